This design comes from an exercise in tuning for small area and a short achievable clock period on the open sky130 flow, not from production work.
At most, simulation tests tie the RTL to the original design; equivalence was not proved.
Runs are listed by start time; runs that overlapped did not see each other's results, and the first one shown may already differ from the original design.
Some runs may be left out. An edit can pass the tests and still lose a function that they never use.
For runs 2 to 8, 11 and 13 to 15, only the layout was checked, not whether the RTL still works.
Power and IR drop assume default switching activity.

File: flow/config.mk
export PLATFORM = sky130hd
export DESIGN_NAME = nco_core
export DESIGN_NICKNAME = nco_core
export VERILOG_FILES = /design/flow/design.v
export SDC_FILE = /design/flow/constraint.sdc
export NUM_CORES = 4
export LEC_CHECK = 0
export CAP_MARGIN = 20
export CORE_MARGIN = 2
export CORE_UTILIZATION = 30
export SLEW_MARGIN = 20
export SYNTH_MEMORY_MAX_BITS = 65536
File: flow/constraint.sdc
create_clock -name core_clock -period 7.0 [get_ports {clk}]
set_input_delay 1.4000 -clock core_clock [delete_from_list [all_inputs] [get_ports {clk}]]
set_output_delay 1.4000 -clock core_clock [all_outputs]
set_load 0.01 [all_outputs]
File: flow/run.sh
#!/bin/bash
# synth_recipe.tcl (not shown) runs the flow's synth.tcl, then flattens the netlist and writes it again
# the make line also repeats each setting of config.mk as NAME=value (left out here)
make -C /OpenROAD-flow-scripts/flow DESIGN_CONFIG=/design/flow/config.mk WORK_HOME=/design/flow/orfs CLKGATE_MAP_FILE= SYNTH_SCRIPT=/design/flow/synth_recipe.tcl finish
File: flow/design.v
module pac(clk, eo, phase, amplitude);
parameter N = 14;
parameter P = 12;
input clk, eo;
input [N-1:0] phase;
output [P-1:0] amplitude;
reg eos;
reg [P-1:0] data;
reg [N-3:0] address;
reg [P-2:0] magnitude;
wire [1:0] quadrant;
assign amplitude = eos ? data : {P{1'b0}};
assign quadrant  = phase[N-1:N-2];
always @(*) begin
    address = quadrant[0] ? ~phase[N-3:0] : phase[N-3:0];
    case (address)
        0 : magnitude = 11'h000;
        1 : magnitude = 11'h000;
        2 : magnitude = 11'h001;
        3 : magnitude = 11'h002;
        4 : magnitude = 11'h003;
        5 : magnitude = 11'h003;
        6 : magnitude = 11'h004;
        7 : magnitude = 11'h005;
        8 : magnitude = 11'h006;
        9 : magnitude = 11'h007;
        10 : magnitude = 11'h007;
        11 : magnitude = 11'h008;
        12 : magnitude = 11'h009;
        13 : magnitude = 11'h00a;
        14 : magnitude = 11'h00a;
        15 : magnitude = 11'h00b;
        16 : magnitude = 11'h00c;
        17 : magnitude = 11'h00d;
        18 : magnitude = 11'h00e;
        19 : magnitude = 11'h00e;
        20 : magnitude = 11'h00f;
        21 : magnitude = 11'h010;
        22 : magnitude = 11'h011;
        23 : magnitude = 11'h012;
        24 : magnitude = 11'h012;
        25 : magnitude = 11'h013;
        26 : magnitude = 11'h014;
        27 : magnitude = 11'h015;
        28 : magnitude = 11'h015;
        29 : magnitude = 11'h016;
        30 : magnitude = 11'h017;
        31 : magnitude = 11'h018;
        32 : magnitude = 11'h019;
        33 : magnitude = 11'h019;
        34 : magnitude = 11'h01a;
        35 : magnitude = 11'h01b;
        36 : magnitude = 11'h01c;
        37 : magnitude = 11'h01d;
        38 : magnitude = 11'h01d;
        39 : magnitude = 11'h01e;
        40 : magnitude = 11'h01f;
        41 : magnitude = 11'h020;
        42 : magnitude = 11'h020;
        43 : magnitude = 11'h021;
        44 : magnitude = 11'h022;
        45 : magnitude = 11'h023;
        46 : magnitude = 11'h024;
        47 : magnitude = 11'h024;
        48 : magnitude = 11'h025;
        49 : magnitude = 11'h026;
        50 : magnitude = 11'h027;
        51 : magnitude = 11'h028;
        52 : magnitude = 11'h028;
        53 : magnitude = 11'h029;
        54 : magnitude = 11'h02a;
        55 : magnitude = 11'h02b;
        56 : magnitude = 11'h02b;
        57 : magnitude = 11'h02c;
        58 : magnitude = 11'h02d;
        59 : magnitude = 11'h02e;
        60 : magnitude = 11'h02f;
        61 : magnitude = 11'h02f;
        62 : magnitude = 11'h030;
        63 : magnitude = 11'h031;
        64 : magnitude = 11'h032;
        65 : magnitude = 11'h033;
        66 : magnitude = 11'h033;
        67 : magnitude = 11'h034;
        68 : magnitude = 11'h035;
        69 : magnitude = 11'h036;
        70 : magnitude = 11'h036;
        71 : magnitude = 11'h037;
        72 : magnitude = 11'h038;
        73 : magnitude = 11'h039;
        74 : magnitude = 11'h03a;
        75 : magnitude = 11'h03a;
        76 : magnitude = 11'h03b;
        77 : magnitude = 11'h03c;
        78 : magnitude = 11'h03d;
        79 : magnitude = 11'h03e;
        80 : magnitude = 11'h03e;
        81 : magnitude = 11'h03f;
        82 : magnitude = 11'h040;
        83 : magnitude = 11'h041;
        84 : magnitude = 11'h041;
        85 : magnitude = 11'h042;
        86 : magnitude = 11'h043;
        87 : magnitude = 11'h044;
        88 : magnitude = 11'h045;
        89 : magnitude = 11'h045;
        90 : magnitude = 11'h046;
        91 : magnitude = 11'h047;
        92 : magnitude = 11'h048;
        93 : magnitude = 11'h049;
        94 : magnitude = 11'h049;
        95 : magnitude = 11'h04a;
        96 : magnitude = 11'h04b;
        97 : magnitude = 11'h04c;
        98 : magnitude = 11'h04c;
        99 : magnitude = 11'h04d;
        100 : magnitude = 11'h04e;
        101 : magnitude = 11'h04f;
        102 : magnitude = 11'h050;
        103 : magnitude = 11'h050;
        104 : magnitude = 11'h051;
        105 : magnitude = 11'h052;
        106 : magnitude = 11'h053;
        107 : magnitude = 11'h053;
        108 : magnitude = 11'h054;
        109 : magnitude = 11'h055;
        110 : magnitude = 11'h056;
        111 : magnitude = 11'h057;
        112 : magnitude = 11'h057;
        113 : magnitude = 11'h058;
        114 : magnitude = 11'h059;
        115 : magnitude = 11'h05a;
        116 : magnitude = 11'h05b;
        117 : magnitude = 11'h05b;
        118 : magnitude = 11'h05c;
        119 : magnitude = 11'h05d;
        120 : magnitude = 11'h05e;
        121 : magnitude = 11'h05e;
        122 : magnitude = 11'h05f;
        123 : magnitude = 11'h060;
        124 : magnitude = 11'h061;
        125 : magnitude = 11'h062;
        126 : magnitude = 11'h062;
        127 : magnitude = 11'h063;
        128 : magnitude = 11'h064;
        129 : magnitude = 11'h065;
        130 : magnitude = 11'h066;
        131 : magnitude = 11'h066;
        132 : magnitude = 11'h067;
        133 : magnitude = 11'h068;
        134 : magnitude = 11'h069;
        135 : magnitude = 11'h069;
        136 : magnitude = 11'h06a;
        137 : magnitude = 11'h06b;
        138 : magnitude = 11'h06c;
        139 : magnitude = 11'h06d;
        140 : magnitude = 11'h06d;
        141 : magnitude = 11'h06e;
        142 : magnitude = 11'h06f;
        143 : magnitude = 11'h070;
        144 : magnitude = 11'h071;
        145 : magnitude = 11'h071;
        146 : magnitude = 11'h072;
        147 : magnitude = 11'h073;
        148 : magnitude = 11'h074;
        149 : magnitude = 11'h074;
        150 : magnitude = 11'h075;
        151 : magnitude = 11'h076;
        152 : magnitude = 11'h077;
        153 : magnitude = 11'h078;
        154 : magnitude = 11'h078;
        155 : magnitude = 11'h079;
        156 : magnitude = 11'h07a;
        157 : magnitude = 11'h07b;
        158 : magnitude = 11'h07b;
        159 : magnitude = 11'h07c;
        160 : magnitude = 11'h07d;
        161 : magnitude = 11'h07e;
        162 : magnitude = 11'h07f;
        163 : magnitude = 11'h07f;
        164 : magnitude = 11'h080;
        165 : magnitude = 11'h081;
        166 : magnitude = 11'h082;
        167 : magnitude = 11'h083;
        168 : magnitude = 11'h083;
        169 : magnitude = 11'h084;
        170 : magnitude = 11'h085;
        171 : magnitude = 11'h086;
        172 : magnitude = 11'h086;
        173 : magnitude = 11'h087;
        174 : magnitude = 11'h088;
        175 : magnitude = 11'h089;
        176 : magnitude = 11'h08a;
        177 : magnitude = 11'h08a;
        178 : magnitude = 11'h08b;
        179 : magnitude = 11'h08c;
        180 : magnitude = 11'h08d;
        181 : magnitude = 11'h08e;
        182 : magnitude = 11'h08e;
        183 : magnitude = 11'h08f;
        184 : magnitude = 11'h090;
        185 : magnitude = 11'h091;
        186 : magnitude = 11'h091;
        187 : magnitude = 11'h092;
        188 : magnitude = 11'h093;
        189 : magnitude = 11'h094;
        190 : magnitude = 11'h095;
        191 : magnitude = 11'h095;
        192 : magnitude = 11'h096;
        193 : magnitude = 11'h097;
        194 : magnitude = 11'h098;
        195 : magnitude = 11'h098;
        196 : magnitude = 11'h099;
        197 : magnitude = 11'h09a;
        198 : magnitude = 11'h09b;
        199 : magnitude = 11'h09c;
        200 : magnitude = 11'h09c;
        201 : magnitude = 11'h09d;
        202 : magnitude = 11'h09e;
        203 : magnitude = 11'h09f;
        204 : magnitude = 11'h0a0;
        205 : magnitude = 11'h0a0;
        206 : magnitude = 11'h0a1;
        207 : magnitude = 11'h0a2;
        208 : magnitude = 11'h0a3;
        209 : magnitude = 11'h0a3;
        210 : magnitude = 11'h0a4;
        211 : magnitude = 11'h0a5;
        212 : magnitude = 11'h0a6;
        213 : magnitude = 11'h0a7;
        214 : magnitude = 11'h0a7;
        215 : magnitude = 11'h0a8;
        216 : magnitude = 11'h0a9;
        217 : magnitude = 11'h0aa;
        218 : magnitude = 11'h0aa;
        219 : magnitude = 11'h0ab;
        220 : magnitude = 11'h0ac;
        221 : magnitude = 11'h0ad;
        222 : magnitude = 11'h0ae;
        223 : magnitude = 11'h0ae;
        224 : magnitude = 11'h0af;
        225 : magnitude = 11'h0b0;
        226 : magnitude = 11'h0b1;
        227 : magnitude = 11'h0b2;
        228 : magnitude = 11'h0b2;
        229 : magnitude = 11'h0b3;
        230 : magnitude = 11'h0b4;
        231 : magnitude = 11'h0b5;
        232 : magnitude = 11'h0b5;
        233 : magnitude = 11'h0b6;
        234 : magnitude = 11'h0b7;
        235 : magnitude = 11'h0b8;
        236 : magnitude = 11'h0b9;
        237 : magnitude = 11'h0b9;
        238 : magnitude = 11'h0ba;
        239 : magnitude = 11'h0bb;
        240 : magnitude = 11'h0bc;
        241 : magnitude = 11'h0bc;
        242 : magnitude = 11'h0bd;
        243 : magnitude = 11'h0be;
        244 : magnitude = 11'h0bf;
        245 : magnitude = 11'h0c0;
        246 : magnitude = 11'h0c0;
        247 : magnitude = 11'h0c1;
        248 : magnitude = 11'h0c2;
        249 : magnitude = 11'h0c3;
        250 : magnitude = 11'h0c4;
        251 : magnitude = 11'h0c4;
        252 : magnitude = 11'h0c5;
        253 : magnitude = 11'h0c6;
        254 : magnitude = 11'h0c7;
        255 : magnitude = 11'h0c7;
        256 : magnitude = 11'h0c8;
        257 : magnitude = 11'h0c9;
        258 : magnitude = 11'h0ca;
        259 : magnitude = 11'h0cb;
        260 : magnitude = 11'h0cb;
        261 : magnitude = 11'h0cc;
        262 : magnitude = 11'h0cd;
        263 : magnitude = 11'h0ce;
        264 : magnitude = 11'h0ce;
        265 : magnitude = 11'h0cf;
        266 : magnitude = 11'h0d0;
        267 : magnitude = 11'h0d1;
        268 : magnitude = 11'h0d2;
        269 : magnitude = 11'h0d2;
        270 : magnitude = 11'h0d3;
        271 : magnitude = 11'h0d4;
        272 : magnitude = 11'h0d5;
        273 : magnitude = 11'h0d5;
        274 : magnitude = 11'h0d6;
        275 : magnitude = 11'h0d7;
        276 : magnitude = 11'h0d8;
        277 : magnitude = 11'h0d9;
        278 : magnitude = 11'h0d9;
        279 : magnitude = 11'h0da;
        280 : magnitude = 11'h0db;
        281 : magnitude = 11'h0dc;
        282 : magnitude = 11'h0dc;
        283 : magnitude = 11'h0dd;
        284 : magnitude = 11'h0de;
        285 : magnitude = 11'h0df;
        286 : magnitude = 11'h0e0;
        287 : magnitude = 11'h0e0;
        288 : magnitude = 11'h0e1;
        289 : magnitude = 11'h0e2;
        290 : magnitude = 11'h0e3;
        291 : magnitude = 11'h0e4;
        292 : magnitude = 11'h0e4;
        293 : magnitude = 11'h0e5;
        294 : magnitude = 11'h0e6;
        295 : magnitude = 11'h0e7;
        296 : magnitude = 11'h0e7;
        297 : magnitude = 11'h0e8;
        298 : magnitude = 11'h0e9;
        299 : magnitude = 11'h0ea;
        300 : magnitude = 11'h0eb;
        301 : magnitude = 11'h0eb;
        302 : magnitude = 11'h0ec;
        303 : magnitude = 11'h0ed;
        304 : magnitude = 11'h0ee;
        305 : magnitude = 11'h0ee;
        306 : magnitude = 11'h0ef;
        307 : magnitude = 11'h0f0;
        308 : magnitude = 11'h0f1;
        309 : magnitude = 11'h0f2;
        310 : magnitude = 11'h0f2;
        311 : magnitude = 11'h0f3;
        312 : magnitude = 11'h0f4;
        313 : magnitude = 11'h0f5;
        314 : magnitude = 11'h0f5;
        315 : magnitude = 11'h0f6;
        316 : magnitude = 11'h0f7;
        317 : magnitude = 11'h0f8;
        318 : magnitude = 11'h0f9;
        319 : magnitude = 11'h0f9;
        320 : magnitude = 11'h0fa;
        321 : magnitude = 11'h0fb;
        322 : magnitude = 11'h0fc;
        323 : magnitude = 11'h0fc;
        324 : magnitude = 11'h0fd;
        325 : magnitude = 11'h0fe;
        326 : magnitude = 11'h0ff;
        327 : magnitude = 11'h100;
        328 : magnitude = 11'h100;
        329 : magnitude = 11'h101;
        330 : magnitude = 11'h102;
        331 : magnitude = 11'h103;
        332 : magnitude = 11'h103;
        333 : magnitude = 11'h104;
        334 : magnitude = 11'h105;
        335 : magnitude = 11'h106;
        336 : magnitude = 11'h107;
        337 : magnitude = 11'h107;
        338 : magnitude = 11'h108;
        339 : magnitude = 11'h109;
        340 : magnitude = 11'h10a;
        341 : magnitude = 11'h10a;
        342 : magnitude = 11'h10b;
        343 : magnitude = 11'h10c;
        344 : magnitude = 11'h10d;
        345 : magnitude = 11'h10e;
        346 : magnitude = 11'h10e;
        347 : magnitude = 11'h10f;
        348 : magnitude = 11'h110;
        349 : magnitude = 11'h111;
        350 : magnitude = 11'h111;
        351 : magnitude = 11'h112;
        352 : magnitude = 11'h113;
        353 : magnitude = 11'h114;
        354 : magnitude = 11'h115;
        355 : magnitude = 11'h115;
        356 : magnitude = 11'h116;
        357 : magnitude = 11'h117;
        358 : magnitude = 11'h118;
        359 : magnitude = 11'h118;
        360 : magnitude = 11'h119;
        361 : magnitude = 11'h11a;
        362 : magnitude = 11'h11b;
        363 : magnitude = 11'h11c;
        364 : magnitude = 11'h11c;
        365 : magnitude = 11'h11d;
        366 : magnitude = 11'h11e;
        367 : magnitude = 11'h11f;
        368 : magnitude = 11'h11f;
        369 : magnitude = 11'h120;
        370 : magnitude = 11'h121;
        371 : magnitude = 11'h122;
        372 : magnitude = 11'h123;
        373 : magnitude = 11'h123;
        374 : magnitude = 11'h124;
        375 : magnitude = 11'h125;
        376 : magnitude = 11'h126;
        377 : magnitude = 11'h126;
        378 : magnitude = 11'h127;
        379 : magnitude = 11'h128;
        380 : magnitude = 11'h129;
        381 : magnitude = 11'h12a;
        382 : magnitude = 11'h12a;
        383 : magnitude = 11'h12b;
        384 : magnitude = 11'h12c;
        385 : magnitude = 11'h12d;
        386 : magnitude = 11'h12d;
        387 : magnitude = 11'h12e;
        388 : magnitude = 11'h12f;
        389 : magnitude = 11'h130;
        390 : magnitude = 11'h131;
        391 : magnitude = 11'h131;
        392 : magnitude = 11'h132;
        393 : magnitude = 11'h133;
        394 : magnitude = 11'h134;
        395 : magnitude = 11'h134;
        396 : magnitude = 11'h135;
        397 : magnitude = 11'h136;
        398 : magnitude = 11'h137;
        399 : magnitude = 11'h138;
        400 : magnitude = 11'h138;
        401 : magnitude = 11'h139;
        402 : magnitude = 11'h13a;
        403 : magnitude = 11'h13b;
        404 : magnitude = 11'h13b;
        405 : magnitude = 11'h13c;
        406 : magnitude = 11'h13d;
        407 : magnitude = 11'h13e;
        408 : magnitude = 11'h13f;
        409 : magnitude = 11'h13f;
        410 : magnitude = 11'h140;
        411 : magnitude = 11'h141;
        412 : magnitude = 11'h142;
        413 : magnitude = 11'h142;
        414 : magnitude = 11'h143;
        415 : magnitude = 11'h144;
        416 : magnitude = 11'h145;
        417 : magnitude = 11'h146;
        418 : magnitude = 11'h146;
        419 : magnitude = 11'h147;
        420 : magnitude = 11'h148;
        421 : magnitude = 11'h149;
        422 : magnitude = 11'h149;
        423 : magnitude = 11'h14a;
        424 : magnitude = 11'h14b;
        425 : magnitude = 11'h14c;
        426 : magnitude = 11'h14d;
        427 : magnitude = 11'h14d;
        428 : magnitude = 11'h14e;
        429 : magnitude = 11'h14f;
        430 : magnitude = 11'h150;
        431 : magnitude = 11'h150;
        432 : magnitude = 11'h151;
        433 : magnitude = 11'h152;
        434 : magnitude = 11'h153;
        435 : magnitude = 11'h153;
        436 : magnitude = 11'h154;
        437 : magnitude = 11'h155;
        438 : magnitude = 11'h156;
        439 : magnitude = 11'h157;
        440 : magnitude = 11'h157;
        441 : magnitude = 11'h158;
        442 : magnitude = 11'h159;
        443 : magnitude = 11'h15a;
        444 : magnitude = 11'h15a;
        445 : magnitude = 11'h15b;
        446 : magnitude = 11'h15c;
        447 : magnitude = 11'h15d;
        448 : magnitude = 11'h15e;
        449 : magnitude = 11'h15e;
        450 : magnitude = 11'h15f;
        451 : magnitude = 11'h160;
        452 : magnitude = 11'h161;
        453 : magnitude = 11'h161;
        454 : magnitude = 11'h162;
        455 : magnitude = 11'h163;
        456 : magnitude = 11'h164;
        457 : magnitude = 11'h165;
        458 : magnitude = 11'h165;
        459 : magnitude = 11'h166;
        460 : magnitude = 11'h167;
        461 : magnitude = 11'h168;
        462 : magnitude = 11'h168;
        463 : magnitude = 11'h169;
        464 : magnitude = 11'h16a;
        465 : magnitude = 11'h16b;
        466 : magnitude = 11'h16b;
        467 : magnitude = 11'h16c;
        468 : magnitude = 11'h16d;
        469 : magnitude = 11'h16e;
        470 : magnitude = 11'h16f;
        471 : magnitude = 11'h16f;
        472 : magnitude = 11'h170;
        473 : magnitude = 11'h171;
        474 : magnitude = 11'h172;
        475 : magnitude = 11'h172;
        476 : magnitude = 11'h173;
        477 : magnitude = 11'h174;
        478 : magnitude = 11'h175;
        479 : magnitude = 11'h176;
        480 : magnitude = 11'h176;
        481 : magnitude = 11'h177;
        482 : magnitude = 11'h178;
        483 : magnitude = 11'h179;
        484 : magnitude = 11'h179;
        485 : magnitude = 11'h17a;
        486 : magnitude = 11'h17b;
        487 : magnitude = 11'h17c;
        488 : magnitude = 11'h17c;
        489 : magnitude = 11'h17d;
        490 : magnitude = 11'h17e;
        491 : magnitude = 11'h17f;
        492 : magnitude = 11'h180;
        493 : magnitude = 11'h180;
        494 : magnitude = 11'h181;
        495 : magnitude = 11'h182;
        496 : magnitude = 11'h183;
        497 : magnitude = 11'h183;
        498 : magnitude = 11'h184;
        499 : magnitude = 11'h185;
        500 : magnitude = 11'h186;
        501 : magnitude = 11'h186;
        502 : magnitude = 11'h187;
        503 : magnitude = 11'h188;
        504 : magnitude = 11'h189;
        505 : magnitude = 11'h18a;
        506 : magnitude = 11'h18a;
        507 : magnitude = 11'h18b;
        508 : magnitude = 11'h18c;
        509 : magnitude = 11'h18d;
        510 : magnitude = 11'h18d;
        511 : magnitude = 11'h18e;
        512 : magnitude = 11'h18f;
        513 : magnitude = 11'h190;
        514 : magnitude = 11'h190;
        515 : magnitude = 11'h191;
        516 : magnitude = 11'h192;
        517 : magnitude = 11'h193;
        518 : magnitude = 11'h194;
        519 : magnitude = 11'h194;
        520 : magnitude = 11'h195;
        521 : magnitude = 11'h196;
        522 : magnitude = 11'h197;
        523 : magnitude = 11'h197;
        524 : magnitude = 11'h198;
        525 : magnitude = 11'h199;
        526 : magnitude = 11'h19a;
        527 : magnitude = 11'h19a;
        528 : magnitude = 11'h19b;
        529 : magnitude = 11'h19c;
        530 : magnitude = 11'h19d;
        531 : magnitude = 11'h19e;
        532 : magnitude = 11'h19e;
        533 : magnitude = 11'h19f;
        534 : magnitude = 11'h1a0;
        535 : magnitude = 11'h1a1;
        536 : magnitude = 11'h1a1;
        537 : magnitude = 11'h1a2;
        538 : magnitude = 11'h1a3;
        539 : magnitude = 11'h1a4;
        540 : magnitude = 11'h1a4;
        541 : magnitude = 11'h1a5;
        542 : magnitude = 11'h1a6;
        543 : magnitude = 11'h1a7;
        544 : magnitude = 11'h1a8;
        545 : magnitude = 11'h1a8;
        546 : magnitude = 11'h1a9;
        547 : magnitude = 11'h1aa;
        548 : magnitude = 11'h1ab;
        549 : magnitude = 11'h1ab;
        550 : magnitude = 11'h1ac;
        551 : magnitude = 11'h1ad;
        552 : magnitude = 11'h1ae;
        553 : magnitude = 11'h1ae;
        554 : magnitude = 11'h1af;
        555 : magnitude = 11'h1b0;
        556 : magnitude = 11'h1b1;
        557 : magnitude = 11'h1b2;
        558 : magnitude = 11'h1b2;
        559 : magnitude = 11'h1b3;
        560 : magnitude = 11'h1b4;
        561 : magnitude = 11'h1b5;
        562 : magnitude = 11'h1b5;
        563 : magnitude = 11'h1b6;
        564 : magnitude = 11'h1b7;
        565 : magnitude = 11'h1b8;
        566 : magnitude = 11'h1b8;
        567 : magnitude = 11'h1b9;
        568 : magnitude = 11'h1ba;
        569 : magnitude = 11'h1bb;
        570 : magnitude = 11'h1bc;
        571 : magnitude = 11'h1bc;
        572 : magnitude = 11'h1bd;
        573 : magnitude = 11'h1be;
        574 : magnitude = 11'h1bf;
        575 : magnitude = 11'h1bf;
        576 : magnitude = 11'h1c0;
        577 : magnitude = 11'h1c1;
        578 : magnitude = 11'h1c2;
        579 : magnitude = 11'h1c2;
        580 : magnitude = 11'h1c3;
        581 : magnitude = 11'h1c4;
        582 : magnitude = 11'h1c5;
        583 : magnitude = 11'h1c5;
        584 : magnitude = 11'h1c6;
        585 : magnitude = 11'h1c7;
        586 : magnitude = 11'h1c8;
        587 : magnitude = 11'h1c9;
        588 : magnitude = 11'h1c9;
        589 : magnitude = 11'h1ca;
        590 : magnitude = 11'h1cb;
        591 : magnitude = 11'h1cc;
        592 : magnitude = 11'h1cc;
        593 : magnitude = 11'h1cd;
        594 : magnitude = 11'h1ce;
        595 : magnitude = 11'h1cf;
        596 : magnitude = 11'h1cf;
        597 : magnitude = 11'h1d0;
        598 : magnitude = 11'h1d1;
        599 : magnitude = 11'h1d2;
        600 : magnitude = 11'h1d2;
        601 : magnitude = 11'h1d3;
        602 : magnitude = 11'h1d4;
        603 : magnitude = 11'h1d5;
        604 : magnitude = 11'h1d6;
        605 : magnitude = 11'h1d6;
        606 : magnitude = 11'h1d7;
        607 : magnitude = 11'h1d8;
        608 : magnitude = 11'h1d9;
        609 : magnitude = 11'h1d9;
        610 : magnitude = 11'h1da;
        611 : magnitude = 11'h1db;
        612 : magnitude = 11'h1dc;
        613 : magnitude = 11'h1dc;
        614 : magnitude = 11'h1dd;
        615 : magnitude = 11'h1de;
        616 : magnitude = 11'h1df;
        617 : magnitude = 11'h1df;
        618 : magnitude = 11'h1e0;
        619 : magnitude = 11'h1e1;
        620 : magnitude = 11'h1e2;
        621 : magnitude = 11'h1e3;
        622 : magnitude = 11'h1e3;
        623 : magnitude = 11'h1e4;
        624 : magnitude = 11'h1e5;
        625 : magnitude = 11'h1e6;
        626 : magnitude = 11'h1e6;
        627 : magnitude = 11'h1e7;
        628 : magnitude = 11'h1e8;
        629 : magnitude = 11'h1e9;
        630 : magnitude = 11'h1e9;
        631 : magnitude = 11'h1ea;
        632 : magnitude = 11'h1eb;
        633 : magnitude = 11'h1ec;
        634 : magnitude = 11'h1ec;
        635 : magnitude = 11'h1ed;
        636 : magnitude = 11'h1ee;
        637 : magnitude = 11'h1ef;
        638 : magnitude = 11'h1ef;
        639 : magnitude = 11'h1f0;
        640 : magnitude = 11'h1f1;
        641 : magnitude = 11'h1f2;
        642 : magnitude = 11'h1f3;
        643 : magnitude = 11'h1f3;
        644 : magnitude = 11'h1f4;
        645 : magnitude = 11'h1f5;
        646 : magnitude = 11'h1f6;
        647 : magnitude = 11'h1f6;
        648 : magnitude = 11'h1f7;
        649 : magnitude = 11'h1f8;
        650 : magnitude = 11'h1f9;
        651 : magnitude = 11'h1f9;
        652 : magnitude = 11'h1fa;
        653 : magnitude = 11'h1fb;
        654 : magnitude = 11'h1fc;
        655 : magnitude = 11'h1fc;
        656 : magnitude = 11'h1fd;
        657 : magnitude = 11'h1fe;
        658 : magnitude = 11'h1ff;
        659 : magnitude = 11'h1ff;
        660 : magnitude = 11'h200;
        661 : magnitude = 11'h201;
        662 : magnitude = 11'h202;
        663 : magnitude = 11'h203;
        664 : magnitude = 11'h203;
        665 : magnitude = 11'h204;
        666 : magnitude = 11'h205;
        667 : magnitude = 11'h206;
        668 : magnitude = 11'h206;
        669 : magnitude = 11'h207;
        670 : magnitude = 11'h208;
        671 : magnitude = 11'h209;
        672 : magnitude = 11'h209;
        673 : magnitude = 11'h20a;
        674 : magnitude = 11'h20b;
        675 : magnitude = 11'h20c;
        676 : magnitude = 11'h20c;
        677 : magnitude = 11'h20d;
        678 : magnitude = 11'h20e;
        679 : magnitude = 11'h20f;
        680 : magnitude = 11'h20f;
        681 : magnitude = 11'h210;
        682 : magnitude = 11'h211;
        683 : magnitude = 11'h212;
        684 : magnitude = 11'h212;
        685 : magnitude = 11'h213;
        686 : magnitude = 11'h214;
        687 : magnitude = 11'h215;
        688 : magnitude = 11'h215;
        689 : magnitude = 11'h216;
        690 : magnitude = 11'h217;
        691 : magnitude = 11'h218;
        692 : magnitude = 11'h219;
        693 : magnitude = 11'h219;
        694 : magnitude = 11'h21a;
        695 : magnitude = 11'h21b;
        696 : magnitude = 11'h21c;
        697 : magnitude = 11'h21c;
        698 : magnitude = 11'h21d;
        699 : magnitude = 11'h21e;
        700 : magnitude = 11'h21f;
        701 : magnitude = 11'h21f;
        702 : magnitude = 11'h220;
        703 : magnitude = 11'h221;
        704 : magnitude = 11'h222;
        705 : magnitude = 11'h222;
        706 : magnitude = 11'h223;
        707 : magnitude = 11'h224;
        708 : magnitude = 11'h225;
        709 : magnitude = 11'h225;
        710 : magnitude = 11'h226;
        711 : magnitude = 11'h227;
        712 : magnitude = 11'h228;
        713 : magnitude = 11'h228;
        714 : magnitude = 11'h229;
        715 : magnitude = 11'h22a;
        716 : magnitude = 11'h22b;
        717 : magnitude = 11'h22b;
        718 : magnitude = 11'h22c;
        719 : magnitude = 11'h22d;
        720 : magnitude = 11'h22e;
        721 : magnitude = 11'h22e;
        722 : magnitude = 11'h22f;
        723 : magnitude = 11'h230;
        724 : magnitude = 11'h231;
        725 : magnitude = 11'h231;
        726 : magnitude = 11'h232;
        727 : magnitude = 11'h233;
        728 : magnitude = 11'h234;
        729 : magnitude = 11'h234;
        730 : magnitude = 11'h235;
        731 : magnitude = 11'h236;
        732 : magnitude = 11'h237;
        733 : magnitude = 11'h238;
        734 : magnitude = 11'h238;
        735 : magnitude = 11'h239;
        736 : magnitude = 11'h23a;
        737 : magnitude = 11'h23b;
        738 : magnitude = 11'h23b;
        739 : magnitude = 11'h23c;
        740 : magnitude = 11'h23d;
        741 : magnitude = 11'h23e;
        742 : magnitude = 11'h23e;
        743 : magnitude = 11'h23f;
        744 : magnitude = 11'h240;
        745 : magnitude = 11'h241;
        746 : magnitude = 11'h241;
        747 : magnitude = 11'h242;
        748 : magnitude = 11'h243;
        749 : magnitude = 11'h244;
        750 : magnitude = 11'h244;
        751 : magnitude = 11'h245;
        752 : magnitude = 11'h246;
        753 : magnitude = 11'h247;
        754 : magnitude = 11'h247;
        755 : magnitude = 11'h248;
        756 : magnitude = 11'h249;
        757 : magnitude = 11'h24a;
        758 : magnitude = 11'h24a;
        759 : magnitude = 11'h24b;
        760 : magnitude = 11'h24c;
        761 : magnitude = 11'h24d;
        762 : magnitude = 11'h24d;
        763 : magnitude = 11'h24e;
        764 : magnitude = 11'h24f;
        765 : magnitude = 11'h250;
        766 : magnitude = 11'h250;
        767 : magnitude = 11'h251;
        768 : magnitude = 11'h252;
        769 : magnitude = 11'h253;
        770 : magnitude = 11'h253;
        771 : magnitude = 11'h254;
        772 : magnitude = 11'h255;
        773 : magnitude = 11'h256;
        774 : magnitude = 11'h256;
        775 : magnitude = 11'h257;
        776 : magnitude = 11'h258;
        777 : magnitude = 11'h259;
        778 : magnitude = 11'h259;
        779 : magnitude = 11'h25a;
        780 : magnitude = 11'h25b;
        781 : magnitude = 11'h25c;
        782 : magnitude = 11'h25c;
        783 : magnitude = 11'h25d;
        784 : magnitude = 11'h25e;
        785 : magnitude = 11'h25f;
        786 : magnitude = 11'h25f;
        787 : magnitude = 11'h260;
        788 : magnitude = 11'h261;
        789 : magnitude = 11'h262;
        790 : magnitude = 11'h262;
        791 : magnitude = 11'h263;
        792 : magnitude = 11'h264;
        793 : magnitude = 11'h265;
        794 : magnitude = 11'h265;
        795 : magnitude = 11'h266;
        796 : magnitude = 11'h267;
        797 : magnitude = 11'h268;
        798 : magnitude = 11'h268;
        799 : magnitude = 11'h269;
        800 : magnitude = 11'h26a;
        801 : magnitude = 11'h26b;
        802 : magnitude = 11'h26b;
        803 : magnitude = 11'h26c;
        804 : magnitude = 11'h26d;
        805 : magnitude = 11'h26e;
        806 : magnitude = 11'h26e;
        807 : magnitude = 11'h26f;
        808 : magnitude = 11'h270;
        809 : magnitude = 11'h271;
        810 : magnitude = 11'h271;
        811 : magnitude = 11'h272;
        812 : magnitude = 11'h273;
        813 : magnitude = 11'h274;
        814 : magnitude = 11'h274;
        815 : magnitude = 11'h275;
        816 : magnitude = 11'h276;
        817 : magnitude = 11'h277;
        818 : magnitude = 11'h277;
        819 : magnitude = 11'h278;
        820 : magnitude = 11'h279;
        821 : magnitude = 11'h27a;
        822 : magnitude = 11'h27a;
        823 : magnitude = 11'h27b;
        824 : magnitude = 11'h27c;
        825 : magnitude = 11'h27d;
        826 : magnitude = 11'h27d;
        827 : magnitude = 11'h27e;
        828 : magnitude = 11'h27f;
        829 : magnitude = 11'h280;
        830 : magnitude = 11'h280;
        831 : magnitude = 11'h281;
        832 : magnitude = 11'h282;
        833 : magnitude = 11'h283;
        834 : magnitude = 11'h283;
        835 : magnitude = 11'h284;
        836 : magnitude = 11'h285;
        837 : magnitude = 11'h285;
        838 : magnitude = 11'h286;
        839 : magnitude = 11'h287;
        840 : magnitude = 11'h288;
        841 : magnitude = 11'h288;
        842 : magnitude = 11'h289;
        843 : magnitude = 11'h28a;
        844 : magnitude = 11'h28b;
        845 : magnitude = 11'h28b;
        846 : magnitude = 11'h28c;
        847 : magnitude = 11'h28d;
        848 : magnitude = 11'h28e;
        849 : magnitude = 11'h28e;
        850 : magnitude = 11'h28f;
        851 : magnitude = 11'h290;
        852 : magnitude = 11'h291;
        853 : magnitude = 11'h291;
        854 : magnitude = 11'h292;
        855 : magnitude = 11'h293;
        856 : magnitude = 11'h294;
        857 : magnitude = 11'h294;
        858 : magnitude = 11'h295;
        859 : magnitude = 11'h296;
        860 : magnitude = 11'h297;
        861 : magnitude = 11'h297;
        862 : magnitude = 11'h298;
        863 : magnitude = 11'h299;
        864 : magnitude = 11'h29a;
        865 : magnitude = 11'h29a;
        866 : magnitude = 11'h29b;
        867 : magnitude = 11'h29c;
        868 : magnitude = 11'h29d;
        869 : magnitude = 11'h29d;
        870 : magnitude = 11'h29e;
        871 : magnitude = 11'h29f;
        872 : magnitude = 11'h2a0;
        873 : magnitude = 11'h2a0;
        874 : magnitude = 11'h2a1;
        875 : magnitude = 11'h2a2;
        876 : magnitude = 11'h2a2;
        877 : magnitude = 11'h2a3;
        878 : magnitude = 11'h2a4;
        879 : magnitude = 11'h2a5;
        880 : magnitude = 11'h2a5;
        881 : magnitude = 11'h2a6;
        882 : magnitude = 11'h2a7;
        883 : magnitude = 11'h2a8;
        884 : magnitude = 11'h2a8;
        885 : magnitude = 11'h2a9;
        886 : magnitude = 11'h2aa;
        887 : magnitude = 11'h2ab;
        888 : magnitude = 11'h2ab;
        889 : magnitude = 11'h2ac;
        890 : magnitude = 11'h2ad;
        891 : magnitude = 11'h2ae;
        892 : magnitude = 11'h2ae;
        893 : magnitude = 11'h2af;
        894 : magnitude = 11'h2b0;
        895 : magnitude = 11'h2b1;
        896 : magnitude = 11'h2b1;
        897 : magnitude = 11'h2b2;
        898 : magnitude = 11'h2b3;
        899 : magnitude = 11'h2b3;
        900 : magnitude = 11'h2b4;
        901 : magnitude = 11'h2b5;
        902 : magnitude = 11'h2b6;
        903 : magnitude = 11'h2b6;
        904 : magnitude = 11'h2b7;
        905 : magnitude = 11'h2b8;
        906 : magnitude = 11'h2b9;
        907 : magnitude = 11'h2b9;
        908 : magnitude = 11'h2ba;
        909 : magnitude = 11'h2bb;
        910 : magnitude = 11'h2bc;
        911 : magnitude = 11'h2bc;
        912 : magnitude = 11'h2bd;
        913 : magnitude = 11'h2be;
        914 : magnitude = 11'h2bf;
        915 : magnitude = 11'h2bf;
        916 : magnitude = 11'h2c0;
        917 : magnitude = 11'h2c1;
        918 : magnitude = 11'h2c2;
        919 : magnitude = 11'h2c2;
        920 : magnitude = 11'h2c3;
        921 : magnitude = 11'h2c4;
        922 : magnitude = 11'h2c4;
        923 : magnitude = 11'h2c5;
        924 : magnitude = 11'h2c6;
        925 : magnitude = 11'h2c7;
        926 : magnitude = 11'h2c7;
        927 : magnitude = 11'h2c8;
        928 : magnitude = 11'h2c9;
        929 : magnitude = 11'h2ca;
        930 : magnitude = 11'h2ca;
        931 : magnitude = 11'h2cb;
        932 : magnitude = 11'h2cc;
        933 : magnitude = 11'h2cd;
        934 : magnitude = 11'h2cd;
        935 : magnitude = 11'h2ce;
        936 : magnitude = 11'h2cf;
        937 : magnitude = 11'h2d0;
        938 : magnitude = 11'h2d0;
        939 : magnitude = 11'h2d1;
        940 : magnitude = 11'h2d2;
        941 : magnitude = 11'h2d2;
        942 : magnitude = 11'h2d3;
        943 : magnitude = 11'h2d4;
        944 : magnitude = 11'h2d5;
        945 : magnitude = 11'h2d5;
        946 : magnitude = 11'h2d6;
        947 : magnitude = 11'h2d7;
        948 : magnitude = 11'h2d8;
        949 : magnitude = 11'h2d8;
        950 : magnitude = 11'h2d9;
        951 : magnitude = 11'h2da;
        952 : magnitude = 11'h2db;
        953 : magnitude = 11'h2db;
        954 : magnitude = 11'h2dc;
        955 : magnitude = 11'h2dd;
        956 : magnitude = 11'h2dd;
        957 : magnitude = 11'h2de;
        958 : magnitude = 11'h2df;
        959 : magnitude = 11'h2e0;
        960 : magnitude = 11'h2e0;
        961 : magnitude = 11'h2e1;
        962 : magnitude = 11'h2e2;
        963 : magnitude = 11'h2e3;
        964 : magnitude = 11'h2e3;
        965 : magnitude = 11'h2e4;
        966 : magnitude = 11'h2e5;
        967 : magnitude = 11'h2e6;
        968 : magnitude = 11'h2e6;
        969 : magnitude = 11'h2e7;
        970 : magnitude = 11'h2e8;
        971 : magnitude = 11'h2e8;
        972 : magnitude = 11'h2e9;
        973 : magnitude = 11'h2ea;
        974 : magnitude = 11'h2eb;
        975 : magnitude = 11'h2eb;
        976 : magnitude = 11'h2ec;
        977 : magnitude = 11'h2ed;
        978 : magnitude = 11'h2ee;
        979 : magnitude = 11'h2ee;
        980 : magnitude = 11'h2ef;
        981 : magnitude = 11'h2f0;
        982 : magnitude = 11'h2f0;
        983 : magnitude = 11'h2f1;
        984 : magnitude = 11'h2f2;
        985 : magnitude = 11'h2f3;
        986 : magnitude = 11'h2f3;
        987 : magnitude = 11'h2f4;
        988 : magnitude = 11'h2f5;
        989 : magnitude = 11'h2f6;
        990 : magnitude = 11'h2f6;
        991 : magnitude = 11'h2f7;
        992 : magnitude = 11'h2f8;
        993 : magnitude = 11'h2f9;
        994 : magnitude = 11'h2f9;
        995 : magnitude = 11'h2fa;
        996 : magnitude = 11'h2fb;
        997 : magnitude = 11'h2fb;
        998 : magnitude = 11'h2fc;
        999 : magnitude = 11'h2fd;
        1000 : magnitude = 11'h2fe;
        1001 : magnitude = 11'h2fe;
        1002 : magnitude = 11'h2ff;
        1003 : magnitude = 11'h300;
        1004 : magnitude = 11'h301;
        1005 : magnitude = 11'h301;
        1006 : magnitude = 11'h302;
        1007 : magnitude = 11'h303;
        1008 : magnitude = 11'h303;
        1009 : magnitude = 11'h304;
        1010 : magnitude = 11'h305;
        1011 : magnitude = 11'h306;
        1012 : magnitude = 11'h306;
        1013 : magnitude = 11'h307;
        1014 : magnitude = 11'h308;
        1015 : magnitude = 11'h309;
        1016 : magnitude = 11'h309;
        1017 : magnitude = 11'h30a;
        1018 : magnitude = 11'h30b;
        1019 : magnitude = 11'h30b;
        1020 : magnitude = 11'h30c;
        1021 : magnitude = 11'h30d;
        1022 : magnitude = 11'h30e;
        1023 : magnitude = 11'h30e;
        1024 : magnitude = 11'h30f;
        1025 : magnitude = 11'h310;
        1026 : magnitude = 11'h310;
        1027 : magnitude = 11'h311;
        1028 : magnitude = 11'h312;
        1029 : magnitude = 11'h313;
        1030 : magnitude = 11'h313;
        1031 : magnitude = 11'h314;
        1032 : magnitude = 11'h315;
        1033 : magnitude = 11'h316;
        1034 : magnitude = 11'h316;
        1035 : magnitude = 11'h317;
        1036 : magnitude = 11'h318;
        1037 : magnitude = 11'h318;
        1038 : magnitude = 11'h319;
        1039 : magnitude = 11'h31a;
        1040 : magnitude = 11'h31b;
        1041 : magnitude = 11'h31b;
        1042 : magnitude = 11'h31c;
        1043 : magnitude = 11'h31d;
        1044 : magnitude = 11'h31e;
        1045 : magnitude = 11'h31e;
        1046 : magnitude = 11'h31f;
        1047 : magnitude = 11'h320;
        1048 : magnitude = 11'h320;
        1049 : magnitude = 11'h321;
        1050 : magnitude = 11'h322;
        1051 : magnitude = 11'h323;
        1052 : magnitude = 11'h323;
        1053 : magnitude = 11'h324;
        1054 : magnitude = 11'h325;
        1055 : magnitude = 11'h325;
        1056 : magnitude = 11'h326;
        1057 : magnitude = 11'h327;
        1058 : magnitude = 11'h328;
        1059 : magnitude = 11'h328;
        1060 : magnitude = 11'h329;
        1061 : magnitude = 11'h32a;
        1062 : magnitude = 11'h32b;
        1063 : magnitude = 11'h32b;
        1064 : magnitude = 11'h32c;
        1065 : magnitude = 11'h32d;
        1066 : magnitude = 11'h32d;
        1067 : magnitude = 11'h32e;
        1068 : magnitude = 11'h32f;
        1069 : magnitude = 11'h330;
        1070 : magnitude = 11'h330;
        1071 : magnitude = 11'h331;
        1072 : magnitude = 11'h332;
        1073 : magnitude = 11'h332;
        1074 : magnitude = 11'h333;
        1075 : magnitude = 11'h334;
        1076 : magnitude = 11'h335;
        1077 : magnitude = 11'h335;
        1078 : magnitude = 11'h336;
        1079 : magnitude = 11'h337;
        1080 : magnitude = 11'h337;
        1081 : magnitude = 11'h338;
        1082 : magnitude = 11'h339;
        1083 : magnitude = 11'h33a;
        1084 : magnitude = 11'h33a;
        1085 : magnitude = 11'h33b;
        1086 : magnitude = 11'h33c;
        1087 : magnitude = 11'h33d;
        1088 : magnitude = 11'h33d;
        1089 : magnitude = 11'h33e;
        1090 : magnitude = 11'h33f;
        1091 : magnitude = 11'h33f;
        1092 : magnitude = 11'h340;
        1093 : magnitude = 11'h341;
        1094 : magnitude = 11'h342;
        1095 : magnitude = 11'h342;
        1096 : magnitude = 11'h343;
        1097 : magnitude = 11'h344;
        1098 : magnitude = 11'h344;
        1099 : magnitude = 11'h345;
        1100 : magnitude = 11'h346;
        1101 : magnitude = 11'h347;
        1102 : magnitude = 11'h347;
        1103 : magnitude = 11'h348;
        1104 : magnitude = 11'h349;
        1105 : magnitude = 11'h349;
        1106 : magnitude = 11'h34a;
        1107 : magnitude = 11'h34b;
        1108 : magnitude = 11'h34c;
        1109 : magnitude = 11'h34c;
        1110 : magnitude = 11'h34d;
        1111 : magnitude = 11'h34e;
        1112 : magnitude = 11'h34e;
        1113 : magnitude = 11'h34f;
        1114 : magnitude = 11'h350;
        1115 : magnitude = 11'h351;
        1116 : magnitude = 11'h351;
        1117 : magnitude = 11'h352;
        1118 : magnitude = 11'h353;
        1119 : magnitude = 11'h353;
        1120 : magnitude = 11'h354;
        1121 : magnitude = 11'h355;
        1122 : magnitude = 11'h356;
        1123 : magnitude = 11'h356;
        1124 : magnitude = 11'h357;
        1125 : magnitude = 11'h358;
        1126 : magnitude = 11'h358;
        1127 : magnitude = 11'h359;
        1128 : magnitude = 11'h35a;
        1129 : magnitude = 11'h35b;
        1130 : magnitude = 11'h35b;
        1131 : magnitude = 11'h35c;
        1132 : magnitude = 11'h35d;
        1133 : magnitude = 11'h35d;
        1134 : magnitude = 11'h35e;
        1135 : magnitude = 11'h35f;
        1136 : magnitude = 11'h360;
        1137 : magnitude = 11'h360;
        1138 : magnitude = 11'h361;
        1139 : magnitude = 11'h362;
        1140 : magnitude = 11'h362;
        1141 : magnitude = 11'h363;
        1142 : magnitude = 11'h364;
        1143 : magnitude = 11'h365;
        1144 : magnitude = 11'h365;
        1145 : magnitude = 11'h366;
        1146 : magnitude = 11'h367;
        1147 : magnitude = 11'h367;
        1148 : magnitude = 11'h368;
        1149 : magnitude = 11'h369;
        1150 : magnitude = 11'h369;
        1151 : magnitude = 11'h36a;
        1152 : magnitude = 11'h36b;
        1153 : magnitude = 11'h36c;
        1154 : magnitude = 11'h36c;
        1155 : magnitude = 11'h36d;
        1156 : magnitude = 11'h36e;
        1157 : magnitude = 11'h36e;
        1158 : magnitude = 11'h36f;
        1159 : magnitude = 11'h370;
        1160 : magnitude = 11'h371;
        1161 : magnitude = 11'h371;
        1162 : magnitude = 11'h372;
        1163 : magnitude = 11'h373;
        1164 : magnitude = 11'h373;
        1165 : magnitude = 11'h374;
        1166 : magnitude = 11'h375;
        1167 : magnitude = 11'h376;
        1168 : magnitude = 11'h376;
        1169 : magnitude = 11'h377;
        1170 : magnitude = 11'h378;
        1171 : magnitude = 11'h378;
        1172 : magnitude = 11'h379;
        1173 : magnitude = 11'h37a;
        1174 : magnitude = 11'h37b;
        1175 : magnitude = 11'h37b;
        1176 : magnitude = 11'h37c;
        1177 : magnitude = 11'h37d;
        1178 : magnitude = 11'h37d;
        1179 : magnitude = 11'h37e;
        1180 : magnitude = 11'h37f;
        1181 : magnitude = 11'h37f;
        1182 : magnitude = 11'h380;
        1183 : magnitude = 11'h381;
        1184 : magnitude = 11'h382;
        1185 : magnitude = 11'h382;
        1186 : magnitude = 11'h383;
        1187 : magnitude = 11'h384;
        1188 : magnitude = 11'h384;
        1189 : magnitude = 11'h385;
        1190 : magnitude = 11'h386;
        1191 : magnitude = 11'h387;
        1192 : magnitude = 11'h387;
        1193 : magnitude = 11'h388;
        1194 : magnitude = 11'h389;
        1195 : magnitude = 11'h389;
        1196 : magnitude = 11'h38a;
        1197 : magnitude = 11'h38b;
        1198 : magnitude = 11'h38b;
        1199 : magnitude = 11'h38c;
        1200 : magnitude = 11'h38d;
        1201 : magnitude = 11'h38e;
        1202 : magnitude = 11'h38e;
        1203 : magnitude = 11'h38f;
        1204 : magnitude = 11'h390;
        1205 : magnitude = 11'h390;
        1206 : magnitude = 11'h391;
        1207 : magnitude = 11'h392;
        1208 : magnitude = 11'h392;
        1209 : magnitude = 11'h393;
        1210 : magnitude = 11'h394;
        1211 : magnitude = 11'h395;
        1212 : magnitude = 11'h395;
        1213 : magnitude = 11'h396;
        1214 : magnitude = 11'h397;
        1215 : magnitude = 11'h397;
        1216 : magnitude = 11'h398;
        1217 : magnitude = 11'h399;
        1218 : magnitude = 11'h399;
        1219 : magnitude = 11'h39a;
        1220 : magnitude = 11'h39b;
        1221 : magnitude = 11'h39c;
        1222 : magnitude = 11'h39c;
        1223 : magnitude = 11'h39d;
        1224 : magnitude = 11'h39e;
        1225 : magnitude = 11'h39e;
        1226 : magnitude = 11'h39f;
        1227 : magnitude = 11'h3a0;
        1228 : magnitude = 11'h3a0;
        1229 : magnitude = 11'h3a1;
        1230 : magnitude = 11'h3a2;
        1231 : magnitude = 11'h3a3;
        1232 : magnitude = 11'h3a3;
        1233 : magnitude = 11'h3a4;
        1234 : magnitude = 11'h3a5;
        1235 : magnitude = 11'h3a5;
        1236 : magnitude = 11'h3a6;
        1237 : magnitude = 11'h3a7;
        1238 : magnitude = 11'h3a7;
        1239 : magnitude = 11'h3a8;
        1240 : magnitude = 11'h3a9;
        1241 : magnitude = 11'h3aa;
        1242 : magnitude = 11'h3aa;
        1243 : magnitude = 11'h3ab;
        1244 : magnitude = 11'h3ac;
        1245 : magnitude = 11'h3ac;
        1246 : magnitude = 11'h3ad;
        1247 : magnitude = 11'h3ae;
        1248 : magnitude = 11'h3ae;
        1249 : magnitude = 11'h3af;
        1250 : magnitude = 11'h3b0;
        1251 : magnitude = 11'h3b1;
        1252 : magnitude = 11'h3b1;
        1253 : magnitude = 11'h3b2;
        1254 : magnitude = 11'h3b3;
        1255 : magnitude = 11'h3b3;
        1256 : magnitude = 11'h3b4;
        1257 : magnitude = 11'h3b5;
        1258 : magnitude = 11'h3b5;
        1259 : magnitude = 11'h3b6;
        1260 : magnitude = 11'h3b7;
        1261 : magnitude = 11'h3b8;
        1262 : magnitude = 11'h3b8;
        1263 : magnitude = 11'h3b9;
        1264 : magnitude = 11'h3ba;
        1265 : magnitude = 11'h3ba;
        1266 : magnitude = 11'h3bb;
        1267 : magnitude = 11'h3bc;
        1268 : magnitude = 11'h3bc;
        1269 : magnitude = 11'h3bd;
        1270 : magnitude = 11'h3be;
        1271 : magnitude = 11'h3be;
        1272 : magnitude = 11'h3bf;
        1273 : magnitude = 11'h3c0;
        1274 : magnitude = 11'h3c1;
        1275 : magnitude = 11'h3c1;
        1276 : magnitude = 11'h3c2;
        1277 : magnitude = 11'h3c3;
        1278 : magnitude = 11'h3c3;
        1279 : magnitude = 11'h3c4;
        1280 : magnitude = 11'h3c5;
        1281 : magnitude = 11'h3c5;
        1282 : magnitude = 11'h3c6;
        1283 : magnitude = 11'h3c7;
        1284 : magnitude = 11'h3c7;
        1285 : magnitude = 11'h3c8;
        1286 : magnitude = 11'h3c9;
        1287 : magnitude = 11'h3ca;
        1288 : magnitude = 11'h3ca;
        1289 : magnitude = 11'h3cb;
        1290 : magnitude = 11'h3cc;
        1291 : magnitude = 11'h3cc;
        1292 : magnitude = 11'h3cd;
        1293 : magnitude = 11'h3ce;
        1294 : magnitude = 11'h3ce;
        1295 : magnitude = 11'h3cf;
        1296 : magnitude = 11'h3d0;
        1297 : magnitude = 11'h3d0;
        1298 : magnitude = 11'h3d1;
        1299 : magnitude = 11'h3d2;
        1300 : magnitude = 11'h3d3;
        1301 : magnitude = 11'h3d3;
        1302 : magnitude = 11'h3d4;
        1303 : magnitude = 11'h3d5;
        1304 : magnitude = 11'h3d5;
        1305 : magnitude = 11'h3d6;
        1306 : magnitude = 11'h3d7;
        1307 : magnitude = 11'h3d7;
        1308 : magnitude = 11'h3d8;
        1309 : magnitude = 11'h3d9;
        1310 : magnitude = 11'h3d9;
        1311 : magnitude = 11'h3da;
        1312 : magnitude = 11'h3db;
        1313 : magnitude = 11'h3db;
        1314 : magnitude = 11'h3dc;
        1315 : magnitude = 11'h3dd;
        1316 : magnitude = 11'h3de;
        1317 : magnitude = 11'h3de;
        1318 : magnitude = 11'h3df;
        1319 : magnitude = 11'h3e0;
        1320 : magnitude = 11'h3e0;
        1321 : magnitude = 11'h3e1;
        1322 : magnitude = 11'h3e2;
        1323 : magnitude = 11'h3e2;
        1324 : magnitude = 11'h3e3;
        1325 : magnitude = 11'h3e4;
        1326 : magnitude = 11'h3e4;
        1327 : magnitude = 11'h3e5;
        1328 : magnitude = 11'h3e6;
        1329 : magnitude = 11'h3e6;
        1330 : magnitude = 11'h3e7;
        1331 : magnitude = 11'h3e8;
        1332 : magnitude = 11'h3e9;
        1333 : magnitude = 11'h3e9;
        1334 : magnitude = 11'h3ea;
        1335 : magnitude = 11'h3eb;
        1336 : magnitude = 11'h3eb;
        1337 : magnitude = 11'h3ec;
        1338 : magnitude = 11'h3ed;
        1339 : magnitude = 11'h3ed;
        1340 : magnitude = 11'h3ee;
        1341 : magnitude = 11'h3ef;
        1342 : magnitude = 11'h3ef;
        1343 : magnitude = 11'h3f0;
        1344 : magnitude = 11'h3f1;
        1345 : magnitude = 11'h3f1;
        1346 : magnitude = 11'h3f2;
        1347 : magnitude = 11'h3f3;
        1348 : magnitude = 11'h3f3;
        1349 : magnitude = 11'h3f4;
        1350 : magnitude = 11'h3f5;
        1351 : magnitude = 11'h3f5;
        1352 : magnitude = 11'h3f6;
        1353 : magnitude = 11'h3f7;
        1354 : magnitude = 11'h3f8;
        1355 : magnitude = 11'h3f8;
        1356 : magnitude = 11'h3f9;
        1357 : magnitude = 11'h3fa;
        1358 : magnitude = 11'h3fa;
        1359 : magnitude = 11'h3fb;
        1360 : magnitude = 11'h3fc;
        1361 : magnitude = 11'h3fc;
        1362 : magnitude = 11'h3fd;
        1363 : magnitude = 11'h3fe;
        1364 : magnitude = 11'h3fe;
        1365 : magnitude = 11'h3ff;
        1366 : magnitude = 11'h400;
        1367 : magnitude = 11'h400;
        1368 : magnitude = 11'h401;
        1369 : magnitude = 11'h402;
        1370 : magnitude = 11'h402;
        1371 : magnitude = 11'h403;
        1372 : magnitude = 11'h404;
        1373 : magnitude = 11'h404;
        1374 : magnitude = 11'h405;
        1375 : magnitude = 11'h406;
        1376 : magnitude = 11'h406;
        1377 : magnitude = 11'h407;
        1378 : magnitude = 11'h408;
        1379 : magnitude = 11'h409;
        1380 : magnitude = 11'h409;
        1381 : magnitude = 11'h40a;
        1382 : magnitude = 11'h40b;
        1383 : magnitude = 11'h40b;
        1384 : magnitude = 11'h40c;
        1385 : magnitude = 11'h40d;
        1386 : magnitude = 11'h40d;
        1387 : magnitude = 11'h40e;
        1388 : magnitude = 11'h40f;
        1389 : magnitude = 11'h40f;
        1390 : magnitude = 11'h410;
        1391 : magnitude = 11'h411;
        1392 : magnitude = 11'h411;
        1393 : magnitude = 11'h412;
        1394 : magnitude = 11'h413;
        1395 : magnitude = 11'h413;
        1396 : magnitude = 11'h414;
        1397 : magnitude = 11'h415;
        1398 : magnitude = 11'h415;
        1399 : magnitude = 11'h416;
        1400 : magnitude = 11'h417;
        1401 : magnitude = 11'h417;
        1402 : magnitude = 11'h418;
        1403 : magnitude = 11'h419;
        1404 : magnitude = 11'h419;
        1405 : magnitude = 11'h41a;
        1406 : magnitude = 11'h41b;
        1407 : magnitude = 11'h41b;
        1408 : magnitude = 11'h41c;
        1409 : magnitude = 11'h41d;
        1410 : magnitude = 11'h41d;
        1411 : magnitude = 11'h41e;
        1412 : magnitude = 11'h41f;
        1413 : magnitude = 11'h41f;
        1414 : magnitude = 11'h420;
        1415 : magnitude = 11'h421;
        1416 : magnitude = 11'h422;
        1417 : magnitude = 11'h422;
        1418 : magnitude = 11'h423;
        1419 : magnitude = 11'h424;
        1420 : magnitude = 11'h424;
        1421 : magnitude = 11'h425;
        1422 : magnitude = 11'h426;
        1423 : magnitude = 11'h426;
        1424 : magnitude = 11'h427;
        1425 : magnitude = 11'h428;
        1426 : magnitude = 11'h428;
        1427 : magnitude = 11'h429;
        1428 : magnitude = 11'h42a;
        1429 : magnitude = 11'h42a;
        1430 : magnitude = 11'h42b;
        1431 : magnitude = 11'h42c;
        1432 : magnitude = 11'h42c;
        1433 : magnitude = 11'h42d;
        1434 : magnitude = 11'h42e;
        1435 : magnitude = 11'h42e;
        1436 : magnitude = 11'h42f;
        1437 : magnitude = 11'h430;
        1438 : magnitude = 11'h430;
        1439 : magnitude = 11'h431;
        1440 : magnitude = 11'h432;
        1441 : magnitude = 11'h432;
        1442 : magnitude = 11'h433;
        1443 : magnitude = 11'h434;
        1444 : magnitude = 11'h434;
        1445 : magnitude = 11'h435;
        1446 : magnitude = 11'h436;
        1447 : magnitude = 11'h436;
        1448 : magnitude = 11'h437;
        1449 : magnitude = 11'h438;
        1450 : magnitude = 11'h438;
        1451 : magnitude = 11'h439;
        1452 : magnitude = 11'h43a;
        1453 : magnitude = 11'h43a;
        1454 : magnitude = 11'h43b;
        1455 : magnitude = 11'h43c;
        1456 : magnitude = 11'h43c;
        1457 : magnitude = 11'h43d;
        1458 : magnitude = 11'h43e;
        1459 : magnitude = 11'h43e;
        1460 : magnitude = 11'h43f;
        1461 : magnitude = 11'h440;
        1462 : magnitude = 11'h440;
        1463 : magnitude = 11'h441;
        1464 : magnitude = 11'h442;
        1465 : magnitude = 11'h442;
        1466 : magnitude = 11'h443;
        1467 : magnitude = 11'h444;
        1468 : magnitude = 11'h444;
        1469 : magnitude = 11'h445;
        1470 : magnitude = 11'h446;
        1471 : magnitude = 11'h446;
        1472 : magnitude = 11'h447;
        1473 : magnitude = 11'h448;
        1474 : magnitude = 11'h448;
        1475 : magnitude = 11'h449;
        1476 : magnitude = 11'h44a;
        1477 : magnitude = 11'h44a;
        1478 : magnitude = 11'h44b;
        1479 : magnitude = 11'h44c;
        1480 : magnitude = 11'h44c;
        1481 : magnitude = 11'h44d;
        1482 : magnitude = 11'h44e;
        1483 : magnitude = 11'h44e;
        1484 : magnitude = 11'h44f;
        1485 : magnitude = 11'h450;
        1486 : magnitude = 11'h450;
        1487 : magnitude = 11'h451;
        1488 : magnitude = 11'h452;
        1489 : magnitude = 11'h452;
        1490 : magnitude = 11'h453;
        1491 : magnitude = 11'h453;
        1492 : magnitude = 11'h454;
        1493 : magnitude = 11'h455;
        1494 : magnitude = 11'h455;
        1495 : magnitude = 11'h456;
        1496 : magnitude = 11'h457;
        1497 : magnitude = 11'h457;
        1498 : magnitude = 11'h458;
        1499 : magnitude = 11'h459;
        1500 : magnitude = 11'h459;
        1501 : magnitude = 11'h45a;
        1502 : magnitude = 11'h45b;
        1503 : magnitude = 11'h45b;
        1504 : magnitude = 11'h45c;
        1505 : magnitude = 11'h45d;
        1506 : magnitude = 11'h45d;
        1507 : magnitude = 11'h45e;
        1508 : magnitude = 11'h45f;
        1509 : magnitude = 11'h45f;
        1510 : magnitude = 11'h460;
        1511 : magnitude = 11'h461;
        1512 : magnitude = 11'h461;
        1513 : magnitude = 11'h462;
        1514 : magnitude = 11'h463;
        1515 : magnitude = 11'h463;
        1516 : magnitude = 11'h464;
        1517 : magnitude = 11'h465;
        1518 : magnitude = 11'h465;
        1519 : magnitude = 11'h466;
        1520 : magnitude = 11'h467;
        1521 : magnitude = 11'h467;
        1522 : magnitude = 11'h468;
        1523 : magnitude = 11'h469;
        1524 : magnitude = 11'h469;
        1525 : magnitude = 11'h46a;
        1526 : magnitude = 11'h46a;
        1527 : magnitude = 11'h46b;
        1528 : magnitude = 11'h46c;
        1529 : magnitude = 11'h46c;
        1530 : magnitude = 11'h46d;
        1531 : magnitude = 11'h46e;
        1532 : magnitude = 11'h46e;
        1533 : magnitude = 11'h46f;
        1534 : magnitude = 11'h470;
        1535 : magnitude = 11'h470;
        1536 : magnitude = 11'h471;
        1537 : magnitude = 11'h472;
        1538 : magnitude = 11'h472;
        1539 : magnitude = 11'h473;
        1540 : magnitude = 11'h474;
        1541 : magnitude = 11'h474;
        1542 : magnitude = 11'h475;
        1543 : magnitude = 11'h476;
        1544 : magnitude = 11'h476;
        1545 : magnitude = 11'h477;
        1546 : magnitude = 11'h478;
        1547 : magnitude = 11'h478;
        1548 : magnitude = 11'h479;
        1549 : magnitude = 11'h47a;
        1550 : magnitude = 11'h47a;
        1551 : magnitude = 11'h47b;
        1552 : magnitude = 11'h47b;
        1553 : magnitude = 11'h47c;
        1554 : magnitude = 11'h47d;
        1555 : magnitude = 11'h47d;
        1556 : magnitude = 11'h47e;
        1557 : magnitude = 11'h47f;
        1558 : magnitude = 11'h47f;
        1559 : magnitude = 11'h480;
        1560 : magnitude = 11'h481;
        1561 : magnitude = 11'h481;
        1562 : magnitude = 11'h482;
        1563 : magnitude = 11'h483;
        1564 : magnitude = 11'h483;
        1565 : magnitude = 11'h484;
        1566 : magnitude = 11'h485;
        1567 : magnitude = 11'h485;
        1568 : magnitude = 11'h486;
        1569 : magnitude = 11'h486;
        1570 : magnitude = 11'h487;
        1571 : magnitude = 11'h488;
        1572 : magnitude = 11'h488;
        1573 : magnitude = 11'h489;
        1574 : magnitude = 11'h48a;
        1575 : magnitude = 11'h48a;
        1576 : magnitude = 11'h48b;
        1577 : magnitude = 11'h48c;
        1578 : magnitude = 11'h48c;
        1579 : magnitude = 11'h48d;
        1580 : magnitude = 11'h48e;
        1581 : magnitude = 11'h48e;
        1582 : magnitude = 11'h48f;
        1583 : magnitude = 11'h490;
        1584 : magnitude = 11'h490;
        1585 : magnitude = 11'h491;
        1586 : magnitude = 11'h491;
        1587 : magnitude = 11'h492;
        1588 : magnitude = 11'h493;
        1589 : magnitude = 11'h493;
        1590 : magnitude = 11'h494;
        1591 : magnitude = 11'h495;
        1592 : magnitude = 11'h495;
        1593 : magnitude = 11'h496;
        1594 : magnitude = 11'h497;
        1595 : magnitude = 11'h497;
        1596 : magnitude = 11'h498;
        1597 : magnitude = 11'h499;
        1598 : magnitude = 11'h499;
        1599 : magnitude = 11'h49a;
        1600 : magnitude = 11'h49a;
        1601 : magnitude = 11'h49b;
        1602 : magnitude = 11'h49c;
        1603 : magnitude = 11'h49c;
        1604 : magnitude = 11'h49d;
        1605 : magnitude = 11'h49e;
        1606 : magnitude = 11'h49e;
        1607 : magnitude = 11'h49f;
        1608 : magnitude = 11'h4a0;
        1609 : magnitude = 11'h4a0;
        1610 : magnitude = 11'h4a1;
        1611 : magnitude = 11'h4a2;
        1612 : magnitude = 11'h4a2;
        1613 : magnitude = 11'h4a3;
        1614 : magnitude = 11'h4a3;
        1615 : magnitude = 11'h4a4;
        1616 : magnitude = 11'h4a5;
        1617 : magnitude = 11'h4a5;
        1618 : magnitude = 11'h4a6;
        1619 : magnitude = 11'h4a7;
        1620 : magnitude = 11'h4a7;
        1621 : magnitude = 11'h4a8;
        1622 : magnitude = 11'h4a9;
        1623 : magnitude = 11'h4a9;
        1624 : magnitude = 11'h4aa;
        1625 : magnitude = 11'h4aa;
        1626 : magnitude = 11'h4ab;
        1627 : magnitude = 11'h4ac;
        1628 : magnitude = 11'h4ac;
        1629 : magnitude = 11'h4ad;
        1630 : magnitude = 11'h4ae;
        1631 : magnitude = 11'h4ae;
        1632 : magnitude = 11'h4af;
        1633 : magnitude = 11'h4b0;
        1634 : magnitude = 11'h4b0;
        1635 : magnitude = 11'h4b1;
        1636 : magnitude = 11'h4b1;
        1637 : magnitude = 11'h4b2;
        1638 : magnitude = 11'h4b3;
        1639 : magnitude = 11'h4b3;
        1640 : magnitude = 11'h4b4;
        1641 : magnitude = 11'h4b5;
        1642 : magnitude = 11'h4b5;
        1643 : magnitude = 11'h4b6;
        1644 : magnitude = 11'h4b7;
        1645 : magnitude = 11'h4b7;
        1646 : magnitude = 11'h4b8;
        1647 : magnitude = 11'h4b8;
        1648 : magnitude = 11'h4b9;
        1649 : magnitude = 11'h4ba;
        1650 : magnitude = 11'h4ba;
        1651 : magnitude = 11'h4bb;
        1652 : magnitude = 11'h4bc;
        1653 : magnitude = 11'h4bc;
        1654 : magnitude = 11'h4bd;
        1655 : magnitude = 11'h4be;
        1656 : magnitude = 11'h4be;
        1657 : magnitude = 11'h4bf;
        1658 : magnitude = 11'h4bf;
        1659 : magnitude = 11'h4c0;
        1660 : magnitude = 11'h4c1;
        1661 : magnitude = 11'h4c1;
        1662 : magnitude = 11'h4c2;
        1663 : magnitude = 11'h4c3;
        1664 : magnitude = 11'h4c3;
        1665 : magnitude = 11'h4c4;
        1666 : magnitude = 11'h4c4;
        1667 : magnitude = 11'h4c5;
        1668 : magnitude = 11'h4c6;
        1669 : magnitude = 11'h4c6;
        1670 : magnitude = 11'h4c7;
        1671 : magnitude = 11'h4c8;
        1672 : magnitude = 11'h4c8;
        1673 : magnitude = 11'h4c9;
        1674 : magnitude = 11'h4c9;
        1675 : magnitude = 11'h4ca;
        1676 : magnitude = 11'h4cb;
        1677 : magnitude = 11'h4cb;
        1678 : magnitude = 11'h4cc;
        1679 : magnitude = 11'h4cd;
        1680 : magnitude = 11'h4cd;
        1681 : magnitude = 11'h4ce;
        1682 : magnitude = 11'h4cf;
        1683 : magnitude = 11'h4cf;
        1684 : magnitude = 11'h4d0;
        1685 : magnitude = 11'h4d0;
        1686 : magnitude = 11'h4d1;
        1687 : magnitude = 11'h4d2;
        1688 : magnitude = 11'h4d2;
        1689 : magnitude = 11'h4d3;
        1690 : magnitude = 11'h4d4;
        1691 : magnitude = 11'h4d4;
        1692 : magnitude = 11'h4d5;
        1693 : magnitude = 11'h4d5;
        1694 : magnitude = 11'h4d6;
        1695 : magnitude = 11'h4d7;
        1696 : magnitude = 11'h4d7;
        1697 : magnitude = 11'h4d8;
        1698 : magnitude = 11'h4d9;
        1699 : magnitude = 11'h4d9;
        1700 : magnitude = 11'h4da;
        1701 : magnitude = 11'h4da;
        1702 : magnitude = 11'h4db;
        1703 : magnitude = 11'h4dc;
        1704 : magnitude = 11'h4dc;
        1705 : magnitude = 11'h4dd;
        1706 : magnitude = 11'h4de;
        1707 : magnitude = 11'h4de;
        1708 : magnitude = 11'h4df;
        1709 : magnitude = 11'h4df;
        1710 : magnitude = 11'h4e0;
        1711 : magnitude = 11'h4e1;
        1712 : magnitude = 11'h4e1;
        1713 : magnitude = 11'h4e2;
        1714 : magnitude = 11'h4e3;
        1715 : magnitude = 11'h4e3;
        1716 : magnitude = 11'h4e4;
        1717 : magnitude = 11'h4e4;
        1718 : magnitude = 11'h4e5;
        1719 : magnitude = 11'h4e6;
        1720 : magnitude = 11'h4e6;
        1721 : magnitude = 11'h4e7;
        1722 : magnitude = 11'h4e7;
        1723 : magnitude = 11'h4e8;
        1724 : magnitude = 11'h4e9;
        1725 : magnitude = 11'h4e9;
        1726 : magnitude = 11'h4ea;
        1727 : magnitude = 11'h4eb;
        1728 : magnitude = 11'h4eb;
        1729 : magnitude = 11'h4ec;
        1730 : magnitude = 11'h4ec;
        1731 : magnitude = 11'h4ed;
        1732 : magnitude = 11'h4ee;
        1733 : magnitude = 11'h4ee;
        1734 : magnitude = 11'h4ef;
        1735 : magnitude = 11'h4f0;
        1736 : magnitude = 11'h4f0;
        1737 : magnitude = 11'h4f1;
        1738 : magnitude = 11'h4f1;
        1739 : magnitude = 11'h4f2;
        1740 : magnitude = 11'h4f3;
        1741 : magnitude = 11'h4f3;
        1742 : magnitude = 11'h4f4;
        1743 : magnitude = 11'h4f4;
        1744 : magnitude = 11'h4f5;
        1745 : magnitude = 11'h4f6;
        1746 : magnitude = 11'h4f6;
        1747 : magnitude = 11'h4f7;
        1748 : magnitude = 11'h4f8;
        1749 : magnitude = 11'h4f8;
        1750 : magnitude = 11'h4f9;
        1751 : magnitude = 11'h4f9;
        1752 : magnitude = 11'h4fa;
        1753 : magnitude = 11'h4fb;
        1754 : magnitude = 11'h4fb;
        1755 : magnitude = 11'h4fc;
        1756 : magnitude = 11'h4fc;
        1757 : magnitude = 11'h4fd;
        1758 : magnitude = 11'h4fe;
        1759 : magnitude = 11'h4fe;
        1760 : magnitude = 11'h4ff;
        1761 : magnitude = 11'h500;
        1762 : magnitude = 11'h500;
        1763 : magnitude = 11'h501;
        1764 : magnitude = 11'h501;
        1765 : magnitude = 11'h502;
        1766 : magnitude = 11'h503;
        1767 : magnitude = 11'h503;
        1768 : magnitude = 11'h504;
        1769 : magnitude = 11'h504;
        1770 : magnitude = 11'h505;
        1771 : magnitude = 11'h506;
        1772 : magnitude = 11'h506;
        1773 : magnitude = 11'h507;
        1774 : magnitude = 11'h507;
        1775 : magnitude = 11'h508;
        1776 : magnitude = 11'h509;
        1777 : magnitude = 11'h509;
        1778 : magnitude = 11'h50a;
        1779 : magnitude = 11'h50b;
        1780 : magnitude = 11'h50b;
        1781 : magnitude = 11'h50c;
        1782 : magnitude = 11'h50c;
        1783 : magnitude = 11'h50d;
        1784 : magnitude = 11'h50e;
        1785 : magnitude = 11'h50e;
        1786 : magnitude = 11'h50f;
        1787 : magnitude = 11'h50f;
        1788 : magnitude = 11'h510;
        1789 : magnitude = 11'h511;
        1790 : magnitude = 11'h511;
        1791 : magnitude = 11'h512;
        1792 : magnitude = 11'h512;
        1793 : magnitude = 11'h513;
        1794 : magnitude = 11'h514;
        1795 : magnitude = 11'h514;
        1796 : magnitude = 11'h515;
        1797 : magnitude = 11'h515;
        1798 : magnitude = 11'h516;
        1799 : magnitude = 11'h517;
        1800 : magnitude = 11'h517;
        1801 : magnitude = 11'h518;
        1802 : magnitude = 11'h518;
        1803 : magnitude = 11'h519;
        1804 : magnitude = 11'h51a;
        1805 : magnitude = 11'h51a;
        1806 : magnitude = 11'h51b;
        1807 : magnitude = 11'h51c;
        1808 : magnitude = 11'h51c;
        1809 : magnitude = 11'h51d;
        1810 : magnitude = 11'h51d;
        1811 : magnitude = 11'h51e;
        1812 : magnitude = 11'h51f;
        1813 : magnitude = 11'h51f;
        1814 : magnitude = 11'h520;
        1815 : magnitude = 11'h520;
        1816 : magnitude = 11'h521;
        1817 : magnitude = 11'h522;
        1818 : magnitude = 11'h522;
        1819 : magnitude = 11'h523;
        1820 : magnitude = 11'h523;
        1821 : magnitude = 11'h524;
        1822 : magnitude = 11'h525;
        1823 : magnitude = 11'h525;
        1824 : magnitude = 11'h526;
        1825 : magnitude = 11'h526;
        1826 : magnitude = 11'h527;
        1827 : magnitude = 11'h528;
        1828 : magnitude = 11'h528;
        1829 : magnitude = 11'h529;
        1830 : magnitude = 11'h529;
        1831 : magnitude = 11'h52a;
        1832 : magnitude = 11'h52b;
        1833 : magnitude = 11'h52b;
        1834 : magnitude = 11'h52c;
        1835 : magnitude = 11'h52c;
        1836 : magnitude = 11'h52d;
        1837 : magnitude = 11'h52e;
        1838 : magnitude = 11'h52e;
        1839 : magnitude = 11'h52f;
        1840 : magnitude = 11'h52f;
        1841 : magnitude = 11'h530;
        1842 : magnitude = 11'h531;
        1843 : magnitude = 11'h531;
        1844 : magnitude = 11'h532;
        1845 : magnitude = 11'h532;
        1846 : magnitude = 11'h533;
        1847 : magnitude = 11'h534;
        1848 : magnitude = 11'h534;
        1849 : magnitude = 11'h535;
        1850 : magnitude = 11'h535;
        1851 : magnitude = 11'h536;
        1852 : magnitude = 11'h536;
        1853 : magnitude = 11'h537;
        1854 : magnitude = 11'h538;
        1855 : magnitude = 11'h538;
        1856 : magnitude = 11'h539;
        1857 : magnitude = 11'h539;
        1858 : magnitude = 11'h53a;
        1859 : magnitude = 11'h53b;
        1860 : magnitude = 11'h53b;
        1861 : magnitude = 11'h53c;
        1862 : magnitude = 11'h53c;
        1863 : magnitude = 11'h53d;
        1864 : magnitude = 11'h53e;
        1865 : magnitude = 11'h53e;
        1866 : magnitude = 11'h53f;
        1867 : magnitude = 11'h53f;
        1868 : magnitude = 11'h540;
        1869 : magnitude = 11'h541;
        1870 : magnitude = 11'h541;
        1871 : magnitude = 11'h542;
        1872 : magnitude = 11'h542;
        1873 : magnitude = 11'h543;
        1874 : magnitude = 11'h544;
        1875 : magnitude = 11'h544;
        1876 : magnitude = 11'h545;
        1877 : magnitude = 11'h545;
        1878 : magnitude = 11'h546;
        1879 : magnitude = 11'h546;
        1880 : magnitude = 11'h547;
        1881 : magnitude = 11'h548;
        1882 : magnitude = 11'h548;
        1883 : magnitude = 11'h549;
        1884 : magnitude = 11'h549;
        1885 : magnitude = 11'h54a;
        1886 : magnitude = 11'h54b;
        1887 : magnitude = 11'h54b;
        1888 : magnitude = 11'h54c;
        1889 : magnitude = 11'h54c;
        1890 : magnitude = 11'h54d;
        1891 : magnitude = 11'h54e;
        1892 : magnitude = 11'h54e;
        1893 : magnitude = 11'h54f;
        1894 : magnitude = 11'h54f;
        1895 : magnitude = 11'h550;
        1896 : magnitude = 11'h550;
        1897 : magnitude = 11'h551;
        1898 : magnitude = 11'h552;
        1899 : magnitude = 11'h552;
        1900 : magnitude = 11'h553;
        1901 : magnitude = 11'h553;
        1902 : magnitude = 11'h554;
        1903 : magnitude = 11'h555;
        1904 : magnitude = 11'h555;
        1905 : magnitude = 11'h556;
        1906 : magnitude = 11'h556;
        1907 : magnitude = 11'h557;
        1908 : magnitude = 11'h558;
        1909 : magnitude = 11'h558;
        1910 : magnitude = 11'h559;
        1911 : magnitude = 11'h559;
        1912 : magnitude = 11'h55a;
        1913 : magnitude = 11'h55a;
        1914 : magnitude = 11'h55b;
        1915 : magnitude = 11'h55c;
        1916 : magnitude = 11'h55c;
        1917 : magnitude = 11'h55d;
        1918 : magnitude = 11'h55d;
        1919 : magnitude = 11'h55e;
        1920 : magnitude = 11'h55f;
        1921 : magnitude = 11'h55f;
        1922 : magnitude = 11'h560;
        1923 : magnitude = 11'h560;
        1924 : magnitude = 11'h561;
        1925 : magnitude = 11'h561;
        1926 : magnitude = 11'h562;
        1927 : magnitude = 11'h563;
        1928 : magnitude = 11'h563;
        1929 : magnitude = 11'h564;
        1930 : magnitude = 11'h564;
        1931 : magnitude = 11'h565;
        1932 : magnitude = 11'h565;
        1933 : magnitude = 11'h566;
        1934 : magnitude = 11'h567;
        1935 : magnitude = 11'h567;
        1936 : magnitude = 11'h568;
        1937 : magnitude = 11'h568;
        1938 : magnitude = 11'h569;
        1939 : magnitude = 11'h56a;
        1940 : magnitude = 11'h56a;
        1941 : magnitude = 11'h56b;
        1942 : magnitude = 11'h56b;
        1943 : magnitude = 11'h56c;
        1944 : magnitude = 11'h56c;
        1945 : magnitude = 11'h56d;
        1946 : magnitude = 11'h56e;
        1947 : magnitude = 11'h56e;
        1948 : magnitude = 11'h56f;
        1949 : magnitude = 11'h56f;
        1950 : magnitude = 11'h570;
        1951 : magnitude = 11'h570;
        1952 : magnitude = 11'h571;
        1953 : magnitude = 11'h572;
        1954 : magnitude = 11'h572;
        1955 : magnitude = 11'h573;
        1956 : magnitude = 11'h573;
        1957 : magnitude = 11'h574;
        1958 : magnitude = 11'h574;
        1959 : magnitude = 11'h575;
        1960 : magnitude = 11'h576;
        1961 : magnitude = 11'h576;
        1962 : magnitude = 11'h577;
        1963 : magnitude = 11'h577;
        1964 : magnitude = 11'h578;
        1965 : magnitude = 11'h578;
        1966 : magnitude = 11'h579;
        1967 : magnitude = 11'h57a;
        1968 : magnitude = 11'h57a;
        1969 : magnitude = 11'h57b;
        1970 : magnitude = 11'h57b;
        1971 : magnitude = 11'h57c;
        1972 : magnitude = 11'h57c;
        1973 : magnitude = 11'h57d;
        1974 : magnitude = 11'h57e;
        1975 : magnitude = 11'h57e;
        1976 : magnitude = 11'h57f;
        1977 : magnitude = 11'h57f;
        1978 : magnitude = 11'h580;
        1979 : magnitude = 11'h580;
        1980 : magnitude = 11'h581;
        1981 : magnitude = 11'h582;
        1982 : magnitude = 11'h582;
        1983 : magnitude = 11'h583;
        1984 : magnitude = 11'h583;
        1985 : magnitude = 11'h584;
        1986 : magnitude = 11'h584;
        1987 : magnitude = 11'h585;
        1988 : magnitude = 11'h586;
        1989 : magnitude = 11'h586;
        1990 : magnitude = 11'h587;
        1991 : magnitude = 11'h587;
        1992 : magnitude = 11'h588;
        1993 : magnitude = 11'h588;
        1994 : magnitude = 11'h589;
        1995 : magnitude = 11'h58a;
        1996 : magnitude = 11'h58a;
        1997 : magnitude = 11'h58b;
        1998 : magnitude = 11'h58b;
        1999 : magnitude = 11'h58c;
        2000 : magnitude = 11'h58c;
        2001 : magnitude = 11'h58d;
        2002 : magnitude = 11'h58e;
        2003 : magnitude = 11'h58e;
        2004 : magnitude = 11'h58f;
        2005 : magnitude = 11'h58f;
        2006 : magnitude = 11'h590;
        2007 : magnitude = 11'h590;
        2008 : magnitude = 11'h591;
        2009 : magnitude = 11'h591;
        2010 : magnitude = 11'h592;
        2011 : magnitude = 11'h593;
        2012 : magnitude = 11'h593;
        2013 : magnitude = 11'h594;
        2014 : magnitude = 11'h594;
        2015 : magnitude = 11'h595;
        2016 : magnitude = 11'h595;
        2017 : magnitude = 11'h596;
        2018 : magnitude = 11'h597;
        2019 : magnitude = 11'h597;
        2020 : magnitude = 11'h598;
        2021 : magnitude = 11'h598;
        2022 : magnitude = 11'h599;
        2023 : magnitude = 11'h599;
        2024 : magnitude = 11'h59a;
        2025 : magnitude = 11'h59a;
        2026 : magnitude = 11'h59b;
        2027 : magnitude = 11'h59c;
        2028 : magnitude = 11'h59c;
        2029 : magnitude = 11'h59d;
        2030 : magnitude = 11'h59d;
        2031 : magnitude = 11'h59e;
        2032 : magnitude = 11'h59e;
        2033 : magnitude = 11'h59f;
        2034 : magnitude = 11'h5a0;
        2035 : magnitude = 11'h5a0;
        2036 : magnitude = 11'h5a1;
        2037 : magnitude = 11'h5a1;
        2038 : magnitude = 11'h5a2;
        2039 : magnitude = 11'h5a2;
        2040 : magnitude = 11'h5a3;
        2041 : magnitude = 11'h5a3;
        2042 : magnitude = 11'h5a4;
        2043 : magnitude = 11'h5a5;
        2044 : magnitude = 11'h5a5;
        2045 : magnitude = 11'h5a6;
        2046 : magnitude = 11'h5a6;
        2047 : magnitude = 11'h5a7;
        2048 : magnitude = 11'h5a7;
        2049 : magnitude = 11'h5a8;
        2050 : magnitude = 11'h5a8;
        2051 : magnitude = 11'h5a9;
        2052 : magnitude = 11'h5aa;
        2053 : magnitude = 11'h5aa;
        2054 : magnitude = 11'h5ab;
        2055 : magnitude = 11'h5ab;
        2056 : magnitude = 11'h5ac;
        2057 : magnitude = 11'h5ac;
        2058 : magnitude = 11'h5ad;
        2059 : magnitude = 11'h5ad;
        2060 : magnitude = 11'h5ae;
        2061 : magnitude = 11'h5af;
        2062 : magnitude = 11'h5af;
        2063 : magnitude = 11'h5b0;
        2064 : magnitude = 11'h5b0;
        2065 : magnitude = 11'h5b1;
        2066 : magnitude = 11'h5b1;
        2067 : magnitude = 11'h5b2;
        2068 : magnitude = 11'h5b2;
        2069 : magnitude = 11'h5b3;
        2070 : magnitude = 11'h5b3;
        2071 : magnitude = 11'h5b4;
        2072 : magnitude = 11'h5b5;
        2073 : magnitude = 11'h5b5;
        2074 : magnitude = 11'h5b6;
        2075 : magnitude = 11'h5b6;
        2076 : magnitude = 11'h5b7;
        2077 : magnitude = 11'h5b7;
        2078 : magnitude = 11'h5b8;
        2079 : magnitude = 11'h5b8;
        2080 : magnitude = 11'h5b9;
        2081 : magnitude = 11'h5ba;
        2082 : magnitude = 11'h5ba;
        2083 : magnitude = 11'h5bb;
        2084 : magnitude = 11'h5bb;
        2085 : magnitude = 11'h5bc;
        2086 : magnitude = 11'h5bc;
        2087 : magnitude = 11'h5bd;
        2088 : magnitude = 11'h5bd;
        2089 : magnitude = 11'h5be;
        2090 : magnitude = 11'h5be;
        2091 : magnitude = 11'h5bf;
        2092 : magnitude = 11'h5c0;
        2093 : magnitude = 11'h5c0;
        2094 : magnitude = 11'h5c1;
        2095 : magnitude = 11'h5c1;
        2096 : magnitude = 11'h5c2;
        2097 : magnitude = 11'h5c2;
        2098 : magnitude = 11'h5c3;
        2099 : magnitude = 11'h5c3;
        2100 : magnitude = 11'h5c4;
        2101 : magnitude = 11'h5c4;
        2102 : magnitude = 11'h5c5;
        2103 : magnitude = 11'h5c6;
        2104 : magnitude = 11'h5c6;
        2105 : magnitude = 11'h5c7;
        2106 : magnitude = 11'h5c7;
        2107 : magnitude = 11'h5c8;
        2108 : magnitude = 11'h5c8;
        2109 : magnitude = 11'h5c9;
        2110 : magnitude = 11'h5c9;
        2111 : magnitude = 11'h5ca;
        2112 : magnitude = 11'h5ca;
        2113 : magnitude = 11'h5cb;
        2114 : magnitude = 11'h5cb;
        2115 : magnitude = 11'h5cc;
        2116 : magnitude = 11'h5cd;
        2117 : magnitude = 11'h5cd;
        2118 : magnitude = 11'h5ce;
        2119 : magnitude = 11'h5ce;
        2120 : magnitude = 11'h5cf;
        2121 : magnitude = 11'h5cf;
        2122 : magnitude = 11'h5d0;
        2123 : magnitude = 11'h5d0;
        2124 : magnitude = 11'h5d1;
        2125 : magnitude = 11'h5d1;
        2126 : magnitude = 11'h5d2;
        2127 : magnitude = 11'h5d2;
        2128 : magnitude = 11'h5d3;
        2129 : magnitude = 11'h5d4;
        2130 : magnitude = 11'h5d4;
        2131 : magnitude = 11'h5d5;
        2132 : magnitude = 11'h5d5;
        2133 : magnitude = 11'h5d6;
        2134 : magnitude = 11'h5d6;
        2135 : magnitude = 11'h5d7;
        2136 : magnitude = 11'h5d7;
        2137 : magnitude = 11'h5d8;
        2138 : magnitude = 11'h5d8;
        2139 : magnitude = 11'h5d9;
        2140 : magnitude = 11'h5d9;
        2141 : magnitude = 11'h5da;
        2142 : magnitude = 11'h5db;
        2143 : magnitude = 11'h5db;
        2144 : magnitude = 11'h5dc;
        2145 : magnitude = 11'h5dc;
        2146 : magnitude = 11'h5dd;
        2147 : magnitude = 11'h5dd;
        2148 : magnitude = 11'h5de;
        2149 : magnitude = 11'h5de;
        2150 : magnitude = 11'h5df;
        2151 : magnitude = 11'h5df;
        2152 : magnitude = 11'h5e0;
        2153 : magnitude = 11'h5e0;
        2154 : magnitude = 11'h5e1;
        2155 : magnitude = 11'h5e1;
        2156 : magnitude = 11'h5e2;
        2157 : magnitude = 11'h5e3;
        2158 : magnitude = 11'h5e3;
        2159 : magnitude = 11'h5e4;
        2160 : magnitude = 11'h5e4;
        2161 : magnitude = 11'h5e5;
        2162 : magnitude = 11'h5e5;
        2163 : magnitude = 11'h5e6;
        2164 : magnitude = 11'h5e6;
        2165 : magnitude = 11'h5e7;
        2166 : magnitude = 11'h5e7;
        2167 : magnitude = 11'h5e8;
        2168 : magnitude = 11'h5e8;
        2169 : magnitude = 11'h5e9;
        2170 : magnitude = 11'h5e9;
        2171 : magnitude = 11'h5ea;
        2172 : magnitude = 11'h5ea;
        2173 : magnitude = 11'h5eb;
        2174 : magnitude = 11'h5ec;
        2175 : magnitude = 11'h5ec;
        2176 : magnitude = 11'h5ed;
        2177 : magnitude = 11'h5ed;
        2178 : magnitude = 11'h5ee;
        2179 : magnitude = 11'h5ee;
        2180 : magnitude = 11'h5ef;
        2181 : magnitude = 11'h5ef;
        2182 : magnitude = 11'h5f0;
        2183 : magnitude = 11'h5f0;
        2184 : magnitude = 11'h5f1;
        2185 : magnitude = 11'h5f1;
        2186 : magnitude = 11'h5f2;
        2187 : magnitude = 11'h5f2;
        2188 : magnitude = 11'h5f3;
        2189 : magnitude = 11'h5f3;
        2190 : magnitude = 11'h5f4;
        2191 : magnitude = 11'h5f4;
        2192 : magnitude = 11'h5f5;
        2193 : magnitude = 11'h5f6;
        2194 : magnitude = 11'h5f6;
        2195 : magnitude = 11'h5f7;
        2196 : magnitude = 11'h5f7;
        2197 : magnitude = 11'h5f8;
        2198 : magnitude = 11'h5f8;
        2199 : magnitude = 11'h5f9;
        2200 : magnitude = 11'h5f9;
        2201 : magnitude = 11'h5fa;
        2202 : magnitude = 11'h5fa;
        2203 : magnitude = 11'h5fb;
        2204 : magnitude = 11'h5fb;
        2205 : magnitude = 11'h5fc;
        2206 : magnitude = 11'h5fc;
        2207 : magnitude = 11'h5fd;
        2208 : magnitude = 11'h5fd;
        2209 : magnitude = 11'h5fe;
        2210 : magnitude = 11'h5fe;
        2211 : magnitude = 11'h5ff;
        2212 : magnitude = 11'h5ff;
        2213 : magnitude = 11'h600;
        2214 : magnitude = 11'h600;
        2215 : magnitude = 11'h601;
        2216 : magnitude = 11'h602;
        2217 : magnitude = 11'h602;
        2218 : magnitude = 11'h603;
        2219 : magnitude = 11'h603;
        2220 : magnitude = 11'h604;
        2221 : magnitude = 11'h604;
        2222 : magnitude = 11'h605;
        2223 : magnitude = 11'h605;
        2224 : magnitude = 11'h606;
        2225 : magnitude = 11'h606;
        2226 : magnitude = 11'h607;
        2227 : magnitude = 11'h607;
        2228 : magnitude = 11'h608;
        2229 : magnitude = 11'h608;
        2230 : magnitude = 11'h609;
        2231 : magnitude = 11'h609;
        2232 : magnitude = 11'h60a;
        2233 : magnitude = 11'h60a;
        2234 : magnitude = 11'h60b;
        2235 : magnitude = 11'h60b;
        2236 : magnitude = 11'h60c;
        2237 : magnitude = 11'h60c;
        2238 : magnitude = 11'h60d;
        2239 : magnitude = 11'h60d;
        2240 : magnitude = 11'h60e;
        2241 : magnitude = 11'h60e;
        2242 : magnitude = 11'h60f;
        2243 : magnitude = 11'h60f;
        2244 : magnitude = 11'h610;
        2245 : magnitude = 11'h610;
        2246 : magnitude = 11'h611;
        2247 : magnitude = 11'h611;
        2248 : magnitude = 11'h612;
        2249 : magnitude = 11'h612;
        2250 : magnitude = 11'h613;
        2251 : magnitude = 11'h614;
        2252 : magnitude = 11'h614;
        2253 : magnitude = 11'h615;
        2254 : magnitude = 11'h615;
        2255 : magnitude = 11'h616;
        2256 : magnitude = 11'h616;
        2257 : magnitude = 11'h617;
        2258 : magnitude = 11'h617;
        2259 : magnitude = 11'h618;
        2260 : magnitude = 11'h618;
        2261 : magnitude = 11'h619;
        2262 : magnitude = 11'h619;
        2263 : magnitude = 11'h61a;
        2264 : magnitude = 11'h61a;
        2265 : magnitude = 11'h61b;
        2266 : magnitude = 11'h61b;
        2267 : magnitude = 11'h61c;
        2268 : magnitude = 11'h61c;
        2269 : magnitude = 11'h61d;
        2270 : magnitude = 11'h61d;
        2271 : magnitude = 11'h61e;
        2272 : magnitude = 11'h61e;
        2273 : magnitude = 11'h61f;
        2274 : magnitude = 11'h61f;
        2275 : magnitude = 11'h620;
        2276 : magnitude = 11'h620;
        2277 : magnitude = 11'h621;
        2278 : magnitude = 11'h621;
        2279 : magnitude = 11'h622;
        2280 : magnitude = 11'h622;
        2281 : magnitude = 11'h623;
        2282 : magnitude = 11'h623;
        2283 : magnitude = 11'h624;
        2284 : magnitude = 11'h624;
        2285 : magnitude = 11'h625;
        2286 : magnitude = 11'h625;
        2287 : magnitude = 11'h626;
        2288 : magnitude = 11'h626;
        2289 : magnitude = 11'h627;
        2290 : magnitude = 11'h627;
        2291 : magnitude = 11'h628;
        2292 : magnitude = 11'h628;
        2293 : magnitude = 11'h629;
        2294 : magnitude = 11'h629;
        2295 : magnitude = 11'h62a;
        2296 : magnitude = 11'h62a;
        2297 : magnitude = 11'h62b;
        2298 : magnitude = 11'h62b;
        2299 : magnitude = 11'h62c;
        2300 : magnitude = 11'h62c;
        2301 : magnitude = 11'h62d;
        2302 : magnitude = 11'h62d;
        2303 : magnitude = 11'h62e;
        2304 : magnitude = 11'h62e;
        2305 : magnitude = 11'h62f;
        2306 : magnitude = 11'h62f;
        2307 : magnitude = 11'h630;
        2308 : magnitude = 11'h630;
        2309 : magnitude = 11'h631;
        2310 : magnitude = 11'h631;
        2311 : magnitude = 11'h632;
        2312 : magnitude = 11'h632;
        2313 : magnitude = 11'h633;
        2314 : magnitude = 11'h633;
        2315 : magnitude = 11'h634;
        2316 : magnitude = 11'h634;
        2317 : magnitude = 11'h635;
        2318 : magnitude = 11'h635;
        2319 : magnitude = 11'h636;
        2320 : magnitude = 11'h636;
        2321 : magnitude = 11'h637;
        2322 : magnitude = 11'h637;
        2323 : magnitude = 11'h638;
        2324 : magnitude = 11'h638;
        2325 : magnitude = 11'h639;
        2326 : magnitude = 11'h639;
        2327 : magnitude = 11'h63a;
        2328 : magnitude = 11'h63a;
        2329 : magnitude = 11'h63b;
        2330 : magnitude = 11'h63b;
        2331 : magnitude = 11'h63c;
        2332 : magnitude = 11'h63c;
        2333 : magnitude = 11'h63d;
        2334 : magnitude = 11'h63d;
        2335 : magnitude = 11'h63e;
        2336 : magnitude = 11'h63e;
        2337 : magnitude = 11'h63f;
        2338 : magnitude = 11'h63f;
        2339 : magnitude = 11'h640;
        2340 : magnitude = 11'h640;
        2341 : magnitude = 11'h641;
        2342 : magnitude = 11'h641;
        2343 : magnitude = 11'h641;
        2344 : magnitude = 11'h642;
        2345 : magnitude = 11'h642;
        2346 : magnitude = 11'h643;
        2347 : magnitude = 11'h643;
        2348 : magnitude = 11'h644;
        2349 : magnitude = 11'h644;
        2350 : magnitude = 11'h645;
        2351 : magnitude = 11'h645;
        2352 : magnitude = 11'h646;
        2353 : magnitude = 11'h646;
        2354 : magnitude = 11'h647;
        2355 : magnitude = 11'h647;
        2356 : magnitude = 11'h648;
        2357 : magnitude = 11'h648;
        2358 : magnitude = 11'h649;
        2359 : magnitude = 11'h649;
        2360 : magnitude = 11'h64a;
        2361 : magnitude = 11'h64a;
        2362 : magnitude = 11'h64b;
        2363 : magnitude = 11'h64b;
        2364 : magnitude = 11'h64c;
        2365 : magnitude = 11'h64c;
        2366 : magnitude = 11'h64d;
        2367 : magnitude = 11'h64d;
        2368 : magnitude = 11'h64e;
        2369 : magnitude = 11'h64e;
        2370 : magnitude = 11'h64f;
        2371 : magnitude = 11'h64f;
        2372 : magnitude = 11'h650;
        2373 : magnitude = 11'h650;
        2374 : magnitude = 11'h651;
        2375 : magnitude = 11'h651;
        2376 : magnitude = 11'h651;
        2377 : magnitude = 11'h652;
        2378 : magnitude = 11'h652;
        2379 : magnitude = 11'h653;
        2380 : magnitude = 11'h653;
        2381 : magnitude = 11'h654;
        2382 : magnitude = 11'h654;
        2383 : magnitude = 11'h655;
        2384 : magnitude = 11'h655;
        2385 : magnitude = 11'h656;
        2386 : magnitude = 11'h656;
        2387 : magnitude = 11'h657;
        2388 : magnitude = 11'h657;
        2389 : magnitude = 11'h658;
        2390 : magnitude = 11'h658;
        2391 : magnitude = 11'h659;
        2392 : magnitude = 11'h659;
        2393 : magnitude = 11'h65a;
        2394 : magnitude = 11'h65a;
        2395 : magnitude = 11'h65b;
        2396 : magnitude = 11'h65b;
        2397 : magnitude = 11'h65c;
        2398 : magnitude = 11'h65c;
        2399 : magnitude = 11'h65d;
        2400 : magnitude = 11'h65d;
        2401 : magnitude = 11'h65d;
        2402 : magnitude = 11'h65e;
        2403 : magnitude = 11'h65e;
        2404 : magnitude = 11'h65f;
        2405 : magnitude = 11'h65f;
        2406 : magnitude = 11'h660;
        2407 : magnitude = 11'h660;
        2408 : magnitude = 11'h661;
        2409 : magnitude = 11'h661;
        2410 : magnitude = 11'h662;
        2411 : magnitude = 11'h662;
        2412 : magnitude = 11'h663;
        2413 : magnitude = 11'h663;
        2414 : magnitude = 11'h664;
        2415 : magnitude = 11'h664;
        2416 : magnitude = 11'h665;
        2417 : magnitude = 11'h665;
        2418 : magnitude = 11'h665;
        2419 : magnitude = 11'h666;
        2420 : magnitude = 11'h666;
        2421 : magnitude = 11'h667;
        2422 : magnitude = 11'h667;
        2423 : magnitude = 11'h668;
        2424 : magnitude = 11'h668;
        2425 : magnitude = 11'h669;
        2426 : magnitude = 11'h669;
        2427 : magnitude = 11'h66a;
        2428 : magnitude = 11'h66a;
        2429 : magnitude = 11'h66b;
        2430 : magnitude = 11'h66b;
        2431 : magnitude = 11'h66c;
        2432 : magnitude = 11'h66c;
        2433 : magnitude = 11'h66d;
        2434 : magnitude = 11'h66d;
        2435 : magnitude = 11'h66d;
        2436 : magnitude = 11'h66e;
        2437 : magnitude = 11'h66e;
        2438 : magnitude = 11'h66f;
        2439 : magnitude = 11'h66f;
        2440 : magnitude = 11'h670;
        2441 : magnitude = 11'h670;
        2442 : magnitude = 11'h671;
        2443 : magnitude = 11'h671;
        2444 : magnitude = 11'h672;
        2445 : magnitude = 11'h672;
        2446 : magnitude = 11'h673;
        2447 : magnitude = 11'h673;
        2448 : magnitude = 11'h674;
        2449 : magnitude = 11'h674;
        2450 : magnitude = 11'h674;
        2451 : magnitude = 11'h675;
        2452 : magnitude = 11'h675;
        2453 : magnitude = 11'h676;
        2454 : magnitude = 11'h676;
        2455 : magnitude = 11'h677;
        2456 : magnitude = 11'h677;
        2457 : magnitude = 11'h678;
        2458 : magnitude = 11'h678;
        2459 : magnitude = 11'h679;
        2460 : magnitude = 11'h679;
        2461 : magnitude = 11'h67a;
        2462 : magnitude = 11'h67a;
        2463 : magnitude = 11'h67a;
        2464 : magnitude = 11'h67b;
        2465 : magnitude = 11'h67b;
        2466 : magnitude = 11'h67c;
        2467 : magnitude = 11'h67c;
        2468 : magnitude = 11'h67d;
        2469 : magnitude = 11'h67d;
        2470 : magnitude = 11'h67e;
        2471 : magnitude = 11'h67e;
        2472 : magnitude = 11'h67f;
        2473 : magnitude = 11'h67f;
        2474 : magnitude = 11'h67f;
        2475 : magnitude = 11'h680;
        2476 : magnitude = 11'h680;
        2477 : magnitude = 11'h681;
        2478 : magnitude = 11'h681;
        2479 : magnitude = 11'h682;
        2480 : magnitude = 11'h682;
        2481 : magnitude = 11'h683;
        2482 : magnitude = 11'h683;
        2483 : magnitude = 11'h684;
        2484 : magnitude = 11'h684;
        2485 : magnitude = 11'h685;
        2486 : magnitude = 11'h685;
        2487 : magnitude = 11'h685;
        2488 : magnitude = 11'h686;
        2489 : magnitude = 11'h686;
        2490 : magnitude = 11'h687;
        2491 : magnitude = 11'h687;
        2492 : magnitude = 11'h688;
        2493 : magnitude = 11'h688;
        2494 : magnitude = 11'h689;
        2495 : magnitude = 11'h689;
        2496 : magnitude = 11'h68a;
        2497 : magnitude = 11'h68a;
        2498 : magnitude = 11'h68a;
        2499 : magnitude = 11'h68b;
        2500 : magnitude = 11'h68b;
        2501 : magnitude = 11'h68c;
        2502 : magnitude = 11'h68c;
        2503 : magnitude = 11'h68d;
        2504 : magnitude = 11'h68d;
        2505 : magnitude = 11'h68e;
        2506 : magnitude = 11'h68e;
        2507 : magnitude = 11'h68e;
        2508 : magnitude = 11'h68f;
        2509 : magnitude = 11'h68f;
        2510 : magnitude = 11'h690;
        2511 : magnitude = 11'h690;
        2512 : magnitude = 11'h691;
        2513 : magnitude = 11'h691;
        2514 : magnitude = 11'h692;
        2515 : magnitude = 11'h692;
        2516 : magnitude = 11'h692;
        2517 : magnitude = 11'h693;
        2518 : magnitude = 11'h693;
        2519 : magnitude = 11'h694;
        2520 : magnitude = 11'h694;
        2521 : magnitude = 11'h695;
        2522 : magnitude = 11'h695;
        2523 : magnitude = 11'h696;
        2524 : magnitude = 11'h696;
        2525 : magnitude = 11'h697;
        2526 : magnitude = 11'h697;
        2527 : magnitude = 11'h697;
        2528 : magnitude = 11'h698;
        2529 : magnitude = 11'h698;
        2530 : magnitude = 11'h699;
        2531 : magnitude = 11'h699;
        2532 : magnitude = 11'h69a;
        2533 : magnitude = 11'h69a;
        2534 : magnitude = 11'h69b;
        2535 : magnitude = 11'h69b;
        2536 : magnitude = 11'h69b;
        2537 : magnitude = 11'h69c;
        2538 : magnitude = 11'h69c;
        2539 : magnitude = 11'h69d;
        2540 : magnitude = 11'h69d;
        2541 : magnitude = 11'h69e;
        2542 : magnitude = 11'h69e;
        2543 : magnitude = 11'h69e;
        2544 : magnitude = 11'h69f;
        2545 : magnitude = 11'h69f;
        2546 : magnitude = 11'h6a0;
        2547 : magnitude = 11'h6a0;
        2548 : magnitude = 11'h6a1;
        2549 : magnitude = 11'h6a1;
        2550 : magnitude = 11'h6a2;
        2551 : magnitude = 11'h6a2;
        2552 : magnitude = 11'h6a2;
        2553 : magnitude = 11'h6a3;
        2554 : magnitude = 11'h6a3;
        2555 : magnitude = 11'h6a4;
        2556 : magnitude = 11'h6a4;
        2557 : magnitude = 11'h6a5;
        2558 : magnitude = 11'h6a5;
        2559 : magnitude = 11'h6a5;
        2560 : magnitude = 11'h6a6;
        2561 : magnitude = 11'h6a6;
        2562 : magnitude = 11'h6a7;
        2563 : magnitude = 11'h6a7;
        2564 : magnitude = 11'h6a8;
        2565 : magnitude = 11'h6a8;
        2566 : magnitude = 11'h6a9;
        2567 : magnitude = 11'h6a9;
        2568 : magnitude = 11'h6a9;
        2569 : magnitude = 11'h6aa;
        2570 : magnitude = 11'h6aa;
        2571 : magnitude = 11'h6ab;
        2572 : magnitude = 11'h6ab;
        2573 : magnitude = 11'h6ac;
        2574 : magnitude = 11'h6ac;
        2575 : magnitude = 11'h6ac;
        2576 : magnitude = 11'h6ad;
        2577 : magnitude = 11'h6ad;
        2578 : magnitude = 11'h6ae;
        2579 : magnitude = 11'h6ae;
        2580 : magnitude = 11'h6af;
        2581 : magnitude = 11'h6af;
        2582 : magnitude = 11'h6af;
        2583 : magnitude = 11'h6b0;
        2584 : magnitude = 11'h6b0;
        2585 : magnitude = 11'h6b1;
        2586 : magnitude = 11'h6b1;
        2587 : magnitude = 11'h6b2;
        2588 : magnitude = 11'h6b2;
        2589 : magnitude = 11'h6b2;
        2590 : magnitude = 11'h6b3;
        2591 : magnitude = 11'h6b3;
        2592 : magnitude = 11'h6b4;
        2593 : magnitude = 11'h6b4;
        2594 : magnitude = 11'h6b5;
        2595 : magnitude = 11'h6b5;
        2596 : magnitude = 11'h6b5;
        2597 : magnitude = 11'h6b6;
        2598 : magnitude = 11'h6b6;
        2599 : magnitude = 11'h6b7;
        2600 : magnitude = 11'h6b7;
        2601 : magnitude = 11'h6b8;
        2602 : magnitude = 11'h6b8;
        2603 : magnitude = 11'h6b8;
        2604 : magnitude = 11'h6b9;
        2605 : magnitude = 11'h6b9;
        2606 : magnitude = 11'h6ba;
        2607 : magnitude = 11'h6ba;
        2608 : magnitude = 11'h6bb;
        2609 : magnitude = 11'h6bb;
        2610 : magnitude = 11'h6bb;
        2611 : magnitude = 11'h6bc;
        2612 : magnitude = 11'h6bc;
        2613 : magnitude = 11'h6bd;
        2614 : magnitude = 11'h6bd;
        2615 : magnitude = 11'h6be;
        2616 : magnitude = 11'h6be;
        2617 : magnitude = 11'h6be;
        2618 : magnitude = 11'h6bf;
        2619 : magnitude = 11'h6bf;
        2620 : magnitude = 11'h6c0;
        2621 : magnitude = 11'h6c0;
        2622 : magnitude = 11'h6c0;
        2623 : magnitude = 11'h6c1;
        2624 : magnitude = 11'h6c1;
        2625 : magnitude = 11'h6c2;
        2626 : magnitude = 11'h6c2;
        2627 : magnitude = 11'h6c3;
        2628 : magnitude = 11'h6c3;
        2629 : magnitude = 11'h6c3;
        2630 : magnitude = 11'h6c4;
        2631 : magnitude = 11'h6c4;
        2632 : magnitude = 11'h6c5;
        2633 : magnitude = 11'h6c5;
        2634 : magnitude = 11'h6c6;
        2635 : magnitude = 11'h6c6;
        2636 : magnitude = 11'h6c6;
        2637 : magnitude = 11'h6c7;
        2638 : magnitude = 11'h6c7;
        2639 : magnitude = 11'h6c8;
        2640 : magnitude = 11'h6c8;
        2641 : magnitude = 11'h6c8;
        2642 : magnitude = 11'h6c9;
        2643 : magnitude = 11'h6c9;
        2644 : magnitude = 11'h6ca;
        2645 : magnitude = 11'h6ca;
        2646 : magnitude = 11'h6cb;
        2647 : magnitude = 11'h6cb;
        2648 : magnitude = 11'h6cb;
        2649 : magnitude = 11'h6cc;
        2650 : magnitude = 11'h6cc;
        2651 : magnitude = 11'h6cd;
        2652 : magnitude = 11'h6cd;
        2653 : magnitude = 11'h6cd;
        2654 : magnitude = 11'h6ce;
        2655 : magnitude = 11'h6ce;
        2656 : magnitude = 11'h6cf;
        2657 : magnitude = 11'h6cf;
        2658 : magnitude = 11'h6cf;
        2659 : magnitude = 11'h6d0;
        2660 : magnitude = 11'h6d0;
        2661 : magnitude = 11'h6d1;
        2662 : magnitude = 11'h6d1;
        2663 : magnitude = 11'h6d2;
        2664 : magnitude = 11'h6d2;
        2665 : magnitude = 11'h6d2;
        2666 : magnitude = 11'h6d3;
        2667 : magnitude = 11'h6d3;
        2668 : magnitude = 11'h6d4;
        2669 : magnitude = 11'h6d4;
        2670 : magnitude = 11'h6d4;
        2671 : magnitude = 11'h6d5;
        2672 : magnitude = 11'h6d5;
        2673 : magnitude = 11'h6d6;
        2674 : magnitude = 11'h6d6;
        2675 : magnitude = 11'h6d6;
        2676 : magnitude = 11'h6d7;
        2677 : magnitude = 11'h6d7;
        2678 : magnitude = 11'h6d8;
        2679 : magnitude = 11'h6d8;
        2680 : magnitude = 11'h6d8;
        2681 : magnitude = 11'h6d9;
        2682 : magnitude = 11'h6d9;
        2683 : magnitude = 11'h6da;
        2684 : magnitude = 11'h6da;
        2685 : magnitude = 11'h6da;
        2686 : magnitude = 11'h6db;
        2687 : magnitude = 11'h6db;
        2688 : magnitude = 11'h6dc;
        2689 : magnitude = 11'h6dc;
        2690 : magnitude = 11'h6dd;
        2691 : magnitude = 11'h6dd;
        2692 : magnitude = 11'h6dd;
        2693 : magnitude = 11'h6de;
        2694 : magnitude = 11'h6de;
        2695 : magnitude = 11'h6df;
        2696 : magnitude = 11'h6df;
        2697 : magnitude = 11'h6df;
        2698 : magnitude = 11'h6e0;
        2699 : magnitude = 11'h6e0;
        2700 : magnitude = 11'h6e1;
        2701 : magnitude = 11'h6e1;
        2702 : magnitude = 11'h6e1;
        2703 : magnitude = 11'h6e2;
        2704 : magnitude = 11'h6e2;
        2705 : magnitude = 11'h6e3;
        2706 : magnitude = 11'h6e3;
        2707 : magnitude = 11'h6e3;
        2708 : magnitude = 11'h6e4;
        2709 : magnitude = 11'h6e4;
        2710 : magnitude = 11'h6e5;
        2711 : magnitude = 11'h6e5;
        2712 : magnitude = 11'h6e5;
        2713 : magnitude = 11'h6e6;
        2714 : magnitude = 11'h6e6;
        2715 : magnitude = 11'h6e7;
        2716 : magnitude = 11'h6e7;
        2717 : magnitude = 11'h6e7;
        2718 : magnitude = 11'h6e8;
        2719 : magnitude = 11'h6e8;
        2720 : magnitude = 11'h6e8;
        2721 : magnitude = 11'h6e9;
        2722 : magnitude = 11'h6e9;
        2723 : magnitude = 11'h6ea;
        2724 : magnitude = 11'h6ea;
        2725 : magnitude = 11'h6ea;
        2726 : magnitude = 11'h6eb;
        2727 : magnitude = 11'h6eb;
        2728 : magnitude = 11'h6ec;
        2729 : magnitude = 11'h6ec;
        2730 : magnitude = 11'h6ec;
        2731 : magnitude = 11'h6ed;
        2732 : magnitude = 11'h6ed;
        2733 : magnitude = 11'h6ee;
        2734 : magnitude = 11'h6ee;
        2735 : magnitude = 11'h6ee;
        2736 : magnitude = 11'h6ef;
        2737 : magnitude = 11'h6ef;
        2738 : magnitude = 11'h6f0;
        2739 : magnitude = 11'h6f0;
        2740 : magnitude = 11'h6f0;
        2741 : magnitude = 11'h6f1;
        2742 : magnitude = 11'h6f1;
        2743 : magnitude = 11'h6f2;
        2744 : magnitude = 11'h6f2;
        2745 : magnitude = 11'h6f2;
        2746 : magnitude = 11'h6f3;
        2747 : magnitude = 11'h6f3;
        2748 : magnitude = 11'h6f3;
        2749 : magnitude = 11'h6f4;
        2750 : magnitude = 11'h6f4;
        2751 : magnitude = 11'h6f5;
        2752 : magnitude = 11'h6f5;
        2753 : magnitude = 11'h6f5;
        2754 : magnitude = 11'h6f6;
        2755 : magnitude = 11'h6f6;
        2756 : magnitude = 11'h6f7;
        2757 : magnitude = 11'h6f7;
        2758 : magnitude = 11'h6f7;
        2759 : magnitude = 11'h6f8;
        2760 : magnitude = 11'h6f8;
        2761 : magnitude = 11'h6f8;
        2762 : magnitude = 11'h6f9;
        2763 : magnitude = 11'h6f9;
        2764 : magnitude = 11'h6fa;
        2765 : magnitude = 11'h6fa;
        2766 : magnitude = 11'h6fa;
        2767 : magnitude = 11'h6fb;
        2768 : magnitude = 11'h6fb;
        2769 : magnitude = 11'h6fc;
        2770 : magnitude = 11'h6fc;
        2771 : magnitude = 11'h6fc;
        2772 : magnitude = 11'h6fd;
        2773 : magnitude = 11'h6fd;
        2774 : magnitude = 11'h6fd;
        2775 : magnitude = 11'h6fe;
        2776 : magnitude = 11'h6fe;
        2777 : magnitude = 11'h6ff;
        2778 : magnitude = 11'h6ff;
        2779 : magnitude = 11'h6ff;
        2780 : magnitude = 11'h700;
        2781 : magnitude = 11'h700;
        2782 : magnitude = 11'h700;
        2783 : magnitude = 11'h701;
        2784 : magnitude = 11'h701;
        2785 : magnitude = 11'h702;
        2786 : magnitude = 11'h702;
        2787 : magnitude = 11'h702;
        2788 : magnitude = 11'h703;
        2789 : magnitude = 11'h703;
        2790 : magnitude = 11'h704;
        2791 : magnitude = 11'h704;
        2792 : magnitude = 11'h704;
        2793 : magnitude = 11'h705;
        2794 : magnitude = 11'h705;
        2795 : magnitude = 11'h705;
        2796 : magnitude = 11'h706;
        2797 : magnitude = 11'h706;
        2798 : magnitude = 11'h707;
        2799 : magnitude = 11'h707;
        2800 : magnitude = 11'h707;
        2801 : magnitude = 11'h708;
        2802 : magnitude = 11'h708;
        2803 : magnitude = 11'h708;
        2804 : magnitude = 11'h709;
        2805 : magnitude = 11'h709;
        2806 : magnitude = 11'h70a;
        2807 : magnitude = 11'h70a;
        2808 : magnitude = 11'h70a;
        2809 : magnitude = 11'h70b;
        2810 : magnitude = 11'h70b;
        2811 : magnitude = 11'h70b;
        2812 : magnitude = 11'h70c;
        2813 : magnitude = 11'h70c;
        2814 : magnitude = 11'h70c;
        2815 : magnitude = 11'h70d;
        2816 : magnitude = 11'h70d;
        2817 : magnitude = 11'h70e;
        2818 : magnitude = 11'h70e;
        2819 : magnitude = 11'h70e;
        2820 : magnitude = 11'h70f;
        2821 : magnitude = 11'h70f;
        2822 : magnitude = 11'h70f;
        2823 : magnitude = 11'h710;
        2824 : magnitude = 11'h710;
        2825 : magnitude = 11'h711;
        2826 : magnitude = 11'h711;
        2827 : magnitude = 11'h711;
        2828 : magnitude = 11'h712;
        2829 : magnitude = 11'h712;
        2830 : magnitude = 11'h712;
        2831 : magnitude = 11'h713;
        2832 : magnitude = 11'h713;
        2833 : magnitude = 11'h713;
        2834 : magnitude = 11'h714;
        2835 : magnitude = 11'h714;
        2836 : magnitude = 11'h715;
        2837 : magnitude = 11'h715;
        2838 : magnitude = 11'h715;
        2839 : magnitude = 11'h716;
        2840 : magnitude = 11'h716;
        2841 : magnitude = 11'h716;
        2842 : magnitude = 11'h717;
        2843 : magnitude = 11'h717;
        2844 : magnitude = 11'h717;
        2845 : magnitude = 11'h718;
        2846 : magnitude = 11'h718;
        2847 : magnitude = 11'h719;
        2848 : magnitude = 11'h719;
        2849 : magnitude = 11'h719;
        2850 : magnitude = 11'h71a;
        2851 : magnitude = 11'h71a;
        2852 : magnitude = 11'h71a;
        2853 : magnitude = 11'h71b;
        2854 : magnitude = 11'h71b;
        2855 : magnitude = 11'h71b;
        2856 : magnitude = 11'h71c;
        2857 : magnitude = 11'h71c;
        2858 : magnitude = 11'h71d;
        2859 : magnitude = 11'h71d;
        2860 : magnitude = 11'h71d;
        2861 : magnitude = 11'h71e;
        2862 : magnitude = 11'h71e;
        2863 : magnitude = 11'h71e;
        2864 : magnitude = 11'h71f;
        2865 : magnitude = 11'h71f;
        2866 : magnitude = 11'h71f;
        2867 : magnitude = 11'h720;
        2868 : magnitude = 11'h720;
        2869 : magnitude = 11'h720;
        2870 : magnitude = 11'h721;
        2871 : magnitude = 11'h721;
        2872 : magnitude = 11'h722;
        2873 : magnitude = 11'h722;
        2874 : magnitude = 11'h722;
        2875 : magnitude = 11'h723;
        2876 : magnitude = 11'h723;
        2877 : magnitude = 11'h723;
        2878 : magnitude = 11'h724;
        2879 : magnitude = 11'h724;
        2880 : magnitude = 11'h724;
        2881 : magnitude = 11'h725;
        2882 : magnitude = 11'h725;
        2883 : magnitude = 11'h725;
        2884 : magnitude = 11'h726;
        2885 : magnitude = 11'h726;
        2886 : magnitude = 11'h726;
        2887 : magnitude = 11'h727;
        2888 : magnitude = 11'h727;
        2889 : magnitude = 11'h728;
        2890 : magnitude = 11'h728;
        2891 : magnitude = 11'h728;
        2892 : magnitude = 11'h729;
        2893 : magnitude = 11'h729;
        2894 : magnitude = 11'h729;
        2895 : magnitude = 11'h72a;
        2896 : magnitude = 11'h72a;
        2897 : magnitude = 11'h72a;
        2898 : magnitude = 11'h72b;
        2899 : magnitude = 11'h72b;
        2900 : magnitude = 11'h72b;
        2901 : magnitude = 11'h72c;
        2902 : magnitude = 11'h72c;
        2903 : magnitude = 11'h72c;
        2904 : magnitude = 11'h72d;
        2905 : magnitude = 11'h72d;
        2906 : magnitude = 11'h72d;
        2907 : magnitude = 11'h72e;
        2908 : magnitude = 11'h72e;
        2909 : magnitude = 11'h72f;
        2910 : magnitude = 11'h72f;
        2911 : magnitude = 11'h72f;
        2912 : magnitude = 11'h730;
        2913 : magnitude = 11'h730;
        2914 : magnitude = 11'h730;
        2915 : magnitude = 11'h731;
        2916 : magnitude = 11'h731;
        2917 : magnitude = 11'h731;
        2918 : magnitude = 11'h732;
        2919 : magnitude = 11'h732;
        2920 : magnitude = 11'h732;
        2921 : magnitude = 11'h733;
        2922 : magnitude = 11'h733;
        2923 : magnitude = 11'h733;
        2924 : magnitude = 11'h734;
        2925 : magnitude = 11'h734;
        2926 : magnitude = 11'h734;
        2927 : magnitude = 11'h735;
        2928 : magnitude = 11'h735;
        2929 : magnitude = 11'h735;
        2930 : magnitude = 11'h736;
        2931 : magnitude = 11'h736;
        2932 : magnitude = 11'h736;
        2933 : magnitude = 11'h737;
        2934 : magnitude = 11'h737;
        2935 : magnitude = 11'h737;
        2936 : magnitude = 11'h738;
        2937 : magnitude = 11'h738;
        2938 : magnitude = 11'h738;
        2939 : magnitude = 11'h739;
        2940 : magnitude = 11'h739;
        2941 : magnitude = 11'h739;
        2942 : magnitude = 11'h73a;
        2943 : magnitude = 11'h73a;
        2944 : magnitude = 11'h73a;
        2945 : magnitude = 11'h73b;
        2946 : magnitude = 11'h73b;
        2947 : magnitude = 11'h73b;
        2948 : magnitude = 11'h73c;
        2949 : magnitude = 11'h73c;
        2950 : magnitude = 11'h73c;
        2951 : magnitude = 11'h73d;
        2952 : magnitude = 11'h73d;
        2953 : magnitude = 11'h73d;
        2954 : magnitude = 11'h73e;
        2955 : magnitude = 11'h73e;
        2956 : magnitude = 11'h73e;
        2957 : magnitude = 11'h73f;
        2958 : magnitude = 11'h73f;
        2959 : magnitude = 11'h73f;
        2960 : magnitude = 11'h740;
        2961 : magnitude = 11'h740;
        2962 : magnitude = 11'h740;
        2963 : magnitude = 11'h741;
        2964 : magnitude = 11'h741;
        2965 : magnitude = 11'h741;
        2966 : magnitude = 11'h742;
        2967 : magnitude = 11'h742;
        2968 : magnitude = 11'h742;
        2969 : magnitude = 11'h743;
        2970 : magnitude = 11'h743;
        2971 : magnitude = 11'h743;
        2972 : magnitude = 11'h744;
        2973 : magnitude = 11'h744;
        2974 : magnitude = 11'h744;
        2975 : magnitude = 11'h745;
        2976 : magnitude = 11'h745;
        2977 : magnitude = 11'h745;
        2978 : magnitude = 11'h746;
        2979 : magnitude = 11'h746;
        2980 : magnitude = 11'h746;
        2981 : magnitude = 11'h747;
        2982 : magnitude = 11'h747;
        2983 : magnitude = 11'h747;
        2984 : magnitude = 11'h748;
        2985 : magnitude = 11'h748;
        2986 : magnitude = 11'h748;
        2987 : magnitude = 11'h749;
        2988 : magnitude = 11'h749;
        2989 : magnitude = 11'h749;
        2990 : magnitude = 11'h74a;
        2991 : magnitude = 11'h74a;
        2992 : magnitude = 11'h74a;
        2993 : magnitude = 11'h74b;
        2994 : magnitude = 11'h74b;
        2995 : magnitude = 11'h74b;
        2996 : magnitude = 11'h74c;
        2997 : magnitude = 11'h74c;
        2998 : magnitude = 11'h74c;
        2999 : magnitude = 11'h74c;
        3000 : magnitude = 11'h74d;
        3001 : magnitude = 11'h74d;
        3002 : magnitude = 11'h74d;
        3003 : magnitude = 11'h74e;
        3004 : magnitude = 11'h74e;
        3005 : magnitude = 11'h74e;
        3006 : magnitude = 11'h74f;
        3007 : magnitude = 11'h74f;
        3008 : magnitude = 11'h74f;
        3009 : magnitude = 11'h750;
        3010 : magnitude = 11'h750;
        3011 : magnitude = 11'h750;
        3012 : magnitude = 11'h751;
        3013 : magnitude = 11'h751;
        3014 : magnitude = 11'h751;
        3015 : magnitude = 11'h752;
        3016 : magnitude = 11'h752;
        3017 : magnitude = 11'h752;
        3018 : magnitude = 11'h753;
        3019 : magnitude = 11'h753;
        3020 : magnitude = 11'h753;
        3021 : magnitude = 11'h753;
        3022 : magnitude = 11'h754;
        3023 : magnitude = 11'h754;
        3024 : magnitude = 11'h754;
        3025 : magnitude = 11'h755;
        3026 : magnitude = 11'h755;
        3027 : magnitude = 11'h755;
        3028 : magnitude = 11'h756;
        3029 : magnitude = 11'h756;
        3030 : magnitude = 11'h756;
        3031 : magnitude = 11'h757;
        3032 : magnitude = 11'h757;
        3033 : magnitude = 11'h757;
        3034 : magnitude = 11'h758;
        3035 : magnitude = 11'h758;
        3036 : magnitude = 11'h758;
        3037 : magnitude = 11'h758;
        3038 : magnitude = 11'h759;
        3039 : magnitude = 11'h759;
        3040 : magnitude = 11'h759;
        3041 : magnitude = 11'h75a;
        3042 : magnitude = 11'h75a;
        3043 : magnitude = 11'h75a;
        3044 : magnitude = 11'h75b;
        3045 : magnitude = 11'h75b;
        3046 : magnitude = 11'h75b;
        3047 : magnitude = 11'h75c;
        3048 : magnitude = 11'h75c;
        3049 : magnitude = 11'h75c;
        3050 : magnitude = 11'h75c;
        3051 : magnitude = 11'h75d;
        3052 : magnitude = 11'h75d;
        3053 : magnitude = 11'h75d;
        3054 : magnitude = 11'h75e;
        3055 : magnitude = 11'h75e;
        3056 : magnitude = 11'h75e;
        3057 : magnitude = 11'h75f;
        3058 : magnitude = 11'h75f;
        3059 : magnitude = 11'h75f;
        3060 : magnitude = 11'h760;
        3061 : magnitude = 11'h760;
        3062 : magnitude = 11'h760;
        3063 : magnitude = 11'h760;
        3064 : magnitude = 11'h761;
        3065 : magnitude = 11'h761;
        3066 : magnitude = 11'h761;
        3067 : magnitude = 11'h762;
        3068 : magnitude = 11'h762;
        3069 : magnitude = 11'h762;
        3070 : magnitude = 11'h763;
        3071 : magnitude = 11'h763;
        3072 : magnitude = 11'h763;
        3073 : magnitude = 11'h763;
        3074 : magnitude = 11'h764;
        3075 : magnitude = 11'h764;
        3076 : magnitude = 11'h764;
        3077 : magnitude = 11'h765;
        3078 : magnitude = 11'h765;
        3079 : magnitude = 11'h765;
        3080 : magnitude = 11'h766;
        3081 : magnitude = 11'h766;
        3082 : magnitude = 11'h766;
        3083 : magnitude = 11'h766;
        3084 : magnitude = 11'h767;
        3085 : magnitude = 11'h767;
        3086 : magnitude = 11'h767;
        3087 : magnitude = 11'h768;
        3088 : magnitude = 11'h768;
        3089 : magnitude = 11'h768;
        3090 : magnitude = 11'h769;
        3091 : magnitude = 11'h769;
        3092 : magnitude = 11'h769;
        3093 : magnitude = 11'h769;
        3094 : magnitude = 11'h76a;
        3095 : magnitude = 11'h76a;
        3096 : magnitude = 11'h76a;
        3097 : magnitude = 11'h76b;
        3098 : magnitude = 11'h76b;
        3099 : magnitude = 11'h76b;
        3100 : magnitude = 11'h76b;
        3101 : magnitude = 11'h76c;
        3102 : magnitude = 11'h76c;
        3103 : magnitude = 11'h76c;
        3104 : magnitude = 11'h76d;
        3105 : magnitude = 11'h76d;
        3106 : magnitude = 11'h76d;
        3107 : magnitude = 11'h76d;
        3108 : magnitude = 11'h76e;
        3109 : magnitude = 11'h76e;
        3110 : magnitude = 11'h76e;
        3111 : magnitude = 11'h76f;
        3112 : magnitude = 11'h76f;
        3113 : magnitude = 11'h76f;
        3114 : magnitude = 11'h770;
        3115 : magnitude = 11'h770;
        3116 : magnitude = 11'h770;
        3117 : magnitude = 11'h770;
        3118 : magnitude = 11'h771;
        3119 : magnitude = 11'h771;
        3120 : magnitude = 11'h771;
        3121 : magnitude = 11'h772;
        3122 : magnitude = 11'h772;
        3123 : magnitude = 11'h772;
        3124 : magnitude = 11'h772;
        3125 : magnitude = 11'h773;
        3126 : magnitude = 11'h773;
        3127 : magnitude = 11'h773;
        3128 : magnitude = 11'h774;
        3129 : magnitude = 11'h774;
        3130 : magnitude = 11'h774;
        3131 : magnitude = 11'h774;
        3132 : magnitude = 11'h775;
        3133 : magnitude = 11'h775;
        3134 : magnitude = 11'h775;
        3135 : magnitude = 11'h776;
        3136 : magnitude = 11'h776;
        3137 : magnitude = 11'h776;
        3138 : magnitude = 11'h776;
        3139 : magnitude = 11'h777;
        3140 : magnitude = 11'h777;
        3141 : magnitude = 11'h777;
        3142 : magnitude = 11'h777;
        3143 : magnitude = 11'h778;
        3144 : magnitude = 11'h778;
        3145 : magnitude = 11'h778;
        3146 : magnitude = 11'h779;
        3147 : magnitude = 11'h779;
        3148 : magnitude = 11'h779;
        3149 : magnitude = 11'h779;
        3150 : magnitude = 11'h77a;
        3151 : magnitude = 11'h77a;
        3152 : magnitude = 11'h77a;
        3153 : magnitude = 11'h77b;
        3154 : magnitude = 11'h77b;
        3155 : magnitude = 11'h77b;
        3156 : magnitude = 11'h77b;
        3157 : magnitude = 11'h77c;
        3158 : magnitude = 11'h77c;
        3159 : magnitude = 11'h77c;
        3160 : magnitude = 11'h77d;
        3161 : magnitude = 11'h77d;
        3162 : magnitude = 11'h77d;
        3163 : magnitude = 11'h77d;
        3164 : magnitude = 11'h77e;
        3165 : magnitude = 11'h77e;
        3166 : magnitude = 11'h77e;
        3167 : magnitude = 11'h77e;
        3168 : magnitude = 11'h77f;
        3169 : magnitude = 11'h77f;
        3170 : magnitude = 11'h77f;
        3171 : magnitude = 11'h780;
        3172 : magnitude = 11'h780;
        3173 : magnitude = 11'h780;
        3174 : magnitude = 11'h780;
        3175 : magnitude = 11'h781;
        3176 : magnitude = 11'h781;
        3177 : magnitude = 11'h781;
        3178 : magnitude = 11'h781;
        3179 : magnitude = 11'h782;
        3180 : magnitude = 11'h782;
        3181 : magnitude = 11'h782;
        3182 : magnitude = 11'h783;
        3183 : magnitude = 11'h783;
        3184 : magnitude = 11'h783;
        3185 : magnitude = 11'h783;
        3186 : magnitude = 11'h784;
        3187 : magnitude = 11'h784;
        3188 : magnitude = 11'h784;
        3189 : magnitude = 11'h784;
        3190 : magnitude = 11'h785;
        3191 : magnitude = 11'h785;
        3192 : magnitude = 11'h785;
        3193 : magnitude = 11'h785;
        3194 : magnitude = 11'h786;
        3195 : magnitude = 11'h786;
        3196 : magnitude = 11'h786;
        3197 : magnitude = 11'h787;
        3198 : magnitude = 11'h787;
        3199 : magnitude = 11'h787;
        3200 : magnitude = 11'h787;
        3201 : magnitude = 11'h788;
        3202 : magnitude = 11'h788;
        3203 : magnitude = 11'h788;
        3204 : magnitude = 11'h788;
        3205 : magnitude = 11'h789;
        3206 : magnitude = 11'h789;
        3207 : magnitude = 11'h789;
        3208 : magnitude = 11'h789;
        3209 : magnitude = 11'h78a;
        3210 : magnitude = 11'h78a;
        3211 : magnitude = 11'h78a;
        3212 : magnitude = 11'h78a;
        3213 : magnitude = 11'h78b;
        3214 : magnitude = 11'h78b;
        3215 : magnitude = 11'h78b;
        3216 : magnitude = 11'h78c;
        3217 : magnitude = 11'h78c;
        3218 : magnitude = 11'h78c;
        3219 : magnitude = 11'h78c;
        3220 : magnitude = 11'h78d;
        3221 : magnitude = 11'h78d;
        3222 : magnitude = 11'h78d;
        3223 : magnitude = 11'h78d;
        3224 : magnitude = 11'h78e;
        3225 : magnitude = 11'h78e;
        3226 : magnitude = 11'h78e;
        3227 : magnitude = 11'h78e;
        3228 : magnitude = 11'h78f;
        3229 : magnitude = 11'h78f;
        3230 : magnitude = 11'h78f;
        3231 : magnitude = 11'h78f;
        3232 : magnitude = 11'h790;
        3233 : magnitude = 11'h790;
        3234 : magnitude = 11'h790;
        3235 : magnitude = 11'h790;
        3236 : magnitude = 11'h791;
        3237 : magnitude = 11'h791;
        3238 : magnitude = 11'h791;
        3239 : magnitude = 11'h791;
        3240 : magnitude = 11'h792;
        3241 : magnitude = 11'h792;
        3242 : magnitude = 11'h792;
        3243 : magnitude = 11'h792;
        3244 : magnitude = 11'h793;
        3245 : magnitude = 11'h793;
        3246 : magnitude = 11'h793;
        3247 : magnitude = 11'h793;
        3248 : magnitude = 11'h794;
        3249 : magnitude = 11'h794;
        3250 : magnitude = 11'h794;
        3251 : magnitude = 11'h794;
        3252 : magnitude = 11'h795;
        3253 : magnitude = 11'h795;
        3254 : magnitude = 11'h795;
        3255 : magnitude = 11'h795;
        3256 : magnitude = 11'h796;
        3257 : magnitude = 11'h796;
        3258 : magnitude = 11'h796;
        3259 : magnitude = 11'h796;
        3260 : magnitude = 11'h797;
        3261 : magnitude = 11'h797;
        3262 : magnitude = 11'h797;
        3263 : magnitude = 11'h797;
        3264 : magnitude = 11'h798;
        3265 : magnitude = 11'h798;
        3266 : magnitude = 11'h798;
        3267 : magnitude = 11'h798;
        3268 : magnitude = 11'h799;
        3269 : magnitude = 11'h799;
        3270 : magnitude = 11'h799;
        3271 : magnitude = 11'h799;
        3272 : magnitude = 11'h79a;
        3273 : magnitude = 11'h79a;
        3274 : magnitude = 11'h79a;
        3275 : magnitude = 11'h79a;
        3276 : magnitude = 11'h79b;
        3277 : magnitude = 11'h79b;
        3278 : magnitude = 11'h79b;
        3279 : magnitude = 11'h79b;
        3280 : magnitude = 11'h79c;
        3281 : magnitude = 11'h79c;
        3282 : magnitude = 11'h79c;
        3283 : magnitude = 11'h79c;
        3284 : magnitude = 11'h79d;
        3285 : magnitude = 11'h79d;
        3286 : magnitude = 11'h79d;
        3287 : magnitude = 11'h79d;
        3288 : magnitude = 11'h79d;
        3289 : magnitude = 11'h79e;
        3290 : magnitude = 11'h79e;
        3291 : magnitude = 11'h79e;
        3292 : magnitude = 11'h79e;
        3293 : magnitude = 11'h79f;
        3294 : magnitude = 11'h79f;
        3295 : magnitude = 11'h79f;
        3296 : magnitude = 11'h79f;
        3297 : magnitude = 11'h7a0;
        3298 : magnitude = 11'h7a0;
        3299 : magnitude = 11'h7a0;
        3300 : magnitude = 11'h7a0;
        3301 : magnitude = 11'h7a1;
        3302 : magnitude = 11'h7a1;
        3303 : magnitude = 11'h7a1;
        3304 : magnitude = 11'h7a1;
        3305 : magnitude = 11'h7a2;
        3306 : magnitude = 11'h7a2;
        3307 : magnitude = 11'h7a2;
        3308 : magnitude = 11'h7a2;
        3309 : magnitude = 11'h7a2;
        3310 : magnitude = 11'h7a3;
        3311 : magnitude = 11'h7a3;
        3312 : magnitude = 11'h7a3;
        3313 : magnitude = 11'h7a3;
        3314 : magnitude = 11'h7a4;
        3315 : magnitude = 11'h7a4;
        3316 : magnitude = 11'h7a4;
        3317 : magnitude = 11'h7a4;
        3318 : magnitude = 11'h7a5;
        3319 : magnitude = 11'h7a5;
        3320 : magnitude = 11'h7a5;
        3321 : magnitude = 11'h7a5;
        3322 : magnitude = 11'h7a5;
        3323 : magnitude = 11'h7a6;
        3324 : magnitude = 11'h7a6;
        3325 : magnitude = 11'h7a6;
        3326 : magnitude = 11'h7a6;
        3327 : magnitude = 11'h7a7;
        3328 : magnitude = 11'h7a7;
        3329 : magnitude = 11'h7a7;
        3330 : magnitude = 11'h7a7;
        3331 : magnitude = 11'h7a8;
        3332 : magnitude = 11'h7a8;
        3333 : magnitude = 11'h7a8;
        3334 : magnitude = 11'h7a8;
        3335 : magnitude = 11'h7a8;
        3336 : magnitude = 11'h7a9;
        3337 : magnitude = 11'h7a9;
        3338 : magnitude = 11'h7a9;
        3339 : magnitude = 11'h7a9;
        3340 : magnitude = 11'h7aa;
        3341 : magnitude = 11'h7aa;
        3342 : magnitude = 11'h7aa;
        3343 : magnitude = 11'h7aa;
        3344 : magnitude = 11'h7aa;
        3345 : magnitude = 11'h7ab;
        3346 : magnitude = 11'h7ab;
        3347 : magnitude = 11'h7ab;
        3348 : magnitude = 11'h7ab;
        3349 : magnitude = 11'h7ac;
        3350 : magnitude = 11'h7ac;
        3351 : magnitude = 11'h7ac;
        3352 : magnitude = 11'h7ac;
        3353 : magnitude = 11'h7ac;
        3354 : magnitude = 11'h7ad;
        3355 : magnitude = 11'h7ad;
        3356 : magnitude = 11'h7ad;
        3357 : magnitude = 11'h7ad;
        3358 : magnitude = 11'h7ae;
        3359 : magnitude = 11'h7ae;
        3360 : magnitude = 11'h7ae;
        3361 : magnitude = 11'h7ae;
        3362 : magnitude = 11'h7ae;
        3363 : magnitude = 11'h7af;
        3364 : magnitude = 11'h7af;
        3365 : magnitude = 11'h7af;
        3366 : magnitude = 11'h7af;
        3367 : magnitude = 11'h7b0;
        3368 : magnitude = 11'h7b0;
        3369 : magnitude = 11'h7b0;
        3370 : magnitude = 11'h7b0;
        3371 : magnitude = 11'h7b0;
        3372 : magnitude = 11'h7b1;
        3373 : magnitude = 11'h7b1;
        3374 : magnitude = 11'h7b1;
        3375 : magnitude = 11'h7b1;
        3376 : magnitude = 11'h7b1;
        3377 : magnitude = 11'h7b2;
        3378 : magnitude = 11'h7b2;
        3379 : magnitude = 11'h7b2;
        3380 : magnitude = 11'h7b2;
        3381 : magnitude = 11'h7b3;
        3382 : magnitude = 11'h7b3;
        3383 : magnitude = 11'h7b3;
        3384 : magnitude = 11'h7b3;
        3385 : magnitude = 11'h7b3;
        3386 : magnitude = 11'h7b4;
        3387 : magnitude = 11'h7b4;
        3388 : magnitude = 11'h7b4;
        3389 : magnitude = 11'h7b4;
        3390 : magnitude = 11'h7b4;
        3391 : magnitude = 11'h7b5;
        3392 : magnitude = 11'h7b5;
        3393 : magnitude = 11'h7b5;
        3394 : magnitude = 11'h7b5;
        3395 : magnitude = 11'h7b5;
        3396 : magnitude = 11'h7b6;
        3397 : magnitude = 11'h7b6;
        3398 : magnitude = 11'h7b6;
        3399 : magnitude = 11'h7b6;
        3400 : magnitude = 11'h7b6;
        3401 : magnitude = 11'h7b7;
        3402 : magnitude = 11'h7b7;
        3403 : magnitude = 11'h7b7;
        3404 : magnitude = 11'h7b7;
        3405 : magnitude = 11'h7b8;
        3406 : magnitude = 11'h7b8;
        3407 : magnitude = 11'h7b8;
        3408 : magnitude = 11'h7b8;
        3409 : magnitude = 11'h7b8;
        3410 : magnitude = 11'h7b9;
        3411 : magnitude = 11'h7b9;
        3412 : magnitude = 11'h7b9;
        3413 : magnitude = 11'h7b9;
        3414 : magnitude = 11'h7b9;
        3415 : magnitude = 11'h7ba;
        3416 : magnitude = 11'h7ba;
        3417 : magnitude = 11'h7ba;
        3418 : magnitude = 11'h7ba;
        3419 : magnitude = 11'h7ba;
        3420 : magnitude = 11'h7bb;
        3421 : magnitude = 11'h7bb;
        3422 : magnitude = 11'h7bb;
        3423 : magnitude = 11'h7bb;
        3424 : magnitude = 11'h7bb;
        3425 : magnitude = 11'h7bc;
        3426 : magnitude = 11'h7bc;
        3427 : magnitude = 11'h7bc;
        3428 : magnitude = 11'h7bc;
        3429 : magnitude = 11'h7bc;
        3430 : magnitude = 11'h7bd;
        3431 : magnitude = 11'h7bd;
        3432 : magnitude = 11'h7bd;
        3433 : magnitude = 11'h7bd;
        3434 : magnitude = 11'h7bd;
        3435 : magnitude = 11'h7be;
        3436 : magnitude = 11'h7be;
        3437 : magnitude = 11'h7be;
        3438 : magnitude = 11'h7be;
        3439 : magnitude = 11'h7be;
        3440 : magnitude = 11'h7bf;
        3441 : magnitude = 11'h7bf;
        3442 : magnitude = 11'h7bf;
        3443 : magnitude = 11'h7bf;
        3444 : magnitude = 11'h7bf;
        3445 : magnitude = 11'h7c0;
        3446 : magnitude = 11'h7c0;
        3447 : magnitude = 11'h7c0;
        3448 : magnitude = 11'h7c0;
        3449 : magnitude = 11'h7c0;
        3450 : magnitude = 11'h7c0;
        3451 : magnitude = 11'h7c1;
        3452 : magnitude = 11'h7c1;
        3453 : magnitude = 11'h7c1;
        3454 : magnitude = 11'h7c1;
        3455 : magnitude = 11'h7c1;
        3456 : magnitude = 11'h7c2;
        3457 : magnitude = 11'h7c2;
        3458 : magnitude = 11'h7c2;
        3459 : magnitude = 11'h7c2;
        3460 : magnitude = 11'h7c2;
        3461 : magnitude = 11'h7c3;
        3462 : magnitude = 11'h7c3;
        3463 : magnitude = 11'h7c3;
        3464 : magnitude = 11'h7c3;
        3465 : magnitude = 11'h7c3;
        3466 : magnitude = 11'h7c4;
        3467 : magnitude = 11'h7c4;
        3468 : magnitude = 11'h7c4;
        3469 : magnitude = 11'h7c4;
        3470 : magnitude = 11'h7c4;
        3471 : magnitude = 11'h7c4;
        3472 : magnitude = 11'h7c5;
        3473 : magnitude = 11'h7c5;
        3474 : magnitude = 11'h7c5;
        3475 : magnitude = 11'h7c5;
        3476 : magnitude = 11'h7c5;
        3477 : magnitude = 11'h7c6;
        3478 : magnitude = 11'h7c6;
        3479 : magnitude = 11'h7c6;
        3480 : magnitude = 11'h7c6;
        3481 : magnitude = 11'h7c6;
        3482 : magnitude = 11'h7c7;
        3483 : magnitude = 11'h7c7;
        3484 : magnitude = 11'h7c7;
        3485 : magnitude = 11'h7c7;
        3486 : magnitude = 11'h7c7;
        3487 : magnitude = 11'h7c7;
        3488 : magnitude = 11'h7c8;
        3489 : magnitude = 11'h7c8;
        3490 : magnitude = 11'h7c8;
        3491 : magnitude = 11'h7c8;
        3492 : magnitude = 11'h7c8;
        3493 : magnitude = 11'h7c8;
        3494 : magnitude = 11'h7c9;
        3495 : magnitude = 11'h7c9;
        3496 : magnitude = 11'h7c9;
        3497 : magnitude = 11'h7c9;
        3498 : magnitude = 11'h7c9;
        3499 : magnitude = 11'h7ca;
        3500 : magnitude = 11'h7ca;
        3501 : magnitude = 11'h7ca;
        3502 : magnitude = 11'h7ca;
        3503 : magnitude = 11'h7ca;
        3504 : magnitude = 11'h7ca;
        3505 : magnitude = 11'h7cb;
        3506 : magnitude = 11'h7cb;
        3507 : magnitude = 11'h7cb;
        3508 : magnitude = 11'h7cb;
        3509 : magnitude = 11'h7cb;
        3510 : magnitude = 11'h7cc;
        3511 : magnitude = 11'h7cc;
        3512 : magnitude = 11'h7cc;
        3513 : magnitude = 11'h7cc;
        3514 : magnitude = 11'h7cc;
        3515 : magnitude = 11'h7cc;
        3516 : magnitude = 11'h7cd;
        3517 : magnitude = 11'h7cd;
        3518 : magnitude = 11'h7cd;
        3519 : magnitude = 11'h7cd;
        3520 : magnitude = 11'h7cd;
        3521 : magnitude = 11'h7cd;
        3522 : magnitude = 11'h7ce;
        3523 : magnitude = 11'h7ce;
        3524 : magnitude = 11'h7ce;
        3525 : magnitude = 11'h7ce;
        3526 : magnitude = 11'h7ce;
        3527 : magnitude = 11'h7ce;
        3528 : magnitude = 11'h7cf;
        3529 : magnitude = 11'h7cf;
        3530 : magnitude = 11'h7cf;
        3531 : magnitude = 11'h7cf;
        3532 : magnitude = 11'h7cf;
        3533 : magnitude = 11'h7cf;
        3534 : magnitude = 11'h7d0;
        3535 : magnitude = 11'h7d0;
        3536 : magnitude = 11'h7d0;
        3537 : magnitude = 11'h7d0;
        3538 : magnitude = 11'h7d0;
        3539 : magnitude = 11'h7d0;
        3540 : magnitude = 11'h7d1;
        3541 : magnitude = 11'h7d1;
        3542 : magnitude = 11'h7d1;
        3543 : magnitude = 11'h7d1;
        3544 : magnitude = 11'h7d1;
        3545 : magnitude = 11'h7d1;
        3546 : magnitude = 11'h7d2;
        3547 : magnitude = 11'h7d2;
        3548 : magnitude = 11'h7d2;
        3549 : magnitude = 11'h7d2;
        3550 : magnitude = 11'h7d2;
        3551 : magnitude = 11'h7d2;
        3552 : magnitude = 11'h7d3;
        3553 : magnitude = 11'h7d3;
        3554 : magnitude = 11'h7d3;
        3555 : magnitude = 11'h7d3;
        3556 : magnitude = 11'h7d3;
        3557 : magnitude = 11'h7d3;
        3558 : magnitude = 11'h7d4;
        3559 : magnitude = 11'h7d4;
        3560 : magnitude = 11'h7d4;
        3561 : magnitude = 11'h7d4;
        3562 : magnitude = 11'h7d4;
        3563 : magnitude = 11'h7d4;
        3564 : magnitude = 11'h7d5;
        3565 : magnitude = 11'h7d5;
        3566 : magnitude = 11'h7d5;
        3567 : magnitude = 11'h7d5;
        3568 : magnitude = 11'h7d5;
        3569 : magnitude = 11'h7d5;
        3570 : magnitude = 11'h7d5;
        3571 : magnitude = 11'h7d6;
        3572 : magnitude = 11'h7d6;
        3573 : magnitude = 11'h7d6;
        3574 : magnitude = 11'h7d6;
        3575 : magnitude = 11'h7d6;
        3576 : magnitude = 11'h7d6;
        3577 : magnitude = 11'h7d7;
        3578 : magnitude = 11'h7d7;
        3579 : magnitude = 11'h7d7;
        3580 : magnitude = 11'h7d7;
        3581 : magnitude = 11'h7d7;
        3582 : magnitude = 11'h7d7;
        3583 : magnitude = 11'h7d8;
        3584 : magnitude = 11'h7d8;
        3585 : magnitude = 11'h7d8;
        3586 : magnitude = 11'h7d8;
        3587 : magnitude = 11'h7d8;
        3588 : magnitude = 11'h7d8;
        3589 : magnitude = 11'h7d8;
        3590 : magnitude = 11'h7d9;
        3591 : magnitude = 11'h7d9;
        3592 : magnitude = 11'h7d9;
        3593 : magnitude = 11'h7d9;
        3594 : magnitude = 11'h7d9;
        3595 : magnitude = 11'h7d9;
        3596 : magnitude = 11'h7d9;
        3597 : magnitude = 11'h7da;
        3598 : magnitude = 11'h7da;
        3599 : magnitude = 11'h7da;
        3600 : magnitude = 11'h7da;
        3601 : magnitude = 11'h7da;
        3602 : magnitude = 11'h7da;
        3603 : magnitude = 11'h7db;
        3604 : magnitude = 11'h7db;
        3605 : magnitude = 11'h7db;
        3606 : magnitude = 11'h7db;
        3607 : magnitude = 11'h7db;
        3608 : magnitude = 11'h7db;
        3609 : magnitude = 11'h7db;
        3610 : magnitude = 11'h7dc;
        3611 : magnitude = 11'h7dc;
        3612 : magnitude = 11'h7dc;
        3613 : magnitude = 11'h7dc;
        3614 : magnitude = 11'h7dc;
        3615 : magnitude = 11'h7dc;
        3616 : magnitude = 11'h7dc;
        3617 : magnitude = 11'h7dd;
        3618 : magnitude = 11'h7dd;
        3619 : magnitude = 11'h7dd;
        3620 : magnitude = 11'h7dd;
        3621 : magnitude = 11'h7dd;
        3622 : magnitude = 11'h7dd;
        3623 : magnitude = 11'h7dd;
        3624 : magnitude = 11'h7de;
        3625 : magnitude = 11'h7de;
        3626 : magnitude = 11'h7de;
        3627 : magnitude = 11'h7de;
        3628 : magnitude = 11'h7de;
        3629 : magnitude = 11'h7de;
        3630 : magnitude = 11'h7de;
        3631 : magnitude = 11'h7df;
        3632 : magnitude = 11'h7df;
        3633 : magnitude = 11'h7df;
        3634 : magnitude = 11'h7df;
        3635 : magnitude = 11'h7df;
        3636 : magnitude = 11'h7df;
        3637 : magnitude = 11'h7df;
        3638 : magnitude = 11'h7df;
        3639 : magnitude = 11'h7e0;
        3640 : magnitude = 11'h7e0;
        3641 : magnitude = 11'h7e0;
        3642 : magnitude = 11'h7e0;
        3643 : magnitude = 11'h7e0;
        3644 : magnitude = 11'h7e0;
        3645 : magnitude = 11'h7e0;
        3646 : magnitude = 11'h7e1;
        3647 : magnitude = 11'h7e1;
        3648 : magnitude = 11'h7e1;
        3649 : magnitude = 11'h7e1;
        3650 : magnitude = 11'h7e1;
        3651 : magnitude = 11'h7e1;
        3652 : magnitude = 11'h7e1;
        3653 : magnitude = 11'h7e2;
        3654 : magnitude = 11'h7e2;
        3655 : magnitude = 11'h7e2;
        3656 : magnitude = 11'h7e2;
        3657 : magnitude = 11'h7e2;
        3658 : magnitude = 11'h7e2;
        3659 : magnitude = 11'h7e2;
        3660 : magnitude = 11'h7e2;
        3661 : magnitude = 11'h7e3;
        3662 : magnitude = 11'h7e3;
        3663 : magnitude = 11'h7e3;
        3664 : magnitude = 11'h7e3;
        3665 : magnitude = 11'h7e3;
        3666 : magnitude = 11'h7e3;
        3667 : magnitude = 11'h7e3;
        3668 : magnitude = 11'h7e3;
        3669 : magnitude = 11'h7e4;
        3670 : magnitude = 11'h7e4;
        3671 : magnitude = 11'h7e4;
        3672 : magnitude = 11'h7e4;
        3673 : magnitude = 11'h7e4;
        3674 : magnitude = 11'h7e4;
        3675 : magnitude = 11'h7e4;
        3676 : magnitude = 11'h7e4;
        3677 : magnitude = 11'h7e5;
        3678 : magnitude = 11'h7e5;
        3679 : magnitude = 11'h7e5;
        3680 : magnitude = 11'h7e5;
        3681 : magnitude = 11'h7e5;
        3682 : magnitude = 11'h7e5;
        3683 : magnitude = 11'h7e5;
        3684 : magnitude = 11'h7e5;
        3685 : magnitude = 11'h7e6;
        3686 : magnitude = 11'h7e6;
        3687 : magnitude = 11'h7e6;
        3688 : magnitude = 11'h7e6;
        3689 : magnitude = 11'h7e6;
        3690 : magnitude = 11'h7e6;
        3691 : magnitude = 11'h7e6;
        3692 : magnitude = 11'h7e6;
        3693 : magnitude = 11'h7e7;
        3694 : magnitude = 11'h7e7;
        3695 : magnitude = 11'h7e7;
        3696 : magnitude = 11'h7e7;
        3697 : magnitude = 11'h7e7;
        3698 : magnitude = 11'h7e7;
        3699 : magnitude = 11'h7e7;
        3700 : magnitude = 11'h7e7;
        3701 : magnitude = 11'h7e8;
        3702 : magnitude = 11'h7e8;
        3703 : magnitude = 11'h7e8;
        3704 : magnitude = 11'h7e8;
        3705 : magnitude = 11'h7e8;
        3706 : magnitude = 11'h7e8;
        3707 : magnitude = 11'h7e8;
        3708 : magnitude = 11'h7e8;
        3709 : magnitude = 11'h7e8;
        3710 : magnitude = 11'h7e9;
        3711 : magnitude = 11'h7e9;
        3712 : magnitude = 11'h7e9;
        3713 : magnitude = 11'h7e9;
        3714 : magnitude = 11'h7e9;
        3715 : magnitude = 11'h7e9;
        3716 : magnitude = 11'h7e9;
        3717 : magnitude = 11'h7e9;
        3718 : magnitude = 11'h7ea;
        3719 : magnitude = 11'h7ea;
        3720 : magnitude = 11'h7ea;
        3721 : magnitude = 11'h7ea;
        3722 : magnitude = 11'h7ea;
        3723 : magnitude = 11'h7ea;
        3724 : magnitude = 11'h7ea;
        3725 : magnitude = 11'h7ea;
        3726 : magnitude = 11'h7ea;
        3727 : magnitude = 11'h7eb;
        3728 : magnitude = 11'h7eb;
        3729 : magnitude = 11'h7eb;
        3730 : magnitude = 11'h7eb;
        3731 : magnitude = 11'h7eb;
        3732 : magnitude = 11'h7eb;
        3733 : magnitude = 11'h7eb;
        3734 : magnitude = 11'h7eb;
        3735 : magnitude = 11'h7eb;
        3736 : magnitude = 11'h7ec;
        3737 : magnitude = 11'h7ec;
        3738 : magnitude = 11'h7ec;
        3739 : magnitude = 11'h7ec;
        3740 : magnitude = 11'h7ec;
        3741 : magnitude = 11'h7ec;
        3742 : magnitude = 11'h7ec;
        3743 : magnitude = 11'h7ec;
        3744 : magnitude = 11'h7ec;
        3745 : magnitude = 11'h7ec;
        3746 : magnitude = 11'h7ed;
        3747 : magnitude = 11'h7ed;
        3748 : magnitude = 11'h7ed;
        3749 : magnitude = 11'h7ed;
        3750 : magnitude = 11'h7ed;
        3751 : magnitude = 11'h7ed;
        3752 : magnitude = 11'h7ed;
        3753 : magnitude = 11'h7ed;
        3754 : magnitude = 11'h7ed;
        3755 : magnitude = 11'h7ee;
        3756 : magnitude = 11'h7ee;
        3757 : magnitude = 11'h7ee;
        3758 : magnitude = 11'h7ee;
        3759 : magnitude = 11'h7ee;
        3760 : magnitude = 11'h7ee;
        3761 : magnitude = 11'h7ee;
        3762 : magnitude = 11'h7ee;
        3763 : magnitude = 11'h7ee;
        3764 : magnitude = 11'h7ee;
        3765 : magnitude = 11'h7ef;
        3766 : magnitude = 11'h7ef;
        3767 : magnitude = 11'h7ef;
        3768 : magnitude = 11'h7ef;
        3769 : magnitude = 11'h7ef;
        3770 : magnitude = 11'h7ef;
        3771 : magnitude = 11'h7ef;
        3772 : magnitude = 11'h7ef;
        3773 : magnitude = 11'h7ef;
        3774 : magnitude = 11'h7ef;
        3775 : magnitude = 11'h7f0;
        3776 : magnitude = 11'h7f0;
        3777 : magnitude = 11'h7f0;
        3778 : magnitude = 11'h7f0;
        3779 : magnitude = 11'h7f0;
        3780 : magnitude = 11'h7f0;
        3781 : magnitude = 11'h7f0;
        3782 : magnitude = 11'h7f0;
        3783 : magnitude = 11'h7f0;
        3784 : magnitude = 11'h7f0;
        3785 : magnitude = 11'h7f0;
        3786 : magnitude = 11'h7f1;
        3787 : magnitude = 11'h7f1;
        3788 : magnitude = 11'h7f1;
        3789 : magnitude = 11'h7f1;
        3790 : magnitude = 11'h7f1;
        3791 : magnitude = 11'h7f1;
        3792 : magnitude = 11'h7f1;
        3793 : magnitude = 11'h7f1;
        3794 : magnitude = 11'h7f1;
        3795 : magnitude = 11'h7f1;
        3796 : magnitude = 11'h7f1;
        3797 : magnitude = 11'h7f2;
        3798 : magnitude = 11'h7f2;
        3799 : magnitude = 11'h7f2;
        3800 : magnitude = 11'h7f2;
        3801 : magnitude = 11'h7f2;
        3802 : magnitude = 11'h7f2;
        3803 : magnitude = 11'h7f2;
        3804 : magnitude = 11'h7f2;
        3805 : magnitude = 11'h7f2;
        3806 : magnitude = 11'h7f2;
        3807 : magnitude = 11'h7f2;
        3808 : magnitude = 11'h7f3;
        3809 : magnitude = 11'h7f3;
        3810 : magnitude = 11'h7f3;
        3811 : magnitude = 11'h7f3;
        3812 : magnitude = 11'h7f3;
        3813 : magnitude = 11'h7f3;
        3814 : magnitude = 11'h7f3;
        3815 : magnitude = 11'h7f3;
        3816 : magnitude = 11'h7f3;
        3817 : magnitude = 11'h7f3;
        3818 : magnitude = 11'h7f3;
        3819 : magnitude = 11'h7f3;
        3820 : magnitude = 11'h7f4;
        3821 : magnitude = 11'h7f4;
        3822 : magnitude = 11'h7f4;
        3823 : magnitude = 11'h7f4;
        3824 : magnitude = 11'h7f4;
        3825 : magnitude = 11'h7f4;
        3826 : magnitude = 11'h7f4;
        3827 : magnitude = 11'h7f4;
        3828 : magnitude = 11'h7f4;
        3829 : magnitude = 11'h7f4;
        3830 : magnitude = 11'h7f4;
        3831 : magnitude = 11'h7f4;
        3832 : magnitude = 11'h7f5;
        3833 : magnitude = 11'h7f5;
        3834 : magnitude = 11'h7f5;
        3835 : magnitude = 11'h7f5;
        3836 : magnitude = 11'h7f5;
        3837 : magnitude = 11'h7f5;
        3838 : magnitude = 11'h7f5;
        3839 : magnitude = 11'h7f5;
        3840 : magnitude = 11'h7f5;
        3841 : magnitude = 11'h7f5;
        3842 : magnitude = 11'h7f5;
        3843 : magnitude = 11'h7f5;
        3844 : magnitude = 11'h7f5;
        3845 : magnitude = 11'h7f6;
        3846 : magnitude = 11'h7f6;
        3847 : magnitude = 11'h7f6;
        3848 : magnitude = 11'h7f6;
        3849 : magnitude = 11'h7f6;
        3850 : magnitude = 11'h7f6;
        3851 : magnitude = 11'h7f6;
        3852 : magnitude = 11'h7f6;
        3853 : magnitude = 11'h7f6;
        3854 : magnitude = 11'h7f6;
        3855 : magnitude = 11'h7f6;
        3856 : magnitude = 11'h7f6;
        3857 : magnitude = 11'h7f6;
        3858 : magnitude = 11'h7f6;
        3859 : magnitude = 11'h7f7;
        3860 : magnitude = 11'h7f7;
        3861 : magnitude = 11'h7f7;
        3862 : magnitude = 11'h7f7;
        3863 : magnitude = 11'h7f7;
        3864 : magnitude = 11'h7f7;
        3865 : magnitude = 11'h7f7;
        3866 : magnitude = 11'h7f7;
        3867 : magnitude = 11'h7f7;
        3868 : magnitude = 11'h7f7;
        3869 : magnitude = 11'h7f7;
        3870 : magnitude = 11'h7f7;
        3871 : magnitude = 11'h7f7;
        3872 : magnitude = 11'h7f7;
        3873 : magnitude = 11'h7f8;
        3874 : magnitude = 11'h7f8;
        3875 : magnitude = 11'h7f8;
        3876 : magnitude = 11'h7f8;
        3877 : magnitude = 11'h7f8;
        3878 : magnitude = 11'h7f8;
        3879 : magnitude = 11'h7f8;
        3880 : magnitude = 11'h7f8;
        3881 : magnitude = 11'h7f8;
        3882 : magnitude = 11'h7f8;
        3883 : magnitude = 11'h7f8;
        3884 : magnitude = 11'h7f8;
        3885 : magnitude = 11'h7f8;
        3886 : magnitude = 11'h7f8;
        3887 : magnitude = 11'h7f8;
        3888 : magnitude = 11'h7f8;
        3889 : magnitude = 11'h7f9;
        3890 : magnitude = 11'h7f9;
        3891 : magnitude = 11'h7f9;
        3892 : magnitude = 11'h7f9;
        3893 : magnitude = 11'h7f9;
        3894 : magnitude = 11'h7f9;
        3895 : magnitude = 11'h7f9;
        3896 : magnitude = 11'h7f9;
        3897 : magnitude = 11'h7f9;
        3898 : magnitude = 11'h7f9;
        3899 : magnitude = 11'h7f9;
        3900 : magnitude = 11'h7f9;
        3901 : magnitude = 11'h7f9;
        3902 : magnitude = 11'h7f9;
        3903 : magnitude = 11'h7f9;
        3904 : magnitude = 11'h7f9;
        3905 : magnitude = 11'h7fa;
        3906 : magnitude = 11'h7fa;
        3907 : magnitude = 11'h7fa;
        3908 : magnitude = 11'h7fa;
        3909 : magnitude = 11'h7fa;
        3910 : magnitude = 11'h7fa;
        3911 : magnitude = 11'h7fa;
        3912 : magnitude = 11'h7fa;
        3913 : magnitude = 11'h7fa;
        3914 : magnitude = 11'h7fa;
        3915 : magnitude = 11'h7fa;
        3916 : magnitude = 11'h7fa;
        3917 : magnitude = 11'h7fa;
        3918 : magnitude = 11'h7fa;
        3919 : magnitude = 11'h7fa;
        3920 : magnitude = 11'h7fa;
        3921 : magnitude = 11'h7fa;
        3922 : magnitude = 11'h7fa;
        3923 : magnitude = 11'h7fa;
        3924 : magnitude = 11'h7fb;
        3925 : magnitude = 11'h7fb;
        3926 : magnitude = 11'h7fb;
        3927 : magnitude = 11'h7fb;
        3928 : magnitude = 11'h7fb;
        3929 : magnitude = 11'h7fb;
        3930 : magnitude = 11'h7fb;
        3931 : magnitude = 11'h7fb;
        3932 : magnitude = 11'h7fb;
        3933 : magnitude = 11'h7fb;
        3934 : magnitude = 11'h7fb;
        3935 : magnitude = 11'h7fb;
        3936 : magnitude = 11'h7fb;
        3937 : magnitude = 11'h7fb;
        3938 : magnitude = 11'h7fb;
        3939 : magnitude = 11'h7fb;
        3940 : magnitude = 11'h7fb;
        3941 : magnitude = 11'h7fb;
        3942 : magnitude = 11'h7fb;
        3943 : magnitude = 11'h7fb;
        3944 : magnitude = 11'h7fc;
        3945 : magnitude = 11'h7fc;
        3946 : magnitude = 11'h7fc;
        3947 : magnitude = 11'h7fc;
        3948 : magnitude = 11'h7fc;
        3949 : magnitude = 11'h7fc;
        3950 : magnitude = 11'h7fc;
        3951 : magnitude = 11'h7fc;
        3952 : magnitude = 11'h7fc;
        3953 : magnitude = 11'h7fc;
        3954 : magnitude = 11'h7fc;
        3955 : magnitude = 11'h7fc;
        3956 : magnitude = 11'h7fc;
        3957 : magnitude = 11'h7fc;
        3958 : magnitude = 11'h7fc;
        3959 : magnitude = 11'h7fc;
        3960 : magnitude = 11'h7fc;
        3961 : magnitude = 11'h7fc;
        3962 : magnitude = 11'h7fc;
        3963 : magnitude = 11'h7fc;
        3964 : magnitude = 11'h7fc;
        3965 : magnitude = 11'h7fc;
        3966 : magnitude = 11'h7fc;
        3967 : magnitude = 11'h7fc;
        3968 : magnitude = 11'h7fd;
        3969 : magnitude = 11'h7fd;
        3970 : magnitude = 11'h7fd;
        3971 : magnitude = 11'h7fd;
        3972 : magnitude = 11'h7fd;
        3973 : magnitude = 11'h7fd;
        3974 : magnitude = 11'h7fd;
        3975 : magnitude = 11'h7fd;
        3976 : magnitude = 11'h7fd;
        3977 : magnitude = 11'h7fd;
        3978 : magnitude = 11'h7fd;
        3979 : magnitude = 11'h7fd;
        3980 : magnitude = 11'h7fd;
        3981 : magnitude = 11'h7fd;
        3982 : magnitude = 11'h7fd;
        3983 : magnitude = 11'h7fd;
        3984 : magnitude = 11'h7fd;
        3985 : magnitude = 11'h7fd;
        3986 : magnitude = 11'h7fd;
        3987 : magnitude = 11'h7fd;
        3988 : magnitude = 11'h7fd;
        3989 : magnitude = 11'h7fd;
        3990 : magnitude = 11'h7fd;
        3991 : magnitude = 11'h7fd;
        3992 : magnitude = 11'h7fd;
        3993 : magnitude = 11'h7fd;
        3994 : magnitude = 11'h7fd;
        3995 : magnitude = 11'h7fd;
        3996 : magnitude = 11'h7fd;
        3997 : magnitude = 11'h7fe;
        3998 : magnitude = 11'h7fe;
        3999 : magnitude = 11'h7fe;
        4000 : magnitude = 11'h7fe;
        4001 : magnitude = 11'h7fe;
        4002 : magnitude = 11'h7fe;
        4003 : magnitude = 11'h7fe;
        4004 : magnitude = 11'h7fe;
        4005 : magnitude = 11'h7fe;
        4006 : magnitude = 11'h7fe;
        4007 : magnitude = 11'h7fe;
        4008 : magnitude = 11'h7fe;
        4009 : magnitude = 11'h7fe;
        4010 : magnitude = 11'h7fe;
        4011 : magnitude = 11'h7fe;
        4012 : magnitude = 11'h7fe;
        4013 : magnitude = 11'h7fe;
        4014 : magnitude = 11'h7fe;
        4015 : magnitude = 11'h7fe;
        4016 : magnitude = 11'h7fe;
        4017 : magnitude = 11'h7fe;
        4018 : magnitude = 11'h7fe;
        4019 : magnitude = 11'h7fe;
        4020 : magnitude = 11'h7fe;
        4021 : magnitude = 11'h7fe;
        4022 : magnitude = 11'h7fe;
        4023 : magnitude = 11'h7fe;
        4024 : magnitude = 11'h7fe;
        4025 : magnitude = 11'h7fe;
        4026 : magnitude = 11'h7fe;
        4027 : magnitude = 11'h7fe;
        4028 : magnitude = 11'h7fe;
        4029 : magnitude = 11'h7fe;
        4030 : magnitude = 11'h7fe;
        4031 : magnitude = 11'h7fe;
        4032 : magnitude = 11'h7fe;
        4033 : magnitude = 11'h7fe;
        4034 : magnitude = 11'h7fe;
        4035 : magnitude = 11'h7fe;
        4036 : magnitude = 11'h7fe;
        4037 : magnitude = 11'h7fe;
        4038 : magnitude = 11'h7fe;
        4039 : magnitude = 11'h7ff;
        4040 : magnitude = 11'h7ff;
        4041 : magnitude = 11'h7ff;
        4042 : magnitude = 11'h7ff;
        4043 : magnitude = 11'h7ff;
        4044 : magnitude = 11'h7ff;
        4045 : magnitude = 11'h7ff;
        4046 : magnitude = 11'h7ff;
        4047 : magnitude = 11'h7ff;
        4048 : magnitude = 11'h7ff;
        4049 : magnitude = 11'h7ff;
        4050 : magnitude = 11'h7ff;
        4051 : magnitude = 11'h7ff;
        4052 : magnitude = 11'h7ff;
        4053 : magnitude = 11'h7ff;
        4054 : magnitude = 11'h7ff;
        4055 : magnitude = 11'h7ff;
        4056 : magnitude = 11'h7ff;
        4057 : magnitude = 11'h7ff;
        4058 : magnitude = 11'h7ff;
        4059 : magnitude = 11'h7ff;
        4060 : magnitude = 11'h7ff;
        4061 : magnitude = 11'h7ff;
        4062 : magnitude = 11'h7ff;
        4063 : magnitude = 11'h7ff;
        4064 : magnitude = 11'h7ff;
        4065 : magnitude = 11'h7ff;
        4066 : magnitude = 11'h7ff;
        4067 : magnitude = 11'h7ff;
        4068 : magnitude = 11'h7ff;
        4069 : magnitude = 11'h7ff;
        4070 : magnitude = 11'h7ff;
        4071 : magnitude = 11'h7ff;
        4072 : magnitude = 11'h7ff;
        4073 : magnitude = 11'h7ff;
        4074 : magnitude = 11'h7ff;
        4075 : magnitude = 11'h7ff;
        4076 : magnitude = 11'h7ff;
        4077 : magnitude = 11'h7ff;
        4078 : magnitude = 11'h7ff;
        4079 : magnitude = 11'h7ff;
        4080 : magnitude = 11'h7ff;
        4081 : magnitude = 11'h7ff;
        4082 : magnitude = 11'h7ff;
        4083 : magnitude = 11'h7ff;
        4084 : magnitude = 11'h7ff;
        4085 : magnitude = 11'h7ff;
        4086 : magnitude = 11'h7ff;
        4087 : magnitude = 11'h7ff;
        4088 : magnitude = 11'h7ff;
        4089 : magnitude = 11'h7ff;
        4090 : magnitude = 11'h7ff;
        4091 : magnitude = 11'h7ff;
        4092 : magnitude = 11'h7ff;
        4093 : magnitude = 11'h7ff;
        4094 : magnitude = 11'h7ff;
        4095 : magnitude = 11'h7ff;
    endcase
end
always @(posedge clk) begin
    eos  <= eo;
    data <= quadrant[1] ? {1'b0, ~magnitude} : {1'b1, magnitude};
end
endmodule
module phase_accumulator(clk, reset, mode, fph, word_in, word_out, phase);
    parameter M = 48;
    parameter N = 14;
    input clk, reset, fph;
    input [1:0] mode;
    input  [M-1:0] word_in;
    output [M-1:0] word_out;
    output [N-1:0] phase;
    reg [M-1:0] freq, acc;
    assign phase    = acc[M-1:M-N];
    assign word_out = mode == 2'b10 ? (fph ? freq : acc) : {M{1'b0}};
    always @ (posedge clk, posedge reset)
    begin
        if (reset) begin
            freq  <= 'b0;
            acc   <= 'b0;
        end
        else begin
            if (!mode)
                acc <= acc + freq;
            else if (mode == 2'b11) begin
                if (fph)
                    freq <= word_in;
                else
                    acc  <= word_in;
            end
        end
    end
endmodule
module nco_core(clk, reset, mode, fph, word_in, word_out, amplitude);
    parameter M = 48;
    parameter N = 14;
    parameter P = 12;
    input clk, reset, fph;
    input [1:0] mode;
    input  [M-1:0] word_in;
    output [M-1:0] word_out;
    output [P-1:0] amplitude;
    wire [N-1:0] phase;
    phase_accumulator #(.M(M), .N(N)) U2_pa (
        .clk        (clk),
        .reset      (reset),
        .mode       (mode),
        .fph        (fph),
        .word_in    (word_in),
        .word_out   (word_out),
        .phase      (phase)
    );
    pac #(.N(N), .P(P)) U4_pac (
        .clk        (clk),
        .eo         (!reset && mode == 2'b00),
        .phase      (phase),
        .amplitude  (amplitude)
    );
endmodule
==> flow_metrics.env, run 1 <==
export IMPL_run_status="complete, no violations"
export IMPL_cts_hold_buf=0
export IMPL_drc=0
export IMPL_io_pins=113
export IMPL_die_y_um=302
export IMPL_period_share_pct=84.1
export IMPL_start_util_pct=30.2
export IMPL_routed_wl_mm=226
export IMPL_timing_rr_start="U2_pa.acc[46]$_DFFE_PP0P_"
export IMPL_dpl_hpwl_mm=157
export IMPL_synth_area_leaders="dfrtp_1, a21oi_1, o21ai_0"
export IMPL_cp_startpoint="U2_pa.acc[46]$_DFFE_PP0P_"
export IMPL_register_area_um2=2690
export IMPL_grt_pass1_wl_mm=305
export IMPL_setup_viol=0
export IMPL_drv_slew=0
export IMPL_dieArea_um2=91500
export IMPL_rsz0062_at_grt="no"
export IMPL_clock_latency_ps=410
export IMPL_num_fill_cells=9829
export IMPL_ys_seq_elements=109
export IMPL_ys_warn_count=2
export IMPL_netlist_top_cells_count="a21oi_1, o21ai_0, nand2_1, nor2_1, buf_2"
export IMPL_ys_types=123
export IMPL_dieWidth_um=302
export IMPL_postCtsSetupBuffers=0
export IMPL_slew_headroom_pct=6.63
export IMPL_drt_iter0_drc=8584
export IMPL_crit_path_max_fanout=31
export IMPL_drive_gt1_share_pct=12.0
export IMPL_syn_nets=4070
export IMPL_critical_path_arrival_ps=6150
export IMPL_antenna_found_initial=25
export IMPL_worst_slew_pin_slew_ps=1370
export IMPL_syn2layout_area_growth_pct=10.9
export IMPL_async_flop_share_pct=88.1
export IMPL_start_kind="flip-flop"
export IMPL_cp_required_ps=7270
export IMPL_cts_sinks=109
export IMPL_grt_max_degree=124
export IMPL_min_period_ps=5880
export IMPL_yosysTopAreaCell="dfrtp_1"
export IMPL_synth_cells=3947
export IMPL_holdCritPathClass="flip-flop to flip-flop"
export IMPL_syn_avg_cell_area_um2=6.77
export IMPL_yosysMostFrequentCell="a21oi_1"
export IMPL_detail_route_antenna_nets=0
export IMPL_cts_buffers=9
export IMPL_cts_max_level=3
export IMPL_synth_top_area_share_pct=8.99
export IMPL_vias=39900
export IMPL_path_clk_slew_ps=80
export IMPL_wl_per_cell_um=44.8
export IMPL_setup_tns_ps=0
export IMPL_routabilityCongestion=1.17
export IMPL_max_clock_freq_mhz=170
export IMPL_cts_root_buf="clkbuf_16"
export IMPL_grt_overflow=0
export IMPL_finalHoldViolCount=0
export IMPL_synth_area_um2=26700
export IMPL_fin_skew_ps=29.5
export IMPL_track_usage_pct=47.4
export IMPL_core_area_um2=88400
export IMPL_num_rows=109
export IMPL_synth_edf_count=0
export IMPL_multi_input_area_um2=21800
export IMPL_synth_flop_cell="dfrtp_1"
export IMPL_vias_per_cell=7.91
export IMPL_hold_path_startpoint="U2_pa.acc[10]$_DFFE_PP0P_"
export IMPL_end_kind="flip-flop"
export IMPL_ys_seq_area_share_pct=9.96
export IMPL_critPathKind="flip-flop to flip-flop"
export IMPL_first_pass_iters=13
export IMPL_cts_resized=0
export IMPL_finish_net_count=3974
export IMPL_first_global_vias=36300
export IMPL_cts_tree="built"
export IMPL_port_buffers=112
export IMPL_maxCapViolCount=0
export IMPL_clockBufferDepth=2
## kinds of logic (layout without fill, tap and decap cells)
| logic type | Yosys count | in the layout | share of synthesized area, % |
|---|---|---|---|
| AO/OA/AOI/OAI | 1831 | 1831 | 45.9 |
| AND/OR/NAND/NOR | 1157 | 1157 | 21.6 |
| buffers and inverters | 522 | 431 | 9.36 |
| multiplexers | 148 | 148 | 5.98 |
| flip-flops | 109 | 109 | 9.96 |
| XOR/XNOR | 107 | 107 | 3.76 |
| adder cells (fa/ha/maj) | 73 | 73 | 3.42 |
| other | 0 | 23 | 0 |
## through the flow
| stage | utilization, % | hold WS (ps) | std cells | worst slack, ps | cell area [um2] |
|---|---|---|---|---|---|
| 6_report | 33.6 | 510 | 5044 | 1120 | 29700 |
| 5_1_grt | 33.5 | 546 | 5023 | 1260 | 29600 |
| 4_1_cts | 33.4 | 518 | 5020 | 1590 | 29500 |
| 3_5_place_dp | 33.1 | 500 | 5004 | 1590 | 29300 |
| 3_3_place_gp | 33.1 | 496 | 5001 | 1570 | 29200 |
| 2_1_floorplan | - | 477 | 3947 | 2680 | 26700 |
## cells in the final DEF, fill, tap and decap left out, drive strengths merged, types with 19 or more instances in the layout
cell type,n
a21oi,425
o21ai,372
nand2,304
nor2,280
buf,258
o22ai,137
clkdlybuf4s50,111
dfrtp,96
nand3,95
nor2b,95
a211oi,90
mux2i,90
o221ai,88
nor3,85
xnor2,82
a31oi,81
a221oi,77
o211ai,75
ha,69
nand2b,62
mux2,54
a22oi,53
a21o,52
inv,42
and2,40
a2111oi,36
o31ai,32
o2111ai,30
or2,26
nand4,25
xor2,25
and3,24
o311ai,24
diode,23
o32ai,23
nor4,22
nor3b,20
a32oi,19
## registers in the layout, indices dropped and copies added (netlist names)
signal / flops
U2_pa.acc: 48
U4_pac.eos: 1
U4_pac.data: 12
U2_pa.freq: 48
## metal layers
metal	wire, um	vias up	global-route usage, %
met5	601	-	2.38
met4	22600	30	33.9
met3	40400	1560	28.2
met2	82900	4377	62.8
met1	79500	18800	55.6
li1	-	15100	-
## critical path: stages (launching register included)
cell	delay, ps
dfrtp_4	780
buf_4	440
inv_2	60
a21boi_0	170
buf_4	220
inv_1	80
ha_1	510
nor2b_1	220
o22ai_1	100
buf_4	210
nor2_1	550
a21oi_1	150
nor2b_1	170
a2111oi_0	950
nor3b_1	330
a2111oi_2	420
o311ai_1	190
xnor2_1	150
## area by class of cell
class,count,area share [%]
clock buffers,12,0.831
clock inverters,4,0.105
inverters,46,0.595
well taps,1165,4.92
multi-input cells,3316,73.6
diodes,23,0.194
repair buffers,369,10.7
flip-flops and latches,109,9.07
## final timing paths
check | depth (start not counted) | slack [ps] | end
max | 17 | 1120 | U4_pac.data[1]$_DFF_P_
max in group asynchronous | 3 | 4160 | U2_pa.acc[35]$_DFFE_PP0P_
min in group asynchronous | 2 | 1460 | U2_pa.acc[3]$_DFFE_PP0P_
min reg2reg | 2 | 510 | U2_pa.acc[10]$_DFFE_PP0P_
min | 2 | 510 | U2_pa.acc[10]$_DFFE_PP0P_
max reg2reg | 17 | 1120 | U4_pac.data[1]$_DFF_P_
Power of run 1 is not shown: the default activity estimate is doubtful for this run.
==> run 2, diff against run 1 <==
==> flow/design.v (replaced) <==
module pac(clk, eo, phase, amplitude);
parameter N = 14;
parameter P = 12;
input clk, eo;
input [N-1:0] phase;
output [P-1:0] amplitude;
wire [11:0] a = phase[12] ? ~phase[11:0] : phase[11:0];
reg [12:0] t0;
wire [7:0] x0 = {a[11],a[10],a[9],a[8],a[7],a[6],a[5],a[4]};
always @(*) begin
  case (x0)
    8'd0: t0 = 13'd0;
    8'd1: t0 = 13'd50;
    8'd2: t0 = 13'd101;
    8'd3: t0 = 13'd151;
    8'd4: t0 = 13'd200;
    8'd5: t0 = 13'd250;
    8'd6: t0 = 13'd301;
    8'd7: t0 = 13'd351;
    8'd8: t0 = 13'd402;
    8'd9: t0 = 13'd452;
    8'd10: t0 = 13'd503;
    8'd11: t0 = 13'd553;
    8'd12: t0 = 13'd602;
    8'd13: t0 = 13'd652;
    8'd14: t0 = 13'd703;
    8'd15: t0 = 13'd753;
    8'd16: t0 = 13'd803;
    8'd17: t0 = 13'd854;
    8'd18: t0 = 13'd903;
    8'd19: t0 = 13'd952;
    8'd20: t0 = 13'd1002;
    8'd21: t0 = 13'd1052;
    8'd22: t0 = 13'd1101;
    8'd23: t0 = 13'd1151;
    8'd24: t0 = 13'd1201;
    8'd25: t0 = 13'd1251;
    8'd26: t0 = 13'd1300;
    8'd27: t0 = 13'd1350;
    8'd28: t0 = 13'd1401;
    8'd29: t0 = 13'd1450;
    8'd30: t0 = 13'd1499;
    8'd31: t0 = 13'd1548;
    8'd32: t0 = 13'd1598;
    8'd33: t0 = 13'd1647;
    8'd34: t0 = 13'd1696;
    8'd35: t0 = 13'd1745;
    8'd36: t0 = 13'd1794;
    8'd37: t0 = 13'd1843;
    8'd38: t0 = 13'd1892;
    8'd39: t0 = 13'd1941;
    8'd40: t0 = 13'd1988;
    8'd41: t0 = 13'd2037;
    8'd42: t0 = 13'd2086;
    8'd43: t0 = 13'd2135;
    8'd44: t0 = 13'd2184;
    8'd45: t0 = 13'd2233;
    8'd46: t0 = 13'd2283;
    8'd47: t0 = 13'd2330;
    8'd48: t0 = 13'd2379;
    8'd49: t0 = 13'd2427;
    8'd50: t0 = 13'd2475;
    8'd51: t0 = 13'd2520;
    8'd52: t0 = 13'd2570;
    8'd53: t0 = 13'd2617;
    8'd54: t0 = 13'd2664;
    8'd55: t0 = 13'd2711;
    8'd56: t0 = 13'd2759;
    8'd57: t0 = 13'd2806;
    8'd58: t0 = 13'd2853;
    8'd59: t0 = 13'd2900;
    8'd60: t0 = 13'd2947;
    8'd61: t0 = 13'd2993;
    8'd62: t0 = 13'd3040;
    8'd63: t0 = 13'd3086;
    8'd64: t0 = 13'd3134;
    8'd65: t0 = 13'd3180;
    8'd66: t0 = 13'd3227;
    8'd67: t0 = 13'd3273;
    8'd68: t0 = 13'd3319;
    8'd69: t0 = 13'd3365;
    8'd70: t0 = 13'd3410;
    8'd71: t0 = 13'd3456;
    8'd72: t0 = 13'd3502;
    8'd73: t0 = 13'd3547;
    8'd74: t0 = 13'd3592;
    8'd75: t0 = 13'd3637;
    8'd76: t0 = 13'd3681;
    8'd77: t0 = 13'd3726;
    8'd78: t0 = 13'd3771;
    8'd79: t0 = 13'd3816;
    8'd80: t0 = 13'd3860;
    8'd81: t0 = 13'd3907;
    8'd82: t0 = 13'd3951;
    8'd83: t0 = 13'd3993;
    8'd84: t0 = 13'd4037;
    8'd85: t0 = 13'd4080;
    8'd86: t0 = 13'd4123;
    8'd87: t0 = 13'd4166;
    8'd88: t0 = 13'd4210;
    8'd89: t0 = 13'd4253;
    8'd90: t0 = 13'd4296;
    8'd91: t0 = 13'd4339;
    8'd92: t0 = 13'd4383;
    8'd93: t0 = 13'd4424;
    8'd94: t0 = 13'd4467;
    8'd95: t0 = 13'd4509;
    8'd96: t0 = 13'd4550;
    8'd97: t0 = 13'd4591;
    8'd98: t0 = 13'd4632;
    8'd99: t0 = 13'd4673;
    8'd100: t0 = 13'd4715;
    8'd101: t0 = 13'd4756;
    8'd102: t0 = 13'd4797;
    8'd103: t0 = 13'd4838;
    8'd104: t0 = 13'd4876;
    8'd105: t0 = 13'd4919;
    8'd106: t0 = 13'd4959;
    8'd107: t0 = 13'd4997;
    8'd108: t0 = 13'd5039;
    8'd109: t0 = 13'd5078;
    8'd110: t0 = 13'd5117;
    8'd111: t0 = 13'd5156;
    8'd112: t0 = 13'd5195;
    8'd113: t0 = 13'd5233;
    8'd114: t0 = 13'd5272;
    8'd115: t0 = 13'd5310;
    8'd116: t0 = 13'd5349;
    8'd117: t0 = 13'd5387;
    8'd118: t0 = 13'd5424;
    8'd119: t0 = 13'd5462;
    8'd120: t0 = 13'd5500;
    8'd121: t0 = 13'd5537;
    8'd122: t0 = 13'd5574;
    8'd123: t0 = 13'd5611;
    8'd124: t0 = 13'd5644;
    8'd125: t0 = 13'd5683;
    8'd126: t0 = 13'd5719;
    8'd127: t0 = 13'd5753;
    8'd128: t0 = 13'd5791;
    8'd129: t0 = 13'd5826;
    8'd130: t0 = 13'd5861;
    8'd131: t0 = 13'd5896;
    8'd132: t0 = 13'd5931;
    8'd133: t0 = 13'd5966;
    8'd134: t0 = 13'd6000;
    8'd135: t0 = 13'd6033;
    8'd136: t0 = 13'd6069;
    8'd137: t0 = 13'd6102;
    8'd138: t0 = 13'd6135;
    8'd139: t0 = 13'd6168;
    8'd140: t0 = 13'd6200;
    8'd141: t0 = 13'd6235;
    8'd142: t0 = 13'd6267;
    8'd143: t0 = 13'd6297;
    8'd144: t0 = 13'd6331;
    8'd145: t0 = 13'd6363;
    8'd146: t0 = 13'd6394;
    8'd147: t0 = 13'd6424;
    8'd148: t0 = 13'd6457;
    8'd149: t0 = 13'd6487;
    8'd150: t0 = 13'd6518;
    8'd151: t0 = 13'd6548;
    8'd152: t0 = 13'd6578;
    8'd153: t0 = 13'd6608;
    8'd154: t0 = 13'd6637;
    8'd155: t0 = 13'd6667;
    8'd156: t0 = 13'd6696;
    8'd157: t0 = 13'd6725;
    8'd158: t0 = 13'd6755;
    8'd159: t0 = 13'd6782;
    8'd160: t0 = 13'd6811;
    8'd161: t0 = 13'd6838;
    8'd162: t0 = 13'd6865;
    8'd163: t0 = 13'd6892;
    8'd164: t0 = 13'd6919;
    8'd165: t0 = 13'd6945;
    8'd166: t0 = 13'd6972;
    8'd167: t0 = 13'd6998;
    8'd168: t0 = 13'd7025;
    8'd169: t0 = 13'd7050;
    8'd170: t0 = 13'd7075;
    8'd171: t0 = 13'd7100;
    8'd172: t0 = 13'd7124;
    8'd173: t0 = 13'd7149;
    8'd174: t0 = 13'd7175;
    8'd175: t0 = 13'd7198;
    8'd176: t0 = 13'd7223;
    8'd177: t0 = 13'd7246;
    8'd178: t0 = 13'd7269;
    8'd179: t0 = 13'd7292;
    8'd180: t0 = 13'd7315;
    8'd181: t0 = 13'd7338;
    8'd182: t0 = 13'd7360;
    8'd183: t0 = 13'd7381;
    8'd184: t0 = 13'd7403;
    8'd185: t0 = 13'd7424;
    8'd186: t0 = 13'd7445;
    8'd187: t0 = 13'd7466;
    8'd188: t0 = 13'd7487;
    8'd189: t0 = 13'd7507;
    8'd190: t0 = 13'd7526;
    8'd191: t0 = 13'd7544;
    8'd192: t0 = 13'd7566;
    8'd193: t0 = 13'd7585;
    8'd194: t0 = 13'd7604;
    8'd195: t0 = 13'd7623;
    8'd196: t0 = 13'd7641;
    8'd197: t0 = 13'd7659;
    8'd198: t0 = 13'd7676;
    8'd199: t0 = 13'd7694;
    8'd200: t0 = 13'd7711;
    8'd201: t0 = 13'd7730;
    8'd202: t0 = 13'd7746;
    8'd203: t0 = 13'd7760;
    8'd204: t0 = 13'd7777;
    8'd205: t0 = 13'd7792;
    8'd206: t0 = 13'd7807;
    8'd207: t0 = 13'd7822;
    8'd208: t0 = 13'd7836;
    8'd209: t0 = 13'd7851;
    8'd210: t0 = 13'd7865;
    8'd211: t0 = 13'd7878;
    8'd212: t0 = 13'd7893;
    8'd213: t0 = 13'd7906;
    8'd214: t0 = 13'd7919;
    8'd215: t0 = 13'd7932;
    8'd216: t0 = 13'd7945;
    8'd217: t0 = 13'd7957;
    8'd218: t0 = 13'd7968;
    8'd219: t0 = 13'd7978;
    8'd220: t0 = 13'd7991;
    8'd221: t0 = 13'd8001;
    8'd222: t0 = 13'd8012;
    8'd223: t0 = 13'd8022;
    8'd224: t0 = 13'd8033;
    8'd225: t0 = 13'd8042;
    8'd226: t0 = 13'd8051;
    8'd227: t0 = 13'd8060;
    8'd228: t0 = 13'd8071;
    8'd229: t0 = 13'd8079;
    8'd230: t0 = 13'd8087;
    8'd231: t0 = 13'd8092;
    8'd232: t0 = 13'd8101;
    8'd233: t0 = 13'd8108;
    8'd234: t0 = 13'd8115;
    8'd235: t0 = 13'd8122;
    8'd236: t0 = 13'd8129;
    8'd237: t0 = 13'd8135;
    8'd238: t0 = 13'd8140;
    8'd239: t0 = 13'd8146;
    8'd240: t0 = 13'd8148;
    8'd241: t0 = 13'd8153;
    8'd242: t0 = 13'd8159;
    8'd243: t0 = 13'd8162;
    8'd244: t0 = 13'd8167;
    8'd245: t0 = 13'd8170;
    8'd246: t0 = 13'd8173;
    8'd247: t0 = 13'd8176;
    8'd248: t0 = 13'd8182;
    8'd249: t0 = 13'd8183;
    8'd250: t0 = 13'd8184;
    8'd251: t0 = 13'd8184;
    8'd252: t0 = 13'd8187;
    8'd253: t0 = 13'd8188;
    8'd254: t0 = 13'd8188;
    8'd255: t0 = 13'd8188;
    default: t0 = 13'd0;
  endcase
end
reg [5:0] t1;
wire [9:0] x1 = {a[11],a[10],a[9],a[8],a[7],a[6],a[3],a[2],a[1],a[0]};
always @(*) begin
  case (x1)
    10'd0: t1 = 6'd0;
    10'd1: t1 = 6'd2;
    10'd2: t1 = 6'd6;
    10'd3: t1 = 6'd9;
    10'd4: t1 = 6'd12;
    10'd5: t1 = 6'd15;
    10'd6: t1 = 6'd18;
    10'd7: t1 = 6'd22;
    10'd8: t1 = 6'd24;
    10'd9: t1 = 6'd28;
    10'd10: t1 = 6'd30;
    10'd11: t1 = 6'd34;
    10'd12: t1 = 6'd37;
    10'd13: t1 = 6'd40;
    10'd14: t1 = 6'd43;
    10'd15: t1 = 6'd46;
    10'd16: t1 = 6'd0;
    10'd17: t1 = 6'd4;
    10'd18: t1 = 6'd6;
    10'd19: t1 = 6'd10;
    10'd20: t1 = 6'd13;
    10'd21: t1 = 6'd16;
    10'd22: t1 = 6'd19;
    10'd23: t1 = 6'd22;
    10'd24: t1 = 6'd26;
    10'd25: t1 = 6'd28;
    10'd26: t1 = 6'd32;
    10'd27: t1 = 6'd34;
    10'd28: t1 = 6'd38;
    10'd29: t1 = 6'd42;
    10'd30: t1 = 6'd44;
    10'd31: t1 = 6'd48;
    10'd32: t1 = 6'd0;
    10'd33: t1 = 6'd2;
    10'd34: t1 = 6'd6;
    10'd35: t1 = 6'd8;
    10'd36: t1 = 6'd12;
    10'd37: t1 = 6'd15;
    10'd38: t1 = 6'd18;
    10'd39: t1 = 6'd21;
    10'd40: t1 = 6'd24;
    10'd41: t1 = 6'd28;
    10'd42: t1 = 6'd30;
    10'd43: t1 = 6'd34;
    10'd44: t1 = 6'd36;
    10'd45: t1 = 6'd40;
    10'd46: t1 = 6'd43;
    10'd47: t1 = 6'd46;
    10'd48: t1 = 6'd0;
    10'd49: t1 = 6'd2;
    10'd50: t1 = 6'd6;
    10'd51: t1 = 6'd9;
    10'd52: t1 = 6'd12;
    10'd53: t1 = 6'd16;
    10'd54: t1 = 6'd18;
    10'd55: t1 = 6'd22;
    10'd56: t1 = 6'd24;
    10'd57: t1 = 6'd28;
    10'd58: t1 = 6'd31;
    10'd59: t1 = 6'd34;
    10'd60: t1 = 6'd38;
    10'd61: t1 = 6'd40;
    10'd62: t1 = 6'd44;
    10'd63: t1 = 6'd46;
    10'd64: t1 = 6'd0;
    10'd65: t1 = 6'd1;
    10'd66: t1 = 6'd5;
    10'd67: t1 = 6'd9;
    10'd68: t1 = 6'd12;
    10'd69: t1 = 6'd16;
    10'd70: t1 = 6'd17;
    10'd71: t1 = 6'd21;
    10'd72: t1 = 6'd24;
    10'd73: t1 = 6'd28;
    10'd74: t1 = 6'd29;
    10'd75: t1 = 6'd33;
    10'd76: t1 = 6'd37;
    10'd77: t1 = 6'd40;
    10'd78: t1 = 6'd44;
    10'd79: t1 = 6'd45;
    10'd80: t1 = 6'd0;
    10'd81: t1 = 6'd3;
    10'd82: t1 = 6'd7;
    10'd83: t1 = 6'd9;
    10'd84: t1 = 6'd13;
    10'd85: t1 = 6'd15;
    10'd86: t1 = 6'd19;
    10'd87: t1 = 6'd22;
    10'd88: t1 = 6'd25;
    10'd89: t1 = 6'd28;
    10'd90: t1 = 6'd31;
    10'd91: t1 = 6'd35;
    10'd92: t1 = 6'd37;
    10'd93: t1 = 6'd41;
    10'd94: t1 = 6'd43;
    10'd95: t1 = 6'd47;
    10'd96: t1 = 6'd0;
    10'd97: t1 = 6'd4;
    10'd98: t1 = 6'd6;
    10'd99: t1 = 6'd9;
    10'd100: t1 = 6'd12;
    10'd101: t1 = 6'd16;
    10'd102: t1 = 6'd19;
    10'd103: t1 = 6'd22;
    10'd104: t1 = 6'd25;
    10'd105: t1 = 6'd28;
    10'd106: t1 = 6'd32;
    10'd107: t1 = 6'd34;
    10'd108: t1 = 6'd37;
    10'd109: t1 = 6'd40;
    10'd110: t1 = 6'd44;
    10'd111: t1 = 6'd47;
    10'd112: t1 = 6'd0;
    10'd113: t1 = 6'd2;
    10'd114: t1 = 6'd5;
    10'd115: t1 = 6'd9;
    10'd116: t1 = 6'd12;
    10'd117: t1 = 6'd14;
    10'd118: t1 = 6'd18;
    10'd119: t1 = 6'd21;
    10'd120: t1 = 6'd24;
    10'd121: t1 = 6'd28;
    10'd122: t1 = 6'd30;
    10'd123: t1 = 6'd33;
    10'd124: t1 = 6'd37;
    10'd125: t1 = 6'd40;
    10'd126: t1 = 6'd42;
    10'd127: t1 = 6'd46;
    10'd128: t1 = 6'd0;
    10'd129: t1 = 6'd3;
    10'd130: t1 = 6'd5;
    10'd131: t1 = 6'd9;
    10'd132: t1 = 6'd12;
    10'd133: t1 = 6'd15;
    10'd134: t1 = 6'd18;
    10'd135: t1 = 6'd21;
    10'd136: t1 = 6'd24;
    10'd137: t1 = 6'd27;
    10'd138: t1 = 6'd31;
    10'd139: t1 = 6'd33;
    10'd140: t1 = 6'd36;
    10'd141: t1 = 6'd40;
    10'd142: t1 = 6'd43;
    10'd143: t1 = 6'd45;
    10'd144: t1 = 6'd0;
    10'd145: t1 = 6'd3;
    10'd146: t1 = 6'd6;
    10'd147: t1 = 6'd9;
    10'd148: t1 = 6'd12;
    10'd149: t1 = 6'd15;
    10'd150: t1 = 6'd18;
    10'd151: t1 = 6'd21;
    10'd152: t1 = 6'd24;
    10'd153: t1 = 6'd27;
    10'd154: t1 = 6'd30;
    10'd155: t1 = 6'd34;
    10'd156: t1 = 6'd37;
    10'd157: t1 = 6'd40;
    10'd158: t1 = 6'd42;
    10'd159: t1 = 6'd46;
    10'd160: t1 = 6'd0;
    10'd161: t1 = 6'd4;
    10'd162: t1 = 6'd8;
    10'd163: t1 = 6'd10;
    10'd164: t1 = 6'd13;
    10'd165: t1 = 6'd16;
    10'd166: t1 = 6'd20;
    10'd167: t1 = 6'd23;
    10'd168: t1 = 6'd25;
    10'd169: t1 = 6'd28;
    10'd170: t1 = 6'd32;
    10'd171: t1 = 6'd35;
    10'd172: t1 = 6'd37;
    10'd173: t1 = 6'd40;
    10'd174: t1 = 6'd44;
    10'd175: t1 = 6'd47;
    10'd176: t1 = 6'd0;
    10'd177: t1 = 6'd2;
    10'd178: t1 = 6'd4;
    10'd179: t1 = 6'd8;
    10'd180: t1 = 6'd12;
    10'd181: t1 = 6'd14;
    10'd182: t1 = 6'd16;
    10'd183: t1 = 6'd20;
    10'd184: t1 = 6'd24;
    10'd185: t1 = 6'd26;
    10'd186: t1 = 6'd28;
    10'd187: t1 = 6'd32;
    10'd188: t1 = 6'd36;
    10'd189: t1 = 6'd39;
    10'd190: t1 = 6'd40;
    10'd191: t1 = 6'd44;
    10'd192: t1 = 6'd0;
    10'd193: t1 = 6'd4;
    10'd194: t1 = 6'd4;
    10'd195: t1 = 6'd8;
    10'd196: t1 = 6'd12;
    10'd197: t1 = 6'd16;
    10'd198: t1 = 6'd16;
    10'd199: t1 = 6'd20;
    10'd200: t1 = 6'd24;
    10'd201: t1 = 6'd28;
    10'd202: t1 = 6'd28;
    10'd203: t1 = 6'd32;
    10'd204: t1 = 6'd36;
    10'd205: t1 = 6'd40;
    10'd206: t1 = 6'd40;
    10'd207: t1 = 6'd44;
    10'd208: t1 = 6'd0;
    10'd209: t1 = 6'd2;
    10'd210: t1 = 6'd5;
    10'd211: t1 = 6'd9;
    10'd212: t1 = 6'd12;
    10'd213: t1 = 6'd13;
    10'd214: t1 = 6'd17;
    10'd215: t1 = 6'd21;
    10'd216: t1 = 6'd24;
    10'd217: t1 = 6'd25;
    10'd218: t1 = 6'd29;
    10'd219: t1 = 6'd33;
    10'd220: t1 = 6'd35;
    10'd221: t1 = 6'd37;
    10'd222: t1 = 6'd41;
    10'd223: t1 = 6'd45;
    10'd224: t1 = 6'd0;
    10'd225: t1 = 6'd3;
    10'd226: t1 = 6'd6;
    10'd227: t1 = 6'd8;
    10'd228: t1 = 6'd12;
    10'd229: t1 = 6'd15;
    10'd230: t1 = 6'd18;
    10'd231: t1 = 6'd20;
    10'd232: t1 = 6'd24;
    10'd233: t1 = 6'd27;
    10'd234: t1 = 6'd29;
    10'd235: t1 = 6'd32;
    10'd236: t1 = 6'd35;
    10'd237: t1 = 6'd38;
    10'd238: t1 = 6'd41;
    10'd239: t1 = 6'd44;
    10'd240: t1 = 6'd0;
    10'd241: t1 = 6'd4;
    10'd242: t1 = 6'd7;
    10'd243: t1 = 6'd10;
    10'd244: t1 = 6'd12;
    10'd245: t1 = 6'd15;
    10'd246: t1 = 6'd18;
    10'd247: t1 = 6'd22;
    10'd248: t1 = 6'd24;
    10'd249: t1 = 6'd27;
    10'd250: t1 = 6'd30;
    10'd251: t1 = 6'd32;
    10'd252: t1 = 6'd36;
    10'd253: t1 = 6'd39;
    10'd254: t1 = 6'd42;
    10'd255: t1 = 6'd44;
    10'd256: t1 = 6'd0;
    10'd257: t1 = 6'd2;
    10'd258: t1 = 6'd5;
    10'd259: t1 = 6'd8;
    10'd260: t1 = 6'd12;
    10'd261: t1 = 6'd14;
    10'd262: t1 = 6'd17;
    10'd263: t1 = 6'd20;
    10'd264: t1 = 6'd22;
    10'd265: t1 = 6'd26;
    10'd266: t1 = 6'd28;
    10'd267: t1 = 6'd32;
    10'd268: t1 = 6'd34;
    10'd269: t1 = 6'd37;
    10'd270: t1 = 6'd40;
    10'd271: t1 = 6'd43;
    10'd272: t1 = 6'd0;
    10'd273: t1 = 6'd2;
    10'd274: t1 = 6'd6;
    10'd275: t1 = 6'd8;
    10'd276: t1 = 6'd11;
    10'd277: t1 = 6'd14;
    10'd278: t1 = 6'd17;
    10'd279: t1 = 6'd20;
    10'd280: t1 = 6'd22;
    10'd281: t1 = 6'd26;
    10'd282: t1 = 6'd28;
    10'd283: t1 = 6'd31;
    10'd284: t1 = 6'd34;
    10'd285: t1 = 6'd37;
    10'd286: t1 = 6'd39;
    10'd287: t1 = 6'd42;
    10'd288: t1 = 6'd0;
    10'd289: t1 = 6'd3;
    10'd290: t1 = 6'd5;
    10'd291: t1 = 6'd8;
    10'd292: t1 = 6'd11;
    10'd293: t1 = 6'd13;
    10'd294: t1 = 6'd17;
    10'd295: t1 = 6'd20;
    10'd296: t1 = 6'd22;
    10'd297: t1 = 6'd25;
    10'd298: t1 = 6'd28;
    10'd299: t1 = 6'd31;
    10'd300: t1 = 6'd33;
    10'd301: t1 = 6'd36;
    10'd302: t1 = 6'd39;
    10'd303: t1 = 6'd42;
    10'd304: t1 = 6'd0;
    10'd305: t1 = 6'd3;
    10'd306: t1 = 6'd6;
    10'd307: t1 = 6'd9;
    10'd308: t1 = 6'd11;
    10'd309: t1 = 6'd15;
    10'd310: t1 = 6'd17;
    10'd311: t1 = 6'd19;
    10'd312: t1 = 6'd23;
    10'd313: t1 = 6'd26;
    10'd314: t1 = 6'd28;
    10'd315: t1 = 6'd31;
    10'd316: t1 = 6'd34;
    10'd317: t1 = 6'd37;
    10'd318: t1 = 6'd39;
    10'd319: t1 = 6'd43;
    10'd320: t1 = 6'd0;
    10'd321: t1 = 6'd0;
    10'd322: t1 = 6'd4;
    10'd323: t1 = 6'd8;
    10'd324: t1 = 6'd11;
    10'd325: t1 = 6'd12;
    10'd326: t1 = 6'd16;
    10'd327: t1 = 6'd20;
    10'd328: t1 = 6'd20;
    10'd329: t1 = 6'd24;
    10'd330: t1 = 6'd28;
    10'd331: t1 = 6'd28;
    10'd332: t1 = 6'd32;
    10'd333: t1 = 6'd36;
    10'd334: t1 = 6'd36;
    10'd335: t1 = 6'd40;
    10'd336: t1 = 6'd0;
    10'd337: t1 = 6'd2;
    10'd338: t1 = 6'd6;
    10'd339: t1 = 6'd9;
    10'd340: t1 = 6'd10;
    10'd341: t1 = 6'd14;
    10'd342: t1 = 6'd17;
    10'd343: t1 = 6'd18;
    10'd344: t1 = 6'd22;
    10'd345: t1 = 6'd25;
    10'd346: t1 = 6'd27;
    10'd347: t1 = 6'd30;
    10'd348: t1 = 6'd33;
    10'd349: t1 = 6'd35;
    10'd350: t1 = 6'd38;
    10'd351: t1 = 6'd41;
    10'd352: t1 = 6'd0;
    10'd353: t1 = 6'd3;
    10'd354: t1 = 6'd5;
    10'd355: t1 = 6'd8;
    10'd356: t1 = 6'd11;
    10'd357: t1 = 6'd13;
    10'd358: t1 = 6'd16;
    10'd359: t1 = 6'd19;
    10'd360: t1 = 6'd22;
    10'd361: t1 = 6'd24;
    10'd362: t1 = 6'd27;
    10'd363: t1 = 6'd30;
    10'd364: t1 = 6'd32;
    10'd365: t1 = 6'd35;
    10'd366: t1 = 6'd38;
    10'd367: t1 = 6'd40;
    10'd368: t1 = 6'd0;
    10'd369: t1 = 6'd1;
    10'd370: t1 = 6'd4;
    10'd371: t1 = 6'd7;
    10'd372: t1 = 6'd9;
    10'd373: t1 = 6'd12;
    10'd374: t1 = 6'd13;
    10'd375: t1 = 6'd17;
    10'd376: t1 = 6'd20;
    10'd377: t1 = 6'd21;
    10'd378: t1 = 6'd25;
    10'd379: t1 = 6'd28;
    10'd380: t1 = 6'd29;
    10'd381: t1 = 6'd33;
    10'd382: t1 = 6'd36;
    10'd383: t1 = 6'd37;
    10'd384: t1 = 6'd0;
    10'd385: t1 = 6'd3;
    10'd386: t1 = 6'd5;
    10'd387: t1 = 6'd8;
    10'd388: t1 = 6'd11;
    10'd389: t1 = 6'd13;
    10'd390: t1 = 6'd16;
    10'd391: t1 = 6'd19;
    10'd392: t1 = 6'd21;
    10'd393: t1 = 6'd24;
    10'd394: t1 = 6'd27;
    10'd395: t1 = 6'd29;
    10'd396: t1 = 6'd32;
    10'd397: t1 = 6'd35;
    10'd398: t1 = 6'd37;
    10'd399: t1 = 6'd40;
    10'd400: t1 = 6'd0;
    10'd401: t1 = 6'd3;
    10'd402: t1 = 6'd5;
    10'd403: t1 = 6'd8;
    10'd404: t1 = 6'd10;
    10'd405: t1 = 6'd13;
    10'd406: t1 = 6'd16;
    10'd407: t1 = 6'd18;
    10'd408: t1 = 6'd21;
    10'd409: t1 = 6'd23;
    10'd410: t1 = 6'd25;
    10'd411: t1 = 6'd29;
    10'd412: t1 = 6'd31;
    10'd413: t1 = 6'd33;
    10'd414: t1 = 6'd36;
    10'd415: t1 = 6'd38;
    10'd416: t1 = 6'd0;
    10'd417: t1 = 6'd4;
    10'd418: t1 = 6'd7;
    10'd419: t1 = 6'd8;
    10'd420: t1 = 6'd12;
    10'd421: t1 = 6'd12;
    10'd422: t1 = 6'd16;
    10'd423: t1 = 6'd20;
    10'd424: t1 = 6'd20;
    10'd425: t1 = 6'd24;
    10'd426: t1 = 6'd25;
    10'd427: t1 = 6'd28;
    10'd428: t1 = 6'd32;
    10'd429: t1 = 6'd32;
    10'd430: t1 = 6'd36;
    10'd431: t1 = 6'd40;
    10'd432: t1 = 6'd0;
    10'd433: t1 = 6'd3;
    10'd434: t1 = 6'd4;
    10'd435: t1 = 6'd8;
    10'd436: t1 = 6'd10;
    10'd437: t1 = 6'd12;
    10'd438: t1 = 6'd15;
    10'd439: t1 = 6'd17;
    10'd440: t1 = 6'd20;
    10'd441: t1 = 6'd22;
    10'd442: t1 = 6'd24;
    10'd443: t1 = 6'd27;
    10'd444: t1 = 6'd29;
    10'd445: t1 = 6'd32;
    10'd446: t1 = 6'd34;
    10'd447: t1 = 6'd36;
    10'd448: t1 = 6'd0;
    10'd449: t1 = 6'd3;
    10'd450: t1 = 6'd6;
    10'd451: t1 = 6'd8;
    10'd452: t1 = 6'd11;
    10'd453: t1 = 6'd12;
    10'd454: t1 = 6'd15;
    10'd455: t1 = 6'd18;
    10'd456: t1 = 6'd20;
    10'd457: t1 = 6'd23;
    10'd458: t1 = 6'd24;
    10'd459: t1 = 6'd27;
    10'd460: t1 = 6'd29;
    10'd461: t1 = 6'd32;
    10'd462: t1 = 6'd35;
    10'd463: t1 = 6'd37;
    10'd464: t1 = 6'd0;
    10'd465: t1 = 6'd2;
    10'd466: t1 = 6'd5;
    10'd467: t1 = 6'd8;
    10'd468: t1 = 6'd10;
    10'd469: t1 = 6'd12;
    10'd470: t1 = 6'd14;
    10'd471: t1 = 6'd16;
    10'd472: t1 = 6'd19;
    10'd473: t1 = 6'd21;
    10'd474: t1 = 6'd24;
    10'd475: t1 = 6'd26;
    10'd476: t1 = 6'd28;
    10'd477: t1 = 6'd31;
    10'd478: t1 = 6'd33;
    10'd479: t1 = 6'd36;
    10'd480: t1 = 6'd0;
    10'd481: t1 = 6'd2;
    10'd482: t1 = 6'd4;
    10'd483: t1 = 6'd7;
    10'd484: t1 = 6'd8;
    10'd485: t1 = 6'd11;
    10'd486: t1 = 6'd13;
    10'd487: t1 = 6'd16;
    10'd488: t1 = 6'd18;
    10'd489: t1 = 6'd20;
    10'd490: t1 = 6'd23;
    10'd491: t1 = 6'd24;
    10'd492: t1 = 6'd27;
    10'd493: t1 = 6'd29;
    10'd494: t1 = 6'd32;
    10'd495: t1 = 6'd34;
    10'd496: t1 = 6'd0;
    10'd497: t1 = 6'd4;
    10'd498: t1 = 6'd7;
    10'd499: t1 = 6'd8;
    10'd500: t1 = 6'd12;
    10'd501: t1 = 6'd12;
    10'd502: t1 = 6'd16;
    10'd503: t1 = 6'd16;
    10'd504: t1 = 6'd20;
    10'd505: t1 = 6'd20;
    10'd506: t1 = 6'd24;
    10'd507: t1 = 6'd28;
    10'd508: t1 = 6'd28;
    10'd509: t1 = 6'd32;
    10'd510: t1 = 6'd32;
    10'd511: t1 = 6'd36;
    10'd512: t1 = 6'd0;
    10'd513: t1 = 6'd3;
    10'd514: t1 = 6'd4;
    10'd515: t1 = 6'd7;
    10'd516: t1 = 6'd9;
    10'd517: t1 = 6'd11;
    10'd518: t1 = 6'd13;
    10'd519: t1 = 6'd16;
    10'd520: t1 = 6'd18;
    10'd521: t1 = 6'd20;
    10'd522: t1 = 6'd22;
    10'd523: t1 = 6'd24;
    10'd524: t1 = 6'd27;
    10'd525: t1 = 6'd29;
    10'd526: t1 = 6'd31;
    10'd527: t1 = 6'd33;
    10'd528: t1 = 6'd0;
    10'd529: t1 = 6'd3;
    10'd530: t1 = 6'd4;
    10'd531: t1 = 6'd7;
    10'd532: t1 = 6'd9;
    10'd533: t1 = 6'd11;
    10'd534: t1 = 6'd13;
    10'd535: t1 = 6'd15;
    10'd536: t1 = 6'd17;
    10'd537: t1 = 6'd19;
    10'd538: t1 = 6'd21;
    10'd539: t1 = 6'd23;
    10'd540: t1 = 6'd25;
    10'd541: t1 = 6'd28;
    10'd542: t1 = 6'd31;
    10'd543: t1 = 6'd32;
    10'd544: t1 = 6'd0;
    10'd545: t1 = 6'd2;
    10'd546: t1 = 6'd4;
    10'd547: t1 = 6'd6;
    10'd548: t1 = 6'd8;
    10'd549: t1 = 6'd10;
    10'd550: t1 = 6'd12;
    10'd551: t1 = 6'd14;
    10'd552: t1 = 6'd17;
    10'd553: t1 = 6'd18;
    10'd554: t1 = 6'd21;
    10'd555: t1 = 6'd22;
    10'd556: t1 = 6'd25;
    10'd557: t1 = 6'd26;
    10'd558: t1 = 6'd29;
    10'd559: t1 = 6'd30;
    10'd560: t1 = 6'd0;
    10'd561: t1 = 6'd3;
    10'd562: t1 = 6'd4;
    10'd563: t1 = 6'd7;
    10'd564: t1 = 6'd8;
    10'd565: t1 = 6'd11;
    10'd566: t1 = 6'd12;
    10'd567: t1 = 6'd15;
    10'd568: t1 = 6'd16;
    10'd569: t1 = 6'd19;
    10'd570: t1 = 6'd20;
    10'd571: t1 = 6'd24;
    10'd572: t1 = 6'd24;
    10'd573: t1 = 6'd28;
    10'd574: t1 = 6'd28;
    10'd575: t1 = 6'd32;
    10'd576: t1 = 6'd0;
    10'd577: t1 = 6'd2;
    10'd578: t1 = 6'd4;
    10'd579: t1 = 6'd6;
    10'd580: t1 = 6'd8;
    10'd581: t1 = 6'd10;
    10'd582: t1 = 6'd12;
    10'd583: t1 = 6'd13;
    10'd584: t1 = 6'd16;
    10'd585: t1 = 6'd17;
    10'd586: t1 = 6'd20;
    10'd587: t1 = 6'd21;
    10'd588: t1 = 6'd24;
    10'd589: t1 = 6'd25;
    10'd590: t1 = 6'd28;
    10'd591: t1 = 6'd29;
    10'd592: t1 = 6'd0;
    10'd593: t1 = 6'd1;
    10'd594: t1 = 6'd3;
    10'd595: t1 = 6'd5;
    10'd596: t1 = 6'd7;
    10'd597: t1 = 6'd9;
    10'd598: t1 = 6'd11;
    10'd599: t1 = 6'd13;
    10'd600: t1 = 6'd14;
    10'd601: t1 = 6'd17;
    10'd602: t1 = 6'd18;
    10'd603: t1 = 6'd21;
    10'd604: t1 = 6'd22;
    10'd605: t1 = 6'd25;
    10'd606: t1 = 6'd26;
    10'd607: t1 = 6'd29;
    10'd608: t1 = 6'd0;
    10'd609: t1 = 6'd2;
    10'd610: t1 = 6'd3;
    10'd611: t1 = 6'd5;
    10'd612: t1 = 6'd7;
    10'd613: t1 = 6'd9;
    10'd614: t1 = 6'd11;
    10'd615: t1 = 6'd12;
    10'd616: t1 = 6'd15;
    10'd617: t1 = 6'd16;
    10'd618: t1 = 6'd18;
    10'd619: t1 = 6'd20;
    10'd620: t1 = 6'd22;
    10'd621: t1 = 6'd24;
    10'd622: t1 = 6'd26;
    10'd623: t1 = 6'd27;
    10'd624: t1 = 6'd0;
    10'd625: t1 = 6'd0;
    10'd626: t1 = 6'd3;
    10'd627: t1 = 6'd4;
    10'd628: t1 = 6'd6;
    10'd629: t1 = 6'd8;
    10'd630: t1 = 6'd10;
    10'd631: t1 = 6'd12;
    10'd632: t1 = 6'd12;
    10'd633: t1 = 6'd16;
    10'd634: t1 = 6'd16;
    10'd635: t1 = 6'd19;
    10'd636: t1 = 6'd20;
    10'd637: t1 = 6'd23;
    10'd638: t1 = 6'd24;
    10'd639: t1 = 6'd24;
    10'd640: t1 = 6'd0;
    10'd641: t1 = 6'd0;
    10'd642: t1 = 6'd3;
    10'd643: t1 = 6'd4;
    10'd644: t1 = 6'd6;
    10'd645: t1 = 6'd8;
    10'd646: t1 = 6'd9;
    10'd647: t1 = 6'd12;
    10'd648: t1 = 6'd12;
    10'd649: t1 = 6'd15;
    10'd650: t1 = 6'd16;
    10'd651: t1 = 6'd18;
    10'd652: t1 = 6'd20;
    10'd653: t1 = 6'd21;
    10'd654: t1 = 6'd23;
    10'd655: t1 = 6'd24;
    10'd656: t1 = 6'd0;
    10'd657: t1 = 6'd2;
    10'd658: t1 = 6'd3;
    10'd659: t1 = 6'd5;
    10'd660: t1 = 6'd7;
    10'd661: t1 = 6'd8;
    10'd662: t1 = 6'd11;
    10'd663: t1 = 6'd12;
    10'd664: t1 = 6'd13;
    10'd665: t1 = 6'd15;
    10'd666: t1 = 6'd17;
    10'd667: t1 = 6'd19;
    10'd668: t1 = 6'd20;
    10'd669: t1 = 6'd21;
    10'd670: t1 = 6'd23;
    10'd671: t1 = 6'd25;
    10'd672: t1 = 6'd0;
    10'd673: t1 = 6'd2;
    10'd674: t1 = 6'd4;
    10'd675: t1 = 6'd5;
    10'd676: t1 = 6'd6;
    10'd677: t1 = 6'd8;
    10'd678: t1 = 6'd10;
    10'd679: t1 = 6'd12;
    10'd680: t1 = 6'd13;
    10'd681: t1 = 6'd14;
    10'd682: t1 = 6'd16;
    10'd683: t1 = 6'd18;
    10'd684: t1 = 6'd19;
    10'd685: t1 = 6'd21;
    10'd686: t1 = 6'd22;
    10'd687: t1 = 6'd24;
    10'd688: t1 = 6'd0;
    10'd689: t1 = 6'd3;
    10'd690: t1 = 6'd4;
    10'd691: t1 = 6'd4;
    10'd692: t1 = 6'd8;
    10'd693: t1 = 6'd8;
    10'd694: t1 = 6'd10;
    10'd695: t1 = 6'd12;
    10'd696: t1 = 6'd12;
    10'd697: t1 = 6'd15;
    10'd698: t1 = 6'd16;
    10'd699: t1 = 6'd16;
    10'd700: t1 = 6'd20;
    10'd701: t1 = 6'd20;
    10'd702: t1 = 6'd21;
    10'd703: t1 = 6'd24;
    10'd704: t1 = 6'd0;
    10'd705: t1 = 6'd1;
    10'd706: t1 = 6'd3;
    10'd707: t1 = 6'd4;
    10'd708: t1 = 6'd6;
    10'd709: t1 = 6'd7;
    10'd710: t1 = 6'd8;
    10'd711: t1 = 6'd10;
    10'd712: t1 = 6'd12;
    10'd713: t1 = 6'd13;
    10'd714: t1 = 6'd15;
    10'd715: t1 = 6'd16;
    10'd716: t1 = 6'd17;
    10'd717: t1 = 6'd19;
    10'd718: t1 = 6'd20;
    10'd719: t1 = 6'd22;
    10'd720: t1 = 6'd0;
    10'd721: t1 = 6'd1;
    10'd722: t1 = 6'd3;
    10'd723: t1 = 6'd4;
    10'd724: t1 = 6'd5;
    10'd725: t1 = 6'd7;
    10'd726: t1 = 6'd8;
    10'd727: t1 = 6'd9;
    10'd728: t1 = 6'd11;
    10'd729: t1 = 6'd13;
    10'd730: t1 = 6'd13;
    10'd731: t1 = 6'd15;
    10'd732: t1 = 6'd17;
    10'd733: t1 = 6'd18;
    10'd734: t1 = 6'd19;
    10'd735: t1 = 6'd21;
    10'd736: t1 = 6'd0;
    10'd737: t1 = 6'd2;
    10'd738: t1 = 6'd3;
    10'd739: t1 = 6'd4;
    10'd740: t1 = 6'd6;
    10'd741: t1 = 6'd7;
    10'd742: t1 = 6'd8;
    10'd743: t1 = 6'd9;
    10'd744: t1 = 6'd11;
    10'd745: t1 = 6'd12;
    10'd746: t1 = 6'd13;
    10'd747: t1 = 6'd15;
    10'd748: t1 = 6'd16;
    10'd749: t1 = 6'd17;
    10'd750: t1 = 6'd19;
    10'd751: t1 = 6'd20;
    10'd752: t1 = 6'd0;
    10'd753: t1 = 6'd4;
    10'd754: t1 = 6'd4;
    10'd755: t1 = 6'd4;
    10'd756: t1 = 6'd8;
    10'd757: t1 = 6'd8;
    10'd758: t1 = 6'd8;
    10'd759: t1 = 6'd10;
    10'd760: t1 = 6'd12;
    10'd761: t1 = 6'd12;
    10'd762: t1 = 6'd13;
    10'd763: t1 = 6'd16;
    10'd764: t1 = 6'd16;
    10'd765: t1 = 6'd16;
    10'd766: t1 = 6'd20;
    10'd767: t1 = 6'd20;
    10'd768: t1 = 6'd0;
    10'd769: t1 = 6'd1;
    10'd770: t1 = 6'd3;
    10'd771: t1 = 6'd3;
    10'd772: t1 = 6'd4;
    10'd773: t1 = 6'd6;
    10'd774: t1 = 6'd7;
    10'd775: t1 = 6'd8;
    10'd776: t1 = 6'd10;
    10'd777: t1 = 6'd11;
    10'd778: t1 = 6'd12;
    10'd779: t1 = 6'd12;
    10'd780: t1 = 6'd14;
    10'd781: t1 = 6'd15;
    10'd782: t1 = 6'd16;
    10'd783: t1 = 6'd18;
    10'd784: t1 = 6'd0;
    10'd785: t1 = 6'd1;
    10'd786: t1 = 6'd2;
    10'd787: t1 = 6'd4;
    10'd788: t1 = 6'd4;
    10'd789: t1 = 6'd5;
    10'd790: t1 = 6'd6;
    10'd791: t1 = 6'd8;
    10'd792: t1 = 6'd9;
    10'd793: t1 = 6'd9;
    10'd794: t1 = 6'd11;
    10'd795: t1 = 6'd12;
    10'd796: t1 = 6'd13;
    10'd797: t1 = 6'd14;
    10'd798: t1 = 6'd16;
    10'd799: t1 = 6'd16;
    10'd800: t1 = 6'd0;
    10'd801: t1 = 6'd1;
    10'd802: t1 = 6'd1;
    10'd803: t1 = 6'd1;
    10'd804: t1 = 6'd4;
    10'd805: t1 = 6'd5;
    10'd806: t1 = 6'd5;
    10'd807: t1 = 6'd5;
    10'd808: t1 = 6'd8;
    10'd809: t1 = 6'd9;
    10'd810: t1 = 6'd9;
    10'd811: t1 = 6'd9;
    10'd812: t1 = 6'd12;
    10'd813: t1 = 6'd13;
    10'd814: t1 = 6'd13;
    10'd815: t1 = 6'd13;
    10'd816: t1 = 6'd0;
    10'd817: t1 = 6'd1;
    10'd818: t1 = 6'd2;
    10'd819: t1 = 6'd2;
    10'd820: t1 = 6'd4;
    10'd821: t1 = 6'd5;
    10'd822: t1 = 6'd6;
    10'd823: t1 = 6'd6;
    10'd824: t1 = 6'd7;
    10'd825: t1 = 6'd9;
    10'd826: t1 = 6'd9;
    10'd827: t1 = 6'd10;
    10'd828: t1 = 6'd11;
    10'd829: t1 = 6'd12;
    10'd830: t1 = 6'd13;
    10'd831: t1 = 6'd14;
    10'd832: t1 = 6'd0;
    10'd833: t1 = 6'd2;
    10'd834: t1 = 6'd2;
    10'd835: t1 = 6'd4;
    10'd836: t1 = 6'd4;
    10'd837: t1 = 6'd6;
    10'd838: t1 = 6'd6;
    10'd839: t1 = 6'd7;
    10'd840: t1 = 6'd8;
    10'd841: t1 = 6'd8;
    10'd842: t1 = 6'd10;
    10'd843: t1 = 6'd10;
    10'd844: t1 = 6'd12;
    10'd845: t1 = 6'd12;
    10'd846: t1 = 6'd13;
    10'd847: t1 = 6'd14;
    10'd848: t1 = 6'd0;
    10'd849: t1 = 6'd1;
    10'd850: t1 = 6'd2;
    10'd851: t1 = 6'd2;
    10'd852: t1 = 6'd3;
    10'd853: t1 = 6'd4;
    10'd854: t1 = 6'd5;
    10'd855: t1 = 6'd6;
    10'd856: t1 = 6'd6;
    10'd857: t1 = 6'd7;
    10'd858: t1 = 6'd7;
    10'd859: t1 = 6'd9;
    10'd860: t1 = 6'd10;
    10'd861: t1 = 6'd11;
    10'd862: t1 = 6'd11;
    10'd863: t1 = 6'd11;
    10'd864: t1 = 6'd0;
    10'd865: t1 = 6'd2;
    10'd866: t1 = 6'd2;
    10'd867: t1 = 6'd2;
    10'd868: t1 = 6'd2;
    10'd869: t1 = 6'd3;
    10'd870: t1 = 6'd6;
    10'd871: t1 = 6'd6;
    10'd872: t1 = 6'd6;
    10'd873: t1 = 6'd6;
    10'd874: t1 = 6'd7;
    10'd875: t1 = 6'd8;
    10'd876: t1 = 6'd10;
    10'd877: t1 = 6'd10;
    10'd878: t1 = 6'd10;
    10'd879: t1 = 6'd10;
    10'd880: t1 = 6'd0;
    10'd881: t1 = 6'd0;
    10'd882: t1 = 6'd1;
    10'd883: t1 = 6'd2;
    10'd884: t1 = 6'd3;
    10'd885: t1 = 6'd3;
    10'd886: t1 = 6'd4;
    10'd887: t1 = 6'd4;
    10'd888: t1 = 6'd5;
    10'd889: t1 = 6'd6;
    10'd890: t1 = 6'd7;
    10'd891: t1 = 6'd7;
    10'd892: t1 = 6'd8;
    10'd893: t1 = 6'd8;
    10'd894: t1 = 6'd9;
    10'd895: t1 = 6'd10;
    10'd896: t1 = 6'd0;
    10'd897: t1 = 6'd1;
    10'd898: t1 = 6'd1;
    10'd899: t1 = 6'd2;
    10'd900: t1 = 6'd2;
    10'd901: t1 = 6'd2;
    10'd902: t1 = 6'd3;
    10'd903: t1 = 6'd4;
    10'd904: t1 = 6'd5;
    10'd905: t1 = 6'd5;
    10'd906: t1 = 6'd6;
    10'd907: t1 = 6'd6;
    10'd908: t1 = 6'd6;
    10'd909: t1 = 6'd7;
    10'd910: t1 = 6'd8;
    10'd911: t1 = 6'd9;
    10'd912: t1 = 6'd0;
    10'd913: t1 = 6'd0;
    10'd914: t1 = 6'd0;
    10'd915: t1 = 6'd0;
    10'd916: t1 = 6'd0;
    10'd917: t1 = 6'd4;
    10'd918: t1 = 6'd4;
    10'd919: t1 = 6'd4;
    10'd920: t1 = 6'd4;
    10'd921: t1 = 6'd4;
    10'd922: t1 = 6'd4;
    10'd923: t1 = 6'd4;
    10'd924: t1 = 6'd4;
    10'd925: t1 = 6'd5;
    10'd926: t1 = 6'd8;
    10'd927: t1 = 6'd8;
    10'd928: t1 = 6'd0;
    10'd929: t1 = 6'd0;
    10'd930: t1 = 6'd1;
    10'd931: t1 = 6'd1;
    10'd932: t1 = 6'd1;
    10'd933: t1 = 6'd2;
    10'd934: t1 = 6'd3;
    10'd935: t1 = 6'd3;
    10'd936: t1 = 6'd4;
    10'd937: t1 = 6'd4;
    10'd938: t1 = 6'd4;
    10'd939: t1 = 6'd5;
    10'd940: t1 = 6'd5;
    10'd941: t1 = 6'd5;
    10'd942: t1 = 6'd5;
    10'd943: t1 = 6'd7;
    10'd944: t1 = 6'd0;
    10'd945: t1 = 6'd0;
    10'd946: t1 = 6'd0;
    10'd947: t1 = 6'd0;
    10'd948: t1 = 6'd0;
    10'd949: t1 = 6'd1;
    10'd950: t1 = 6'd1;
    10'd951: t1 = 6'd1;
    10'd952: t1 = 6'd2;
    10'd953: t1 = 6'd2;
    10'd954: t1 = 6'd3;
    10'd955: t1 = 6'd3;
    10'd956: t1 = 6'd4;
    10'd957: t1 = 6'd4;
    10'd958: t1 = 6'd4;
    10'd959: t1 = 6'd4;
    10'd960: t1 = 6'd0;
    10'd961: t1 = 6'd2;
    10'd962: t1 = 6'd2;
    10'd963: t1 = 6'd3;
    10'd964: t1 = 6'd3;
    10'd965: t1 = 6'd4;
    10'd966: t1 = 6'd4;
    10'd967: t1 = 6'd4;
    10'd968: t1 = 6'd4;
    10'd969: t1 = 6'd4;
    10'd970: t1 = 6'd4;
    10'd971: t1 = 6'd4;
    10'd972: t1 = 6'd4;
    10'd973: t1 = 6'd4;
    10'd974: t1 = 6'd4;
    10'd975: t1 = 6'd4;
    10'd976: t1 = 6'd0;
    10'd977: t1 = 6'd1;
    10'd978: t1 = 6'd1;
    10'd979: t1 = 6'd1;
    10'd980: t1 = 6'd2;
    10'd981: t1 = 6'd2;
    10'd982: t1 = 6'd2;
    10'd983: t1 = 6'd2;
    10'd984: t1 = 6'd3;
    10'd985: t1 = 6'd3;
    10'd986: t1 = 6'd3;
    10'd987: t1 = 6'd3;
    10'd988: t1 = 6'd3;
    10'd989: t1 = 6'd3;
    10'd990: t1 = 6'd3;
    10'd991: t1 = 6'd3;
    10'd992: t1 = 6'd0;
    10'd993: t1 = 6'd0;
    10'd994: t1 = 6'd0;
    10'd995: t1 = 6'd0;
    10'd996: t1 = 6'd0;
    10'd997: t1 = 6'd0;
    10'd998: t1 = 6'd0;
    10'd999: t1 = 6'd0;
    10'd1000: t1 = 6'd0;
    10'd1001: t1 = 6'd0;
    10'd1002: t1 = 6'd0;
    10'd1003: t1 = 6'd0;
    10'd1004: t1 = 6'd0;
    10'd1005: t1 = 6'd1;
    10'd1006: t1 = 6'd1;
    10'd1007: t1 = 6'd1;
    10'd1008: t1 = 6'd0;
    10'd1009: t1 = 6'd0;
    10'd1010: t1 = 6'd0;
    10'd1011: t1 = 6'd0;
    10'd1012: t1 = 6'd0;
    10'd1013: t1 = 6'd0;
    10'd1014: t1 = 6'd0;
    10'd1015: t1 = 6'd1;
    10'd1016: t1 = 6'd1;
    10'd1017: t1 = 6'd1;
    10'd1018: t1 = 6'd1;
    10'd1019: t1 = 6'd1;
    10'd1020: t1 = 6'd1;
    10'd1021: t1 = 6'd1;
    10'd1022: t1 = 6'd1;
    10'd1023: t1 = 6'd1;
    default: t1 = 6'd0;
  endcase
end
wire [14:0] s = t0 + t1 + 15'd0;
wire [10:0] m = s[12:2];
reg [P-1:0] data;
always @(posedge clk) data <= eo ? (phase[13] ? {1'b0, ~m} : {1'b1, m}) : {P{1'b0}};
assign amplitude = data;
endmodule
module phase_accumulator(clk, reset, mode, fph, word_in, word_out, phase);
    parameter M = 48;
    parameter N = 14;
    input clk, reset, fph;
    input [1:0] mode;
    input  [M-1:0] word_in;
    output [M-1:0] word_out;
    output [N-1:0] phase;
    reg [M-1:0] freq, acc;
    assign phase    = acc[M-1:M-N];
    assign word_out = mode == 2'b10 ? (fph ? freq : acc) : {M{1'b0}};
    always @ (posedge clk, posedge reset)
    begin
        if (reset) begin
            freq  <= 'b0;
            acc   <= 'b0;
        end
        else begin
            if (!mode)
                acc <= acc + freq;
            else if (mode == 2'b11) begin
                if (fph)
                    freq <= word_in;
                else
                    acc  <= word_in;
            end
        end
    end
endmodule
module nco_core(clk, reset, mode, fph, word_in, word_out, amplitude);
    parameter M = 48;
    parameter N = 14;
    parameter P = 12;
    input clk, reset, fph;
    input [1:0] mode;
    input  [M-1:0] word_in;
    output [M-1:0] word_out;
    output [P-1:0] amplitude;
    wire [N-1:0] phase;
    phase_accumulator #(.M(M), .N(N)) U2_pa (
        .clk        (clk),
        .reset      (reset),
        .mode       (mode),
        .fph        (fph),
        .word_in    (word_in),
        .word_out   (word_out),
        .phase      (phase)
    );
    pac #(.N(N), .P(P)) U4_pac (
        .clk        (clk),
        .eo         (!reset && mode == 2'b00),
        .phase      (phase),
        .amplitude  (amplitude)
    );
endmodule
--- a/flow/config.mk
+++ b/flow/config.mk
@@ -7,5 +7,6 @@
 export LEC_CHECK = 0
+export ABC_AREA = 1
 export CAP_MARGIN = 20
 export CORE_MARGIN = 2
-export CORE_UTILIZATION = 30
+export CORE_UTILIZATION = 40
 export SLEW_MARGIN = 20
==> run 2 against run 1 <==
Global-route usage is 9.4 points lower. Sequential share of layout area grew 6.5 points. Clock skew is 20 ps lower. Maximum frequency is 6.0% higher. Routed wire length fell by 66%. Highest routed layer unchanged.
==> flow_metrics.env, run 2 <==
export IMPL_cts_tree="built"
export IMPL_start_kind="primary input"
export IMPL_period_share_pct=79.3
export IMPL_dieWidth_um=200
export IMPL_dp_cells=3158
export IMPL_slew_headroom_pct=37.5
export IMPL_cts_max_level=3
export IMPL_yosysTopAreaCell="nand2_1"
export IMPL_fin_cells=3175
export IMPL_clock_latency_ps=390
export IMPL_ys_seq_elements=108
export IMPL_setup_viol=0
export IMPL_num_rows=71
export IMPL_dieArea_um2=39900
export IMPL_drt_iter0_drc=2318
export IMPL_synth_top_area_share_pct=17.1
export IMPL_setup_tns_ps=0
export IMPL_finalHoldViolCount=0
export IMPL_synth_flop_cell="dfrtp_1"
export IMPL_grt_max_degree=92
export IMPL_cp_required_ps=5600
export IMPL_syn_avg_cell_area_um2=5.84
export IMPL_detail_route_antenna_nets=0
export IMPL_synth_area_leaders="nand2_1, dfrtp_1, o21ai_0"
export IMPL_routabilityCongestion=1.05
export IMPL_maxCapViolCount=0
export IMPL_power_density_nw_per_um2=475
export IMPL_drive_gt1_share_pct=6.27
export IMPL_dp_slack_ps=1470
export IMPL_core_area_um2=37700
export IMPL_vias_per_cell=6.13
export IMPL_critical_path_arrival_ps=4150
export IMPL_final_common_cell="nand2_1"
export IMPL_vias=19500
export IMPL_fin_ws_ps=1450
export IMPL_wl_per_cell_um=24.0
export IMPL_grt_pass1_wl_mm=115
export IMPL_leakagePower_nw=8.22
export IMPL_synth_cells=2624
export IMPL_async_flop_share_pct=88.9
export IMPL_cts_resized=0
export IMPL_critPathKind="primary input to output pin"
export IMPL_max_clock_freq_mhz=180
export IMPL_fin_skew_ps=9.83
export IMPL_track_usage_pct=38.0
export IMPL_dpl_cell_area_um2=16700
export IMPL_holdCritPathClass="flip-flop to flip-flop"
export IMPL_io_pins=113
export IMPL_routed_wl_mm=76.1
export IMPL_antenna_found_initial=2
export IMPL_top_regs="U2_pa.acc x48, U2_pa.freq x48, U4_pac.data x12"
export IMPL_postCtsSetupBuffers=0
export IMPL_hold_ws_ps=524
export IMPL_first_pass_iters=8
export IMPL_end_kind="output pin"
export IMPL_syn_nets=2755
export IMPL_clockBufferDepth=2
export IMPL_cts_buffers=9
export IMPL_drc=0
export IMPL_run_status="complete, no violations"
export IMPL_synth_edf_count=0
export IMPL_stdcell_area_um2=17000
export IMPL_die_y_um=200
export IMPL_ys_seq_area_share_pct=17.3
export IMPL_worst_slew_pin_slew_ps=938
export IMPL_start_util_pct=40.7
export IMPL_synth_area_um2=15300
export IMPL_ys_warn_count=2
export IMPL_ir_drop_v=0.000253
export IMPL_finish_net_count=2789
export IMPL_netlist_top_cells_count="nand2_1, o21ai_0, inv_1, a21oi_1, nor2_1"
export IMPL_cts_hold_buf=0
export IMPL_first_global_vias=18900
export IMPL_drv_slew=0
export IMPL_totalPowerFinal_mw=8.08
export IMPL_port_buffers=112
export IMPL_dpl_hpwl_mm=56.6
export IMPL_grt_overflow=0
export IMPL_rsz0062_at_grt="no"
export IMPL_ys_types=64
export IMPL_crit_path_max_fanout=77
export IMPL_path_clk_slew_ps=80
export IMPL_min_period_ps=5550
export IMPL_syn2layout_area_growth_pct=11.1
export IMPL_yosysMostFrequentCell="nand2_1"
export IMPL_utilization_pct=45.2
export IMPL_cts_root_buf="clkbuf_16"
export IMPL_cts_sinks=108
export IMPL_r2r_slack_ps=1620
export IMPL_layout_common_cells="nand2_1, o21ai_0, inv_1"
[run 2: cell count changes in the layout (fill, tap and decap cells not counted), sizes merged, moves of 79 or more]
cell and change:
a211oi -84, a21oi -157, buf -217, inv +265, mux2i -90, nand2 +447, nand3 +79, nor2b -95
o22ai -124
[run 2: final timing paths]
path                                             from                          to  depth (start not counted)
max reg2reg                 U2_pa.acc[46]$_DFFE_PP0P_   U4_pac.data[6]$_SDFF_PN0_                         27
max in group asynchronous                       reset  U2_pa.freq[30]$_DFFE_PP0P_                          3
min                        U2_pa.freq[25]$_DFFE_PP0P_  U2_pa.freq[25]$_DFFE_PP0P_                          2
min in group asynchronous                       reset   U2_pa.freq[3]$_DFFE_PP0P_                          2
max                                               fph                word_out[43]                          6
min reg2reg                U2_pa.freq[25]$_DFFE_PP0P_  U2_pa.freq[25]$_DFFE_PP0P_                          2
[run 2: area by class of cell]
| type | count | area [um2] |
|---|---|---|
| antenna | 1 | 2.50 |
| sequential | 108 | 2640 |
| clock inverter | 6 | 53.8 |
| inverter | 306 | 1150 |
| multi-input combinational | 2080 | 10900 |
| timing repair buffer | 153 | 1430 |
| clock buffer | 10 | 239 |
| fill | 4221 | 20700 |
| tap | 511 | 639 |
[run 2: worst max-delay path: stages]
cell and delay, ps:
clkdlybuf4s50_1 810, inv_2 420, buf_4 570, o21ai_0 170
a21oi_1 180, clkdlybuf4s50_1 560
[run 2: kinds of logic (layout without fill, tap and decap cells)]
logic type | count (synthesis) | after routing | share of synthesized area [%]
adders and majority gates | 78 | 78 | 6.42
muxes | 5 | 5 | 0.368
other | 0 | 1 | 0
xor gates and xnor gates | 48 | 48 | 2.87
and+or+nand+nor | 1183 | 1183 | 32.8
DFF | 108 | 108 | 17.3
buffers and inverters | 436 | 475 | 12.1
AOI/OAI and AO/OA | 766 | 766 | 28.2
[run 2: metal layers]
layer | GRT usage (%) | part of all wire (%) | vias up | routed length, um
met3 | 9.35 | 11 | 294 | 8330
met5 | 0 | 0.013 | - | 10
met1 | 46.6 | 38 | 9017 | 29000
met4 | 22.7 | 6.4 | 2 | 4880
li1 | - | - | 8909 | -
met2 | 60.3 | 44 | 1253 | 33800
[run 2: where the power goes]
group          internal, mW  switching, mW  leakage (nW)
sequential            0.767          0.127          1.28
clock                 0.258          0.267         0.142
combinational          1.86           4.79          6.80
total                  2.89           5.19          8.22
==> run 3, diff against run 2 <==
--- a/flow/config.mk
+++ b/flow/config.mk
@@ -11,2 +11,3 @@
 export CORE_UTILIZATION = 40
+export SETUP_SLACK_MARGIN = 3.5
 export SLEW_MARGIN = 20
==> run 3 against run 2 <==
Non-clock buffer count up 123. Still clean on timing, DRC and antenna. Synthesized cell count unchanged. Combinational power up 33%. Count of clock-buffer cells in the layout up 1. Critical path type is now flip-flop to flip-flop. Flip-flop and latch count unchanged.
==> flow_metrics.env, run 3 <==
export IMPL_slew_headroom_pct=37.8
export IMPL_setup_viol=0
export IMPL_hold_path_startpoint="U2_pa.freq[32]$_DFFE_PP0P_"
export IMPL_fin_skew_ps=9.90
export IMPL_setup_tns_ps=0
export IMPL_top_regs="U2_pa.acc x48, U2_pa.freq x48, U4_pac.data x12"
export IMPL_pwr_share_clk_pct=5.1
export IMPL_drv_slew=0
export IMPL_crit_end="U4_pac.data[8]$_SDFF_PN0_"
export IMPL_synth_area_leaders="nand2_1, dfrtp_1, o21ai_0"
export IMPL_min_period_ps=4060
export IMPL_cpMaxStageDelayCell="dfrtp_2"
export IMPL_synth_cells=2624
export IMPL_syn2layout_area_growth_pct=34.9
export IMPL_end_kind="flip-flop"
export IMPL_start_util_pct=40.7
export IMPL_finalHoldViolCount=0
export IMPL_dp_cells=3146
export IMPL_first_global_vias=20500
export IMPL_timing_rr_start="U2_pa.acc[46]$_DFFE_PP0P_"
export IMPL_cp_required_ps=7250
export IMPL_stdcell_area_um2=20700
export IMPL_clockBufferDepth=2
export IMPL_path_delay_family="simple AND/OR/NAND/NOR gates"
export IMPL_final_common_cell="nand2_1"
export IMPL_cts_sinks=108
export IMPL_clock_latency_ps=360
export IMPL_r2r_slack_ps=2940
export IMPL_antenna_cells=0
export IMPL_max_clock_freq_mhz=246
export IMPL_critPathKind="flip-flop to flip-flop"
export IMPL_synth_xor_area_share_pct=2.87
export IMPL_synth_compound_area_share_pct=28.2
export IMPL_synth_edf_count=0
export IMPL_critical_path_arrival_ps=4310
export IMPL_track_usage_pct=42.2
export IMPL_dp_slack_ps=1110
export IMPL_hold_ws_ps=524
export IMPL_netlist_top_cells_count="nand2_1, o21ai_0, inv_1, a21oi_1, nor2_1"
export IMPL_routabilityCongestion=1.05
export IMPL_intPower_mw=3.99
export IMPL_period_share_pct=58.0
export IMPL_ys_types=64
export IMPL_cts_buffers=9
export IMPL_ys_seq_elements=108
export IMPL_synth_area_um2=15300
export IMPL_first_pass_iters=8
export IMPL_path_common_cell="nand2_2"
export IMPL_pwr_share_comb_pct=85.9
export IMPL_maxCapViolCount=0
export IMPL_rsz0062_at_grt="yes"
export IMPL_io_pins=113
export IMPL_crit_path_max_fanout=8
export IMPL_ir_drop_v=0.000306
export IMPL_cts_tree="built"
export IMPL_power_switching_mw=6.34
export IMPL_num_rows=71
export IMPL_cts_max_level=3
export IMPL_dpl_hpwl_mm=55.5
export IMPL_p_sw_share_pct=61.4
export IMPL_yosysMostFrequentCell="nand2_1"
export IMPL_dieWidth_um=200
export IMPL_cp_startpoint="U2_pa.acc[46]$_DFFE_PP0P_"
export IMPL_vias=21200
export IMPL_wl_per_cell_um=26.3
export IMPL_run_status="complete, no violations"
export IMPL_drc=0
export IMPL_crit_reg2reg_capture="U4_pac.data[8]$_SDFF_PN0_"
export IMPL_power_density_nw_per_um2=500
export IMPL_syn_nets=2755
export IMPL_synth_top_area_share_pct=17.1
export IMPL_cp_depth=25
export IMPL_vias_per_cell=6.40
export IMPL_grt_pass1_wl_mm=126
export IMPL_dpl_cell_area_um2=16800
export IMPL_ys_warn_count=2
export IMPL_leakagePower_nw=9.53
export IMPL_ff2ff_path_depth=25
export IMPL_drive_gt1_share_pct=23.5
export IMPL_grt_max_degree=92
export IMPL_finish_net_count=2929
export IMPL_detail_route_antenna_nets=0
export IMPL_die_y_um=200
export IMPL_dieArea_um2=39900
export IMPL_ys_seq_area_share_pct=17.3
export IMPL_async_flop_share_pct=88.9
export IMPL_synth_simple_area_share_pct=32.8
export IMPL_routed_wl_mm=87.1
export IMPL_synth_flop_cell="dfrtp_1"
export IMPL_path_clk_slew_ps=80
export IMPL_cts_hold_buf=0
export IMPL_yosysTopAreaCell="nand2_1"
export IMPL_path_buf_inv=5
export IMPL_utilization_pct=54.9
export IMPL_antenna_found_initial=2
export IMPL_worst_slew_pin_slew_ps=932
export IMPL_synth_adder_area_share_pct=6.42
export IMPL_fin_cells=3314
export IMPL_cts_root_buf="clkbuf_16"
export IMPL_syn_avg_cell_area_um2=5.84
export IMPL_core_area_um2=37700
export IMPL_grt_overflow=0
export IMPL_synth_top_family_by_area="simple AND/OR/NAND/NOR gates"
export IMPL_max_stage_delay_ps=550
export IMPL_start_kind="flip-flop"
export IMPL_totalPowerFinal_mw=10.3
export IMPL_holdCritPathClass="flip-flop to flip-flop"
export IMPL_drt_iter0_drc=2616
export IMPL_seq_power_share_pct=9.0
export IMPL_layout_common_cells="nand2_1, inv_1, o21ai_0"
export IMPL_synthMuxAreaShare_pct=0.368
export IMPL_fin_ws_ps=2940
export IMPL_port_buffers=112
==> run 3: worst min-delay path by stage <==
stage,end,cells after the start,slack [ps]
5_1_grt,U2_pa.freq[32]$_DFFE_PP0P_,2,550
2_1_floorplan,U2_pa.acc[33]$_DFFE_PP0P_,2,470
6_report,U2_pa.freq[32]$_DFFE_PP0P_,2,520
3_5_place_dp,U2_pa.freq[12]$_DFFE_PP0P_,2,500
4_1_cts,U2_pa.freq[41]$_DFFE_PP0P_,2,520
3_3_place_gp,U2_pa.acc[33]$_DFFE_PP0P_,2,490
==> run 3: final cells by class <==
| cell class | count | area, um2 |
|---|---|---|
| fill | 3866 | 17000 |
| multi-input combinational | 2093 | 13000 |
| timing repair buffer | 276 | 2700 |
| sequential | 108 | 2650 |
| inverter | 306 | 1270 |
| tap | 511 | 639 |
| clock buffer | 11 | 233 |
| timing repair inverter | 4 | 68.8 |
| clock inverter | 5 | 60.1 |
==> run 3: timing repair <==
action	CTS	global route
gates resized for setup	599	204
pin swaps	80	60
setup endpoints to repair	151	123
cloned	19	5
hold endpoints to repair	0	0
setup buffers	97	31
==> run 3: logic make-up (layout without fill, tap and decap cells) <==
group,Yosys count,count (layout)
flops,108,108
compound gates,766,766
buf+inv,436,602
simple gates,1183,1196
fa+ha+maj,78,78
mux,5,5
xor+xnor,48,48
==> run 3: power by group through the flow <==
stage / Sequential (mW) / Combinational, mW / Clock, mW
2_1_floorplan: 0.869 / 4.37 / 0
3_3_place_gp: 0.900 / 6.44 / 0
3_5_place_dp: 0.907 / 6.33 / 0
4_1_cts: 0.909 / 7.80 / 0.537
5_1_grt: 0.947 / 9.25 / 0.557
6_report: 0.926 / 8.87 / 0.531
==> run 3: metal layers <==
layer | track usage, % | wire length (um) | vias to the layer above
met4 | 26.7 | 6640 | 2
met5 | 0 | 14 | -
li1 | - | - | 9218
met1 | 49.5 | 31000 | 9885
met2 | 66.3 | 38300 | 1623
met3 | 14.0 | 11100 | 485
==> run 3: worst min-delay path: cells and delay by family, from the launching register on <==
family / cells / cell delay (ps)
and+or+nand+nor: 1 / 60
DFF: 1 / 380
AOI/OAI and AO/OA: 1 / 60
==> run 4, diff against run 3 <==
--- a/flow/config.mk
+++ b/flow/config.mk
@@ -11,3 +11,3 @@
 export CORE_UTILIZATION = 40
-export SETUP_SLACK_MARGIN = 3.5
+export SETUP_SLACK_MARGIN = 2.5
 export SLEW_MARGIN = 20
==> run 4 against run 3 <==
Still clean. Sequential power fell by 3.2%. Clock power fell by 2%. Cell area fell by 15%. Critical path depth fell by 17. Core utilization fell by 8.0 points. Count of clock-buffer cells in the layout fell by 1. Flip-flop and latch count did not move. First-iteration DRC count fell by 7.7%. Die area did not move. Routed wire length fell by 12%.
==> flow_metrics.env, run 4 <==
export IMPL_async_flop_share_pct=88.9
export IMPL_dp_slack_ps=1470
export IMPL_first_global_vias=19000
export IMPL_max_stage_delay_ps=440
export IMPL_critical_path_arrival_ps=3000
export IMPL_antenna_found_initial=3
export IMPL_layout_common_cells="nand2_1, o21ai_0, inv_1"
export IMPL_rsz0062_at_grt="yes"
export IMPL_run_status="complete, no violations"
export IMPL_core_area_um2=37700
export IMPL_cts_hold_buf=0
export IMPL_cp_startpoint="mode[0]"
export IMPL_ys_types=64
export IMPL_vias=19700
export IMPL_max_clock_freq_mhz=227
export IMPL_power_density_nw_per_um2=476
export IMPL_cts_buffers=9
export IMPL_syn_avg_cell_area_um2=5.84
export IMPL_leakagePower_nw=8.71
export IMPL_end_kind="output pin"
export IMPL_setup_viol=0
export IMPL_ys_warn_count=2
export IMPL_start_util_pct=40.7
export IMPL_yosysTopAreaCell="nand2_1"
export IMPL_dieArea_um2=39900
export IMPL_synth_top_area_share_pct=17.1
export IMPL_fin_ws_ps=2600
export IMPL_dpl_cell_area_um2=16700
export IMPL_die_y_um=200
export IMPL_clockBufferDepth=2
export IMPL_cts_tree="built"
export IMPL_synth_area_leaders="nand2_1, dfrtp_1, o21ai_0"
export IMPL_grt_pass1_wl_mm=115
export IMPL_yosysMostFrequentCell="nand2_1"
export IMPL_drt_iter0_drc=2415
export IMPL_cts_max_level=3
export IMPL_worst_slew_pin_slew_ps=935
export IMPL_routabilityCongestion=1.05
export IMPL_drive_gt1_share_pct=8.89
export IMPL_cts_root_buf="clkbuf_16"
export IMPL_cp_required_ps=5600
export IMPL_fin_cells=3202
export IMPL_detail_route_antenna_nets=0
export IMPL_slew_headroom_pct=37.7
export IMPL_final_common_cell="nand2_1"
export IMPL_syn2layout_area_growth_pct=15.1
export IMPL_cts_sinks=108
export IMPL_ir_drop_v=0.000260
export IMPL_top_regs="U2_pa.acc x48, U2_pa.freq x48, U4_pac.data x12"
export IMPL_netlist_top_cells_count="nand2_1, o21ai_0, inv_1, a21oi_1, nor2_1"
export IMPL_num_rows=71
export IMPL_syn_nets=2755
export IMPL_clock_latency_ps=380
export IMPL_grt_overflow=0
export IMPL_period_share_pct=62.8
export IMPL_dp_cells=3158
export IMPL_critical_path_cell_chain="clkdlybuf4s50_1 > inv_2 > ha_4 > buf_4 > clkbuf_16 > o21ai_0 > a21oi_1 > dlygate4sd2_1"
export IMPL_path_clk_slew_ps=70
export IMPL_crit_path_max_fanout=13
export IMPL_finish_net_count=2814
export IMPL_hold_path_startpoint="U2_pa.freq[20]$_DFFE_PP0P_"
export IMPL_vias_per_cell=6.16
export IMPL_ys_seq_elements=108
export IMPL_cpMaxStageDelayCell="clkdlybuf4s50_1"
export IMPL_synth_flop_cell="dfrtp_1"
export IMPL_finalHoldViolCount=0
export IMPL_synth_area_um2=15300
export IMPL_stdcell_area_um2=17600
export IMPL_wl_per_cell_um=24.0
export IMPL_timing_rr_start="U2_pa.acc[46]$_DFFE_PP0P_"
export IMPL_routed_wl_mm=76.9
export IMPL_track_usage_pct=38.2
export IMPL_hold_ws_ps=524
export IMPL_dpl_hpwl_mm=56.6
export IMPL_synth_edf_count=0
export IMPL_critPathKind="primary input to output pin"
export IMPL_port_buffers=112
export IMPL_io_pins=113
export IMPL_drc=0
export IMPL_utilization_pct=46.8
export IMPL_maxCapViolCount=0
export IMPL_fin_skew_ps=8.66
export IMPL_setup_tns_ps=0
export IMPL_holdCritPathClass="flip-flop to flip-flop"
export IMPL_grt_max_degree=92
export IMPL_synth_cells=2624
export IMPL_dieWidth_um=200
export IMPL_first_pass_iters=7
export IMPL_totalPowerFinal_mw=8.40
export IMPL_min_period_ps=4400
export IMPL_drv_slew=0
export IMPL_start_kind="primary input"
export IMPL_ys_seq_area_share_pct=17.3
[run 4: repair_timing]
action / CTS / global route
buffers inserted: 6 / 18
cloned: 0 / 1
pin swaps: 2 / 7
gates resized for setup: 86 / 70
endpoints found under the setup margin: 59 / 18
[run 4: layer usage]
metal  routed length [um]  global-route usage (%)  vias to the layer above
li1                     -                       -                     8945
met1                29200                    46.7                     9099
met3                 8360                    9.72                      329
met5                   23                       0                        -
met2                34300                    60.2                     1344
met4                 5050                    23.5                        4
[run 4: cell type report]
cell class | instances | area [um2]
multi-input combinational | 2080 | 11200
sequential | 108 | 2640
clock inverter | 6 | 53.8
antenna | 3 | 7.51
clock buffer | 10 | 239
inverter | 306 | 1180
tap | 511 | 639
fill | 4194 | 20000
timing repair buffer | 178 | 1680
[run 4: cell families after synthesis]
| family | count (synthesis) | share of synthesized area [%] |
|---|---|---|
| and+or+nand+nor | 1183 | 32.8 |
| xor gates and xnor gates | 48 | 2.87 |
| buffers and inverters | 436 | 12.1 |
| adders and majority gates | 78 | 6.42 |
| muxes | 5 | 0.368 |
| DFF | 108 | 17.3 |
| AOI/OAI and AO/OA | 766 | 28.2 |
[run 4: power breakdown]
group	leakage, nW	switching, mW	total (mW)	internal [mW]
clock	0.142	0.266	0.523	0.258
sequential	1.28	0.129	0.896	0.767
combinational	7.30	4.94	6.98	2.04
[run 4: worst max-delay path, delay by kind of cell]
family | cells | cell delay (ps)
fa+ha+maj | 1 | 200
compound gates | 2 | 230
buf+inv | 5 | 1150
[run 4: path summary, 6_finish.rpt]
check	to	slack, ps	depth (start not counted)
worst max-delay path	word_out[15]	2600	8
worst min-delay path	U2_pa.freq[20]$_DFFE_PP0P_	520	2
worst max register to register	U4_pac.data[8]$_SDFF_PN0_	2640	20
worst min register to register	U2_pa.freq[20]$_DFFE_PP0P_	520	2
max in group asynchronous	U2_pa.freq[30]$_DFFE_PP0P_	4460	3
min in group asynchronous	U2_pa.acc[7]$_DFFE_PP0P_	1480	2
==> run 5, diff against run 4 <==
==> flow/design.v (replaced) <==
module pac(clk, eo, phase, amplitude);
parameter N = 14;
parameter P = 12;
input clk, eo;
input [N-1:0] phase;
output [P-1:0] amplitude;
wire [11:0] a = phase[12] ? ~phase[11:0] : phase[11:0];
reg [18:0] t0;
wire [6:0] x0 = {a[11],a[10],a[9],a[8],a[7],a[6],a[5]};
always @(*) begin
  case (x0)
    7'd0: t0 = 19'd0;
    7'd1: t0 = 19'd6432;
    7'd2: t0 = 19'd12864;
    7'd3: t0 = 19'd19280;
    7'd4: t0 = 19'd25728;
    7'd5: t0 = 19'd32144;
    7'd6: t0 = 19'd38560;
    7'd7: t0 = 19'd44976;
    7'd8: t0 = 19'd51368;
    7'd9: t0 = 19'd57792;
    7'd10: t0 = 19'd64160;
    7'd11: t0 = 19'd70528;
    7'd12: t0 = 19'd76896;
    7'd13: t0 = 19'd83272;
    7'd14: t0 = 19'd89616;
    7'd15: t0 = 19'd95936;
    7'd16: t0 = 19'd102256;
    7'd17: t0 = 19'd108544;
    7'd18: t0 = 19'd114840;
    7'd19: t0 = 19'd121120;
    7'd20: t0 = 19'd127360;
    7'd21: t0 = 19'd133592;
    7'd22: t0 = 19'd139784;
    7'd23: t0 = 19'd145984;
    7'd24: t0 = 19'd152128;
    7'd25: t0 = 19'd158336;
    7'd26: t0 = 19'd164424;
    7'd27: t0 = 19'd170528;
    7'd28: t0 = 19'd176584;
    7'd29: t0 = 19'd182632;
    7'd30: t0 = 19'd188648;
    7'd31: t0 = 19'd194640;
    7'd32: t0 = 19'd200568;
    7'd33: t0 = 19'd206520;
    7'd34: t0 = 19'd212416;
    7'd35: t0 = 19'd218280;
    7'd36: t0 = 19'd224116;
    7'd37: t0 = 19'd229912;
    7'd38: t0 = 19'd235664;
    7'd39: t0 = 19'd241400;
    7'd40: t0 = 19'd247088;
    7'd41: t0 = 19'd252736;
    7'd42: t0 = 19'd258360;
    7'd43: t0 = 19'd263932;
    7'd44: t0 = 19'd269472;
    7'd45: t0 = 19'd274944;
    7'd46: t0 = 19'd280432;
    7'd47: t0 = 19'd285832;
    7'd48: t0 = 19'd291224;
    7'd49: t0 = 19'd296536;
    7'd50: t0 = 19'd301816;
    7'd51: t0 = 19'd307060;
    7'd52: t0 = 19'd312240;
    7'd53: t0 = 19'd317400;
    7'd54: t0 = 19'd322496;
    7'd55: t0 = 19'd327536;
    7'd56: t0 = 19'd332528;
    7'd57: t0 = 19'd337496;
    7'd58: t0 = 19'd342352;
    7'd59: t0 = 19'd347208;
    7'd60: t0 = 19'd352008;
    7'd61: t0 = 19'd356736;
    7'd62: t0 = 19'd361424;
    7'd63: t0 = 19'd366072;
    7'd64: t0 = 19'd370656;
    7'd65: t0 = 19'd375168;
    7'd66: t0 = 19'd379616;
    7'd67: t0 = 19'd384024;
    7'd68: t0 = 19'd388384;
    7'd69: t0 = 19'd392672;
    7'd70: t0 = 19'd396896;
    7'd71: t0 = 19'd401024;
    7'd72: t0 = 19'd405184;
    7'd73: t0 = 19'd409232;
    7'd74: t0 = 19'd413216;
    7'd75: t0 = 19'd417136;
    7'd76: t0 = 19'd421008;
    7'd77: t0 = 19'd424808;
    7'd78: t0 = 19'd428544;
    7'd79: t0 = 19'd432224;
    7'd80: t0 = 19'd435840;
    7'd81: t0 = 19'd439352;
    7'd82: t0 = 19'd442848;
    7'd83: t0 = 19'd446248;
    7'd84: t0 = 19'd449600;
    7'd85: t0 = 19'd452848;
    7'd86: t0 = 19'd456064;
    7'd87: t0 = 19'd459224;
    7'd88: t0 = 19'd462272;
    7'd89: t0 = 19'd465280;
    7'd90: t0 = 19'd468184;
    7'd91: t0 = 19'd471040;
    7'd92: t0 = 19'd473792;
    7'd93: t0 = 19'd476576;
    7'd94: t0 = 19'd479200;
    7'd95: t0 = 19'd481776;
    7'd96: t0 = 19'd484264;
    7'd97: t0 = 19'd486688;
    7'd98: t0 = 19'd489024;
    7'd99: t0 = 19'd491328;
    7'd100: t0 = 19'd493536;
    7'd101: t0 = 19'd495616;
    7'd102: t0 = 19'd497704;
    7'd103: t0 = 19'd499696;
    7'd104: t0 = 19'd501600;
    7'd105: t0 = 19'd503424;
    7'd106: t0 = 19'd505168;
    7'd107: t0 = 19'd506856;
    7'd108: t0 = 19'd508448;
    7'd109: t0 = 19'd509968;
    7'd110: t0 = 19'd511424;
    7'd111: t0 = 19'd512808;
    7'd112: t0 = 19'd514096;
    7'd113: t0 = 19'd515320;
    7'd114: t0 = 19'd516448;
    7'd115: t0 = 19'd517496;
    7'd116: t0 = 19'd518496;
    7'd117: t0 = 19'd519396;
    7'd118: t0 = 19'd520224;
    7'd119: t0 = 19'd520976;
    7'd120: t0 = 19'd521648;
    7'd121: t0 = 19'd522224;
    7'd122: t0 = 19'd522740;
    7'd123: t0 = 19'd523176;
    7'd124: t0 = 19'd523520;
    7'd125: t0 = 19'd523776;
    7'd126: t0 = 19'd524004;
    7'd127: t0 = 19'd524032;
    default: t0 = 19'd0;
  endcase
end
reg [7:0] t1;
wire [6:0] x1 = {a[11],a[10],a[9],a[8],a[7],a[6],a[5]};
always @(*) begin
  case (x1)
    7'd0: t1 = 8'd201;
    7'd1: t1 = 8'd201;
    7'd2: t1 = 8'd201;
    7'd3: t1 = 8'd201;
    7'd4: t1 = 8'd200;
    7'd5: t1 = 8'd201;
    7'd6: t1 = 8'd200;
    7'd7: t1 = 8'd200;
    7'd8: t1 = 8'd200;
    7'd9: t1 = 8'd199;
    7'd10: t1 = 8'd199;
    7'd11: t1 = 8'd199;
    7'd12: t1 = 8'd199;
    7'd13: t1 = 8'd198;
    7'd14: t1 = 8'd198;
    7'd15: t1 = 8'd198;
    7'd16: t1 = 8'd197;
    7'd17: t1 = 8'd197;
    7'd18: t1 = 8'd196;
    7'd19: t1 = 8'd195;
    7'd20: t1 = 8'd195;
    7'd21: t1 = 8'd194;
    7'd22: t1 = 8'd194;
    7'd23: t1 = 8'd193;
    7'd24: t1 = 8'd192;
    7'd25: t1 = 8'd191;
    7'd26: t1 = 8'd190;
    7'd27: t1 = 8'd189;
    7'd28: t1 = 8'd189;
    7'd29: t1 = 8'd188;
    7'd30: t1 = 8'd187;
    7'd31: t1 = 8'd186;
    7'd32: t1 = 8'd186;
    7'd33: t1 = 8'd184;
    7'd34: t1 = 8'd183;
    7'd35: t1 = 8'd182;
    7'd36: t1 = 8'd181;
    7'd37: t1 = 8'd180;
    7'd38: t1 = 8'd179;
    7'd39: t1 = 8'd178;
    7'd40: t1 = 8'd177;
    7'd41: t1 = 8'd176;
    7'd42: t1 = 8'd174;
    7'd43: t1 = 8'd173;
    7'd44: t1 = 8'd172;
    7'd45: t1 = 8'd171;
    7'd46: t1 = 8'd169;
    7'd47: t1 = 8'd168;
    7'd48: t1 = 8'd166;
    7'd49: t1 = 8'd165;
    7'd50: t1 = 8'd164;
    7'd51: t1 = 8'd162;
    7'd52: t1 = 8'd161;
    7'd53: t1 = 8'd159;
    7'd54: t1 = 8'd157;
    7'd55: t1 = 8'd156;
    7'd56: t1 = 8'd155;
    7'd57: t1 = 8'd152;
    7'd58: t1 = 8'd152;
    7'd59: t1 = 8'd150;
    7'd60: t1 = 8'd148;
    7'd61: t1 = 8'd146;
    7'd62: t1 = 8'd145;
    7'd63: t1 = 8'd143;
    7'd64: t1 = 8'd141;
    7'd65: t1 = 8'd140;
    7'd66: t1 = 8'd138;
    7'd67: t1 = 8'd136;
    7'd68: t1 = 8'd134;
    7'd69: t1 = 8'd132;
    7'd70: t1 = 8'd131;
    7'd71: t1 = 8'd129;
    7'd72: t1 = 8'd127;
    7'd73: t1 = 8'd125;
    7'd74: t1 = 8'd123;
    7'd75: t1 = 8'd121;
    7'd76: t1 = 8'd119;
    7'd77: t1 = 8'd117;
    7'd78: t1 = 8'd115;
    7'd79: t1 = 8'd112;
    7'd80: t1 = 8'd110;
    7'd81: t1 = 8'd109;
    7'd82: t1 = 8'd107;
    7'd83: t1 = 8'd104;
    7'd84: t1 = 8'd102;
    7'd85: t1 = 8'd101;
    7'd86: t1 = 8'd98;
    7'd87: t1 = 8'd95;
    7'd88: t1 = 8'd93;
    7'd89: t1 = 8'd91;
    7'd90: t1 = 8'd90;
    7'd91: t1 = 8'd87;
    7'd92: t1 = 8'd85;
    7'd93: t1 = 8'd82;
    7'd94: t1 = 8'd80;
    7'd95: t1 = 8'd78;
    7'd96: t1 = 8'd76;
    7'd97: t1 = 8'd74;
    7'd98: t1 = 8'd72;
    7'd99: t1 = 8'd69;
    7'd100: t1 = 8'd66;
    7'd101: t1 = 8'd64;
    7'd102: t1 = 8'd62;
    7'd103: t1 = 8'd59;
    7'd104: t1 = 8'd57;
    7'd105: t1 = 8'd55;
    7'd106: t1 = 8'd53;
    7'd107: t1 = 8'd50;
    7'd108: t1 = 8'd48;
    7'd109: t1 = 8'd46;
    7'd110: t1 = 8'd43;
    7'd111: t1 = 8'd40;
    7'd112: t1 = 8'd38;
    7'd113: t1 = 8'd35;
    7'd114: t1 = 8'd33;
    7'd115: t1 = 8'd31;
    7'd116: t1 = 8'd28;
    7'd117: t1 = 8'd26;
    7'd118: t1 = 8'd23;
    7'd119: t1 = 8'd21;
    7'd120: t1 = 8'd18;
    7'd121: t1 = 8'd16;
    7'd122: t1 = 8'd14;
    7'd123: t1 = 8'd11;
    7'd124: t1 = 8'd9;
    7'd125: t1 = 8'd6;
    7'd126: t1 = 8'd4;
    7'd127: t1 = 8'd1;
    default: t1 = 8'd0;
  endcase
end
wire [20:0] s = t0 + (t1 * a[4:0]) + 21'd0;
wire [10:0] m = s[18:8];
reg [P-1:0] data;
always @(posedge clk) data <= eo ? (phase[13] ? {1'b0, ~m} : {1'b1, m}) : {P{1'b0}};
assign amplitude = data;
endmodule
module phase_accumulator(clk, reset, mode, fph, word_in, word_out, phase);
    parameter M = 48;
    parameter N = 14;
    input clk, reset, fph;
    input [1:0] mode;
    input  [M-1:0] word_in;
    output [M-1:0] word_out;
    output [N-1:0] phase;
    reg [M-1:0] freq, acc;
    wire run = mode == 2'b00;
    wire wr  = mode == 2'b11;
    wire rd  = mode == 2'b10;
    wire wf = wr & fph;
    wire wa = wr & ~fph;
    assign phase    = acc[M-1:M-N];
    assign word_out = ({M{rd & fph}} & freq) | ({M{rd & ~fph}} & acc);
    wire [M-1:0] g0 = acc & freq;
    wire [M-1:0] p0 = acc ^ freq;
    localparam TOPL = 1 << ($clog2(M) - 2);
    reg [M-1:0] G, P;
    integer l, i;
    always @(*) begin
        G = g0; P = p0;
        for (l = 1; l < M; l = l * 2)
            for (i = 2*l-1; i < M; i = i + 2*l) begin
                G[i] = G[i] | (P[i] & G[i-l]);
                P[i] = P[i] & P[i-l];
            end
        for (l = TOPL; l >= 1; l = l / 2)
            for (i = 3*l-1; i < M; i = i + 2*l) begin
                G[i] = G[i] | (P[i] & G[i-l]);
                P[i] = P[i] & P[i-l];
            end
    end
    wire [M-1:0] sum = p0 ^ {G[M-2:0], 1'b0};
    wire [M-1:0] acc_n = run ? sum : (wa ? word_in : acc);
    always @ (posedge clk, posedge reset)
        if (reset) begin
            freq  <= 'b0;
            acc   <= 'b0;
        end else begin
            acc <= acc_n;
            if (wf) freq <= word_in;
        end
endmodule
module nco_core(clk, reset, mode, fph, word_in, word_out, amplitude);
    parameter M = 48;
    parameter N = 14;
    parameter P = 12;
    input clk, reset, fph;
    input [1:0] mode;
    input  [M-1:0] word_in;
    output [M-1:0] word_out;
    output [P-1:0] amplitude;
    wire [N-1:0] phase;
    phase_accumulator #(.M(M), .N(N)) U2_pa (
        .clk        (clk),
        .reset      (reset),
        .mode       (mode),
        .fph        (fph),
        .word_in    (word_in),
        .word_out   (word_out),
        .phase      (phase)
    );
    pac #(.N(N), .P(P)) U4_pac (
        .clk        (clk),
        .eo         (!reset && mode == 2'b00),
        .phase      (phase),
        .amplitude  (amplitude)
    );
endmodule
--- a/flow/config.mk
+++ b/flow/config.mk
@@ -11,3 +11,3 @@
 export CORE_UTILIZATION = 40
-export SETUP_SLACK_MARGIN = 2.5
+export SETUP_SLACK_MARGIN = 2.75
 export SLEW_MARGIN = 20
==> run 5 against run 4 <==
Clock skew about the same. Synthesized cell count shrank 38%. Sequential share of layout area rose by 3.0 points. Non-clock buffer count grew 69. Cell area down 16%. Core utilization rose by 4.7 points. Largest cell class unchanged.
==> flow_metrics.env, run 5 <==
export IMPL_vias=12400
export IMPL_cp_required_ps=7240
export IMPL_crit_path_max_fanout=5
export IMPL_num_rows=62
export IMPL_fin_skew_ps=8.40
export IMPL_path_delay_family="adder cells"
export IMPL_worst_slew_pin_slew_ps=892
export IMPL_cts_buffers=9
export IMPL_cpMaxStageDelayCell="dfrtp_4"
export IMPL_first_global_vias=12500
export IMPL_cts_root_buf="clkbuf_16"
export IMPL_drv_slew=0
export IMPL_dieWidth_um=174
export IMPL_cp_depth=38
export IMPL_run_status="complete, no violations"
export IMPL_drc=0
export IMPL_netlist_top_cells_count="nand2_1, inv_1, o21ai_0, nor2_1, dfrtp_1"
export IMPL_layout_common_cells="nand2_1, inv_1, buf_4"
export IMPL_final_common_cell="nand2_1"
export IMPL_synth_cells=1618
export IMPL_syn2layout_area_growth_pct=27.5
export IMPL_timing_rr_start="U2_pa.acc[46]$_DFFE_PP0P_"
export IMPL_cts_tree="built"
export IMPL_detail_route_antenna_nets=0
export IMPL_port_buffers=112
export IMPL_critPathKind="flip-flop to flip-flop"
export IMPL_cts_sinks=108
export IMPL_end_kind="flip-flop"
export IMPL_grt_overflow=0
export IMPL_finish_net_count=1995
export IMPL_drive_gt1_share_pct=17.6
export IMPL_yosysMostFrequentCell="nand2_1"
export IMPL_track_usage_pct=30.2
export IMPL_clockBufferDepth=2
export IMPL_multi_input_area_um2=8180
export IMPL_io_pins=113
export IMPL_start_util_pct=40.4
export IMPL_setup_tns_ps=0
export IMPL_synth_flop_cell="dfrtp_1"
export IMPL_path_clk_slew_ps=70
export IMPL_grt_max_degree=97
export IMPL_crit_reg2reg_capture="U4_pac.data[6]$_SDFF_PN0_"
export IMPL_max_stage_delay_ps=520
export IMPL_synth_area_leaders="dfrtp_1, nand2_1, ha_1"
export IMPL_holdCritPathClass="flip-flop to flip-flop"
export IMPL_clock_latency_ps=360
export IMPL_syn_avg_cell_area_um2=7.15
export IMPL_holdPathEnd="U2_pa.freq[47]$_DFFE_PP0P_"
export IMPL_critical_path_arrival_ps=6390
export IMPL_setup_viol=0
export IMPL_num_fill_cells=2861
export IMPL_period_share_pct=87.8
export IMPL_path_buf_inv=6
export IMPL_min_period_ps=6150
export IMPL_routabilityCongestion=1.01
export IMPL_dpl_hpwl_mm=33.2
export IMPL_ys_seq_area_share_pct=22.8
export IMPL_syn_nets=1806
export IMPL_max_clock_freq_mhz=163
export IMPL_core_area_um2=28600
export IMPL_slew_headroom_pct=40.1
export IMPL_start_kind="flip-flop"
export IMPL_synth_area_um2=11600
export IMPL_async_flop_share_pct=88.9
export IMPL_cts_hold_buf=0
export IMPL_drt_iter0_drc=1112
export IMPL_die_y_um=174
export IMPL_hold_depth=2
export IMPL_routed_wl_mm=45.2
export IMPL_ys_warn_count=2
export IMPL_path_common_cell="nand2_4"
export IMPL_vias_per_cell=5.65
export IMPL_rsz0062_at_grt="yes"
export IMPL_wl_per_cell_um=20.6
export IMPL_maxCapViolCount=0
export IMPL_ff2ff_path_depth=38
export IMPL_cts_max_level=3
export IMPL_r2r_slack_ps=850
export IMPL_dieArea_um2=30300
export IMPL_yosysTopAreaCell="dfrtp_1"
export IMPL_finalHoldViolCount=0
export IMPL_ys_seq_elements=108
export IMPL_antenna_found_initial=1
export IMPL_first_pass_iters=6
export IMPL_synth_top_area_share_pct=20.8
export IMPL_register_area_um2=2650
export IMPL_ys_types=56
export IMPL_hold_path_startpoint="U2_pa.freq[47]$_DFFE_PP0P_"
export IMPL_top_regs="U2_pa.acc x48, U2_pa.freq x48, U4_pac.data x12"
export IMPL_synth_edf_count=0
export IMPL_grt_pass1_wl_mm=70.9
## run 5: cell count changes after synthesis, sizes merged, moves of 19 or more
cell | before | now
o221ai | 10 | 46
xor2 | 33 | 14
nand2 | 751 | 386
nand3 | 174 | 88
fa | 1 | 42
inv | 303 | 260
buf | 69 | 32
xnor2 | 15 | 37
clkbuf | 61 | 37
o21ai | 326 | 112
nor2 | 205 | 106
a21oi | 268 | 86
o22ai | 13 | 57
## run 5: per-layer routing
metal  share of wire (%)  wire length (um)  track usage, %  up-vias
li1                    -                 -               -     5791
met1                  40             18300            38.5     5906
met2                  46             20800            48.7      536
met3                 7.1              3220            4.53      158
met4                 6.4              2900            17.4        0
met5                   0                 0               0        -
## run 5: how the worst max path moves through the flow
stage | start | slack (ps) | end
after floorplan | U2_pa.acc[46]$_DFFE_PP0P_ | 1060 | U4_pac.data[6]$_SDFF_PN0_
after global placement | U2_pa.acc[46]$_DFFE_PP0P_ | 360 | U4_pac.data[6]$_SDFF_PN0_
after detailed placement | U2_pa.acc[46]$_DFFE_PP0P_ | 250 | U4_pac.data[6]$_SDFF_PN0_
after CTS | U2_pa.acc[46]$_DFFE_PP0P_ | 860 | U4_pac.data[6]$_SDFF_PN0_
after global routing | U2_pa.acc[42]$_DFFE_PP0P_ | 470 | U4_pac.data[10]$_SDFF_PN0_
final | U2_pa.acc[46]$_DFFE_PP0P_ | 850 | U4_pac.data[6]$_SDFF_PN0_
## run 5: worst register-to-register path: cells and delay by family, from the launching register on
family	cells	cell delay, ps
AND/OR/NAND/NOR	18	1730
adder cells (fa/ha/maj)	6	2150
XOR/XNOR	2	310
flip-flops	1	520
buffers and inverters	6	560
AO/OA/AOI/OAI	6	770
## run 5: repair_timing
action                                  CTS  global route
cloned                                    0             0
endpoints found under the setup margin   59            11
resized for setup                       131            44
buffers inserted                         28            14
pin swaps                                34            17
## run 5: layout make-up
class	instances	area share [%]
diodes	1	0.0170
multi-input cells	1179	55.5
clock buffers	11	1.58
well taps	384	3.26
inverters	262	6.75
flip-flops and latches	108	18.0
clock inverters	3	0.271
repair buffers	247	14.7
## run 5: stage by stage
stage / cell area [um2] / worst slack, ps / hold slack (ps) / utilization (%) / std cells
3_3_place_gp: 13700 / 357 / 468 / 47.9 / 2136
4_1_cts: 14400 / 859 / 496 / 50.4 / 2178
5_1_grt: 14700 / 468 / 551 / 51.5 / 2194
3_5_place_dp: 13700 / 251 / 480 / 47.9 / 2136
6_report: 14700 / 853 / 490 / 51.5 / 2195
2_1_floorplan: 11800 / 1060 / 453 / - / 1618
## run 5: kinds of logic after synthesis
group	after synthesis	share of synthesized area, %
compound gates	382	20.7
fa+ha+maj	135	17.3
buf+inv	331	11.8
simple gates	611	23.0
xor+xnor	51	4.31
flops	108	22.8
Power of run 5 is left out: the tool's default activity adds up to more than one toggle a clock period on the data nets, which glitch-free logic cannot reach.
==> run 6: too many edits to list; what changed since run 5 <==
flow/design.v: 354 -> 1378 lines; modules unchanged: 2
  pac: edited, 283 -> 1307 lines, shown in part
==> module pac as of run 6, first 69 of 1307 lines <==
module pac(clk, eo, phase, amplitude);
parameter N = 14;
parameter P = 12;
input clk, eo;
input [N-1:0] phase;
output [P-1:0] amplitude;
wire [11:0] a = phase[12] ? ~phase[11:0] : phase[11:0];
reg [12:0] t0;
wire [7:0] x0 = {a[11],a[10],a[9],a[8],a[7],a[6],a[5],a[4]};
always @(*) begin
  case (x0)
    8'd0: t0 = 13'd0;
    8'd1: t0 = 13'd50;
    8'd2: t0 = 13'd101;
    8'd3: t0 = 13'd151;
    8'd4: t0 = 13'd200;
    8'd5: t0 = 13'd250;
    8'd6: t0 = 13'd301;
    8'd7: t0 = 13'd351;
    8'd8: t0 = 13'd402;
    8'd9: t0 = 13'd452;
    8'd10: t0 = 13'd503;
    8'd11: t0 = 13'd553;
    8'd12: t0 = 13'd602;
    8'd13: t0 = 13'd652;
    8'd14: t0 = 13'd703;
    8'd15: t0 = 13'd753;
    8'd16: t0 = 13'd803;
    8'd17: t0 = 13'd854;
    8'd18: t0 = 13'd903;
    8'd19: t0 = 13'd952;
    8'd20: t0 = 13'd1002;
    8'd21: t0 = 13'd1052;
    8'd22: t0 = 13'd1101;
    8'd23: t0 = 13'd1151;
    8'd24: t0 = 13'd1201;
    8'd25: t0 = 13'd1251;
    8'd26: t0 = 13'd1300;
    8'd27: t0 = 13'd1350;
    8'd28: t0 = 13'd1401;
    8'd29: t0 = 13'd1450;
    8'd30: t0 = 13'd1499;
    8'd31: t0 = 13'd1548;
    8'd32: t0 = 13'd1598;
    8'd33: t0 = 13'd1647;
    8'd34: t0 = 13'd1696;
    8'd35: t0 = 13'd1745;
    8'd36: t0 = 13'd1794;
    8'd37: t0 = 13'd1843;
    8'd38: t0 = 13'd1892;
    8'd39: t0 = 13'd1941;
    8'd40: t0 = 13'd1988;
    8'd41: t0 = 13'd2037;
    8'd42: t0 = 13'd2086;
    8'd43: t0 = 13'd2135;
    8'd44: t0 = 13'd2184;
    8'd45: t0 = 13'd2233;
    8'd46: t0 = 13'd2283;
    8'd47: t0 = 13'd2330;
    8'd48: t0 = 13'd2379;
    8'd49: t0 = 13'd2427;
    8'd50: t0 = 13'd2475;
    8'd51: t0 = 13'd2520;
    8'd52: t0 = 13'd2570;
    8'd53: t0 = 13'd2617;
    8'd54: t0 = 13'd2664;
    8'd55: t0 = 13'd2711;
    8'd56: t0 = 13'd2759;
    8'd57: t0 = 13'd2806;
--- a/flow/config.mk
+++ b/flow/config.mk
@@ -11,3 +11,3 @@
 export CORE_UTILIZATION = 40
-export SETUP_SLACK_MARGIN = 2.75
+export SETUP_SLACK_MARGIN = 2.5
 export SLEW_MARGIN = 20
==> run 6 against run 5 <==
Via count grew 40%. Sequential share of layout area fell by 2.1 points. Cell area up 13%. Clock skew grew 1.5 ps. Register-to-register slack improved by 1800 ps. Non-clock buffer count is 83 lower. Synthesized cell count grew 39%. Hold slack better by 37 ps. Routed wire length grew 53%. Critical path depth decreased by 17. Global-route usage increased by 7.6 points. Flip-flop and latch count unchanged. Still clean on timing, DRC and antenna. Largest cell class unchanged.
==> flow_metrics.env, run 6 <==
export IMPL_run_status="complete, no violations"
export IMPL_top_regs="U2_pa.acc x48, U2_pa.freq x48, U4_pac.data x12"
export IMPL_fin_skew_ps=9.87
export IMPL_wl_per_cell_um=25.0
export IMPL_max_stage_delay_ps=460
export IMPL_yosysTopAreaCell="dfrtp_1"
export IMPL_synth_area_leaders="dfrtp_1, nand2_1, inv_1"
export IMPL_min_period_ps=4370
export IMPL_clockBufferDepth=2
export IMPL_finish_net_count=2453
export IMPL_critical_path_cell_chain="buf_8 > nand2_1 > nand2_4 > ha_1 > inv_1 > nand2_1 > a31o_2 > o2111ai_1 > o211ai_1 > o31ai_4 > ha_2 > nand2_1 > inv_1 > nand2_1 > nand2_1 > nand2_1 > nand3_1 > nand2_1 > nand2_1 > nand2_1 > nor2_1"
export IMPL_io_pins=113
export IMPL_drv_slew=0
export IMPL_core_area_um2=34500
export IMPL_drive_gt1_share_pct=10.9
export IMPL_detail_route_antenna_nets=0
export IMPL_rsz0062_at_grt="yes"
export IMPL_period_share_pct=62.4
export IMPL_setup_viol=0
export IMPL_dieArea_um2=36500
export IMPL_track_usage_pct=37.8
export IMPL_path_delay_family="simple AND/OR/NAND/NOR gates"
export IMPL_path_common_cell="nand2_1"
export IMPL_timing_rr_start="U2_pa.acc[46]$_DFFE_PP0P_"
export IMPL_start_util_pct=40.5
export IMPL_routed_wl_mm=68.9
export IMPL_netlist_top_cells_count="nand2_1, inv_1, o21ai_0, a21oi_1, nand3_1"
export IMPL_cts_root_buf="clkbuf_16"
export IMPL_vias=17400
export IMPL_synth_flop_cell="dfrtp_1"
export IMPL_path_clk_slew_ps=80
export IMPL_drc=0
export IMPL_cp_required_ps=7240
export IMPL_port_buffers=112
export IMPL_die_y_um=191
export IMPL_num_fill_cells=3697
export IMPL_holdCritPathClass="flip-flop to flip-flop"
export IMPL_first_global_vias=17200
export IMPL_worst_slew_pin_slew_ps=901
export IMPL_maxCapViolCount=0
export IMPL_cts_buffers=9
export IMPL_grt_overflow=0
export IMPL_slew_headroom_pct=39.9
export IMPL_synth_cells=2242
export IMPL_crit_path_max_fanout=12
export IMPL_path_buf_inv=3
export IMPL_setup_tns_ps=0
export IMPL_cts_sinks=108
export IMPL_start_kind="flip-flop"
export IMPL_end_kind="flip-flop"
export IMPL_cp_startpoint="U2_pa.acc[46]$_DFFE_PP0P_"
export IMPL_antenna_found_initial=1
export IMPL_dpl_hpwl_mm=48.1
export IMPL_grt_max_degree=97
export IMPL_hold_path_startpoint="U2_pa.freq[21]$_DFFE_PP0P_"
export IMPL_ys_seq_area_share_pct=18.9
export IMPL_routabilityCongestion=1.05
export IMPL_critical_path_arrival_ps=4600
export IMPL_num_rows=68
export IMPL_finalHoldViolCount=0
export IMPL_ys_types=59
export IMPL_drt_iter0_drc=2275
export IMPL_clock_latency_ps=360
export IMPL_syn_avg_cell_area_um2=6.24
export IMPL_cts_tree="built"
export IMPL_async_flop_share_pct=88.9
export IMPL_grt_pass1_wl_mm=105
export IMPL_dieWidth_um=191
export IMPL_synth_top_area_share_pct=17.2
export IMPL_final_common_cell="nand2_1"
export IMPL_synth_area_um2=14000
export IMPL_layout_common_cells="nand2_1, inv_1, o21ai_0"
export IMPL_ys_warn_count=2
export IMPL_syn2layout_area_growth_pct=18.8
export IMPL_ys_seq_elements=108
export IMPL_max_clock_freq_mhz=229
export IMPL_critPathKind="flip-flop to flip-flop"
export IMPL_vias_per_cell=6.29
export IMPL_first_pass_iters=7
export IMPL_cpMaxStageDelayCell="ha_1"
export IMPL_synth_edf_count=0
export IMPL_syn_nets=2396
export IMPL_cts_max_level=3
export IMPL_yosysMostFrequentCell="nand2_1"
run 6: cell types whose count changed after synthesis, moves of 16 or more:
cell      before  now
fa_1          42   24
xnor2_1       35   14
nor2_1        97  142
nand2_1      358  598
a21oi_1       86  153
buf_2         11   30
a31oi_1        8   25
ha_1          93   77
o21ai_0      102  176
clkbuf_1      37   57
nand3_1       85  150
run 6: cell type report:
type | count | area [um2] | share of cell area (%)
Antenna cell | 2 | 5.00 | 0.0301
Clock buffer | 11 | 243 | 1.46
Clock inverter | 5 | 60.1 | 0.361
Inverter | 278 | 1070 | 6.44
Multi-Input combinational cell | 1738 | 10400 | 62.4
Sequential cell | 108 | 2650 | 15.9
Tap cell | 455 | 569 | 3.42
Timing Repair Buffer | 164 | 1660 | 9.99
run 6: stage by stage:
step | instance area (um2) | std cells | setup slack, ps | hold slack (ps) | util (%)
2_1_floorplan | 14000 | 2242 | 3090 | 453 | -
3_3_place_gp | 15300 | 2715 | 1070 | 480 | 44.4
3_5_place_dp | 15400 | 2715 | 1610 | 508 | 44.5
4_1_cts | 16200 | 2749 | 2470 | 526 | 46.9
5_1_grt | 16600 | 2759 | 2420 | 546 | 48.2
6_report | 16600 | 2761 | 2630 | 527 | 48.2
run 6: worst min-delay path, stage by stage, from the launching register on:
cell	delay [ps]
dfrtp_1	380
nand2_1	60
o21ai_0	60
run 6: kinds of logic after synthesis:
| logic type | after synthesis | synth area share (%) |
|---|---|---|
| AOI/OAI and AO/OA | 596 | 25.7 |
| DFF | 108 | 18.9 |
| adders and majority gates | 101 | 10.3 |
| xor gates and xnor gates | 31 | 2.40 |
| buffers and inverters | 406 | 12.2 |
| and+or+nand+nor | 1000 | 30.5 |
run 6: metal layers:
metal  GRT usage (%)  vias up  share of wire, %
met4            19.6        0               5.5
met2            59.5     1226                45
met5               0        -                 0
met3            10.0      285                11
met1            47.3     8133                38
li1                -     7724                 -
run 6: worst paths after layout:
check | end | slack [ps] | depth (start not counted)
max reg2reg | U4_pac.data[5]$_SDFF_PN0_ | 2630 | 21
min in group asynchronous | U2_pa.acc[2]$_DFFE_PP0P_ | 1460 | 2
max | U4_pac.data[5]$_SDFF_PN0_ | 2630 | 21
min | U2_pa.freq[21]$_DFFE_PP0P_ | 530 | 2
max in group asynchronous | U2_pa.acc[36]$_DFFE_PP0P_ | 4300 | 3
min reg2reg | U2_pa.freq[21]$_DFFE_PP0P_ | 530 | 2
run 6: what timing repair did:
item | CTS | global route
gates resized for setup | 72 | 85
pin swaps | 5 | 4
buffers inserted | 11 | 6
hold buffers | 0 | 0
cloned | 7 | 3
endpoints found under the setup margin | 60 | 57
Power of run 6 is left out for the same reason.
==> run 7, diff against run 6 <==
==> flow/design.v (replaced) <==
module pac(clk, eo, phase, amplitude);
parameter N = 14;
parameter P = 12;
input clk, eo;
input [N-1:0] phase;
output [P-1:0] amplitude;
wire [11:0] i = phase[12] ? ~phase[11:0] : phase[11:0];
wire [4:0] c = i[4:0];
reg [18:0] T;
reg [7:0] S;
always @(*) begin
    case (i[11:5])
        0: T = 19'd0;
        1: T = 19'd6432;
        2: T = 19'd12864;
        3: T = 19'd19296;
        4: T = 19'd25728;
        5: T = 19'd32144;
        6: T = 19'd38560;
        7: T = 19'd44976;
        8: T = 19'd51392;
        9: T = 19'd57792;
        10: T = 19'd64160;
        11: T = 19'd70528;
        12: T = 19'd76896;
        13: T = 19'd83296;
        14: T = 19'd89616;
        15: T = 19'd95936;
        16: T = 19'd102256;
        17: T = 19'd108544;
        18: T = 19'd114840;
        19: T = 19'd121120;
        20: T = 19'd127360;
        21: T = 19'd133592;
        22: T = 19'd139784;
        23: T = 19'd146048;
        24: T = 19'd152192;
        25: T = 19'd158336;
        26: T = 19'd164424;
        27: T = 19'd170528;
        28: T = 19'd176560;
        29: T = 19'd182656;
        30: T = 19'd188656;
        31: T = 19'd194640;
        32: T = 19'd200568;
        33: T = 19'd206520;
        34: T = 19'd212416;
        35: T = 19'd218304;
        36: T = 19'd224096;
        37: T = 19'd229920;
        38: T = 19'd235648;
        39: T = 19'd241400;
        40: T = 19'd247088;
        41: T = 19'd252736;
        42: T = 19'd258368;
        43: T = 19'd263932;
        44: T = 19'd269472;
        45: T = 19'd274944;
        46: T = 19'd280448;
        47: T = 19'd285856;
        48: T = 19'd291224;
        49: T = 19'd296512;
        50: T = 19'd301816;
        51: T = 19'd307040;
        52: T = 19'd312224;
        53: T = 19'd317416;
        54: T = 19'd322496;
        55: T = 19'd327552;
        56: T = 19'd332512;
        57: T = 19'd337496;
        58: T = 19'd342336;
        59: T = 19'd347200;
        60: T = 19'd352024;
        61: T = 19'd356736;
        62: T = 19'd361424;
        63: T = 19'd366048;
        64: T = 19'd370656;
        65: T = 19'd375168;
        66: T = 19'd379616;
        67: T = 19'd384048;
        68: T = 19'd388352;
        69: T = 19'd392672;
        70: T = 19'd396864;
        71: T = 19'd401024;
        72: T = 19'd405120;
        73: T = 19'd409248;
        74: T = 19'd413216;
        75: T = 19'd417152;
        76: T = 19'd421008;
        77: T = 19'd424800;
        78: T = 19'd428544;
        79: T = 19'd432224;
        80: T = 19'd435840;
        81: T = 19'd439352;
        82: T = 19'd442848;
        83: T = 19'd446256;
        84: T = 19'd449600;
        85: T = 19'd452848;
        86: T = 19'd456064;
        87: T = 19'd459224;
        88: T = 19'd462272;
        89: T = 19'd465280;
        90: T = 19'd468184;
        91: T = 19'd471040;
        92: T = 19'd473792;
        93: T = 19'd476576;
        94: T = 19'd479200;
        95: T = 19'd481760;
        96: T = 19'd484264;
        97: T = 19'd486688;
        98: T = 19'd489024;
        99: T = 19'd491328;
        100: T = 19'd493504;
        101: T = 19'd495616;
        102: T = 19'd497728;
        103: T = 19'd499696;
        104: T = 19'd501600;
        105: T = 19'd503424;
        106: T = 19'd505168;
        107: T = 19'd506856;
        108: T = 19'd508448;
        109: T = 19'd509952;
        110: T = 19'd511424;
        111: T = 19'd512808;
        112: T = 19'd514080;
        113: T = 19'd515320;
        114: T = 19'd516480;
        115: T = 19'd517496;
        116: T = 19'd518496;
        117: T = 19'd519396;
        118: T = 19'd520224;
        119: T = 19'd520960;
        120: T = 19'd521648;
        121: T = 19'd522224;
        122: T = 19'd522748;
        123: T = 19'd523200;
        124: T = 19'd523520;
        125: T = 19'd523776;
        126: T = 19'd523968;
        127: T = 19'd524032;
        default: T = 19'd0;
    endcase
end
always @(*) begin
    case (i[11:5])
        0: S = 8'd201;
        1: S = 8'd201;
        2: S = 8'd201;
        3: S = 8'd200;
        4: S = 8'd200;
        5: S = 8'd201;
        6: S = 8'd200;
        7: S = 8'd200;
        8: S = 8'd199;
        9: S = 8'd199;
        10: S = 8'd199;
        11: S = 8'd199;
        12: S = 8'd199;
        13: S = 8'd197;
        14: S = 8'd198;
        15: S = 8'd198;
        16: S = 8'd197;
        17: S = 8'd197;
        18: S = 8'd196;
        19: S = 8'd195;
        20: S = 8'd195;
        21: S = 8'd194;
        22: S = 8'd194;
        23: S = 8'd190;
        24: S = 8'd190;
        25: S = 8'd190;
        26: S = 8'd190;
        27: S = 8'd189;
        28: S = 8'd190;
        29: S = 8'd187;
        30: S = 8'd186;
        31: S = 8'd186;
        32: S = 8'd186;
        33: S = 8'd184;
        34: S = 8'd183;
        35: S = 8'd181;
        36: S = 8'd182;
        37: S = 8'd179;
        38: S = 8'd180;
        39: S = 8'd178;
        40: S = 8'd177;
        41: S = 8'd176;
        42: S = 8'd173;
        43: S = 8'd172;
        44: S = 8'd172;
        45: S = 8'd171;
        46: S = 8'd168;
        47: S = 8'd167;
        48: S = 8'd166;
        49: S = 8'd167;
        50: S = 8'd164;
        51: S = 8'd163;
        52: S = 8'd162;
        53: S = 8'd158;
        54: S = 8'd157;
        55: S = 8'd155;
        56: S = 8'd156;
        57: S = 8'd152;
        58: S = 8'd153;
        59: S = 8'd151;
        60: S = 8'd147;
        61: S = 8'd146;
        62: S = 8'd145;
        63: S = 8'd144;
        64: S = 8'd141;
        65: S = 8'd140;
        66: S = 8'd138;
        67: S = 8'd135;
        68: S = 8'd136;
        69: S = 8'd132;
        70: S = 8'd134;
        71: S = 8'd128;
        72: S = 8'd128;
        73: S = 8'd123;
        74: S = 8'd123;
        75: S = 8'd120;
        76: S = 8'd119;
        77: S = 8'd118;
        78: S = 8'd115;
        79: S = 8'd112;
        80: S = 8'd110;
        81: S = 8'd109;
        82: S = 8'd107;
        83: S = 8'd103;
        84: S = 8'd102;
        85: S = 8'd101;
        86: S = 8'd98;
        87: S = 8'd95;
        88: S = 8'd93;
        89: S = 8'd91;
        90: S = 8'd90;
        91: S = 8'd86;
        92: S = 8'd85;
        93: S = 8'd82;
        94: S = 8'd80;
        95: S = 8'd79;
        96: S = 8'd76;
        97: S = 8'd74;
        98: S = 8'd72;
        99: S = 8'd69;
        100: S = 8'd68;
        101: S = 8'd64;
        102: S = 8'd61;
        103: S = 8'd59;
        104: S = 8'd57;
        105: S = 8'd55;
        106: S = 8'd53;
        107: S = 8'd50;
        108: S = 8'd48;
        109: S = 8'd47;
        110: S = 8'd42;
        111: S = 8'd40;
        112: S = 8'd39;
        113: S = 8'd35;
        114: S = 8'd31;
        115: S = 8'd31;
        116: S = 8'd28;
        117: S = 8'd26;
        118: S = 8'd23;
        119: S = 8'd22;
        120: S = 8'd18;
        121: S = 8'd16;
        122: S = 8'd13;
        123: S = 8'd8;
        124: S = 8'd9;
        125: S = 8'd0;
        126: S = 8'd10;
        127: S = 8'd0;
        default: S = 8'd0;
    endcase
end
wire [19:0] pp [0:5];
assign pp[0] = {20{c[0]}} & (S << 0);
assign pp[1] = {20{c[1]}} & (S << 1);
assign pp[2] = {20{c[2]}} & (S << 2);
assign pp[3] = {20{c[3]}} & (S << 3);
assign pp[4] = {20{c[4]}} & (S << 4);
assign pp[5] = T;
wire [19:0] cs0 = pp[0] ^ pp[1] ^ pp[2];
wire [19:0] cc0 = ((pp[0] & pp[1]) | (pp[0] & pp[2]) | (pp[1] & pp[2])) << 1;
wire [19:0] cs1 = pp[3] ^ pp[4] ^ pp[5];
wire [19:0] cc1 = ((pp[3] & pp[4]) | (pp[3] & pp[5]) | (pp[4] & pp[5])) << 1;
wire [19:0] cs2 = cs0 ^ cc0 ^ cs1;
wire [19:0] cc2 = ((cs0 & cc0) | (cs0 & cs1) | (cc0 & cs1)) << 1;
wire [19:0] cs3 = cs2 ^ cc2 ^ cc1;
wire [19:0] cc3 = ((cs2 & cc2) | (cs2 & cc1) | (cc2 & cc1)) << 1;
wire [19:0] s = cs3 + cc3;
wire [10:0] m = s[18:8];
reg [P-1:0] data;
always @(posedge clk) data <= eo ? (phase[13] ? {1'b0, ~m} : {1'b1, m}) : {P{1'b0}};
assign amplitude = data;
endmodule
module phase_accumulator(clk, reset, mode, fph, word_in, word_out, phase);
    parameter M = 48;
    parameter N = 14;
    input clk, reset, fph;
    input [1:0] mode;
    input  [M-1:0] word_in;
    output [M-1:0] word_out;
    output [N-1:0] phase;
    reg [M-1:0] freq, acc;
    wire run = mode == 2'b00;
    wire wr  = mode == 2'b11;
    wire rd  = mode == 2'b10;
    wire wf = wr & fph;
    wire wa = wr & ~fph;
    assign phase    = acc[M-1:M-N];
    assign word_out = ({M{rd & fph}} & freq) | ({M{rd & ~fph}} & acc);
    wire [M-1:0] g0 = acc & freq;
    wire [M-1:0] p0 = acc ^ freq;
    localparam TOPL = 1 << ($clog2(M) - 2);
    reg [M-1:0] G, P;
    integer l, i;
    always @(*) begin
        G = g0; P = p0;
        for (l = 1; l < M; l = l * 2)
            for (i = 2*l-1; i < M; i = i + 2*l) begin
                G[i] = G[i] | (P[i] & G[i-l]);
                P[i] = P[i] & P[i-l];
            end
        for (l = TOPL; l >= 1; l = l / 2)
            for (i = 3*l-1; i < M; i = i + 2*l) begin
                G[i] = G[i] | (P[i] & G[i-l]);
                P[i] = P[i] & P[i-l];
            end
    end
    wire [M-1:0] sum = p0 ^ {G[M-2:0], 1'b0};
    wire [M-1:0] acc_n = run ? sum : (wa ? word_in : acc);
    always @ (posedge clk, posedge reset)
        if (reset) begin
            freq  <= 'b0;
            acc   <= 'b0;
        end else begin
            acc <= acc_n;
            if (wf) freq <= word_in;
        end
endmodule
module nco_core(clk, reset, mode, fph, word_in, word_out, amplitude);
    parameter M = 48;
    parameter N = 14;
    parameter P = 12;
    input clk, reset, fph;
    input [1:0] mode;
    input  [M-1:0] word_in;
    output [M-1:0] word_out;
    output [P-1:0] amplitude;
    wire [N-1:0] phase;
    phase_accumulator #(.M(M), .N(N)) U2_pa (
        .clk        (clk),
        .reset      (reset),
        .mode       (mode),
        .fph        (fph),
        .word_in    (word_in),
        .word_out   (word_out),
        .phase      (phase)
    );
    pac #(.N(N), .P(P)) U4_pac (
        .clk        (clk),
        .eo         (!reset && mode == 2'b00),
        .phase      (phase),
        .amplitude  (amplitude)
    );
endmodule
==> run 7 against run 6 <==
Still clean on timing, DRC and antenna. Non-clock buffer count rose by 85. Final cell count fell by 22%. Global-route usage fell by 4.5 points.
==> flow_metrics.env, run 7 <==
export IMPL_cts_buffers=9
export IMPL_routed_wl_mm=48.4
export IMPL_rsz0062_at_grt="yes"
export IMPL_fin_ws_ps=2090
export IMPL_num_fill_cells=2610
export IMPL_cts_hold_buf=0
export IMPL_dp_cells=2005
export IMPL_final_common_cell="nand2_1"
export IMPL_detail_route_antenna_nets=0
export IMPL_hold_path_startpoint="U2_pa.freq[47]$_DFFE_PP0P_"
export IMPL_setup_viol=0
export IMPL_critical_path_arrival_ps=5200
export IMPL_grt_overflow=0
export IMPL_io_pins=113
export IMPL_antenna_found_initial=2
export IMPL_syn_avg_cell_area_um2=7.20
export IMPL_clock_latency_ps=370
export IMPL_grt_max_degree=97
export IMPL_cts_max_level=3
export IMPL_synth_area_leaders="dfrtp_1, nand2_1, fa_1"
export IMPL_ys_types=66
export IMPL_max_stage_delay_ps=550
export IMPL_grt_met2_usage_pct=52.3
export IMPL_met1_usage_pct=41.6
export IMPL_run_status="complete, no violations"
export IMPL_top_regs="U2_pa.acc x48, U2_pa.freq x48, U4_pac.data x12"
export IMPL_start_util_pct=40.5
export IMPL_maxCapViolCount=0
export IMPL_drt_iter0_drc=1458
export IMPL_worst_slew_pin_slew_ps=987
export IMPL_async_flop_share_pct=88.9
export IMPL_fin_cells=2148
export IMPL_holdPathEnd="U2_pa.freq[47]$_DFFE_PP0P_"
export IMPL_first_global_vias=12500
export IMPL_drc=0
export IMPL_end_kind="flip-flop"
export IMPL_fin_skew_ps=14.9
export IMPL_track_usage_pct=33.3
export IMPL_critical_path_cell_chain="buf_12 > clkinv_16 > nand2_8 > nand2_8 > ha_4 > nand3_4 > a21oi_4 > a311oi_2 > nor2_1 > a21oi_1 > o211ai_1 > fa_1 > fa_1 > inv_1 > fa_2 > ha_4 > a21oi_4 > o21ai_2 > a21oi_4 > nand2_4 > a21o_1 > a21oi_1"
export IMPL_busiest_layer="met2"
export IMPL_yosysMostFrequentCell="nand2_1"
export IMPL_dieWidth_um=172
export IMPL_ys_warn_count=2
export IMPL_cpMaxStageDelayCell="fa_2"
export IMPL_antenna_cells=0
export IMPL_cts_sinks=108
export IMPL_crit_reg2reg_capture="U4_pac.data[7]$_SDFF_PN0_"
export IMPL_synth_area_um2=11300
export IMPL_netlist_top_cells_count="nand2_1, inv_1, a21oi_1, o21ai_0, dfrtp_1"
export IMPL_cp_required_ps=7290
export IMPL_ys_seq_elements=108
export IMPL_dp_slack_ps=1290
export IMPL_drv_slew=0
export IMPL_cts_root_buf="clkbuf_16"
export IMPL_start_kind="flip-flop"
export IMPL_syn2layout_area_growth_pct=40.3
export IMPL_synth_top_area_share_pct=21.3
export IMPL_vias=12700
export IMPL_r2r_slack_ps=2090
export IMPL_path_clk_slew_ps=80
export IMPL_vias_per_cell=5.91
export IMPL_wl_per_cell_um=22.5
export IMPL_first_pass_iters=7
export IMPL_core_area_um2=27800
export IMPL_grt_pass1_wl_mm=73.9
export IMPL_synth_cells=1564
export IMPL_die_y_um=172
export IMPL_port_buffers=112
export IMPL_path_common_cell="a21oi_4"
export IMPL_cts_tree="built"
export IMPL_timing_rr_start="U2_pa.acc[46]$_DFFE_PP0P_"
export IMPL_drive_gt1_share_pct=23.1
export IMPL_syn_nets=1745
export IMPL_layout_common_cells="nand2_1, inv_1, buf_4"
export IMPL_clockBufferDepth=2
export IMPL_num_rows=61
export IMPL_crit_path_max_fanout=6
export IMPL_min_period_ps=4910
export IMPL_grtUsageMet3_pct=9.69
export IMPL_synth_flop_cell="dfrtp_1"
export IMPL_hold_depth=2
export IMPL_routabilityCongestion=1.07
export IMPL_ff2ff_path_depth=22
export IMPL_max_clock_freq_mhz=204
export IMPL_critPathKind="flip-flop to flip-flop"
export IMPL_finish_net_count=1946
export IMPL_dieArea_um2=29500
export IMPL_setup_tns_ps=0
export IMPL_holdCritPathClass="flip-flop to flip-flop"
export IMPL_ys_seq_area_share_pct=23.5
export IMPL_yosysTopAreaCell="dfrtp_1"
export IMPL_period_share_pct=70.2
export IMPL_finalHoldViolCount=0
export IMPL_dpl_hpwl_mm=31.7
export IMPL_slew_headroom_pct=34.2
export IMPL_synth_edf_count=0
## run 7: worst max-delay path: cells and delay by family (launching register included)
kind	cells	cell delay (ps)
AO/OA/AOI/OAI	9	1420
flip-flops	1	440
adder cells (fa/ha/maj)	5	2010
AND/OR/NAND/NOR	5	660
buffers and inverters	3	290
## run 7: layout make-up
type	count	area, um2	area share, %
multi-input combinational	1142	8730	55.3
sequential	108	2650	16.8
timing repair buffer	249	2560	16.2
inverter	254	1030	6.51
tap	378	473	3.00
clock buffer	9	225	1.43
clock inverter	7	115	0.729
timing repair inverter	1	6.26	0.0396
## run 7: metal layers
metal  routed length (um)  vias to the layer above
met2                21700                      764
li1                     -                     5662
met1                18700                     6029
met4                 3020                        2
met5                   13                        -
met3                 4930                      236
## run 7: kinds of logic (layout without fill, tap and decap cells)
| kind of cell | count (synthesis) | in the layout | synth area share [%] |
|---|---|---|---|
| AOI/OAI and AO/OA | 395 | 395 | 21.9 |
| xor gates and xnor gates | 42 | 42 | 3.44 |
| adders and majority gates | 128 | 128 | 17.6 |
| buffers and inverters | 322 | 520 | 11.8 |
| DFF | 108 | 108 | 23.5 |
| and+or+nand+nor | 569 | 577 | 21.8 |
## run 7: what timing repair did
| action | CTS | global route |
|---|---|---|
| resized for setup | 203 | 73 |
| buffers inserted | 92 | 22 |
| cloned | 12 | 1 |
| pin swaps | 68 | 26 |
| endpoints found under the setup margin | 59 | 49 |
## run 7: worst max-delay path by stage
stage,from,cells after the start,endpoint
after CTS,U2_pa.acc[46]$_DFFE_PP0P_,23,U4_pac.data[7]$_SDFF_PN0_
final,U2_pa.acc[46]$_DFFE_PP0P_,22,U4_pac.data[7]$_SDFF_PN0_
after floorplan,U2_pa.acc[46]$_DFFE_PP0P_,24,U4_pac.data[6]$_SDFF_PN0_
after detailed placement,U2_pa.acc[46]$_DFFE_PP0P_,21,U4_pac.data[6]$_SDFF_PN0_
after global routing,U2_pa.acc[46]$_DFFE_PP0P_,25,U4_pac.data[7]$_SDFF_PN0_
after global placement,U2_pa.acc[46]$_DFFE_PP0P_,22,U4_pac.data[9]$_SDFF_PN0_
## run 7: metrics by stage
| step | cell area (um2) | hold WS, ps | util, % |
|---|---|---|---|
| after floorplan | 11700 | 453 | - |
| after global placement | 13100 | 473 | 47.0 |
| after detailed placement | 13100 | 476 | 47.1 |
| after CTS | 15300 | 496 | 55.1 |
| after global routing | 15800 | 554 | 56.8 |
| final | 15800 | 494 | 56.8 |
Power of run 7 is left out for the same reason.
==> run 8, diff against run 7 <==
==> flow/design.v: back to that of run 6 <==
==> flow/flow/run.sh (new file) <==
#!/bin/bash
# Standard synthesis and layout (standard.sh), with two layout settings changed:
# ports are buffered with buf_2 instead of the delay-cell buffer buffer_ports picks,
# and timing repair may resize a cell into one of a different footprint.
set -euo pipefail
cd "$(dirname "$0")/.."
bash standard.sh \
  "BUFFER_PORTS_ARGS=-buffer_cell sky130_fd_sc_hd__buf_2" \
  MATCH_CELL_FOOTPRINT=0 \
  finish > flow_make.log 2>&1
==> flow/standard.sh (new file) <==
#!/bin/bash
# synth_recipe.tcl (not shown) runs the flow's synth.tcl, then flattens the netlist and writes it again
# the make line also repeats each setting of config.mk as NAME=value (left out here)
make -C /OpenROAD-flow-scripts/flow DESIGN_CONFIG=/design/flow/config.mk WORK_HOME=/design/flow/orfs CLKGATE_MAP_FILE= SYNTH_SCRIPT=/design/flow/synth_recipe.tcl "${@:-finish}"
removed: flow/run.sh
==> run 8 against run 7 <==
Flip-flop and latch count unchanged. Cell area is 0.25% lower. Die area rose by 24%. Maximum frequency rose by 13%. Setup slack better by 570 ps. Sequential share of layout area hardly changed. Final cell count rose by 29%. Non-clock buffer count shrank 75. Via count is 36% higher. Routed wire length rose by 40%. Largest cell class unchanged.
==> flow_metrics.env, run 8 <==
export IMPL_run_status="complete, no violations"
export IMPL_num_rows=68
export IMPL_clock_latency_ps=370
export IMPL_cts_hold_buf=0
export IMPL_ys_warn_count=2
export IMPL_io_pins=113
export IMPL_port_buffers=112
export IMPL_detail_route_antenna_nets=0
export IMPL_synth_area_leaders="dfrtp_1, nand2_1, inv_1"
export IMPL_ys_seq_elements=108
export IMPL_wl_per_cell_um=24.4
export IMPL_setup_tns_ps=0
export IMPL_ys_types=59
export IMPL_routed_wl_mm=67.5
export IMPL_synth_top_area_share_pct=17.2
export IMPL_core_area_um2=34500
export IMPL_period_share_pct=62.1
export IMPL_grt_pass1_wl_mm=101
export IMPL_finalHoldViolCount=0
export IMPL_vias_per_cell=6.27
export IMPL_slew_headroom_pct=46.2
export IMPL_first_pass_iters=7
export IMPL_synth_flop_cell="dfrtp_1"
export IMPL_dieArea_um2=36500
export IMPL_first_global_vias=16500
export IMPL_vias=17300
export IMPL_worst_slew_pin_slew_ps=807
export IMPL_synth_cells=2242
export IMPL_routabilityCongestion=1.04
export IMPL_crit_path_max_fanout=16
export IMPL_met1Wirelength_mm=26.5
export IMPL_path_clk_slew_ps=80
export IMPL_start_util_pct=40.5
export IMPL_dp_cells=2711
export IMPL_cts_buffers=9
export IMPL_maxCapViolCount=0
export IMPL_drc=0
export IMPL_synth_area_um2=14000
export IMPL_setup_viol=0
export IMPL_grt_max_degree=97
export IMPL_end_kind="flip-flop"
export IMPL_routed_top_layer="met4"
export IMPL_dpl_hpwl_mm=46.8
export IMPL_syn_avg_cell_area_um2=6.24
export IMPL_critPathKind="flip-flop to flip-flop"
export IMPL_async_flop_share_pct=88.9
export IMPL_ys_seq_area_share_pct=18.9
export IMPL_netlist_top_cells_count="nand2_1, inv_1, o21ai_0, a21oi_1, nand3_1"
export IMPL_fin_cells=2764
export IMPL_yosysMostFrequentCell="nand2_1"
export IMPL_critical_path_arrival_ps=4590
export IMPL_syn_nets=2396
export IMPL_wl_met3_mm=8.04
export IMPL_dieWidth_um=191
export IMPL_top_regs="U2_pa.acc x48, U2_pa.freq x48, U4_pac.data x12"
export IMPL_rsz0062_at_grt="yes"
export IMPL_clockBufferDepth=2
export IMPL_layout_common_cells="nand2_1, inv_1, o21ai_0"
export IMPL_track_usage_pct=36.2
export IMPL_start_kind="flip-flop"
export IMPL_cts_max_level=3
export IMPL_drive_gt1_share_pct=14.6
export IMPL_yosysTopAreaCell="dfrtp_1"
export IMPL_drv_slew=0
export IMPL_fin_skew_ps=10.3
export IMPL_max_clock_freq_mhz=230
export IMPL_cp_required_ps=7250
export IMPL_wl_met2_mm=29.2
export IMPL_drt_iter0_drc=2407
export IMPL_cts_tree="built"
export IMPL_synth_edf_count=0
export IMPL_utilization_pct=45.6
export IMPL_syn2layout_area_growth_pct=12.5
export IMPL_holdCritPathClass="flip-flop to flip-flop"
export IMPL_die_y_um=191
export IMPL_cts_sinks=108
export IMPL_antenna_found_initial=2
export IMPL_finish_net_count=2456
export IMPL_min_period_ps=4340
export IMPL_final_common_cell="nand2_1"
export IMPL_cts_root_buf="clkbuf_16"
export IMPL_grt_overflow=0
[run 8: changes by cell type after synthesis, sizes merged, moves of 26 or more]
| cell | before | now |
|---|---|---|
| nand2 | 388 | 636 |
| o21ai | 106 | 201 |
| nand3 | 61 | 152 |
| nor2 | 90 | 153 |
| a21oi | 111 | 155 |
| buf | 30 | 71 |
| fa | 51 | 24 |
| inv | 252 | 278 |
[run 8: cells by family after synthesis]
group	count (synthesis)	share of synthesized area [%]
AO/OA/AOI/OAI	596	25.7
adder cells (fa/ha/maj)	101	10.3
AND/OR/NAND/NOR	1000	30.5
XOR/XNOR	31	2.40
flip-flops	108	18.9
buffers and inverters	406	12.2
[run 8: final timing paths]
kind | startpoint | end | slack, ps | depth (start not counted)
setup / recovery | U2_pa.acc[46]$_DFFE_PP0P_ | U4_pac.data[8]$_SDFF_PN0_ | 2660 | 24
max in group asynchronous | reset | U2_pa.acc[34]$_DFFE_PP0P_ | 4710 | 3
setup reg to reg | U2_pa.acc[46]$_DFFE_PP0P_ | U4_pac.data[8]$_SDFF_PN0_ | 2660 | 24
hold / removal | U2_pa.freq[47]$_DFFE_PP0P_ | U2_pa.freq[47]$_DFFE_PP0P_ | 500 | 2
min in group asynchronous | reset | U2_pa.acc[11]$_DFFE_PP0P_ | 1070 | 2
hold reg to reg | U2_pa.freq[47]$_DFFE_PP0P_ | U2_pa.freq[47]$_DFFE_PP0P_ | 500 | 2
[run 8: area by class of cell]
| cell class | count | area, um2 |
|---|---|---|
| Antenna cell | 2 | 5.00 |
| Clock buffer | 11 | 243 |
| Clock inverter | 5 | 61.3 |
| Fill cell | 3791 | 18800 |
| Inverter | 278 | 1080 |
| Multi-Input combinational cell | 1730 | 10000 |
| Sequential cell | 108 | 2650 |
| Tap cell | 455 | 569 |
| Timing Repair Buffer | 174 | 1140 |
| Timing Repair inverter | 1 | 5.00 |
[run 8: per-layer routing]
metal / vias to the layer above / track usage [%]
met5: - / 0
met4: 0 / 17.8
met3: 292 / 9.47
met2: 1279 / 55.1
met1: 8023 / 47.3
li1: 7724 / -
[run 8: through the flow]
| step | instance area (um2) | hold slack, ps | setup slack, ps |
|---|---|---|---|
| after detailed placement | 14800 | 487 | 1470 |
| after floorplan | 14000 | 453 | 3090 |
| after global routing | 15700 | 538 | 2440 |
| after global placement | 14800 | 468 | 1440 |
| after CTS | 15300 | 506 | 2510 |
| final | 15800 | 498 | 2660 |
[run 8: what timing repair did]
item / CTS / global route
setup buffers: 4 / 25
resized for setup: 42 / 53
pin swaps: 2 / 12
endpoints found under the setup margin: 12 / 11
endpoints found under the hold margin: 0 / 0
gates cloned: 1 / 4
[run 8: worst max-delay path: stages, from the launching register on]
cell	delay [ps]
dfrtp_2	440
buf_12	170
inv_6	70
nand2_1	110
nand2_4	110
buf_4	180
nor2_2	430
nand2_1	210
nand2_1	150
nor2_1	80
a2111oi_0	360
o21ai_0	270
a21oi_1	200
o21ai_1	90
a21oi_2	170
ha_2	340
a21oi_4	180
o21ai_2	80
nand3_1	90
nand2_1	50
inv_1	50
nand2_2	60
nand2_1	90
xor2_1	180
nor2_1	50
Power of run 8 is left out for the same reason.
==> run 9, diff against run 8 <==
--- a/flow/design.v
+++ b/flow/design.v
@@ -27,5 +27,5 @@
     8'd15: t0 = 13'd753;
-    8'd16: t0 = 13'd803;
-    8'd17: t0 = 13'd854;
-    8'd18: t0 = 13'd903;
+    8'd16: t0 = 13'd802;
+    8'd17: t0 = 13'd852;
+    8'd18: t0 = 13'd902;
     8'd19: t0 = 13'd952;
@@ -39,4 +39,4 @@
     8'd27: t0 = 13'd1350;
-    8'd28: t0 = 13'd1401;
-    8'd29: t0 = 13'd1450;
+    8'd28: t0 = 13'd1400;
+    8'd29: t0 = 13'd1449;
     8'd30: t0 = 13'd1499;
@@ -57,8 +57,8 @@
     8'd45: t0 = 13'd2233;
-    8'd46: t0 = 13'd2283;
+    8'd46: t0 = 13'd2282;
     8'd47: t0 = 13'd2330;
-    8'd48: t0 = 13'd2379;
-    8'd49: t0 = 13'd2427;
-    8'd50: t0 = 13'd2475;
-    8'd51: t0 = 13'd2520;
+    8'd48: t0 = 13'd2377;
+    8'd49: t0 = 13'd2425;
+    8'd50: t0 = 13'd2473;
+    8'd51: t0 = 13'd2521;
     8'd52: t0 = 13'd2570;
@@ -72,5 +72,5 @@
     8'd60: t0 = 13'd2947;
-    8'd61: t0 = 13'd2993;
-    8'd62: t0 = 13'd3040;
-    8'd63: t0 = 13'd3086;
+    8'd61: t0 = 13'd2994;
+    8'd62: t0 = 13'd3041;
+    8'd63: t0 = 13'd3087;
     8'd64: t0 = 13'd3134;
@@ -92,4 +92,4 @@
     8'd80: t0 = 13'd3860;
-    8'd81: t0 = 13'd3907;
-    8'd82: t0 = 13'd3951;
+    8'd81: t0 = 13'd3905;
+    8'd82: t0 = 13'd3949;
     8'd83: t0 = 13'd3993;
@@ -107,4 +107,4 @@
     8'd95: t0 = 13'd4509;
-    8'd96: t0 = 13'd4550;
-    8'd97: t0 = 13'd4591;
+    8'd96: t0 = 13'd4549;
+    8'd97: t0 = 13'd4590;
     8'd98: t0 = 13'd4632;
@@ -115,6 +115,6 @@
     8'd103: t0 = 13'd4838;
-    8'd104: t0 = 13'd4876;
+    8'd104: t0 = 13'd4877;
     8'd105: t0 = 13'd4919;
     8'd106: t0 = 13'd4959;
-    8'd107: t0 = 13'd4997;
+    8'd107: t0 = 13'd4998;
     8'd108: t0 = 13'd5039;
@@ -135,6 +135,6 @@
     8'd123: t0 = 13'd5611;
-    8'd124: t0 = 13'd5644;
-    8'd125: t0 = 13'd5683;
-    8'd126: t0 = 13'd5719;
-    8'd127: t0 = 13'd5753;
+    8'd124: t0 = 13'd5645;
+    8'd125: t0 = 13'd5682;
+    8'd126: t0 = 13'd5718;
+    8'd127: t0 = 13'd5754;
     8'd128: t0 = 13'd5791;
@@ -146,4 +146,4 @@
     8'd134: t0 = 13'd6000;
-    8'd135: t0 = 13'd6033;
-    8'd136: t0 = 13'd6069;
+    8'd135: t0 = 13'd6034;
+    8'd136: t0 = 13'd6068;
     8'd137: t0 = 13'd6102;
@@ -151,6 +151,6 @@
     8'd139: t0 = 13'd6168;
-    8'd140: t0 = 13'd6200;
-    8'd141: t0 = 13'd6235;
-    8'd142: t0 = 13'd6267;
-    8'd143: t0 = 13'd6297;
+    8'd140: t0 = 13'd6201;
+    8'd141: t0 = 13'd6234;
+    8'd142: t0 = 13'd6266;
+    8'd143: t0 = 13'd6298;
     8'd144: t0 = 13'd6331;
@@ -158,3 +158,3 @@
     8'd146: t0 = 13'd6394;
-    8'd147: t0 = 13'd6424;
+    8'd147: t0 = 13'd6425;
     8'd148: t0 = 13'd6457;
@@ -169,3 +169,3 @@
     8'd157: t0 = 13'd6725;
-    8'd158: t0 = 13'd6755;
+    8'd158: t0 = 13'd6754;
     8'd159: t0 = 13'd6782;
@@ -202,3 +202,3 @@
     8'd190: t0 = 13'd7526;
-    8'd191: t0 = 13'd7544;
+    8'd191: t0 = 13'd7545;
     8'd192: t0 = 13'd7566;
@@ -212,4 +212,4 @@
     8'd200: t0 = 13'd7711;
-    8'd201: t0 = 13'd7730;
-    8'd202: t0 = 13'd7746;
+    8'd201: t0 = 13'd7728;
+    8'd202: t0 = 13'd7744;
     8'd203: t0 = 13'd7760;
@@ -230,3 +230,3 @@
     8'd218: t0 = 13'd7968;
-    8'd219: t0 = 13'd7978;
+    8'd219: t0 = 13'd7979;
     8'd220: t0 = 13'd7991;
@@ -242,3 +242,3 @@
     8'd230: t0 = 13'd8087;
-    8'd231: t0 = 13'd8092;
+    8'd231: t0 = 13'd8094;
     8'd232: t0 = 13'd8101;
@@ -252,5 +252,5 @@
     8'd240: t0 = 13'd8148;
-    8'd241: t0 = 13'd8153;
+    8'd241: t0 = 13'd8154;
     8'd242: t0 = 13'd8159;
-    8'd243: t0 = 13'd8162;
+    8'd243: t0 = 13'd8163;
     8'd244: t0 = 13'd8167;
@@ -259,3 +259,3 @@
     8'd247: t0 = 13'd8176;
-    8'd248: t0 = 13'd8182;
+    8'd248: t0 = 13'd8180;
     8'd249: t0 = 13'd8183;
@@ -339,17 +339,17 @@
     10'd64: t1 = 6'd0;
-    10'd65: t1 = 6'd1;
-    10'd66: t1 = 6'd5;
-    10'd67: t1 = 6'd9;
-    10'd68: t1 = 6'd12;
+    10'd65: t1 = 6'd3;
+    10'd66: t1 = 6'd6;
+    10'd67: t1 = 6'd10;
+    10'd68: t1 = 6'd13;
     10'd69: t1 = 6'd16;
-    10'd70: t1 = 6'd17;
-    10'd71: t1 = 6'd21;
-    10'd72: t1 = 6'd24;
+    10'd70: t1 = 6'd19;
+    10'd71: t1 = 6'd22;
+    10'd72: t1 = 6'd25;
     10'd73: t1 = 6'd28;
-    10'd74: t1 = 6'd29;
-    10'd75: t1 = 6'd33;
-    10'd76: t1 = 6'd37;
-    10'd77: t1 = 6'd40;
+    10'd74: t1 = 6'd31;
+    10'd75: t1 = 6'd34;
+    10'd76: t1 = 6'd38;
+    10'd77: t1 = 6'd41;
     10'd78: t1 = 6'd44;
-    10'd79: t1 = 6'd45;
+    10'd79: t1 = 6'd47;
     10'd80: t1 = 6'd0;
@@ -387,8 +387,8 @@
     10'd112: t1 = 6'd0;
-    10'd113: t1 = 6'd2;
-    10'd114: t1 = 6'd5;
+    10'd113: t1 = 6'd3;
+    10'd114: t1 = 6'd6;
     10'd115: t1 = 6'd9;
     10'd116: t1 = 6'd12;
-    10'd117: t1 = 6'd14;
-    10'd118: t1 = 6'd18;
+    10'd117: t1 = 6'd15;
+    10'd118: t1 = 6'd19;
     10'd119: t1 = 6'd21;
@@ -396,8 +396,8 @@
     10'd121: t1 = 6'd28;
-    10'd122: t1 = 6'd30;
-    10'd123: t1 = 6'd33;
+    10'd122: t1 = 6'd31;
+    10'd123: t1 = 6'd34;
     10'd124: t1 = 6'd37;
     10'd125: t1 = 6'd40;
-    10'd126: t1 = 6'd42;
-    10'd127: t1 = 6'd46;
+    10'd126: t1 = 6'd43;
+    10'd127: t1 = 6'd47;
     10'd128: t1 = 6'd0;
@@ -464,20 +464,20 @@
     10'd189: t1 = 6'd39;
-    10'd190: t1 = 6'd40;
+    10'd190: t1 = 6'd41;
     10'd191: t1 = 6'd44;
     10'd192: t1 = 6'd0;
-    10'd193: t1 = 6'd4;
-    10'd194: t1 = 6'd4;
-    10'd195: t1 = 6'd8;
+    10'd193: t1 = 6'd3;
+    10'd194: t1 = 6'd6;
+    10'd195: t1 = 6'd9;
     10'd196: t1 = 6'd12;
-    10'd197: t1 = 6'd16;
-    10'd198: t1 = 6'd16;
-    10'd199: t1 = 6'd20;
+    10'd197: t1 = 6'd15;
+    10'd198: t1 = 6'd18;
+    10'd199: t1 = 6'd21;
     10'd200: t1 = 6'd24;
-    10'd201: t1 = 6'd28;
-    10'd202: t1 = 6'd28;
-    10'd203: t1 = 6'd32;
+    10'd201: t1 = 6'd27;
+    10'd202: t1 = 6'd30;
+    10'd203: t1 = 6'd33;
     10'd204: t1 = 6'd36;
-    10'd205: t1 = 6'd40;
-    10'd206: t1 = 6'd40;
-    10'd207: t1 = 6'd44;
+    10'd205: t1 = 6'd39;
+    10'd206: t1 = 6'd42;
+    10'd207: t1 = 6'd45;
     10'd208: t1 = 6'd0;
@@ -515,16 +515,16 @@
     10'd240: t1 = 6'd0;
-    10'd241: t1 = 6'd4;
-    10'd242: t1 = 6'd7;
-    10'd243: t1 = 6'd10;
-    10'd244: t1 = 6'd12;
-    10'd245: t1 = 6'd15;
-    10'd246: t1 = 6'd18;
-    10'd247: t1 = 6'd22;
-    10'd248: t1 = 6'd24;
-    10'd249: t1 = 6'd27;
-    10'd250: t1 = 6'd30;
+    10'd241: t1 = 6'd3;
+    10'd242: t1 = 6'd6;
+    10'd243: t1 = 6'd9;
+    10'd244: t1 = 6'd11;
+    10'd245: t1 = 6'd14;
+    10'd246: t1 = 6'd17;
+    10'd247: t1 = 6'd21;
+    10'd248: t1 = 6'd23;
+    10'd249: t1 = 6'd26;
+    10'd250: t1 = 6'd29;
     10'd251: t1 = 6'd32;
-    10'd252: t1 = 6'd36;
-    10'd253: t1 = 6'd39;
-    10'd254: t1 = 6'd42;
+    10'd252: t1 = 6'd35;
+    10'd253: t1 = 6'd38;
+    10'd254: t1 = 6'd41;
     10'd255: t1 = 6'd44;
@@ -595,16 +595,16 @@
     10'd320: t1 = 6'd0;
-    10'd321: t1 = 6'd0;
-    10'd322: t1 = 6'd4;
+    10'd321: t1 = 6'd2;
+    10'd322: t1 = 6'd5;
     10'd323: t1 = 6'd8;
     10'd324: t1 = 6'd11;
-    10'd325: t1 = 6'd12;
-    10'd326: t1 = 6'd16;
+    10'd325: t1 = 6'd14;
+    10'd326: t1 = 6'd17;
     10'd327: t1 = 6'd20;
-    10'd328: t1 = 6'd20;
-    10'd329: t1 = 6'd24;
+    10'd328: t1 = 6'd22;
+    10'd329: t1 = 6'd25;
     10'd330: t1 = 6'd28;
-    10'd331: t1 = 6'd28;
-    10'd332: t1 = 6'd32;
+    10'd331: t1 = 6'd30;
+    10'd332: t1 = 6'd33;
     10'd333: t1 = 6'd36;
-    10'd334: t1 = 6'd36;
+    10'd334: t1 = 6'd38;
     10'd335: t1 = 6'd40;
@@ -643,33 +643,33 @@
     10'd368: t1 = 6'd0;
-    10'd369: t1 = 6'd1;
+    10'd369: t1 = 6'd2;
     10'd370: t1 = 6'd4;
     10'd371: t1 = 6'd7;
-    10'd372: t1 = 6'd9;
+    10'd372: t1 = 6'd10;
     10'd373: t1 = 6'd12;
-    10'd374: t1 = 6'd13;
+    10'd374: t1 = 6'd14;
     10'd375: t1 = 6'd17;
     10'd376: t1 = 6'd20;
-    10'd377: t1 = 6'd21;
+    10'd377: t1 = 6'd22;
     10'd378: t1 = 6'd25;
     10'd379: t1 = 6'd28;
-    10'd380: t1 = 6'd29;
+    10'd380: t1 = 6'd30;
     10'd381: t1 = 6'd33;
     10'd382: t1 = 6'd36;
-    10'd383: t1 = 6'd37;
+    10'd383: t1 = 6'd38;
     10'd384: t1 = 6'd0;
     10'd385: t1 = 6'd3;
-    10'd386: t1 = 6'd5;
+    10'd386: t1 = 6'd6;
     10'd387: t1 = 6'd8;
     10'd388: t1 = 6'd11;
-    10'd389: t1 = 6'd13;
+    10'd389: t1 = 6'd14;
     10'd390: t1 = 6'd16;
     10'd391: t1 = 6'd19;
-    10'd392: t1 = 6'd21;
+    10'd392: t1 = 6'd22;
     10'd393: t1 = 6'd24;
     10'd394: t1 = 6'd27;
-    10'd395: t1 = 6'd29;
-    10'd396: t1 = 6'd32;
+    10'd395: t1 = 6'd30;
+    10'd396: t1 = 6'd33;
     10'd397: t1 = 6'd35;
-    10'd398: t1 = 6'd37;
-    10'd399: t1 = 6'd40;
+    10'd398: t1 = 6'd38;
+    10'd399: t1 = 6'd41;
     10'd400: t1 = 6'd0;
@@ -691,17 +691,17 @@
     10'd416: t1 = 6'd0;
-    10'd417: t1 = 6'd4;
-    10'd418: t1 = 6'd7;
+    10'd417: t1 = 6'd3;
+    10'd418: t1 = 6'd6;
     10'd419: t1 = 6'd8;
-    10'd420: t1 = 6'd12;
+    10'd420: t1 = 6'd11;
     10'd421: t1 = 6'd12;
-    10'd422: t1 = 6'd16;
-    10'd423: t1 = 6'd20;
+    10'd422: t1 = 6'd15;
+    10'd423: t1 = 6'd19;
     10'd424: t1 = 6'd20;
-    10'd425: t1 = 6'd24;
+    10'd425: t1 = 6'd23;
     10'd426: t1 = 6'd25;
     10'd427: t1 = 6'd28;
-    10'd428: t1 = 6'd32;
+    10'd428: t1 = 6'd31;
     10'd429: t1 = 6'd32;
-    10'd430: t1 = 6'd36;
-    10'd431: t1 = 6'd40;
+    10'd430: t1 = 6'd35;
+    10'd431: t1 = 6'd39;
     10'd432: t1 = 6'd0;
@@ -771,17 +771,17 @@
     10'd496: t1 = 6'd0;
-    10'd497: t1 = 6'd4;
-    10'd498: t1 = 6'd7;
-    10'd499: t1 = 6'd8;
-    10'd500: t1 = 6'd12;
-    10'd501: t1 = 6'd12;
-    10'd502: t1 = 6'd16;
-    10'd503: t1 = 6'd16;
-    10'd504: t1 = 6'd20;
-    10'd505: t1 = 6'd20;
+    10'd497: t1 = 6'd3;
+    10'd498: t1 = 6'd6;
+    10'd499: t1 = 6'd9;
+    10'd500: t1 = 6'd11;
+    10'd501: t1 = 6'd13;
+    10'd502: t1 = 6'd15;
+    10'd503: t1 = 6'd17;
+    10'd504: t1 = 6'd19;
+    10'd505: t1 = 6'd21;
     10'd506: t1 = 6'd24;
-    10'd507: t1 = 6'd28;
-    10'd508: t1 = 6'd28;
-    10'd509: t1 = 6'd32;
-    10'd510: t1 = 6'd32;
-    10'd511: t1 = 6'd36;
+    10'd507: t1 = 6'd27;
+    10'd508: t1 = 6'd29;
+    10'd509: t1 = 6'd31;
+    10'd510: t1 = 6'd33;
+    10'd511: t1 = 6'd35;
     10'd512: t1 = 6'd0;
@@ -803,5 +803,5 @@
     10'd528: t1 = 6'd0;
-    10'd529: t1 = 6'd3;
+    10'd529: t1 = 6'd2;
     10'd530: t1 = 6'd4;
-    10'd531: t1 = 6'd7;
+    10'd531: t1 = 6'd6;
     10'd532: t1 = 6'd9;
@@ -816,3 +816,3 @@
     10'd541: t1 = 6'd28;
-    10'd542: t1 = 6'd31;
+    10'd542: t1 = 6'd30;
     10'd543: t1 = 6'd32;
@@ -825,27 +825,27 @@
     10'd550: t1 = 6'd12;
-    10'd551: t1 = 6'd14;
+    10'd551: t1 = 6'd15;
     10'd552: t1 = 6'd17;
-    10'd553: t1 = 6'd18;
+    10'd553: t1 = 6'd19;
     10'd554: t1 = 6'd21;
-    10'd555: t1 = 6'd22;
+    10'd555: t1 = 6'd23;
     10'd556: t1 = 6'd25;
-    10'd557: t1 = 6'd26;
+    10'd557: t1 = 6'd27;
     10'd558: t1 = 6'd29;
-    10'd559: t1 = 6'd30;
+    10'd559: t1 = 6'd31;
     10'd560: t1 = 6'd0;
-    10'd561: t1 = 6'd3;
+    10'd561: t1 = 6'd2;
     10'd562: t1 = 6'd4;
-    10'd563: t1 = 6'd7;
+    10'd563: t1 = 6'd6;
     10'd564: t1 = 6'd8;
-    10'd565: t1 = 6'd11;
+    10'd565: t1 = 6'd10;
     10'd566: t1 = 6'd12;
-    10'd567: t1 = 6'd15;
+    10'd567: t1 = 6'd14;
     10'd568: t1 = 6'd16;
-    10'd569: t1 = 6'd19;
+    10'd569: t1 = 6'd18;
     10'd570: t1 = 6'd20;
-    10'd571: t1 = 6'd24;
-    10'd572: t1 = 6'd24;
-    10'd573: t1 = 6'd28;
-    10'd574: t1 = 6'd28;
-    10'd575: t1 = 6'd32;
+    10'd571: t1 = 6'd23;
+    10'd572: t1 = 6'd25;
+    10'd573: t1 = 6'd27;
+    10'd574: t1 = 6'd29;
+    10'd575: t1 = 6'd31;
     10'd576: t1 = 6'd0;
@@ -856,11 +856,11 @@
     10'd581: t1 = 6'd10;
-    10'd582: t1 = 6'd12;
+    10'd582: t1 = 6'd11;
     10'd583: t1 = 6'd13;
-    10'd584: t1 = 6'd16;
+    10'd584: t1 = 6'd15;
     10'd585: t1 = 6'd17;
-    10'd586: t1 = 6'd20;
+    10'd586: t1 = 6'd19;
     10'd587: t1 = 6'd21;
-    10'd588: t1 = 6'd24;
+    10'd588: t1 = 6'd23;
     10'd589: t1 = 6'd25;
-    10'd590: t1 = 6'd28;
+    10'd590: t1 = 6'd27;
     10'd591: t1 = 6'd29;
@@ -899,3 +899,3 @@
     10'd624: t1 = 6'd0;
-    10'd625: t1 = 6'd0;
+    10'd625: t1 = 6'd1;
     10'd626: t1 = 6'd3;
@@ -906,10 +906,10 @@
     10'd631: t1 = 6'd12;
-    10'd632: t1 = 6'd12;
+    10'd632: t1 = 6'd13;
     10'd633: t1 = 6'd16;
-    10'd634: t1 = 6'd16;
+    10'd634: t1 = 6'd17;
     10'd635: t1 = 6'd19;
-    10'd636: t1 = 6'd20;
+    10'd636: t1 = 6'd21;
     10'd637: t1 = 6'd23;
     10'd638: t1 = 6'd24;
-    10'd639: t1 = 6'd24;
+    10'd639: t1 = 6'd25;
     10'd640: t1 = 6'd0;
@@ -1027,16 +1027,16 @@
     10'd752: t1 = 6'd0;
-    10'd753: t1 = 6'd4;
-    10'd754: t1 = 6'd4;
+    10'd753: t1 = 6'd3;
+    10'd754: t1 = 6'd3;
     10'd755: t1 = 6'd4;
-    10'd756: t1 = 6'd8;
-    10'd757: t1 = 6'd8;
+    10'd756: t1 = 6'd7;
+    10'd757: t1 = 6'd7;
     10'd758: t1 = 6'd8;
     10'd759: t1 = 6'd10;
-    10'd760: t1 = 6'd12;
+    10'd760: t1 = 6'd11;
     10'd761: t1 = 6'd12;
     10'd762: t1 = 6'd13;
-    10'd763: t1 = 6'd16;
+    10'd763: t1 = 6'd15;
     10'd764: t1 = 6'd16;
     10'd765: t1 = 6'd16;
-    10'd766: t1 = 6'd20;
+    10'd766: t1 = 6'd19;
     10'd767: t1 = 6'd20;
@@ -1076,16 +1076,16 @@
     10'd801: t1 = 6'd1;
-    10'd802: t1 = 6'd1;
-    10'd803: t1 = 6'd1;
+    10'd802: t1 = 6'd2;
+    10'd803: t1 = 6'd3;
     10'd804: t1 = 6'd4;
     10'd805: t1 = 6'd5;
-    10'd806: t1 = 6'd5;
-    10'd807: t1 = 6'd5;
+    10'd806: t1 = 6'd6;
+    10'd807: t1 = 6'd7;
     10'd808: t1 = 6'd8;
     10'd809: t1 = 6'd9;
-    10'd810: t1 = 6'd9;
-    10'd811: t1 = 6'd9;
+    10'd810: t1 = 6'd10;
+    10'd811: t1 = 6'd11;
     10'd812: t1 = 6'd12;
     10'd813: t1 = 6'd13;
-    10'd814: t1 = 6'd13;
-    10'd815: t1 = 6'd13;
+    10'd814: t1 = 6'd14;
+    10'd815: t1 = 6'd15;
     10'd816: t1 = 6'd0;
@@ -1139,10 +1139,10 @@
     10'd864: t1 = 6'd0;
-    10'd865: t1 = 6'd2;
-    10'd866: t1 = 6'd2;
-    10'd867: t1 = 6'd2;
-    10'd868: t1 = 6'd2;
+    10'd865: t1 = 6'd1;
+    10'd866: t1 = 6'd1;
+    10'd867: t1 = 6'd1;
+    10'd868: t1 = 6'd1;
     10'd869: t1 = 6'd3;
-    10'd870: t1 = 6'd6;
-    10'd871: t1 = 6'd6;
-    10'd872: t1 = 6'd6;
+    10'd870: t1 = 6'd5;
+    10'd871: t1 = 6'd5;
+    10'd872: t1 = 6'd5;
     10'd873: t1 = 6'd6;
@@ -1150,6 +1150,6 @@
     10'd875: t1 = 6'd8;
-    10'd876: t1 = 6'd10;
-    10'd877: t1 = 6'd10;
-    10'd878: t1 = 6'd10;
-    10'd879: t1 = 6'd10;
+    10'd876: t1 = 6'd9;
+    10'd877: t1 = 6'd9;
+    10'd878: t1 = 6'd9;
+    10'd879: t1 = 6'd9;
     10'd880: t1 = 6'd0;
@@ -1191,13 +1191,13 @@
     10'd916: t1 = 6'd0;
-    10'd917: t1 = 6'd4;
-    10'd918: t1 = 6'd4;
-    10'd919: t1 = 6'd4;
-    10'd920: t1 = 6'd4;
-    10'd921: t1 = 6'd4;
-    10'd922: t1 = 6'd4;
-    10'd923: t1 = 6'd4;
+    10'd917: t1 = 6'd2;
+    10'd918: t1 = 6'd2;
+    10'd919: t1 = 6'd2;
+    10'd920: t1 = 6'd2;
+    10'd921: t1 = 6'd2;
+    10'd922: t1 = 6'd2;
+    10'd923: t1 = 6'd3;
     10'd924: t1 = 6'd4;
     10'd925: t1 = 6'd5;
-    10'd926: t1 = 6'd8;
-    10'd927: t1 = 6'd8;
+    10'd926: t1 = 6'd6;
+    10'd927: t1 = 6'd7;
     10'd928: t1 = 6'd0;
@@ -1235,5 +1235,5 @@
     10'd960: t1 = 6'd0;
-    10'd961: t1 = 6'd2;
-    10'd962: t1 = 6'd2;
-    10'd963: t1 = 6'd3;
+    10'd961: t1 = 6'd1;
+    10'd962: t1 = 6'd1;
+    10'd963: t1 = 6'd2;
     10'd964: t1 = 6'd3;
@@ -1280,4 +1280,4 @@
     10'd1005: t1 = 6'd1;
-    10'd1006: t1 = 6'd1;
-    10'd1007: t1 = 6'd1;
+    10'd1006: t1 = 6'd2;
+    10'd1007: t1 = 6'd3;
     10'd1008: t1 = 6'd0;
@@ -1325,3 +1325,3 @@
     wire [M-1:0] p0 = acc ^ freq;
-    localparam TOPL = 1 << ($clog2(M) - 2);
+    localparam TOPL = 16;  
     reg [M-1:0] G, P;
==> run 9 against run 8 <==
Still clean. Area after synthesis down 2.0%. Setup slack got worse by 68 ps. Non-clock buffer count is 4 higher. Die area is 2.0% lower. Core utilization is 0.81 points higher. Cell area shrank 0.96%. Hold slack worse by 3.5 ps. Synthesized cell count barely moved. Maximum frequency is 1.5% lower. Routed wire length increased by 0.48%. First-iteration DRC count increased by 0.66%. Global-route usage rose by 1.0 points. Critical path type unchanged.
==> flow_metrics.env, run 9 <==
export IMPL_run_status="complete, no violations"
export IMPL_busiest_layer="met2"
export IMPL_final_common_cell="nand2_1"
export IMPL_cp_required_ps=7300
export IMPL_ys_types=60
export IMPL_max_stage_delay_ps=530
export IMPL_track_usage_pct=37.2
export IMPL_layout_common_cells="nand2_1, inv_1, o21ai_0"
export IMPL_ff2ff_path_depth=16
export IMPL_critical_path_arrival_ps=4710
export IMPL_cts_max_level=3
export IMPL_max_clock_freq_mhz=227
export IMPL_start_util_pct=40.8
export IMPL_async_flop_share_pct=88.9
export IMPL_slew_headroom_pct=38.3
export IMPL_wl_per_cell_um=24.5
export IMPL_hold_path_startpoint="U2_pa.freq[47]$_DFFE_PP0P_"
export IMPL_rsz0062_at_grt="yes"
export IMPL_ys_warn_count=2
export IMPL_critical_path_cell_chain="buf_4 > xnor2_4 > buf_4 > nor2_4 > buf_4 > inv_2 > nor2_1 > a311o_1 > a221oi_2 > ha_1 > a21oi_1 > o21ai_1 > a21oi_1 > nand2_1 > or2_1 > a21oi_1"
export IMPL_grt_overflow=0
export IMPL_drive_gt1_share_pct=13.2
export IMPL_setup_tns_ps=0
export IMPL_multi_input_area_um2=9890
export IMPL_syn2layout_area_growth_pct=13.7
export IMPL_path_delay_family="compound AO/OA/AOI/OAI gates"
export IMPL_antenna_found_initial=1
export IMPL_synth_area_leaders="dfrtp_1, nand2_1, inv_1"
export IMPL_top_regs="U2_pa.acc x48, U2_pa.freq x48, U4_pac.data x12"
export IMPL_cts_buffers=9
export IMPL_drv_slew=0
export IMPL_holdCritPathClass="flip-flop to flip-flop"
export IMPL_ys_seq_elements=108
export IMPL_syn_avg_cell_area_um2=6.12
export IMPL_first_global_vias=16500
export IMPL_cp_depth=16
export IMPL_port_buffers=112
export IMPL_detail_route_antenna_nets=0
export IMPL_start_kind="flip-flop"
export IMPL_synth_area_um2=13700
export IMPL_cpMaxStageDelayCell="xnor2_4"
export IMPL_maxCapViolCount=0
export IMPL_synth_edf_count=0
export IMPL_grt_pass1_wl_mm=102
export IMPL_cts_root_buf="clkbuf_16"
export IMPL_setup_viol=0
export IMPL_grtUsageMet3_pct=10.7
export IMPL_routed_wl_mm=67.9
export IMPL_num_rows=67
export IMPL_grt_met2_usage_pct=55.1
export IMPL_core_area_um2=33600
export IMPL_cts_sinks=108
export IMPL_die_y_um=189
export IMPL_fin_skew_ps=17.6
export IMPL_worst_slew_pin_slew_ps=926
export IMPL_hold_depth=2
export IMPL_drt_iter0_drc=2423
export IMPL_period_share_pct=63.0
export IMPL_yosysMostFrequentCell="nand2_1"
export IMPL_io_pins=113
export IMPL_clockBufferDepth=2
export IMPL_min_period_ps=4410
export IMPL_drc=0
export IMPL_synth_cells=2243
export IMPL_dpl_hpwl_mm=47.7
export IMPL_first_pass_iters=6
export IMPL_path_clk_slew_ps=90
export IMPL_clock_latency_ps=370
export IMPL_critPathKind="flip-flop to flip-flop"
export IMPL_register_area_um2=2650
export IMPL_syn_nets=2389
export IMPL_num_fill_cells=3613
export IMPL_timing_rr_start="U2_pa.acc[46]$_DFFE_PP0P_"
export IMPL_ys_seq_area_share_pct=19.3
export IMPL_cp_startpoint="U2_pa.acc[46]$_DFFE_PP0P_"
export IMPL_dieArea_um2=35800
export IMPL_met1_usage_pct=49.4
export IMPL_crit_path_max_fanout=19
export IMPL_dieWidth_um=189
export IMPL_finalHoldViolCount=0
export IMPL_grt_max_degree=97
export IMPL_cts_hold_buf=0
export IMPL_cts_tree="built"
export IMPL_end_kind="flip-flop"
export IMPL_synth_top_area_share_pct=17.5
export IMPL_netlist_top_cells_count="nand2_1, inv_1, o21ai_0, nand3_1"
export IMPL_routabilityCongestion=1.10
export IMPL_path_buf_inv=4
export IMPL_finish_net_count=2461
export IMPL_vias_per_cell=6.23
export IMPL_yosysTopAreaCell="dfrtp_1"
export IMPL_synth_flop_cell="dfrtp_1"
export IMPL_vias=17200
==> run 9: cell types whose count changed after synthesis, sizes merged, moves of 8 or more <==
cell	change
nand2	+24
buf	-18
a21oi	-15
xor2	+12
a211oi	-11
nand3	+11
clkbuf	+10
or2	-9
ha	-8
==> run 9: path summary, 6_finish.rpt <==
kind                                              end  slack (ps)
setup reg to reg            U4_pac.data[7]$_SDFF_PN0_        2590
setup / recovery            U4_pac.data[7]$_SDFF_PN0_        2590
hold reg to reg            U2_pa.freq[47]$_DFFE_PP0P_         490
hold / removal             U2_pa.freq[47]$_DFFE_PP0P_         490
max in group asynchronous   U2_pa.acc[40]$_DFFE_PP0P_        4670
min in group asynchronous   U2_pa.freq[5]$_DFFE_PP0P_        1010
==> run 9: kinds of logic after synthesis <==
family,after synthesis,synth area share [%]
buffers and inverters,398,11.5
AND/OR/NAND/NOR,1018,30.6
AO/OA/AOI/OAI,580,25.6
flip-flops,108,19.3
XOR/XNOR,46,3.24
adder cells (fa/ha/maj),93,9.79
==> run 9: per-layer routing <==
layer  share of wire (%)  wire (um)  vias to the layer above
li1                    -          -                     7738
met1                  40      27300                     8030
met2                  41      28000                     1202
met3                  12       8400                      272
met4                 6.1       4120                        0
met5                   0          0                        -
==> run 9: what timing repair did <==
item                                   4_1_cts  5_1_grt
gates cloned                                 1        2
setup endpoints to repair                   44       12
pin swaps                                    0        6
endpoints found under the hold margin        0        0
gates resized for setup                     21       75
buffers inserted                             4       19
==> run 9: tightest hold or removal path: stages, from the launching register on <==
cell and delay [ps]:
dfrtp_1 350, nand2_1 50, o21ai_0 60
==> run 9: per-stage QoR <==
| stage | instance area (um2) | hold slack [ps] | utilization (%) | std cells | setup slack, ps |
|---|---|---|---|---|---|
| 3_5_place_dp | 14700 | 474 | 43.7 | 2725 | 1860 |
| 2_1_floorplan | 13700 | 453 | - | 2243 | 3090 |
| 4_1_cts | 15100 | 494 | 45.0 | 2746 | 2500 |
| 5_1_grt | 15600 | 519 | 46.4 | 2768 | 2470 |
| 3_3_place_gp | 14700 | 470 | 43.7 | 2725 | 1840 |
| 6_report | 15600 | 495 | 46.4 | 2769 | 2590 |
==> run 9: area by class of cell <==
type | instances | area share, %
sequential | 108 | 17.0
multi-input combinational | 1739 | 63.4
antenna | 1 | 0.0160
tap | 448 | 3.59
timing repair inverter | 1 | 0.0321
timing repair buffer | 178 | 7.04
clock buffer | 9 | 1.44
clock inverter | 7 | 0.658
inverter | 278 | 6.83
Power of run 9 is left out for the same reason.
==> run 10, diff against run 9 <==
--- a/flow/config.mk
+++ b/flow/config.mk
@@ -10,4 +10,4 @@
 export CORE_MARGIN = 2
-export CORE_UTILIZATION = 40
-export SETUP_SLACK_MARGIN = 2.5
+export CORE_UTILIZATION = 50
+export SETUP_SLACK_MARGIN = 2.8
 export SLEW_MARGIN = 20
==> run 10 against run 9 <==
Synthesized cell count is the same. Critical endpoint unchanged. Cell area grew 3.6%. Die area shrank 20%. Core utilization grew 14 points. Largest cell class unchanged. Setup slack gained 220 ps. First-iteration DRC count grew 35%. Highest routed layer unchanged.
==> flow_metrics.env, run 10 <==
export IMPL_yosysTopAreaCell="dfrtp_1"
export IMPL_min_period_ps=4200
export IMPL_async_flop_share_pct=88.9
export IMPL_die_y_um=170
export IMPL_fin_skew_ps=11.7
export IMPL_hold_depth=2
export IMPL_port_buffers=112
export IMPL_drv_slew=0
export IMPL_hold_path_startpoint="U2_pa.freq[47]$_DFFE_PP0P_"
export IMPL_worst_slew_pin_slew_ps=1020
export IMPL_run_status="complete, no violations"
export IMPL_routabilityCongestion=1.09
export IMPL_wl_per_cell_um=24.1
export IMPL_track_usage_pct=43.6
export IMPL_finish_net_count=2495
export IMPL_finalHoldViolCount=0
export IMPL_layout_common_cells="nand2_1, inv_1, o21ai_0"
export IMPL_holdCritPathClass="flip-flop to flip-flop"
export IMPL_antenna_cells=0
export IMPL_final_common_cell="nand2_1"
export IMPL_clock_latency_ps=370
export IMPL_ys_seq_area_share_pct=19.3
export IMPL_drc=0
export IMPL_dieWidth_um=170
export IMPL_cts_tree="built"
export IMPL_cts_root_buf="clkbuf_16"
export IMPL_num_fill_cells=2632
export IMPL_ys_types=60
export IMPL_grt_overflow=0
export IMPL_period_share_pct=59.9
export IMPL_slew_headroom_pct=31.8
export IMPL_synth_flop_cell="dfrtp_1"
export IMPL_netlist_top_cells_count="nand2_1, inv_1, o21ai_0, nand3_1"
export IMPL_timing_rr_start="U2_pa.acc[46]$_DFFE_PP0P_"
export IMPL_setup_viol=0
export IMPL_grt_max_degree=97
export IMPL_dieArea_um2=28800
export IMPL_synth_top_area_share_pct=17.5
export IMPL_drt_iter0_drc=3277
export IMPL_grt_pass1_wl_mm=96.8
export IMPL_vias_per_cell=6.63
export IMPL_drive_gt1_share_pct=16.9
export IMPL_synth_edf_count=0
export IMPL_maxCapViolCount=0
export IMPL_first_global_vias=16700
export IMPL_syn_nets=2389
export IMPL_ys_warn_count=2
export IMPL_core_area_um2=27000
export IMPL_top_regs="U2_pa.acc x48, U2_pa.freq x48, U4_pac.data x12"
export IMPL_synth_area_leaders="dfrtp_1, nand2_1, inv_1"
export IMPL_r2r_slack_ps=2800
export IMPL_critPathKind="flip-flop to flip-flop"
export IMPL_setup_tns_ps=0
export IMPL_clockBufferDepth=2
export IMPL_start_util_pct=50.9
export IMPL_crit_path_max_fanout=31
export IMPL_end_kind="flip-flop"
export IMPL_syn_avg_cell_area_um2=6.12
export IMPL_path_clk_slew_ps=80
export IMPL_first_pass_iters=8
export IMPL_routed_wl_mm=64.8
export IMPL_antenna_found_initial=0
export IMPL_detail_route_antenna_nets=0
export IMPL_holdPathEnd="U2_pa.freq[47]$_DFFE_PP0P_"
export IMPL_cts_buffers=9
export IMPL_critical_path_arrival_ps=4500
export IMPL_cts_max_level=3
export IMPL_syn2layout_area_growth_pct=17.8
export IMPL_synth_area_um2=13700
export IMPL_yosysMostFrequentCell="nand2_1"
export IMPL_start_kind="flip-flop"
export IMPL_cts_sinks=108
export IMPL_cp_required_ps=7300
export IMPL_rsz0062_at_grt="yes"
export IMPL_num_rows=60
export IMPL_ff2ff_path_depth=17
export IMPL_vias=17900
export IMPL_cp_startpoint="U2_pa.acc[46]$_DFFE_PP0P_"
export IMPL_io_pins=113
export IMPL_synth_cells=2243
export IMPL_ys_seq_elements=108
export IMPL_crit_reg2reg_capture="U4_pac.data[7]$_SDFF_PN0_"
export IMPL_max_clock_freq_mhz=238
export IMPL_dpl_hpwl_mm=43.7
## run 10: cell types whose count changed in the layout (fill, tap and decap cells not counted), sizes merged
cell and delta:
nand2 +2, clkbuf +2, clkinv -2, buf +30, xor2 +1, diode -1
## run 10: per-stage QoR
| stage | cell area [um2] | util, % | setup slack [ps] | hold slack, ps | cells |
|---|---|---|---|---|---|
| after floorplan | 13700 | - | 3090 | 453 | 2243 |
| after global placement | 14500 | 53.9 | 1570 | 472 | 2614 |
| after detailed placement | 14500 | 53.9 | 1480 | 501 | 2614 |
| after CTS | 15200 | 56.3 | 2740 | 518 | 2642 |
| after global routing | 16200 | 60.0 | 2720 | 556 | 2694 |
| final | 16200 | 60.0 | 2800 | 521 | 2694 |
## run 10: kinds of logic after synthesis
kind of cell / synth area share [%]
DFF: 19.3
adders and majority gates: 9.79
buffers and inverters: 11.5
AOI/OAI and AO/OA: 25.6
and+or+nand+nor: 30.6
xor gates and xnor gates: 3.24
## run 10: worst max path at each step
stage                     slack [ps]                        end
after floorplan                 3090   U2_pa.acc[0]$_DFFE_PP0P_
after global placement          1570  U4_pac.data[7]$_SDFF_PN0_
after detailed placement        1480  U4_pac.data[7]$_SDFF_PN0_
after CTS                       2740  U4_pac.data[7]$_SDFF_PN0_
after global routing            2720  U4_pac.data[7]$_SDFF_PN0_
final                           2800  U4_pac.data[7]$_SDFF_PN0_
## run 10: final cells by class
| type | instances | area [um2] | area share [%] |
|---|---|---|---|
| multi-input cells | 1742 | 10200 | 63.3 |
| well taps | 341 | 427 | 2.64 |
| flip-flops and latches | 108 | 2650 | 16.4 |
| clock inverters | 6 | 78.8 | 0.488 |
| clock buffers | 9 | 225 | 1.39 |
| inverters | 278 | 1070 | 6.64 |
| repair buffers | 210 | 1470 | 9.08 |
## run 10: critical path, stage by stage (launching register included)
cell      delay (ps)
dfrtp_4          530
buf_8            180
xor2_4           450
buf_6            360
nor2_2            90
buf_4            230
inv_1            340
o221ai_1         180
a32oi_1          180
a21oi_1          100
a21oi_2          340
ha_4             280
a21oi_2          160
o21ai_1          100
a21oi_1          140
nand2_1          120
or2_1            220
a21oi_1          110
## run 10: per-layer routing
layer	wire length [um]	up-vias	global-route usage, %
li1	-	7802	-
met1	23800	8097	56.8
met2	26900	1557	64.7
met3	9370	404	12.4
met4	4780	0	24.7
met5	0	-	0
## run 10: repair_timing
action,in CTS,in global routing
cloned,2,5
pin swaps,3,28
hold buffers,0,0
buffers inserted,11,46
endpoints found under the hold margin,0,0
gates resized for setup,69,144
endpoints found under the setup margin,68,12
Power of run 10 is left out for the same reason.
==> run 11, diff against run 10 <==
--- a/flow/design.v
+++ b/flow/design.v
@@ -1301,7 +1301,14 @@
 end
-wire [14:0] s = t0 + t1 + 15'd0;
+reg [6:0] hr;
+reg [6:0] lr;
+reg q13, eos;
+always @(posedge clk) begin
+    hr <= t0[12:6];
+    lr <= {1'b0, t0[5:0]} + {1'b0, t1};
+    q13 <= phase[13];
+    eos <= eo;
+end
+wire [12:0] s = {hr + lr[6], lr[5:0]};
 wire [10:0] m = s[12:2];
-reg [P-1:0] data;
-always @(posedge clk) data <= eo ? (phase[13] ? {1'b0, ~m} : {1'b1, m}) : {P{1'b0}};
-assign amplitude = data;
+assign amplitude = eos ? (q13 ? {1'b0, ~m} : {1'b1, m}) : {P{1'b0}};
 endmodule
--- a/flow/config.mk
+++ b/flow/config.mk
@@ -10,4 +10,4 @@
 export CORE_MARGIN = 2
-export CORE_UTILIZATION = 50
-export SETUP_SLACK_MARGIN = 2.8
+export CORE_UTILIZATION = 40
+export SETUP_SLACK_MARGIN = 3.0
 export SLEW_MARGIN = 20
==> run 11 against run 10 <==
Hold slack got worse by 150 ps. Cell area decreased by 2.1%. Count of clock-buffer cells in the layout is 1 higher. Highest routed layer unchanged. Still clean. Setup slack gained 160 ps. First-iteration DRC count fell by 13%. Via count down 3.4%. Critical endpoint is now word_out[0]. Sequential share of layout area up 0.55 points. Critical path depth is 11 lower. Critical path type is now primary input to output pin. Final cell count increased by 0.59%.
==> flow_metrics.env, run 11 <==
export IMPL_wl_per_cell_um=23.5
export IMPL_layout_common_cells="nand2_1, inv_1, o21ai_0"
export IMPL_detail_route_antenna_nets=0
export IMPL_top_regs="U2_pa.acc x48, U2_pa.freq x48, U4_pac.hr x7"
export IMPL_dp_slack_ps=2410
export IMPL_grt_pass1_wl_mm=96.0
export IMPL_synth_edf_count=0
export IMPL_antenna_found_initial=0
export IMPL_routed_wl_mm=63.7
export IMPL_synth_area_leaders="dfrtp_1, nand2_1, ha_1"
export IMPL_cts_tree="built"
export IMPL_synth_area_um2=14000
export IMPL_yosysTopAreaCell="dfrtp_1"
export IMPL_clock_latency_ps=370
export IMPL_core_area_um2=34500
export IMPL_crit_path_max_fanout=12
export IMPL_drive_gt1_share_pct=14.1
export IMPL_fin_cells=2710
export IMPL_final_common_cell="nand2_1"
export IMPL_max_stage_delay_ps=300
export IMPL_vias_per_cell=6.37
export IMPL_syn_avg_cell_area_um2=6.40
export IMPL_syn2layout_area_growth_pct=12.8
export IMPL_syn_nets=2357
export IMPL_cts_root_buf="clkbuf_16"
export IMPL_port_buffers=112
export IMPL_path_delay_family="buffers and inverters"
export IMPL_first_pass_iters=8
export IMPL_dpl_hpwl_mm=42.5
export IMPL_run_status="complete, no violations"
export IMPL_finish_net_count=2413
export IMPL_finalHoldViolCount=0
export IMPL_path_clk_slew_ps=80
export IMPL_cts_max_level=3
export IMPL_setup_viol=0
export IMPL_grt_overflow=0
export IMPL_ys_warn_count=2
export IMPL_critPathKind="primary input to output pin"
export IMPL_cts_hold_buf=0
export IMPL_holdCritPathClass="flip-flop to flip-flop"
export IMPL_start_kind="primary input"
export IMPL_critical_path_arrival_ps=2640
export IMPL_holdPathEnd="U4_pac.q13$_DFF_P_"
export IMPL_critical_path_cell_chain="buf_2 > clkinvlp_4 > buf_4 > nand3_4 > o22ai_1 > buf_2"
export IMPL_num_rows=68
export IMPL_start_util_pct=40.6
export IMPL_grt_max_degree=97
export IMPL_worst_slew_pin_slew_ps=1120
export IMPL_path_common_cell="buf_2"
export IMPL_hold_path_startpoint="U2_pa.acc[47]$_DFFE_PP0P_"
export IMPL_min_period_ps=4040
export IMPL_synth_flop_cell="dfrtp_1"
export IMPL_end_kind="output pin"
export IMPL_max_clock_freq_mhz=248
export IMPL_cts_buffers=9
export IMPL_hold_depth=0
export IMPL_ys_seq_elements=110
export IMPL_io_pins=113
export IMPL_synth_cells=2194
export IMPL_dieWidth_um=191
export IMPL_drv_slew=0
export IMPL_ys_types=62
export IMPL_fin_skew_ps=20.5
export IMPL_ys_seq_area_share_pct=19.1
export IMPL_first_global_vias=16500
export IMPL_netlist_top_cells_count="nand2_1, inv_1, o21ai_0, a21oi_1, nand3_1"
export IMPL_timing_rr_start="U2_pa.acc[46]$_DFFE_PP0P_"
export IMPL_clockBufferDepth=2
export IMPL_fin_ws_ps=2960
export IMPL_yosysMostFrequentCell="nand2_1"
export IMPL_antenna_cells=0
export IMPL_cp_startpoint="mode[0]"
export IMPL_r2r_slack_ps=3060
export IMPL_drt_iter0_drc=2845
export IMPL_cts_sinks=110
export IMPL_slew_headroom_pct=25.1
export IMPL_crit_reg2reg_capture="U4_pac.lr[5]$_DFF_P_"
export IMPL_synth_top_area_share_pct=17.1
export IMPL_vias=17300
export IMPL_cpMaxStageDelayCell="o22ai_1"
export IMPL_maxCapViolCount=0
export IMPL_ff2ff_path_depth=20
export IMPL_rsz0062_at_grt="yes"
export IMPL_dieArea_um2=36600
export IMPL_period_share_pct=57.7
export IMPL_track_usage_pct=34.0
export IMPL_setup_tns_ps=0
export IMPL_drc=0
export IMPL_num_fill_cells=3685
export IMPL_path_buf_inv=4
export IMPL_dp_cells=2663
export IMPL_routabilityCongestion=1.07
export IMPL_die_y_um=191
export IMPL_async_flop_share_pct=87.3
export IMPL_cp_required_ps=5600
run 11: cell types whose count changed in the layout (fill, tap and decap cells not counted), sizes merged, moves of 6 or more:
cell / previous run / this run
a21oi: 140 / 155
buf: 208 / 157
ha: 69 / 85
nand2: 663 / 580
nand3b: 7 / 1
o21ai: 206 / 186
o32ai: 1 / 7
xnor2: 19 / 35
xor2: 28 / 12
run 11: routing by layer:
metal | share of wire [%] | vias to the layer above | track usage, %
li1 | - | 7618 | -
met1 | 38 | 7922 | 44.6
met2 | 42 | 1409 | 51.3
met3 | 14 | 309 | 9.31
met4 | 5.6 | 0 | 16.4
met5 | 0 | - | 0
run 11: worst max-delay path by stage:
stage	endpoint	cells after the start
5_1_grt	word_out[46]	6
6_report	word_out[0]	6
3_5_place_dp	U2_pa.acc[47]$_DFFE_PP0P_	23
3_3_place_gp	word_out[39]	5
2_1_floorplan	U2_pa.acc[0]$_DFFE_PP0P_	1
4_1_cts	word_out[27]	6
run 11: kinds of logic (layout without fill, tap and decap cells):
kind of cell / Yosys count / in the layout / synth area share [%]
fa+ha+maj: 110 / 110 / 11.1
simple gates: 933 / 942 / 28.5
compound gates: 589 / 589 / 25.6
buf+inv: 405 / 457 / 12.4
flops: 110 / 110 / 19.1
xor+xnor: 47 / 47 / 3.23
run 11: cell type report:
cell class,count,area [um2],area share (%)
multi-input combinational,1688,10200,64.2
tap,455,569,3.60
timing repair buffer,159,1010,6.38
inverter,281,1100,6.96
clock buffer,10,229,1.45
timing repair inverter,1,7.51,0.0474
clock inverter,6,67.6,0.427
sequential,110,2690,17.0
run 11: worst reg2reg max path: cells and delay by family (launching register included):
| family | cells | cell delay [ps] |
|---|---|---|
| buf+inv | 1 | 190 |
| fa+ha+maj | 2 | 690 |
| compound gates | 5 | 1160 |
| flops | 1 | 440 |
| simple gates | 12 | 1360 |
run 11: timing repair:
action / 4_1_cts / 5_1_grt
setup endpoints to repair: 68 / 51
cloned: 7 / 3
gates resized for setup: 58 / 66
pin swaps: 7 / 6
buffers inserted: 13 / 7
run 11: stage by stage:
| stage | area (um2) | utilization, % | hold slack [ps] |
|---|---|---|---|
| final | 15800 | 45.8 | 374 |
| after global routing | 15800 | 45.8 | 395 |
| after CTS | 15400 | 44.6 | 378 |
| after detailed placement | 14700 | 42.6 | 358 |
| after global placement | 14700 | 42.6 | 356 |
| after floorplan | 14000 | - | 347 |
Power of run 11 is left out for the same reason.
==> run 12, diff against run 11 <==
--- a/flow/design.v
+++ b/flow/design.v
@@ -1301,8 +1301,8 @@
 end
-reg [6:0] hr;
-reg [6:0] lr;
+reg [12:0] t0r;
+reg [5:0] t1r;
 reg q13, eos;
 always @(posedge clk) begin
-    hr <= t0[12:6];
-    lr <= {1'b0, t0[5:0]} + {1'b0, t1};
+    t0r <= t0;
+    t1r <= t1;
     q13 <= phase[13];
@@ -1310,3 +1310,3 @@
 end
-wire [12:0] s = {hr + lr[6], lr[5:0]};
+wire [14:0] s = t0r + t1r + 15'd0;
 wire [10:0] m = s[12:2];
--- a/flow/config.mk
+++ b/flow/config.mk
@@ -11,3 +11,3 @@
 export CORE_UTILIZATION = 40
-export SETUP_SLACK_MARGIN = 3.0
+export SETUP_SLACK_MARGIN = 3.3
 export SLEW_MARGIN = 20
==> run 12 against run 11 <==
Register-to-register slack better by 330 ps. Critical path type unchanged. Largest cell class unchanged. Flip-flop and latch count up 7. Cell area up 5.8%. Routed wire length up 4.4%. Critical endpoint is now word_out[12]. Final cell count up 7.9%. Global-route usage up 0.60 points. Still clean on timing, DRC and antenna.
==> flow_metrics.env, run 12 <==
export IMPL_run_status="complete, no violations"
export IMPL_worst_slew_pin_slew_ps=1110
export IMPL_antenna_found_initial=4
export IMPL_synth_edf_count=0
export IMPL_min_period_ps=3880
export IMPL_wl_per_cell_um=22.7
export IMPL_final_common_cell="nand2_1"
export IMPL_synth_xor_area_share_pct=2.87
export IMPL_slew_headroom_pct=25.7
export IMPL_dieWidth_um=195
export IMPL_first_pass_iters=8
export IMPL_first_global_vias=17500
export IMPL_critical_path_arrival_ps=2480
export IMPL_drc=0
export IMPL_core_area_um2=35700
export IMPL_crit_path_max_fanout=8
export IMPL_async_flop_share_pct=82.1
export IMPL_dieArea_um2=37900
export IMPL_grt_overflow=0
export IMPL_start_kind="primary input"
export IMPL_port_buffers=112
export IMPL_synth_top_area_share_pct=20.6
export IMPL_finalHoldViolCount=0
export IMPL_met1_usage_pct=44.7
export IMPL_setup_viol=0
export IMPL_dpl_hpwl_mm=43.0
export IMPL_cts_max_level=4
export IMPL_synth_area_leaders="nand2_1, dfrtp_1, ha_1"
export IMPL_cts_sinks=117
export IMPL_critPathKind="primary input to output pin"
export IMPL_drive_gt1_share_pct=13.5
export IMPL_synth_cells=2400
export IMPL_cts_root_buf="clkbuf_16"
export IMPL_path_common_cell="buf_8"
export IMPL_routed_wl_mm=66.5
export IMPL_path_clk_slew_ps=60
export IMPL_yosysMostFrequentCell="nand2_1"
export IMPL_num_fill_cells=3794
export IMPL_syn_avg_cell_area_um2=6.06
export IMPL_busiest_layer="met2"
export IMPL_detail_route_antenna_nets=0
export IMPL_cpMaxStageDelayCell="buf_8"
export IMPL_rsz0062_at_grt="yes"
export IMPL_start_util_pct=40.8
export IMPL_yosysTopAreaCell="nand2_1"
export IMPL_clock_latency_ps=450
export IMPL_holdCritPathClass="flip-flop to flip-flop"
export IMPL_hold_ws_ps=371
export IMPL_ys_seq_area_share_pct=19.4
export IMPL_layout_common_cells="nand2_1, inv_1, nand3_1"
export IMPL_drt_iter0_drc=2557
export IMPL_vias_per_cell=6.19
export IMPL_synth_compound_area_share_pct=20.4
export IMPL_clockBufferDepth=2
export IMPL_max_stage_delay_ps=200
export IMPL_ys_types=54
export IMPL_top_regs="U2_pa.acc x48, U2_pa.freq x48, U4_pac.t0r x13"
export IMPL_drv_slew=0
export IMPL_netlist_top_cells_count="nand2_1, inv_1, nand3_1, o21ai_0, nor2_1"
export IMPL_num_rows=69
export IMPL_path_delay_family="buffers and inverters"
export IMPL_synth_top_family_by_area="simple AND/OR/NAND/NOR gates"
export IMPL_track_usage_pct=34.6
export IMPL_synth_flop_cell="dfrtp_1"
export IMPL_setup_tns_ps=0
export IMPL_max_clock_freq_mhz=257
export IMPL_grt_pass1_wl_mm=102
export IMPL_ys_warn_count=2
export IMPL_ys_seq_elements=117
export IMPL_vias=18100
export IMPL_grtUsageMet3_pct=8.57
export IMPL_synth_area_um2=14500
export IMPL_cts_tree="built"
export IMPL_cts_buffers=17
export IMPL_cp_required_ps=5600
export IMPL_grt_met2_usage_pct=52.3
export IMPL_die_y_um=195
export IMPL_grt_max_degree=97
export IMPL_io_pins=113
export IMPL_period_share_pct=55.5
export IMPL_critical_path_cell_chain="buf_8 > clkinvlp_4 > buf_6 > nand3b_1 > buf_8 > clkbuf_16 > o22ai_1 > buf_2"
export IMPL_fin_skew_ps=14.1
export IMPL_synthMuxAreaShare_pct=0
export IMPL_syn2layout_area_growth_pct=15.2
export IMPL_utilization_pct=47.0
export IMPL_synth_simple_area_share_pct=34.8
export IMPL_syn_nets=2562
export IMPL_end_kind="output pin"
export IMPL_finish_net_count=2609
export IMPL_routabilityCongestion=1.01
export IMPL_maxCapViolCount=0
export IMPL_synth_adder_area_share_pct=10.6
export IMPL_path_buf_inv=6
[run 12: worst paths after layout]
check | startpoint | slack (ps) | cells past startpoint | endpoint
setup / recovery | mode[0] | 3120 | 8 | word_out[12]
hold / removal | U2_pa.acc[47]$_DFFE_PP0P_ | 370 | 0 | U4_pac.q13$_DFF_P_
setup reg to reg | U2_pa.acc[46]$_DFFE_PP0P_ | 3390 | 17 | U4_pac.t1r[1]$_DFF_P_
hold reg to reg | U2_pa.acc[47]$_DFFE_PP0P_ | 370 | 0 | U4_pac.q13$_DFF_P_
max in group asynchronous | reset | 4990 | 3 | U2_pa.freq[38]$_DFFE_PP0P_
min in group asynchronous | reset | 940 | 2 | U2_pa.freq[11]$_DFFE_PP0P_
[run 12: layout make-up]
| type | count | area, um2 | share of cell area [%] |
|---|---|---|---|
| antenna | 3 | 7.51 | 0.0448 |
| clock buffer | 18 | 439 | 2.62 |
| clock inverter | 14 | 141 | 0.844 |
| inverter | 273 | 1040 | 6.24 |
| multi-input combinational | 1882 | 10600 | 63.2 |
| sequential | 117 | 2830 | 16.9 |
| tap | 461 | 577 | 3.44 |
| timing repair buffer | 154 | 1110 | 6.62 |
| timing repair inverter | 2 | 15.0 | 0.0897 |
[run 12: cells by family (layout without fill, tap and decap cells)]
kind of cell               after synthesis  count (layout)
AOI/OAI and AO/OA                      499             499
xor gates and xnor gates                40              40
adders and majority gates              109             109
buffers and inverters                  407             461
DFF                                    117             117
other                                    0               3
and+or+nand+nor                       1228            1234
[run 12: repair_timing]
item	CTS	global route
gates cloned	14	1
endpoints found under the setup margin	66	73
setup buffers	11	0
hold buffers	0	0
pin swaps	10	12
gates resized for setup	95	50
[run 12: worst reg2reg max path, cell delays in order, from the launching register on]
cell,delay (ps)
dfrtp_1,370
buf_6,200
inv_2,270
nand2_1,100
nand2_2,400
buf_6,410
nand2_2,370
inv_4,410
nand2_1,150
nand2_1,80
a21oi_1,50
a21oi_1,180
nand2_1,100
nand3_1,120
nand2_1,60
nand2_1,70
nand2_1,140
inv_1,80
[run 12: metrics by stage]
stage / instances / setup slack [ps] / cell area [um2]
2_1_floorplan: 2400 / 3330 / 14500
3_3_place_gp: 2862 / 2670 / 15200
3_5_place_dp: 2862 / 2470 / 15200
4_1_cts: 2919 / 3190 / 16500
5_1_grt: 2922 / 3110 / 16700
6_report: 2924 / 3120 / 16700
[run 12: routing by layer]
metal	share of wire (%)	wire length (um)	vias up
met3	12	8050	290
met5	0.032	21	-
met2	43	28400	1331
met1	39	26000	8398
li1	-	-	8065
met4	6.0	3980	4
Power of run 12 is left out for the same reason.
## Run 13: large edit since run 12, in outline
flow/design.v: 1385 -> 356 lines; modules unchanged: 2
  pac: edited, 1314 -> 285 lines, shown in part
==> module pac as of run 13, first 69 of 285 lines <==
module pac(clk, eo, phase, amplitude);
parameter N = 14;
parameter P = 12;
input clk, eo;
input [N-1:0] phase;
output [P-1:0] amplitude;
wire [11:0] a = phase[12] ? ~phase[11:0] : phase[11:0];
wire [7:0] x0 = {a[11],a[10],a[9],a[8],a[7],a[6],a[5],a[4]};
reg [12:0] t0;
always @(*) begin
  case (x0)
    8'd0: t0 = 13'd0;
    8'd1: t0 = 13'd50;
    8'd2: t0 = 13'd101;
    8'd3: t0 = 13'd151;
    8'd4: t0 = 13'd200;
    8'd5: t0 = 13'd250;
    8'd6: t0 = 13'd301;
    8'd7: t0 = 13'd351;
    8'd8: t0 = 13'd402;
    8'd9: t0 = 13'd452;
    8'd10: t0 = 13'd503;
    8'd11: t0 = 13'd553;
    8'd12: t0 = 13'd602;
    8'd13: t0 = 13'd652;
    8'd14: t0 = 13'd703;
    8'd15: t0 = 13'd753;
    8'd16: t0 = 13'd802;
    8'd17: t0 = 13'd852;
    8'd18: t0 = 13'd902;
    8'd19: t0 = 13'd952;
    8'd20: t0 = 13'd1002;
    8'd21: t0 = 13'd1052;
    8'd22: t0 = 13'd1101;
    8'd23: t0 = 13'd1151;
    8'd24: t0 = 13'd1201;
    8'd25: t0 = 13'd1251;
    8'd26: t0 = 13'd1300;
    8'd27: t0 = 13'd1350;
    8'd28: t0 = 13'd1400;
    8'd29: t0 = 13'd1449;
    8'd30: t0 = 13'd1499;
    8'd31: t0 = 13'd1548;
    8'd32: t0 = 13'd1598;
    8'd33: t0 = 13'd1647;
    8'd34: t0 = 13'd1696;
    8'd35: t0 = 13'd1745;
    8'd36: t0 = 13'd1794;
    8'd37: t0 = 13'd1843;
    8'd38: t0 = 13'd1892;
    8'd39: t0 = 13'd1941;
    8'd40: t0 = 13'd1988;
    8'd41: t0 = 13'd2037;
    8'd42: t0 = 13'd2086;
    8'd43: t0 = 13'd2135;
    8'd44: t0 = 13'd2184;
    8'd45: t0 = 13'd2233;
    8'd46: t0 = 13'd2282;
    8'd47: t0 = 13'd2330;
    8'd48: t0 = 13'd2377;
    8'd49: t0 = 13'd2425;
    8'd50: t0 = 13'd2473;
    8'd51: t0 = 13'd2521;
    8'd52: t0 = 13'd2570;
    8'd53: t0 = 13'd2617;
    8'd54: t0 = 13'd2664;
    8'd55: t0 = 13'd2711;
    8'd56: t0 = 13'd2759;
    8'd57: t0 = 13'd2806;
==> flow/flow/run.sh (replaced) <==
#!/bin/bash
# Standard synthesis and layout (standard.sh), with these layout settings changed:
# - ports are buffered with buf_2 instead of the delay-cell buffer buffer_ports picks;
# - timing repair may resize a cell into one of a different footprint;
# - clock tree: clkbuf_4/clkbuf_8 buffers and no dummy loads.
set -euo pipefail
cd "$(dirname "$0")/.."
bash standard.sh \
  "BUFFER_PORTS_ARGS=-buffer_cell sky130_fd_sc_hd__buf_2" \
  MATCH_CELL_FOOTPRINT=0 \
  "CTS_ARGS=-sink_clustering_enable -repair_clock_nets -dont_use_dummy_load -buf_list {sky130_fd_sc_hd__clkbuf_4 sky130_fd_sc_hd__clkbuf_8} -sink_clustering_size 12 -root_buf sky130_fd_sc_hd__clkbuf_8" \
  finish > flow_make.log 2>&1
--- a/flow/config.mk
+++ b/flow/config.mk
@@ -10,4 +10,4 @@
 export CORE_MARGIN = 2
-export CORE_UTILIZATION = 40
-export SETUP_SLACK_MARGIN = 3.3
+export CORE_UTILIZATION = 55
+export SETUP_SLACK_MARGIN = 3.0
 export SLEW_MARGIN = 20
==> run 13 against run 12 <==
Die area is 29% lower. Synthesized cell count is 4.7% lower. Global-route usage is 13 points higher. Via count is 0.23% lower. Hold slack better by 32 ps. Clock skew is 20 ps higher. Final cell count is 8.9% lower. Sequential share of layout area is 1.6 points higher. Maximum frequency is 4.4% lower. Core utilization is 14 points higher.
==> flow_metrics.env, run 13 <==
export IMPL_cpMaxStageDelayCell="o22ai_1"
export IMPL_setup_tns_ps=0
export IMPL_ys_warn_count=2
export IMPL_crit_path_max_fanout=12
export IMPL_synth_area_leaders="nand2_1, dfrtp_1, nand3_1"
export IMPL_yosysMostFrequentCell="nand2_1"
export IMPL_antenna_found_initial=1
export IMPL_cp_required_ps=5600
export IMPL_ys_seq_elements=117
export IMPL_layout_common_cells="nand2_1, inv_1, nand3_1"
export IMPL_async_flop_share_pct=82.1
export IMPL_min_period_ps=4060
export IMPL_dieArea_um2=27000
export IMPL_ys_types=55
export IMPL_core_area_um2=25300
export IMPL_final_common_cell="nand2_1"
export IMPL_syn2layout_area_growth_pct=8.10
export IMPL_maxCapViolCount=0
export IMPL_ys_seq_area_share_pct=19.9
export IMPL_wl_met2_mm=27.0
export IMPL_finish_net_count=2496
export IMPL_max_stage_delay_ps=290
export IMPL_grt_max_degree=97
export IMPL_routed_top_layer="met5"
export IMPL_dp_cells=2635
export IMPL_cts_buffers=17
export IMPL_synth_cells=2288
export IMPL_syn_nets=2450
export IMPL_synth_edf_count=0
export IMPL_cts_max_level=4
export IMPL_max_clock_freq_mhz=246
export IMPL_path_common_cell="buf_2"
export IMPL_netlist_top_cells_count="nand2_1, inv_1, nand3_1, o21ai_0, nor2_1"
export IMPL_vias=18000
export IMPL_wl_met3_mm=10.1
export IMPL_drv_slew=0
export IMPL_dpl_hpwl_mm=42.2
export IMPL_start_kind="primary input"
export IMPL_critical_path_arrival_ps=2660
export IMPL_port_buffers=112
export IMPL_register_area_um2=2830
export IMPL_vias_per_cell=6.78
export IMPL_drt_iter0_drc=3610
export IMPL_routed_wl_mm=64.5
export IMPL_io_pins=113
export IMPL_finalHoldViolCount=0
export IMPL_worst_slew_pin_slew_ps=1140
export IMPL_die_y_um=164
export IMPL_rsz0062_at_grt="yes"
export IMPL_multi_input_area_um2=9990
export IMPL_critical_path_cell_chain="buf_2 > clkinvlp_4 > buf_4 > nand3_4 > o22ai_1 > buf_2"
export IMPL_fin_skew_ps=34.1
export IMPL_dieWidth_um=164
export IMPL_synth_top_area_share_pct=18.5
export IMPL_critPathKind="primary input to output pin"
export IMPL_num_rows=58
export IMPL_grt_pass1_wl_mm=97.0
export IMPL_end_kind="output pin"
export IMPL_syn_avg_cell_area_um2=6.19
export IMPL_wl_per_cell_um=24.2
export IMPL_path_buf_inv=4
export IMPL_fin_ws_ps=2940
export IMPL_cts_root_buf="clkbuf_8"
export IMPL_run_status="complete, no violations"
export IMPL_fin_cells=2663
export IMPL_path_clk_slew_ps=90
export IMPL_start_util_pct=56.1
export IMPL_first_pass_iters=10
export IMPL_setup_viol=0
export IMPL_met1Wirelength_mm=22.4
export IMPL_drive_gt1_share_pct=10.5
export IMPL_clockBufferDepth=2
export IMPL_cts_sinks=117
export IMPL_detail_route_antenna_nets=0
export IMPL_utilization_pct=60.6
export IMPL_slew_headroom_pct=23.4
export IMPL_yosysTopAreaCell="nand2_1"
export IMPL_grt_overflow=0
export IMPL_top_regs="U2_pa.acc x48, U2_pa.freq x48, U4_pac.t0r x13"
export IMPL_holdCritPathClass="flip-flop to flip-flop"
export IMPL_track_usage_pct=47.2
export IMPL_routabilityCongestion=1.06
export IMPL_synth_flop_cell="dfrtp_1"
export IMPL_num_fill_cells=2389
export IMPL_cts_tree="built"
export IMPL_first_global_vias=16800
export IMPL_path_delay_family="buffers and inverters"
export IMPL_clock_latency_ps=450
export IMPL_synth_area_um2=14200
export IMPL_dp_slack_ps=2520
export IMPL_drc=0
export IMPL_period_share_pct=58.1
[run 13: cell types whose count changed in the layout (fill, tap and decap cells not counted), moves of 16 or more]
cell and delta:
clkbuf_8 +16, nand2_1 -85, o22ai_2 -36, nand3_1 +29, o22ai_1 +34, clkbuf_16 -21
[run 13: routing by layer]
layer,up-vias,GRT usage (%)
met1,8156,59.0
met4,2,26.4
li1,7715,-
met3,444,16.7
met2,1729,70.7
met5,-,0
[run 13: cells by family after synthesis]
family / after synthesis / share of synthesized area (%)
AO/OA/AOI/OAI: 487 / 20.5
flip-flops: 117 / 19.9
buffers and inverters: 390 / 11.5
adder cells (fa/ha/maj): 109 / 10.9
XOR/XNOR: 44 / 3.36
AND/OR/NAND/NOR: 1141 / 33.7
[run 13: final timing paths]
path	from	cells past startpoint	to	slack, ps
min in group asynchronous	reset	2	U2_pa.freq[2]$_DFFE_PP0P_	890
setup / recovery	fph	6	word_out[41]	2940
max in group asynchronous	reset	4	U2_pa.freq[29]$_DFFE_PP0P_	5060
hold / removal	U2_pa.acc[47]$_DFFE_PP0P_	0	U4_pac.q13$_DFF_P_	400
setup reg to reg	U2_pa.acc[46]$_DFFE_PP0P_	10	U4_pac.t0r[6]$_DFF_P_	3200
hold reg to reg	U2_pa.acc[47]$_DFFE_PP0P_	0	U4_pac.q13$_DFF_P_	400
[run 13: stage by stage]
stage	hold slack (ps)	area, um2
after floorplan	347	14200
after global placement	354	14800
after detailed placement	396	14800
after CTS	408	15100
after global routing	419	15300
final	404	15300
[run 13: area by class of cell]
cell class / instances / area share, %
inverter: 270 / 6.69
antenna: 1 / 0.0164
tap: 330 / 2.70
timing repair buffer: 141 / 5.31
multi-input combinational: 1787 / 65.3
clock buffer: 17 / 1.53
sequential: 117 / 18.5
[run 13: timing repair]
item | in CTS | in global routing
hold buffers | 0 | 0
resized for setup | 12 | 27
setup buffers | 0 | 3
endpoints found under the setup margin | 50 | 53
pin swaps | 2 | 14
gates cloned | 6 | 0
Power of run 13 is left out for the same reason.
==> run 14, diff against run 13 <==
--- a/flow/flow/run.sh
+++ b/flow/flow/run.sh
@@ -10,3 +10,3 @@
   MATCH_CELL_FOOTPRINT=0 \
-  "CTS_ARGS=-sink_clustering_enable -repair_clock_nets -dont_use_dummy_load -buf_list {sky130_fd_sc_hd__clkbuf_4 sky130_fd_sc_hd__clkbuf_8} -sink_clustering_size 12 -root_buf sky130_fd_sc_hd__clkbuf_8" \
+  "CTS_ARGS=-sink_clustering_enable -repair_clock_nets -dont_use_dummy_load -buf_list sky130_fd_sc_hd__clkbuf_8 -root_buf sky130_fd_sc_hd__clkbuf_8" \
   finish > flow_make.log 2>&1
==> run 14 against run 13 <==
Still clean on timing, DRC and antenna. Via count is the same. Hold slack did not move. Critical path depth is the same. Sequential share of layout area is the same. Register-to-register slack about the same. Core utilization is the same. Routed wire length unchanged. Global-route usage unchanged. Area after synthesis is the same.
==> flow_metrics.env, run 14 <==
export IMPL_run_status="complete, no violations"
export IMPL_synthMuxAreaShare_pct=0
export IMPL_dpl_hpwl_mm=42.2
export IMPL_synth_adder_area_share_pct=10.9
export IMPL_async_flop_share_pct=82.1
export IMPL_synth_flop_cell="dfrtp_1"
export IMPL_drc=0
export IMPL_vias=18000
export IMPL_crit_path_max_fanout=12
export IMPL_register_area_um2=2830
export IMPL_syn_nets=2450
export IMPL_start_util_pct=56.1
export IMPL_clockBufferDepth=2
export IMPL_port_buffers=112
export IMPL_fin_cells=2663
export IMPL_core_area_um2=25300
export IMPL_routabilityCongestion=1.06
export IMPL_syn2layout_area_growth_pct=8.10
export IMPL_multi_input_area_um2=9990
export IMPL_met1Wirelength_mm=22.4
export IMPL_grt_overflow=0
export IMPL_synth_cells=2288
export IMPL_netlist_top_cells_count="nand2_1, inv_1, nand3_1, o21ai_0, nor2_1"
export IMPL_critical_path_arrival_ps=2660
export IMPL_vias_per_cell=6.78
export IMPL_dieWidth_um=164
export IMPL_setup_tns_ps=0
export IMPL_detail_route_antenna_nets=0
export IMPL_max_clock_freq_mhz=246
export IMPL_worst_slew_pin_slew_ps=1140
export IMPL_cts_sinks=117
export IMPL_syn_avg_cell_area_um2=6.19
export IMPL_holdCritPathClass="flip-flop to flip-flop"
export IMPL_fin_skew_ps=34.1
export IMPL_min_period_ps=4060
export IMPL_grt_pass1_wl_mm=97.0
export IMPL_synth_area_um2=14200
export IMPL_top_regs="U2_pa.acc x48, U2_pa.freq x48, U4_pac.t0r x13"
export IMPL_wl_met2_mm=27.0
export IMPL_dieArea_um2=27000
export IMPL_synth_area_leaders="nand2_1, dfrtp_1, nand3_1"
export IMPL_drive_gt1_share_pct=10.5
export IMPL_drv_slew=0
export IMPL_cts_max_level=4
export IMPL_end_kind="output pin"
export IMPL_period_share_pct=58.1
export IMPL_max_stage_delay_ps=290
export IMPL_setup_viol=0
export IMPL_finalHoldViolCount=0
export IMPL_dp_slack_ps=2520
export IMPL_synth_simple_area_share_pct=33.7
export IMPL_critical_path_cell_chain="buf_2 > clkinvlp_4 > buf_4 > nand3_4 > o22ai_1 > buf_2"
export IMPL_clock_latency_ps=450
export IMPL_synth_compound_area_share_pct=20.5
export IMPL_drt_iter0_drc=3610
export IMPL_synth_edf_count=0
export IMPL_ys_types=55
export IMPL_synth_top_family_by_area="simple AND/OR/NAND/NOR gates"
export IMPL_path_common_cell="buf_2"
export IMPL_num_fill_cells=2389
export IMPL_synth_top_area_share_pct=18.5
export IMPL_yosysTopAreaCell="nand2_1"
export IMPL_slew_headroom_pct=23.4
export IMPL_ys_seq_area_share_pct=19.9
export IMPL_wl_met3_mm=10.1
export IMPL_finish_net_count=2496
export IMPL_yosysMostFrequentCell="nand2_1"
export IMPL_cpMaxStageDelayCell="o22ai_1"
export IMPL_cts_tree="built"
export IMPL_dp_cells=2635
export IMPL_io_pins=113
export IMPL_rsz0062_at_grt="yes"
export IMPL_hold_ws_ps=404
export IMPL_layout_common_cells="nand2_1, inv_1, nand3_1"
export IMPL_routed_wl_mm=64.5
export IMPL_num_rows=58
export IMPL_fin_ws_ps=2940
export IMPL_antenna_found_initial=1
export IMPL_first_global_vias=16800
export IMPL_maxCapViolCount=0
export IMPL_first_pass_iters=10
export IMPL_wl_per_cell_um=24.2
export IMPL_routed_top_layer="met5"
export IMPL_cp_required_ps=5600
export IMPL_start_kind="primary input"
export IMPL_critPathKind="primary input to output pin"
export IMPL_ys_seq_elements=117
export IMPL_grt_max_degree=97
export IMPL_ys_warn_count=2
export IMPL_track_usage_pct=47.2
export IMPL_final_common_cell="nand2_1"
export IMPL_cts_root_buf="clkbuf_8"
export IMPL_synth_xor_area_share_pct=3.36
export IMPL_die_y_um=164
export IMPL_path_clk_slew_ps=90
export IMPL_cts_buffers=17
[run 14: cell counts after synthesis]
Identical to the previous run, type by type.
[run 14: final timing paths]
| kind | cells past startpoint | to | start | slack (ps) |
|---|---|---|---|---|
| hold / removal | 0 | U4_pac.q13$_DFF_P_ | U2_pa.acc[47]$_DFFE_PP0P_ | 400 |
| setup reg to reg | 10 | U4_pac.t0r[6]$_DFF_P_ | U2_pa.acc[46]$_DFFE_PP0P_ | 3200 |
| setup / recovery | 6 | word_out[41] | fph | 2940 |
| max in group asynchronous | 4 | U2_pa.freq[29]$_DFFE_PP0P_ | reset | 5060 |
| min in group asynchronous | 2 | U2_pa.freq[2]$_DFFE_PP0P_ | reset | 890 |
| hold reg to reg | 0 | U4_pac.q13$_DFF_P_ | U2_pa.acc[47]$_DFFE_PP0P_ | 400 |
[run 14: worst max-delay path, delay by kind of cell]
| family | cells | cell delay [ps] |
|---|---|---|
| buf+inv | 4 | 720 |
| compound gates | 1 | 290 |
| simple gates | 1 | 250 |
[run 14: cells by family (layout without fill, tap and decap cells)]
family	Yosys count	in the layout
buffers and inverters	390	428
adder cells (fa/ha/maj)	109	109
other	0	1
AO/OA/AOI/OAI	487	487
AND/OR/NAND/NOR	1141	1147
flip-flops	117	117
XOR/XNOR	44	44
[run 14: layer usage]
metal | GRT usage (%) | vias to the layer above
met5 | 0 | -
met4 | 26.4 | 2
met3 | 16.7 | 444
met2 | 70.7 | 1729
met1 | 59.0 | 8156
li1 | - | 7715
[run 14: stage by stage]
stage                     instance area (um2)  util (%)
after global routing                    15300      60.6
after floorplan                         14200         -
after CTS                               15100      59.9
after global placement                  14800      58.4
after detailed placement                14800      58.4
final                                   15300      60.6
[run 14: cell type report]
cell class | instances | share of cell area, %
sequential | 117 | 18.5
antenna | 1 | 0.0164
inverter | 270 | 6.69
timing repair buffer | 141 | 5.31
tap | 330 | 2.70
clock buffer | 17 | 1.53
multi-input combinational | 1787 | 65.3
[run 14: what timing repair did]
item / CTS / global route
pin swaps: 2 / 14
endpoints found under the setup margin: 50 / 53
hold endpoints to repair: 0 / 0
resized for setup: 12 / 27
cloned: 6 / 0
hold buffers: 0 / 0
buffers inserted: 0 / 3
Power of run 14 is left out for the same reason.
==> run 15, diff against run 14 <==
--- a/flow/config.mk
+++ b/flow/config.mk
@@ -11,2 +11,3 @@
 export CORE_UTILIZATION = 55
+export GPL_TIMING_DRIVEN = 1
 export SETUP_SLACK_MARGIN = 3.0
==> run 15 against run 14 <==
Hold slack unchanged. Setup slack unchanged. Synthesized cell count unchanged. Critical path type unchanged. Critical endpoint unchanged.
==> flow_metrics.env, run 15 <==
export IMPL_synth_flop_cell="dfrtp_1"
export IMPL_ff2ff_path_depth=10
export IMPL_core_area_um2=25300
export IMPL_dieArea_um2=27000
export IMPL_synth_area_leaders="nand2_1, dfrtp_1, nand3_1"
export IMPL_top_regs="U2_pa.acc x48, U2_pa.freq x48, U4_pac.t0r x13"
export IMPL_crit_end="word_out[41]"
export IMPL_worst_slew_pin_slew_ps=1140
export IMPL_synth_area_um2=14200
export IMPL_ys_types=55
export IMPL_ys_warn_count=2
export IMPL_io_pins=113
export IMPL_maxCapViolCount=0
export IMPL_min_period_ps=4060
export IMPL_routabilityCongestion=1.06
export IMPL_cts_sinks=117
export IMPL_cp_required_ps=5600
export IMPL_clock_latency_ps=450
export IMPL_dieWidth_um=164
export IMPL_crit_reg2reg_capture="U4_pac.t0r[6]$_DFF_P_"
export IMPL_dpl_hpwl_mm=42.2
export IMPL_r2r_slack_ps=3200
export IMPL_ys_seq_elements=117
export IMPL_drc=0
export IMPL_drv_slew=0
export IMPL_first_pass_iters=10
export IMPL_num_rows=58
export IMPL_start_util_pct=56.1
export IMPL_finalHoldViolCount=0
export IMPL_critical_path_arrival_ps=2660
export IMPL_netlist_top_cells_count="nand2_1, inv_1, nand3_1, o21ai_0, nor2_1"
export IMPL_finish_net_count=2496
export IMPL_final_common_cell="nand2_1"
export IMPL_holdCritPathClass="flip-flop to flip-flop"
export IMPL_setup_viol=0
export IMPL_end_kind="output pin"
export IMPL_cts_hold_buf=0
export IMPL_slew_headroom_pct=23.4
export IMPL_synth_top_area_share_pct=18.5
export IMPL_antenna_found_initial=1
export IMPL_track_usage_pct=47.2
export IMPL_vias=18000
export IMPL_syn_nets=2450
export IMPL_first_global_vias=16800
export IMPL_synth_edf_count=0
export IMPL_period_share_pct=58.1
export IMPL_routed_wl_mm=64.5
export IMPL_timing_rr_start="U2_pa.acc[46]$_DFFE_PP0P_"
export IMPL_drive_gt1_share_pct=10.5
export IMPL_vias_per_cell=6.78
export IMPL_detail_route_antenna_nets=0
export IMPL_syn_avg_cell_area_um2=6.19
export IMPL_yosysTopAreaCell="nand2_1"
export IMPL_critPathKind="primary input to output pin"
export IMPL_async_flop_share_pct=82.1
export IMPL_setup_tns_ps=0
export IMPL_fin_skew_ps=34.1
export IMPL_path_clk_slew_ps=90
export IMPL_wl_per_cell_um=24.2
export IMPL_cts_buffers=17
export IMPL_grt_overflow=0
export IMPL_cp_startpoint="fph"
export IMPL_yosysMostFrequentCell="nand2_1"
export IMPL_rsz0062_at_grt="yes"
export IMPL_cts_max_level=4
export IMPL_grt_pass1_wl_mm=97.0
export IMPL_crit_path_max_fanout=12
export IMPL_synth_cells=2288
export IMPL_syn2layout_area_growth_pct=8.10
export IMPL_ys_seq_area_share_pct=19.9
export IMPL_cts_root_buf="clkbuf_8"
export IMPL_start_kind="primary input"
export IMPL_layout_common_cells="nand2_1, inv_1, nand3_1"
export IMPL_cts_tree="built"
export IMPL_clockBufferDepth=2
export IMPL_run_status="complete, no violations"
export IMPL_die_y_um=164
export IMPL_max_clock_freq_mhz=246
export IMPL_num_fill_cells=2389
export IMPL_port_buffers=112
export IMPL_drt_iter0_drc=3610
export IMPL_grt_max_degree=97
run 15: layout make-up:
class	count	area (um2)	area share (%)
antenna	1	2.50	0.0164
clock buffer	17	234	1.53
inverter	270	1020	6.69
multi-input combinational	1787	9990	65.3
sequential	117	2830	18.5
tap	330	413	2.70
timing repair buffer	141	813	5.31
run 15: kinds of logic (layout without fill, tap and decap cells):
| logic type | Yosys count | count (layout) | synth area share, % |
|---|---|---|---|
| xor gates and xnor gates | 44 | 44 | 3.36 |
| AOI/OAI and AO/OA | 487 | 487 | 20.5 |
| buffers and inverters | 390 | 428 | 11.5 |
| other | 0 | 1 | 0 |
| and+or+nand+nor | 1141 | 1147 | 33.7 |
| DFF | 117 | 117 | 19.9 |
| adders and majority gates | 109 | 109 | 10.9 |
run 15: stage by stage:
| step | hold slack (ps) | util (%) | instance area (um2) | instances | setup WS [ps] |
|---|---|---|---|---|---|
| 6_report | 404 | 60.6 | 15300 | 2663 | 2940 |
| 5_1_grt | 419 | 60.6 | 15300 | 2662 | 2930 |
| 4_1_cts | 408 | 59.9 | 15100 | 2658 | 3000 |
| 3_5_place_dp | 396 | 58.4 | 14800 | 2635 | 2520 |
| 3_3_place_gp | 354 | 58.4 | 14800 | 2635 | 2710 |
| 2_1_floorplan | 347 | - | 14200 | 2288 | 3090 |
run 15: what timing repair did:
| item | in CTS | in global routing |
|---|---|---|
| resized for setup | 12 | 27 |
| pin swaps | 2 | 14 |
| hold endpoints to repair | 0 | 0 |
| gates cloned | 6 | 0 |
| endpoints found under the setup margin | 50 | 53 |
| setup buffers | 0 | 3 |
run 15: worst min-delay path by stage:
stage | from | endpoint | slack [ps] | depth (start not counted)
6_report | U2_pa.acc[47]$_DFFE_PP0P_ | U4_pac.q13$_DFF_P_ | 400 | 0
5_1_grt | U2_pa.acc[47]$_DFFE_PP0P_ | U4_pac.q13$_DFF_P_ | 420 | 0
4_1_cts | U2_pa.acc[47]$_DFFE_PP0P_ | U4_pac.q13$_DFF_P_ | 410 | 0
3_5_place_dp | U2_pa.acc[47]$_DFFE_PP0P_ | U4_pac.q13$_DFF_P_ | 400 | 0
3_3_place_gp | U2_pa.acc[47]$_DFFE_PP0P_ | U4_pac.q13$_DFF_P_ | 350 | 0
2_1_floorplan | U2_pa.acc[47]$_DFFE_PP0P_ | U4_pac.q13$_DFF_P_ | 350 | 0
run 15: layer usage:
metal	part of all wire, %	global-route usage (%)	vias to the layer above
li1	-	-	7715
met1	35	59.0	8156
met2	42	70.7	1729
met3	16	16.7	444
met4	7.7	26.4	2
met5	0.014	0	-
run 15: worst max-delay path: stages:
cell	delay, ps
buf_2	220
clkinvlp_4	110
buf_4	190
nand3_4	250
o22ai_1	290
buf_2	200
Power of run 15 is left out for the same reason.
==> run 16, diff against run 15 <==
==> flow/design.v: back to that of run 12 <==
==> flow/flow/run.sh (replaced) <==
#!/bin/bash
# Standard synthesis and layout (standard.sh), with two layout settings changed:
# ports are buffered with buf_2 instead of the delay-cell buffer buffer_ports picks,
# and timing repair may resize a cell into one of a different footprint.
set -euo pipefail
cd "$(dirname "$0")/.."
bash standard.sh \
  "BUFFER_PORTS_ARGS=-buffer_cell sky130_fd_sc_hd__buf_2" \
  MATCH_CELL_FOOTPRINT=0 \
  finish > flow_make.log 2>&1
--- a/flow/config.mk
+++ b/flow/config.mk
@@ -10,4 +10,3 @@
 export CORE_MARGIN = 2
-export CORE_UTILIZATION = 55
-export GPL_TIMING_DRIVEN = 1
+export CORE_UTILIZATION = 40
 export SETUP_SLACK_MARGIN = 3.0
==> run 16 against run 15 <==
Core utilization decreased by 16 points. Maximum frequency increased by 5.6%. Final cell count increased by 9.0%. Area after synthesis increased by 2.7%. Still clean on timing, DRC and antenna. First-iteration DRC count decreased by 38%. Via count decreased by 2.1%. Critical path type unchanged.
==> flow_metrics.env, run 16 <==
export IMPL_run_status="complete, no violations"
export IMPL_path_common_cell="buf_2"
export IMPL_synth_edf_count=0
export IMPL_yosysMostFrequentCell="nand2_1"
export IMPL_dpl_cell_area_um2=15200
export IMPL_drc=0
export IMPL_port_buffers=112
export IMPL_worst_slew_pin_slew_ps=1140
export IMPL_wl_per_cell_um=22.2
export IMPL_min_period_ps=3850
export IMPL_synth_top_area_share_pct=20.6
export IMPL_rsz0062_at_grt="yes"
export IMPL_async_flop_share_pct=82.1
export IMPL_vias=17700
export IMPL_synth_cells=2400
export IMPL_layout_common_cells="nand2_1, inv_1, nand3_1"
export IMPL_critical_path_cell_chain="buf_2 > clkinvlp_4 > buf_12 > nand3_4 > o22ai_1 > buf_2"
export IMPL_final_common_cell="nand2_1"
export IMPL_cts_sinks=117
export IMPL_synth_area_leaders="nand2_1, dfrtp_1, ha_1"
export IMPL_cts_root_buf="clkbuf_16"
export IMPL_vias_per_cell=6.08
export IMPL_cpMaxStageDelayCell="o22ai_1"
export IMPL_syn2layout_area_growth_pct=9.93
export IMPL_first_pass_iters=6
export IMPL_synth_area_um2=14500
export IMPL_fin_skew_ps=15.4
export IMPL_core_area_um2=35700
export IMPL_cts_tree="built"
export IMPL_ys_seq_elements=117
export IMPL_ys_warn_count=2
export IMPL_synth_flop_cell="dfrtp_1"
export IMPL_routed_wl_mm=64.4
export IMPL_drv_slew=0
export IMPL_max_clock_freq_mhz=260
export IMPL_cts_hold_buf=0
export IMPL_path_clk_slew_ps=60
export IMPL_holdCritPathClass="flip-flop to flip-flop"
export IMPL_cts_buffers=17
export IMPL_first_global_vias=17000
export IMPL_netlist_top_cells_count="nand2_1, inv_1, nand3_1, o21ai_0, nor2_1"
export IMPL_critical_path_arrival_ps=2450
export IMPL_yosysTopAreaCell="nand2_1"
export IMPL_crit_path_max_fanout=12
export IMPL_r2r_slack_ps=3210
export IMPL_drive_gt1_share_pct=9.71
export IMPL_period_share_pct=55.0
export IMPL_syn_avg_cell_area_um2=6.06
export IMPL_ys_types=54
export IMPL_setup_tns_ps=0
export IMPL_slew_headroom_pct=23.9
export IMPL_top_regs="U2_pa.acc x48, U2_pa.freq x48, U4_pac.t0r x13"
export IMPL_dpl_hpwl_mm=44.3
export IMPL_drt_iter0_drc=2247
export IMPL_start_util_pct=40.8
export IMPL_max_stage_delay_ps=270
export IMPL_detail_route_antenna_nets=0
export IMPL_stdcell_area_um2=16000
export IMPL_die_y_um=195
export IMPL_antenna_found_initial=5
export IMPL_setup_viol=0
export IMPL_finish_net_count=2592
export IMPL_end_kind="output pin"
export IMPL_clock_latency_ps=430
export IMPL_dieWidth_um=195
export IMPL_dieArea_um2=37900
export IMPL_start_kind="primary input"
export IMPL_syn_nets=2562
export IMPL_grt_overflow=0
export IMPL_antenna_cells=0
export IMPL_ys_seq_area_share_pct=19.4
export IMPL_track_usage_pct=33.4
export IMPL_critPathKind="primary input to output pin"
export IMPL_num_rows=69
export IMPL_finalHoldViolCount=0
export IMPL_grt_pass1_wl_mm=99.2
export IMPL_grt_max_degree=97
export IMPL_cts_max_level=4
export IMPL_routabilityCongestion=1.02
export IMPL_clockBufferDepth=2
export IMPL_io_pins=113
export IMPL_maxCapViolCount=0
export IMPL_cp_required_ps=5600
run 16: kinds of logic (layout without fill, tap and decap cells):
group | Yosys count | after routing | synth area share, %
buffers and inverters | 407 | 446 | 11.9
AND/OR/NAND/NOR | 1228 | 1231 | 34.8
XOR/XNOR | 40 | 40 | 2.87
adder cells (fa/ha/maj) | 109 | 109 | 10.6
AO/OA/AOI/OAI | 499 | 499 | 20.4
flip-flops | 117 | 117 | 19.4
run 16: final cells by class:
type | count | area, um2
Timing Repair Buffer | 142 | 831
Clock inverter | 14 | 176
Tap cell | 461 | 577
Inverter | 273 | 1030
Sequential cell | 117 | 2820
Multi-Input combinational cell | 1879 | 10100
Clock buffer | 17 | 425
Fill cell | 3861 | 19700
run 16: worst paths after layout:
path,depth (start not counted),end,startpoint
worst min-delay path,0,U4_pac.q13$_DFF_P_,U2_pa.acc[47]$_DFFE_PP0P_
worst max-delay path,6,word_out[33],mode[0]
worst min register to register,0,U4_pac.q13$_DFF_P_,U2_pa.acc[47]$_DFFE_PP0P_
worst max register to register,19,U4_pac.t1r[0]$_DFF_P_,U2_pa.acc[46]$_DFFE_PP0P_
min in group asynchronous,2,U2_pa.acc[1]$_DFFE_PP0P_,reset
max in group asynchronous,3,U2_pa.freq[33]$_DFFE_PP0P_,reset
run 16: what timing repair did:
item,CTS,global route
endpoints found under the setup margin,49,53
gates cloned,1,2
gates resized for setup,3,19
setup buffers,0,3
pin swaps,0,6
run 16: routing by layer:
| metal | global-route usage, % | routed length, um | up-vias |
|---|---|---|---|
| li1 | - | - | 8013 |
| met1 | 45.3 | 26200 | 8138 |
| met2 | 50.2 | 27200 | 1239 |
| met3 | 7.43 | 7520 | 259 |
| met4 | 16.4 | 3400 | 10 |
| met5 | 0 | 57 | - |
run 16: metrics by stage:
stage	utilization [%]	std cells	setup WS, ps	hold slack, ps
after CTS	44.5	2898	3000	383
after global placement	42.6	2865	2680	363
final	44.8	2903	3150	373
after global routing	44.8	2903	2950	408
after detailed placement	42.7	2866	2460	364
after floorplan	-	2400	3090	347
run 16: critical path, delay by kind of cell:
| family | cells | cell delay (ps) |
|---|---|---|
| buf+inv | 4 | 520 |
| simple gates | 1 | 240 |
| compound gates | 1 | 270 |
Power of run 16 is left out for the same reason.
==> run 17, diff against run 16 <==
==> flow/design.v (replaced) <==
module pac(clk, eo, phase, amplitude);
parameter N = 14;
parameter P = 12;
input clk, eo;
input [N-1:0] phase;
output [P-1:0] amplitude;
wire [11:0] a = phase[12] ? ~phase[11:0] : phase[11:0];
reg [14:0] t0;
always @(*) begin
  case (a[11:4])
    8'd0: t0 = 15'd2;
    8'd1: t0 = 15'd202;
    8'd2: t0 = 15'd403;
    8'd3: t0 = 15'd604;
    8'd4: t0 = 15'd804;
    8'd5: t0 = 15'd1004;
    8'd6: t0 = 15'd1205;
    8'd7: t0 = 15'd1406;
    8'd8: t0 = 15'd1608;
    8'd9: t0 = 15'd1809;
    8'd10: t0 = 15'd2010;
    8'd11: t0 = 15'd2211;
    8'd12: t0 = 15'd2410;
    8'd13: t0 = 15'd2610;
    8'd14: t0 = 15'd2811;
    8'd15: t0 = 15'd3011;
    8'd16: t0 = 15'd3212;
    8'd17: t0 = 15'd3411;
    8'd18: t0 = 15'd3612;
    8'd19: t0 = 15'd3811;
    8'd20: t0 = 15'd4009;
    8'd21: t0 = 15'd4209;
    8'd22: t0 = 15'd4408;
    8'd23: t0 = 15'd4607;
    8'd24: t0 = 15'd4807;
    8'd25: t0 = 15'd5005;
    8'd26: t0 = 15'd5205;
    8'd27: t0 = 15'd5402;
    8'd28: t0 = 15'd5601;
    8'd29: t0 = 15'd5799;
    8'd30: t0 = 15'd5996;
    8'd31: t0 = 15'd6193;
    8'd32: t0 = 15'd6391;
    8'd33: t0 = 15'd6588;
    8'd34: t0 = 15'd6785;
    8'd35: t0 = 15'd6982;
    8'd36: t0 = 15'd7178;
    8'd37: t0 = 15'd7374;
    8'd38: t0 = 15'd7570;
    8'd39: t0 = 15'd7764;
    8'd40: t0 = 15'd7960;
    8'd41: t0 = 15'd8155;
    8'd42: t0 = 15'd8348;
    8'd43: t0 = 15'd8543;
    8'd44: t0 = 15'd8736;
    8'd45: t0 = 15'd8930;
    8'd46: t0 = 15'd9124;
    8'd47: t0 = 15'd9316;
    8'd48: t0 = 15'd9511;
    8'd49: t0 = 15'd9703;
    8'd50: t0 = 15'd9895;
    8'd51: t0 = 15'd10087;
    8'd52: t0 = 15'd10277;
    8'd53: t0 = 15'd10467;
    8'd54: t0 = 15'd10658;
    8'd55: t0 = 15'd10847;
    8'd56: t0 = 15'd11036;
    8'd57: t0 = 15'd11226;
    8'd58: t0 = 15'd11415;
    8'd59: t0 = 15'd11602;
    8'd60: t0 = 15'd11791;
    8'd61: t0 = 15'd11977;
    8'd62: t0 = 15'd12165;
    8'd63: t0 = 15'd12351;
    8'd64: t0 = 15'd12536;
    8'd65: t0 = 15'd12722;
    8'd66: t0 = 15'd12907;
    8'd67: t0 = 15'd13091;
    8'd68: t0 = 15'd13277;
    8'd69: t0 = 15'd13460;
    8'd70: t0 = 15'd13643;
    8'd71: t0 = 15'd13825;
    8'd72: t0 = 15'd14008;
    8'd73: t0 = 15'd14189;
    8'd74: t0 = 15'd14370;
    8'd75: t0 = 15'd14549;
    8'd76: t0 = 15'd14729;
    8'd77: t0 = 15'd14908;
    8'd78: t0 = 15'd15087;
    8'd79: t0 = 15'd15265;
    8'd80: t0 = 15'd15444;
    8'd81: t0 = 15'd15621;
    8'd82: t0 = 15'd15797;
    8'd83: t0 = 15'd15973;
    8'd84: t0 = 15'd16146;
    8'd85: t0 = 15'd16320;
    8'd86: t0 = 15'd16495;
    8'd87: t0 = 15'd16666;
    8'd88: t0 = 15'd16842;
    8'd89: t0 = 15'd17014;
    8'd90: t0 = 15'd17184;
    8'd91: t0 = 15'd17355;
    8'd92: t0 = 15'd17531;
    8'd93: t0 = 15'd17697;
    8'd94: t0 = 15'd17867;
    8'd95: t0 = 15'd18034;
    8'd96: t0 = 15'd18202;
    8'd97: t0 = 15'd18367;
    8'd98: t0 = 15'd18533;
    8'd99: t0 = 15'd18698;
    8'd100: t0 = 15'd18863;
    8'd101: t0 = 15'd19027;
    8'd102: t0 = 15'd19190;
    8'd103: t0 = 15'd19353;
    8'd104: t0 = 15'd19516;
    8'd105: t0 = 15'd19678;
    8'd106: t0 = 15'd19838;
    8'd107: t0 = 15'd19997;
    8'd108: t0 = 15'd20156;
    8'd109: t0 = 15'd20313;
    8'd110: t0 = 15'd20471;
    8'd111: t0 = 15'd20627;
    8'd112: t0 = 15'd20783;
    8'd113: t0 = 15'd20938;
    8'd114: t0 = 15'd21092;
    8'd115: t0 = 15'd21244;
    8'd116: t0 = 15'd21398;
    8'd117: t0 = 15'd21550;
    8'd118: t0 = 15'd21701;
    8'd119: t0 = 15'd21851;
    8'd120: t0 = 15'd22003;
    8'd121: t0 = 15'd22151;
    8'd122: t0 = 15'd22298;
    8'd123: t0 = 15'd22444;
    8'd124: t0 = 15'd22589;
    8'd125: t0 = 15'd22734;
    8'd126: t0 = 15'd22878;
    8'd127: t0 = 15'd23022;
    8'd128: t0 = 15'd23166;
    8'd129: t0 = 15'd23306;
    8'd130: t0 = 15'd23448;
    8'd131: t0 = 15'd23587;
    8'd132: t0 = 15'd23727;
    8'd133: t0 = 15'd23868;
    8'd134: t0 = 15'd24004;
    8'd135: t0 = 15'd24140;
    8'd136: t0 = 15'd24272;
    8'd137: t0 = 15'd24408;
    8'd138: t0 = 15'd24543;
    8'd139: t0 = 15'd24672;
    8'd140: t0 = 15'd24806;
    8'd141: t0 = 15'd24936;
    8'd142: t0 = 15'd25064;
    8'd143: t0 = 15'd25192;
    8'd144: t0 = 15'd25327;
    8'd145: t0 = 15'd25455;
    8'd146: t0 = 15'd25579;
    8'd147: t0 = 15'd25703;
    8'd148: t0 = 15'd25827;
    8'd149: t0 = 15'd25951;
    8'd150: t0 = 15'd26071;
    8'd151: t0 = 15'd26192;
    8'd152: t0 = 15'd26314;
    8'd153: t0 = 15'd26433;
    8'd154: t0 = 15'd26550;
    8'd155: t0 = 15'd26668;
    8'd156: t0 = 15'd26784;
    8'd157: t0 = 15'd26899;
    8'd158: t0 = 15'd27012;
    8'd159: t0 = 15'd27124;
    8'd160: t0 = 15'd27241;
    8'd161: t0 = 15'd27350;
    8'd162: t0 = 15'd27460;
    8'd163: t0 = 15'd27569;
    8'd164: t0 = 15'd27679;
    8'd165: t0 = 15'd27785;
    8'd166: t0 = 15'd27890;
    8'd167: t0 = 15'd27994;
    8'd168: t0 = 15'd28101;
    8'd169: t0 = 15'd28203;
    8'd170: t0 = 15'd28302;
    8'd171: t0 = 15'd28404;
    8'd172: t0 = 15'd28506;
    8'd173: t0 = 15'd28604;
    8'd174: t0 = 15'd28702;
    8'd175: t0 = 15'd28797;
    8'd176: t0 = 15'd28893;
    8'd177: t0 = 15'd28986;
    8'd178: t0 = 15'd29079;
    8'd179: t0 = 15'd29170;
    8'd180: t0 = 15'd29262;
    8'd181: t0 = 15'd29352;
    8'd182: t0 = 15'd29440;
    8'd183: t0 = 15'd29525;
    8'd184: t0 = 15'd29615;
    8'd185: t0 = 15'd29701;
    8'd186: t0 = 15'd29786;
    8'd187: t0 = 15'd29868;
    8'd188: t0 = 15'd29951;
    8'd189: t0 = 15'd30031;
    8'd190: t0 = 15'd30110;
    8'd191: t0 = 15'd30189;
    8'd192: t0 = 15'd30267;
    8'd193: t0 = 15'd30343;
    8'd194: t0 = 15'd30418;
    8'd195: t0 = 15'd30492;
    8'd196: t0 = 15'd30566;
    8'd197: t0 = 15'd30638;
    8'd198: t0 = 15'd30709;
    8'd199: t0 = 15'd30777;
    8'd200: t0 = 15'd30845;
    8'd201: t0 = 15'd30913;
    8'd202: t0 = 15'd30977;
    8'd203: t0 = 15'd31041;
    8'd204: t0 = 15'd31108;
    8'd205: t0 = 15'd31170;
    8'd206: t0 = 15'd31231;
    8'd207: t0 = 15'd31290;
    8'd208: t0 = 15'd31350;
    8'd209: t0 = 15'd31407;
    8'd210: t0 = 15'd31464;
    8'd211: t0 = 15'd31518;
    8'd212: t0 = 15'd31574;
    8'd213: t0 = 15'd31626;
    8'd214: t0 = 15'd31677;
    8'd215: t0 = 15'd31728;
    8'd216: t0 = 15'd31780;
    8'd217: t0 = 15'd31828;
    8'd218: t0 = 15'd31873;
    8'd219: t0 = 15'd31919;
    8'd220: t0 = 15'd31965;
    8'd221: t0 = 15'd32007;
    8'd222: t0 = 15'd32050;
    8'd223: t0 = 15'd32090;
    8'd224: t0 = 15'd32131;
    8'd225: t0 = 15'd32170;
    8'd226: t0 = 15'd32207;
    8'd227: t0 = 15'd32241;
    8'd228: t0 = 15'd32280;
    8'd229: t0 = 15'd32312;
    8'd230: t0 = 15'd32344;
    8'd231: t0 = 15'd32375;
    8'd232: t0 = 15'd32407;
    8'd233: t0 = 15'd32435;
    8'd234: t0 = 15'd32462;
    8'd235: t0 = 15'd32488;
    8'd236: t0 = 15'd32522;
    8'd237: t0 = 15'd32541;
    8'd238: t0 = 15'd32569;
    8'd239: t0 = 15'd32587;
    8'd240: t0 = 15'd32603;
    8'd241: t0 = 15'd32621;
    8'd242: t0 = 15'd32639;
    8'd243: t0 = 15'd32655;
    8'd244: t0 = 15'd32671;
    8'd245: t0 = 15'd32684;
    8'd246: t0 = 15'd32696;
    8'd247: t0 = 15'd32704;
    8'd248: t0 = 15'd32720;
    8'd249: t0 = 15'd32732;
    8'd250: t0 = 15'd32736;
    8'd251: t0 = 15'd32736;
    8'd252: t0 = 15'd32750;
    8'd253: t0 = 15'd32752;
    8'd254: t0 = 15'd32752;
    8'd255: t0 = 15'd32752;
    default: t0 = 15'd0;
  endcase
end
reg [7:0] k;
always @(*) begin
  case (a[11:6])
    6'd0: k = 8'd198;
    6'd1: k = 8'd202;
    6'd2: k = 8'd198;
    6'd3: k = 8'd200;
    6'd4: k = 8'd198;
    6'd5: k = 8'd199;
    6'd6: k = 8'd198;
    6'd7: k = 8'd198;
    6'd8: k = 8'd196;
    6'd9: k = 8'd195;
    6'd10: k = 8'd196;
    6'd11: k = 8'd195;
    6'd12: k = 8'd189;
    6'd13: k = 8'd188;
    6'd14: k = 8'd188;
    6'd15: k = 8'd186;
    6'd16: k = 8'd185;
    6'd17: k = 8'd181;
    6'd18: k = 8'd179;
    6'd19: k = 8'd179;
    6'd20: k = 8'd174;
    6'd21: k = 8'd176;
    6'd22: k = 8'd172;
    6'd23: k = 8'd164;
    6'd24: k = 8'd166;
    6'd25: k = 8'd163;
    6'd26: k = 8'd158;
    6'd27: k = 8'd156;
    6'd28: k = 8'd154;
    6'd29: k = 8'd149;
    6'd30: k = 8'd143;
    6'd31: k = 8'd145;
    6'd32: k = 8'd140;
    6'd33: k = 8'd133;
    6'd34: k = 8'd130;
    6'd35: k = 8'd131;
    6'd36: k = 8'd121;
    6'd37: k = 8'd121;
    6'd38: k = 8'd117;
    6'd39: k = 8'd115;
    6'd40: k = 8'd108;
    6'd41: k = 8'd104;
    6'd42: k = 8'd101;
    6'd43: k = 8'd94;
    6'd44: k = 8'd92;
    6'd45: k = 8'd89;
    6'd46: k = 8'd80;
    6'd47: k = 8'd79;
    6'd48: k = 8'd74;
    6'd49: k = 8'd68;
    6'd50: k = 8'd63;
    6'd51: k = 8'd59;
    6'd52: k = 8'd56;
    6'd53: k = 8'd51;
    6'd54: k = 8'd46;
    6'd55: k = 8'd41;
    6'd56: k = 8'd36;
    6'd57: k = 8'd30;
    6'd58: k = 8'd27;
    6'd59: k = 8'd10;
    6'd60: k = 8'd17;
    6'd61: k = 8'd16;
    6'd62: k = 8'd5;
    6'd63: k = 8'd5;
    default: k = 8'd0;
  endcase
end
wire r = ({a[11:6], a[3:0]} == 10'd223) | ({a[11:6], a[3:0]} == 10'd303) | ({a[11:6], a[3:0]} == 10'd411) | ({a[11:6], a[3:0]} == 10'd450) | ({a[11:6], a[3:0]} == 10'd455) | ({a[11:6], a[3:0]} == 10'd463) | ({a[11:6], a[3:0]} == 10'd477) | ({a[11:6], a[3:0]} == 10'd525) | ({a[11:6], a[3:0]} == 10'd630) | ({a[11:6], a[3:0]} == 10'd663) | ({a[11:6], a[3:0]} == 10'd837) | ({a[11:6], a[3:0]} == 10'd853) | ({a[11:6], a[3:0]} == 10'd861);
wire w0 = (a[0] & k[2]) ^ (a[1] & k[1]) ^ (a[2] & k[0]);
wire w1 = ((a[0] & k[2]) & (a[1] & k[1])) | ((a[0] & k[2]) & (a[2] & k[0])) | ((a[1] & k[1]) & (a[2] & k[0]));
wire w2 = (a[0] & k[3]) ^ (a[1] & k[2]) ^ (a[2] & k[1]);
wire w3 = ((a[0] & k[3]) & (a[1] & k[2])) | ((a[0] & k[3]) & (a[2] & k[1])) | ((a[1] & k[2]) & (a[2] & k[1]));
wire w4 = (a[0] & k[4]) ^ (a[1] & k[3]) ^ (a[2] & k[2]);
wire w5 = ((a[0] & k[4]) & (a[1] & k[3])) | ((a[0] & k[4]) & (a[2] & k[2])) | ((a[1] & k[3]) & (a[2] & k[2]));
wire w6 = (a[0] & k[5]) ^ (a[1] & k[4]) ^ (a[2] & k[3]);
wire w7 = ((a[0] & k[5]) & (a[1] & k[4])) | ((a[0] & k[5]) & (a[2] & k[3])) | ((a[1] & k[4]) & (a[2] & k[3]));
wire w8 = (a[0] & k[6]) ^ (a[1] & k[5]) ^ (a[2] & k[4]);
wire w9 = ((a[0] & k[6]) & (a[1] & k[5])) | ((a[0] & k[6]) & (a[2] & k[4])) | ((a[1] & k[5]) & (a[2] & k[4]));
wire w10 = (a[0] & k[7]) ^ (a[1] & k[6]) ^ (a[2] & k[5]);
wire w11 = ((a[0] & k[7]) & (a[1] & k[6])) | ((a[0] & k[7]) & (a[2] & k[5])) | ((a[1] & k[6]) & (a[2] & k[5]));
wire w12 = (a[1] & k[7]) ^ (a[2] & k[6]) ^ (a[3] & k[5]);
wire w13 = ((a[1] & k[7]) & (a[2] & k[6])) | ((a[1] & k[7]) & (a[3] & k[5])) | ((a[2] & k[6]) & (a[3] & k[5]));
wire w14 = w1 ^ w2 ^ (a[3] & k[0]);
wire w15 = (w1 & w2) | (w1 & (a[3] & k[0])) | (w2 & (a[3] & k[0]));
wire w16 = w3 ^ w4 ^ (a[3] & k[1]);
wire w17 = (w3 & w4) | (w3 & (a[3] & k[1])) | (w4 & (a[3] & k[1]));
wire w18 = w5 ^ w6 ^ (a[3] & k[2]);
wire w19 = (w5 & w6) | (w5 & (a[3] & k[2])) | (w6 & (a[3] & k[2]));
wire w20 = w7 ^ w8 ^ (a[3] & k[3]);
wire w21 = (w7 & w8) | (w7 & (a[3] & k[3])) | (w8 & (a[3] & k[3]));
wire w22 = w9 ^ w10 ^ (a[3] & k[4]);
wire w23 = (w9 & w10) | (w9 & (a[3] & k[4])) | (w10 & (a[3] & k[4]));
wire w24 = w13 ^ (a[2] & k[7]) ^ (a[3] & k[6]);
wire w25 = (w13 & (a[2] & k[7])) | (w13 & (a[3] & k[6])) | ((a[2] & k[7]) & (a[3] & k[6]));
wire w26 = w23 ^ w11 ^ w12;
wire w27 = (w23 & w11) | (w23 & w12) | (w11 & w12);
wire w28 = w15 ^ w16 ^ t0[0];
wire w29 = (w15 & w16) | (w15 & t0[0]) | (w16 & t0[0]);
wire w30 = w17 ^ w18 ^ t0[1];
wire w31 = (w17 & w18) | (w17 & t0[1]) | (w18 & t0[1]);
wire w32 = w19 ^ w20 ^ t0[2];
wire w33 = (w19 & w20) | (w19 & t0[2]) | (w20 & t0[2]);
wire w34 = w21 ^ w22 ^ t0[3];
wire w35 = (w21 & w22) | (w21 & t0[3]) | (w22 & t0[3]);
wire w36 = w27 ^ w24 ^ t0[5];
wire w37 = (w27 & w24) | (w27 & t0[5]) | (w24 & t0[5]);
wire w38 = w25 ^ (a[3] & k[7]) ^ t0[6];
wire w39 = (w25 & (a[3] & k[7])) | (w25 & t0[6]) | ((a[3] & k[7]) & t0[6]);
wire w40 = w35 ^ w26 ^ t0[4];
wire w41 = (w35 & w26) | (w35 & t0[4]) | (w26 & t0[4]);
wire [18:0] x = {t0[14], t0[13], t0[12], t0[11], t0[10], t0[9], t0[8], w39, w37, w41, w40, w33, w31, w29, w28, w14, w0, (a[0] & k[1]), (a[0] & k[0])};
wire [18:0] y = {1'b0, 1'b0, 1'b0, 1'b0, 1'b0, 1'b0, 1'b0, t0[7], w38, w36, 1'b0, w34, w32, w30, 1'b0, 1'b0, 1'b0, (a[1] & k[0]), 1'b0};
wire [4:0] lo = x[3:0] + y[3:0];
reg [14:0] xr, yr;
reg cr, rr, q13, eos;
always @(posedge clk) begin
    xr <= x[18:4];
    yr <= y[18:4];
    cr <= lo[4];
    rr <= r;
    q13 <= phase[13];
    eos <= eo;
end
wire [15:0] s = xr + yr + cr + rr;
wire [10:0] m = s[14:4];
assign amplitude = eos ? (q13 ? {1'b0, ~m} : {1'b1, m}) : {P{1'b0}};
endmodule
module phase_accumulator(clk, reset, mode, fph, word_in, word_out, phase);
    parameter M = 48;
    parameter N = 14;
    input clk, reset, fph;
    input [1:0] mode;
    input  [M-1:0] word_in;
    output [M-1:0] word_out;
    output [N-1:0] phase;
    reg [M-1:0] freq, acc;
    wire run = mode == 2'b00;
    wire wr  = mode == 2'b11;
    wire rd  = mode == 2'b10;
    wire wf = wr & fph;
    wire wa = wr & ~fph;
    assign phase    = acc[M-1:M-N];
    assign word_out = ({M{rd & fph}} & freq) | ({M{rd & ~fph}} & acc);
    wire [M-1:0] g0 = acc & freq;
    wire [M-1:0] p0 = acc ^ freq;
    localparam TOPL = 16;  
    reg [M-1:0] G, P;
    integer l, i;
    always @(*) begin
        G = g0; P = p0;
        for (l = 1; l < M; l = l * 2)
            for (i = 2*l-1; i < M; i = i + 2*l) begin
                G[i] = G[i] | (P[i] & G[i-l]);
                P[i] = P[i] & P[i-l];
            end
        for (l = TOPL; l >= 1; l = l / 2)
            for (i = 3*l-1; i < M; i = i + 2*l) begin
                G[i] = G[i] | (P[i] & G[i-l]);
                P[i] = P[i] & P[i-l];
            end
    end
    wire [M-1:0] sum = p0 ^ {G[M-2:0], 1'b0};
    wire [M-1:0] acc_n = run ? sum : (wa ? word_in : acc);
    always @ (posedge clk, posedge reset)
        if (reset) begin
            freq  <= 'b0;
            acc   <= 'b0;
        end else begin
            acc <= acc_n;
            if (wf) freq <= word_in;
        end
endmodule
module nco_core(clk, reset, mode, fph, word_in, word_out, amplitude);
    parameter M = 48;
    parameter N = 14;
    parameter P = 12;
    input clk, reset, fph;
    input [1:0] mode;
    input  [M-1:0] word_in;
    output [M-1:0] word_out;
    output [P-1:0] amplitude;
    wire [N-1:0] phase;
    phase_accumulator #(.M(M), .N(N)) U2_pa (
        .clk        (clk),
        .reset      (reset),
        .mode       (mode),
        .fph        (fph),
        .word_in    (word_in),
        .word_out   (word_out),
        .phase      (phase)
    );
    pac #(.N(N), .P(P)) U4_pac (
        .clk        (clk),
        .eo         (!reset && mode == 2'b00),
        .phase      (phase),
        .amplitude  (amplitude)
    );
endmodule
==> flow/flow/run.sh (replaced) <==
#!/bin/bash
# Standard synthesis and layout (standard.sh), with these layout settings changed:
# - ports are buffered with buf_2 instead of the delay-cell buffer buffer_ports picks;
# - timing repair may resize a cell into one of a different footprint;
# - clock tree: clkbuf_4/clkbuf_8 buffers and no dummy loads.
set -euo pipefail
cd "$(dirname "$0")/.."
bash standard.sh \
  "BUFFER_PORTS_ARGS=-buffer_cell sky130_fd_sc_hd__buf_2" \
  MATCH_CELL_FOOTPRINT=0 \
  "CTS_ARGS=-sink_clustering_enable -repair_clock_nets -dont_use_dummy_load -buf_list sky130_fd_sc_hd__clkbuf_8 -root_buf sky130_fd_sc_hd__clkbuf_8" \
  finish > flow_make.log 2>&1
==> run 17 against run 16 <==
Area after synthesis down 14%. Final cell count is 20% lower. Maximum frequency is 5.1% lower. Cell area down 11%. Flip-flop and latch count up 4. Hold slack improved by 12 ps. Routed wire length is 25% lower. Synthesized cell count down 23%. Sequential share of layout area up 2.9 points. Critical endpoint is now U4_pac.xr[4]$_DFF_P_. Largest cell class unchanged.
==> flow_metrics.env, run 17 <==
export IMPL_num_rows=64
export IMPL_first_global_vias=12900
export IMPL_syn_avg_cell_area_um2=6.80
export IMPL_async_flop_share_pct=79.3
export IMPL_cts_tree="built"
export IMPL_ys_warn_count=2
export IMPL_vias=13500
export IMPL_core_area_um2=30700
export IMPL_antenna_found_initial=1
export IMPL_antenna_cells=0
export IMPL_dpl_cell_area_um2=13300
export IMPL_num_fill_cells=3251
export IMPL_critical_path_arrival_ps=4380
export IMPL_die_y_um=181
export IMPL_holdCritPathClass="flip-flop to flip-flop"
export IMPL_end_kind="flip-flop"
export IMPL_ys_types=49
export IMPL_ff2ff_path_depth=14
export IMPL_met1_usage_pct=38.3
export IMPL_max_clock_freq_mhz=247
export IMPL_rsz0062_at_grt="yes"
export IMPL_syn2layout_area_growth_pct=13.5
export IMPL_finalHoldViolCount=0
export IMPL_setup_tns_ps=0
export IMPL_grtUsageMet3_pct=6.09
export IMPL_finish_net_count=2120
export IMPL_cts_max_level=4
export IMPL_yosysTopAreaCell="dfrtp_1"
export IMPL_fin_skew_ps=29.9
export IMPL_dieWidth_um=181
export IMPL_period_share_pct=57.9
export IMPL_start_kind="flip-flop"
export IMPL_setup_viol=0
export IMPL_drv_slew=0
export IMPL_vias_per_cell=5.82
export IMPL_cp_required_ps=7330
export IMPL_dpl_hpwl_mm=32.8
export IMPL_detail_route_antenna_nets=0
export IMPL_routabilityCongestion=1.02
export IMPL_drive_gt1_share_pct=13.2
export IMPL_wl_per_cell_um=20.8
export IMPL_stdcell_area_um2=14200
export IMPL_ys_seq_elements=121
export IMPL_hold_ws_ps=385
export IMPL_critPathKind="flip-flop to flip-flop"
export IMPL_yosysMostFrequentCell="nand2_1"
export IMPL_synth_flop_cell="dfrtp_1"
export IMPL_final_common_cell="nand2_1"
export IMPL_cts_hold_buf=0
export IMPL_holdPathEnd="U4_pac.q13$_DFF_P_"
export IMPL_port_buffers=112
export IMPL_r2r_slack_ps=2950
export IMPL_grt_max_degree=97
export IMPL_top_regs="U2_pa.acc x48, U2_pa.freq x48, U4_pac.xr x15"
export IMPL_dieArea_um2=32700
export IMPL_synth_cells=1838
export IMPL_synth_top_area_share_pct=19.2
export IMPL_synth_area_um2=12500
export IMPL_ys_seq_area_share_pct=23.2
export IMPL_busiest_layer="met2"
export IMPL_min_period_ps=4050
export IMPL_track_usage_pct=28.5
export IMPL_crit_path_max_fanout=13
export IMPL_path_clk_slew_ps=70
export IMPL_worst_slew_pin_slew_ps=827
export IMPL_grt_pass1_wl_mm=73.1
export IMPL_maxCapViolCount=0
export IMPL_cts_sinks=121
export IMPL_timing_rr_start="U2_pa.acc[46]$_DFFE_PP0P_"
export IMPL_layout_common_cells="nand2_1, inv_1, nor2_1"
export IMPL_clockBufferDepth=2
export IMPL_clock_latency_ps=460
export IMPL_drt_iter0_drc=1646
export IMPL_crit_reg2reg_capture="U4_pac.xr[4]$_DFF_P_"
export IMPL_first_pass_iters=6
export IMPL_run_status="complete, no violations"
export IMPL_cts_root_buf="clkbuf_8"
export IMPL_io_pins=113
export IMPL_hold_path_startpoint="U2_pa.acc[47]$_DFFE_PP0P_"
export IMPL_synth_area_leaders="dfrtp_1, nand2_1, ha_1"
export IMPL_start_util_pct=40.8
export IMPL_drc=0
export IMPL_grt_met2_usage_pct=44.1
export IMPL_grt_overflow=0
export IMPL_hold_depth=0
export IMPL_routed_wl_mm=48.3
export IMPL_netlist_top_cells_count="nand2_1, inv_1, nor2_1, o21ai_0, nand3_1"
export IMPL_cts_buffers=17
export IMPL_synth_edf_count=0
export IMPL_syn_nets=2027
export IMPL_slew_headroom_pct=44.8
[run 17: per-layer routing]
layer / up-vias / routed length (um) / share of wire [%]
met5: - / 0 / 0
met4: 0 / 2130 / 4.4
li1: 6263 / - / -
met1: 6284 / 19800 / 41
met3: 146 / 5130 / 11
met2: 840 / 21200 / 44
[run 17: worst max path at each step]
stage,startpoint,end,slack [ps],cells after the start
after detailed placement,U2_pa.acc[46]$_DFFE_PP0P_,U4_pac.xr[4]$_DFF_P_,1990,13
final,U2_pa.acc[46]$_DFFE_PP0P_,U4_pac.xr[4]$_DFF_P_,2950,14
after global routing,U2_pa.acc[46]$_DFFE_PP0P_,U4_pac.xr[4]$_DFF_P_,2860,14
after CTS,mode[0],word_out[41],2880,5
after global placement,mode[0],word_out[41],1940,5
after floorplan,reset,U2_pa.acc[0]$_DFFE_PP0P_,3090,1
[run 17: metrics by stage]
| stage | utilization, % | setup WS, ps | std cells |
|---|---|---|---|
| after floorplan | - | 3090 | 1838 |
| after global placement | 43.4 | 1940 | 2277 |
| after detailed placement | 43.4 | 1990 | 2277 |
| after CTS | 44.9 | 2880 | 2304 |
| after global routing | 46.2 | 2860 | 2325 |
| final | 46.2 | 2950 | 2325 |
[run 17: area by class of cell]
class                      instances  area, um2  area share, %
inverter                         256        988           6.97
timing repair buffer             151        970           6.84
clock buffer                      17        234           1.65
timing repair inverter             1       7.51         0.0529
sequential                       121       2910           20.5
tap                              396        495           3.49
multi-input combinational       1383       8580           60.5
[run 17: cell families (layout without fill, tap and decap cells)]
logic type | Yosys count | count (layout) | synth area share (%)
AND/OR/NAND/NOR | 802 | 809 | 26.7
AO/OA/AOI/OAI | 395 | 395 | 18.8
adder cells (fa/ha/maj) | 136 | 136 | 16.4
XOR/XNOR | 43 | 43 | 3.85
flip-flops | 121 | 121 | 23.2
buffers and inverters | 341 | 425 | 11.0
[run 17: repair_timing]
action | 4_1_cts | 5_1_grt
gates cloned | 3 | 7
buffers inserted | 7 | 13
endpoints found under the hold margin | 0 | 0
endpoints found under the setup margin | 73 | 85
resized for setup | 32 | 52
pin swaps | 4 | 10
[run 17: critical path: stages (launching register included)]
cell and delay [ps]:
dfrtp_4 550, buf_12 190, xor2_4 450, ha_2 330, ha_1 320, inv_1 160
nand2_1 330, inv_1 190, a21oi_1 140, o21ai_0 90, nand2_1 70, nand2_1 100
nor2_1 330, fa_1 260, fa_1 400
Power of run 17 is left out for the same reason.
==> run 18, diff against run 17 <==
--- a/flow/config.mk
+++ b/flow/config.mk
@@ -10,3 +10,3 @@
 export CORE_MARGIN = 2
-export CORE_UTILIZATION = 40
+export CORE_UTILIZATION = 55
 export SETUP_SLACK_MARGIN = 3.0
==> run 18 against run 17 <==
Cell area is 1.2% lower. First-iteration DRC count grew 17%. Via count grew 1.9%. Count of clock-buffer cells in the layout stayed put. Register-to-register slack improved by 90 ps. Final cell count shrank 4.6%. Clock skew is 13 ps higher. Sequential share of layout area up 0.24 points. Non-clock buffer count rose by 8. Core utilization grew 16 points. Critical path depth increased by 1. Hold slack improved by 28 ps.
==> flow_metrics.env, run 18 <==
export IMPL_critical_path_arrival_ps=4290
export IMPL_start_util_pct=55.5
export IMPL_fin_skew_ps=42.9
export IMPL_synth_area_um2=12500
export IMPL_synth_flop_cell="dfrtp_1"
export IMPL_finish_net_count=2125
export IMPL_vias_per_cell=6.21
export IMPL_slew_headroom_pct=29.8
export IMPL_worst_slew_pin_slew_ps=1050
export IMPL_routed_wl_mm=46.6
export IMPL_wl_per_cell_um=21.0
export IMPL_path_clk_slew_ps=80
export IMPL_netlist_top_cells_count="nand2_1, inv_1, nor2_1, o21ai_0, nand3_1"
export IMPL_clock_latency_ps=460
export IMPL_cts_sinks=121
export IMPL_grt_pass1_wl_mm=70.1
export IMPL_cpMaxStageDelayCell="dfrtp_4"
export IMPL_synth_adder_area_share_pct=16.4
export IMPL_die_y_um=155
export IMPL_dieArea_um2=23900
export IMPL_setup_tns_ps=0
export IMPL_top_regs="U2_pa.acc x48, U2_pa.freq x48, U4_pac.xr x15"
export IMPL_path_buf_inv=5
export IMPL_drv_slew=0
export IMPL_synth_area_leaders="dfrtp_1, nand2_1, ha_1"
export IMPL_cts_root_buf="clkbuf_8"
export IMPL_critPathKind="flip-flop to flip-flop"
export IMPL_layout_common_cells="nand2_1, inv_1, nor2_1"
export IMPL_cts_hold_buf=0
export IMPL_first_global_vias=12800
export IMPL_cp_required_ps=7330
export IMPL_start_kind="flip-flop"
export IMPL_antenna_found_initial=0
export IMPL_ys_types=49
export IMPL_antenna_cells=0
export IMPL_ys_warn_count=2
export IMPL_drt_iter0_drc=1928
export IMPL_holdCritPathClass="flip-flop to flip-flop"
export IMPL_end_kind="flip-flop"
export IMPL_cts_tree="built"
export IMPL_port_buffers=112
export IMPL_finalHoldViolCount=0
export IMPL_max_clock_freq_mhz=252
export IMPL_synth_top_family_by_area="simple AND/OR/NAND/NOR gates"
export IMPL_syn2layout_area_growth_pct=12.1
export IMPL_critical_path_cell_chain="buf_8 > nand2_1 > nand2_4 > nor2_4 > buf_6 > inv_4 > o221ai_1 > nand3_1 > nor2_1 > fa_1 > inv_1 > fa_1 > inv_1 > fa_2 > fa_1"
export IMPL_syn_avg_cell_area_um2=6.80
export IMPL_synth_simple_area_share_pct=26.7
export IMPL_ys_seq_elements=121
export IMPL_dieWidth_um=155
export IMPL_drc=0
export IMPL_first_pass_iters=7
export IMPL_path_common_cell="fa_1"
export IMPL_setup_viol=0
export IMPL_syn_nets=2027
export IMPL_track_usage_pct=37.6
export IMPL_grt_overflow=0
export IMPL_min_period_ps=3970
export IMPL_rsz0062_at_grt="yes"
export IMPL_detail_route_antenna_nets=0
export IMPL_async_flop_share_pct=79.3
export IMPL_io_pins=113
export IMPL_num_rows=55
export IMPL_cts_buffers=17
export IMPL_yosysMostFrequentCell="nand2_1"
export IMPL_r2r_slack_ps=3030
export IMPL_crit_path_max_fanout=27
export IMPL_synth_compound_area_share_pct=18.8
export IMPL_cts_max_level=4
export IMPL_synth_cells=1838
export IMPL_synth_edf_count=0
export IMPL_drive_gt1_share_pct=13.1
export IMPL_dpl_hpwl_mm=31.8
export IMPL_ys_seq_area_share_pct=23.2
export IMPL_path_delay_family="adder cells"
export IMPL_max_stage_delay_ps=520
export IMPL_yosysTopAreaCell="dfrtp_1"
export IMPL_grt_max_degree=97
export IMPL_maxCapViolCount=0
export IMPL_run_status="complete, no violations"
export IMPL_synthMuxAreaShare_pct=0
export IMPL_final_common_cell="nand2_1"
export IMPL_period_share_pct=56.6
export IMPL_vias=13800
export IMPL_clockBufferDepth=2
export IMPL_routabilityCongestion=1.05
export IMPL_core_area_um2=22500
export IMPL_synth_top_area_share_pct=19.2
export IMPL_synth_xor_area_share_pct=3.85
==> run 18: cell counts after synthesis <==
Identical to the previous run, type by type.
==> run 18: routing by layer <==
metal | part of all wire (%) | wire (um) | GRT usage [%] | up-vias
met4 | 6.3 | 2950 | 20.7 | 0
met2 | 45 | 21000 | 59.7 | 940
li1 | - | - | - | 6280
met5 | 0 | 0 | 0 | -
met1 | 37 | 17400 | 48.5 | 6339
met3 | 11 | 5200 | 7.26 | 232
==> run 18: final timing paths <==
path,cells after the start,end,from
max in group asynchronous,3,U2_pa.acc[46]$_DFFE_PP0P_,reset
worst min-delay path,0,U4_pac.q13$_DFF_P_,U2_pa.acc[47]$_DFFE_PP0P_
worst max register to register,15,U4_pac.xr[4]$_DFF_P_,U2_pa.acc[46]$_DFFE_PP0P_
worst min register to register,0,U4_pac.q13$_DFF_P_,U2_pa.acc[47]$_DFFE_PP0P_
worst max-delay path,15,U4_pac.xr[4]$_DFF_P_,U2_pa.acc[46]$_DFFE_PP0P_
min in group asynchronous,2,U2_pa.freq[28]$_DFFE_PP0P_,reset
==> run 18: per-stage QoR <==
| stage | hold WS [ps] | setup WS (ps) | utilization [%] | cells | instance area [um2] |
|---|---|---|---|---|---|
| final | 414 | 3030 | 62.3 | 2219 | 14000 |
| after global routing | 412 | 2930 | 62.3 | 2219 | 14000 |
| after CTS | 425 | 2950 | 60.4 | 2192 | 13600 |
| after detailed placement | 422 | 1820 | 58.4 | 2163 | 13100 |
| after global placement | 415 | 1970 | 58.4 | 2163 | 13100 |
| after floorplan | 347 | 3090 | - | 1838 | 12500 |
==> run 18: area by class of cell <==
type                    instances  area, um2
well taps                     285        357
fillers                      2143       8490
clock buffers                  17        234
flip-flops and latches        121       2910
inverters                     256        991
repair buffers                159       1010
multi-input cells            1381       8520
==> run 18: cell families after synthesis <==
| family | after synthesis |
|---|---|
| simple gates | 802 |
| compound gates | 395 |
| buf+inv | 341 |
| fa+ha+maj | 136 |
| flops | 121 |
| xor+xnor | 43 |
==> run 18: what timing repair did <==
action,CTS,global route
endpoints found under the setup margin,22,11
pin swaps,2,9
gates resized for setup,28,44
gates cloned,1,5
buffers inserted,11,21
Power of run 18 is left out for the same reason.
==> run 19, diff against run 18 <==
==> flow/flow/run.sh (replaced) <==
#!/bin/bash
# Standard synthesis and layout (standard.sh), with two layout settings changed:
# ports are buffered with buf_2 instead of the delay-cell buffer buffer_ports picks,
# and timing repair may resize a cell into one of a different footprint.
set -euo pipefail
cd "$(dirname "$0")/.."
bash standard.sh \
  "BUFFER_PORTS_ARGS=-buffer_cell sky130_fd_sc_hd__buf_2" \
  MATCH_CELL_FOOTPRINT=0 \
  finish > flow_make.log 2>&1
--- a/flow/config.mk
+++ b/flow/config.mk
@@ -10,3 +10,3 @@
 export CORE_MARGIN = 2
-export CORE_UTILIZATION = 55
+export CORE_UTILIZATION = 40
 export SETUP_SLACK_MARGIN = 3.0
==> run 19 against run 18 <==
Critical path type is now primary input to output pin. Flip-flop and latch count is the same. Critical endpoint is now word_out[47]. Routed wire length increased by 4.9%. Synthesized cell count stayed put. Count of clock-buffer cells in the layout is 3 higher. Largest cell class unchanged. Register-to-register slack better by 90 ps.
==> flow_metrics.env, run 19 <==
export IMPL_run_status="complete, no violations"
export IMPL_routed_top_layer="met4"
export IMPL_drc=0
export IMPL_async_flop_share_pct=79.3
export IMPL_synth_flop_cell="dfrtp_1"
export IMPL_first_pass_iters=6
export IMPL_routabilityCongestion=1.02
export IMPL_period_share_pct=56.9
export IMPL_cp_required_ps=5600
export IMPL_antenna_found_initial=1
export IMPL_detail_route_antenna_nets=0
export IMPL_num_rows=64
export IMPL_end_kind="output pin"
export IMPL_wl_met2_mm=21.5
export IMPL_final_common_cell="nand2_1"
export IMPL_clockBufferDepth=2
export IMPL_grt_max_degree=97
export IMPL_wl_met3_mm=4.68
export IMPL_path_clk_slew_ps=60
export IMPL_r2r_slack_ps=3120
export IMPL_ys_seq_area_share_pct=23.2
export IMPL_cts_max_level=4
export IMPL_routed_wl_mm=48.8
export IMPL_dieArea_um2=32700
export IMPL_worst_slew_pin_slew_ps=823
export IMPL_maxCapViolCount=0
export IMPL_cts_tree="built"
export IMPL_critPathKind="primary input to output pin"
export IMPL_cts_root_buf="clkbuf_16"
export IMPL_start_util_pct=40.8
export IMPL_top_regs="U2_pa.acc x48, U2_pa.freq x48, U4_pac.xr x15"
export IMPL_antenna_cells=0
export IMPL_hold_depth=0
export IMPL_grt_overflow=0
export IMPL_yosysTopAreaCell="dfrtp_1"
export IMPL_ys_seq_elements=121
export IMPL_wl_per_cell_um=20.8
export IMPL_synth_edf_count=0
export IMPL_core_area_um2=30700
export IMPL_met1Wirelength_mm=20.3
export IMPL_synth_area_leaders="dfrtp_1, nand2_1, ha_1"
export IMPL_dieWidth_um=181
export IMPL_syn_avg_cell_area_um2=6.80
export IMPL_rsz0062_at_grt="yes"
export IMPL_ys_types=49
export IMPL_fin_skew_ps=10.6
export IMPL_cts_buffers=17
export IMPL_syn2layout_area_growth_pct=16.4
export IMPL_critical_path_arrival_ps=2580
export IMPL_clock_latency_ps=430
export IMPL_max_clock_freq_mhz=251
export IMPL_start_kind="primary input"
export IMPL_ys_warn_count=2
export IMPL_drive_gt1_share_pct=14.1
export IMPL_finalHoldViolCount=0
export IMPL_io_pins=113
export IMPL_slew_headroom_pct=45.1
export IMPL_ff2ff_path_depth=14
export IMPL_cts_sinks=121
export IMPL_setup_viol=0
export IMPL_dpl_hpwl_mm=32.8
export IMPL_die_y_um=181
export IMPL_grt_pass1_wl_mm=73.9
export IMPL_drv_slew=0
export IMPL_port_buffers=112
export IMPL_crit_path_max_fanout=48
export IMPL_syn_nets=2027
export IMPL_setup_tns_ps=0
export IMPL_drt_iter0_drc=1517
export IMPL_layout_common_cells="nand2_1, inv_1, nor2_1"
export IMPL_synth_cells=1838
export IMPL_synth_area_um2=12500
export IMPL_vias_per_cell=5.82
export IMPL_yosysMostFrequentCell="nand2_1"
export IMPL_vias=13600
export IMPL_first_global_vias=13000
export IMPL_track_usage_pct=28.8
export IMPL_holdCritPathClass="flip-flop to flip-flop"
export IMPL_min_period_ps=3980
export IMPL_netlist_top_cells_count="nand2_1, inv_1, nor2_1, o21ai_0, nand3_1"
export IMPL_synth_top_area_share_pct=19.2
export IMPL_finish_net_count=2126
## run 19: cell count changes in the layout (fill, tap and decap cells not counted), moves of 3 or more
| cell | change |
|---|---|
| clkinvlp_4 | +3 |
| nand3_4 | +4 |
| buf_6 | -5 |
| clkbuf_8 | -14 |
| clkinv_2 | +3 |
| nand2_2 | +4 |
| clkbuf_16 | +17 |
| inv_6 | +4 |
| nand2_1 | -6 |
## run 19: worst paths after layout
kind / start / end
worst max register to register: U2_pa.acc[46]$_DFFE_PP0P_ / U4_pac.xr[4]$_DFF_P_
min in group asynchronous: reset / U2_pa.acc[34]$_DFFE_PP0P_
max in group asynchronous: reset / U2_pa.acc[35]$_DFFE_PP0P_
worst min-delay path: U2_pa.acc[47]$_DFFE_PP0P_ / U4_pac.q13$_DFF_P_
worst min register to register: U2_pa.acc[47]$_DFFE_PP0P_ / U4_pac.q13$_DFF_P_
worst max-delay path: fph / word_out[47]
## run 19: cell families (layout without fill, tap and decap cells)
kind of cell / after synthesis / after routing / share of synthesized area, %
buffers and inverters: 341 / 445 / 11.0
and+or+nand+nor: 802 / 810 / 26.7
AOI/OAI and AO/OA: 395 / 395 / 18.8
adders and majority gates: 136 / 136 / 16.4
DFF: 121 / 121 / 23.2
xor gates and xnor gates: 43 / 43 / 3.85
## run 19: critical path: stages
cell,delay (ps)
buf_2,280
inv_1,140
nand3_2,110
buf_12,270
o22ai_1,180
buf_2,180
## run 19: repair_timing
item                                    in CTS  in global routing
pin swaps                                    3                  9
endpoints found under the setup margin      86                 39
gates resized for setup                     38                 46
buffers inserted                             7                 19
cloned                                       4                  6
hold buffers                                 0                  0
## run 19: through the flow
step	hold slack [ps]	instance area (um2)	cells	setup slack (ps)	util (%)
after floorplan	347	12500	1838	3090	-
after global placement	357	13300	2277	1940	43.4
after detailed placement	374	13300	2277	1990	43.4
after CTS	388	14100	2320	2940	46.1
after global routing	402	14600	2346	2950	47.4
final	382	14600	2346	3020	47.4
## run 19: layout make-up
type                            count  area, um2
Timing Repair Buffer              156        990
Inverter                          256        991
Sequential cell                   121       2910
Timing Repair inverter              1       7.51
Clock buffer                       20        467
Fill cell                        3222      16100
Clock inverter                     12        113
Multi-Input combinational cell   1384       8580
Tap cell                          396        495
## run 19: routing by layer
metal  track usage (%)  up-vias
met1              38.6     6393
li1                  -     6304
met5                 0        -
met3              5.74      167
met4              13.6        0
met2              44.7      778
Power of run 19 is left out for the same reason.
==> run 20, diff against run 19 <==
==> flow/flow/run.sh (replaced) <==
#!/bin/bash
# Standard synthesis and layout (standard.sh), with these layout settings changed:
# - ports are buffered with buf_2 instead of the delay-cell buffer buffer_ports picks;
# - timing repair may resize a cell into one of a different footprint;
# - clock tree: clkbuf_4/clkbuf_8 buffers and no dummy loads.
set -euo pipefail
cd "$(dirname "$0")/.."
bash standard.sh \
  "BUFFER_PORTS_ARGS=-buffer_cell sky130_fd_sc_hd__buf_2" \
  MATCH_CELL_FOOTPRINT=0 \
  "CTS_ARGS=-sink_clustering_enable -repair_clock_nets -dont_use_dummy_load -buf_list sky130_fd_sc_hd__clkbuf_8 -root_buf sky130_fd_sc_hd__clkbuf_8" \
  finish > flow_make.log 2>&1
--- a/flow/config.mk
+++ b/flow/config.mk
@@ -10,3 +10,3 @@
 export CORE_MARGIN = 2
-export CORE_UTILIZATION = 40
+export CORE_UTILIZATION = 65
 export SETUP_SLACK_MARGIN = 3.0
==> run 20 against run 19 <==
Hold slack gained 140 ps. Area after synthesis stayed put. Clock skew rose by 43 ps. Maximum frequency down 0.27%. Count of clock-buffer cells in the layout fell by 3. Die area decreased by 38%. Cell area decreased by 4.2%. Routed wire length down 1.0%. Core utilization rose by 27 points. Setup slack worse by 11 ps. Synthesized cell count stayed put. Final cell count is 7.8% lower.
==> flow_metrics.env, run 20 <==
export IMPL_run_status="complete, no violations"
export IMPL_dieArea_um2=20400
export IMPL_grt_pass1_wl_mm=72.9
export IMPL_critical_path_cell_chain="buf_6 > inv_6 > nand2_4 > nand2_8 > buf_4 > nor2_4 > nor2_2 > a21oi_1 > nand3_1 > nor2_1 > fa_1 > inv_1 > fa_1 > inv_1 > fa_1 > fa_1"
export IMPL_period_share_pct=57.1
export IMPL_critPathKind="flip-flop to flip-flop"
export IMPL_drv_slew=0
export IMPL_path_clk_slew_ps=70
export IMPL_top_regs="U2_pa.acc x48, U2_pa.freq x48, U4_pac.xr x15"
export IMPL_core_area_um2=18800
export IMPL_clockBufferDepth=2
export IMPL_slew_headroom_pct=30.4
export IMPL_min_period_ps=4000
export IMPL_path_common_cell="fa_1"
export IMPL_cts_tree="built"
export IMPL_ys_seq_area_share_pct=23.2
export IMPL_layout_common_cells="nand2_1, inv_1, nor2_1"
export IMPL_die_y_um=143
export IMPL_cts_max_level=4
export IMPL_syn_avg_cell_area_um2=6.80
export IMPL_grt_max_degree=97
export IMPL_drt_iter0_drc=2538
export IMPL_dp_slack_ps=1680
export IMPL_cp_required_ps=7330
export IMPL_antenna_found_initial=0
export IMPL_maxCapViolCount=0
export IMPL_end_kind="flip-flop"
export IMPL_drc=0
export IMPL_clock_latency_ps=470
export IMPL_rsz0062_at_grt="yes"
export IMPL_routed_wl_mm=48.4
export IMPL_syn2layout_area_growth_pct=11.5
export IMPL_cpMaxStageDelayCell="fa_1"
export IMPL_port_buffers=112
export IMPL_first_pass_iters=11
export IMPL_synth_area_um2=12500
export IMPL_detail_route_antenna_nets=0
export IMPL_setup_viol=0
export IMPL_start_util_pct=66.6
export IMPL_finalHoldViolCount=0
export IMPL_num_fill_cells=1345
export IMPL_cts_hold_buf=0
export IMPL_setup_tns_ps=0
export IMPL_cts_buffers=17
export IMPL_crit_path_max_fanout=10
export IMPL_ys_seq_elements=121
export IMPL_io_pins=113
export IMPL_synth_flop_cell="dfrtp_1"
export IMPL_antenna_cells=0
export IMPL_yosysMostFrequentCell="nand2_1"
export IMPL_fin_skew_ps=53.1
export IMPL_yosysTopAreaCell="dfrtp_1"
export IMPL_max_stage_delay_ps=550
export IMPL_async_flop_share_pct=79.3
export IMPL_ys_types=49
export IMPL_start_kind="flip-flop"
export IMPL_fin_ws_ps=3000
export IMPL_routabilityCongestion=1.10
export IMPL_final_common_cell="nand2_1"
export IMPL_worst_slew_pin_slew_ps=1040
export IMPL_synth_area_leaders="dfrtp_1, nand2_1, ha_1"
export IMPL_cts_root_buf="clkbuf_8"
export IMPL_grt_overflow=0
export IMPL_drive_gt1_share_pct=12.7
export IMPL_synth_edf_count=0
export IMPL_first_global_vias=13800
export IMPL_dieWidth_um=143
export IMPL_vias=14700
export IMPL_synth_cells=1838
export IMPL_finish_net_count=2121
export IMPL_track_usage_pct=46.4
export IMPL_syn_nets=2027
export IMPL_num_rows=50
export IMPL_max_clock_freq_mhz=250
export IMPL_netlist_top_cells_count="nand2_1, inv_1, nor2_1, o21ai_0, nand3_1"
export IMPL_wl_per_cell_um=22.3
export IMPL_vias_per_cell=6.78
export IMPL_ys_warn_count=2
export IMPL_cts_sinks=121
export IMPL_critical_path_arrival_ps=4330
export IMPL_dpl_hpwl_mm=31.7
export IMPL_holdCritPathClass="flip-flop to flip-flop"
export IMPL_synth_top_area_share_pct=19.2
==> run 20: cell counts after synthesis <==
No cell type changed its count.
==> run 20: worst max-delay path: cells and delay by family, from the launching register on <==
family / cells / cell delay, ps
AO/OA/AOI/OAI: 1 / 120
AND/OR/NAND/NOR: 6 / 790
adder cells (fa/ha/maj): 4 / 1900
buffers and inverters: 5 / 550
flip-flops: 1 / 520
==> run 20: per-stage QoR <==
| stage | utilization (%) | hold WS, ps | std cells | cell area (um2) |
|---|---|---|---|---|
| 5_1_grt | 74.2 | 503 | 2164 | 13900 |
| 3_3_place_gp | 69.6 | 473 | 2110 | 13100 |
| 6_report | 74.2 | 522 | 2164 | 13900 |
| 3_5_place_dp | 69.8 | 476 | 2112 | 13100 |
| 4_1_cts | 72.6 | 509 | 2144 | 13600 |
| 2_1_floorplan | - | 347 | 1838 | 12500 |
==> run 20: logic make-up (layout without fill, tap and decap cells) <==
| group | Yosys count | after routing | share of synthesized area [%] |
|---|---|---|---|
| AO/OA/AOI/OAI | 395 | 395 | 18.8 |
| XOR/XNOR | 43 | 43 | 3.85 |
| adder cells (fa/ha/maj) | 136 | 136 | 16.4 |
| buffers and inverters | 341 | 428 | 11.0 |
| flip-flops | 121 | 121 | 23.2 |
| AND/OR/NAND/NOR | 802 | 807 | 26.7 |
==> run 20: path summary, 6_finish.rpt <==
path,startpoint,end,slack (ps),cells after the start
worst max-delay path,U2_pa.acc[46]$_DFFE_PP0P_,U4_pac.xr[4]$_DFF_P_,3000,16
worst max register to register,U2_pa.acc[46]$_DFFE_PP0P_,U4_pac.xr[4]$_DFF_P_,3000,16
min in group asynchronous,reset,U2_pa.freq[32]$_DFFE_PP0P_,930,2
max in group asynchronous,reset,U2_pa.acc[46]$_DFFE_PP0P_,4710,3
worst min-delay path,U2_pa.freq[9]$_DFFE_PP0P_,U2_pa.freq[9]$_DFFE_PP0P_,520,2
worst min register to register,U2_pa.freq[9]$_DFFE_PP0P_,U2_pa.freq[9]$_DFFE_PP0P_,520,2
==> run 20: what timing repair did <==
item                       4_1_cts  5_1_grt
hold endpoints to repair         0        0
gates cloned                     3        3
pin swaps                        5        6
gates resized for setup         33       36
setup buffers                   12       17
setup endpoints to repair       49       11
==> run 20: area by class of cell <==
type	count	area (um2)	area share [%]
clock buffers	17	234	1.68
inverters	256	992	7.12
multi-input cells	1381	8530	61.2
flip-flops and latches	121	2910	20.9
well taps	234	293	2.10
repair buffers	155	978	7.02
==> run 20: per-layer routing <==
layer	global-route usage (%)	vias to the layer above	part of all wire [%]
li1	-	6257	-
met1	58.0	6683	34
met2	73.6	1370	44
met3	11.5	362	14
met4	26.0	0	7.6
met5	0	-	0
Power of run 20 is left out for the same reason.
==> run 21, diff against run 20 <==
--- a/flow/flow/run.sh
+++ b/flow/flow/run.sh
@@ -2,3 +2,3 @@
 # Standard synthesis and layout (standard.sh), with these layout settings changed:
-# - ports are buffered with buf_2 instead of the delay-cell buffer buffer_ports picks;
+# - ports are buffered with buf_1 instead of the delay-cell buffer buffer_ports picks;
 # - timing repair may resize a cell into one of a different footprint;
@@ -8,3 +8,3 @@
 bash standard.sh \
-  "BUFFER_PORTS_ARGS=-buffer_cell sky130_fd_sc_hd__buf_2" \
+  "BUFFER_PORTS_ARGS=-buffer_cell sky130_fd_sc_hd__buf_1" \
   MATCH_CELL_FOOTPRINT=0 \
--- a/flow/config.mk
+++ b/flow/config.mk
@@ -10,3 +10,3 @@
 export CORE_MARGIN = 2
-export CORE_UTILIZATION = 65
+export CORE_UTILIZATION = 55
 export SETUP_SLACK_MARGIN = 3.0
==> run 21 against run 20 <==
Flip-flop and latch count did not move. Setup slack improved by 38 ps. Critical path type unchanged. Critical path depth fell by 3.
==> flow_metrics.env, run 21 <==
export IMPL_synth_flop_cell="dfrtp_1"
export IMPL_io_pins=113
export IMPL_synth_top_area_share_pct=19.2
export IMPL_drv_slew=0
export IMPL_first_global_vias=13100
export IMPL_dp_slack_ps=1880
export IMPL_critical_path_arrival_ps=4280
export IMPL_cp_required_ps=7320
export IMPL_synth_area_um2=12500
export IMPL_cts_buffers=17
export IMPL_clockBufferDepth=2
export IMPL_holdCritPathClass="flip-flop to flip-flop"
export IMPL_cts_root_buf="clkbuf_8"
export IMPL_port_buffers=112
export IMPL_min_period_ps=3960
export IMPL_track_usage_pct=38.0
export IMPL_yosysTopAreaCell="dfrtp_1"
export IMPL_syn_avg_cell_area_um2=6.80
export IMPL_setup_tns_ps=0
export IMPL_fin_ws_ps=3040
export IMPL_hold_ws_ps=440
export IMPL_num_fill_cells=2071
export IMPL_dieArea_um2=23900
export IMPL_start_kind="flip-flop"
export IMPL_drt_iter0_drc=1864
export IMPL_vias_per_cell=6.27
export IMPL_cts_tree="built"
export IMPL_grt_max_degree=97
export IMPL_path_clk_slew_ps=70
export IMPL_finish_net_count=2133
export IMPL_async_flop_share_pct=79.3
export IMPL_synth_area_leaders="dfrtp_1, nand2_1, ha_1"
export IMPL_ys_types=49
export IMPL_antenna_found_initial=0
export IMPL_ys_seq_elements=121
export IMPL_period_share_pct=56.5
export IMPL_worst_slew_pin_slew_ps=1010
export IMPL_die_y_um=155
export IMPL_routabilityCongestion=1.03
export IMPL_finalHoldViolCount=0
export IMPL_dpl_cell_area_um2=13100
export IMPL_grt_pass1_wl_mm=71.0
export IMPL_num_rows=55
export IMPL_dieWidth_um=155
export IMPL_multi_input_area_um2=8550
export IMPL_register_area_um2=2910
export IMPL_cts_max_level=4
export IMPL_core_area_um2=22500
export IMPL_synth_cells=1838
export IMPL_routed_wl_mm=46.6
export IMPL_maxCapViolCount=0
export IMPL_start_util_pct=55.5
export IMPL_dpl_hpwl_mm=32.0
export IMPL_slew_headroom_pct=32.6
export IMPL_grt_overflow=0
export IMPL_final_common_cell="nand2_1"
export IMPL_cts_hold_buf=0
export IMPL_first_pass_iters=12
export IMPL_setup_viol=0
export IMPL_end_kind="flip-flop"
export IMPL_max_clock_freq_mhz=253
export IMPL_vias=14000
export IMPL_clock_latency_ps=460
export IMPL_netlist_top_cells_count="nand2_1, inv_1, nor2_1, o21ai_0, nand3_1"
export IMPL_wl_per_cell_um=20.9
export IMPL_syn_nets=2027
export IMPL_rsz0062_at_grt="no"
export IMPL_layout_common_cells="nand2_1, inv_1, nor2_1"
export IMPL_drc=0
export IMPL_yosysMostFrequentCell="nand2_1"
export IMPL_stdcell_area_um2=14000
export IMPL_syn2layout_area_growth_pct=12.0
export IMPL_drive_gt1_share_pct=7.72
export IMPL_synth_edf_count=0
export IMPL_ys_warn_count=2
export IMPL_antenna_cells=0
export IMPL_crit_path_max_fanout=8
export IMPL_run_status="complete, no violations"
export IMPL_top_regs="U2_pa.acc x48, U2_pa.freq x48, U4_pac.xr x15"
export IMPL_detail_route_antenna_nets=0
export IMPL_ys_seq_area_share_pct=23.2
export IMPL_critPathKind="flip-flop to flip-flop"
export IMPL_cts_sinks=121
export IMPL_fin_skew_ps=44.7
==> run 21: cell counts after synthesis <==
No cell type changed its count.
==> run 21: cells by family after synthesis <==
group | count (synthesis) | share of synthesized area [%]
AOI/OAI and AO/OA | 395 | 18.8
xor gates and xnor gates | 43 | 3.85
adders and majority gates | 136 | 16.4
buffers and inverters | 341 | 11.0
DFF | 121 | 23.2
and+or+nand+nor | 802 | 26.7
==> run 21: through the flow <==
stage                     cells  utilization [%]
after floorplan            1838                -
after global placement     2162             57.7
after detailed placement   2166             58.2
after CTS                  2189             60.1
after global routing       2227             62.2
final                      2227             62.2
==> run 21: final timing paths <==
path / from / end / slack, ps / depth (start not counted)
worst min-delay path: U2_pa.acc[47]$_DFFE_PP0P_ / U4_pac.q13$_DFF_P_ / 440 / 0
max in group asynchronous: reset / U2_pa.acc[46]$_DFFE_PP0P_ / 4710 / 3
worst min register to register: U2_pa.acc[47]$_DFFE_PP0P_ / U4_pac.q13$_DFF_P_ / 440 / 0
min in group asynchronous: reset / U2_pa.freq[27]$_DFFE_PP0P_ / 910 / 2
worst max-delay path: U2_pa.acc[46]$_DFFE_PP0P_ / U4_pac.xr[4]$_DFF_P_ / 3040 / 13
worst max register to register: U2_pa.acc[46]$_DFFE_PP0P_ / U4_pac.xr[4]$_DFF_P_ / 3040 / 13
==> run 21: timing repair <==
action,4_1_cts,5_1_grt
gates resized for setup,27,49
gates cloned,1,5
endpoints found under the hold margin,0,0
setup endpoints to repair,62,40
setup buffers,5,33
pin swaps,2,7
==> run 21: metal layers <==
layer / up-vias / track usage, % / part of all wire [%]
met5: - / 0 / 0
met4: 0 / 20.5 / 6.1
met3: 234 / 8.04 / 11
met2: 952 / 60.2 / 45
met1: 6462 / 48.7 / 37
li1: 6307 / - / -
==> run 21: final cells by class <==
type | count | area share [%]
clock buffers | 17 | 1.67
inverters | 256 | 7.08
multi-input cells | 1382 | 61.1
flip-flops and latches | 121 | 20.8
well taps | 285 | 2.55
repair buffers | 166 | 6.84
==> run 21: critical path: stages, from the launching register on <==
cell      delay (ps)
dfrtp_4          520
buf_4            210
xor2_4           230
ha_2             560
nor2_1           100
nor2_2           400
nand2_1          110
o211ai_1         130
nand3_1          110
o21ai_0          330
nand2_1          110
nor2_1           360
fa_1             270
fa_1             400
Power of run 21 is left out for the same reason.
==> run 22, diff against run 21 <==
==> flow/flow/run.sh (replaced) <==
#!/bin/bash
# The standard synthesis and layout (standard.sh), with these changes:
# - synthesis: the same script (synth_recipe.tcl and ORFS synth.tcl, so the same registers with
#   the same names and cells), except that ABC maps the logic with flow/abc_nf.script;
# - ports are buffered with buf_2 instead of the delay-cell buffer buffer_ports picks;
# - timing repair may resize a cell into one of a different footprint;
# - clock tree: clkbuf_8 buffers and no dummy loads.
set -euo pipefail
W="$(cd "$(dirname "$0")/.." && pwd)"
cd "$W"
# ORFS synth.tcl with the ABC script replaced after synth_preamble.tcl sets it
sed '/^source \$::env(SCRIPTS_DIR)\/synth_preamble.tcl/a set abc_script $::env(ABCX_SCRIPT)\nset abc_args [list -script $abc_script {*}$lib_args {*}$lib_dont_use_args -constr $::env(OBJECTS_DIR)/abc.constr]' \
  "$FLOW_HOME/scripts/synth.tcl" > flow_synth.tcl
grep -q 'ABCX_SCRIPT' flow_synth.tcl
# The standard flow's synthesis wrapper, sourcing that copy
sed "s|^source \$::env(SCRIPTS_DIR)/synth.tcl|source $W/flow_synth.tcl|" synth_recipe.tcl > flow_synth_recipe.tcl
grep -q "flow_synth.tcl" flow_synth_recipe.tcl
# standard.sh with the synthesis script replaced
sed "s|SYNTH_SCRIPT=[^ ]*|SYNTH_SCRIPT=$W/flow_synth_recipe.tcl|" standard.sh > flow_standard.sh
grep -q "flow_synth_recipe.tcl" flow_standard.sh
export ABCX_SCRIPT="$W/flow/abc_nf.script"
bash flow_standard.sh \
  "BUFFER_PORTS_ARGS=-buffer_cell sky130_fd_sc_hd__buf_2" \
  MATCH_CELL_FOOTPRINT=0 \
  "CTS_ARGS=-sink_clustering_enable -repair_clock_nets -dont_use_dummy_load -buf_list sky130_fd_sc_hd__clkbuf_8 -root_buf sky130_fd_sc_hd__clkbuf_8" \
  finish > flow_make.log 2>&1
==> flow/flow/abc_nf.script (new file) <==
strash
&get -n
&st
&dch
&nf
&put
topo
stime -c
buffer -c
upsize -c
dnsize -c
==> run 22 against run 21 <==
Global-route usage grew 1.3 points. First-iteration DRC count grew 11%. Core utilization grew 2.3 points. Hold slack lost 15 ps. Setup slack lost 140 ps. Non-clock buffer count grew 9. Highest routed layer is now met5. Critical path type unchanged. Count of clock-buffer cells in the layout is the same. Sequential share of layout area grew 0.69 points. Final cell count shrank 18%. Maximum frequency shrank 3.4%. Synthesized cell count shrank 21%.
==> flow_metrics.env, run 22 <==
export IMPL_clock_latency_ps=460
export IMPL_end_kind="flip-flop"
export IMPL_dieWidth_um=150
export IMPL_ys_warn_count=2
export IMPL_stdcell_area_um2=13600
export IMPL_cts_buffers=17
export IMPL_cp_required_ps=7340
export IMPL_cpMaxStageDelayCell="dfrtp_4"
export IMPL_path_common_cell="nor2_1"
export IMPL_ys_types=78
export IMPL_wl_per_cell_um=24.9
export IMPL_netlist_top_cells_count="a21oi_1, nand2_1, nor2_1, o21ai_0, dfrtp_1"
export IMPL_num_rows=53
export IMPL_drive_gt1_share_pct=20.4
export IMPL_yosysTopAreaCell="dfrtp_1"
export IMPL_fin_skew_ps=40.1
export IMPL_drt_iter0_drc=2074
export IMPL_syn_avg_cell_area_um2=8.08
export IMPL_max_clock_freq_mhz=244
export IMPL_start_util_pct=56.1
export IMPL_cts_sinks=121
export IMPL_clockBufferDepth=2
export IMPL_first_global_vias=12000
export IMPL_grt_pass1_wl_mm=67.5
export IMPL_holdCritPathClass="flip-flop to flip-flop"
export IMPL_setup_viol=0
export IMPL_grt_overflow=0
export IMPL_antenna_found_initial=3
export IMPL_maxCapViolCount=0
export IMPL_top_regs="U2_pa.acc x48, U2_pa.freq x48, U4_pac.xr x15"
export IMPL_detail_route_antenna_nets=0
export IMPL_cts_max_level=4
export IMPL_start_kind="flip-flop"
export IMPL_min_period_ps=4100
export IMPL_core_area_um2=21000
export IMPL_finalHoldViolCount=0
export IMPL_drc=0
export IMPL_period_share_pct=58.5
export IMPL_max_stage_delay_ps=560
export IMPL_crit_path_max_fanout=7
export IMPL_port_buffers=112
export IMPL_syn_nets=1647
export IMPL_finish_net_count=1752
export IMPL_num_fill_cells=1774
export IMPL_vias_per_cell=6.99
export IMPL_ys_seq_area_share_pct=24.6
export IMPL_rsz0062_at_grt="yes"
export IMPL_slew_headroom_pct=27.0
export IMPL_synth_edf_count=0
export IMPL_synth_cells=1458
export IMPL_critical_path_cell_chain="buf_4 > xor2_4 > buf_4 > ha_2 > ha_1 > nor2_1 > nor2_1 > nor2_1 > o21ai_0 > o311ai_0 > a31oi_1 > o221ai_1 > a21oi_1 > fa_1"
export IMPL_synth_area_um2=11800
export IMPL_run_status="complete, no violations"
export IMPL_path_buf_inv=2
export IMPL_drv_slew=0
export IMPL_layout_common_cells="a21oi_1, nand2_1, nor2_1"
export IMPL_dpl_cell_area_um2=12500
export IMPL_async_flop_share_pct=79.3
export IMPL_cts_root_buf="clkbuf_8"
export IMPL_track_usage_pct=39.2
export IMPL_critPathKind="flip-flop to flip-flop"
export IMPL_final_common_cell="a21oi_1"
export IMPL_io_pins=113
export IMPL_synth_top_area_share_pct=20.4
export IMPL_critical_path_arrival_ps=4430
export IMPL_grt_max_degree=76
export IMPL_path_delay_family="adder cells"
export IMPL_yosysMostFrequentCell="a21oi_1"
export IMPL_dpl_hpwl_mm=29.9
export IMPL_ys_seq_elements=121
export IMPL_worst_slew_pin_slew_ps=1090
export IMPL_setup_tns_ps=0
export IMPL_die_y_um=150
export IMPL_vias=12800
export IMPL_path_clk_slew_ps=80
export IMPL_synth_flop_cell="dfrtp_1"
export IMPL_syn2layout_area_growth_pct=15.0
export IMPL_first_pass_iters=8
export IMPL_dieArea_um2=22600
export IMPL_cts_tree="built"
export IMPL_routed_wl_mm=45.8
export IMPL_cts_hold_buf=0
export IMPL_synth_area_leaders="dfrtp_1, ha_1, fa_1"
export IMPL_routabilityCongestion=1.04
-- run 22: cell types whose count changed after synthesis, sizes merged, moves of 24 or more --
cell    change
o221ai     -31
nor3       +24
mux2       +37
a21oi      +69
inv       -200
a211oi     +24
nand3      -78
a22o       +51
o21ai      -26
o22ai      -37
nand2     -328
-- run 22: cell families (layout without fill, tap and decap cells) --
logic type	Yosys count	in the layout	synth area share (%)
AO/OA/AOI/OAI	509	509	27.8
AND/OR/NAND/NOR	460	461	17.0
buffers and inverters	148	249	5.45
adder cells (fa/ha/maj)	136	136	17.4
flip-flops	121	121	24.6
XOR/XNOR	44	45	3.97
multiplexers	40	40	3.79
other	0	1	0
-- run 22: layer usage --
metal / vias to the layer above / GRT usage, % / part of all wire, %
li1: 5508 / - / -
met1: 5985 / 49.0 / 36
met2: 1025 / 60.8 / 44
met3: 310 / 11.8 / 12
met4: 4 / 21.7 / 7.4
met5: - / 0 / 0.072
-- run 22: worst paths after layout --
path,startpoint,end,slack (ps),cells after the start
max,U2_pa.acc[46]$_DFFE_PP0P_,U4_pac.xr[4]$_DFF_P_,2900,14
min,U2_pa.acc[47]$_DFFE_PP0P_,U4_pac.q13$_DFF_P_,420,0
max reg2reg,U2_pa.acc[46]$_DFFE_PP0P_,U4_pac.xr[4]$_DFF_P_,2900,14
min reg2reg,U2_pa.acc[47]$_DFFE_PP0P_,U4_pac.q13$_DFF_P_,420,0
max in group asynchronous,reset,U2_pa.acc[46]$_DFFE_PP0P_,4680,3
min in group asynchronous,reset,U2_pa.freq[36]$_DFFE_PP0P_,890,2
-- run 22: cell type report --
class	instances	area, um2	area share (%)
inverters	56	228	1.68
multi-input cells	1191	8630	63.7
repair inverters	1	5.00	0.0369
clock buffers	17	234	1.73
repair buffers	175	1200	8.83
well taps	275	344	2.54
diodes	1	2.50	0.0185
flip-flops and latches	121	2910	21.5
-- run 22: repair_timing --
action | in CTS | in global routing
buffers inserted | 12 | 21
pin swaps | 2 | 19
endpoints found under the setup margin | 69 | 57
gates cloned | 2 | 6
gates resized for setup | 34 | 66
-- run 22: per-stage QoR --
stage	utilization, %	worst slack (ps)	std cells	hold slack, ps
2_1_floorplan	-	3000	1458	405
3_3_place_gp	59.5	2070	1778	435
3_5_place_dp	59.5	1950	1778	436
4_1_cts	61.8	2940	1809	429
5_1_grt	64.5	2830	1836	454
6_report	64.5	2900	1837	425
Power of run 22 is left out for the same reason.
==> run 23, diff against run 22 <==
==> flow/flow/run.sh (replaced) <==
#!/bin/bash
# The standard synthesis and layout (standard.sh), with these layout settings changed:
# - ports are buffered with buf_1 instead of the delay-cell buffer buffer_ports picks
#   (timing repair still resizes the ones on critical paths);
# - timing repair may resize a cell into one of a different footprint;
# - clock tree: clkbuf_8 buffers and no dummy loads.
# All output of the flow goes to flow_make.log; ORFS keeps each step's log under orfs/logs/.
set -euo pipefail
cd "$(dirname "$0")/.."
bash standard.sh \
  "BUFFER_PORTS_ARGS=-buffer_cell sky130_fd_sc_hd__buf_1" \
  MATCH_CELL_FOOTPRINT=0 \
  "CTS_ARGS=-sink_clustering_enable -repair_clock_nets -dont_use_dummy_load -buf_list sky130_fd_sc_hd__clkbuf_8 -root_buf sky130_fd_sc_hd__clkbuf_8" \
  finish > flow_make.log 2>&1
removed: flow/flow/abc_nf.script
==> run 23 against run 22 <==
First-iteration DRC count decreased by 10%. Core utilization shrank 2.3 points. Highest routed layer is now met4. Flip-flop and latch count stayed put. Hold slack improved by 15 ps.
==> flow_metrics.env, run 23 <==
export IMPL_crit_path_max_fanout=8
export IMPL_yosysTopAreaCell="dfrtp_1"
export IMPL_first_pass_iters=12
export IMPL_clockBufferDepth=2
export IMPL_port_buffers=112
export IMPL_ys_seq_elements=121
export IMPL_top_regs="U2_pa.acc x48, U2_pa.freq x48, U4_pac.xr x15"
export IMPL_cp_required_ps=7320
export IMPL_cts_max_level=4
export IMPL_antenna_cells=0
export IMPL_async_flop_share_pct=79.3
export IMPL_finish_net_count=2133
export IMPL_yosysMostFrequentCell="nand2_1"
export IMPL_grt_max_degree=97
export IMPL_critical_path_arrival_ps=4280
export IMPL_path_clk_slew_ps=70
export IMPL_drv_slew=0
export IMPL_dieArea_um2=23900
export IMPL_ys_warn_count=2
export IMPL_syn_nets=2027
export IMPL_io_pins=113
export IMPL_wl_per_cell_um=20.9
export IMPL_start_kind="flip-flop"
export IMPL_start_util_pct=55.5
export IMPL_run_status="complete, no violations"
export IMPL_synth_flop_cell="dfrtp_1"
export IMPL_synth_top_area_share_pct=19.2
export IMPL_fin_skew_ps=44.7
export IMPL_netlist_top_cells_count="nand2_1, inv_1, nor2_1, o21ai_0, nand3_1"
export IMPL_cts_tree="built"
export IMPL_cts_buffers=17
export IMPL_drc=0
export IMPL_die_y_um=155
export IMPL_cts_root_buf="clkbuf_8"
export IMPL_maxCapViolCount=0
export IMPL_slew_headroom_pct=32.6
export IMPL_finalHoldViolCount=0
export IMPL_ys_seq_area_share_pct=23.2
export IMPL_synth_area_um2=12500
export IMPL_core_area_um2=22500
export IMPL_syn2layout_area_growth_pct=12.0
export IMPL_routed_wl_mm=46.6
export IMPL_min_period_ps=3960
export IMPL_dieWidth_um=155
export IMPL_end_kind="flip-flop"
export IMPL_final_common_cell="nand2_1"
export IMPL_layout_common_cells="nand2_1, inv_1, nor2_1"
export IMPL_first_global_vias=13100
export IMPL_period_share_pct=56.5
export IMPL_rsz0062_at_grt="no"
export IMPL_ys_types=49
export IMPL_max_clock_freq_mhz=253
export IMPL_synth_area_leaders="dfrtp_1, nand2_1, ha_1"
export IMPL_detail_route_antenna_nets=0
export IMPL_utilization_pct=62.2
export IMPL_drive_gt1_share_pct=7.72
export IMPL_num_fill_cells=2071
export IMPL_cts_hold_buf=0
export IMPL_synth_edf_count=0
export IMPL_setup_viol=0
export IMPL_syn_avg_cell_area_um2=6.80
export IMPL_grt_overflow=0
export IMPL_critPathKind="flip-flop to flip-flop"
export IMPL_dpl_hpwl_mm=32.0
export IMPL_antenna_found_initial=0
export IMPL_clock_latency_ps=460
export IMPL_synth_cells=1838
export IMPL_grt_pass1_wl_mm=71.0
export IMPL_num_rows=55
export IMPL_holdCritPathClass="flip-flop to flip-flop"
export IMPL_vias_per_cell=6.27
export IMPL_setup_tns_ps=0
export IMPL_drt_iter0_drc=1864
export IMPL_cts_sinks=121
export IMPL_worst_slew_pin_slew_ps=1010
export IMPL_routabilityCongestion=1.03
export IMPL_vias=14000
export IMPL_track_usage_pct=38.0
[run 23: per-layer routing]
layer	track usage [%]	up-vias	wire length (um)
met4	20.5	0	2840
met2	60.2	952	21100
met5	0	-	0
met3	8.04	234	5220
li1	-	6307	-
met1	48.7	6462	17500
[run 23: worst max-delay path, cell delays in order (launching register included)]
cell and delay, ps:
dfrtp_4 520, buf_4 210, xor2_4 230, ha_2 560, nor2_1 100, nor2_2 400
nand2_1 110, o211ai_1 130, nand3_1 110, o21ai_0 330, nand2_1 110, nor2_1 360
fa_1 270, fa_1 400
[run 23: layout make-up]
type	instances	area, um2	share of cell area, %
multi-input combinational	1382	8550	61.1
sequential	121	2910	20.8
tap	285	357	2.55
clock buffer	17	234	1.67
timing repair buffer	166	957	6.84
inverter	256	991	7.08
[run 23: per-stage QoR]
| stage | hold slack, ps | instances | setup WS [ps] | cell area [um2] |
|---|---|---|---|---|
| 2_1_floorplan | 347 | 1838 | 3090 | 12500 |
| 3_3_place_gp | 417 | 2162 | 1960 | 13000 |
| 3_5_place_dp | 422 | 2166 | 1880 | 13100 |
| 4_1_cts | 433 | 2189 | 2930 | 13500 |
| 5_1_grt | 431 | 2227 | 2970 | 14000 |
| 6_report | 440 | 2227 | 3040 | 14000 |
[run 23: logic make-up after synthesis]
family | count (synthesis) | synth area share [%]
AO/OA/AOI/OAI | 395 | 18.8
XOR/XNOR | 43 | 3.85
adder cells (fa/ha/maj) | 136 | 16.4
buffers and inverters | 341 | 11.0
flip-flops | 121 | 23.2
AND/OR/NAND/NOR | 802 | 26.7
[run 23: what timing repair did]
item,in CTS,in global routing
setup buffers,5,33
pin swaps,2,7
gates resized for setup,27,49
gates cloned,1,5
setup endpoints to repair,62,40
[run 23: worst paths after layout]
kind | depth (start not counted) | from | slack [ps] | end
min in group asynchronous | 2 | reset | 910 | U2_pa.freq[27]$_DFFE_PP0P_
worst max register to register | 13 | U2_pa.acc[46]$_DFFE_PP0P_ | 3040 | U4_pac.xr[4]$_DFF_P_
max in group asynchronous | 3 | reset | 4710 | U2_pa.acc[46]$_DFFE_PP0P_
worst max-delay path | 13 | U2_pa.acc[46]$_DFFE_PP0P_ | 3040 | U4_pac.xr[4]$_DFF_P_
worst min register to register | 0 | U2_pa.acc[47]$_DFFE_PP0P_ | 440 | U4_pac.q13$_DFF_P_
worst min-delay path | 0 | U2_pa.acc[47]$_DFFE_PP0P_ | 440 | U4_pac.q13$_DFF_P_
Power of run 23 is left out for the same reason.
==> run 24, diff against run 23 <==
==> flow/flow/run.sh (replaced) <==
#!/bin/bash
# The standard synthesis and layout (standard.sh), with these changes:
# - synthesis: the same script (synth_recipe.tcl and ORFS synth.tcl, so the same registers with
#   the same names and cells), except that ABC maps the logic with flow/abc_nf.script;
# - ports are buffered with buf_1 instead of the delay-cell buffer buffer_ports picks;
# - timing repair may resize a cell into one of a different footprint;
# - clock tree: clkbuf_8 buffers and no dummy loads.
set -euo pipefail
W="$(cd "$(dirname "$0")/.." && pwd)"
cd "$W"
# ORFS synth.tcl with the ABC script replaced after synth_preamble.tcl sets it
sed '/^source \$::env(SCRIPTS_DIR)\/synth_preamble.tcl/a set abc_script $::env(ABCX_SCRIPT)\nset abc_args [list -script $abc_script {*}$lib_args {*}$lib_dont_use_args -constr $::env(OBJECTS_DIR)/abc.constr]' \
  "$FLOW_HOME/scripts/synth.tcl" > flow_synth.tcl
grep -q 'ABCX_SCRIPT' flow_synth.tcl
# The standard flow's synthesis wrapper, sourcing that copy
sed "s|^source \$::env(SCRIPTS_DIR)/synth.tcl|source $W/flow_synth.tcl|" synth_recipe.tcl > flow_synth_recipe.tcl
grep -q "flow_synth.tcl" flow_synth_recipe.tcl
# standard.sh with the synthesis script replaced
sed "s|SYNTH_SCRIPT=[^ ]*|SYNTH_SCRIPT=$W/flow_synth_recipe.tcl|" standard.sh > flow_standard.sh
grep -q "flow_synth_recipe.tcl" flow_standard.sh
export ABCX_SCRIPT="$W/flow/abc_nf.script"
bash flow_standard.sh \
  "BUFFER_PORTS_ARGS=-buffer_cell sky130_fd_sc_hd__buf_1" \
  MATCH_CELL_FOOTPRINT=0 \
  "CTS_ARGS=-sink_clustering_enable -repair_clock_nets -dont_use_dummy_load -buf_list sky130_fd_sc_hd__clkbuf_8 -root_buf sky130_fd_sc_hd__clkbuf_8" \
  finish > flow_make.log 2>&1
==> flow/flow/abc_nf.script (new file) <==
strash
&get -n
&st
&dch
&nf
&put
topo
stime -c
buffer -c
upsize -c
dnsize -c
==> run 24 against run 23 <==
Critical path depth is 2 lower. Cell area down 3.3%. First-iteration DRC count up 5.2%. Global-route usage increased by 1.3 points. Synthesized cell count is 21% lower. Sequential share of layout area grew 0.72 points. Via count is 6.5% lower. Clock skew increased by 5.6 ps. Non-clock buffer count is 13 higher. Area after synthesis decreased by 5.7%. Routed wire length grew 1.6%. Critical path type unchanged.
==> flow_metrics.env, run 24 <==
export IMPL_io_pins=113
export IMPL_antenna_cells=0
export IMPL_fin_skew_ps=50.3
export IMPL_cpMaxStageDelayCell="nor3_1"
export IMPL_num_rows=53
export IMPL_min_period_ps=4080
export IMPL_async_flop_share_pct=79.3
export IMPL_cp_required_ps=7320
export IMPL_routed_wl_mm=47.3
export IMPL_syn_avg_cell_area_um2=8.08
export IMPL_start_util_pct=56.1
export IMPL_cts_hold_buf=0
export IMPL_synth_edf_count=0
export IMPL_cts_root_buf="clkbuf_8"
export IMPL_detail_route_antenna_nets=0
export IMPL_critical_path_cell_chain="buf_8 > buf_4 > xor2_4 > buf_4 > buf_4 > nor3_1 > a32oi_1 > a31oi_1 > a21oi_1 > and3_1 > fa_1"
export IMPL_first_global_vias=11900
export IMPL_clockBufferDepth=2
export IMPL_max_stage_delay_ps=1020
export IMPL_timing_rr_start="U2_pa.acc[46]$_DFFE_PP0P_"
export IMPL_dpl_hpwl_mm=30.0
export IMPL_r2r_slack_ps=2920
export IMPL_first_pass_iters=8
export IMPL_slew_headroom_pct=14.3
export IMPL_synth_cells=1458
export IMPL_path_common_cell="buf_4"
export IMPL_critical_path_arrival_ps=4400
export IMPL_grt_pass1_wl_mm=67.4
export IMPL_cts_sinks=121
export IMPL_synth_flop_cell="dfrtp_1"
export IMPL_ys_seq_elements=121
export IMPL_maxCapViolCount=0
export IMPL_track_usage_pct=39.3
export IMPL_ys_seq_area_share_pct=24.6
export IMPL_critPathKind="flip-flop to flip-flop"
export IMPL_drc=0
export IMPL_met1_usage_pct=49.9
export IMPL_clock_latency_ps=470
export IMPL_run_status="complete, no violations"
export IMPL_netlist_top_cells_count="a21oi_1, nand2_1, nor2_1, o21ai_0, dfrtp_1"
export IMPL_max_clock_freq_mhz=245
export IMPL_crit_path_max_fanout=15
export IMPL_path_buf_inv=4
export IMPL_start_kind="flip-flop"
export IMPL_holdPathEnd="U4_pac.q13$_DFF_P_"
export IMPL_vias=13000
export IMPL_dieArea_um2=22600
export IMPL_period_share_pct=58.3
export IMPL_path_delay_family="simple AND/OR/NAND/NOR gates"
export IMPL_finish_net_count=1761
export IMPL_final_common_cell="a21oi_1"
export IMPL_worst_slew_pin_slew_ps=1280
export IMPL_syn2layout_area_growth_pct=14.8
export IMPL_finalHoldViolCount=0
export IMPL_drv_slew=0
export IMPL_top_regs="U2_pa.acc x48, U2_pa.freq x48, U4_pac.xr x15"
export IMPL_grtUsageMet3_pct=10.8
export IMPL_core_area_um2=21000
export IMPL_drive_gt1_share_pct=13.7
export IMPL_hold_depth=0
export IMPL_dieWidth_um=150
export IMPL_setup_viol=0
export IMPL_grt_overflow=0
export IMPL_hold_path_startpoint="U2_pa.acc[47]$_DFFE_PP0P_"
export IMPL_wl_per_cell_um=25.7
export IMPL_synth_top_area_share_pct=20.4
export IMPL_yosysTopAreaCell="dfrtp_1"
export IMPL_syn_nets=1647
export IMPL_ff2ff_path_depth=11
export IMPL_antenna_found_initial=1
export IMPL_die_y_um=150
export IMPL_holdCritPathClass="flip-flop to flip-flop"
export IMPL_crit_reg2reg_capture="U4_pac.yr[2]$_DFF_P_"
export IMPL_synth_area_leaders="dfrtp_1, ha_1, fa_1"
export IMPL_yosysMostFrequentCell="a21oi_1"
export IMPL_layout_common_cells="a21oi_1, nand2_1, nor2_1"
export IMPL_setup_tns_ps=0
export IMPL_path_clk_slew_ps=60
export IMPL_hold_ws_ps=441
export IMPL_vias_per_cell=7.07
export IMPL_drt_iter0_drc=1961
export IMPL_synth_area_um2=11800
export IMPL_rsz0062_at_grt="yes"
export IMPL_ys_warn_count=2
export IMPL_cts_tree="built"
export IMPL_cts_max_level=4
export IMPL_port_buffers=112
export IMPL_grt_met2_usage_pct=60.3
export IMPL_routabilityCongestion=1.04
export IMPL_end_kind="flip-flop"
export IMPL_ys_types=78
export IMPL_grt_max_degree=72
export IMPL_cts_buffers=17
export IMPL_busiest_layer="met2"
## run 24: cell types whose count changed after synthesis, moves of 51 or more
cell and change:
nand2_1 -317, a22o_1 +51, nand3_1 -77, inv_1 -198
a21oi_1 +68
## run 24: logic make-up after synthesis
logic type,Yosys count,share of synthesized area [%]
muxes,40,3.79
DFF,121,24.6
xor gates and xnor gates,44,3.97
AOI/OAI and AO/OA,509,27.8
buffers and inverters,148,5.45
adders and majority gates,136,17.4
and+or+nand+nor,460,17.0
## run 24: area by class of cell
cell class | instances | area (um2)
multi-input cells | 1193 | 8630
fillers | 1779 | 7490
flip-flops and latches | 121 | 2910
repair buffers | 179 | 1130
well taps | 275 | 344
inverters | 56 | 243
clock buffers | 17 | 234
repair inverters | 4 | 35.0
## run 24: how the worst max path moves through the flow
stage | depth (start not counted) | slack [ps] | to | start
after floorplan | 17 | 3000 | U4_pac.xr[4]$_DFF_P_ | U2_pa.acc[46]$_DFFE_PP0P_
after global placement | 13 | 2080 | U4_pac.xr[4]$_DFF_P_ | U2_pa.acc[46]$_DFFE_PP0P_
after detailed placement | 13 | 1960 | U4_pac.xr[4]$_DFF_P_ | U2_pa.acc[46]$_DFFE_PP0P_
after CTS | 4 | 2950 | word_out[0] | fph
after global routing | 13 | 2920 | U4_pac.xr[4]$_DFF_P_ | U2_pa.acc[46]$_DFFE_PP0P_
final | 11 | 2920 | U4_pac.yr[2]$_DFF_P_ | U2_pa.acc[46]$_DFFE_PP0P_
## run 24: per-layer routing
| layer | up-vias | wire [um] |
|---|---|---|
| li1 | 5547 | - |
| met1 | 6086 | 16800 |
| met2 | 1105 | 20700 |
| met3 | 304 | 6220 |
| met4 | 2 | 3580 |
| met5 | - | 13 |
## run 24: repair_timing
| item | CTS | global route |
|---|---|---|
| pin swaps | 2 | 15 |
| gates cloned | 2 | 12 |
| resized for setup | 37 | 69 |
| setup endpoints to repair | 67 | 67 |
| setup buffers | 10 | 27 |
## run 24: through the flow
step | setup WS, ps | cells | instance area (um2) | util (%)
floorplan | 3000 | 1458 | 11800 | -
global placement | 2080 | 1777 | 12400 | 58.8
detailed placement | 1960 | 1777 | 12400 | 58.8
CTS | 2950 | 1806 | 12900 | 61.2
global route | 2920 | 1845 | 13500 | 64.3
finish | 2920 | 1845 | 13500 | 64.3
Power of run 24 is left out for the same reason.
==> run 25, diff against run 24 <==
==> flow/flow/run.sh (replaced) <==
#!/bin/bash
# The standard synthesis and layout (standard.sh), with these layout settings changed:
# - ports are buffered with buf_1 instead of the delay-cell buffer buffer_ports picks
#   (timing repair still resizes the ones on critical paths);
# - timing repair may resize a cell into one of a different footprint;
# - clock tree: clkbuf_8 buffers and no dummy loads.
# All output of the flow goes to flow_make.log; ORFS keeps each step's log under orfs/logs/.
set -euo pipefail
cd "$(dirname "$0")/.."
bash standard.sh \
  "BUFFER_PORTS_ARGS=-buffer_cell sky130_fd_sc_hd__buf_1" \
  MATCH_CELL_FOOTPRINT=0 \
  "CTS_ARGS=-sink_clustering_enable -repair_clock_nets -dont_use_dummy_load -buf_list sky130_fd_sc_hd__clkbuf_8 -root_buf sky130_fd_sc_hd__clkbuf_8" \
  finish > flow_make.log 2>&1
--- a/flow/config.mk
+++ b/flow/config.mk
@@ -8,3 +8,3 @@
 export ABC_AREA = 1
-export CAP_MARGIN = 20
+export CAP_MARGIN = 5
 export CORE_MARGIN = 2
@@ -12,3 +12,3 @@
 export SETUP_SLACK_MARGIN = 3.0
-export SLEW_MARGIN = 20
+export SLEW_MARGIN = 5
 export SYNTH_MEMORY_MAX_BITS = 65536
removed: flow/flow/abc_nf.script
==> run 25 against run 24 <==
Global-route usage up 0.64 points. Maximum frequency up 2.1%. Largest cell class unchanged. Via count up 6.4%. Routed wire length up 1.8%. Highest routed layer is now met4. Sequential share of layout area down 0.87 points. Still clean on timing, DRC and antenna.
==> flow_metrics.env, run 25 <==
export IMPL_die_y_um=155
export IMPL_vias_per_cell=6.24
export IMPL_setup_tns_ps=0
export IMPL_min_period_ps=4000
export IMPL_synth_area_leaders="dfrtp_1, nand2_1, ha_1"
export IMPL_final_common_cell="nand2_1"
export IMPL_ys_types=49
export IMPL_finish_net_count=2132
export IMPL_synth_cells=1838
export IMPL_routabilityCongestion=1.03
export IMPL_drive_gt1_share_pct=8.24
export IMPL_cts_max_level=4
export IMPL_synth_edf_count=0
export IMPL_top_regs="U2_pa.acc x48, U2_pa.freq x48, U4_pac.xr x15"
export IMPL_drt_iter0_drc=1963
export IMPL_vias=13900
export IMPL_track_usage_pct=39.9
export IMPL_holdCritPathClass="flip-flop to flip-flop"
export IMPL_run_status="complete, no violations"
export IMPL_cts_hold_buf=0
export IMPL_fin_skew_ps=40.7
export IMPL_syn_nets=2027
export IMPL_path_clk_slew_ps=60
export IMPL_syn2layout_area_growth_pct=12.8
export IMPL_first_pass_iters=7
export IMPL_crit_path_max_fanout=12
export IMPL_syn_avg_cell_area_um2=6.80
export IMPL_critPathKind="primary input to output pin"
export IMPL_netlist_top_cells_count="nand2_1, inv_1, nor2_1, o21ai_0, nand3_1"
export IMPL_port_buffers=112
export IMPL_dieWidth_um=155
export IMPL_cp_required_ps=5600
export IMPL_setup_viol=0
export IMPL_synth_top_area_share_pct=19.2
export IMPL_worst_slew_pin_slew_ps=1050
export IMPL_cts_buffers=17
export IMPL_ys_seq_elements=121
export IMPL_rsz0062_at_grt="yes"
export IMPL_grt_overflow=0
export IMPL_start_util_pct=55.5
export IMPL_grt_max_degree=97
export IMPL_clockBufferDepth=2
export IMPL_wl_per_cell_um=21.6
export IMPL_synth_flop_cell="dfrtp_1"
export IMPL_num_rows=55
export IMPL_first_global_vias=13400
export IMPL_dieArea_um2=23900
export IMPL_period_share_pct=57.1
export IMPL_routed_wl_mm=48.2
export IMPL_ys_seq_area_share_pct=23.2
export IMPL_ys_warn_count=2
export IMPL_async_flop_share_pct=79.3
export IMPL_dpl_hpwl_mm=31.7
export IMPL_grt_pass1_wl_mm=74.0
export IMPL_drc=0
export IMPL_yosysMostFrequentCell="nand2_1"
export IMPL_end_kind="output pin"
export IMPL_antenna_cells=0
export IMPL_antenna_found_initial=0
export IMPL_slew_headroom_pct=30.0
export IMPL_cts_tree="built"
export IMPL_synth_area_um2=12500
export IMPL_finalHoldViolCount=0
export IMPL_max_clock_freq_mhz=250
export IMPL_critical_path_arrival_ps=2600
export IMPL_yosysTopAreaCell="dfrtp_1"
export IMPL_hold_path_startpoint="U2_pa.acc[47]$_DFFE_PP0P_"
export IMPL_drv_slew=0
export IMPL_io_pins=113
export IMPL_detail_route_antenna_nets=0
export IMPL_clock_latency_ps=470
export IMPL_timing_rr_start="U2_pa.acc[46]$_DFFE_PP0P_"
export IMPL_layout_common_cells="nand2_1, inv_1, nor2_1"
export IMPL_cp_startpoint="fph"
export IMPL_cts_root_buf="clkbuf_8"
export IMPL_start_kind="primary input"
export IMPL_core_area_um2=22500
export IMPL_maxCapViolCount=0
export IMPL_cts_sinks=121
## run 25: cell types whose count changed in the layout (fill, tap and decap cells not counted), moves of 31 or more
cell	previous run	this run
a21oi_1	162	97
inv_1	50	243
nand2_1	159	470
o221ai_1	5	36
a22o_1	51	0
nand3_1	35	109
mux2_2	37	0
## run 25: critical path: stages
cell        delay [ps]
buf_4              200
clkinvlp_4         100
buf_4              200
nand3_4            250
o22ai_1            260
buf_1              180
## run 25: through the flow
stage          instances  setup WS, ps  hold slack (ps)  utilization (%)  area [um2]
5_1_grt             2226          2900              433             62.6       14100
3_5_place_dp        2162          1880              415             57.7       13000
3_3_place_gp        2162          1960              417             57.7       13000
6_report            2226          3000              430             62.6       14100
2_1_floorplan       1838          3090              347                -       12500
4_1_cts             2206          2990              419             61.2       13800
## run 25: what timing repair did
action | 4_1_cts | 5_1_grt
gates cloned | 11 | 3
resized for setup | 59 | 39
setup buffers | 16 | 17
endpoints found under the setup margin | 62 | 57
pin swaps | 6 | 6
## run 25: per-layer routing
metal  part of all wire, %  wire length (um)  GRT usage (%)
met4                   5.5              2630           20.8
met3                    12              5550           9.25
met2                    46             22300           64.6
met1                    37             17700           49.9
met5                     0                 0              0
## run 25: cells by family after synthesis
group	after synthesis	share of synthesized area [%]
AND/OR/NAND/NOR	802	26.7
AO/OA/AOI/OAI	395	18.8
buffers and inverters	341	11.0
adder cells (fa/ha/maj)	136	16.4
flip-flops	121	23.2
XOR/XNOR	43	3.85
## run 25: cell type report
cell class / instances / area (um2)
clock buffer: 17 / 234
fill: 2077 / 8410
inverter: 256 / 998
multi-input combinational: 1390 / 8750
sequential: 121 / 2910
tap: 285 / 357
timing repair buffer: 157 / 846
## run 25: final timing paths
kind / slack [ps] / end / cells past startpoint
worst max register to register: 3040 / U4_pac.xr[4]$_DFF_P_ / 14
max in group asynchronous: 4710 / U2_pa.acc[46]$_DFFE_PP0P_ / 3
worst max-delay path: 3000 / word_out[0] / 6
worst min register to register: 430 / U4_pac.q13$_DFF_P_ / 0
min in group asynchronous: 910 / U2_pa.freq[27]$_DFFE_PP0P_ / 2
worst min-delay path: 430 / U4_pac.q13$_DFF_P_ / 0
Power of run 25 is left out for the same reason.

static timing again, ports no longer ideal:
The results above use ideal ports. As a check the final layouts listed here were re-extracted and re-timed, cells and wires unchanged. Step 1, drivers: a clkbuf_16 drives clk and a buf_2 each remaining input, both assumed. Step 2 also shifts input and output timing later by t, the mid clock arrival at the registers, as if the neighbouring blocks saw the same clock. Three values: ideal ports, drivers, drivers and shift; two values: the first two.
| run | shift t [ns] | slack for setup (ns) | worst setup path at the end |
|---|---|---|---|
| run 1 | 0.438 | 1.115 / 1.115 / 1.115 | register to register |
| run 2 | 0.430 | 1.450 / 1.421 / 1.421 | input to output |
| run 3 | 0.409 | 2.940 / 2.940 / 2.940 | register to register |
| run 4 | 0.425 | 2.603 / 2.581 / 2.581 | input to output |
| run 5 | 0.402 | 0.853 / 0.853 / 0.853 | register to register |
| run 6 | 0.400 | 2.635 / 2.634 / 2.634 | input to output |
| run 7 | 0.412 | 2.089 / 2.089 / 2.089 | register to register |
| run 8 | 0.411 | 2.656 / 2.656 / 2.656 | register to register |
| run 9 | 0.416 | 2.588 / 2.588 / 2.588 | register to register |
| run 10 | 0.417 | 2.805 / 2.805 / 2.805 | register to register |
| run 11 | 0.414 | 2.962 / 2.942 / 2.942 | input to output |
| run 12 | 0.490 | 3.115 / 3.064 / 2.926 | input to register |
| run 13 | 0.479 | 2.936 / 2.918 / 2.885 | input to register |
| run 14 | 0.479 | 2.936 / 2.918 / 2.885 | input to register |
| run 15 | 0.479 | 2.936 / 2.918 / 2.885 | input to register |
| run 16 | 0.474 | 3.153 / 3.127 / 2.933 | input to register |
| run 17 | 0.499 | 2.947 / 2.947 / 2.769 | input to register |
| run 18 | 0.485 | 3.035 / 3.035 / 3.035 | register to register |
| run 19 | 0.481 | 3.015 / 2.993 / 2.731 | input to register |
| run 20 | 0.487 | 3.004 / 2.993 / 2.818 | input to register |
| run 21 | 0.488 | 3.042 / 3.042 / 3.009 | input to register |
| run 22 | 0.487 | 2.902 / 2.902 / 2.902 | register to register |
| run 23 | 0.488 | 3.042 / 3.042 / 3.009 | input to register |
| run 24 | 0.492 | 2.917 / 2.917 / 2.917 | register to register |
| run 25 | 0.493 | 3.002 / 2.980 / 2.784 | input to register |
After both steps setup and hold are still met in every run listed. The setup slack of run 19, which loses most, moves by -0.022 ns with the drivers and by -0.284 ns with both steps.
